Context: an optimization exercise on an open-source flow, tuned for small area. The choices shown serve that exercise and are no tape-out recipe.
At most, simulation tests tie the RTL to the original design; equivalence was not proved.
Runs are listed by start time; runs that overlapped did not see each other's results, and the first one shown may already differ from the original design.
Not every run is shown, and edits may drop behaviour that the tests do not exercise.
Function not checked in runs 10, 12 and 13: the RTL went through the layout flow alone.

==> design/flow/design.v <==
module FFT32_pipeline (
		input clk,
		input i_rst,
		input signed [11-1:0] FFTInRe, 
		input signed [11-1:0] FFTInIm, 
		input in_valid,
		output signed [11-1:0] MDCOutUpRe, 
		output signed [11-1:0] MDCOutUpIm, 
		output signed [11-1:0] MDCOutDownRe, 
		output signed [11-1:0] MDCOutDownIm, 
		output MDC_out_valid,
		output signed [11-1:0] FFTOutRe, 
		output signed [11-1:0] FFTOutIm, 
		output FFT_out_valid
);
reg [4:0] cnt_r, cnt_w;
reg flag_start_cal_r;
reg flag_start_out_r;
reg signed [11-1:0] commutator_UO_re_pipe_r[0:3];
reg signed [11-1:0] commutator_UO_im_pipe_r[0:3];
reg signed [11-1:0] commutator_LO_re_pipe_r[0:3];
reg signed [11-1:0] commutator_LO_im_pipe_r[0:3];
reg signed [11-1:0] butterfly_UO_re_pipe_r[0:3];
reg signed [11-1:0] butterfly_UO_im_pipe_r[0:3];
reg signed [11-1:0] butterfly_LO_re_pipe_r[0:3];
reg signed [11-1:0] butterfly_LO_im_pipe_r[0:3];
reg signed [11-1:0] ROM_re_pipe_r[0:3];
reg signed [11-1:0] ROM_im_pipe_r[0:3];
reg [11-1:0] FFTInRe_FF_r;
reg [11-1:0] FFTInIm_FF_r;
reg in_valid_FF_r;
reg signed [11-1:0] MDCOutUpRe_FF_r; 
reg signed [11-1:0] MDCOutUpIm_FF_r; 
reg signed [11-1:0] MDCOutDownRe_FF_r; 
reg signed [11-1:0] MDCOutDownIm_FF_r; 
reg MDC_out_valid_FF_r;
reg signed [11-1:0] FFTOutRe_FF_r;
reg signed [11-1:0] FFTOutIm_FF_r;
reg FFT_out_valid_FF_r;
wire signed [11-1:0] w_delay_out_re_L_stage[1:4];
wire signed [11-1:0] w_delay_out_im_L_stage[1:4];
wire w_commutator_mode_stage[0:4];  
wire signed [11-1:0] w_commutator_UO_re_stage[0:4];
wire signed [11-1:0] w_commutator_UO_im_stage[0:4];
wire signed [11-1:0] w_commutator_LO_re_stage[0:4];
wire signed [11-1:0] w_commutator_LO_im_stage[0:4];
wire signed [11-1:0] w_delay_out_re_U_stage[0:4]; 
wire signed [11-1:0] w_delay_out_im_U_stage[0:4];
wire signed [11-1:0] w_butterfly_UO_re_stage[0:4];
wire signed [11-1:0] w_butterfly_UO_im_stage[0:4];
wire signed [11-1:0] w_butterfly_LO_re_stage[0:4];
wire signed [11-1:0] w_butterfly_LO_im_stage[0:4];
wire [3:0] w_addr_stage[0:4]; 
wire signed [11-1:0] w_ROM_out_re_stage[0:4];
wire signed [11-1:0] w_ROM_out_im_stage[0:4];
wire signed [11-1:0] w_twiddle_mul_result_re_stage[0:4];
wire signed [11-1:0] w_twiddle_mul_result_im_stage[0:4];
wire [11*2-1:0] w_MemOut;  
wire w_out_valid;
assign MDCOutUpRe = MDCOutUpRe_FF_r;
assign MDCOutUpIm = MDCOutUpIm_FF_r;
assign MDCOutDownRe = MDCOutDownRe_FF_r;  
assign MDCOutDownIm = MDCOutDownIm_FF_r;  
assign MDC_out_valid = MDC_out_valid_FF_r;
assign FFTOutRe = FFTOutRe_FF_r;
assign FFTOutIm = FFTOutIm_FF_r;
assign FFT_out_valid = FFT_out_valid_FF_r;
assign w_commutator_mode_stage[0] = (cnt_r <= 15)? 0: 1;  
assign w_addr_stage[0] = cnt_r[3:0] ;  
assign w_commutator_mode_stage[1] = (cnt_r >= 25 || cnt_r == 0)? 0: 1;  
assign w_addr_stage[1] = cnt_r[2:0] - 2;  
assign w_commutator_mode_stage[2] = (cnt_r == 31 || cnt_r <= 2 || (cnt_r >= 7 && cnt_r <= 10))? 0: 1;  
assign w_addr_stage[2] = cnt_r[1:0] ;  
assign w_commutator_mode_stage[3] = ((cnt_r >= 3 && cnt_r <= 4) || (cnt_r >= 7 && cnt_r <= 8) || (cnt_r >= 11 && cnt_r <= 12) || (cnt_r >= 15 && cnt_r <= 16))? 0: 1;  
assign w_addr_stage[3] = cnt_r[0];  
assign w_commutator_mode_stage[4] = (cnt_r == 16 || cnt_r == 18 || cnt_r == 20 || cnt_r == 6 || cnt_r == 8 || cnt_r == 10 || cnt_r == 12 || cnt_r == 14)? 0: 1;  
commutator commutator_stage1(
		.i_commutator_UI_re(0),
		.i_commutator_UI_im(0),
		.i_commutator_LI_re(FFTInRe_FF_r),
		.i_commutator_LI_im(FFTInIm_FF_r),
		.i_commutator_mode(w_commutator_mode_stage[0]), 
		.o_commutator_UO_re(w_commutator_UO_re_stage[0]),
		.o_commutator_UO_im(w_commutator_UO_im_stage[0]),
		.o_commutator_LO_re(w_commutator_LO_re_stage[0]),
		.o_commutator_LO_im(w_commutator_LO_im_stage[0])
);
delay_element #(16) delay_element_U_stage1(
		.clk(clk),
		.i_rst(i_rst),
		.i_delay_in_re(w_commutator_UO_re_stage[0]), 
		.i_delay_in_im(w_commutator_UO_im_stage[0]),
		.o_delay_out_re(w_delay_out_re_U_stage[0]), 
		.o_delay_out_im(w_delay_out_im_U_stage[0])
);
butterfly_unit butterfly_unit_stage1(
		.i_butterfly_UI_re(w_delay_out_re_U_stage[0]),
		.i_butterfly_UI_im(w_delay_out_im_U_stage[0]),
		.i_butterfly_LI_re(w_commutator_LO_re_stage[0]),
		.i_butterfly_LI_im(w_commutator_LO_im_stage[0]),
		.o_butterfly_UO_re(w_butterfly_UO_re_stage[0]),
		.o_butterfly_UO_im(w_butterfly_UO_im_stage[0]),
		.o_butterfly_LO_re(w_butterfly_LO_re_stage[0]),
		.o_butterfly_LO_im(w_butterfly_LO_im_stage[0])
);
always@(posedge clk or posedge i_rst)begin
	if(i_rst)begin
		butterfly_UO_re_pipe_r[0] <= 0;
		butterfly_UO_im_pipe_r[0] <= 0;
		butterfly_LO_re_pipe_r[0] <= 0;
		butterfly_LO_im_pipe_r[0] <= 0;
	end
	else begin
		butterfly_UO_re_pipe_r[0] <= w_butterfly_UO_re_stage[0];
		butterfly_UO_im_pipe_r[0] <= w_butterfly_UO_im_stage[0];
		butterfly_LO_re_pipe_r[0] <= w_butterfly_LO_re_stage[0];
		butterfly_LO_im_pipe_r[0] <= w_butterfly_LO_im_stage[0];
	end
end
ROM32 ROM32_stage1(
		.i_addr(w_addr_stage[0]),  
		.o_ROM_out_re(w_ROM_out_re_stage[0]),
		.o_ROM_out_im(w_ROM_out_im_stage[0])
);
always@(posedge clk or posedge i_rst)begin
	if(i_rst)begin
		ROM_re_pipe_r[0] <= 0;
		ROM_im_pipe_r[0] <= 0;
	end
	else begin
		ROM_re_pipe_r[0] <= w_ROM_out_re_stage[0];
		ROM_im_pipe_r[0] <= w_ROM_out_im_stage[0];
	end
end
twiddle_mul twiddle_mul_stage1(
		.i_twiddle_factor_re(ROM_re_pipe_r[0]),
		.i_twiddle_factor_im(ROM_im_pipe_r[0]),
		.i_butterfly_LO_re(butterfly_LO_re_pipe_r[0]),
		.i_butterfly_LO_im(butterfly_LO_im_pipe_r[0]),
		.o_twiddle_mul_result_re(w_twiddle_mul_result_re_stage[0]),
		.o_twiddle_mul_result_im(w_twiddle_mul_result_im_stage[0])
);
delay_element #(8) delay_element_L_stage2(
		.clk(clk),
		.i_rst(i_rst),
		.i_delay_in_re(w_twiddle_mul_result_re_stage[0]), 
		.i_delay_in_im(w_twiddle_mul_result_im_stage[0]),
		.o_delay_out_re(w_delay_out_re_L_stage[1]), 
		.o_delay_out_im(w_delay_out_im_L_stage[1])
);
commutator commutator_stage2(
		.i_commutator_UI_re(butterfly_UO_re_pipe_r[0]),
		.i_commutator_UI_im(butterfly_UO_im_pipe_r[0]),
		.i_commutator_LI_re(w_delay_out_re_L_stage[1]),
		.i_commutator_LI_im(w_delay_out_im_L_stage[1]),
		.i_commutator_mode(w_commutator_mode_stage[1]), 
		.o_commutator_UO_re(w_commutator_UO_re_stage[1]),
		.o_commutator_UO_im(w_commutator_UO_im_stage[1]),
		.o_commutator_LO_re(w_commutator_LO_re_stage[1]),
		.o_commutator_LO_im(w_commutator_LO_im_stage[1])
);
always@(posedge clk or posedge i_rst)begin
	if(i_rst)begin
		commutator_UO_re_pipe_r[0] <= 0;
		commutator_UO_im_pipe_r[0] <= 0;
		commutator_LO_re_pipe_r[0] <= 0;
		commutator_LO_im_pipe_r[0] <= 0;
	end
	else begin
		commutator_UO_re_pipe_r[0] <= w_commutator_UO_re_stage[1];
		commutator_UO_im_pipe_r[0] <= w_commutator_UO_im_stage[1];
		commutator_LO_re_pipe_r[0] <= w_commutator_LO_re_stage[1];
		commutator_LO_im_pipe_r[0] <= w_commutator_LO_im_stage[1];
	end
end
delay_element #(8) delay_element_U_stage2(
		.clk(clk),
		.i_rst(i_rst),
		.i_delay_in_re(commutator_UO_re_pipe_r[0]), 
		.i_delay_in_im(commutator_UO_im_pipe_r[0]),
		.o_delay_out_re(w_delay_out_re_U_stage[1]), 
		.o_delay_out_im(w_delay_out_im_U_stage[1])
);
butterfly_unit butterfly_unit_stage2(
		.i_butterfly_UI_re(w_delay_out_re_U_stage[1]),
		.i_butterfly_UI_im(w_delay_out_im_U_stage[1]),
		.i_butterfly_LI_re(commutator_LO_re_pipe_r[0]),
		.i_butterfly_LI_im(commutator_LO_im_pipe_r[0]),
		.o_butterfly_UO_re(w_butterfly_UO_re_stage[1]),
		.o_butterfly_UO_im(w_butterfly_UO_im_stage[1]),
		.o_butterfly_LO_re(w_butterfly_LO_re_stage[1]),
		.o_butterfly_LO_im(w_butterfly_LO_im_stage[1])
);
always@(posedge clk or posedge i_rst)begin
	if(i_rst)begin
		butterfly_UO_re_pipe_r[1] <= 0;
		butterfly_UO_im_pipe_r[1] <= 0;
		butterfly_LO_re_pipe_r[1] <= 0;
		butterfly_LO_im_pipe_r[1] <= 0;
	end
	else begin
		butterfly_UO_re_pipe_r[1] <= w_butterfly_UO_re_stage[1];
		butterfly_UO_im_pipe_r[1] <= w_butterfly_UO_im_stage[1];
		butterfly_LO_re_pipe_r[1] <= w_butterfly_LO_re_stage[1];
		butterfly_LO_im_pipe_r[1] <= w_butterfly_LO_im_stage[1];
	end
end
ROM16 ROM16_stage2(
		.i_addr(w_addr_stage[1]),  
		.o_ROM_out_re(w_ROM_out_re_stage[1]),
		.o_ROM_out_im(w_ROM_out_im_stage[1])
);
always@(posedge clk or posedge i_rst)begin
	if(i_rst)begin
		ROM_re_pipe_r[1] <= 0;
		ROM_im_pipe_r[1] <= 0;
	end
	else begin
		ROM_re_pipe_r[1] <= w_ROM_out_re_stage[1];
		ROM_im_pipe_r[1] <= w_ROM_out_im_stage[1];
	end
end
twiddle_mul twiddle_mul_stage2(
		.i_twiddle_factor_re(ROM_re_pipe_r[1]),
		.i_twiddle_factor_im(ROM_im_pipe_r[1]),
		.i_butterfly_LO_re(butterfly_LO_re_pipe_r[1]),
		.i_butterfly_LO_im(butterfly_LO_im_pipe_r[1]),
		.o_twiddle_mul_result_re(w_twiddle_mul_result_re_stage[1]),
		.o_twiddle_mul_result_im(w_twiddle_mul_result_im_stage[1])
);
delay_element #(4) delay_element_L_stage3(
		.clk(clk),
		.i_rst(i_rst),
		.i_delay_in_re(w_twiddle_mul_result_re_stage[1]), 
		.i_delay_in_im(w_twiddle_mul_result_im_stage[1]),
		.o_delay_out_re(w_delay_out_re_L_stage[2]), 
		.o_delay_out_im(w_delay_out_im_L_stage[2])
);
commutator commutator_stage3(
		.i_commutator_UI_re(butterfly_UO_re_pipe_r[1]),
		.i_commutator_UI_im(butterfly_UO_im_pipe_r[1]),
		.i_commutator_LI_re(w_delay_out_re_L_stage[2]),
		.i_commutator_LI_im(w_delay_out_im_L_stage[2]),
		.i_commutator_mode(w_commutator_mode_stage[2]), 
		.o_commutator_UO_re(w_commutator_UO_re_stage[2]),
		.o_commutator_UO_im(w_commutator_UO_im_stage[2]),
		.o_commutator_LO_re(w_commutator_LO_re_stage[2]),
		.o_commutator_LO_im(w_commutator_LO_im_stage[2])
);
always@(posedge clk or posedge i_rst)begin
	if(i_rst)begin
		commutator_UO_re_pipe_r[1] <= 0;
		commutator_UO_im_pipe_r[1] <= 0;
		commutator_LO_re_pipe_r[1] <= 0;
		commutator_LO_im_pipe_r[1] <= 0;
	end
	else begin
		commutator_UO_re_pipe_r[1] <= w_commutator_UO_re_stage[2];
		commutator_UO_im_pipe_r[1] <= w_commutator_UO_im_stage[2];
		commutator_LO_re_pipe_r[1] <= w_commutator_LO_re_stage[2];
		commutator_LO_im_pipe_r[1] <= w_commutator_LO_im_stage[2];
	end
end
delay_element #(4) delay_element_U_stage3(
		.clk(clk),
		.i_rst(i_rst),
		.i_delay_in_re(commutator_UO_re_pipe_r[1]), 
		.i_delay_in_im(commutator_UO_im_pipe_r[1]),
		.o_delay_out_re(w_delay_out_re_U_stage[2]), 
		.o_delay_out_im(w_delay_out_im_U_stage[2])
);
butterfly_unit butterfly_unit_stage3(
		.i_butterfly_UI_re(w_delay_out_re_U_stage[2]),
		.i_butterfly_UI_im(w_delay_out_im_U_stage[2]),
		.i_butterfly_LI_re(commutator_LO_re_pipe_r[1]),
		.i_butterfly_LI_im(commutator_LO_im_pipe_r[1]),
		.o_butterfly_UO_re(w_butterfly_UO_re_stage[2]),
		.o_butterfly_UO_im(w_butterfly_UO_im_stage[2]),
		.o_butterfly_LO_re(w_butterfly_LO_re_stage[2]),
		.o_butterfly_LO_im(w_butterfly_LO_im_stage[2])
);
always@(posedge clk or posedge i_rst)begin
	if(i_rst)begin
		butterfly_UO_re_pipe_r[2] <= 0;
		butterfly_UO_im_pipe_r[2] <= 0;
		butterfly_LO_re_pipe_r[2] <= 0;
		butterfly_LO_im_pipe_r[2] <= 0;
	end
	else begin
		butterfly_UO_re_pipe_r[2] <= w_butterfly_UO_re_stage[2];
		butterfly_UO_im_pipe_r[2] <= w_butterfly_UO_im_stage[2];
		butterfly_LO_re_pipe_r[2] <= w_butterfly_LO_re_stage[2];
		butterfly_LO_im_pipe_r[2] <= w_butterfly_LO_im_stage[2];
	end
end
ROM8 ROM8_stage3(
		.i_addr(w_addr_stage[2]),  
		.o_ROM_out_re(w_ROM_out_re_stage[2]),
		.o_ROM_out_im(w_ROM_out_im_stage[2])
);
always@(posedge clk or posedge i_rst)begin
	if(i_rst)begin
		ROM_re_pipe_r[2] <= 0;
		ROM_im_pipe_r[2] <= 0;
	end
	else begin
		ROM_re_pipe_r[2] <= w_ROM_out_re_stage[2];
		ROM_im_pipe_r[2] <= w_ROM_out_im_stage[2];
	end
end
twiddle_mul twiddle_mul_stage3(
		.i_twiddle_factor_re(ROM_re_pipe_r[2]),
		.i_twiddle_factor_im(ROM_im_pipe_r[2]),
		.i_butterfly_LO_re(butterfly_LO_re_pipe_r[2]),
		.i_butterfly_LO_im(butterfly_LO_im_pipe_r[2]),
		.o_twiddle_mul_result_re(w_twiddle_mul_result_re_stage[2]),
		.o_twiddle_mul_result_im(w_twiddle_mul_result_im_stage[2])
);
delay_element #(2) delay_element_L_stage4(
		.clk(clk),
		.i_rst(i_rst),
		.i_delay_in_re(w_twiddle_mul_result_re_stage[2]), 
		.i_delay_in_im(w_twiddle_mul_result_im_stage[2]),
		.o_delay_out_re(w_delay_out_re_L_stage[3]), 
		.o_delay_out_im(w_delay_out_im_L_stage[3])
);
commutator commutator_stage4(
		.i_commutator_UI_re(butterfly_UO_re_pipe_r[2]),
		.i_commutator_UI_im(butterfly_UO_im_pipe_r[2]),
		.i_commutator_LI_re(w_delay_out_re_L_stage[3]),
		.i_commutator_LI_im(w_delay_out_im_L_stage[3]),
		.i_commutator_mode(w_commutator_mode_stage[3]), 
		.o_commutator_UO_re(w_commutator_UO_re_stage[3]),
		.o_commutator_UO_im(w_commutator_UO_im_stage[3]),
		.o_commutator_LO_re(w_commutator_LO_re_stage[3]),
		.o_commutator_LO_im(w_commutator_LO_im_stage[3])
);
always@(posedge clk or posedge i_rst)begin
	if(i_rst)begin
		commutator_UO_re_pipe_r[2] <= 0;
		commutator_UO_im_pipe_r[2] <= 0;
		commutator_LO_re_pipe_r[2] <= 0;
		commutator_LO_im_pipe_r[2] <= 0;
	end
	else begin
		commutator_UO_re_pipe_r[2] <= w_commutator_UO_re_stage[3];
		commutator_UO_im_pipe_r[2] <= w_commutator_UO_im_stage[3];
		commutator_LO_re_pipe_r[2] <= w_commutator_LO_re_stage[3];
		commutator_LO_im_pipe_r[2] <= w_commutator_LO_im_stage[3];
	end
end
delay_element #(2) delay_element_U_stage4(
		.clk(clk),
		.i_rst(i_rst),
		.i_delay_in_re(commutator_UO_re_pipe_r[2]), 
		.i_delay_in_im(commutator_UO_im_pipe_r[2]),
		.o_delay_out_re(w_delay_out_re_U_stage[3]), 
		.o_delay_out_im(w_delay_out_im_U_stage[3])
);
butterfly_unit butterfly_unit_stage4(
		.i_butterfly_UI_re(w_delay_out_re_U_stage[3]),
		.i_butterfly_UI_im(w_delay_out_im_U_stage[3]),
		.i_butterfly_LI_re(commutator_LO_re_pipe_r[2]),
		.i_butterfly_LI_im(commutator_LO_im_pipe_r[2]),
		.o_butterfly_UO_re(w_butterfly_UO_re_stage[3]),
		.o_butterfly_UO_im(w_butterfly_UO_im_stage[3]),
		.o_butterfly_LO_re(w_butterfly_LO_re_stage[3]),
		.o_butterfly_LO_im(w_butterfly_LO_im_stage[3])
);
always@(posedge clk or posedge i_rst)begin
	if(i_rst)begin
		butterfly_UO_re_pipe_r[3] <= 0;
		butterfly_UO_im_pipe_r[3] <= 0;
		butterfly_LO_re_pipe_r[3] <= 0;
		butterfly_LO_im_pipe_r[3] <= 0;
	end
	else begin
		butterfly_UO_re_pipe_r[3] <= w_butterfly_UO_re_stage[3];
		butterfly_UO_im_pipe_r[3] <= w_butterfly_UO_im_stage[3];
		butterfly_LO_re_pipe_r[3] <= w_butterfly_LO_re_stage[3];
		butterfly_LO_im_pipe_r[3] <= w_butterfly_LO_im_stage[3];
	end
end
ROM4 ROM4_stage4(
		.i_addr(w_addr_stage[3]),  
		.o_ROM_out_re(w_ROM_out_re_stage[3]),
		.o_ROM_out_im(w_ROM_out_im_stage[3])
);
always@(posedge clk or posedge i_rst)begin
	if(i_rst)begin
		ROM_re_pipe_r[3] <= 0;
		ROM_im_pipe_r[3] <= 0;
	end
	else begin
		ROM_re_pipe_r[3] <= w_ROM_out_re_stage[3];
		ROM_im_pipe_r[3] <= w_ROM_out_im_stage[3];
	end
end
twiddle_mul twiddle_mul_stage4(
		.i_twiddle_factor_re(ROM_re_pipe_r[3]),
		.i_twiddle_factor_im(ROM_im_pipe_r[3]),
		.i_butterfly_LO_re(butterfly_LO_re_pipe_r[3]),
		.i_butterfly_LO_im(butterfly_LO_im_pipe_r[3]),
		.o_twiddle_mul_result_re(w_twiddle_mul_result_re_stage[3]),
		.o_twiddle_mul_result_im(w_twiddle_mul_result_im_stage[3])
);
delay_element #(1) delay_element_L_stage5(
		.clk(clk),
		.i_rst(i_rst),
		.i_delay_in_re(w_twiddle_mul_result_re_stage[3]), 
		.i_delay_in_im(w_twiddle_mul_result_im_stage[3]),
		.o_delay_out_re(w_delay_out_re_L_stage[4]), 
		.o_delay_out_im(w_delay_out_im_L_stage[4])
);
commutator commutator_stage5(
		.i_commutator_UI_re(butterfly_UO_re_pipe_r[3]),
		.i_commutator_UI_im(butterfly_UO_im_pipe_r[3]),
		.i_commutator_LI_re(w_delay_out_re_L_stage[4]),
		.i_commutator_LI_im(w_delay_out_im_L_stage[4]),
		.i_commutator_mode(w_commutator_mode_stage[4]), 
		.o_commutator_UO_re(w_commutator_UO_re_stage[4]),
		.o_commutator_UO_im(w_commutator_UO_im_stage[4]),
		.o_commutator_LO_re(w_commutator_LO_re_stage[4]),
		.o_commutator_LO_im(w_commutator_LO_im_stage[4])
);
always@(posedge clk or posedge i_rst)begin
	if(i_rst)begin
		commutator_UO_re_pipe_r[3] <= 0;
		commutator_UO_im_pipe_r[3] <= 0;
		commutator_LO_re_pipe_r[3] <= 0;
		commutator_LO_im_pipe_r[3] <= 0;
	end
	else begin
		commutator_UO_re_pipe_r[3] <= w_commutator_UO_re_stage[4];
		commutator_UO_im_pipe_r[3] <= w_commutator_UO_im_stage[4];
		commutator_LO_re_pipe_r[3] <= w_commutator_LO_re_stage[4];
		commutator_LO_im_pipe_r[3] <= w_commutator_LO_im_stage[4];
	end
end
delay_element #(1) delay_element_U_stage5(
		.clk(clk),
		.i_rst(i_rst),
		.i_delay_in_re(commutator_UO_re_pipe_r[3]), 
		.i_delay_in_im(commutator_UO_im_pipe_r[3]),
		.o_delay_out_re(w_delay_out_re_U_stage[4]), 
		.o_delay_out_im(w_delay_out_im_U_stage[4])
);
butterfly_unit butterfly_unit_stage5(
		.i_butterfly_UI_re(w_delay_out_re_U_stage[4]),
		.i_butterfly_UI_im(w_delay_out_im_U_stage[4]),
		.i_butterfly_LI_re(commutator_LO_re_pipe_r[3]),
		.i_butterfly_LI_im(commutator_LO_im_pipe_r[3]),
		.o_butterfly_UO_re(w_butterfly_UO_re_stage[4]),
		.o_butterfly_UO_im(w_butterfly_UO_im_stage[4]),
		.o_butterfly_LO_re(w_butterfly_LO_re_stage[4]),
		.o_butterfly_LO_im(w_butterfly_LO_im_stage[4])
);
pin_pon_buffer pin_pon_buffer_u0(
		.clk(clk),
		.i_rst(i_rst),
		.MemInUp({MDCOutUpRe_FF_r, MDCOutUpIm_FF_r}),  
		.MemInDown({MDCOutDownRe_FF_r, MDCOutDownIm_FF_r}),  
		.in_valid(MDC_out_valid_FF_r),
		.MemOut(w_MemOut),  
		.out_valid(w_out_valid)
);
always@(*)begin
	cnt_w = cnt_r;
	if(flag_start_cal_r) cnt_w = cnt_r + 1;
end
always@(posedge clk or posedge i_rst)begin
	if(i_rst)begin
		cnt_r <= 0;
	end
	else begin
		cnt_r <= cnt_w;
	end
end
always@(posedge clk or posedge i_rst)begin
	if(i_rst)begin
		flag_start_cal_r <= 0;
	end
	else if(in_valid)begin
		flag_start_cal_r <= 1;
	end
end
always@(posedge clk or posedge i_rst)begin
	if(i_rst)begin
		flag_start_out_r <= 0;
	end
	else if(cnt_r==31)begin
		flag_start_out_r <= in_valid_FF_r;
	end
end
always@(posedge clk or posedge i_rst)begin
	if(i_rst)begin
		FFTInRe_FF_r <= 0;
		FFTInIm_FF_r <= 0;
		in_valid_FF_r <= 0;
	end
	else begin
		FFTInRe_FF_r <= FFTInRe;
		FFTInIm_FF_r <= FFTInIm;
		in_valid_FF_r <= in_valid;
	end
end
always@(posedge clk or posedge i_rst)begin
	if(i_rst)begin
		MDCOutUpRe_FF_r <= 0;
		MDCOutUpIm_FF_r <= 0;
		MDCOutDownRe_FF_r <= 0;
		MDCOutDownIm_FF_r <= 0;
		MDC_out_valid_FF_r <= 0;
		FFTOutRe_FF_r <= 0;
		FFTOutIm_FF_r <= 0;
		FFT_out_valid_FF_r <= 0;
	end
	else begin
		MDCOutUpRe_FF_r <= w_butterfly_UO_re_stage[4];
		MDCOutUpIm_FF_r <= w_butterfly_UO_im_stage[4];
		MDCOutDownRe_FF_r <= w_butterfly_LO_re_stage[4];
		MDCOutDownIm_FF_r <= w_butterfly_LO_im_stage[4];
		MDC_out_valid_FF_r <= (flag_start_out_r && (cnt_r >= 7 && cnt_r <= 22));
		FFTOutRe_FF_r <= w_MemOut[11*2-1:11];
		FFTOutIm_FF_r <= w_MemOut[11-1:0];
		FFT_out_valid_FF_r <= w_out_valid;
	end
end
endmodule
module commutator (
		input signed [11-1:0] i_commutator_UI_re,
		input signed [11-1:0] i_commutator_UI_im,
		input signed [11-1:0] i_commutator_LI_re,
		input signed [11-1:0] i_commutator_LI_im,
		input i_commutator_mode,  
		output signed [11-1:0] o_commutator_UO_re,
		output signed [11-1:0] o_commutator_UO_im,
		output signed [11-1:0] o_commutator_LO_re,
		output signed [11-1:0] o_commutator_LO_im
);
assign {o_commutator_UO_re, o_commutator_UO_im}  = (i_commutator_mode==0)? {i_commutator_LI_re, i_commutator_LI_im}:{i_commutator_UI_re, i_commutator_UI_im};
assign {o_commutator_LO_re, o_commutator_LO_im}  = (i_commutator_mode==0)? {i_commutator_UI_re, i_commutator_UI_im}:{i_commutator_LI_re, i_commutator_LI_im};
endmodule
module delay_element #(
	parameter DELAY = 16
)(
		input clk,
		input i_rst,
		input signed [11-1:0] i_delay_in_re, 
		input signed [11-1:0] i_delay_in_im,
		output signed[11-1:0] o_delay_out_re, 
		output signed[11-1:0] o_delay_out_im
);
integer i;
reg signed [11-1:0] DFF_re_r [0:DELAY-1];
reg signed [11-1:0] DFF_im_r [0:DELAY-1];
assign o_delay_out_re = DFF_re_r[DELAY-1];
assign o_delay_out_im = DFF_im_r[DELAY-1];
always@(posedge clk or posedge i_rst)begin
	if(i_rst)begin
		for (i = 0; i < DELAY; i = i + 1)begin
			DFF_re_r[i] <= 0;
			DFF_im_r[i] <= 0;
		end
	end
	else begin
		DFF_re_r[0] <= i_delay_in_re;
		DFF_im_r[0] <= i_delay_in_im;
		for (i = 1; i < DELAY; i = i + 1)begin
			DFF_re_r[i] <= DFF_re_r[i - 1];
			DFF_im_r[i] <= DFF_im_r[i - 1];
		end
	end
end
endmodule
module butterfly_unit (
		input signed [11-1:0] i_butterfly_UI_re,
		input signed [11-1:0] i_butterfly_UI_im,
		input signed [11-1:0] i_butterfly_LI_re,
		input signed [11-1:0] i_butterfly_LI_im,
		output signed [11-1:0] o_butterfly_UO_re,
		output signed [11-1:0] o_butterfly_UO_im,
		output signed [11-1:0] o_butterfly_LO_re,
		output signed [11-1:0] o_butterfly_LO_im
);
wire signed[11:0] sum_re = i_butterfly_UI_re + i_butterfly_LI_re;  
wire signed[11:0] sum_im = i_butterfly_UI_im + i_butterfly_LI_im;  
wire signed[11:0] sub_re = i_butterfly_UI_re - i_butterfly_LI_re;  
wire signed[11:0] sub_im = i_butterfly_UI_im - i_butterfly_LI_im;  
assign o_butterfly_UO_re = (sum_re > 1023)? 1023: (sum_re < -1024)? -1024: sum_re[11-1:0];
assign o_butterfly_UO_im = (sum_im > 1023)? 1023: (sum_im < -1024)? -1024: sum_im[11-1:0];
assign o_butterfly_LO_re = (sub_re > 1023)? 1023: (sub_re < -1024)? -1024: sub_re[11-1:0];
assign o_butterfly_LO_im = (sub_im > 1023)? 1023: (sub_im < -1024)? -1024: sub_im[11-1:0];
endmodule
module twiddle_mul (
		input signed [11-1:0] i_twiddle_factor_re,
		input signed [11-1:0] i_twiddle_factor_im,
		input signed [11-1:0] i_butterfly_LO_re,
		input signed [11-1:0] i_butterfly_LO_im,
		output signed [11-1:0] o_twiddle_mul_result_re,
		output signed [11-1:0] o_twiddle_mul_result_im
);
wire signed[11*2 - 1:0] prod_arbr = i_twiddle_factor_re * i_butterfly_LO_re;   
wire signed[11*2 - 1:0] prod_aibi = i_twiddle_factor_im * i_butterfly_LO_im;   
wire signed[11*2 - 1:0] prod_arbi = i_twiddle_factor_re * i_butterfly_LO_im;   
wire signed[11*2 - 1:0] prod_aibr = i_twiddle_factor_im * i_butterfly_LO_re;   
wire signed[11*2:0] result_re = prod_arbr - prod_aibi;  
wire signed[11*2:0] result_im = prod_arbi + prod_aibr;  
wire signed[11*2 - 10:0] result_re_round = result_re[11*2:10] + result_re[9];  
wire signed[11*2 - 10:0] result_im_round = result_im[11*2:10] + result_im[9];  
assign o_twiddle_mul_result_re = (result_re_round > 1023)? 1023: (result_re_round < -1024)? -1024: result_re_round[11 - 1:0];  
assign o_twiddle_mul_result_im = (result_im_round > 1023)? 1023: (result_im_round < -1024)? -1024: result_im_round[11 - 1:0];  
endmodule
module ROM32 (
		input [3:0] i_addr,  
		output signed[11-1:0] o_ROM_out_re,
		output signed[11-1:0] o_ROM_out_im
);
wire signed [11-1:0] W_re [0:8];
wire signed [11-1:0] W_im [0:8];
assign W_re[0] = 'b01111111111;  assign W_im[0] = 'b00000000000;   
assign W_re[1] = 'b01111101100;  assign W_im[1] = 'b11100111000;   
assign W_re[2] = 'b01110110010;  assign W_im[2] = 'b11001111000;   
assign W_re[3] = 'b01101010011;  assign W_im[3] = 'b10111000111;   
assign W_re[4] = 'b01011010100;  assign W_im[4] = 'b10100101100;   
assign W_re[5] = 'b01000111001;  assign W_im[5] = 'b10010101101;   
assign W_re[6] = 'b00110001000;  assign W_im[6] = 'b10001001110;   
assign W_re[7] = 'b00011001000;  assign W_im[7] = 'b10000010100;   
assign W_re[8] = 'b00000000000;  assign W_im[8] = 'b10000000000;   
wire [3:0] mux_sel = (i_addr > 4'd8)? 16 - i_addr:i_addr;
wire signed [11-1:0] mux_out_re = W_re[mux_sel];
wire signed [11-1:0] mux_out_im = W_im[mux_sel];
assign o_ROM_out_re = (i_addr > 4'd8)? (~mux_out_re) + 1'b1:mux_out_re;
assign o_ROM_out_im = mux_out_im;
endmodule
module ROM16 (
		input [2:0] i_addr,  
		output signed[11-1:0] o_ROM_out_re,
		output signed[11-1:0] o_ROM_out_im
);
wire signed [11-1:0] W_re [0:4];
wire signed [11-1:0] W_im [0:4];
assign W_re[0] = 'b01111111111;  assign W_im[0] = 'b00000000000;   
assign W_re[1] = 'b01110110010;  assign W_im[1] = 'b11001111000;   
assign W_re[2] = 'b01011010100;  assign W_im[2] = 'b10100101100;   
assign W_re[3] = 'b00110001000;  assign W_im[3] = 'b10001001110;   
assign W_re[4] = 'b00000000000;  assign W_im[4] = 'b10000000000;   
wire [2:0] mux_sel = (i_addr > 4'd4)? 8 - i_addr:i_addr;
wire signed [11-1:0] mux_out_re = W_re[mux_sel];
wire signed [11-1:0] mux_out_im = W_im[mux_sel];
assign o_ROM_out_re = (i_addr > 4'd4)? (~mux_out_re) + 1'b1:mux_out_re;
assign o_ROM_out_im = mux_out_im;
endmodule
module ROM8 (
		input [1:0] i_addr,  
		output signed[11-1:0] o_ROM_out_re,
		output signed[11-1:0] o_ROM_out_im
);
wire signed [11-1:0] W_re [0:2];
wire signed [11-1:0] W_im [0:2];
assign W_re[0] = 'b01111111111;  assign W_im[0] = 'b00000000000;   
assign W_re[1] = 'b01011010100;  assign W_im[1] = 'b10100101100;   
assign W_re[2] = 'b00000000000;  assign W_im[2] = 'b10000000000;   
wire [1:0] mux_sel = (i_addr > 4'd2)? 4 - i_addr:i_addr;
wire signed [11-1:0] mux_out_re = W_re[mux_sel];
wire signed [11-1:0] mux_out_im = W_im[mux_sel];
assign o_ROM_out_re = (i_addr > 4'd2)? (~mux_out_re) + 1'b1:mux_out_re;
assign o_ROM_out_im = mux_out_im;
endmodule
module ROM4 (
		input  i_addr,  
		output signed[11-1:0] o_ROM_out_re,
		output signed[11-1:0] o_ROM_out_im
);
wire signed [11-1:0] W_re [0:1];
wire signed [11-1:0] W_im [0:1];
assign W_re[0] = 'b01111111111;  assign W_im[0] = 'b00000000000;   
assign W_re[1] = 'b00000000000;  assign W_im[1] = 'b10000000000;   
assign o_ROM_out_re = W_re[i_addr];
assign o_ROM_out_im = W_im[i_addr];
endmodule
module pin_pon_buffer (
		input clk,
		input i_rst,
		input [11*2-1:0] MemInUp,  
		input [11*2-1:0] MemInDown,  
		input in_valid,
		output [11*2-1:0] MemOut,  
		output out_valid
);
integer i;
localparam IDLE = 0, OUTPUT_STATE = 1;
reg st, nst;
reg [3:0] sub_cnt_r, sub_cnt_w;  
reg  in_bank_id_r, in_bank_id_w;  
reg  out_bank_id_r, out_bank_id_w;  
reg [4:0] main_cnt_r, main_cnt_w;  
reg [11*2-1:0] bank_A_regfile_r [0:31];
reg [11*2-1:0] bank_A_regfile_w [0:31];
reg [11*2-1:0] bank_B_regfile_r [0:31];
reg [11*2-1:0] bank_B_regfile_w [0:31];
assign out_valid = (st == OUTPUT_STATE);
assign MemOut = (out_bank_id_r==0)? bank_A_regfile_r[main_cnt_r]:bank_B_regfile_r[main_cnt_r];
always@(*)begin
	case(st)
		IDLE: nst = (sub_cnt_r==15)? OUTPUT_STATE:IDLE;
		OUTPUT_STATE: begin
			if(main_cnt_r==31 && sub_cnt_r!=15) nst = IDLE;
			else nst = OUTPUT_STATE;
		end
	endcase
end
always@(posedge clk or posedge i_rst)begin
	if(i_rst)begin
		st <= IDLE;
	end
	else begin
		st <= nst;
	end
end
always@(*)begin
	sub_cnt_w = sub_cnt_r;
	if(in_valid)begin
		sub_cnt_w = sub_cnt_r + 1;
	end
end
always@(posedge clk or posedge i_rst)begin
	if(i_rst)begin
		sub_cnt_r <= 0;
	end
	else begin
		sub_cnt_r <= sub_cnt_w;
	end
end
always@(*)begin
	main_cnt_w = main_cnt_r;
	if(st == IDLE)begin
		main_cnt_w = 0;
	end
	else if(st == OUTPUT_STATE)begin
		main_cnt_w = main_cnt_r + 1;
	end
end
always@(posedge clk or posedge i_rst)begin
	if(i_rst)begin
		main_cnt_r <= 0;
	end
	else begin
		main_cnt_r <= main_cnt_w;
	end
end
always@(*)begin
	in_bank_id_w = in_bank_id_r;
	out_bank_id_w = out_bank_id_r;
	if(sub_cnt_r == 15)begin  
		in_bank_id_w = ~in_bank_id_r;
	end
	if(main_cnt_r == 31)begin  
		out_bank_id_w = ~out_bank_id_r;
	end
end
always@(posedge clk or posedge i_rst)begin
	if(i_rst)begin
		in_bank_id_r <= 0;
		out_bank_id_r <= 0;
	end
	else begin
		in_bank_id_r <= in_bank_id_w;
		out_bank_id_r <= out_bank_id_w;
	end
end
wire [4:0]sub_cnt_x2 = {sub_cnt_r, 1'b0};
wire [4:0]sub_cnt_x2_plus1 = {sub_cnt_r, 1'b1};
wire [4:0]sub_cnt_x2_reverse = {sub_cnt_x2[0], sub_cnt_x2[1],sub_cnt_x2[2],sub_cnt_x2[3],sub_cnt_x2[4]};
wire [4:0]sub_cnt_x2_plus1_reverse = {sub_cnt_x2_plus1[0], sub_cnt_x2_plus1[1],sub_cnt_x2_plus1[2],sub_cnt_x2_plus1[3],sub_cnt_x2_plus1[4]};
always@(*)begin
	for (i = 0; i < 32; i = i + 1)begin
		bank_A_regfile_w[i] = bank_A_regfile_r[i];
		bank_B_regfile_w[i] = bank_B_regfile_r[i];
	end
	if(in_valid)begin
		if (in_bank_id_r==0)begin  
			bank_A_regfile_w[sub_cnt_x2_reverse] = MemInUp;
			bank_A_regfile_w[sub_cnt_x2_plus1_reverse] = MemInDown;
		end
		else begin  
			bank_B_regfile_w[sub_cnt_x2_reverse] = MemInUp;
			bank_B_regfile_w[sub_cnt_x2_plus1_reverse] = MemInDown;
		end	
	end
end
always@(posedge clk or posedge i_rst)begin
	if(i_rst)begin
		for (i = 0; i < 32; i = i + 1)begin
			bank_A_regfile_r[i] <= 0;
			bank_B_regfile_r[i] <= 0;
		end
	end
	else begin
		for (i = 0; i < 32; i = i + 1)begin
			bank_A_regfile_r[i] <= bank_A_regfile_w[i];
			bank_B_regfile_r[i] <= bank_B_regfile_w[i];
		end
	end
end
endmodule
==> design/flow/run.sh <==
#!/bin/bash
# synth_recipe.tcl (not shown) runs the flow's synth.tcl, then flattens the netlist and writes it again
# the make line also repeats each setting of config.mk as NAME=value (left out here)
make -C /OpenROAD-flow-scripts/flow DESIGN_CONFIG=/design/flow/config.mk WORK_HOME=/design/flow/orfs CLKGATE_MAP_FILE= SYNTH_SCRIPT=/design/flow/synth_recipe.tcl finish
==> design/flow/config.mk <==
export PLATFORM = sky130hd
export DESIGN_NAME = FFT32_pipeline
export DESIGN_NICKNAME = FFT32_pipeline
export VERILOG_FILES = /design/flow/design.v
export SDC_FILE = /design/flow/constraint.sdc
export NUM_CORES = 8
export LEC_CHECK = 0
export CAP_MARGIN = 20
export CORE_MARGIN = 2
export CORE_UTILIZATION = 40
export SLEW_MARGIN = 20
==> design/flow/constraint.sdc <==
create_clock -name core_clock -period 9.0 [get_ports {clk}]
set_input_delay 1.8000 -clock core_clock [delete_from_list [all_inputs] [get_ports {clk}]]
set_output_delay 1.8000 -clock core_clock [all_outputs]
set_load 0.01 [all_outputs]
==> impl_metrics.json, run 1 <==
{
  "status": "complete, no violations",
  "synth_edf_count": 0,
  "drt_wl_total_um": 462000,
  "rsz0062_at_grt": "no",
  "first_iter_violations": 8565,
  "final.min_clock_period_ns": 8.56,
  "syn-cell-area_sq_mm": 0.177,
  "ant_nets": 0,
  "cts_setup_buffers": 0,
  "layout_commonest_cell": "dfrtp_1",
  "dieArea_sq_mm": 0.448,
  "slowest_delay_ns": 0.94,
  "drc": 0,
  "cts_tree": "built",
  "final_layout_size_suffix_gt1_share_pct": 16.1,
  "track_usage_pct": 20.7,
  "rows": 244,
  "htree_levels": 5,
  "grt_pass1_vias": 117000,
  "grt_max_degree": 182,
  "numPortBuffers": 92,
  "syn_to_final_growth_pct": 10.9,
  "fin_skew_ns": 0.143,
  "critical_path_class": "flop to flop",
  "r2r_setup_slack_ns": 0.44,
  "setup_violations": 0,
  "r2r-end": "delay_element_L_stage4.DFF_re_r[0][0]",
  "grt_first_pass_wirelength_um": 717000,
  "whs_ns": 0.233,
  "critPathLaunch": "ROM_im_pipe_r[2][10]",
  "max_slew_margin_pct": 18.8,
  "cp-endpoint": "delay_element_L_stage4.DFF_re_r[0][0]",
  "max_freq_mhz": 117,
  "ys.flop_type": "dfrtp_1",
  "min_path_type": "flop to flop",
  "die_x_um": 670,
  "die_h_um": 670,
  "fin_util_pct": 44.5,
  "dr.pass1.iters": 8,
  "num_vias": 110000,
  "yosys-top-cells-area": "dfrtp_1, fa_1, mux2_2, ha_1, inv_1",
  "io_pins": 93,
  "final_cell_mix": "dfrtp_1, inv_1, fa_1, mux2_2, ha_1",
  "clockBufferDepth": 4,
  "cts_buffers": 316,
  "ys_ff_latch": 2928,
  "synthArstFlopShare_pct": 100,
  "cp-end-kind": "flop",
  "antenna_found_initial": 26,
  "yosys_warnings": 45,
  "grt_overflow": 0,
  "synth_largest_area_cell": "dfrtp_1",
  "crit_path_max_fanout": 22,
  "wl_per_cell_um": 21.9,
  "clock_sinks": 2928,
  "ys_seq_area_share_pct": 41.3,
  "crit_path_frequent_cell": "fa_1",
  "place.gp.congestion": 0.861,
  "tightest_slew_ns": 1.22,
  "setup.worst_path.start_class": "flop",
  "cts_root_buffer": "clkbuf_16",
  "start_util_pct": 40.1,
  "slew_viol_final": 0,
  "critPathSlowestCell": "fa_1",
  "clk_latency_ns": 0.99,
  "cap_violations": 0,
  "reg2regPathDepth": 25,
  "dpl.hpwl_um": 311000,
  "vias_per_cell": 5.23,
  "synth_cell_type_count": 97,
  "clkTransAtPathRegs_ns": 0.07,
  "fin_nets": 17600,
  "finalSetupTns_ns": 0,
  "synth_cells": 14900,
  "critPathArrivalTime_ns": 9.26,
  "core_area_sq_mm": 0.441,
  "syn-mean-instance-area_sq_um": 11.9,
  "fin_crit_sh_pct": 95.1,
  "r2r-start": "ROM_im_pipe_r[2][10]",
  "report.final.hold_viol_count": 0,
  "worstPathRequired_ns": 9.70,
  "netlist.area_leader.share_pct": 41.3
}
## routing by layer
layer	part of all wire (%)	routed length (um)	global-route usage, %
met1	42	194000	27.6
met2	49	224000	35.1
met3	5.8	26600	2.77
met4	3.7	17300	6.90
met5	0.0089	41	0
## through the flow
step / cells / instance area (sq um) / worst slack [ns]
2_1_floorplan: 14900 / 177000 / -33.54
3_3_place_gp: 20500 / 186000 / 0.602
3_5_place_dp: 20500 / 186000 / 0.509
4_1_cts: 21000 / 196000 / 0.441
5_1_grt: 21100 / 197000 / 0.00584
6_report: 21100 / 197000 / 0.442
## critical path, delay by kind of cell, from the launching register on
kind | cells | cell delay (ns)
flip-flops | 1 | 0.63
adder cells (fa/ha/maj) | 8 | 4.33
XOR/XNOR | 1 | 0.57
AO/OA/AOI/OAI | 8 | 1.69
AND/OR/NAND/NOR | 2 | 0.55
buffers and inverters | 5 | 0.34
multiplexers | 1 | 0.19
## cell usage after synthesis, types with 27 or more instances
library cell  instances
dfrtp_1            2928
inv_1              2443
fa_1               1668
mux2_2             1545
ha_1                982
nand2_1             770
clkbuf_1            639
and2_1              562
a21oi_1             383
o21ai_0             372
xnor2_1             356
nor2_1              285
a22oi_1             249
a221oi_1            171
xor2_1              115
nand4_1             109
nand3_1             106
nor2b_1              90
nor3_1               89
a222oi_1             87
a22o_1               86
a21o_1               80
mux2i_1              80
nand2b_1             70
o31ai_1              51
o21bai_1             44
o211ai_1             42
and3_1               38
a21boi_0             34
o21a_1               34
maj3_1               33
buf_1                32
a211oi_1             30
or3_1                27
## worst min path at each step
stage / startpoint / to / slack, ns / cells past startpoint
2_1_floorplan: delay_element_L_stage2.DFF_im_r[0][0] / delay_element_L_stage2.DFF_im_r[1][0] / 0.33 / 0
3_3_place_gp: delay_element_U_stage2.DFF_im_r[2][6] / delay_element_U_stage2.DFF_im_r[3][6] / 0.33 / 0
3_5_place_dp: delay_element_L_stage2.DFF_im_r[0][7] / delay_element_L_stage2.DFF_im_r[1][7] / 0.33 / 0
4_1_cts: delay_element_U_stage3.DFF_re_r[2][10] / delay_element_U_stage3.DFF_re_r[3][10] / 0.25 / 0
5_1_grt: delay_element_U_stage3.DFF_re_r[2][10] / delay_element_U_stage3.DFF_re_r[3][10] / 0.26 / 0
6_report: delay_element_U_stage3.DFF_re_r[2][10] / delay_element_U_stage3.DFF_re_r[3][10] / 0.23 / 0
## layout make-up
type / instances / area [sq um]
Fill cell: 40900 / 245000
Multi-Input combinational cell: 8866 / 92900
Sequential cell: 2928 / 73300
Inverter: 2446 / 9190
Clock buffer: 445 / 9160
Tap cell: 5904 / 7390
Timing Repair Buffer: 336 / 3000
Clock inverter: 124 / 1640
Antenna cell: 8 / 20.0
## registers in the layout, indices dropped and copies added, names as in the netlist, 88 cells and up
register,flops
delay_element_L_stage2.DFF_im_r,88
delay_element_L_stage2.DFF_re_r,88
delay_element_U_stage1.DFF_im_r,176
delay_element_U_stage1.DFF_re_r,176
delay_element_U_stage2.DFF_im_r,88
delay_element_U_stage2.DFF_re_r,88
pin_pon_buffer_u0.bank_A_regfile_r,704
pin_pon_buffer_u0.bank_B_regfile_r,704
## cell families after synthesis
| kind of cell | synth area share (%) |
|---|---|
| multiplexers | 10.3 |
| other | 0.00212 |
| XOR/XNOR | 2.33 |
| buffers and inverters | 6.62 |
| adder cells (fa/ha/maj) | 26.0 |
| flip-flops | 41.3 |
| AND/OR/NAND/NOR | 6.31 |
| AO/OA/AOI/OAI | 7.18 |
## repair_timing
item                                    CTS  global route
hold buffers                              0             0
endpoints found under the setup margin    0            26
resized for setup                         0             9
Power of run 1 is not shown: default switching activity piles up to over one toggle a cycle in this logic, so the estimate is an artifact.
==> run 2, diff against run 1 <==
==> design/flow/design.v (replaced) <==
module FFT32_pipeline (
    input clk,
    input i_rst,
    input signed [10:0] FFTInRe,
    input signed [10:0] FFTInIm,
    input in_valid,
    output signed [10:0] MDCOutUpRe,
    output signed [10:0] MDCOutUpIm,
    output signed [10:0] MDCOutDownRe,
    output signed [10:0] MDCOutDownIm,
    output MDC_out_valid,
    output signed [10:0] FFTOutRe,
    output signed [10:0] FFTOutIm,
    output FFT_out_valid
);
reg run;
reg [4:0] cnt;
reg vf1, vf2;    
always @(posedge clk or posedge i_rst) begin
    if (i_rst) begin
        run <= 1'b0; cnt <= 5'd0; vf1 <= 1'b0; vf2 <= 1'b0;
    end else begin
        if (in_valid) run <= 1'b1;
        if (run | in_valid) cnt <= cnt + 5'd1;
        if (cnt == 5'd31) begin vf1 <= in_valid; vf2 <= vf1; end
    end
end
wire [4:0] p1 = cnt;
wire [4:0] p2 = cnt - 5'd17;
wire [4:0] p3 = cnt - 5'd26;
wire [4:0] p4 = cnt - 5'd31;
wire [4:0] p5 = cnt - 5'd2;
wire [21:0] o1, o2, o3, o4, o5;
reg  [21:0] r1, r2, r3, r4;
wire [21:0] up5, dn5;
sdf_stage #(.S(16), .LOGS(4), .TSH(0)) st1 (.clk(clk), .pos(p1), .din({FFTInRe, FFTInIm}), .dout(o1), .bsum(), .bdiff());
always @(posedge clk) r1 <= o1;
sdf_stage #(.S(8), .LOGS(3), .TSH(1)) st2 (.clk(clk), .pos(p2), .din(r1), .dout(o2), .bsum(), .bdiff());
always @(posedge clk) r2 <= o2;
sdf_stage #(.S(4), .LOGS(2), .TSH(2)) st3 (.clk(clk), .pos(p3), .din(r2), .dout(o3), .bsum(), .bdiff());
always @(posedge clk) r3 <= o3;
sdf_stage #(.S(2), .LOGS(1), .TSH(3)) st4 (.clk(clk), .pos(p4), .din(r3), .dout(o4), .bsum(), .bdiff());
always @(posedge clk) r4 <= o4;
sdf_stage #(.S(1), .LOGS(0), .TSH(4)) st5 (.clk(clk), .pos(p5), .din(r4), .dout(o5), .bsum(up5), .bdiff(dn5));
assign {MDCOutUpRe, MDCOutUpIm} = up5;
assign {MDCOutDownRe, MDCOutDownIm} = dn5;
assign MDC_out_valid = cnt[0] & ((cnt == 5'd1) ? vf2 : vf1);
wire [21:0] br1, br2;
bitswap #(.L(6), .P(3), .Q(1)) bs1 (.clk(clk), .pos(cnt - 5'd3), .din(o5), .dout(br1));
bitswap #(.L(15), .P(4), .Q(0)) bs2 (.clk(clk), .pos(cnt - 5'd9), .din(br1), .dout(br2));
assign {FFTOutRe, FFTOutIm} = br2;
assign FFT_out_valid = (cnt >= 5'd24) ? vf1 : vf2;
endmodule
module sdf_stage #(parameter S = 16, parameter LOGS = 4, parameter TSH = 0) (
    input clk,
    input [4:0] pos,
    input [21:0] din,
    output [21:0] dout,
    output [21:0] bsum,
    output [21:0] bdiff
);
reg [21:0] D [0:S-1];
wire b = pos[LOGS];
wire [21:0] dl = D[S-1];
butterfly_unit bf (.u(dl), .l(din), .s(bsum), .d(bdiff));
assign dout = b ? bsum : dl;
always @(posedge clk) D[0] <= b ? bdiff : din;
generate if (S > 1) begin : g_rot
    wire [4:0] pp = pos - 5'd1;
    wire isdiff = pp[LOGS];
    wire [3:0] k = (pp[3:0] << TSH) & 4'hf;
    wire [21:0] rot;
    twiddle_mul tm (.k(k), .x(D[0]), .y(rot));
    always @(posedge clk) D[1] <= isdiff ? rot : D[0];
    genvar j;
    for (j = 2; j < S; j = j + 1) begin : g_d
        always @(posedge clk) D[j] <= D[j-1];
    end
end endgenerate
endmodule
module butterfly_unit (
    input [21:0] u,
    input [21:0] l,
    output [21:0] s,
    output [21:0] d
);
wire signed [10:0] ur = u[21:11], ui = u[10:0], lr = l[21:11], li = l[10:0];
wire signed [11:0] sr = ur + lr, si = ui + li, dr = ur - lr, di = ui - li;
function [10:0] sat12(input [11:0] v);
    sat12 = (v[11] != v[10]) ? {v[11], {10{~v[11]}}} : v[10:0];
endfunction
assign s = {sat12(sr), sat12(si)};
assign d = {sat12(dr), sat12(di)};
endmodule
module twiddle_mul (
    input [3:0] k,
    input [21:0] x,
    output [21:0] y
);
reg signed [10:0] wr, wi;
always @(*) case (k)
    4'd0: begin wr = 11'sd1023; wi = 11'sd0; end
    4'd1: begin wr = 11'sd1004; wi = -11'sd200; end
    4'd2: begin wr = 11'sd946; wi = -11'sd392; end
    4'd3: begin wr = 11'sd851; wi = -11'sd569; end
    4'd4: begin wr = 11'sd724; wi = -11'sd724; end
    4'd5: begin wr = 11'sd569; wi = -11'sd851; end
    4'd6: begin wr = 11'sd392; wi = -11'sd946; end
    4'd7: begin wr = 11'sd200; wi = -11'sd1004; end
    4'd8: begin wr = 11'sd0; wi = -11'sd1024; end
    4'd9: begin wr = -11'sd200; wi = -11'sd1004; end
    4'd10: begin wr = -11'sd392; wi = -11'sd946; end
    4'd11: begin wr = -11'sd569; wi = -11'sd851; end
    4'd12: begin wr = -11'sd724; wi = -11'sd724; end
    4'd13: begin wr = -11'sd851; wi = -11'sd569; end
    4'd14: begin wr = -11'sd946; wi = -11'sd392; end
    default: begin wr = -11'sd1004; wi = -11'sd200; end
endcase
wire signed [10:0] xr = x[21:11], xi = x[10:0];
wire signed [22:0] pre = wr * xr - wi * xi;
wire signed [22:0] pim = wr * xi + wi * xr;
wire signed [12:0] rr = pre[22:10] + pre[9];
wire signed [12:0] ri = pim[22:10] + pim[9];
assign y[21:11] = (rr > 13'sd1023) ? 11'sd1023 : (rr < -13'sd1024) ? -11'sd1024 : rr[10:0];
assign y[10:0]  = (ri > 13'sd1023) ? 11'sd1023 : (ri < -13'sd1024) ? -11'sd1024 : ri[10:0];
endmodule
module bitswap #(parameter L = 6, parameter P = 3, parameter Q = 1) (
    input clk,
    input [4:0] pos,
    input [21:0] din,
    output [21:0] dout
);
reg [21:0] D [0:L-1];
wire s = pos[P] & ~pos[Q];
assign dout = s ? din : D[L-1];
always @(posedge clk) D[0] <= s ? D[L-1] : din;
genvar j;
generate for (j = 1; j < L; j = j + 1) begin : g_d
    always @(posedge clk) D[j] <= D[j-1];
end endgenerate
endmodule
==> impl_metrics.json, run 2 <==
{
  "status": "complete, but fails checks",
  "checkFailReasons": "setup timing",
  "final.min_clock_period_ns": 9.07,
  "num_vias": 75200,
  "syn-mean-instance-area_sq_um": 9.77,
  "rsz0062_at_grt": "yes",
  "critPathLaunch": "cnt[1]",
  "clockBufferDepth": 3,
  "wl_per_cell_um": 18.7,
  "die_h_um": 520,
  "min_to": "bs2.D[12][1]",
  "layout_commonest_cell": "inv_1",
  "io_pins": 93,
  "top_register": "st1.D",
  "dr.pass1.iters": 8,
  "dieArea_sq_mm": 0.270,
  "syn-cell-area_sq_mm": 0.106,
  "rows": 189,
  "r2r-end": "st1.D[1][16]",
  "seq_area_sq_mm": 0.0249,
  "grt_pass1_vias": 80600,
  "max_slew_margin_pct": 20.9,
  "ys_ff_latch": 1240,
  "numPortBuffers": 92,
  "r2r_setup_slack_ns": -0.07,
  "reg2regPathDepth": 37,
  "hold_path_startpoint": "bs2.D[11][1]",
  "max_freq_mhz": 110,
  "grt_max_degree": 70,
  "critPathSlowestCell": "fa_1",
  "cts_root_buffer": "clkbuf_16",
  "ys.flop_type": "dfxtp_1",
  "cts_buffers": 121,
  "setup_slack_ns": -0.0675,
  "critical_path_class": "flop to flop",
  "ant_nets": 0,
  "yosys_warnings": 21,
  "r2r-start": "cnt[1]",
  "synth_edf_count": 0,
  "place.gp.congestion": 0.914,
  "synth_cell_type_count": 111,
  "synth_most_common_cell": "inv_1",
  "yosys-top-cells-area": "fa_1, dfxtp_1, ha_1, inv_1, nand2_1",
  "cts-hold-fix-buffers": 0,
  "netlist.area_leader.share_pct": 31.4,
  "final_layout_size_suffix_gt1_share_pct": 12.4,
  "syn_to_final_growth_pct": 16.3,
  "drt_wl_total_um": 286000,
  "antenna_found_initial": 9,
  "ys_seq_area_share_pct": 23.4,
  "grt_first_pass_wirelength_um": 457000,
  "clkTransAtPathRegs_ns": 0.06,
  "htree_levels": 3,
  "worstPathRequired_ns": 9.65,
  "min_path_cells": 0,
  "fin_util_pct": 46.7,
  "synth_cells": 10900,
  "tightest_slew_ns": 1.18,
  "multi_input_area_sq_mm": 0.0729,
  "crit_path_frequent_cell": "fa_1",
  "whs_ns": 0.235,
  "clk_latency_ns": 0.83,
  "crit_path_max_fanout": 12,
  "slowest_delay_ns": 0.54,
  "synth_common_cells": "inv_1, fa_1, dfxtp_1",
  "track_usage_pct": 21.5,
  "first_iter_violations": 4374,
  "largest_reg_flops": 352,
  "report.final.hold_viol_count": 0,
  "fin_nets": 14300,
  "reg_top3": "st1.D: 352 flops, bs2.D: 330 flops, st2.D: 176 flops",
  "cp-end-kind": "flop",
  "vias_per_cell": 4.93,
  "fin_skew_ns": 0.103,
  "slew_viol_final": 0,
  "fillers": 24900,
  "drc": 0,
  "critPathArrivalTime_ns": 9.72,
  "start_util_pct": 40.2,
  "clock_sinks": 1240,
  "grt_overflow": 0,
  "die_x_um": 520,
  "dpl.hpwl_um": 236000,
  "setup_violations": 18,
  "core_area_sq_mm": 0.265,
  "cap_violations": 0,
  "min_path_type": "flop to flop",
  "finalSetupTns_ns": -0.474,
  "setup.worst_path.start_class": "flop",
  "synth_largest_area_cell": "fa_1",
  "final_cell_mix": "inv_1, fa_1, dfxtp_1, ha_1, buf_4",
  "fin_crit_sh_pct": 101,
  "cts_tree": "built",
  "place_ws_ns": -0.836,
  "synthArstFlopShare_pct": 0.645
}
run 2: kinds of logic (layout without fill, tap and decap cells):
logic type      Yosys count  after routing  synth area share (%)
xor+xnor                408            408                  3.38
flops                  1240           1240                  23.4
fa+ha+maj              2678           2678                  43.2
other cells               2              9               0.00706
buf+inv                2724           3552                  9.63
compound gates         1460           1463                  9.05
simple gates           2316           2316                  10.7
mux                      60             60                 0.602
run 2: what timing repair did:
item | in CTS | in global routing
pin swaps | 69 | 52
resized for setup | 121 | 126
cloned | 6 | 2
setup buffers | 40 | 17
endpoints found under the setup margin | 58 | 85
run 2: how the worst max path moves through the flow:
stage                         to
detailed placement   st3.D[1][2]
finish              st1.D[1][16]
global route        st1.D[1][20]
floorplan            st2.D[1][0]
CTS                 st1.D[1][12]
global placement     st3.D[1][2]
run 2: area by class of cell:
| cell class | count | share of cell area (%) |
|---|---|---|
| Multi-Input combinational cell | 6928 | 59.0 |
| Sequential cell | 1240 | 20.1 |
| Inverter | 2368 | 7.20 |
| Timing Repair Buffer | 955 | 6.56 |
| Tap cell | 3533 | 3.57 |
| Clock buffer | 165 | 2.81 |
| Clock inverter | 64 | 0.779 |
| Antenna cell | 6 | 0.0121 |
run 2: routing by layer:
layer,GRT usage (%),wire [um]
met4,5.72,7830
met5,0,0
met1,29.5,129000
met2,36.1,137000
met3,2.20,12600
run 2: worst max-delay path: cells and delay by family (launching register included):
family	cells	cell delay, ns
simple gates	6	0.62
flops	1	0.37
compound gates	9	2.19
fa+ha+maj	9	3.96
buf+inv	13	1.75
run 2: through the flow:
| step | area [sq um] | std cells |
|---|---|---|
| finish | 124000 | 15300 |
| global route | 124000 | 15300 |
| CTS | 123000 | 15200 |
| detailed placement | 118000 | 15000 |
| global placement | 118000 | 15000 |
| floorplan | 107000 | 10900 |
Power of run 2 is left out for the same reason.
## Run 3: large edit since run 2, in outline
design/flow/design.v: 141 -> 1442 lines; modules unchanged: 1
  FFT32_pipeline: edited, 53 -> 76 lines
  sdf_stage1: new, 25 lines
  sdf_stage2: new, 21 lines
  sdf_stage3: new, 36 lines
  addsub12: new, 19 lines
  sdf_stage4: new, 18 lines
  sdf_stage5: new, 13 lines
  fa_cell: new, 4 lines
  ha_cell: new, 4 lines
  addsat11: new, 18 lines
  butterfly_unit: edited, 14 -> 11 lines
  twiddle_rot: new, 1007 lines, shown in part
  m724g: new, 141 lines
  triv_rot: new, 34 lines
  removed: sdf_stage, twiddle_mul
==> module FFT32_pipeline as of run 3 <==
module FFT32_pipeline (
    input clk,
    input i_rst,
    input signed [10:0] FFTInRe,
    input signed [10:0] FFTInIm,
    input in_valid,
    output signed [10:0] MDCOutUpRe,
    output signed [10:0] MDCOutUpIm,
    output signed [10:0] MDCOutDownRe,
    output signed [10:0] MDCOutDownIm,
    output MDC_out_valid,
    output signed [10:0] FFTOutRe,
    output signed [10:0] FFTOutIm,
    output FFT_out_valid
);
reg run;
reg [4:0] cnt;
reg vf1, vf2;    
always @(posedge clk or posedge i_rst) begin
    if (i_rst) begin
        run <= 1'b0; cnt <= 5'd0; vf1 <= 1'b0; vf2 <= 1'b0;
    end else begin
        if (in_valid) run <= 1'b1;
        if (run | in_valid) cnt <= cnt + 5'd1;
        if (cnt == 5'd31) begin vf1 <= in_valid; vf2 <= vf1; end
    end
end
wire [4:0] p2 = cnt - 5'd17;
wire [4:0] p3 = cnt - 5'd26;
wire [4:0] p4 = cnt - 5'd31;
wire [4:0] p5 = cnt - 5'd2;
wire w1a = (cnt >= 5'd18) & (cnt <= 5'd25);
wire w1b = (cnt >= 5'd2) & (cnt <= 5'd9);
wire [4:0] q1a = cnt - 5'd18;
wire [4:0] q1b = cnt + 5'd6;
wire [4:0] q2a = cnt - 5'd26;
wire [4:0] q2b = cnt - 5'd10;
wire [3:0] rk = w1a ? q1a[3:0] : w1b ? q1b[3:0] :
                (cnt[4:3] == 2'b01 || cnt == 5'd16 || cnt == 5'd17) ? {q2b[2:0], 1'b0} : {q2a[2:0], 1'b0};
reg we3, we11, we2;
always @(posedge clk) begin
    we3 <= w1a; we11 <= w1b; we2 <= ~(w1a | w1b);
end
wire [21:0] tap1, tap9, tap0, rot_in, rot_out;
assign rot_in = w1a ? tap1 : w1b ? tap9 : tap0;
twiddle_rot rot (.clk(clk), .k(rk), .x(rot_in), .y(rot_out));
wire [21:0] o1, o2, o3, o4, o5;
reg  [21:0] r1, r2, r3, r4;
wire [21:0] up5, dn5;
sdf_stage1 st1 (.clk(clk), .b(cnt[4]), .din({FFTInRe, FFTInIm}), .rot(rot_out),
                .we3(we3), .we11(we11), .tap1(tap1), .tap9(tap9), .dout(o1));
always @(posedge clk) r1 <= o1;
sdf_stage2 st2 (.clk(clk), .b(p2[3]), .din(r1), .rot(rot_out), .we2(we2),
                .tap0(tap0), .dout(o2));
always @(posedge clk) r2 <= o2;
wire [4:0] p3a = p3 - 5'd1;
wire [4:0] p3b = p3 - 5'd2;
wire [4:0] p3c = p3 - 5'd3;
sdf_stage3 st3 (.clk(clk), .b(p3[2]), .din(r2),
                .m0(p3a[2]), .n0(p3a[1:0]),
                .m1(p3b[2] & p3b[0]), .w4_1(~p3b[1]),
                .m2(p3c[2] & p3c[0]), .dout(o3));
always @(posedge clk) r3 <= o3;
wire [4:0] p4a = p4 - 5'd1;
sdf_stage4 st4 (.clk(clk), .b(p4[1]), .din(r3), .m0(p4a[1]), .w8(p4a[0]), .dout(o4));
always @(posedge clk) r4 <= o4;
sdf_stage5 st5 (.clk(clk), .b(p5[0]), .din(r4), .up(up5), .dn(dn5), .dout(o5));
assign {MDCOutUpRe, MDCOutUpIm} = up5;
assign {MDCOutDownRe, MDCOutDownIm} = dn5;
assign MDC_out_valid = cnt[0] & ((cnt == 5'd1) ? vf2 : vf1);
wire [21:0] br1, br2;
bitswap #(.L(6), .P(3), .Q(1)) bs1 (.clk(clk), .pos(cnt - 5'd3), .din(o5), .dout(br1));
bitswap #(.L(15), .P(4), .Q(0)) bs2 (.clk(clk), .pos(cnt - 5'd9), .din(br1), .dout(br2));
assign {FFTOutRe, FFTOutIm} = br2;
assign FFT_out_valid = (cnt >= 5'd24) ? vf1 : vf2;
endmodule
==> module sdf_stage1 as of run 3 <==
module sdf_stage1 (
    input clk,
    input b,
    input [21:0] din,
    input [21:0] rot,
    input we3,
    input we11,
    output [21:0] tap1,
    output [21:0] tap9,
    output [21:0] dout
);
reg [21:0] D [0:15];
wire [21:0] bs, bd;
butterfly_unit bf (.u(D[15]), .l(din), .s(bs), .d(bd));
assign dout = b ? bs : D[15];
assign tap1 = D[1];
assign tap9 = D[9];
integer j;
always @(posedge clk) begin
    D[0] <= b ? bd : din;
    for (j = 1; j < 16; j = j + 1) D[j] <= D[j-1];
    if (we3) D[3] <= rot;
    if (we11) D[11] <= rot;
end
endmodule
==> module sdf_stage2 as of run 3 <==
module sdf_stage2 (
    input clk,
    input b,
    input [21:0] din,
    input [21:0] rot,
    input we2,
    output [21:0] tap0,
    output [21:0] dout
);
reg [21:0] D [0:7];
wire [21:0] bs, bd;
butterfly_unit bf (.u(D[7]), .l(din), .s(bs), .d(bd));
assign dout = b ? bs : D[7];
assign tap0 = D[0];
integer j;
always @(posedge clk) begin
    D[0] <= b ? bd : din;
    for (j = 1; j < 8; j = j + 1) D[j] <= D[j-1];
    if (we2) D[2] <= rot;
end
endmodule
==> module sdf_stage3 as of run 3 <==
module sdf_stage3 (
    input clk,
    input b,
    input [21:0] din,
    input m0,       
    input [1:0] n0,  
    input m1,       
    input w4_1,     
    input m2,       
    output [21:0] dout
);
reg [21:0] D0, D3;
reg [23:0] D1;
reg [22:0] D2;
wire [21:0] bs, bd;
butterfly_unit bf (.u(D3), .l(din), .s(bs), .d(bd));
assign dout = b ? bs : D3;
wire [21:0] tv;
triv_rot tr (.x(D0), .w8(n0[1]), .y(tv));
wire w4_0 = ~n0[1];    
wire [11:0] f1, f2;
addsub12 p1 (.a(D0[21:11]), .b(D0[10:0]), .sub(~w4_0), .y(f1));
addsub12 p2 (.a(D0[21:11]), .b(D0[10:0]), .sub(w4_0), .y(f2));
wire [11:0] ma = m1 ? D1[23:12] : D2[11:0];
wire mng = m1 ? ~w4_1 : 1'b1;
wire [10:0] my;
m724g mul (.a(ma), .ng(mng), .y(my));
always @(posedge clk) begin
    D0 <= b ? bd : din;
    if (m0 & n0[0]) D1 <= {f1, f2};
    else if (m0) D1 <= {2'b00, tv};
    else D1 <= {2'b00, D0};
    D2 <= m1 ? {my, D1[11:0]} : {1'b0, D1[21:0]};
    D3 <= m2 ? {D2[22:12], my} : D2[21:0];
end
endmodule
==> module addsub12 as of run 3 <==
module addsub12 (
    input [10:0] a,
    input [10:0] b,
    input sub,
    output [11:0] y
);
wire [11:0] ae = {a[10], a};
wire [11:0] be = {b[10], b} ^ {12{sub}};
wire [12:0] c;
assign c[0] = sub;
genvar i;
generate for (i = 0; i < 12; i = i + 1) begin : g
    if (i < 11) begin : f
        fa_cell u (.a(ae[i]), .b(be[i]), .c(c[i]), .s(y[i]), .co(c[i+1]));
    end else begin : l
        assign y[i] = ae[i] ^ be[i] ^ c[i];
    end
end endgenerate
endmodule
==> module sdf_stage4 as of run 3 <==
module sdf_stage4 (
    input clk,
    input b,
    input [21:0] din,
    input m0,
    input w8,
    output [21:0] dout
);
reg [21:0] D0, D1;
wire [21:0] bs, bd, tv;
butterfly_unit bf (.u(D1), .l(din), .s(bs), .d(bd));
assign dout = b ? bs : D1;
triv_rot tr (.x(D0), .w8(w8), .y(tv));
always @(posedge clk) begin
    D0 <= b ? bd : din;
    D1 <= m0 ? tv : D0;
end
endmodule
==> module sdf_stage5 as of run 3 <==
module sdf_stage5 (
    input clk,
    input b,
    input [21:0] din,
    output [21:0] up,
    output [21:0] dn,
    output [21:0] dout
);
reg [21:0] D0;
butterfly_unit bf (.u(D0), .l(din), .s(up), .d(dn));
assign dout = b ? up : D0;
always @(posedge clk) D0 <= b ? dn : din;
endmodule
==> module fa_cell as of run 3 <==
module fa_cell (input a, input b, input c, output s, output co);
assign s = a ^ b ^ c;
assign co = (a & b) | (a & c) | (b & c);
endmodule
==> module ha_cell as of run 3 <==
module ha_cell (input a, input b, output s, output co);
assign s = a ^ b;
assign co = a & b;
endmodule
==> module addsat11 as of run 3 <==
module addsat11 #(parameter SUB = 0) (
    input [10:0] a,
    input [10:0] b,
    output [10:0] y
);
wire [10:0] bb = SUB ? ~b : b;
wire [11:0] c;
wire [10:0] s;
assign s[0] = SUB ? ~(a[0] ^ bb[0]) : (a[0] ^ bb[0]);
assign c[1] = SUB ? (a[0] | bb[0]) : (a[0] & bb[0]);
assign c[0] = 1'b0;
genvar i;
generate for (i = 1; i < 11; i = i + 1) begin : g
    fa_cell u (.a(a[i]), .b(bb[i]), .c(c[i]), .s(s[i]), .co(c[i+1]));
end endgenerate
wire ovf = c[11] ^ c[10];
assign y = ovf ? {a[10], {10{~a[10]}}} : s;
endmodule
==> module butterfly_unit as of run 3 <==
module butterfly_unit (
    input [21:0] u,
    input [21:0] l,
    output [21:0] s,
    output [21:0] d
);
addsat11 #(.SUB(0)) a0 (.a(u[21:11]), .b(l[21:11]), .y(s[21:11]));
addsat11 #(.SUB(0)) a1 (.a(u[10:0]),  .b(l[10:0]),  .y(s[10:0]));
addsat11 #(.SUB(1)) a2 (.a(u[21:11]), .b(l[21:11]), .y(d[21:11]));
addsat11 #(.SUB(1)) a3 (.a(u[10:0]),  .b(l[10:0]),  .y(d[10:0]));
endmodule
==> module twiddle_rot as of run 3, first 27 of 1007 lines <==
module twiddle_rot (input clk, input [3:0] k, input [21:0] x, output [21:0] y);
wire swi = ((k >= 4'd5) & (k <= 4'd7)) | (k >= 4'd13);
wire [10:0] u = swi ? x[10:0] : x[21:11];
wire [10:0] v = swi ? x[21:11] : x[10:0];
reg [12:0] t1_r0;
always @(*) case (k)
  4'd0: t1_r0 = {u[10],~u[10],~u[10],~u[9],~u[8],~u[7],~u[6],~u[5],~u[4],~u[3],~u[2],~u[1],~u[0]};
  4'd1: t1_r0 = {1'b1,1'b0,1'b0,1'b0,1'b0,1'b0,1'b0,1'b0,1'b0,1'b0,1'b0,1'b0,1'b0};
  4'd2: t1_r0 = {1'b1,1'b0,1'b0,1'b0,1'b0,1'b0,1'b0,1'b0,1'b0,1'b0,1'b0,1'b0,1'b0};
  4'd3: t1_r0 = {~v[10],v[10],v[10],v[9],v[8],v[7],v[6],v[5],v[4],v[3],v[2],v[1],v[0]};
  4'd4: t1_r0 = {~u[10],u[9],u[8],u[7],u[6],u[5],u[4],u[3],u[2],u[1],u[0],1'b0,1'b0};
  4'd5: t1_r0 = {~v[10],v[10],v[10],v[9],v[8],v[7],v[6],v[5],v[4],v[3],v[2],v[1],v[0]};
  4'd6: t1_r0 = {1'b1,1'b0,1'b0,1'b0,1'b0,1'b0,1'b0,1'b0,1'b0,1'b0,1'b0,1'b0,1'b0};
  4'd7: t1_r0 = {1'b1,1'b0,1'b0,1'b0,1'b0,1'b0,1'b0,1'b0,1'b0,1'b0,1'b0,1'b0,1'b0};
  4'd8: t1_r0 = {1'b1,1'b0,1'b0,1'b0,1'b0,1'b0,1'b0,1'b0,1'b0,1'b0,1'b0,1'b0,1'b0};
  4'd9: t1_r0 = {1'b1,1'b0,1'b0,1'b0,1'b0,1'b0,1'b0,1'b0,1'b0,1'b0,1'b0,1'b0,1'b0};
  4'd10: t1_r0 = {1'b1,1'b0,1'b0,1'b0,1'b0,1'b0,1'b0,1'b0,1'b0,1'b0,1'b0,1'b0,1'b0};
  4'd11: t1_r0 = {~v[10],v[10],v[10],v[9],v[8],v[7],v[6],v[5],v[4],v[3],v[2],v[1],v[0]};
  4'd12: t1_r0 = {~u[10],u[9],u[8],u[7],u[6],u[5],u[4],u[3],u[2],u[1],u[0],1'b0,1'b0};
  4'd13: t1_r0 = {~v[10],v[10],v[10],v[9],v[8],v[7],v[6],v[5],v[4],v[3],v[2],v[1],v[0]};
  4'd14: t1_r0 = {1'b1,1'b0,1'b0,1'b0,1'b0,1'b0,1'b0,1'b0,1'b0,1'b0,1'b0,1'b0,1'b0};
  4'd15: t1_r0 = {1'b1,1'b0,1'b0,1'b0,1'b0,1'b0,1'b0,1'b0,1'b0,1'b0,1'b0,1'b0,1'b0};
  default: t1_r0 = 13'bx;
endcase
reg [10:0] t1_r1;
always @(*) case (k)
  4'd0: t1_r1 = {1'b1,1'b0,1'b0,1'b0,1'b0,1'b0,1'b0,1'b0,1'b0,1'b0,1'b0};
==> module m724g as of run 3 <==
module m724g (input [11:0] a, input ng, output [10:0] y);
wire m724g_n1, m724g_n2;
fa_cell m724g_n1_fa (.a(a[0]), .b(a[2]), .c(ng), .s(m724g_n1), .co(m724g_n2));
wire m724g_n3, m724g_n4;
fa_cell m724g_n3_fa (.a(a[1]), .b(a[3]), .c(ng), .s(m724g_n3), .co(m724g_n4));
wire m724g_n5, m724g_n6;
fa_cell m724g_n5_fa (.a(a[0]), .b(a[2]), .c(a[4]), .s(m724g_n5), .co(m724g_n6));
wire m724g_n7, m724g_n8;
fa_cell m724g_n7_fa (.a(ng), .b(m724g_n4), .c(m724g_n5), .s(m724g_n7), .co(m724g_n8));
wire m724g_n9, m724g_n10;
fa_cell m724g_n9_fa (.a(a[0]), .b(a[1]), .c(a[3]), .s(m724g_n9), .co(m724g_n10));
wire m724g_n11, m724g_n12;
fa_cell m724g_n11_fa (.a(a[5]), .b(ng), .c(m724g_n6), .s(m724g_n11), .co(m724g_n12));
wire m724g_n13, m724g_n14;
fa_cell m724g_n13_fa (.a(m724g_n9), .b(m724g_n8), .c(m724g_n11), .s(m724g_n13), .co(m724g_n14));
wire m724g_n15, m724g_n16;
fa_cell m724g_n15_fa (.a(a[1]), .b(a[2]), .c(a[4]), .s(m724g_n15), .co(m724g_n16));
wire m724g_n17, m724g_n18;
fa_cell m724g_n17_fa (.a(a[6]), .b(ng), .c(m724g_n10), .s(m724g_n17), .co(m724g_n18));
wire m724g_n19, m724g_n20;
fa_cell m724g_n19_fa (.a(m724g_n15), .b(m724g_n12), .c(m724g_n17), .s(m724g_n19), .co(m724g_n20));
wire m724g_n21, m724g_n22;
fa_cell m724g_n21_fa (.a(a[0]), .b(a[2]), .c(a[3]), .s(m724g_n21), .co(m724g_n22));
wire m724g_n23, m724g_n24;
fa_cell m724g_n23_fa (.a(a[5]), .b(a[7]), .c(~ng), .s(m724g_n23), .co(m724g_n24));
wire m724g_n25, m724g_n26;
fa_cell m724g_n25_fa (.a(m724g_n16), .b(m724g_n21), .c(m724g_n23), .s(m724g_n25), .co(m724g_n26));
wire m724g_n27, m724g_n28;
fa_cell m724g_n27_fa (.a(m724g_n18), .b(m724g_n25), .c(m724g_n20), .s(m724g_n27), .co(m724g_n28));
wire m724g_n29, m724g_n30;
fa_cell m724g_n29_fa (.a(a[1]), .b(a[3]), .c(a[4]), .s(m724g_n29), .co(m724g_n30));
wire m724g_n31, m724g_n32;
fa_cell m724g_n31_fa (.a(a[6]), .b(a[8]), .c(ng), .s(m724g_n31), .co(m724g_n32));
wire m724g_n33, m724g_n34;
fa_cell m724g_n33_fa (.a(m724g_n22), .b(m724g_n24), .c(m724g_n29), .s(m724g_n33), .co(m724g_n34));
wire m724g_n35, m724g_n36;
fa_cell m724g_n35_fa (.a(m724g_n31), .b(m724g_n26), .c(m724g_n33), .s(m724g_n35), .co(m724g_n36));
wire m724g_n37, m724g_n38;
fa_cell m724g_n37_fa (.a(a[2]), .b(a[4]), .c(a[5]), .s(m724g_n37), .co(m724g_n38));
wire m724g_n39, m724g_n40;
fa_cell m724g_n39_fa (.a(a[7]), .b(a[9]), .c(ng), .s(m724g_n39), .co(m724g_n40));
wire m724g_n41, m724g_n42;
fa_cell m724g_n41_fa (.a(m724g_n30), .b(m724g_n32), .c(m724g_n37), .s(m724g_n41), .co(m724g_n42));
wire m724g_n43, m724g_n44;
fa_cell m724g_n43_fa (.a(m724g_n39), .b(m724g_n34), .c(m724g_n41), .s(m724g_n43), .co(m724g_n44));
wire m724g_n45, m724g_n46;
fa_cell m724g_n45_fa (.a(a[3]), .b(a[5]), .c(a[6]), .s(m724g_n45), .co(m724g_n46));
wire m724g_n47, m724g_n48;
fa_cell m724g_n47_fa (.a(a[8]), .b(a[10]), .c(ng), .s(m724g_n47), .co(m724g_n48));
wire m724g_n49, m724g_n50;
fa_cell m724g_n49_fa (.a(m724g_n38), .b(m724g_n40), .c(m724g_n45), .s(m724g_n49), .co(m724g_n50));
wire m724g_n51, m724g_n52;
fa_cell m724g_n51_fa (.a(m724g_n47), .b(m724g_n42), .c(m724g_n49), .s(m724g_n51), .co(m724g_n52));
wire m724g_n53, m724g_n54;
fa_cell m724g_n53_fa (.a(a[4]), .b(a[6]), .c(a[7]), .s(m724g_n53), .co(m724g_n54));
wire m724g_n55, m724g_n56;
fa_cell m724g_n55_fa (.a(a[9]), .b(~a[11]), .c(~ng), .s(m724g_n55), .co(m724g_n56));
wire m724g_n57, m724g_n58;
fa_cell m724g_n57_fa (.a(m724g_n46), .b(m724g_n48), .c(m724g_n53), .s(m724g_n57), .co(m724g_n58));
wire m724g_n59, m724g_n60;
fa_cell m724g_n59_fa (.a(m724g_n55), .b(m724g_n50), .c(m724g_n57), .s(m724g_n59), .co(m724g_n60));
wire m724g_n61 = ~(a[5] ^ a[7]);
wire m724g_n62 = a[5] | a[7];
wire m724g_n63, m724g_n64;
fa_cell m724g_n63_fa (.a(a[8]), .b(a[10]), .c(m724g_n54), .s(m724g_n63), .co(m724g_n64));
wire m724g_n65, m724g_n66;
fa_cell m724g_n65_fa (.a(m724g_n56), .b(m724g_n61), .c(m724g_n58), .s(m724g_n65), .co(m724g_n66));
wire m724g_n67, m724g_n68;
fa_cell m724g_n67_fa (.a(m724g_n63), .b(m724g_n60), .c(m724g_n65), .s(m724g_n67), .co(m724g_n68));
wire m724g_n69, m724g_n70;
fa_cell m724g_n69_fa (.a(a[6]), .b(a[8]), .c(a[9]), .s(m724g_n69), .co(m724g_n70));
wire m724g_n71, m724g_n72;
fa_cell m724g_n71_fa (.a(~a[11]), .b(m724g_n62), .c(m724g_n69), .s(m724g_n71), .co(m724g_n72));
wire m724g_n73, m724g_n74;
fa_cell m724g_n73_fa (.a(m724g_n64), .b(m724g_n71), .c(m724g_n66), .s(m724g_n73), .co(m724g_n74));
wire m724g_n75 = ~(a[7] ^ a[9]);
wire m724g_n76 = a[7] | a[9];
wire m724g_n77, m724g_n78;
fa_cell m724g_n77_fa (.a(a[10]), .b(m724g_n70), .c(m724g_n75), .s(m724g_n77), .co(m724g_n78));
wire m724g_n79, m724g_n80;
fa_cell m724g_n79_fa (.a(m724g_n72), .b(m724g_n77), .c(m724g_n74), .s(m724g_n79), .co(m724g_n80));
wire m724g_n81, m724g_n82;
fa_cell m724g_n81_fa (.a(a[8]), .b(a[10]), .c(~a[11]), .s(m724g_n81), .co(m724g_n82));
wire m724g_n83, m724g_n84;
fa_cell m724g_n83_fa (.a(m724g_n76), .b(m724g_n81), .c(m724g_n78), .s(m724g_n83), .co(m724g_n84));
wire m724g_n85, m724g_n86;
fa_cell m724g_n85_fa (.a(a[9]), .b(~a[11]), .c(m724g_n82), .s(m724g_n85), .co(m724g_n86));
wire m724g_n87 = ~(a[10] ^ m724g_n86);
wire m724g_n88 = a[10] | m724g_n86;
wire m724g_n89 = a[0] & ng;
wire m724g_n90 = (a[1] & ng) | (m724g_n89 & (a[1] | ng));
wire m724g_n91 = m724g_n1 & m724g_n90;
wire m724g_n92 = (m724g_n2 & m724g_n3) | (m724g_n91 & (m724g_n2 | m724g_n3));
wire m724g_n93 = m724g_n7 & m724g_n92;
wire m724g_n94 = m724g_n13 & m724g_n93;
wire m724g_n95 = (m724g_n14 & m724g_n19) | (m724g_n94 & (m724g_n14 | m724g_n19));
wire m724g_n96 = m724g_n27 & m724g_n95;
wire m724g_n97, m724g_n98;
fa_cell m724g_n97_fa (.a(m724g_n28), .b(m724g_n35), .c(m724g_n96), .s(m724g_n97), .co(m724g_n98));
wire m724g_n99, m724g_n100;
fa_cell m724g_n99_fa (.a(m724g_n36), .b(m724g_n43), .c(m724g_n98), .s(m724g_n99), .co(m724g_n100));
wire m724g_n101, m724g_n102;
fa_cell m724g_n101_fa (.a(m724g_n44), .b(m724g_n51), .c(m724g_n100), .s(m724g_n101), .co(m724g_n102));
wire m724g_n103, m724g_n104;
fa_cell m724g_n103_fa (.a(m724g_n52), .b(m724g_n59), .c(m724g_n102), .s(m724g_n103), .co(m724g_n104));
wire m724g_n105, m724g_n106;
ha_cell m724g_n105_ha (.a(m724g_n67), .b(m724g_n104), .s(m724g_n105), .co(m724g_n106));
wire m724g_n107, m724g_n108;
fa_cell m724g_n107_fa (.a(m724g_n68), .b(m724g_n73), .c(m724g_n106), .s(m724g_n107), .co(m724g_n108));
wire m724g_n109, m724g_n110;
ha_cell m724g_n109_ha (.a(m724g_n80), .b(m724g_n83), .s(m724g_n109), .co(m724g_n110));
wire m724g_n111, m724g_n112;
fa_cell m724g_n111_fa (.a(m724g_n84), .b(m724g_n85), .c(m724g_n110), .s(m724g_n111), .co(m724g_n112));
wire m724g_n113, m724g_n114;
ha_cell m724g_n113_ha (.a(m724g_n87), .b(m724g_n112), .s(m724g_n113), .co(m724g_n114));
wire m724g_n115, m724g_n116;
fa_cell m724g_n115_fa (.a(~a[11]), .b(m724g_n88), .c(m724g_n114), .s(m724g_n115), .co(m724g_n116));
wire m724g_n117 = ~m724g_n116;
wire m724g_n118 = 1'b1 ^ m724g_n116;
wire m724g_n119 = ~m724g_n79;
wire m724g_n120, m724g_n121;
fa_cell m724g_n120_fa (.a(m724g_n80), .b(m724g_n83), .c(m724g_n79), .s(m724g_n120), .co(m724g_n121));
wire m724g_n122, m724g_n123;
fa_cell m724g_n122_fa (.a(m724g_n84), .b(m724g_n85), .c(m724g_n121), .s(m724g_n122), .co(m724g_n123));
wire m724g_n124, m724g_n125;
ha_cell m724g_n124_ha (.a(m724g_n87), .b(m724g_n123), .s(m724g_n124), .co(m724g_n125));
wire m724g_n126, m724g_n127;
fa_cell m724g_n126_fa (.a(~a[11]), .b(m724g_n88), .c(m724g_n125), .s(m724g_n126), .co(m724g_n127));
wire m724g_n128 = ~m724g_n127;
wire m724g_n129 = 1'b1 ^ m724g_n127;
wire m724g_n130 = m724g_n108 ? m724g_n119 : m724g_n79;
wire m724g_n131 = m724g_n108 ? m724g_n120 : m724g_n109;
wire m724g_n132 = m724g_n108 ? m724g_n122 : m724g_n111;
wire m724g_n133 = m724g_n108 ? m724g_n124 : m724g_n113;
wire m724g_n134 = m724g_n108 ? m724g_n126 : m724g_n115;
wire m724g_n135 = m724g_n108 ? m724g_n128 : m724g_n117;
wire m724g_n136 = m724g_n108 ? m724g_n129 : m724g_n118;
wire [12:0] q = {m724g_n136,m724g_n135,m724g_n134,m724g_n133,m724g_n132,m724g_n131,m724g_n130,m724g_n107,m724g_n105,m724g_n103,m724g_n101,m724g_n99,m724g_n97};
wire [12:0] z = q ^ {13{ng}};
assign y = (z[12] != z[10] || z[11] != z[10]) ? {z[12], {10{~z[12]}}} : z[10:0];
endmodule
==> module triv_rot as of run 3 <==
module triv_rot (
    input [21:0] x,
    input w8,
    output [21:0] y
);
wire [10:0] xr = x[21:11], xi = x[10:0];
function [10:0] w0f(input [10:0] v);
    reg inc, dec, an, nr;
    integer i;
    begin
        inc = v[10] & (~v[9] | (v[8:0] == 9'd0));
        dec = ~v[10] & v[9] & (v[8:0] != 9'd0);
        an = 1'b1; nr = 1'b1;
        for (i = 0; i < 11; i = i + 1) begin
            w0f[i] = v[i] ^ ((inc & an) | (dec & nr));
            an = an & v[i];
            nr = nr & ~v[i];
        end
    end
endfunction
function [10:0] negsat(input [10:0] v);
    reg nr, lim;
    integer i;
    begin
        lim = v[10] & (v[9:0] == 10'd0);
        nr = 1'b1;
        for (i = 0; i < 11; i = i + 1) begin
            negsat[i] = ~v[i] ^ (nr & ~lim);
            nr = nr & ~v[i];
        end
    end
endfunction
assign y = w8 ? {xi, negsat(xr)} : {w0f(xr), w0f(xi)};
endmodule
--- a/design/flow/config.mk
+++ b/design/flow/config.mk
@@ -9,3 +9,4 @@
 export CORE_MARGIN = 2
 export CORE_UTILIZATION = 40
 export SLEW_MARGIN = 20
+export SYNTH_HIERARCHICAL = 1
==> impl_metrics.json, run 3 <==
{
  "status": "complete, no violations",
  "max_freq_mhz": 113,
  "r2r_setup_slack_ns": 0.33,
  "clkTransAtPathRegs_ns": 0.06,
  "top_register": "st1.D",
  "largest_reg_flops": 352,
  "htree_levels": 4,
  "cts_tree": "built",
  "worstPathRequired_ns": 7.20,
  "fin_crit_sh_pct": 98.0,
  "min_to": "st2.D[6][12]",
  "setup_violations": 0,
  "dieArea_sq_mm": 0.146,
  "core_area_sq_mm": 0.142,
  "reg_top3": "st1.D: 352 flops, bs2.D: 330 flops, st2.D: 176 flops",
  "dr.pass1.iters": 6,
  "track_usage_pct": 21.1,
  "hold_path_startpoint": "st2.D[5][12]",
  "die_x_um": 382,
  "cts_root_buffer": "clkbuf_16",
  "setup.worst_path.start_class": "flop",
  "rows": 138,
  "synth_cells": 4531,
  "drc": 0,
  "vias_per_cell": 5.09,
  "min_path_type": "flop to flop",
  "layout_commonest_cell": "dfxtp_1",
  "antenna_found_initial": 0,
  "yosys_warnings": 22,
  "final.min_clock_period_ns": 8.82,
  "fin_skew_ns": 0.0293,
  "min_path_cells": 0,
  "wl_per_cell_um": 22.8,
  "grt_pass1_vias": 35100,
  "first_iter_violations": 2554,
  "grt_overflow": 0,
  "cts-hold-fix-buffers": 0,
  "cp-end-kind": "output pin",
  "cap_violations": 0,
  "cts_buffers": 132,
  "report.final.hold_viol_count": 0,
  "clk_latency_ns": 0.76,
  "syn_to_final_growth_pct": 14.4,
  "tightest_slew_ns": 1.13,
  "critPathArrivalTime_ns": 7.02,
  "grt_first_pass_wirelength_um": 230000,
  "max_slew_margin_pct": 24.8,
  "clock_sinks": 1276,
  "fillers": 12800,
  "num_vias": 34300,
  "syn-cell-area_sq_mm": 0.0570,
  "clockBufferDepth": 3,
  "final_layout_size_suffix_gt1_share_pct": 22.2,
  "grt_max_degree": 69,
  "place.gp.congestion": 0.986,
  "start_util_pct": 40.3,
  "final_cell_mix": "dfxtp_1, fa_1, inv_1, mux2_4, mux2i_1",
  "die_h_um": 382,
  "r2r-end": "rot.t1_lo_q[5]",
  "crit_path_max_fanout": 4,
  "r2r-start": "cnt[0]",
  "reg2regPathDepth": 28,
  "postLayoutCellArea_sq_mm": 0.0652,
  "ant_nets": 0,
  "numPortBuffers": 92,
  "setup_slack_ns": 0.180,
  "syn-mean-instance-area_sq_um": 12.6,
  "slew_viol_final": 0,
  "placed_area_sq_mm": 0.0603,
  "fin_nets": 5334,
  "dpl.hpwl_um": 115000,
  "io_pins": 93,
  "critical_path_class": "flop to output pin",
  "drt_wl_total_um": 154000,
  "place_ws_ns": 0.169
}
run 3: repair_timing:
| action | 4_1_cts | 5_1_grt |
|---|---|---|
| pin swaps | 1 | 2 |
| setup buffers | 6 | 7 |
| cloned | 1 | 1 |
| gates resized for setup | 18 | 27 |
| hold endpoints to repair | 0 | 0 |
| endpoints found under the setup margin | 22 | 28 |
run 3: worst max-delay path by stage:
stage | from | endpoint
final | r4[0] | FFTOutIm[5]
after global routing | st5.D0[0] | FFTOutIm[5]
after CTS | st5.D0[11] | FFTOutRe[7]
after detailed placement | cnt[1] | rot.t2_lo_q[5]
after global placement | cnt[0] | rot.t1_lo_q[5]
after floorplan | cnt[1] | rot.t2_lo_q[5]
run 3: through the flow:
step	std cells	utilization [%]	TNS, ns	hold WS (ns)
6_report	6738	46.1	0	0.301
2_1_floorplan	4531	-	0	0.310
5_1_grt	6737	46.1	-0.0270	0.301
3_3_place_gp	6485	42.6	0	0.310
3_5_place_dp	6485	42.6	0	0.312
4_1_cts	6729	45.9	0	0.300
run 3: per-layer routing:
metal  vias to the layer above  global-route usage, %  wire length (um)
li1                      15700                      -                 -
met1                     17200                   28.3             67500
met2                      1104                   33.2             70000
met3                       306                   3.63              8240
met4                         0                   10.1              7930
met5                         -                      0                 0
run 3: critical path, stage by stage, from the launching register on:
cell	delay, ns
dfxtp_1	0.34
ha_1	0.20
fa_1	0.38
fa_1	0.39
fa_1	0.40
fa_2	0.36
fa_2	0.36
fa_2	0.35
fa_1	0.38
fa_1	0.40
fa_2	0.39
fa_2	0.38
xor2_2	0.24
buf_4	0.19
mux2i_1	0.13
mux2_4	0.36
mux2_4	0.26
mux2_4	0.26
clkdlybuf4s50_1	0.48
run 3: area by class of cell:
cell class / count / area (sq um) / share of cell area, %
antenna: 1 / 2.50 / 0.00384
clock buffer: 167 / 3620 / 5.56
clock inverter: 70 / 998 / 1.53
inverter: 385 / 1450 / 2.22
multi-input combinational: 2614 / 28200 / 43.3
sequential: 1276 / 25600 / 39.3
tap: 1890 / 2360 / 3.63
timing repair buffer: 335 / 2930 / 4.49
Power of run 3 is left out for the same reason.
==> run 4, diff against run 3 <==
==> design/flow/config.mk (replaced) <==
export PLATFORM = sky130hd
export DESIGN_NAME = FFT32_pipeline
export DESIGN_NICKNAME = FFT32_pipeline
export VERILOG_FILES = /design/flow/design.v
export SDC_FILE = /design/flow/constraint.sdc
export NUM_CORES = 8
export LEC_CHECK = 0
export CAP_MARGIN = 0
export CORE_MARGIN = 2
export CORE_UTILIZATION = 70
export CTS_BUF_LIST = sky130_fd_sc_hd__clkbuf_2 sky130_fd_sc_hd__clkbuf_4 sky130_fd_sc_hd__clkbuf_8
export SLEW_MARGIN = 0
export SYNTH_HIERARCHICAL = 1
==> impl_metrics.json, run 4 <==
{
  "max_freq_mhz": 113,
  "core_area_sq_mm": 0.0805,
  "final.min_clock_period_ns": 8.88,
  "grt_first_pass_wirelength_um": 242000,
  "numPortBuffers": 92,
  "final_cell_mix": "dfxtp_1, fa_1, inv_1, mux2_4, mux2i_1",
  "syn-mean-instance-area_sq_um": 12.6,
  "synth_cells": 4531,
  "whs_ns": 0.300,
  "max_slew_margin_pct": 7.04,
  "clockBufferDepth": 3,
  "top_register": "st1.D",
  "die_x_um": 289,
  "syn-cell-area_sq_mm": 0.0570,
  "cts_root_buffer": "clkbuf_8",
  "drt_wl_total_um": 164000,
  "dp_cells": 5598,
  "dpl.hpwl_um": 112000,
  "fin_nets": 5332,
  "htree_levels": 4,
  "clock_sinks": 1276,
  "status": "complete, no violations",
  "cts-hold-fix-buffers": 0,
  "postLayoutCellArea_sq_mm": 0.0634,
  "fin_skew_ns": 0.0497,
  "placed_area_sq_mm": 0.0587,
  "rows": 104,
  "crit_path_max_fanout": 23,
  "drc": 0,
  "critical_path_class": "flop to flop",
  "start_util_pct": 70.8,
  "vias_per_cell": 6.14,
  "syn_to_final_growth_pct": 11.2,
  "largest_reg_flops": 352,
  "ant_nets": 0,
  "clkTransAtPathRegs_ns": 0.07,
  "slew_viol_final": 0,
  "first_iter_violations": 4117,
  "cts_tree": "built",
  "die_h_um": 289,
  "final_layout_size_suffix_gt1_share_pct": 23.3,
  "cp-end-kind": "flop",
  "tightest_slew_ns": 1.39,
  "num_vias": 36600,
  "dr.pass1.iters": 6,
  "grt_overflow": 0,
  "final_cells": 5960,
  "layout_commonest_cell": "dfxtp_1",
  "min_path_type": "flop to flop",
  "clk_latency_ns": 0.90,
  "grt_pass1_vias": 38100,
  "track_usage_pct": 39.4,
  "report.final.hold_viol_count": 0,
  "grt_max_degree": 61,
  "dieArea_sq_mm": 0.0837,
  "wl_per_cell_um": 27.5,
  "place.gp.congestion": 1.07,
  "cap_violations": 0,
  "critPathArrivalTime_ns": 9.65,
  "setup_violations": 0,
  "reg_top3": "st1.D: 352 flops, bs2.D: 330 flops, st2.D: 176 flops",
  "antenna_found_initial": 14,
  "fin_crit_sh_pct": 98.7,
  "io_pins": 93,
  "setup.worst_path.start_class": "flop",
  "worstPathRequired_ns": 9.76,
  "yosys_warnings": 22,
  "cts_buffers": 182
}
## run 4: final cells by class
type,count,area [sq um]
fill,4463,17200
sequential,1276,25600
clock inverter,59,746
inverter,385,1450
timing repair buffer,281,2370
multi-input combinational,2616,28300
clock buffer,280,3600
tap,1060,1330
antenna,3,7.51
## run 4: path summary, 6_finish.rpt
check,start,to,slack [ns],depth (start not counted)
max,cnt[1],rot.t1_lo_q[5],0.12,26
min,bs2.D[3][17],bs2.D[4][17],0.30,0
max reg2reg,cnt[1],rot.t1_lo_q[5],0.12,26
min reg2reg,bs2.D[3][17],bs2.D[4][17],0.30,0
max in group asynchronous,i_rst,cnt[0],7.36,2
min in group asynchronous,i_rst,cnt[1],1.34,2
## run 4: stage by stage
stage | setup TNS (ns) | setup slack [ns] | utilization, %
6_report | 0 | 0.119 | 78.7
5_1_grt | -0.0337 | -0.0278 | 78.7
4_1_cts | 0 | 0.00610 | 78.4
3_5_place_dp | -0.0619 | -0.0567 | 72.9
3_3_place_gp | 0 | 0.0577 | 72.9
2_1_floorplan | 0 | 0.397 | -
## run 4: what timing repair did
action	CTS	global route
resized for setup	43	19
cloned	1	2
endpoints found under the setup margin	24	28
pin swaps	5	3
buffers inserted	9	8
## run 4: critical path, cell delays in order (launching register included)
cell       delay [ns]
dfrtp_1          0.38
inv_1            0.18
ha_1             0.31
nor2b_4          0.30
o31a_2           0.18
a2bb2oi_2        0.08
buf_4            0.17
a221o_2          0.53
buf_4            0.28
or3b_1           0.44
nand2_1          0.43
nor2_1           0.11
buf_4            0.23
a211oi_1         0.63
fa_1             0.57
fa_1             0.45
fa_1             0.43
and4_1           0.22
maj3_1           0.39
o2111ai_1        0.20
nand3_1          0.14
ha_1             0.22
fa_1             0.38
fa_1             0.43
fa_1             0.38
ha_1             0.20
fa_1             0.45
## run 4: per-layer routing
| layer | up-vias | GRT usage (%) | share of wire, % |
|---|---|---|---|
| li1 | 15800 | - | - |
| met1 | 18400 | 52.0 | 40 |
| met2 | 1930 | 59.7 | 45 |
| met3 | 465 | 9.98 | 9.2 |
| met4 | 6 | 22.2 | 5.6 |
| met5 | - | 0.284 | 0.027 |
Power of run 4 is left out for the same reason.
==> run 5, diff against run 4 <==
==> design/flow/config.mk (replaced) <==
export PLATFORM = sky130hd
export DESIGN_NAME = FFT32_pipeline
export DESIGN_NICKNAME = FFT32_pipeline
export VERILOG_FILES = /design/flow/design.v
export SDC_FILE = /design/flow/constraint.sdc
export NUM_CORES = 8
export LEC_CHECK = 0
export CAP_MARGIN = 20
export CORE_MARGIN = 2
export CORE_UTILIZATION = 60
export CTS_BUF_LIST = sky130_fd_sc_hd__clkbuf_4 sky130_fd_sc_hd__clkbuf_8
export SLEW_MARGIN = 20
export SYNTH_HIERARCHICAL = 1
==> impl_metrics.json, run 5 <==
{
  "io_pins": 93,
  "first_iter_violations": 3030,
  "worstPathRequired_ns": 7.20,
  "die_h_um": 312,
  "syn-cell-area_sq_mm": 0.0570,
  "r2r-end": "rot.t2_lo_q[5]",
  "synth_cells": 4531,
  "postLayoutCellArea_sq_mm": 0.0637,
  "r2r-start": "cnt[0]",
  "clockBufferDepth": 3,
  "grt_pass1_vias": 35800,
  "final_layout_size_suffix_gt1_share_pct": 23.9,
  "ant_nets": 0,
  "reg_top3": "st1.D: 352 flops, bs2.D: 330 flops, st2.D: 176 flops",
  "final_cells": 6202,
  "fin_crit_sh_pct": 97.6,
  "yosys_warnings": 22,
  "grt_first_pass_wirelength_um": 223000,
  "crit_chain": "ha_1 -> fa_2 -> fa_1 -> fa_2 -> fa_1 -> fa_2 -> fa_2 -> fa_2 -> fa_2 -> fa_2 -> fa_2 -> xor2_4 -> buf_6 -> buf_4 -> mux2i_1 -> mux2_4 -> mux2_4 -> mux2_4 -> dlygate4sd2_1",
  "fin_skew_ns": 0.0489,
  "numPortBuffers": 92,
  "top_register": "st1.D",
  "clk_latency_ns": 0.91,
  "track_usage_pct": 30.5,
  "clock_sinks": 1276,
  "antenna_found_initial": 6,
  "dieArea_sq_mm": 0.0975,
  "htree_levels": 4,
  "wl_met3_um": 9340,
  "min_path_type": "flop to flop",
  "largest_reg_flops": 352,
  "r2r_setup_slack_ns": 0.26,
  "fillers": 6966,
  "fin_nets": 5376,
  "cp-end-kind": "output pin",
  "reg2regPathDepth": 24,
  "rows": 113,
  "tightest_slew_ns": 1.06,
  "vias_per_cell": 5.60,
  "dpl.hpwl_um": 107000,
  "placed_area_sq_mm": 0.0593,
  "die_x_um": 312,
  "crit_path_max_fanout": 4,
  "slew_viol_final": 0,
  "drc": 0,
  "hold_path_startpoint": "st2.D[2][14]",
  "wl_per_cell_um": 23.6,
  "syn-mean-instance-area_sq_um": 12.6,
  "clkTransAtPathRegs_ns": 0.06,
  "min_to": "st2.D[3][14]",
  "grt_overflow": 0,
  "max_slew_margin_pct": 28.6,
  "slowest_delay_ns": 0.39,
  "grt_max_degree": 49,
  "setup_violations": 0,
  "cts_root_buffer": "clkbuf_8",
  "status": "complete, no violations",
  "setup.worst_path.start_class": "flop",
  "layout_commonest_cell": "dfxtp_1",
  "core_area_sq_mm": 0.0946,
  "drt_wl_total_um": 147000,
  "critPathArrivalTime_ns": 6.98,
  "wl_met1_um": 65000,
  "critical_path_class": "flop to output pin",
  "cap_violations": 0,
  "met2_length_um": 65100,
  "start_util_pct": 60.3,
  "cts_buffers": 189,
  "cts_tree": "built",
  "top_layer": "met5",
  "report.final.hold_viol_count": 0,
  "place.gp.congestion": 1.02,
  "final.min_clock_period_ns": 8.78,
  "min_path_cells": 0,
  "cts-hold-fix-buffers": 0,
  "final_cell_mix": "dfxtp_1, fa_1, inv_1, mux2_4, mux2i_1",
  "max_freq_mhz": 114,
  "crit_path_frequent_cell": "fa_2",
  "dp_cells": 5842,
  "syn_to_final_growth_pct": 11.8,
  "dr.pass1.iters": 6,
  "num_vias": 34800,
  "critPathSlowestCell": "fa_1",
  "fin_util_pct": 67.4
}
[run 5: worst max path at each step]
stage,startpoint,endpoint,slack (ns),cells past startpoint
after floorplan,cnt[1],rot.t2_lo_q[5],0.40,30
after global placement,cnt[0],rot.t2_h20_0,0.16,24
after detailed placement,cnt[0],rot.t2_h20_0,0.04,24
after CTS,st5.D0[0],FFTOutIm[6],0.0008,19
after global routing,cnt[0],rot.t2_lo_q[5],-0.003,29
final,st5.D0[0],FFTOutIm[6],0.22,19
[run 5: metrics by stage]
| stage | hold slack [ns] | setup TNS (ns) | setup WS (ns) |
|---|---|---|---|
| after global routing | 0.282 | -0.00255 | -0.00255 |
| after detailed placement | 0.312 | 0 | 0.0366 |
| after global placement | 0.310 | 0 | 0.157 |
| after floorplan | 0.310 | 0 | 0.397 |
| final | 0.297 | 0 | 0.217 |
| after CTS | 0.291 | 0 | 0.000771 |
[run 5: final cells by class]
class | count | area [sq um] | area share, %
sequential | 1276 | 25600 | 40.1
inverter | 385 | 1450 | 2.27
timing repair buffer | 320 | 2730 | 4.28
antenna | 3 | 7.51 | 0.0118
clock inverter | 51 | 532 | 0.834
clock buffer | 288 | 3610 | 5.66
tap | 1265 | 1580 | 2.48
multi-input combinational | 2614 | 28300 | 44.3
[run 5: routing by layer]
metal	up-vias	global-route usage (%)
li1	15800	-
met1	17300	42.4
met2	1240	46.0
met3	364	6.08
met4	6	14.6
met5	-	0
[run 5: what timing repair did]
action | CTS | global route
gates resized for setup | 47 | 17
setup endpoints to repair | 22 | 27
cloned | 2 | 0
pin swaps | 4 | 4
buffers inserted | 9 | 7
[run 5: critical path: cells and delay by family, from the launching register on]
family,cells,cell delay [ns]
buffers and inverters,3,0.58
DFF,1,0.33
muxes,4,1.11
xor gates and xnor gates,1,0.19
adders and majority gates,11,3.88
Power of run 5 is left out for the same reason.
==> run 6, diff against run 5 <==
--- a/design/flow/config.mk
+++ b/design/flow/config.mk
@@ -8,6 +8,8 @@
 export CAP_MARGIN = 20
 export CORE_MARGIN = 2
 export CORE_UTILIZATION = 60
-export CTS_BUF_LIST = sky130_fd_sc_hd__clkbuf_4 sky130_fd_sc_hd__clkbuf_8
+export CTS_BUF_LIST = sky130_fd_sc_hd__clkbuf_4 sky130_fd_sc_hd__clkbuf_8 sky130_fd_sc_hd__clkbuf_16
+export CTS_CLUSTER_DIAMETER = 60
+export CTS_CLUSTER_SIZE = 20
 export SLEW_MARGIN = 20
 export SYNTH_HIERARCHICAL = 1
==> impl_metrics.json, run 6 <==
{
  "die_x_um": 312,
  "postLayoutCellArea_sq_mm": 0.0626,
  "start_util_pct": 60.3,
  "cts_tree": "built",
  "top_register": "st1.D",
  "yosys_warnings": 22,
  "num_vias": 34100,
  "die_h_um": 312,
  "clkTransAtPathRegs_ns": 0.08,
  "drt_wl_total_um": 146000,
  "cts_root_buffer": "clkbuf_16",
  "fin_nets": 5275,
  "final.min_clock_period_ns": 8.83,
  "worstPathRequired_ns": 7.20,
  "final_cell_mix": "dfxtp_1, fa_1, inv_1, mux2_4, mux2i_1",
  "rows": 113,
  "cap_violations": 0,
  "reg_top3": "st1.D: 352 flops, bs2.D: 330 flops, st2.D: 176 flops",
  "status": "complete, no violations",
  "ant_nets": 0,
  "max_slew_margin_pct": 23.7,
  "setup_slack_ns": 0.173,
  "slew_viol_final": 0,
  "vias_per_cell": 5.69,
  "critPathSlowestCell": "clkdlybuf4s50_1",
  "critical_path_class": "flop to output pin",
  "setup.worst_path.start_class": "flop",
  "antenna_found_initial": 5,
  "setup_violations": 0,
  "drc": 0,
  "first_iter_violations": 2906,
  "dieArea_sq_mm": 0.0975,
  "cts_buffers": 91,
  "htree_levels": 3,
  "syn_to_final_growth_pct": 9.81,
  "min_path_type": "flop to flop",
  "cp-end-kind": "output pin",
  "finalSetupTns_ns": 0,
  "slowest_delay_ns": 0.47,
  "track_usage_pct": 30.0,
  "layout_commonest_cell": "dfxtp_1",
  "max_freq_mhz": 113,
  "cts-hold-fix-buffers": 0,
  "placed_area_sq_mm": 0.0593,
  "syn-mean-instance-area_sq_um": 12.6,
  "crit_path_frequent_cell": "fa_1",
  "dr.pass1.iters": 6,
  "io_pins": 93,
  "fin_crit_sh_pct": 98.1,
  "grt_first_pass_wirelength_um": 220000,
  "place_ws_ns": 0.0366,
  "wl_per_cell_um": 24.3,
  "tightest_slew_ns": 1.13,
  "largest_reg_flops": 352,
  "place.gp.congestion": 1.02,
  "grt_overflow": 0,
  "final_cells": 6000,
  "grt_pass1_vias": 34800,
  "clockBufferDepth": 3,
  "critPathArrivalTime_ns": 7.03,
  "dpl.hpwl_um": 107000,
  "critPathTopFamily": "adder cells",
  "clock_sinks": 1276,
  "crit_chain": "ha_1 -> fa_1 -> fa_1 -> fa_1 -> fa_1 -> fa_1 -> fa_2 -> fa_2 -> fa_1 -> fa_2 -> fa_2 -> xor2_2 -> buf_2 -> mux2i_1 -> mux2_4 -> mux2_4 -> mux2_4 -> clkdlybuf4s50_1",
  "cp.buffers_inverters": 2,
  "syn-cell-area_sq_mm": 0.0570,
  "final_layout_size_suffix_gt1_share_pct": 20.4,
  "numPortBuffers": 92,
  "clk_latency_ns": 0.69,
  "core_area_sq_mm": 0.0946,
  "report.final.hold_viol_count": 0,
  "dp_cells": 5842,
  "grt_max_degree": 49,
  "synth_cells": 4531,
  "crit_path_max_fanout": 5,
  "fin_skew_ns": 0.0296
}
[run 6: cell count changes in the layout (fill, tap and decap cells not counted), sizes merged, moves of 4 or more]
cell	change
buf	-4
clkdlybuf4s50	+4
dlymetal6s2s	+11
inv	+8
clkbuf	-189
dlygate4sd2	-13
clkinv	-13
[run 6: cell type report]
class / count / area, sq um
well taps: 1265 / 1580
inverters: 385 / 1450
fillers: 7040 / 32000
flip-flops and latches: 1276 / 25600
multi-input cells: 2614 / 28200
clock buffers: 98 / 2390
diodes: 1 / 2.50
repair buffers: 317 / 2730
clock inverters: 44 / 661
[run 6: repair_timing]
| item | CTS | global route |
|---|---|---|
| setup buffers | 2 | 12 |
| setup endpoints to repair | 19 | 28 |
| resized for setup | 7 | 27 |
| cloned | 0 | 1 |
[run 6: stage by stage]
step	util [%]	hold WS, ns
floorplan	-	0.310
finish	66.2	0.313
global route	66.2	0.319
CTS	66.0	0.319
detailed placement	62.7	0.312
global placement	62.7	0.310
[run 6: final timing paths]
check,from,end,cells past startpoint,slack (ns)
min,st2.D[5][20],st2.D[6][20],0,0.31
min reg2reg,st2.D[5][20],st2.D[6][20],0,0.31
min in group asynchronous,i_rst,vf1,2,1.52
max,st5.D0[11],FFTOutRe[3],18,0.17
max in group asynchronous,i_rst,cnt[0],2,7.22
max reg2reg,cnt[0],rot.t2_h20_0,23,0.25
[run 6: metal layers]
metal	wire length (um)	track usage, %	vias to the layer above
li1	-	-	15500
met1	64900	42.4	17100
met2	65000	46.0	1156
met5	36	0	-
met3	9070	4.90	331
met4	6550	12.5	6
Power of run 6 is left out for the same reason.
==> run 7, diff against run 6 <==
--- a/design/flow/design.v
+++ b/design/flow/design.v
@@ -86,9 +86,12 @@
     output [21:0] dout
 );
 reg [21:0] D [0:15];
-wire [21:0] bs, bd;
-butterfly_unit bf (.u(D[15]), .l(din), .s(bs), .d(bd));
-assign dout = b ? bs : D[15];
+wire [21:0] u = D[15];
+wire [21:0] sr, dr;
+wire [1:0] so, dov;
+bfly_raw bf (.u(u), .l(din), .g(b), .s(sr), .so(so), .d(dr), .dov(dov));
+assign dout = {so[1] ? {u[21], {10{~u[21]}}} : sr[21:11], so[0] ? {u[10], {10{~u[10]}}} : sr[10:0]};
+wire [21:0] bd = {dov[1] ? {u[21], {10{~u[21]}}} : dr[21:11], dov[0] ? {u[10], {10{~u[10]}}} : dr[10:0]};
 assign tap1 = D[1];
 assign tap9 = D[9];
 integer j;
@@ -109,9 +112,12 @@
     output [21:0] dout
 );
 reg [21:0] D [0:7];
-wire [21:0] bs, bd;
-butterfly_unit bf (.u(D[7]), .l(din), .s(bs), .d(bd));
-assign dout = b ? bs : D[7];
+wire [21:0] u = D[7];
+wire [21:0] sr, dr;
+wire [1:0] so, dov;
+bfly_raw bf (.u(u), .l(din), .g(b), .s(sr), .so(so), .d(dr), .dov(dov));
+assign dout = {so[1] ? {u[21], {10{~u[21]}}} : sr[21:11], so[0] ? {u[10], {10{~u[10]}}} : sr[10:0]};
+wire [21:0] bd = {dov[1] ? {u[21], {10{~u[21]}}} : dr[21:11], dov[0] ? {u[10], {10{~u[10]}}} : dr[10:0]};
 assign tap0 = D[0];
 integer j;
 always @(posedge clk) begin
@@ -134,9 +140,12 @@
 reg [21:0] D0, D3;
 reg [23:0] D1;
 reg [22:0] D2;
-wire [21:0] bs, bd;
-butterfly_unit bf (.u(D3), .l(din), .s(bs), .d(bd));
-assign dout = b ? bs : D3;
+wire [21:0] u = D3;
+wire [21:0] sr, dr;
+wire [1:0] so, dov;
+bfly_raw bf (.u(u), .l(din), .g(b), .s(sr), .so(so), .d(dr), .dov(dov));
+assign dout = {so[1] ? {u[21], {10{~u[21]}}} : sr[21:11], so[0] ? {u[10], {10{~u[10]}}} : sr[10:0]};
+wire [21:0] bd = {dov[1] ? {u[21], {10{~u[21]}}} : dr[21:11], dov[0] ? {u[10], {10{~u[10]}}} : dr[10:0]};
 wire [21:0] tv;
 triv_rot tr (.x(D0), .w8(n0[1]), .y(tv));
 wire w4_0 = ~n0[1];    
@@ -184,9 +193,12 @@
     output [21:0] dout
 );
 reg [21:0] D0, D1;
-wire [21:0] bs, bd, tv;
-butterfly_unit bf (.u(D1), .l(din), .s(bs), .d(bd));
-assign dout = b ? bs : D1;
+wire [21:0] u = D1;
+wire [21:0] sr, dr, tv;
+wire [1:0] so, dov;
+bfly_raw bf (.u(u), .l(din), .g(b), .s(sr), .so(so), .d(dr), .dov(dov));
+assign dout = {so[1] ? {u[21], {10{~u[21]}}} : sr[21:11], so[0] ? {u[10], {10{~u[10]}}} : sr[10:0]};
+wire [21:0] bd = {dov[1] ? {u[21], {10{~u[21]}}} : dr[21:11], dov[0] ? {u[10], {10{~u[10]}}} : dr[10:0]};
 triv_rot tr (.x(D0), .w8(w8), .y(tv));
 always @(posedge clk) begin
     D0 <= b ? bd : din;
@@ -202,8 +214,13 @@
     output [21:0] dout
 );
 reg [21:0] D0;
-butterfly_unit bf (.u(D0), .l(din), .s(up), .d(dn));
-assign dout = b ? up : D0;
+wire [21:0] u = D0;
+wire [21:0] sr, dr;
+wire [1:0] so, dov;
+bfly_raw bf (.u(u), .l(din), .g(b), .s(sr), .so(so), .d(dr), .dov(dov));
+assign up = {so[1] ? {u[21], {10{~u[21]}}} : sr[21:11], so[0] ? {u[10], {10{~u[10]}}} : sr[10:0]};
+assign dn = {dov[1] ? {u[21], {10{~u[21]}}} : dr[21:11], dov[0] ? {u[10], {10{~u[10]}}} : dr[10:0]};
+assign dout = up;
 always @(posedge clk) D0 <= b ? dn : din;
 endmodule
 module fa_cell (input a, input b, input c, output s, output co);
@@ -214,14 +231,14 @@
 assign s = a ^ b;
 assign co = a & b;
 endmodule
-module addsat11 #(parameter SUB = 0) (
+module rca11 #(parameter SUB = 0) (
     input [10:0] a,
     input [10:0] b,
-    output [10:0] y
+    output [10:0] s,
+    output ovf
 );
 wire [10:0] bb = SUB ? ~b : b;
 wire [11:0] c;
-wire [10:0] s;
 assign s[0] = SUB ? ~(a[0] ^ bb[0]) : (a[0] ^ bb[0]);
 assign c[1] = SUB ? (a[0] | bb[0]) : (a[0] & bb[0]);
 assign c[0] = 1'b0;
@@ -229,19 +246,22 @@
 generate for (i = 1; i < 11; i = i + 1) begin : g
     fa_cell u (.a(a[i]), .b(bb[i]), .c(c[i]), .s(s[i]), .co(c[i+1]));
 end endgenerate
-wire ovf = c[11] ^ c[10];
-assign y = ovf ? {a[10], {10{~a[10]}}} : s;
+assign ovf = c[11] ^ c[10];
 endmodule
-module butterfly_unit (
+module bfly_raw (
     input [21:0] u,
     input [21:0] l,
+    input g,
     output [21:0] s,
-    output [21:0] d
+    output [1:0] so,
+    output [21:0] d,
+    output [1:0] dov
 );
-addsat11 #(.SUB(0)) a0 (.a(u[21:11]), .b(l[21:11]), .y(s[21:11]));
-addsat11 #(.SUB(0)) a1 (.a(u[10:0]),  .b(l[10:0]),  .y(s[10:0]));
-addsat11 #(.SUB(1)) a2 (.a(u[21:11]), .b(l[21:11]), .y(d[21:11]));
-addsat11 #(.SUB(1)) a3 (.a(u[10:0]),  .b(l[10:0]),  .y(d[10:0]));
+wire [21:0] lg = l & {22{g}};
+rca11 #(.SUB(0)) a0 (.a(u[21:11]), .b(lg[21:11]), .s(s[21:11]), .ovf(so[1]));
+rca11 #(.SUB(0)) a1 (.a(u[10:0]),  .b(lg[10:0]),  .s(s[10:0]),  .ovf(so[0]));
+rca11 #(.SUB(1)) a2 (.a(u[21:11]), .b(l[21:11]),  .s(d[21:11]), .ovf(dov[1]));
+rca11 #(.SUB(1)) a3 (.a(u[10:0]),  .b(l[10:0]),   .s(d[10:0]),  .ovf(dov[0]));
 endmodule
 module twiddle_rot (input clk, input [3:0] k, input [21:0] x, output [21:0] y);
 wire swi = ((k >= 4'd5) & (k <= 4'd7)) | (k >= 4'd13);
@@ -1397,33 +1417,30 @@
     output [21:0] y
 );
 wire [10:0] xr = x[21:11], xi = x[10:0];
-function [10:0] w0f(input [10:0] v);
-    reg inc, dec, an, nr;
-    integer i;
-    begin
-        inc = v[10] & (~v[9] | (v[8:0] == 9'd0));
-        dec = ~v[10] & v[9] & (v[8:0] != 9'd0);
-        an = 1'b1; nr = 1'b1;
-        for (i = 0; i < 11; i = i + 1) begin
-            w0f[i] = v[i] ^ ((inc & an) | (dec & nr));
-            an = an & v[i];
-            nr = nr & ~v[i];
-        end
-    end
-endfunction
-function [10:0] negsat(input [10:0] v);
-    reg nr, lim;
-    integer i;
-    begin
-        lim = v[10] & (v[9:0] == 10'd0);
-        nr = 1'b1;
-        for (i = 0; i < 11; i = i + 1) begin
-            negsat[i] = ~v[i] ^ (nr & ~lim);
-            nr = nr & ~v[i];
-        end
-    end
-endfunction
-assign y = w8 ? {xi, negsat(xr)} : {w0f(xr), w0f(xi)};
+wire inc_r = xr[10] & (~xr[9] | (xr[8:0] == 9'd0));
+wire dec_r = ~xr[10] & xr[9] & (xr[8:0] != 9'd0);
+wire inc_i = xi[10] & (~xi[9] | (xi[8:0] == 9'd0));
+wire dec_i = ~xi[10] & xi[9] & (xi[8:0] != 9'd0);
+wire nz_r = ~(xr[10] & (xr[9:0] == 10'd0));
+wire [9:0] ar = w8 ? xi[9:0] : xr[9:0];
+wire br = dec_r & ~w8;
+wire cr = inc_r & ~w8;
+wire [9:0] ai = w8 ? ~xr[9:0] : xi[9:0];
+wire bi = dec_i & ~w8;
+wire ci = w8 ? nz_r : inc_i;
+wire [10:0] c1, c2;
+assign c1[0] = cr; assign c2[0] = ci;
+wire [9:0] sr, si;
+genvar i;
+generate for (i = 0; i < 10; i = i + 1) begin : g
+    fa_cell f1 (.a(ar[i]), .b(br), .c(c1[i]), .s(sr[i]), .co(c1[i+1]));
+    fa_cell f2 (.a(ai[i]), .b(bi), .c(c2[i]), .s(si[i]), .co(c2[i+1]));
+end endgenerate
+wire ti10 = ~xr[10] ^ (c2[10] & ~bi);
+assign y[21] = w8 ? xi[10] : xr[10];
+assign y[20:11] = sr;
+assign y[10] = w8 ? (~xr[10] ^ c2[10]) : xi[10];
+assign y[9:0] = si;
 endmodule
 module bitswap #(parameter L = 6, parameter P = 3, parameter Q = 1) (
     input clk,
==> design/flow/config.mk (replaced) <==
export PLATFORM = sky130hd
export DESIGN_NAME = FFT32_pipeline
export DESIGN_NICKNAME = FFT32_pipeline
export VERILOG_FILES = /design/flow/design.v
export SDC_FILE = /design/flow/constraint.sdc
export NUM_CORES = 8
export LEC_CHECK = 0
export CAP_MARGIN = 20
export CORE_MARGIN = 2
export CORE_UTILIZATION = 65
export CTS_BUF_LIST = sky130_fd_sc_hd__clkbuf_16
export CTS_CLUSTER_DIAMETER = 60
export CTS_CLUSTER_SIZE = 24
export SLEW_MARGIN = 20
export SYNTH_HIERARCHICAL = 1
==> impl_metrics.json, run 7 <==
{
  "layout_commonest_cell": "dfxtp_1",
  "syn_to_final_growth_pct": 8.82,
  "final.min_clock_period_ns": 8.84,
  "fin_nets": 5151,
  "grt_max_degree": 67,
  "r2r-end": "rot.t1_lo_q[5]",
  "fin_skew_ns": 0.0405,
  "finalSetupTns_ns": 0,
  "track_usage_pct": 32.9,
  "top_register": "st1.D",
  "largest_reg_flops": 352,
  "placed_area_sq_mm": 0.0560,
  "r2r_setup_slack_ns": 0.37,
  "cp-end-kind": "output pin",
  "drc": 0,
  "wl_per_cell_um": 24.7,
  "max_freq_mhz": 113,
  "syn-mean-instance-area_sq_um": 12.2,
  "dr.pass1.iters": 8,
  "cts-hold-fix-buffers": 0,
  "drt_wl_total_um": 139000,
  "cts_root_buffer": "clkbuf_16",
  "tightest_slew_ns": 1.03,
  "dieArea_sq_mm": 0.0855,
  "critPathArrivalTime_ns": 7.04,
  "min_path_type": "flop to flop",
  "cts_buffers": 74,
  "yosys_warnings": 19,
  "clockBufferDepth": 3,
  "fin_crit_sh_pct": 98.2,
  "start_util_pct": 65.8,
  "first_iter_violations": 2762,
  "io_pins": 93,
  "hold_path_startpoint": "st1.D[4][15]",
  "clkTransAtPathRegs_ns": 0.09,
  "cts_tree": "built",
  "worstPathRequired_ns": 7.20,
  "antennaDiodeCount": 0,
  "final_layout_size_suffix_gt1_share_pct": 17.4,
  "reg_top3": "st1.D: 352 flops, bs2.D: 330 flops, st2.D: 176 flops",
  "antenna_found_initial": 2,
  "min_to": "st1.D[5][15]",
  "cap_violations": 0,
  "setup.worst_path.start_class": "flop",
  "grt_pass1_vias": 33900,
  "ant_nets": 0,
  "min_path_cells": 0,
  "max_slew_margin_pct": 31.2,
  "dp_cells": 5492,
  "grt_overflow": 0,
  "grt_first_pass_wirelength_um": 210000,
  "numPortBuffers": 92,
  "rows": 105,
  "setup_violations": 0,
  "critical_path_class": "flop to output pin",
  "die_h_um": 292,
  "slew_viol_final": 0,
  "final_cell_mix": "dfxtp_1, fa_1, inv_1, o21ai_0, nor2_1",
  "clk_latency_ns": 0.67,
  "num_vias": 33100,
  "crit_path_max_fanout": 22,
  "core_area_sq_mm": 0.0822,
  "place.gp.congestion": 1.03,
  "report.final.hold_viol_count": 0,
  "vias_per_cell": 5.89,
  "final_cells": 5627,
  "dpl.hpwl_um": 102000,
  "postLayoutCellArea_sq_mm": 0.0588,
  "synth_cells": 4429,
  "r2r-start": "cnt[0]",
  "whs_ns": 0.301,
  "syn-cell-area_sq_mm": 0.0541,
  "die_x_um": 292,
  "clock_sinks": 1276,
  "status": "complete, no violations",
  "htree_levels": 3,
  "reg2regPathDepth": 27
}
==> run 7: area by class of cell <==
class	count	area, sq um
Tap cell	1070	1340
Timing Repair Buffer	280	2410
Fill cell	5704	23400
Clock inverter	36	566
Clock buffer	74	1850
Sequential cell	1276	25600
Multi-Input combinational cell	2592	26000
Inverter	299	1130
==> run 7: worst max-delay path: stages, from the launching register on <==
cell,delay (ns)
dfrtp_2,0.43
buf_12,0.16
and2_2,0.17
ha_1,0.18
fa_1,0.39
fa_2,0.36
fa_1,0.39
fa_1,0.40
fa_1,0.40
fa_2,0.37
fa_2,0.36
fa_2,0.36
fa_2,0.38
fa_2,0.42
xor2_4,0.29
buf_4,0.17
mux2_4,0.32
mux2_2,0.27
mux2_2,0.27
dlygate4sd2_1,0.29
==> run 7: timing repair <==
action                     4_1_cts  5_1_grt
buffers inserted                 3       19
gates cloned                     2        1
setup endpoints to repair       25       29
pin swaps                        1        4
resized for setup               48       27
==> run 7: per-stage QoR <==
step	util [%]	setup slack (ns)
after global routing	71.6	-0.0140
after CTS	71.2	0.0184
after global placement	68.1	0.328
after floorplan	-	0.361
after detailed placement	68.1	0.208
final	71.6	0.164
==> run 7: routing by layer <==
| metal | global-route usage (%) | part of all wire (%) | up-vias |
|---|---|---|---|
| li1 | - | - | 14900 |
| met3 | 5.67 | 7.0 | 320 |
| met2 | 52.4 | 46 | 1423 |
| met5 | 0 | 0.0058 | - |
| met1 | 44.5 | 42 | 16500 |
| met4 | 15.0 | 5.0 | 2 |
==> run 7: worst max-delay path by stage <==
stage,startpoint,end,depth (start not counted)
2_1_floorplan,cnt[0],rot.t2_lo_q[5],31
3_3_place_gp,cnt[0],rot.t1_lo_q[5],25
3_5_place_dp,cnt[0],FFTOutRe[4],19
4_1_cts,cnt[0],FFTOutRe[7],19
5_1_grt,cnt[0],FFTOutRe[10],19
6_report,cnt[0],FFTOutRe[10],19
Power of run 7 is left out for the same reason.
==> run 8, diff against run 7 <==
--- a/design/flow/config.mk
+++ b/design/flow/config.mk
@@ -8,8 +8,8 @@
 export CAP_MARGIN = 20
 export CORE_MARGIN = 2
 export CORE_UTILIZATION = 65
-export CTS_BUF_LIST = sky130_fd_sc_hd__clkbuf_16
-export CTS_CLUSTER_DIAMETER = 60
-export CTS_CLUSTER_SIZE = 24
+export CTS_BUF_LIST = sky130_fd_sc_hd__clkbuf_8
+export CTS_CLUSTER_DIAMETER = 50
+export CTS_CLUSTER_SIZE = 16
 export SLEW_MARGIN = 20
 export SYNTH_HIERARCHICAL = 1
==> impl_metrics.json, run 8 <==
{
  "status": "complete, no violations",
  "worstPathRequired_ns": 7.20,
  "io_pins": 93,
  "start_util_pct": 65.8,
  "cts_tree": "built",
  "dieArea_sq_mm": 0.0855,
  "vias_per_cell": 5.84,
  "min_path_type": "flop to flop",
  "fin_nets": 5180,
  "clockBufferDepth": 3,
  "syn_to_final_growth_pct": 7.91,
  "cts_root_buffer": "clkbuf_8",
  "clkTransAtPathRegs_ns": 0.09,
  "report.final.hold_viol_count": 0,
  "die_h_um": 292,
  "rsz0062_at_grt": "yes",
  "cts_buffers": 105,
  "die_x_um": 292,
  "syn-cell-area_sq_mm": 0.0541,
  "largest_reg_flops": 352,
  "max_freq_mhz": 113,
  "num_vias": 33100,
  "numPortBuffers": 92,
  "critPathLaunch": "cnt[0]",
  "crit_chain": "buf_12 -> and2_2 -> ha_1 -> fa_1 -> fa_2 -> fa_1 -> fa_2 -> fa_2 -> fa_2 -> fa_2 -> fa_2 -> fa_2 -> fa_2 -> xor2_4 -> buf_6 -> o21ai_2 -> mux2_4 -> mux2_4 -> clkdlybuf4s50_1",
  "reg_top3": "st1.D: 352 flops, bs2.D: 330 flops, st2.D: 176 flops",
  "first_iter_violations": 2840,
  "setup_slack_ns": 0.181,
  "fin_skew_ns": 0.0585,
  "final_cell_mix": "dfxtp_1, fa_1, inv_1, o21ai_0, nor2_1",
  "grt_first_pass_wirelength_um": 207000,
  "place.gp.congestion": 1.03,
  "max_slew_margin_pct": 27.9,
  "clock_sinks": 1276,
  "critPathSlowestCell": "clkdlybuf4s50_1",
  "antenna_found_initial": 4,
  "slowest_delay_ns": 0.49,
  "dpl.hpwl_um": 102000,
  "ant_nets": 0,
  "crit_path_frequent_cell": "fa_2",
  "cp.buffers_inverters": 3,
  "wl_per_cell_um": 24.0,
  "drc": 0,
  "rows": 105,
  "grt_overflow": 0,
  "critical_path_class": "flop to output pin",
  "yosys_warnings": 19,
  "grt_pass1_vias": 33700,
  "final_layout_size_suffix_gt1_share_pct": 18.2,
  "dr.pass1.iters": 6,
  "core_area_sq_mm": 0.0822,
  "r2r-start": "cnt[0]",
  "cap_violations": 0,
  "grt_max_degree": 67,
  "htree_levels": 3,
  "layout_commonest_cell": "dfxtp_1",
  "drt_wl_total_um": 136000,
  "synth_cells": 4429,
  "setup_violations": 0,
  "slew_viol_final": 0,
  "top_register": "st1.D",
  "place_ws_ns": 0.208,
  "final.min_clock_period_ns": 8.82,
  "hold_path_startpoint": "bs2.D[7][3]",
  "critPathArrivalTime_ns": 7.02,
  "setup.worst_path.start_class": "flop",
  "critPathTopFamily": "adder cells",
  "syn-mean-instance-area_sq_um": 12.2,
  "clk_latency_ns": 0.78,
  "fin_crit_sh_pct": 98.0,
  "crit_path_max_fanout": 22,
  "tightest_slew_ns": 1.08,
  "cp-end-kind": "output pin",
  "track_usage_pct": 32.4
}
==> run 8: per-layer routing <==
layer / GRT usage (%) / routed length [um] / up-vias
li1: - / - / 14900
met1: 44.1 / 57600 / 16500
met2: 50.6 / 61800 / 1320
met3: 5.53 / 9160 / 325
met4: 15.9 / 7230 / 2
met5: 0 / 13 / -
==> run 8: per-stage QoR <==
step	instances	TNS [ns]	hold slack, ns	util (%)	cell area, sq um
after floorplan	4429	0	0.310	-	54100
after global placement	5492	0	0.310	68.1	56000
after detailed placement	5492	0	0.312	68.1	56000
after CTS	5648	0	0.292	70.7	58100
after global routing	5665	-0.0713	0.306	71.0	58400
final	5666	0	0.296	71.0	58400
==> run 8: layout make-up <==
type	instances	area, sq um
multi-input combinational	2592	26000
sequential	1276	25600
inverter	299	1130
clock inverter	38	440
clock buffer	111	1530
fill	5849	23900
antenna	2	5.00
timing repair buffer	278	2370
tap	1070	1340
==> run 8: repair_timing <==
action	4_1_cts	5_1_grt
hold buffers	0	0
cloned	1	1
endpoints found under the setup margin	42	36
buffers inserted	6	15
pin swaps	5	3
resized for setup	60	28
==> run 8: path summary, 6_finish.rpt <==
kind                                       end  slack (ns)  cells past startpoint
min in group asynchronous               cnt[0]        1.43                      2
worst min-delay path               bs2.D[8][3]        0.30                      0
worst max register to register  rot.t1_lo_q[5]        0.32                     27
max in group asynchronous               cnt[4]        7.25                      2
worst min register to register     bs2.D[8][3]        0.30                      0
worst max-delay path               FFTOutRe[4]        0.18                     19
Power of run 8 is left out for the same reason.
==> run 9, diff against run 8 <==
--- a/design/flow/config.mk
+++ b/design/flow/config.mk
@@ -11,5 +11,6 @@
 export CTS_BUF_LIST = sky130_fd_sc_hd__clkbuf_8
 export CTS_CLUSTER_DIAMETER = 50
 export CTS_CLUSTER_SIZE = 16
+export GPL_TIMING_DRIVEN = 0
 export SLEW_MARGIN = 20
 export SYNTH_HIERARCHICAL = 1
==> impl_metrics.json, run 9 <==
{
  "clk_latency_ns": 0.80,
  "dr.pass1.iters": 7,
  "fillers": 5511,
  "status": "complete, no violations",
  "grt_max_degree": 18,
  "cap_violations": 0,
  "cp-endpoint": "rot.t2_lo_q[5]",
  "crit_path_frequent_cell": "fa_1",
  "cts_root_buffer": "clkbuf_8",
  "critical_path_class": "flop to flop",
  "syn-mean-instance-area_sq_um": 12.2,
  "htree_levels": 3,
  "syn-cell-area_sq_mm": 0.0541,
  "top_register": "st1.D",
  "place.gp.congestion": 1.08,
  "reg2regPathDepth": 29,
  "drt_wl_total_um": 146000,
  "rsz0062_at_grt": "yes",
  "drc": 0,
  "num_vias": 34400,
  "r2r-start": "cnt[0]",
  "final_layout_size_suffix_gt1_share_pct": 21.3,
  "vias_per_cell": 5.92,
  "cp.buffers_inverters": 4,
  "ant_nets": 0,
  "fin_nets": 5307,
  "grt_pass1_vias": 35400,
  "report.final.hold_viol_count": 0,
  "dpl.hpwl_um": 111000,
  "worstPathRequired_ns": 9.66,
  "critPathLaunch": "cnt[0]",
  "grt_overflow": 0,
  "die_h_um": 292,
  "die_x_um": 292,
  "cp-end-kind": "flop",
  "grt_first_pass_wirelength_um": 220000,
  "setup_slack_ns": 0.160,
  "reg_top3": "st1.D: 352 flops, bs2.D: 330 flops, st2.D: 176 flops",
  "cts-hold-fix-buffers": 0,
  "cts_tree": "built",
  "setup_violations": 0,
  "yosys_warnings": 19,
  "cp.depth": 29,
  "slowest_delay_ns": 0.52,
  "syn_to_final_growth_pct": 10.8,
  "wl_per_cell_um": 25.1,
  "critPathSlowestCell": "fa_1",
  "setup.worst_path.start_class": "flop",
  "r2r_setup_slack_ns": 0.16,
  "clockBufferDepth": 3,
  "crit_path_max_fanout": 10,
  "io_pins": 93,
  "max_freq_mhz": 113,
  "place_ws_ns": -1.97,
  "final.min_clock_period_ns": 8.84,
  "min_path_type": "flop to flop",
  "start_util_pct": 65.8,
  "fin_skew_ns": 0.0618,
  "rows": 105,
  "track_usage_pct": 34.7,
  "antenna_found_initial": 3,
  "clock_sinks": 1276,
  "max_slew_margin_pct": 26.6,
  "slew_viol_final": 0,
  "critPathArrivalTime_ns": 9.50,
  "multi_input_area_sq_mm": 0.0267,
  "numPortBuffers": 92,
  "fin_crit_sh_pct": 98.2,
  "cts_buffers": 108,
  "first_iter_violations": 3012,
  "core_area_sq_mm": 0.0822,
  "seq_area_sq_mm": 0.0256,
  "layout_commonest_cell": "dfxtp_1",
  "largest_reg_flops": 352,
  "critPathTopFamily": "adder cells",
  "r2r-end": "rot.t2_lo_q[5]",
  "synth_cells": 4429,
  "tightest_slew_ns": 1.10,
  "clkTransAtPathRegs_ns": 0.10,
  "final_cell_mix": "dfxtp_1, fa_1, inv_1, o21ai_0, mux2_2",
  "dieArea_sq_mm": 0.0855
}
-- run 9: cell count changes in the layout (fill, tap and decap cells not counted), sizes merged, moves of 2 or more --
cell,before,now
clkdlybuf4s15,0,4
clkinv,9,22
clkbuf,112,203
buf,186,219
bufinv,3,1
diode,2,7
dlymetal6s2s,3,0
-- run 9: stage by stage --
step | setup TNS (ns) | cell area [sq um] | cells | hold slack, ns | utilization (%)
final | 0 | 59900 | 5805 | 0.279 | 72.9
after global routing | -0.0456 | 59900 | 5803 | 0.289 | 72.9
after CTS | 0 | 59200 | 5779 | 0.278 | 72.0
after detailed placement | -29.57 | 56400 | 5595 | 0.312 | 68.6
after global placement | -29.51 | 56300 | 5591 | 0.310 | 68.5
after floorplan | 0 | 54100 | 4429 | 0.310 | -
-- run 9: layout make-up --
cell class	instances	area share (%)
diodes	7	0.0292
plain buffers	255	2.98
clock buffers	112	2.57
clock inverters	47	0.873
inverters	299	1.89
multi-input cells	2592	44.5
flip-flops and latches	1276	42.7
well taps	1070	2.23
repair buffers	147	2.20
-- run 9: worst min-delay path by stage --
stage,start,to,slack (ns),cells after the start
detailed placement,bs1.D[4][0],bs1.D[5][0],0.31,0
finish,st2.D[2][4],st2.D[3][4],0.28,0
global route,st2.D[2][4],st2.D[3][4],0.29,0
CTS,st2.D[2][4],st2.D[3][4],0.28,0
floorplan,bs1.D[0][0],bs1.D[1][0],0.31,0
global placement,st1.D[7][12],st1.D[8][12],0.31,0
-- run 9: routing by layer --
layer	GRT usage [%]	share of wire (%)
met1	46.0	40
met2	54.7	45
met3	6.68	7.9
met4	18.0	6.1
met5	0	0.082
-- run 9: repair_timing --
action	4_1_cts	5_1_grt
gates resized for setup	191	142
pin swaps	16	26
cloned	2	0
endpoints found under the setup margin	70	39
buffers inserted	29	19
Power of run 9 is left out for the same reason.
==> run 10: too many edits to list; what changed since run 9 <==
design/flow/design.v: 1459 -> 1722 lines; modules unchanged: 2
  FFT32_pipeline: edited, 76 -> 1714 lines, shown in part
  removed: sdf_stage1, sdf_stage2, sdf_stage3, addsub12, sdf_stage4, sdf_stage5, rca11, bfly_raw, twiddle_rot, m724g, triv_rot, bitswap
==> module FFT32_pipeline, changes in run 10, first 45 of 1713 lines <==
@@ -25,9 +25,15 @@
         if (cnt == 5'd31) begin vf1 <= in_valid; vf2 <= vf1; end
     end
 end
+wire [21:0] xin = {FFTInRe, FFTInIm};
+reg [21:0] r1, r2, r3, r4;
 wire [4:0] p2 = cnt - 5'd17;
 wire [4:0] p3 = cnt - 5'd26;
+wire [4:0] p3a = p3 - 5'd1;
+wire [4:0] p3b = p3 - 5'd2;
+wire [4:0] p3c = p3 - 5'd3;
 wire [4:0] p4 = cnt - 5'd31;
+wire [4:0] p4a = p4 - 5'd1;
 wire [4:0] p5 = cnt - 5'd2;
 wire w1a = (cnt >= 5'd18) & (cnt <= 5'd25);
 wire w1b = (cnt >= 5'd2) & (cnt <= 5'd9);
@@ -41,36 +47,1668 @@
 always @(posedge clk) begin
     we3 <= w1a; we11 <= w1b; we2 <= ~(w1a | w1b);
 end
-wire [21:0] tap1, tap9, tap0, rot_in, rot_out;
-assign rot_in = w1a ? tap1 : w1b ? tap9 : tap0;
-twiddle_rot rot (.clk(clk), .k(rk), .x(rot_in), .y(rot_out));
-wire [21:0] o1, o2, o3, o4, o5;
-reg  [21:0] r1, r2, r3, r4;
-wire [21:0] up5, dn5;
-sdf_stage1 st1 (.clk(clk), .b(cnt[4]), .din({FFTInRe, FFTInIm}), .rot(rot_out),
-                .we3(we3), .we11(we11), .tap1(tap1), .tap9(tap9), .dout(o1));
+wire [21:0] rot_in;
+wire [21:0] rot_out;
+wire [3:0] rot_k;
+assign rot_k = rk;
+wire [21:0] rot_x;
+assign rot_x = rot_in;
+wire [21:0] rot_y;
+assign rot_out = rot_y;
+wire rot_swi = ((rot_k >= 4'd5) & (rot_k <= 4'd7)) | (rot_k >= 4'd13);
+wire [10:0] rot_u = rot_swi ? rot_x[10:0] : rot_x[21:11];
+wire [10:0] rot_v = rot_swi ? rot_x[21:11] : rot_x[10:0];
+reg [10:0] rot_t1_r0;
+always @(*) case (rot_k)
+  4'd0: rot_t1_r0 = {1'b1,1'b0,1'b0,1'b0,1'b0,1'b0,1'b0,1'b0,1'b0,1'b0,1'b0};
+  4'd1: rot_t1_r0 = {1'b1,1'b0,1'b0,1'b0,1'b0,1'b0,1'b0,1'b0,1'b0,1'b0,1'b0};
+  4'd2: rot_t1_r0 = {1'b1,1'b0,1'b0,1'b0,1'b0,1'b0,1'b0,1'b0,1'b0,1'b0,1'b0};
+  4'd3: rot_t1_r0 = {rot_u[10],~rot_u[9],~rot_u[8],~rot_u[7],~rot_u[6],~rot_u[5],~rot_u[4],~rot_u[3],~rot_u[2],~rot_u[1],~rot_u[0]};
--- a/design/flow/config.mk
+++ b/design/flow/config.mk
@@ -11,6 +11,5 @@
 export CTS_BUF_LIST = sky130_fd_sc_hd__clkbuf_8
 export CTS_CLUSTER_DIAMETER = 50
 export CTS_CLUSTER_SIZE = 16
-export GPL_TIMING_DRIVEN = 0
 export SLEW_MARGIN = 20
 export SYNTH_HIERARCHICAL = 1
==> impl_metrics.json, run 10 <==
{
  "final_cell_mix": "dfxtp_1, fa_1, nor2_1, a21oi_1, nand2_1",
  "synthAdderAreaFrac_pct": 23.3,
  "syn_to_final_growth_pct": 10.9,
  "cts-hold-fix-buffers": 0,
  "crit_chain": "buf_4 -> and2_1 -> ha_1 -> fa_2 -> fa_2 -> fa_1 -> fa_2 -> fa_2 -> fa_1 -> fa_1 -> fa_2 -> fa_2 -> fa_2 -> xnor2_2 -> buf_6 -> buf_12 -> a21oi_4 -> o21ai_2 -> mux2_2 -> clkdlybuf4s50_1",
  "place.gp.congestion": 0.946,
  "dp_cells": 5113,
  "cp.buffers_inverters": 4,
  "fin_util_pct": 72.9,
  "grt_first_pass_wirelength_um": 188000,
  "dieArea_sq_mm": 0.0791,
  "fillers": 5074,
  "dpl.hpwl_um": 91100,
  "syn-mean-instance-area_sq_um": 12.4,
  "reg_top3": "D1: 352 flops, E15: 330 flops, D2: 176 flops",
  "fin_skew_ns": 0.0433,
  "placed_area_sq_mm": 0.0526,
  "min_path_type": "flop to flop",
  "rows": 101,
  "vias_per_cell": 5.67,
  "place_ws_ns": -0.0610,
  "track_usage_pct": 31.4,
  "setup_slack_ns": 0.206,
  "synthArstFlopShare_pct": 0.623,
  "top_register": "D1",
  "num_vias": 30100,
  "report.final.hold_viol_count": 0,
  "numPortBuffers": 92,
  "setup.worst_path.start_class": "flop",
  "dr.pass1.iters": 5,
  "status": "complete, no violations",
  "worstPathRequired_ns": 7.20,
  "cap_violations": 0,
  "final_layout_size_suffix_gt1_share_pct": 15.1,
  "max_slew_margin_pct": 24.8,
  "die_x_um": 281,
  "htree_levels": 3,
  "critPathTopFamily": "adder cells",
  "grt_max_degree": 89,
  "busiest_layer": "met2",
  "slew_viol_final": 0,
  "yosys_warnings": 11,
  "ant_nets": 0,
  "synth-compound-area-share_pct": 9.05,
  "ys_seq_area_share_pct": 51.5,
  "synthMuxAreaShare_pct": 6.20,
  "fin_nets": 4848,
  "yosys.area_share.xor_xnor_pct": 1.38,
  "tightest_slew_ns": 1.13,
  "syn-cell-area_sq_mm": 0.0500,
  "netlist.area_leader.share_pct": 51.1,
  "crit_path_max_fanout": 8,
  "multi_input_area_sq_mm": 0.0233,
  "grt_pass1_vias": 32000,
  "clkTransAtPathRegs_ns": 0.10,
  "crit_path_frequent_cell": "fa_2",
  "clockBufferDepth": 3,
  "fin_crit_sh_pct": 97.7,
  "ys.flop_type": "dfxtp_1",
  "critPathArrivalTime_ns": 6.99,
  "antenna_found_initial": 4,
  "use_met1_pct": 41.8,
  "critical_path_class": "flop to output pin",
  "synth_cell_type_count": 71,
  "yosys-top-cells-area": "dfxtp_1, fa_1, mux2_2, nor2_1, a21oi_1",
  "cp-end-kind": "output pin",
  "cts_buffers": 107,
  "drt_wl_total_um": 121000,
  "final.min_clock_period_ns": 8.79,
  "synth_cells": 4033,
  "rsz0062_at_grt": "yes",
  "drc": 0,
  "clk_latency_ns": 0.78,
  "grtUsageMet3_pct": 4.51,
  "use_met2_pct": 52.2,
  "io_pins": 93,
  "layout_commonest_cell": "dfxtp_1",
  "critPathSlowestCell": "dfrtp_4",
  "setup_violations": 0,
  "wl_per_cell_um": 22.9,
  "ys_ff_latch": 1284,
  "synth_largest_area_cell": "dfxtp_1",
  "die_h_um": 281,
  "start_util_pct": 65.7,
  "synth_edf_count": 0,
  "largest_reg_flops": 352,
  "final_cells": 5301,
  "postLayoutCellArea_sq_mm": 0.0554,
  "seq_area_sq_mm": 0.0258,
  "synth_common_cells": "dfxtp_1, fa_1, nor2_1",
  "synth_most_common_cell": "dfxtp_1",
  "synth_top_family_by_area": "adder cells",
  "core_area_sq_mm": 0.0761,
  "max_freq_mhz": 114,
  "cts_tree": "built",
  "clock_sinks": 1284,
  "synth-simple-area-share_pct": 5.49,
  "first_iter_violations": 2457,
  "slowest_delay_ns": 0.51,
  "cts_root_buffer": "clkbuf_8",
  "grt_overflow": 0
}
run 10: cell type report:
cell class	count	area share (%)
Tap cell	1030	2.32
Sequential cell	1284	46.5
Multi-Input combinational cell	2370	42.0
Clock inverter	50	1.05
Inverter	195	1.33
Timing Repair Buffer	264	4.19
Clock buffer	107	2.66
Antenna cell	1	0.00451
run 10: routing by layer:
layer / vias to the layer above / part of all wire (%)
li1: 13600 / -
met1: 15200 / 42
met2: 1029 / 49
met3: 277 / 5.2
met4: 2 / 4.2
met5: - / 0.0083
run 10: path summary, 6_finish.rpt:
kind                                from        endpoint  slack (ns)  cells after the start
worst min-delay path            D1[4][0]        D1[5][0]        0.31                      0
min in group asynchronous          i_rst             vf2        1.41                      2
worst min register to register  D1[4][0]        D1[5][0]        0.31                      0
max in group asynchronous          i_rst          cnt[0]        7.29                      2
worst max-delay path              cnt[0]     FFTOutIm[8]        0.21                     20
worst max register to register    cnt[1]  rot_t2_lo_q[5]        0.31                     33
run 10: kinds of logic (layout without fill, tap and decap cells):
logic type	after synthesis	count (layout)
simple gates	683	684
xor+xnor	79	79
other cells	0	1
flops	1284	1284
mux	276	276
compound gates	729	729
fa+ha+maj	602	602
buf+inv	380	616
run 10: worst register-to-register path: cells and delay by family (launching register included):
family / cells / cell delay [ns]
AOI/OAI and AO/OA: 6 / 1.20
adders and majority gates: 15 / 5.39
buffers and inverters: 4 / 0.50
DFF: 1 / 0.39
muxes: 1 / 0.36
and+or+nand+nor: 7 / 0.79
run 10: stage by stage:
stage	TNS (ns)	hold WS (ns)
final	0	0.313
after global routing	-0.0288	0.307
after CTS	-0.563	0.291
after detailed placement	-0.0615	0.312
after global placement	0	0.310
after floorplan	0	0.310
run 10: per-module statistics from Yosys (local to each module, per instance):
module          flip-flops and latches  cell area, sq um  cells inside  times used
fa_cell                              0              20.0             1         548
ha_cell                              0              12.5             1           8
FFT32_pipeline                    1284             38900          3477           1
run 10: timing repair:
action / 4_1_cts / 5_1_grt
gates cloned: 2 / 0
pin swaps: 7 / 9
setup buffers: 13 / 14
setup endpoints to repair: 45 / 39
gates resized for setup: 80 / 63
Power of run 10 is left out for the same reason.
==> run 11: too many edits to list; what changed since run 10 <==
design/flow/design.v: 1722 -> 1718 lines; modules unchanged: 2
  FFT32_pipeline: edited, 1714 -> 1710 lines, shown in part
==> module FFT32_pipeline as of run 11, first 58 of 1710 lines <==
module FFT32_pipeline (
    input clk,
    input i_rst,
    input signed [10:0] FFTInRe,
    input signed [10:0] FFTInIm,
    input in_valid,
    output signed [10:0] MDCOutUpRe,
    output signed [10:0] MDCOutUpIm,
    output signed [10:0] MDCOutDownRe,
    output signed [10:0] MDCOutDownIm,
    output MDC_out_valid,
    output signed [10:0] FFTOutRe,
    output signed [10:0] FFTOutIm,
    output FFT_out_valid
);
reg run;
reg [4:0] cnt;
reg vf1, vf2;    
always @(posedge clk or posedge i_rst) begin
    if (i_rst) begin
        run <= 1'b0; cnt <= 5'd0; vf1 <= 1'b0; vf2 <= 1'b0;
    end else begin
        if (in_valid) run <= 1'b1;
        if (run | in_valid) cnt <= cnt + 5'd1;
        if (cnt == 5'd31) begin vf1 <= in_valid; vf2 <= vf1; end
    end
end
wire [21:0] xin = {FFTInRe, FFTInIm};
reg [21:0] r1, r2, r3, r4;
wire [4:0] p2 = cnt - 5'd17;
wire [4:0] p3 = cnt - 5'd26;
wire [4:0] p3a = p3 - 5'd1;
wire [4:0] p3b = p3 - 5'd2;
wire [4:0] p3c = p3 - 5'd3;
wire [4:0] p4 = cnt - 5'd31;
wire [4:0] p4a = p4 - 5'd1;
wire [4:0] p5 = cnt - 5'd2;
wire w1a = (cnt >= 5'd18) & (cnt <= 5'd25);
wire w1b = (cnt >= 5'd2) & (cnt <= 5'd9);
wire [4:0] q1a = cnt - 5'd18;
wire [4:0] q1b = cnt + 5'd6;
wire [4:0] q2a = cnt - 5'd26;
wire [4:0] q2b = cnt - 5'd10;
wire [3:0] rk = w1a ? q1a[3:0] : w1b ? q1b[3:0] :
                (cnt[4:3] == 2'b01 || cnt == 5'd16 || cnt == 5'd17) ? {q2b[2:0], 1'b0} : {q2a[2:0], 1'b0};
reg we3, we11, we2;
always @(posedge clk) begin
    we3 <= w1a; we11 <= w1b; we2 <= ~(w1a | w1b);
end
wire [21:0] rot_in;
wire [21:0] rot_out;
wire [3:0] rot_k;
assign rot_k = rk;
wire [21:0] rot_x;
assign rot_x = rot_in;
wire [21:0] rot_y;
assign rot_out = rot_y;
wire rot_swi = ((rot_k >= 4'd5) & (rot_k <= 4'd7)) | (rot_k >= 4'd13);
==> impl_metrics.json, run 11 <==
{
  "cts_buffers": 106,
  "synth_most_common_cell": "dfxtp_1",
  "final_cell_mix": "dfxtp_1, fa_1, nor2_1, nand2_1, a21oi_1",
  "ys_seq_area_share_pct": 50.7,
  "numPortBuffers": 92,
  "die_x_um": 282,
  "critPathLaunch": "cnt[0]",
  "wl_per_cell_um": 21.6,
  "cap_violations": 0,
  "clkTransAtPathRegs_ns": 0.09,
  "netlist.area_leader.share_pct": 50.4,
  "crit_path_max_fanout": 16,
  "synth_cell_type_count": 73,
  "syn-cell-area_sq_mm": 0.0504,
  "clock_sinks": 1276,
  "worstPathRequired_ns": 7.20,
  "tightest_slew_ns": 1.05,
  "start_util_pct": 65.4,
  "synthArstFlopShare_pct": 0.627,
  "cts_tree": "built",
  "fillers": 5437,
  "dieArea_sq_mm": 0.0798,
  "setup_violations": 0,
  "yosys_warnings": 11,
  "postLayoutCellArea_sq_mm": 0.0555,
  "synth_edf_count": 0,
  "syn_to_final_growth_pct": 10.1,
  "grt_first_pass_wirelength_um": 179000,
  "fin_nets": 4888,
  "final.min_clock_period_ns": 8.87,
  "drt_wl_total_um": 116000,
  "critPathSlowestCell": "dfrtp_4",
  "status": "complete, no violations",
  "place.gp.congestion": 1.05,
  "clockBufferDepth": 3,
  "yosys-top-cells-area": "dfxtp_1, fa_1, mux2_2, a21oi_1, nor2_1",
  "crit_path_frequent_cell": "fa_1",
  "grt_max_degree": 66,
  "grt_overflow": 0,
  "first_iter_violations": 2091,
  "vias_per_cell": 5.63,
  "crit_chain": "inv_2 -> buf_8 -> nor2_1 -> fa_1 -> fa_1 -> fa_1 -> fa_1 -> fa_1 -> fa_1 -> fa_1 -> fa_1 -> fa_2 -> fa_2 -> xnor2_4 -> nor2_4 -> a21oi_2 -> o21ai_1 -> mux2_2 -> clkdlybuf4s50_1",
  "ys.flop_type": "dfxtp_1",
  "dr.pass1.iters": 9,
  "io_pins": 93,
  "rows": 102,
  "reg_top3": "D1: 352 flops, E15: 330 flops, D2: 176 flops",
  "dpl.hpwl_um": 87100,
  "die_h_um": 282,
  "cp-endpoint": "FFTOutIm[1]",
  "r2r_setup_slack_ns": 0.30,
  "grt_pass1_vias": 30700,
  "min_path_type": "flop to flop",
  "htree_levels": 3,
  "reg2regPathDepth": 32,
  "slowest_delay_ns": 0.53,
  "synth_common_cells": "dfxtp_1, fa_1, nor2_1",
  "setup.worst_path.start_class": "flop",
  "synth_largest_area_cell": "dfxtp_1",
  "core_area_sq_mm": 0.0771,
  "top_register": "D1",
  "setup_slack_ns": 0.125,
  "syn-mean-instance-area_sq_um": 12.3,
  "r2r-end": "rot_t1_lo_q[5]",
  "layout_commonest_cell": "dfxtp_1",
  "fin_skew_ns": 0.0399,
  "largest_reg_flops": 352,
  "ys_ff_latch": 1276,
  "cts-hold-fix-buffers": 0,
  "fin_crit_sh_pct": 98.6,
  "ant_nets": 0,
  "r2r-start": "cnt[1]",
  "whs_ns": 0.313,
  "max_slew_margin_pct": 29.3,
  "drc": 0,
  "clk_latency_ns": 0.76,
  "final_layout_size_suffix_gt1_share_pct": 14.0,
  "report.final.hold_viol_count": 0,
  "num_vias": 30100,
  "antenna_found_initial": 7,
  "track_usage_pct": 29.9,
  "max_freq_mhz": 113,
  "cp-end-kind": "output pin",
  "slew_viol_final": 0,
  "placed_area_sq_mm": 0.0530,
  "critical_path_class": "flop to output pin",
  "synth_cells": 4107,
  "rsz0062_at_grt": "yes",
  "cts_root_buffer": "clkbuf_8",
  "critPathArrivalTime_ns": 7.07,
  "place_ws_ns": 0.139
}
-- run 11: layout make-up --
| class | count | area (sq um) | share of cell area [%] |
|---|---|---|---|
| repair buffers | 238 | 2080 | 3.74 |
| clock inverters | 41 | 498 | 0.898 |
| diodes | 3 | 7.51 | 0.0135 |
| inverters | 215 | 817 | 1.47 |
| well taps | 1040 | 1300 | 2.35 |
| multi-input cells | 2419 | 23600 | 42.6 |
| clock buffers | 113 | 1560 | 2.80 |
| flip-flops and latches | 1276 | 25600 | 46.1 |
-- run 11: repair_timing --
action                     4_1_cts  5_1_grt
buffers inserted                 4        7
gates resized for setup         63       44
pin swaps                        5        7
setup endpoints to repair       43       25
cloned                           3        0
-- run 11: kinds of logic after synthesis --
kind of cell / share of synthesized area (%)
flops: 50.7
compound gates: 9.94
simple gates: 5.38
fa+ha+maj: 23.1
buf+inv: 3.19
mux: 6.28
xor+xnor: 1.36
-- run 11: metal layers --
layer / vias up / routed length, um / part of all wire (%) / track usage [%]
met4: 8 / 5960 / 5.2 / 13.5
li1: 13900 / - / - / -
met1: 14800 / 49400 / 43 / 40.4
met2: 1037 / 52900 / 46 / 47.2
met3: 348 / 7240 / 6.3 / 5.76
met5: - / 52 / 0.045 / 0
-- run 11: metrics by stage --
step                TNS (ns)  instances  utilization, %
finish                     0       5345            72.0
global placement           0       5173            68.8
global route          -0.652       5343            72.0
CTS                  -0.0184       5335            71.7
detailed placement         0       5174            68.8
floorplan                  0       4107               -
-- run 11: how the worst min path moves through the flow --
| stage | start | to | slack (ns) | cells past startpoint |
|---|---|---|---|---|
| finish | E15[7][9] | E15[8][9] | 0.31 | 0 |
| global route | E15[3][15] | E15[4][15] | 0.31 | 0 |
| CTS | D1[14][11] | D1[15][11] | 0.30 | 0 |
| detailed placement | D1[3][17] | D1[4][17] | 0.31 | 0 |
| global placement | D2[4][10] | D2[5][10] | 0.31 | 0 |
| floorplan | D1[11][0] | D1[12][0] | 0.31 | 0 |
-- run 11: Yosys stat by module (local to each module, per instance) --
module          flops+latches  cells inside  copies in the design
FFT32_pipeline           1276          3556                     1
fa_cell                     0             1                   533
ha_cell                     0             1                    18
-- run 11: critical path: cells and delay by family, from the launching register on --
kind,cells,cell delay (ns)
simple gates,2,0.20
compound gates,2,0.29
xor+xnor,1,0.30
mux,1,0.30
flops,1,0.53
buf+inv,3,0.74
fa+ha+maj,10,3.96
Power of run 11 is left out for the same reason.
==> run 12, diff against run 11 <==
--- a/design/flow/design.v
+++ b/design/flow/design.v
@@ -35,14 +35,20 @@
 wire [4:0] p4 = cnt - 5'd31;
 wire [4:0] p4a = p4 - 5'd1;
 wire [4:0] p5 = cnt - 5'd2;
-wire w1a = (cnt >= 5'd18) & (cnt <= 5'd25);
-wire w1b = (cnt >= 5'd2) & (cnt <= 5'd9);
-wire [4:0] q1a = cnt - 5'd18;
-wire [4:0] q1b = cnt + 5'd6;
-wire [4:0] q2a = cnt - 5'd26;
-wire [4:0] q2b = cnt - 5'd10;
-wire [3:0] rk = w1a ? q1a[3:0] : w1b ? q1b[3:0] :
-                (cnt[4:3] == 2'b01 || cnt == 5'd16 || cnt == 5'd17) ? {q2b[2:0], 1'b0} : {q2a[2:0], 1'b0};
+wire [4:0] cnt_n = (run | in_valid) ? cnt + 5'd1 : cnt;
+wire w1a_n = (cnt_n >= 5'd18) & (cnt_n <= 5'd25);
+wire w1b_n = (cnt_n >= 5'd2) & (cnt_n <= 5'd9);
+wire [4:0] q1a = cnt_n - 5'd18;
+wire [4:0] q1b = cnt_n + 5'd6;
+wire [4:0] q2a = cnt_n - 5'd26;
+wire [4:0] q2b = cnt_n - 5'd10;
+reg w1a, w1b;
+reg [3:0] rk;
+always @(posedge clk) begin
+    w1a <= w1a_n; w1b <= w1b_n;
+    rk <= w1a_n ? q1a[3:0] : w1b_n ? q1b[3:0] :
+          (cnt_n[4:3] == 2'b01 || cnt_n == 5'd16 || cnt_n == 5'd17) ? {q2b[2:0], 1'b0} : {q2a[2:0], 1'b0};
+end
 reg we3, we11, we2;
 always @(posedge clk) begin
     we3 <= w1a; we11 <= w1b; we2 <= ~(w1a | w1b);
==> impl_metrics.json, run 12 <==
{
  "status": "complete, no violations",
  "max_freq_mhz": 113,
  "numPortBuffers": 92,
  "fin_nets": 5159,
  "ys_ff_latch": 1302,
  "die_x_um": 287,
  "synth_largest_area_cell": "dfxtp_1",
  "use_met1_pct": 40.5,
  "grt_pass1_vias": 31500,
  "crit_path_max_fanout": 6,
  "cp-endpoint": "FFTOutRe[10]",
  "ant_nets": 0,
  "dieArea_sq_mm": 0.0821,
  "worstPathRequired_ns": 7.20,
  "synth_cell_type_count": 71,
  "synthArstFlopShare_pct": 0.614,
  "htree_levels": 3,
  "final.min_clock_period_ns": 8.84,
  "r2r_setup_slack_ns": 0.89,
  "rsz0062_at_grt": "yes",
  "setup_violations": 0,
  "clockBufferDepth": 3,
  "reg2regPathDepth": 22,
  "synth_cells": 4444,
  "syn-cell-area_sq_mm": 0.0519,
  "clk_latency_ns": 0.77,
  "fin_crit_sh_pct": 98.3,
  "dp_cells": 5464,
  "grt_overflow": 0,
  "busiest_layer": "met2",
  "wl_per_cell_um": 21.0,
  "cp-end-kind": "output pin",
  "critPathLaunch": "cnt[0]",
  "finalSetupTns_ns": 0,
  "syn_to_final_growth_pct": 8.62,
  "grt_first_pass_wirelength_um": 182000,
  "drt_wl_total_um": 118000,
  "final_layout_size_suffix_gt1_share_pct": 10.9,
  "netlist.area_leader.share_pct": 49.9,
  "cts_buffers": 103,
  "clkTransAtPathRegs_ns": 0.09,
  "core_area_sq_mm": 0.0790,
  "placed_area_sq_mm": 0.0540,
  "top_register": "D1",
  "synth_edf_count": 0,
  "cts-hold-fix-buffers": 0,
  "setup.worst_path.start_class": "flop",
  "first_iter_violations": 2486,
  "report.final.hold_viol_count": 0,
  "tightest_slew_ns": 1.09,
  "yosys-top-cells-area": "dfxtp_1, fa_1, mux2_2, nor2_1, a21oi_1",
  "final_cell_mix": "dfxtp_1, fa_1, nor2_1, nand2_1, a21oi_1",
  "ys_seq_area_share_pct": 50.3,
  "r2r-start": "rk[0]",
  "clock_sinks": 1302,
  "num_vias": 31600,
  "largest_reg_flops": 352,
  "syn-mean-instance-area_sq_um": 11.7,
  "cts_root_buffer": "clkbuf_8",
  "dpl.hpwl_um": 88100,
  "synth_common_cells": "dfxtp_1, fa_1, nor2_1",
  "drc": 0,
  "vias_per_cell": 5.61,
  "fin_skew_ns": 0.0395,
  "critical_path_class": "flop to output pin",
  "slew_viol_final": 0,
  "synth_most_common_cell": "dfxtp_1",
  "antenna_found_initial": 5,
  "critPathArrivalTime_ns": 7.04,
  "postLayoutCellArea_sq_mm": 0.0564,
  "layout_commonest_cell": "dfxtp_1",
  "reg_top3": "D1: 352 flops, E15: 330 flops, D2: 176 flops",
  "ys.flop_type": "dfxtp_1",
  "grtUsageMet3_pct": 4.62,
  "yosys_warnings": 11,
  "cts_tree": "built",
  "max_slew_margin_pct": 25.6,
  "use_met2_pct": 46.5,
  "min_path_type": "flop to flop",
  "io_pins": 93,
  "final_cells": 5621,
  "place.gp.congestion": 0.992,
  "dr.pass1.iters": 7,
  "start_util_pct": 65.7,
  "r2r-end": "rot_t1_lo_q[5]",
  "rows": 103,
  "die_h_um": 287,
  "grt_max_degree": 89,
  "track_usage_pct": 29.3,
  "fillers": 5793,
  "cap_violations": 0
}
-- run 12: changes by cell type in the layout (fill, tap and decap cells not counted), sizes merged, moves of 13 or more --
cell	before	now
a222oi	13	0
buf	146	104
dfxtp	1268	1294
o22a	25	0
o21ai	168	266
nor2	315	393
o21a	1	14
nand2	238	366
o221ai	33	13
mux2	193	172
clkdlybuf4s50	74	87
inv	234	249
a21oi	237	288
-- run 12: area by class of cell --
class                           count  area, sq um  area share (%)
Antenna cell                        3         7.51          0.0133
Clock buffer                      108         1490            2.64
Clock inverter                     38          483           0.857
Inverter                          227          852            1.51
Multi-Input combinational cell   2697        24300            43.2
Sequential cell                  1302        26100            46.4
Tap cell                         1050         1310            2.33
Timing Repair Buffer              196         1740            3.09
-- run 12: per-layer routing --
metal | wire length (um) | vias to the layer above
li1 | - | 14700
met1 | 50800 | 15400
met2 | 54600 | 1115
met3 | 7300 | 283
met4 | 5300 | 0
met5 | 0 | -
-- run 12: critical path, cell delays in order (launching register included) --
cell and delay, ns:
dfrtp_2 0.44, and2_1 0.15, ha_1 0.19, fa_1 0.39, fa_1 0.39, fa_1 0.39, fa_1 0.39, fa_1 0.38
fa_1 0.38, fa_1 0.38, fa_1 0.39, fa_2 0.39, fa_2 0.41, xnor2_4 0.25, buf_6 0.18, mux2i_4 0.26
o21ai_0 0.12, mux2_2 0.32, clkdlybuf4s50_1 0.48
-- run 12: cell families after synthesis --
| kind of cell | after synthesis | share of synthesized area [%] |
|---|---|---|
| xor+xnor | 78 | 1.35 |
| buf+inv | 446 | 3.38 |
| compound gates | 876 | 10.1 |
| flops | 1302 | 50.3 |
| mux | 275 | 5.75 |
| fa+ha+maj | 613 | 22.5 |
| simple gates | 854 | 6.67 |
-- run 12: worst min path at each step --
| stage | to | depth (start not counted) | startpoint | slack (ns) |
|---|---|---|---|---|
| after floorplan | D1[12][0] | 0 | D1[11][0] | 0.31 |
| after global placement | E15[6][5] | 0 | E15[5][5] | 0.31 |
| after detailed placement | D1[4][20] | 0 | D1[3][20] | 0.31 |
| after CTS | D2[5][14] | 0 | D2[4][14] | 0.29 |
| after global routing | E15[6][14] | 0 | E15[5][14] | 0.32 |
| final | D2[5][14] | 0 | D2[4][14] | 0.31 |
-- run 12: Yosys stat by module, one instance, submodules excluded --
module / copies in the design / flops+latches / cells / area [sq um]
ha_cell: 18 / 0 / 1 / 12.5
fa_cell: 533 / 0 / 1 / 20.0
FFT32_pipeline: 1 / 1302 / 3893 / 41000
-- run 12: repair_timing --
item / CTS / global route
setup buffers: 0 / 5
cloned: 1 / 2
endpoints found under the setup margin: 22 / 31
pin swaps: 1 / 3
gates resized for setup: 12 / 57
-- run 12: per-stage QoR --
stage | util (%) | setup slack (ns) | hold WS (ns)
final | 71.3 | 0.156 | 0.312
after global routing | 71.3 | -0.0233 | 0.316
after CTS | 70.9 | -0.0423 | 0.295
after detailed placement | 68.4 | 0.490 | 0.312
after global placement | 68.4 | 0.588 | 0.310
after floorplan | - | 0.856 | 0.310
Power of run 12 is left out for the same reason.
==> run 13, diff against run 12 <==
--- a/design/flow/design.v
+++ b/design/flow/design.v
@@ -35,20 +35,14 @@
 wire [4:0] p4 = cnt - 5'd31;
 wire [4:0] p4a = p4 - 5'd1;
 wire [4:0] p5 = cnt - 5'd2;
-wire [4:0] cnt_n = (run | in_valid) ? cnt + 5'd1 : cnt;
-wire w1a_n = (cnt_n >= 5'd18) & (cnt_n <= 5'd25);
-wire w1b_n = (cnt_n >= 5'd2) & (cnt_n <= 5'd9);
-wire [4:0] q1a = cnt_n - 5'd18;
-wire [4:0] q1b = cnt_n + 5'd6;
-wire [4:0] q2a = cnt_n - 5'd26;
-wire [4:0] q2b = cnt_n - 5'd10;
-reg w1a, w1b;
-reg [3:0] rk;
-always @(posedge clk) begin
-    w1a <= w1a_n; w1b <= w1b_n;
-    rk <= w1a_n ? q1a[3:0] : w1b_n ? q1b[3:0] :
-          (cnt_n[4:3] == 2'b01 || cnt_n == 5'd16 || cnt_n == 5'd17) ? {q2b[2:0], 1'b0} : {q2a[2:0], 1'b0};
-end
+wire w1a = (cnt >= 5'd18) & (cnt <= 5'd25);
+wire w1b = (cnt >= 5'd2) & (cnt <= 5'd9);
+wire [4:0] q1a = cnt - 5'd18;
+wire [4:0] q1b = cnt + 5'd6;
+wire [4:0] q2a = cnt - 5'd26;
+wire [4:0] q2b = cnt - 5'd10;
+wire [3:0] rk = w1a ? q1a[3:0] : w1b ? q1b[3:0] :
+                (cnt[4:3] == 2'b01 || cnt == 5'd16 || cnt == 5'd17) ? {q2b[2:0], 1'b0} : {q2a[2:0], 1'b0};
 reg we3, we11, we2;
 always @(posedge clk) begin
     we3 <= w1a; we11 <= w1b; we2 <= ~(w1a | w1b);
@@ -1145,9 +1139,9 @@
     if (we3) D1[3] <= rot_out;
     if (we11) D1[11] <= rot_out;
 end
-always @(posedge clk) r1 <= o1;
+always @(posedge clk) r1 <= ~o1;    
 reg [21:0] D2 [0:7];
-wire [21:0] b2_lg = r1 & {22{p2[3]}};
+wire [21:0] b2_lg = ~r1 & {22{p2[3]}};
 wire [10:0] b2_ur = D2[7][21:11], b2_ui = D2[7][10:0];
 wire [10:0] b2_lgr = b2_lg[21:11], b2_lgi = b2_lg[10:0];
 wire [10:0] b2_lr = r1[21:11], b2_li = r1[10:0];
@@ -1182,7 +1176,7 @@
 fa_cell b2_a1_f10 (.a(b2_ui[10]), .b(b2_a1_b[10]), .c(b2_a1_c[10]), .s(b2_a1_s[10]), .co(b2_a1_c[11]));
 assign b2_a1_o = b2_a1_c[11] ^ b2_a1_c[10];
 wire [10:0] b2_a2_s; wire [11:0] b2_a2_c; wire b2_a2_o;
-wire [10:0] b2_a2_b = ~b2_lr;
+wire [10:0] b2_a2_b = b2_lr;
 assign b2_a2_s[0] = ~(b2_ur[0] ^ b2_a2_b[0]); assign b2_a2_c[1] = b2_ur[0] | b2_a2_b[0];
 assign b2_a2_c[0] = 1'b0;
 fa_cell b2_a2_f1 (.a(b2_ur[1]), .b(b2_a2_b[1]), .c(b2_a2_c[1]), .s(b2_a2_s[1]), .co(b2_a2_c[2]));
@@ -1197,7 +1191,7 @@
 fa_cell b2_a2_f10 (.a(b2_ur[10]), .b(b2_a2_b[10]), .c(b2_a2_c[10]), .s(b2_a2_s[10]), .co(b2_a2_c[11]));
 assign b2_a2_o = b2_a2_c[11] ^ b2_a2_c[10];
 wire [10:0] b2_a3_s; wire [11:0] b2_a3_c; wire b2_a3_o;
-wire [10:0] b2_a3_b = ~b2_li;
+wire [10:0] b2_a3_b = b2_li;
 assign b2_a3_s[0] = ~(b2_ui[0] ^ b2_a3_b[0]); assign b2_a3_c[1] = b2_ui[0] | b2_a3_b[0];
 assign b2_a3_c[0] = 1'b0;
 fa_cell b2_a3_f1 (.a(b2_ui[1]), .b(b2_a3_b[1]), .c(b2_a3_c[1]), .s(b2_a3_s[1]), .co(b2_a3_c[2]));
@@ -1215,16 +1209,16 @@
 wire [21:0] b2_dif = {(b2_a2_o ? {D2[7][21], {10{~D2[7][21]}}} : b2_a2_s), (b2_a3_o ? {D2[7][10], {10{~D2[7][10]}}} : b2_a3_s)};
 integer j2;
 always @(posedge clk) begin
-    D2[0] <= p2[3] ? b2_dif : r1;
+    D2[0] <= p2[3] ? b2_dif : ~r1;
     for (j2 = 1; j2 < 8; j2 = j2 + 1) D2[j2] <= D2[j2-1];
     if (we2) D2[2] <= rot_out;
 end
-always @(posedge clk) r2 <= b2_sum;
+always @(posedge clk) r2 <= ~b2_sum;
 assign rot_in = w1a ? D1[1] : w1b ? D1[9] : D2[0];
 reg [21:0] D3_0, D3_3;
 reg [23:0] D3_1;
 reg [22:0] D3_2;
-wire [21:0] b3_lg = r2 & {22{p3[2]}};
+wire [21:0] b3_lg = ~r2 & {22{p3[2]}};
 wire [10:0] b3_ur = D3_3[21:11], b3_ui = D3_3[10:0];
 wire [10:0] b3_lgr = b3_lg[21:11], b3_lgi = b3_lg[10:0];
 wire [10:0] b3_lr = r2[21:11], b3_li = r2[10:0];
@@ -1259,7 +1253,7 @@
 fa_cell b3_a1_f10 (.a(b3_ui[10]), .b(b3_a1_b[10]), .c(b3_a1_c[10]), .s(b3_a1_s[10]), .co(b3_a1_c[11]));
 assign b3_a1_o = b3_a1_c[11] ^ b3_a1_c[10];
 wire [10:0] b3_a2_s; wire [11:0] b3_a2_c; wire b3_a2_o;
-wire [10:0] b3_a2_b = ~b3_lr;
+wire [10:0] b3_a2_b = b3_lr;
 assign b3_a2_s[0] = ~(b3_ur[0] ^ b3_a2_b[0]); assign b3_a2_c[1] = b3_ur[0] | b3_a2_b[0];
 assign b3_a2_c[0] = 1'b0;
 fa_cell b3_a2_f1 (.a(b3_ur[1]), .b(b3_a2_b[1]), .c(b3_a2_c[1]), .s(b3_a2_s[1]), .co(b3_a2_c[2]));
@@ -1274,7 +1268,7 @@
 fa_cell b3_a2_f10 (.a(b3_ur[10]), .b(b3_a2_b[10]), .c(b3_a2_c[10]), .s(b3_a2_s[10]), .co(b3_a2_c[11]));
 assign b3_a2_o = b3_a2_c[11] ^ b3_a2_c[10];
 wire [10:0] b3_a3_s; wire [11:0] b3_a3_c; wire b3_a3_o;
-wire [10:0] b3_a3_b = ~b3_li;
+wire [10:0] b3_a3_b = b3_li;
 assign b3_a3_s[0] = ~(b3_ui[0] ^ b3_a3_b[0]); assign b3_a3_c[1] = b3_ui[0] | b3_a3_b[0];
 assign b3_a3_c[0] = 1'b0;
 fa_cell b3_a3_f1 (.a(b3_ui[1]), .b(b3_a3_b[1]), .c(b3_a3_c[1]), .s(b3_a3_s[1]), .co(b3_a3_c[2]));
@@ -1509,16 +1503,16 @@
 wire [12:0] m7_z = m7_q ^ {13{m7_ng}};
 assign m7_y = (m7_z[12] != m7_z[10] || m7_z[11] != m7_z[10]) ? {m7_z[12], {10{~m7_z[12]}}} : m7_z[10:0];
 always @(posedge clk) begin
-    D3_0 <= p3[2] ? b3_dif : r2;
+    D3_0 <= p3[2] ? b3_dif : ~r2;
     if (p3a[2] & p3a[0]) D3_1 <= {f1_y, f2_y};
     else if (p3a[2]) D3_1 <= {2'b00, t3_y};
     else D3_1 <= {2'b00, D3_0};
     D3_2 <= m3_1 ? {my, D3_1[11:0]} : {1'b0, D3_1[21:0]};
     D3_3 <= m3_2 ? {D3_2[22:12], my} : D3_2[21:0];
 end
-always @(posedge clk) r3 <= b3_sum;
+always @(posedge clk) r3 <= ~b3_sum;
 reg [21:0] D4_0, D4_1;
-wire [21:0] b4_lg = r3 & {22{p4[1]}};
+wire [21:0] b4_lg = ~r3 & {22{p4[1]}};
 wire [10:0] b4_ur = D4_1[21:11], b4_ui = D4_1[10:0];
 wire [10:0] b4_lgr = b4_lg[21:11], b4_lgi = b4_lg[10:0];
 wire [10:0] b4_lr = r3[21:11], b4_li = r3[10:0];
@@ -1553,7 +1547,7 @@
 fa_cell b4_a1_f10 (.a(b4_ui[10]), .b(b4_a1_b[10]), .c(b4_a1_c[10]), .s(b4_a1_s[10]), .co(b4_a1_c[11]));
 assign b4_a1_o = b4_a1_c[11] ^ b4_a1_c[10];
 wire [10:0] b4_a2_s; wire [11:0] b4_a2_c; wire b4_a2_o;
-wire [10:0] b4_a2_b = ~b4_lr;
+wire [10:0] b4_a2_b = b4_lr;
 assign b4_a2_s[0] = ~(b4_ur[0] ^ b4_a2_b[0]); assign b4_a2_c[1] = b4_ur[0] | b4_a2_b[0];
 assign b4_a2_c[0] = 1'b0;
 fa_cell b4_a2_f1 (.a(b4_ur[1]), .b(b4_a2_b[1]), .c(b4_a2_c[1]), .s(b4_a2_s[1]), .co(b4_a2_c[2]));
@@ -1568,7 +1562,7 @@
 fa_cell b4_a2_f10 (.a(b4_ur[10]), .b(b4_a2_b[10]), .c(b4_a2_c[10]), .s(b4_a2_s[10]), .co(b4_a2_c[11]));
 assign b4_a2_o = b4_a2_c[11] ^ b4_a2_c[10];
 wire [10:0] b4_a3_s; wire [11:0] b4_a3_c; wire b4_a3_o;
-wire [10:0] b4_a3_b = ~b4_li;
+wire [10:0] b4_a3_b = b4_li;
 assign b4_a3_s[0] = ~(b4_ui[0] ^ b4_a3_b[0]); assign b4_a3_c[1] = b4_ui[0] | b4_a3_b[0];
 assign b4_a3_c[0] = 1'b0;
 fa_cell b4_a3_f1 (.a(b4_ui[1]), .b(b4_a3_b[1]), .c(b4_a3_c[1]), .s(b4_a3_s[1]), .co(b4_a3_c[2]));
@@ -1620,12 +1614,12 @@
 fa_cell t4_g9 (.a(t4_ai[9]), .b(t4_bi), .c(t4_c2[9]), .s(t4_si[9]), .co(t4_c2[10]));
 wire [21:0] t4_y = {p4a[0] ? t4_xi[10] : t4_xr[10], t4_sr, p4a[0] ? (~t4_xr[10] ^ t4_c2[10]) : t4_xi[10], t4_si};
 always @(posedge clk) begin
-    D4_0 <= p4[1] ? b4_dif : r3;
+    D4_0 <= p4[1] ? b4_dif : ~r3;
     D4_1 <= p4a[1] ? t4_y : D4_0;
 end
-always @(posedge clk) r4 <= b4_sum;
+always @(posedge clk) r4 <= ~b4_sum;
 reg [21:0] D5;
-wire [21:0] b5_lg = r4 & {22{p5[0]}};
+wire [21:0] b5_lg = ~r4 & {22{p5[0]}};
 wire [10:0] b5_ur = D5[21:11], b5_ui = D5[10:0];
 wire [10:0] b5_lgr = b5_lg[21:11], b5_lgi = b5_lg[10:0];
 wire [10:0] b5_lr = r4[21:11], b5_li = r4[10:0];
@@ -1660,7 +1654,7 @@
 fa_cell b5_a1_f10 (.a(b5_ui[10]), .b(b5_a1_b[10]), .c(b5_a1_c[10]), .s(b5_a1_s[10]), .co(b5_a1_c[11]));
 assign b5_a1_o = b5_a1_c[11] ^ b5_a1_c[10];
 wire [10:0] b5_a2_s; wire [11:0] b5_a2_c; wire b5_a2_o;
-wire [10:0] b5_a2_b = ~b5_lr;
+wire [10:0] b5_a2_b = b5_lr;
 assign b5_a2_s[0] = ~(b5_ur[0] ^ b5_a2_b[0]); assign b5_a2_c[1] = b5_ur[0] | b5_a2_b[0];
 assign b5_a2_c[0] = 1'b0;
 fa_cell b5_a2_f1 (.a(b5_ur[1]), .b(b5_a2_b[1]), .c(b5_a2_c[1]), .s(b5_a2_s[1]), .co(b5_a2_c[2]));
@@ -1675,7 +1669,7 @@
 fa_cell b5_a2_f10 (.a(b5_ur[10]), .b(b5_a2_b[10]), .c(b5_a2_c[10]), .s(b5_a2_s[10]), .co(b5_a2_c[11]));
 assign b5_a2_o = b5_a2_c[11] ^ b5_a2_c[10];
 wire [10:0] b5_a3_s; wire [11:0] b5_a3_c; wire b5_a3_o;
-wire [10:0] b5_a3_b = ~b5_li;
+wire [10:0] b5_a3_b = b5_li;
 assign b5_a3_s[0] = ~(b5_ui[0] ^ b5_a3_b[0]); assign b5_a3_c[1] = b5_ui[0] | b5_a3_b[0];
 assign b5_a3_c[0] = 1'b0;
 fa_cell b5_a3_f1 (.a(b5_ui[1]), .b(b5_a3_b[1]), .c(b5_a3_c[1]), .s(b5_a3_s[1]), .co(b5_a3_c[2]));
@@ -1691,7 +1685,7 @@
 assign b5_a3_o = b5_a3_c[11] ^ b5_a3_c[10];
 wire [21:0] b5_sum = {(b5_a0_o ? {D5[21], {10{~D5[21]}}} : b5_a0_s), (b5_a1_o ? {D5[10], {10{~D5[10]}}} : b5_a1_s)};
 wire [21:0] b5_dif = {(b5_a2_o ? {D5[21], {10{~D5[21]}}} : b5_a2_s), (b5_a3_o ? {D5[10], {10{~D5[10]}}} : b5_a3_s)};
-always @(posedge clk) D5 <= p5[0] ? b5_dif : r4;
+always @(posedge clk) D5 <= p5[0] ? b5_dif : ~r4;
 assign {MDCOutUpRe, MDCOutUpIm} = b5_sum;
 assign {MDCOutDownRe, MDCOutDownIm} = b5_dif;
 assign MDC_out_valid = cnt[0] & ((cnt == 5'd1) ? vf2 : vf1);
==> design/flow/flow/run.sh (new file) <==
#!/bin/bash
# Layout flow: the standard ORFS flow (standard.sh), with two changes:
#  - the port buffers are sky130_fd_sc_hd__buf_2 cells instead of the
#    delay-buffer cells buffer_ports picks by itself;
#  - clock tree synthesis inserts no dummy loads.
# Every tool's output goes to standard.log.
set -euo pipefail
export BUFFER_PORTS_ARGS="-buffer_cell sky130_fd_sc_hd__buf_2"
export CTS_ARGS="-sink_clustering_enable -repair_clock_nets -sink_clustering_size 16 -sink_clustering_max_diameter 50 -buf_list sky130_fd_sc_hd__clkbuf_8 -dont_use_dummy_load"
bash standard.sh > standard.log 2>&1
==> design/flow/standard.sh (new file) <==
#!/bin/bash
# synth_recipe.tcl (not shown) runs the flow's synth.tcl, then flattens the netlist and writes it again
# the make line also repeats each setting of config.mk as NAME=value (left out here)
make -C /OpenROAD-flow-scripts/flow DESIGN_CONFIG=/design/flow/config.mk WORK_HOME=/design/flow/orfs CLKGATE_MAP_FILE= SYNTH_SCRIPT=/design/flow/synth_recipe.tcl "${@:-finish}"
removed: design/flow/run.sh
==> impl_metrics.json, run 13 <==
{
  "synth_top_family_by_area": "adder cells",
  "setup_violations": 0,
  "synth_cells": 4022,
  "synth_common_cells": "dfxtp_1, fa_1, nor2_1",
  "largest_reg_flops": 352,
  "finalSetupTns_ns": 0,
  "num_vias": 30400,
  "place.gp.congestion": 1.02,
  "top_layer": "met4",
  "grt_max_degree": 89,
  "wl_met1_um": 51400,
  "layout_commonest_cell": "dfxtp_1",
  "ys.flop_type": "dfxtp_1",
  "ant_nets": 0,
  "fillers": 5185,
  "top_register": "D1",
  "cts_buffers": 101,
  "cp-end-kind": "output pin",
  "max_freq_mhz": 113,
  "vias_per_cell": 5.84,
  "numPortBuffers": 92,
  "reg2regPathDepth": 33,
  "wl_met3_um": 7780,
  "start_util_pct": 65.6,
  "critPathSlowestCell": "dfrtp_2",
  "slowest_delay_ns": 0.46,
  "io_pins": 93,
  "synth_edf_count": 0,
  "htree_levels": 3,
  "crit_path_frequent_cell": "fa_1",
  "dieArea_sq_mm": 0.0789,
  "r2r-end": "rot_t1_lo_q[5]",
  "rows": 101,
  "hold_path_startpoint": "D1[7][8]",
  "min_to": "D1[8][8]",
  "r2r-start": "cnt[1]",
  "grt_overflow": 0,
  "syn-mean-instance-area_sq_um": 12.4,
  "clk_latency_ns": 0.73,
  "clockBufferDepth": 3,
  "min_path_type": "flop to flop",
  "grt_first_pass_wirelength_um": 189000,
  "drc": 0,
  "synth_most_common_cell": "dfxtp_1",
  "report.final.hold_viol_count": 0,
  "slew_viol_final": 0,
  "setup.worst_path.start_class": "flop",
  "final_cell_mix": "dfxtp_1, fa_1, nor2_1, a21oi_1, nand2_1",
  "synth_cell_type_count": 69,
  "antenna_found_initial": 5,
  "multi_input_area_sq_mm": 0.0233,
  "grt_pass1_vias": 32000,
  "synthArstFlopShare_pct": 0.627,
  "crit_chain": "inv_6 -> buf_16 -> nor2_1 -> ha_1 -> fa_1 -> fa_1 -> fa_1 -> fa_1 -> fa_1 -> fa_1 -> fa_1 -> fa_1 -> fa_2 -> fa_2 -> xnor2_4 -> buf_6 -> mux2i_4 -> o21ai_1 -> mux2_2 -> buf_2",
  "tightest_slew_ns": 1.09,
  "reg_top3": "D1: 352 flops, E15: 330 flops, D2: 176 flops",
  "cts_tree": "built",
  "critical_path_class": "flop to output pin",
  "yosys-top-cells-area": "dfxtp_1, fa_1, mux2_2, a21oi_1, nor2_1",
  "fin_skew_ns": 0.117,
  "die_x_um": 281,
  "netlist.area_leader.share_pct": 50.9,
  "final.min_clock_period_ns": 8.82,
  "syn-cell-area_sq_mm": 0.0498,
  "min_path_cells": 0,
  "seq_area_sq_mm": 0.0256,
  "synth-simple-area-share_pct": 5.22,
  "met2_length_um": 58400,
  "ys_seq_area_share_pct": 51.3,
  "syn_to_final_growth_pct": 8.08,
  "cts_root_buffer": "clkbuf_8",
  "clkTransAtPathRegs_ns": 0.09,
  "yosys.area_share.xor_xnor_pct": 1.42,
  "synth_largest_area_cell": "dfxtp_1",
  "core_area_sq_mm": 0.0759,
  "synth-compound-area-share_pct": 9.71,
  "dr.pass1.iters": 8,
  "cap_violations": 0,
  "critPathLaunch": "cnt[0]",
  "crit_path_max_fanout": 11,
  "yosys_warnings": 11,
  "status": "complete, no violations",
  "drt_wl_total_um": 123000,
  "r2r_setup_slack_ns": 0.24,
  "wl_per_cell_um": 23.7,
  "dpl.hpwl_um": 91400,
  "fin_nets": 4797,
  "fin_crit_sh_pct": 98.0,
  "ys_ff_latch": 1276,
  "synthAdderAreaFrac_pct": 23.4,
  "final_layout_size_suffix_gt1_share_pct": 15.0,
  "clock_sinks": 1276,
  "synthMuxAreaShare_pct": 6.16,
  "max_slew_margin_pct": 27.0,
  "first_iter_violations": 2453,
  "die_h_um": 281,
  "worstPathRequired_ns": 7.20,
  "critPathArrivalTime_ns": 7.02,
  "track_usage_pct": 31.8
}
==> run 13: cell count changes after synthesis, moves of 13 or more <==
cell / delta
o22ai_1: +39
o211ai_1: +13
nand2_1: -117
a21o_1: -76
inv_1: -79
o21ai_1: -13
dfxtp_1: -26
o21ai_0: -107
a2bb2oi_1: +20
o221ai_1: +25
nor2_1: -83
clkbuf_1: -32
==> run 13: final cells by class <==
class,count,share of cell area [%]
inverters,148,1.06
flip-flops and latches,1276,47.5
clock buffers,101,2.58
well taps,1030,2.39
diodes,8,0.0372
repair buffers,238,3.13
multi-input cells,2400,43.3
==> run 13: modules after synthesis, one instance, submodules excluded <==
module          times used  cells  cell area [sq um]  flip-flops and latches
fa_cell                533      1               20.0                       0
FFT32_pipeline           1   3471              38900                    1276
ha_cell                 18      1               12.5                       0
==> run 13: cell families (layout without fill, tap and decap cells) <==
family          after synthesis  count (layout)
buf+inv                     346             487
compound gates              788             788
mux                         283             283
flops                      1276            1276
other cells                   0               8
simple gates                636             636
fa+ha+maj                   612             612
xor+xnor                     81              81
==> run 13: worst max path at each step <==
stage	end	slack, ns	depth (start not counted)
floorplan	rot_t1_lo_q[5]	-0.07	38
global placement	rot_t1_lo_q[5]	0.26	32
detailed placement	rot_t1_lo_q[5]	0.05	32
CTS	FFTOutRe[6]	-0.006	20
global route	FFTOutIm[10]	-0.05	20
finish	FFTOutIm[10]	0.18	20
==> run 13: routing by layer <==
| layer | GRT usage, % | vias up |
|---|---|---|
| li1 | - | 13600 |
| met1 | 42.9 | 15300 |
| met2 | 51.6 | 1177 |
| met3 | 4.95 | 309 |
| met4 | 13.3 | 0 |
| met5 | 0 | - |
==> run 13: repair_timing <==
| item | 4_1_cts | 5_1_grt |
|---|---|---|
| pin swaps | 1 | 6 |
| setup buffers | 2 | 12 |
| endpoints found under the setup margin | 25 | 37 |
| cloned | 3 | 2 |
| hold buffers | 0 | 0 |
| gates resized for setup | 22 | 42 |
==> run 13: critical path, delay by kind of cell, from the launching register on <==
family | cells | cell delay, ns
mux | 2 | 0.61
buf+inv | 4 | 0.60
fa+ha+maj | 11 | 4.17
flops | 1 | 0.46
xor+xnor | 1 | 0.26
compound gates | 1 | 0.12
simple gates | 1 | 0.06
==> run 13: metrics by stage <==
step | instance area, sq um | hold slack, ns | worst slack, ns | utilization [%] | cells
finish | 53900 | 0.248 | 0.178 | 70.9 | 5201
global route | 53900 | 0.239 | -0.0514 | 70.9 | 5197
CTS | 53500 | 0.242 | -0.00626 | 70.5 | 5177
floorplan | 50000 | 0.310 | -0.0664 | - | 4022
detailed placement | 51900 | 0.312 | 0.0521 | 68.4 | 5071
global placement | 51900 | 0.309 | 0.255 | 68.4 | 5071
Power of run 13 is left out for the same reason.
==> run 14: too many edits to list; what changed since run 13 <==
design/flow/design.v: 1718 -> 1761 lines; modules unchanged: 2
  FFT32_pipeline: edited, 1710 -> 1753 lines, shown in part
==> module FFT32_pipeline, changes in run 14, first 59 of 1246 lines <==
@@ -35,14 +35,47 @@
 wire [4:0] p4 = cnt - 5'd31;
 wire [4:0] p4a = p4 - 5'd1;
 wire [4:0] p5 = cnt - 5'd2;
-wire w1a = (cnt >= 5'd18) & (cnt <= 5'd25);
-wire w1b = (cnt >= 5'd2) & (cnt <= 5'd9);
-wire [4:0] q1a = cnt - 5'd18;
-wire [4:0] q1b = cnt + 5'd6;
-wire [4:0] q2a = cnt - 5'd26;
-wire [4:0] q2b = cnt - 5'd10;
-wire [3:0] rk = w1a ? q1a[3:0] : w1b ? q1b[3:0] :
-                (cnt[4:3] == 2'b01 || cnt == 5'd16 || cnt == 5'd17) ? {q2b[2:0], 1'b0} : {q2a[2:0], 1'b0};
+wire [4:0] cnt_n = (run | in_valid) ? cnt + 5'd1 : cnt;
+reg w1a, w1b;
+reg [3:0] rk;
+always @(posedge clk) begin
+    w1a <= (cnt_n >= 5'd18) & (cnt_n <= 5'd25);
+    w1b <= (cnt_n >= 5'd2) & (cnt_n <= 5'd9);
+    case (cnt_n)
+        5'd0: rk <= 4'd12;
+        5'd1: rk <= 4'd14;
+        5'd2: rk <= 4'd8;
+        5'd3: rk <= 4'd9;
+        5'd4: rk <= 4'd10;
+        5'd5: rk <= 4'd11;
+        5'd6: rk <= 4'd12;
+        5'd7: rk <= 4'd13;
+        5'd8: rk <= 4'd14;
+        5'd9: rk <= 4'd15;
+        5'd10: rk <= 4'd0;
+        5'd11: rk <= 4'd2;
+        5'd12: rk <= 4'd4;
+        5'd13: rk <= 4'd6;
+        5'd14: rk <= 4'd8;
+        5'd15: rk <= 4'd10;
+        5'd16: rk <= 4'd12;
+        5'd17: rk <= 4'd14;
+        5'd18: rk <= 4'd0;
+        5'd19: rk <= 4'd1;
+        5'd20: rk <= 4'd2;
+        5'd21: rk <= 4'd3;
+        5'd22: rk <= 4'd4;
+        5'd23: rk <= 4'd5;
+        5'd24: rk <= 4'd6;
+        5'd25: rk <= 4'd7;
+        5'd26: rk <= 4'd0;
+        5'd27: rk <= 4'd2;
+        5'd28: rk <= 4'd4;
+        5'd29: rk <= 4'd6;
+        5'd30: rk <= 4'd8;
+        5'd31: rk <= 4'd10;
+    endcase
+end
 reg we3, we11, we2;
 always @(posedge clk) begin
     we3 <= w1a; we11 <= w1b; we2 <= ~(w1a | w1b);
@@ -499,568 +532,604 @@
   default: rot_t2_kc = 23'bx;
 endcase
removed: design/flow/flow/run.sh
removed: design/flow/standard.sh
==> design/flow/run.sh (new file) <==
#!/bin/bash
# synth_recipe.tcl (not shown) runs the flow's synth.tcl, then flattens the netlist and writes it again
# the make line also repeats each setting of config.mk as NAME=value (left out here)
make -C /OpenROAD-flow-scripts/flow DESIGN_CONFIG=/design/flow/config.mk WORK_HOME=/design/flow/orfs CLKGATE_MAP_FILE= SYNTH_SCRIPT=/design/flow/synth_recipe.tcl finish
==> impl_metrics.json, run 14 <==
{
  "status": "complete, no violations",
  "reg_top3": "D1: 352 flops, E15: 330 flops, D2: 176 flops",
  "cts-hold-fix-buffers": 0,
  "antenna_found_initial": 4,
  "rows": 100,
  "crit_path_max_fanout": 6,
  "clk_latency_ns": 0.79,
  "grt_first_pass_wirelength_um": 176000,
  "synth_common_cells": "dfxtp_1, fa_1, nor2_1",
  "report.final.hold_viol_count": 0,
  "wl_per_cell_um": 22.2,
  "grt_pass1_vias": 30700,
  "clkTransAtPathRegs_ns": 0.09,
  "synth_cell_type_count": 76,
  "place.gp.congestion": 0.977,
  "final_layout_size_suffix_gt1_share_pct": 9.98,
  "setup_violations": 0,
  "dr.pass1.iters": 6,
  "slowest_delay_ns": 0.48,
  "vias_per_cell": 5.78,
  "critPathArrivalTime_ns": 7.09,
  "die_h_um": 279,
  "critical_path_class": "flop to output pin",
  "setup.worst_path.start_class": "flop",
  "ys.flop_type": "dfxtp_1",
  "cap_violations": 0,
  "syn-cell-area_sq_mm": 0.0491,
  "syn_to_final_growth_pct": 8.84,
  "synth_cells": 4012,
  "tightest_slew_ns": 1.16,
  "start_util_pct": 65.9,
  "fin_skew_ns": 0.0793,
  "grt_max_degree": 65,
  "r2r-start": "cnt[1]",
  "num_vias": 29600,
  "track_usage_pct": 29.6,
  "r2r-end": "D3_3[4]",
  "htree_levels": 3,
  "drt_wl_total_um": 114000,
  "grt_overflow": 0,
  "critPathLaunch": "cnt[0]",
  "first_iter_violations": 2487,
  "rsz0062_at_grt": "yes",
  "crit_chain": "inv_4 -> nor2_1 -> ha_1 -> fa_1 -> fa_1 -> fa_1 -> fa_1 -> fa_1 -> fa_1 -> fa_1 -> fa_1 -> fa_2 -> fa_2 -> xnor2_4 -> buf_4 -> buf_4 -> a21oi_2 -> o21ai_0 -> mux2_2 -> clkdlybuf4s50_1",
  "fin_crit_sh_pct": 98.7,
  "reg2regPathDepth": 19,
  "syn-mean-instance-area_sq_um": 12.2,
  "yosys-top-cells-area": "dfxtp_1, fa_1, a21oi_1, nor2_1, mux2_2",
  "clock_sinks": 1296,
  "drc": 0,
  "crit_path_frequent_cell": "fa_1",
  "dpl.hpwl_um": 83600,
  "cp-end-kind": "output pin",
  "ys_seq_area_share_pct": 52.9,
  "synth_edf_count": 0,
  "max_slew_margin_pct": 22.3,
  "cts_buffers": 104,
  "dieArea_sq_mm": 0.0778,
  "synth_largest_area_cell": "dfxtp_1",
  "r2r_setup_slack_ns": 1.02,
  "min_path_type": "flop to flop",
  "synth_most_common_cell": "dfxtp_1",
  "netlist.area_leader.share_pct": 52.5,
  "synthArstFlopShare_pct": 0.617,
  "slew_viol_final": 0,
  "critPathSlowestCell": "clkdlybuf4s50_1",
  "layout_commonest_cell": "dfxtp_1",
  "placed_area_sq_mm": 0.0510,
  "io_pins": 93,
  "core_area_sq_mm": 0.0746,
  "worstPathRequired_ns": 7.20,
  "ys_ff_latch": 1296,
  "numPortBuffers": 92,
  "final.min_clock_period_ns": 8.89,
  "die_x_um": 279,
  "yosys_warnings": 11,
  "top_register": "D1",
  "cts_tree": "built",
  "ant_nets": 0,
  "hold_path_startpoint": "E6[2][21]",
  "max_freq_mhz": 113,
  "fin_nets": 4717,
  "cts_root_buffer": "clkbuf_8",
  "final_cell_mix": "dfxtp_1, fa_1, nor2_1, a21oi_1, nand2_1",
  "clockBufferDepth": 3,
  "postLayoutCellArea_sq_mm": 0.0535,
  "largest_reg_flops": 352,
  "cp-endpoint": "FFTOutRe[4]"
}
[run 14: changes by cell type after synthesis, moves of 18 or more]
cell and delta:
nor2b_1 +24, nor2_1 +68, dfxtp_1 +20, a2bb2oi_1 -18, o21ai_0 -45, a21oi_1 +61
fa_1 -31, o22ai_1 -29, buf_2 +23, mux2_2 -78, clkbuf_1 -19
[run 14: layout make-up]
type | instances | area, sq um
fill | 5022 | 21100
inverter | 151 | 577
tap | 969 | 1210
antenna | 5 | 12.5
clock inverter | 40 | 517
sequential | 1296 | 26000
multi-input combinational | 2373 | 22000
clock buffer | 109 | 1500
timing repair buffer | 181 | 1650
[run 14: stage by stage]
| step | util (%) | TNS (ns) | hold WS, ns | setup slack (ns) | std cells |
|---|---|---|---|---|---|
| CTS | 71.3 | -0.0811 | 0.278 | -0.0506 | 5107 |
| finish | 71.7 | 0 | 0.280 | 0.113 | 5124 |
| detailed placement | 68.4 | 0 | 0.312 | 0.452 | 4958 |
| floorplan | - | 0 | 0.310 | 0.909 | 4012 |
| global route | 71.7 | -0.863 | 0.275 | -0.118 | 5121 |
| global placement | 68.4 | 0 | 0.310 | 0.529 | 4958 |
[run 14: Yosys stat by module, one instance, submodules excluded]
module	times used	cells inside	cell area (sq um)
FFT32_pipeline	1	3481	38700
fa_cell	502	1	20.0
ha_cell	29	1	12.5
[run 14: worst max-delay path: cells and delay by family, from the launching register on]
family | cells | cell delay, ns
xor+xnor | 1 | 0.19
compound gates | 2 | 0.32
flops | 1 | 0.42
buf+inv | 4 | 0.91
fa+ha+maj | 11 | 4.11
mux | 1 | 0.30
simple gates | 1 | 0.05
[run 14: repair_timing]
action / 4_1_cts / 5_1_grt
buffers inserted: 0 / 7
pin swaps: 1 / 7
endpoints found under the setup margin: 22 / 22
gates cloned: 0 / 5
gates resized for setup: 29 / 45
[run 14: worst min path at each step]
stage,slack [ns],endpoint,cells past startpoint
after floorplan,0.31,D1[12][0],0
after global placement,0.31,E15[10][16],0
after detailed placement,0.31,D2[7][1],0
after CTS,0.28,E6[3][21],0
after global routing,0.28,E6[3][21],0
final,0.28,E6[3][21],0
[run 14: kinds of logic after synthesis]
| kind of cell | after synthesis | share of synthesized area (%) |
|---|---|---|
| compound gates | 763 | 9.37 |
| xor+xnor | 58 | 1.03 |
| fa+ha+maj | 589 | 22.7 |
| buf+inv | 345 | 2.92 |
| flops | 1296 | 52.9 |
| mux | 220 | 4.83 |
| simple gates | 741 | 6.29 |
[run 14: metal layers]
layer | vias to the layer above | global-route usage (%) | share of wire, %
li1 | 13500 | - | -
met1 | 14600 | 40.4 | 42
met2 | 1223 | 47.7 | 47
met3 | 292 | 4.43 | 6.5
met4 | 2 | 12.4 | 4.5
met5 | - | 0 | 0.0088
Power of run 14 is left out for the same reason.
==> run 15, diff against run 14 <==
==> design/flow/flow/run.sh (new file) <==
#!/bin/bash
# Layout flow: the standard ORFS flow (standard.sh), with two changes:
#  - the port buffers are sky130_fd_sc_hd__buf_2 cells instead of the
#    delay-buffer cells buffer_ports picks by itself;
#  - clock tree synthesis inserts no dummy loads.
# Every tool's output goes to standard.log.
set -euo pipefail
export BUFFER_PORTS_ARGS="-buffer_cell sky130_fd_sc_hd__buf_2"
export CTS_ARGS="-sink_clustering_enable -repair_clock_nets -sink_clustering_size 16 -sink_clustering_max_diameter 50 -buf_list sky130_fd_sc_hd__clkbuf_8 -dont_use_dummy_load"
bash standard.sh > standard.log 2>&1
==> design/flow/standard.sh (new file) <==
#!/bin/bash
# synth_recipe.tcl (not shown) runs the flow's synth.tcl, then flattens the netlist and writes it again
# the make line also repeats each setting of config.mk as NAME=value (left out here)
make -C /OpenROAD-flow-scripts/flow DESIGN_CONFIG=/design/flow/config.mk WORK_HOME=/design/flow/orfs CLKGATE_MAP_FILE= SYNTH_SCRIPT=/design/flow/synth_recipe.tcl "${@:-finish}"
removed: design/flow/run.sh
==> impl_metrics.json, run 15 <==
{
  "status": "complete, no violations",
  "final_cell_mix": "dfxtp_1, fa_1, nor2_1, a21oi_1, nand2_1",
  "synth_most_common_cell": "dfxtp_1",
  "clockBufferDepth": 3,
  "ant_nets": 0,
  "reg2regPathDepth": 23,
  "ys_ff_latch": 1296,
  "min_path_cells": 0,
  "rsz0062_at_grt": "yes",
  "r2r_setup_slack_ns": 1.12,
  "cp-end-kind": "output pin",
  "drt_wl_total_um": 112000,
  "dr.pass1.iters": 6,
  "final_cells": 5065,
  "cts_root_buffer": "clkbuf_8",
  "cts_buffers": 106,
  "critical_path_class": "flop to output pin",
  "clkTransAtPathRegs_ns": 0.09,
  "numPortBuffers": 92,
  "fillers": 5229,
  "placed_area_sq_mm": 0.0506,
  "cts_setup_buffers": 0,
  "num_vias": 29300,
  "synth_cell_type_count": 76,
  "antenna_found_initial": 11,
  "crit_path_max_fanout": 30,
  "cts-hold-fix-buffers": 0,
  "critPathLaunch": "cnt[0]",
  "tightest_slew_ns": 1.23,
  "setup.worst_path.start_class": "flop",
  "critPathArrivalTime_ns": 6.89,
  "report.final.hold_viol_count": 0,
  "reg_top3": "D1: 352 flops, E15: 330 flops, D2: 176 flops",
  "place.gp.congestion": 1.02,
  "dpl.hpwl_um": 82600,
  "syn-cell-area_sq_mm": 0.0491,
  "netlist.area_leader.share_pct": 52.5,
  "first_iter_violations": 2355,
  "final_layout_size_suffix_gt1_share_pct": 10.7,
  "final.min_clock_period_ns": 8.69,
  "largest_reg_flops": 352,
  "fin_nets": 4706,
  "io_pins": 93,
  "die_x_um": 279,
  "multi_input_area_sq_mm": 0.0218,
  "ys_seq_area_share_pct": 52.9,
  "grt_max_degree": 67,
  "yosys-top-cells-area": "dfxtp_1, fa_1, a21oi_1, nor2_1, mux2_2",
  "dp_cells": 4957,
  "clock_sinks": 1296,
  "grt_overflow": 0,
  "setup_violations": 0,
  "syn_to_final_growth_pct": 6.13,
  "clk_latency_ns": 0.77,
  "r2r-end": "rot_t2_lo_q[3]",
  "synth_edf_count": 0,
  "vias_per_cell": 5.78,
  "cap_violations": 0,
  "cts_tree": "built",
  "hold_path_startpoint": "E6[0][18]",
  "max_freq_mhz": 115,
  "layout_commonest_cell": "dfxtp_1",
  "postLayoutCellArea_sq_mm": 0.0521,
  "fin_skew_ns": 0.135,
  "worstPathRequired_ns": 7.20,
  "drc": 0,
  "dieArea_sq_mm": 0.0778,
  "die_h_um": 279,
  "core_area_sq_mm": 0.0746,
  "wl_per_cell_um": 22.1,
  "synth_cells": 4012,
  "synth_common_cells": "dfxtp_1, fa_1, nor2_1",
  "yosys_warnings": 11,
  "fin_crit_sh_pct": 96.6,
  "htree_levels": 3,
  "r2r-start": "rk[1]",
  "track_usage_pct": 29.4,
  "grt_pass1_vias": 30900,
  "syn-mean-instance-area_sq_um": 12.2,
  "rows": 100,
  "start_util_pct": 65.9,
  "min_path_type": "flop to flop",
  "seq_area_sq_mm": 0.0260,
  "synth_largest_area_cell": "dfxtp_1",
  "slew_viol_final": 0,
  "synthArstFlopShare_pct": 0.617,
  "max_slew_margin_pct": 17.1,
  "min_to": "E6[1][18]",
  "finalSetupTns_ns": 0,
  "ys.flop_type": "dfxtp_1",
  "grt_first_pass_wirelength_um": 175000,
  "top_register": "D1"
}
[run 15: critical path: stages (launching register included)]
cell and delay, ns:
dfrtp_1 0.39, inv_2 0.12, buf_6 0.23, nor2_1 0.10, fa_1 0.42, fa_1 0.39
fa_1 0.39, fa_1 0.38, fa_1 0.38, fa_1 0.40, fa_1 0.40, fa_1 0.40
fa_1 0.44, fa_1 0.41, xnor2_1 0.21, buf_6 0.22, nor2_4 0.11, a21oi_1 0.25
o21ai_0 0.14, mux2_2 0.28, buf_2 0.14
[run 15: stage by stage]
step                      hold slack [ns]  setup WS, ns  utilization, %
after detailed placement            0.312         0.451            67.8
after floorplan                     0.310         0.909               -
final                               0.212         0.309            69.9
after global placement              0.309         0.647            67.8
after global routing                0.207       -0.0123            69.9
after CTS                           0.209        0.0474            69.8
[run 15: logic make-up after synthesis]
| kind of cell | Yosys count | synth area share (%) |
|---|---|---|
| DFF | 1296 | 52.9 |
| AOI/OAI and AO/OA | 763 | 9.37 |
| and+or+nand+nor | 741 | 6.29 |
| adders and majority gates | 589 | 22.7 |
| buffers and inverters | 345 | 2.92 |
| muxes | 220 | 4.83 |
| xor gates and xnor gates | 58 | 1.03 |
[run 15: cell type report]
| class | count | share of cell area, % |
|---|---|---|
| flip-flops and latches | 1296 | 49.9 |
| multi-input cells | 2371 | 41.9 |
| clock buffers | 106 | 2.80 |
| well taps | 969 | 2.33 |
| repair buffers | 170 | 2.03 |
| inverters | 151 | 1.10 |
| diodes | 2 | 0.00960 |
[run 15: what timing repair did]
item | 4_1_cts | 5_1_grt
resized for setup | 3 | 17
setup endpoints to repair | 12 | 20
gates cloned | 0 | 0
[run 15: worst max-delay path by stage]
stage | endpoint | slack (ns) | cells after the start
floorplan | FFTOutRe[9] | 0.91 | 20
global placement | FFTOutIm[0] | 0.65 | 20
detailed placement | FFTOutIm[0] | 0.45 | 20
CTS | FFTOutIm[0] | 0.05 | 20
global route | FFTOutIm[4] | -0.01 | 20
finish | FFTOutRe[0] | 0.31 | 20
[run 15: layer usage]
metal | track usage (%) | part of all wire, % | up-vias
li1 | - | - | 13400
met3 | 4.64 | 6.0 | 308
met5 | 0 | 0.012 | -
met4 | 12.4 | 4.7 | 2
met2 | 47.7 | 47 | 1086
met1 | 39.7 | 43 | 14500
[run 15: per-module statistics from Yosys, one instance, submodules excluded]
module | area [sq um] | cells | copies in the design
fa_cell | 20.0 | 1 | 502
ha_cell | 12.5 | 1 | 29
FFT32_pipeline | 38700 | 3481 | 1
Power of run 15 is left out for the same reason.
==> run 16, diff against run 15 <==
==> design/flow/flow/run.sh (replaced) <==
#!/bin/bash
# Layout flow: the standard ORFS flow (standard.sh), with two changes:
#  - the port buffers are sky130_fd_sc_hd__buf_2 cells instead of the
#    delay-buffer cells buffer_ports picks by itself;
#  - clock tree synthesis inserts no dummy loads.
# Every tool's output goes to standard.log.
set -euo pipefail
export BUFFER_PORTS_ARGS="-buffer_cell sky130_fd_sc_hd__buf_2"
export CTS_ARGS="-sink_clustering_enable -repair_clock_nets -sink_clustering_size 20 -sink_clustering_max_diameter 60 -buf_list sky130_fd_sc_hd__clkbuf_8 -dont_use_dummy_load"
bash standard.sh > standard.log 2>&1
==> design/flow/config.mk (replaced) <==
export PLATFORM = sky130hd
export DESIGN_NAME = FFT32_pipeline
export DESIGN_NICKNAME = FFT32_pipeline
export VERILOG_FILES = /design/flow/design.v
export SDC_FILE = /design/flow/constraint.sdc
export NUM_CORES = 8
export LEC_CHECK = 0
export CAP_MARGIN = 0
export CORE_MARGIN = 2
export CORE_UTILIZATION = 65
export SLEW_MARGIN = 0
export SYNTH_HIERARCHICAL = 1
==> impl_metrics.json, run 16 <==
{
  "status": "complete, no violations",
  "numPortBuffers": 92,
  "ant_nets": 0,
  "max_freq_mhz": 115,
  "cp.buffers_inverters": 4,
  "antenna_found_initial": 11,
  "ys_seq_area_share_pct": 52.9,
  "setup.worst_path.start_class": "flop",
  "reg_top3": "D1: 352 flops, E15: 330 flops, D2: 176 flops",
  "slowest_delay_ns": 0.44,
  "cts_tree": "built",
  "layout_commonest_cell": "dfxtp_1",
  "core_area_sq_mm": 0.0746,
  "grt_max_degree": 67,
  "place_ws_ns": 0.451,
  "grt_overflow": 0,
  "fin_nets": 4684,
  "critPathTopFamily": "adder cells",
  "drc": 0,
  "clk_latency_ns": 0.75,
  "synth_edf_count": 0,
  "synth_common_cells": "dfxtp_1, fa_1, nor2_1",
  "cts-hold-fix-buffers": 0,
  "clock_sinks": 1296,
  "io_pins": 93,
  "first_iter_violations": 2381,
  "ys_ff_latch": 1296,
  "tightest_slew_ns": 1.25,
  "vias_per_cell": 5.76,
  "final_layout_size_suffix_gt1_share_pct": 10.1,
  "fin_crit_sh_pct": 96.6,
  "cts_root_buffer": "clkbuf_8",
  "synthArstFlopShare_pct": 0.617,
  "syn_to_final_growth_pct": 5.45,
  "crit_chain": "inv_2 -> buf_6 -> nor2_1 -> fa_1 -> fa_1 -> fa_1 -> fa_1 -> fa_1 -> fa_1 -> fa_1 -> fa_1 -> fa_1 -> fa_1 -> xnor2_1 -> buf_6 -> nor2_4 -> a21oi_1 -> o21ai_0 -> mux2_2 -> buf_2",
  "syn-cell-area_sq_mm": 0.0491,
  "crit_path_max_fanout": 30,
  "ys.flop_type": "dfxtp_1",
  "dpl.hpwl_um": 82600,
  "drt_wl_total_um": 111000,
  "largest_reg_flops": 352,
  "track_usage_pct": 29.2,
  "fin_skew_ns": 0.0982,
  "rows": 100,
  "final.min_clock_period_ns": 8.69,
  "setup_violations": 0,
  "setup_slack_ns": 0.309,
  "slew_viol_final": 0,
  "synth_cells": 4012,
  "die_h_um": 279,
  "grt_pass1_vias": 30500,
  "critPathArrivalTime_ns": 6.89,
  "report.final.hold_viol_count": 0,
  "yosys_warnings": 11,
  "dieArea_sq_mm": 0.0778,
  "netlist.area_leader.share_pct": 52.5,
  "syn-mean-instance-area_sq_um": 12.2,
  "top_register": "D1",
  "die_x_um": 279,
  "synth_cell_type_count": 76,
  "grt_first_pass_wirelength_um": 174000,
  "clockBufferDepth": 3,
  "htree_levels": 3,
  "min_path_type": "flop to flop",
  "critical_path_class": "flop to output pin",
  "synth_most_common_cell": "dfxtp_1",
  "place.gp.congestion": 1.02,
  "cap_violations": 0,
  "dr.pass1.iters": 8,
  "cp-end-kind": "output pin",
  "worstPathRequired_ns": 7.20,
  "cts_buffers": 84,
  "wl_per_cell_um": 22.0,
  "synth_largest_area_cell": "dfxtp_1",
  "critPathSlowestCell": "fa_1",
  "max_slew_margin_pct": 16.3,
  "rsz0062_at_grt": "yes",
  "final_cell_mix": "dfxtp_1, fa_1, nor2_1, a21oi_1, nand2_1",
  "clkTransAtPathRegs_ns": 0.11,
  "yosys-top-cells-area": "dfxtp_1, fa_1, a21oi_1, nor2_1, mux2_2",
  "num_vias": 29000,
  "start_util_pct": 65.9,
  "crit_path_frequent_cell": "fa_1"
}
==> run 16: cell counts after synthesis <==
Identical to the previous run, type by type.
==> run 16: cells by family after synthesis <==
| family | synth area share (%) |
|---|---|
| DFF | 52.9 |
| muxes | 4.83 |
| adders and majority gates | 22.7 |
| and+or+nand+nor | 6.29 |
| xor gates and xnor gates | 1.03 |
| AOI/OAI and AO/OA | 9.37 |
| buffers and inverters | 2.92 |
==> run 16: worst paths after layout <==
| path | startpoint | endpoint | slack [ns] | cells after the start |
|---|---|---|---|---|
| setup / recovery | cnt[0] | FFTOutRe[8] | 0.31 | 20 |
| hold / removal | E6[2][10] | E6[3][10] | 0.23 | 0 |
| setup reg to reg | rk[1] | rot_t2_lo_q[3] | 1.11 | 23 |
| hold reg to reg | E6[2][10] | E6[3][10] | 0.23 | 0 |
| max in group asynchronous | i_rst | cnt[4] | 7.61 | 2 |
| min in group asynchronous | i_rst | cnt[1] | 1.09 | 2 |
==> run 16: cell type report <==
cell class,instances,area (sq um)
clock buffer,84,1160
inverter,151,574
antenna,2,5.00
tap,969,1210
multi-input combinational,2371,21800
fill,5307,22800
sequential,1296,26000
timing repair buffer,170,1060
==> run 16: stage by stage <==
| step | area, sq um | util, % | cells | hold WS [ns] | TNS (ns) |
|---|---|---|---|---|---|
| 3_3_place_gp | 50600 | 67.8 | 4957 | 0.309 | 0 |
| 3_5_place_dp | 50600 | 67.8 | 4957 | 0.312 | 0 |
| 4_1_cts | 51700 | 69.4 | 5041 | 0.231 | 0 |
| 5_1_grt | 51800 | 69.5 | 5042 | 0.228 | -0.103 |
| 2_1_floorplan | 49100 | - | 4012 | 0.310 | 0 |
| 6_report | 51800 | 69.5 | 5043 | 0.235 | 0 |
==> run 16: timing repair <==
action | in CTS | in global routing
pin swaps | 0 | 0
buffers inserted | 0 | 0
setup endpoints to repair | 9 | 20
resized for setup | 3 | 15
==> run 16: per-module statistics from Yosys (local to each module, per instance) <==
| module | times used | cell area (sq um) | cells | flops+latches |
|---|---|---|---|---|
| ha_cell | 29 | 12.5 | 1 | 0 |
| fa_cell | 502 | 20.0 | 1 | 0 |
| FFT32_pipeline | 1 | 38700 | 3481 | 1296 |
==> run 16: per-layer routing <==
layer,wire length [um],part of all wire [%],track usage (%),vias up
li1,-,-,-,13300
met3,6530,5.9,4.47,284
met4,5100,4.6,12.3,2
met1,47600,43,39.8,14400
met2,51500,47,47.0,1093
met5,14,0.013,0,-
Power of run 16 is left out for the same reason.
==> run 17, diff against run 16 <==
==> design/flow/flow/run.sh (replaced) <==
#!/bin/bash
# Layout flow: the standard ORFS flow (standard.sh), with two changes:
#  - the port buffers are sky130_fd_sc_hd__buf_2 cells instead of the
#    delay-buffer cells buffer_ports picks by itself;
#  - clock tree synthesis inserts no dummy loads.
# Every tool's output goes to standard.log.
set -euo pipefail
export BUFFER_PORTS_ARGS="-buffer_cell sky130_fd_sc_hd__buf_2"
export CTS_ARGS="-sink_clustering_enable -repair_clock_nets -sink_clustering_size 16 -sink_clustering_max_diameter 50 -buf_list sky130_fd_sc_hd__clkbuf_8 -dont_use_dummy_load"
bash standard.sh > standard.log 2>&1
==> impl_metrics.json, run 17 <==
{
  "status": "complete, no violations",
  "cp.buffers_inverters": 4,
  "cap_violations": 0,
  "yosys_warnings": 11,
  "critical_path_class": "flop to output pin",
  "start_util_pct": 65.9,
  "cts_buffers": 106,
  "synth_common_cells": "dfxtp_1, fa_1, nor2_1",
  "critPathTopFamily": "adder cells",
  "syn-cell-area_sq_mm": 0.0491,
  "rows": 100,
  "grt_overflow": 0,
  "seq_area_sq_mm": 0.0260,
  "layout_commonest_cell": "dfxtp_1",
  "tightest_slew_ns": 1.21,
  "dpl.hpwl_um": 82600,
  "synthArstFlopShare_pct": 0.617,
  "dieArea_sq_mm": 0.0778,
  "min_to": "E6[3][10]",
  "track_usage_pct": 29.4,
  "clk_latency_ns": 0.77,
  "largest_reg_flops": 352,
  "max_freq_mhz": 115,
  "fillers": 5236,
  "grt_first_pass_wirelength_um": 175000,
  "ant_nets": 0,
  "synth_edf_count": 0,
  "reg_top3": "D1: 352 flops, E15: 330 flops, D2: 176 flops",
  "yosys-top-cells-area": "dfxtp_1, fa_1, a21oi_1, nor2_1, mux2_2",
  "r2r-end": "rot_t2_lo_q[3]",
  "die_h_um": 279,
  "crit_path_max_fanout": 30,
  "first_iter_violations": 2298,
  "cp-end-kind": "output pin",
  "crit_chain": "inv_2 -> buf_6 -> nor2_1 -> fa_1 -> fa_1 -> fa_1 -> fa_1 -> fa_1 -> fa_1 -> fa_1 -> fa_1 -> fa_1 -> fa_1 -> xnor2_1 -> buf_6 -> nor2_4 -> a21oi_1 -> o21ai_0 -> mux2_2 -> buf_2",
  "final.min_clock_period_ns": 8.70,
  "hold_path_startpoint": "E6[2][10]",
  "drc": 0,
  "synth_largest_area_cell": "dfxtp_1",
  "syn_to_final_growth_pct": 6.08,
  "r2r_setup_slack_ns": 1.13,
  "fin_util_pct": 69.9,
  "max_slew_margin_pct": 18.4,
  "synth_cell_type_count": 76,
  "ys_ff_latch": 1296,
  "wl_per_cell_um": 22.1,
  "final_layout_size_suffix_gt1_share_pct": 10.6,
  "final_cell_mix": "dfxtp_1, fa_1, nor2_1, a21oi_1, nand2_1",
  "clockBufferDepth": 3,
  "synth_most_common_cell": "dfxtp_1",
  "min_path_cells": 0,
  "min_path_type": "flop to flop",
  "die_x_um": 279,
  "htree_levels": 3,
  "io_pins": 93,
  "syn-mean-instance-area_sq_um": 12.2,
  "place.gp.congestion": 1.02,
  "fin_nets": 4706,
  "critPathSlowestCell": "fa_1",
  "place_ws_ns": 0.451,
  "r2r-start": "rk[1]",
  "synth_cells": 4012,
  "setup.worst_path.start_class": "flop",
  "multi_input_area_sq_mm": 0.0218,
  "ys_seq_area_share_pct": 52.9,
  "cts_setup_buffers": 0,
  "numPortBuffers": 92,
  "critPathArrivalTime_ns": 6.90,
  "cts_tree": "built",
  "grt_pass1_vias": 30900,
  "dr.pass1.iters": 6,
  "setup_slack_ns": 0.304,
  "crit_path_frequent_cell": "fa_1",
  "setup_violations": 0,
  "clkTransAtPathRegs_ns": 0.09,
  "grt_max_degree": 67,
  "slew_viol_final": 0,
  "top_register": "D1",
  "rsz0062_at_grt": "yes",
  "vias_per_cell": 5.76,
  "fin_crit_sh_pct": 96.6,
  "clock_sinks": 1296,
  "core_area_sq_mm": 0.0746,
  "drt_wl_total_um": 112000,
  "netlist.area_leader.share_pct": 52.5,
  "worstPathRequired_ns": 7.20,
  "antenna_found_initial": 11,
  "reg2regPathDepth": 23,
  "slowest_delay_ns": 0.44,
  "cts_root_buffer": "clkbuf_8",
  "finalSetupTns_ns": 0,
  "fin_skew_ns": 0.133,
  "ys.flop_type": "dfxtp_1",
  "report.final.hold_viol_count": 0,
  "num_vias": 29200
}
run 17: changes by cell type in the layout (fill, tap and decap cells not counted), sizes merged:
cell / change
clkbuf: +22
diode: -1
run 17: logic make-up after synthesis:
kind of cell | after synthesis | synth area share, %
fa+ha+maj | 589 | 22.7
xor+xnor | 58 | 1.03
simple gates | 741 | 6.29
compound gates | 763 | 9.37
flops | 1296 | 52.9
mux | 220 | 4.83
buf+inv | 345 | 2.92
run 17: per-module statistics from Yosys, one instance, submodules excluded:
module	area, sq um	flops+latches	times used
FFT32_pipeline	38700	1296	1
fa_cell	20.0	0	502
ha_cell	12.5	0	29
run 17: worst max-delay path by stage:
stage	startpoint	slack [ns]	endpoint	cells past startpoint
after floorplan	cnt[0]	0.91	FFTOutRe[9]	20
after global placement	cnt[0]	0.65	FFTOutIm[0]	20
after detailed placement	cnt[0]	0.45	FFTOutIm[0]	20
after CTS	cnt[0]	0.05	FFTOutIm[0]	20
after global routing	cnt[0]	-0.01	FFTOutIm[4]	20
final	cnt[0]	0.30	FFTOutRe[0]	20
run 17: worst reg2reg max path, stage by stage (launching register included):
cell and delay, ns:
dfxtp_1 0.45, inv_1 0.13, ha_1 0.31, inv_1 0.11, a21o_1 0.73, inv_8 0.23, mux2i_1 0.23, buf_4 0.29
o22a_1 0.19, nand3_1 0.12, fa_1 0.52, fa_1 0.57, fa_1 0.45, fa_1 0.51, a31oi_1 0.18, nor2_1 0.07
maj3_1 0.36, a21oi_1 0.13, o2bb2ai_1 0.11, maj3_1 0.38, fa_1 0.43, fa_1 0.39, fa_1 0.39, fa_1 0.42
run 17: layout make-up:
type                    instances  share of cell area [%]
diodes                          1                 0.00480
clock buffers                 106                    2.80
inverters                     151                    1.10
multi-input cells            2371                    41.9
flip-flops and latches       1296                    49.9
well taps                     969                    2.33
repair buffers                170                    2.03
run 17: repair_timing:
item / 4_1_cts / 5_1_grt
hold endpoints to repair: 0 / 0
gates resized for setup: 3 / 17
hold buffers: 0 / 0
pin swaps: 0 / 0
setup endpoints to repair: 12 / 20
run 17: routing by layer:
layer  global-route usage (%)  wire length [um]  part of all wire, %  vias to the layer above
met1                     39.7             47600                   43                    14400
met5                        0                13                0.012                        -
met3                     4.64              6910                  6.2                      277
li1                         -                 -                    -                    13400
met2                     47.7             52300                   47                     1091
met4                     12.4              5040                  4.5                        2
run 17: metrics by stage:
step                      hold WS, ns  instances  instance area, sq um
after floorplan                 0.310       4012                 49100
after global placement          0.309       4957                 50600
after detailed placement        0.312       4957                 50600
after CTS                       0.209       5063                 52000
after global routing            0.207       5064                 52100
final                           0.215       5064                 52100
Power of run 17 is left out for the same reason.
==> run 18, diff against run 17 <==
==> design/flow/flow/run.sh (replaced) <==
#!/bin/bash
# Layout flow: the standard ORFS flow (standard.sh), with two changes:
#  - the port buffers are sky130_fd_sc_hd__buf_2 cells instead of the
#    delay-buffer cells buffer_ports picks by itself;
#  - clock tree synthesis inserts no dummy loads.
# Every tool's output goes to standard.log.
set -euo pipefail
export BUFFER_PORTS_ARGS="-buffer_cell sky130_fd_sc_hd__buf_2"
export CTS_ARGS="-sink_clustering_enable -repair_clock_nets -sink_clustering_size 18 -sink_clustering_max_diameter 50 -buf_list sky130_fd_sc_hd__clkbuf_8 -dont_use_dummy_load"
bash standard.sh > standard.log 2>&1
==> impl_metrics.json, run 18 <==
{
  "status": "complete, no violations",
  "synth_edf_count": 0,
  "clkTransAtPathRegs_ns": 0.10,
  "finalSetupTns_ns": 0,
  "synthAdderAreaFrac_pct": 22.7,
  "die_h_um": 279,
  "rows": 100,
  "fin_crit_sh_pct": 96.7,
  "place.gp.congestion": 1.02,
  "netlist.area_leader.share_pct": 52.5,
  "largest_reg_flops": 352,
  "dieArea_sq_mm": 0.0778,
  "cts_setup_buffers": 0,
  "grt_overflow": 0,
  "layout_commonest_cell": "dfxtp_1",
  "ys.flop_type": "dfxtp_1",
  "ant_nets": 0,
  "dpl.hpwl_um": 82600,
  "final.min_clock_period_ns": 8.70,
  "fillers": 5255,
  "cts_root_buffer": "clkbuf_8",
  "start_util_pct": 65.9,
  "synth_common_cells": "dfxtp_1, fa_1, nor2_1",
  "ys_ff_latch": 1296,
  "crit_chain": "inv_2 -> buf_6 -> nor2_1 -> fa_1 -> fa_1 -> fa_1 -> fa_1 -> fa_1 -> fa_1 -> fa_1 -> fa_1 -> fa_1 -> fa_1 -> xnor2_1 -> buf_4 -> nor2_4 -> a21oi_1 -> o21ai_0 -> mux2_2 -> buf_2",
  "synthMuxAreaShare_pct": 4.83,
  "fin_util_pct": 69.8,
  "grt_first_pass_wirelength_um": 174000,
  "syn-mean-instance-area_sq_um": 12.2,
  "worstPathRequired_ns": 7.20,
  "r2r_setup_slack_ns": 1.12,
  "htree_levels": 3,
  "reg_top3": "D1: 352 flops, E15: 330 flops, D2: 176 flops",
  "yosys-top-cells-area": "dfxtp_1, fa_1, a21oi_1, nor2_1, mux2_2",
  "track_usage_pct": 29.2,
  "num_vias": 29100,
  "report.final.hold_viol_count": 0,
  "core_area_sq_mm": 0.0746,
  "vias_per_cell": 5.76,
  "max_freq_mhz": 115,
  "slowest_delay_ns": 0.44,
  "numPortBuffers": 92,
  "final_cell_mix": "dfxtp_1, fa_1, nor2_1, a21oi_1, nand2_1",
  "clockBufferDepth": 3,
  "syn-cell-area_sq_mm": 0.0491,
  "dr.pass1.iters": 6,
  "crit_path_max_fanout": 30,
  "synth_cell_type_count": 76,
  "yosys.area_share.xor_xnor_pct": 1.03,
  "fin_skew_ns": 0.163,
  "clock_sinks": 1296,
  "top_register": "D1",
  "whs_ns": 0.249,
  "synth_cells": 4012,
  "first_iter_violations": 2298,
  "critPathArrivalTime_ns": 6.90,
  "grt_max_degree": 67,
  "seq_area_sq_mm": 0.0260,
  "synth-compound-area-share_pct": 9.37,
  "final_cells": 5060,
  "cap_violations": 0,
  "setup_violations": 0,
  "dp_cells": 4957,
  "synth-simple-area-share_pct": 6.29,
  "cts_tree": "built",
  "synthArstFlopShare_pct": 0.617,
  "fin_nets": 4702,
  "final_layout_size_suffix_gt1_share_pct": 10.3,
  "synth_most_common_cell": "dfxtp_1",
  "critical_path_class": "flop to output pin",
  "cts_buffers": 102,
  "drc": 0,
  "multi_input_area_sq_mm": 0.0218,
  "cts-hold-fix-buffers": 0,
  "synth_top_family_by_area": "adder cells",
  "cp-end-kind": "output pin",
  "io_pins": 93,
  "clk_latency_ns": 0.77,
  "wl_per_cell_um": 21.9,
  "yosys_warnings": 11,
  "max_slew_margin_pct": 18.0,
  "crit_path_frequent_cell": "fa_1",
  "antenna_found_initial": 10,
  "synth_largest_area_cell": "dfxtp_1",
  "setup.worst_path.start_class": "flop",
  "syn_to_final_growth_pct": 5.89,
  "slew_viol_final": 0,
  "grt_pass1_vias": 30900,
  "min_path_type": "flop to flop",
  "drt_wl_total_um": 111000,
  "critPathSlowestCell": "fa_1",
  "tightest_slew_ns": 1.22,
  "die_x_um": 279,
  "ys_seq_area_share_pct": 52.9
}
run 18: cell counts after synthesis:
Identical to the previous run, type by type.
run 18: routing by layer:
| layer | global-route usage (%) | vias up | routed length, um |
|---|---|---|---|
| li1 | - | 13300 | - |
| met4 | 12.1 | 2 | 5000 |
| met3 | 4.41 | 308 | 6730 |
| met1 | 39.8 | 14400 | 47600 |
| met2 | 47.3 | 1070 | 51600 |
| met5 | 0 | - | 13 |
run 18: final timing paths:
kind | from | end | depth (start not counted)
setup / recovery | cnt[0] | FFTOutRe[5] | 20
hold / removal | E15[8][10] | E15[9][10] | 0
setup reg to reg | rk[1] | rot_t2_lo_q[3] | 23
hold reg to reg | E15[8][10] | E15[9][10] | 0
max in group asynchronous | i_rst | cnt[4] | 2
min in group asynchronous | i_rst | cnt[1] | 2
run 18: what timing repair did:
| action | CTS | global route |
|---|---|---|
| setup endpoints to repair | 6 | 20 |
| resized for setup | 3 | 7 |
| pin swaps | 0 | 0 |
run 18: critical path: cells and delay by family (launching register included):
family,cells,cell delay [ns]
AO/OA/AOI/OAI,2,0.45
buffers and inverters,4,0.73
adder cells (fa/ha/maj),10,4.02
flip-flops,1,0.39
multiplexers,1,0.30
AND/OR/NAND/NOR,2,0.19
XOR/XNOR,1,0.18
run 18: cells by family (layout without fill, tap and decap cells):
kind of cell	after synthesis	count (layout)
simple gates	741	741
mux	220	220
flops	1296	1296
buf+inv	345	423
fa+ha+maj	589	589
other cells	0	1
xor+xnor	58	58
compound gates	763	763
run 18: final cells by class:
type | count | share of cell area, %
clock buffers | 102 | 2.70
inverters | 151 | 1.10
flip-flops and latches | 1296 | 50.0
multi-input cells | 2371 | 41.9
repair buffers | 170 | 2.03
diodes | 1 | 0.00481
well taps | 969 | 2.33
run 18: per-stage QoR:
stage          cell area (sq um)  setup slack (ns)
3_3_place_gp               50600             0.647
2_1_floorplan              49100             0.909
4_1_cts                    52000            0.0795
6_report                   52000             0.301
3_5_place_dp               50600             0.451
5_1_grt                    52000           -0.0155
run 18: Yosys stat by module, one instance, submodules excluded:
module | cells inside | cell area [sq um] | flip-flops and latches
ha_cell | 1 | 12.5 | 0
fa_cell | 1 | 20.0 | 0
FFT32_pipeline | 3481 | 38700 | 1296
Power of run 18 is left out for the same reason.
==> run 19, diff against run 18 <==
==> design/flow/flow/run.sh (replaced) <==
#!/bin/bash
# Layout flow: the standard ORFS flow (standard.sh), with two changes:
#  - the port buffers are sky130_fd_sc_hd__buf_2 cells instead of the
#    delay-buffer cells buffer_ports picks by itself;
#  - clock tree synthesis inserts no dummy loads.
# Every tool's output goes to standard.log.
set -euo pipefail
export BUFFER_PORTS_ARGS="-buffer_cell sky130_fd_sc_hd__buf_2"
export CTS_ARGS="-sink_clustering_enable -repair_clock_nets -sink_clustering_size 20 -sink_clustering_max_diameter 50 -buf_list sky130_fd_sc_hd__clkbuf_8 -dont_use_dummy_load"
bash standard.sh > standard.log 2>&1
--- a/design/flow/config.mk
+++ b/design/flow/config.mk
@@ -5,8 +5,8 @@
 export SDC_FILE = /design/flow/constraint.sdc
 export NUM_CORES = 8
 export LEC_CHECK = 0
-export CAP_MARGIN = 0
+export CAP_MARGIN = 20
 export CORE_MARGIN = 2
 export CORE_UTILIZATION = 65
-export SLEW_MARGIN = 0
+export SLEW_MARGIN = 20
 export SYNTH_HIERARCHICAL = 1
==> impl_metrics.json, run 19 <==
{
  "clock_sinks": 1296,
  "num_vias": 29100,
  "min_path_type": "flop to flop",
  "die_x_um": 279,
  "r2r-end": "rot_t2_lo_q[3]",
  "max_freq_mhz": 114,
  "slew_viol_final": 0,
  "cts_buffers": 97,
  "die_h_um": 279,
  "place_ws_ns": 0.451,
  "setup_violations": 0,
  "netlist.area_leader.share_pct": 52.5,
  "fillers": 5256,
  "clkTransAtPathRegs_ns": 0.11,
  "numPortBuffers": 92,
  "drc": 0,
  "ys_seq_area_share_pct": 52.9,
  "top_layer": "met5",
  "critical_path_class": "flop to output pin",
  "drt_wl_total_um": 111000,
  "fin_nets": 4697,
  "yosys-top-cells-area": "dfxtp_1, fa_1, a21oi_1, nor2_1, mux2_2",
  "seq_area_sq_mm": 0.0260,
  "yosys_warnings": 11,
  "reg_top3": "D1: 352 flops, E15: 330 flops, D2: 176 flops",
  "rsz0062_at_grt": "yes",
  "reg2regPathDepth": 23,
  "cp-end-kind": "output pin",
  "r2r-start": "rk[1]",
  "place.gp.congestion": 1.02,
  "fin_skew_ns": 0.116,
  "grt_max_degree": 67,
  "setup_slack_ns": 0.204,
  "final.min_clock_period_ns": 8.80,
  "synth_most_common_cell": "dfxtp_1",
  "wl_met3_um": 6600,
  "layout_commonest_cell": "dfxtp_1",
  "largest_reg_flops": 352,
  "cap_violations": 0,
  "final_layout_size_suffix_gt1_share_pct": 10.6,
  "dp_cells": 4957,
  "syn-mean-instance-area_sq_um": 12.2,
  "final_cells": 5057,
  "syn_to_final_growth_pct": 5.90,
  "ys.flop_type": "dfxtp_1",
  "top_register": "D1",
  "synth_cells": 4012,
  "setup.worst_path.start_class": "flop",
  "synthArstFlopShare_pct": 0.617,
  "grt_overflow": 0,
  "synth_cell_type_count": 76,
  "synth_edf_count": 0,
  "clockBufferDepth": 3,
  "critPathArrivalTime_ns": 7.00,
  "dpl.hpwl_um": 82600,
  "tightest_slew_ns": 1.25,
  "clk_latency_ns": 0.76,
  "wl_met1_um": 47800,
  "final_cell_mix": "dfxtp_1, fa_1, nor2_1, a21oi_1, nand2_1",
  "track_usage_pct": 29.3,
  "vias_per_cell": 5.75,
  "start_util_pct": 65.9,
  "first_iter_violations": 2301,
  "crit_path_max_fanout": 23,
  "met2_length_um": 51600,
  "grt_first_pass_wirelength_um": 174000,
  "r2r_setup_slack_ns": 1.11,
  "cts_tree": "built",
  "dieArea_sq_mm": 0.0778,
  "antenna_found_initial": 9,
  "max_slew_margin_pct": 15.8,
  "htree_levels": 3,
  "fin_crit_sh_pct": 97.7,
  "cts-hold-fix-buffers": 0,
  "finalSetupTns_ns": 0,
  "critPathLaunch": "cnt[0]",
  "dr.pass1.iters": 6,
  "rows": 100,
  "core_area_sq_mm": 0.0746,
  "synth_largest_area_cell": "dfxtp_1",
  "grt_pass1_vias": 30700,
  "ys_ff_latch": 1296,
  "report.final.hold_viol_count": 0,
  "worstPathRequired_ns": 7.20,
  "cts_setup_buffers": 0,
  "cp-endpoint": "FFTOutIm[0]",
  "ant_nets": 0,
  "multi_input_area_sq_mm": 0.0218,
  "status": "complete, no violations",
  "wl_per_cell_um": 22.0,
  "syn-cell-area_sq_mm": 0.0491,
  "synth_common_cells": "dfxtp_1, fa_1, nor2_1",
  "cts_root_buffer": "clkbuf_8",
  "io_pins": 93
}
-- run 19: cell counts after synthesis --
No cell type changed its count.
-- run 19: area by class of cell --
| type | count | area share [%] |
|---|---|---|
| multi-input combinational | 2371 | 42.0 |
| timing repair buffer | 170 | 2.03 |
| clock buffer | 97 | 2.57 |
| tap | 969 | 2.33 |
| antenna | 3 | 0.0144 |
| sequential | 1296 | 50.0 |
| inverter | 151 | 1.10 |
-- run 19: worst max-delay path: stages (launching register included) --
cell and delay, ns:
dfrtp_1 0.39, inv_2 0.12, buf_6 0.21, nor2_1 0.09
fa_1 0.42, fa_1 0.39, fa_1 0.38, fa_1 0.39
fa_1 0.39, fa_1 0.40, fa_1 0.40, fa_1 0.40
fa_1 0.43, fa_1 0.40, xnor2_1 0.13, buf_4 0.19
nor2_4 0.26, a21oi_2 0.10, o21ai_1 0.36, mux2_2 0.27
buf_2 0.14
-- run 19: kinds of logic after synthesis --
group,Yosys count,share of synthesized area (%)
DFF,1296,52.9
AOI/OAI and AO/OA,763,9.37
and+or+nand+nor,741,6.29
adders and majority gates,589,22.7
buffers and inverters,345,2.92
muxes,220,4.83
xor gates and xnor gates,58,1.03
-- run 19: modules after synthesis, one instance, submodules excluded --
module	flops+latches	area [sq um]	cells inside
fa_cell	0	20.0	1
ha_cell	0	12.5	1
FFT32_pipeline	1296	38700	3481
-- run 19: metrics by stage --
step	hold slack (ns)	area, sq um	utilization, %
floorplan	0.310	49100	-
global placement	0.309	50600	67.8
detailed placement	0.312	50600	67.8
CTS	0.234	51900	69.6
global route	0.238	52000	69.8
finish	0.234	52000	69.8
-- run 19: worst min path at each step --
stage | startpoint | end | slack [ns] | cells past startpoint
2_1_floorplan | D1[11][0] | D1[12][0] | 0.31 | 0
3_3_place_gp | E15[0][14] | E15[1][14] | 0.31 | 0
3_5_place_dp | D1[3][19] | D1[4][19] | 0.31 | 0
4_1_cts | E6[0][18] | E6[1][18] | 0.23 | 0
5_1_grt | E6[1][13] | E6[2][13] | 0.24 | 0
6_report | E6[0][18] | E6[1][18] | 0.23 | 0
-- run 19: metal layers --
| metal | track usage (%) | up-vias |
|---|---|---|
| met5 | 0 | - |
| met4 | 13.2 | 2 |
| met3 | 4.45 | 312 |
| met2 | 47.0 | 1073 |
| met1 | 39.7 | 14300 |
| li1 | - | 13300 |
-- run 19: repair_timing --
action / CTS / global route
setup endpoints to repair: 17 / 21
resized for setup: 3 / 20
pin swaps: 0 / 0
Power of run 19 is left out for the same reason.
==> run 20, diff against run 19 <==
==> design/flow/flow/run.sh (replaced) <==
#!/bin/bash
# Layout flow: the standard ORFS flow (standard.sh), with two changes:
#  - the port buffers are sky130_fd_sc_hd__buf_2 cells instead of the
#    delay-buffer cells buffer_ports picks by itself;
#  - clock tree synthesis inserts no dummy loads.
# Every tool's output goes to standard.log.
set -euo pipefail
export BUFFER_PORTS_ARGS="-buffer_cell sky130_fd_sc_hd__buf_2"
export CTS_ARGS="-sink_clustering_enable -repair_clock_nets -sink_clustering_size 18 -sink_clustering_max_diameter 60 -buf_list sky130_fd_sc_hd__clkbuf_8 -dont_use_dummy_load"
bash standard.sh > standard.log 2>&1
==> impl_metrics.json, run 20 <==
{
  "die_h_um": 279,
  "yosys-top-cells-area": "dfxtp_1, fa_1, a21oi_1, nor2_1, mux2_2",
  "cp-end-kind": "output pin",
  "reg2regPathDepth": 23,
  "first_iter_violations": 2291,
  "grt_first_pass_wirelength_um": 174000,
  "wl_per_cell_um": 22.0,
  "yosys_warnings": 11,
  "synth_most_common_cell": "dfxtp_1",
  "dpl.hpwl_um": 82600,
  "status": "complete, no violations",
  "critPathArrivalTime_ns": 6.91,
  "seq_area_sq_mm": 0.0260,
  "crit_path_max_fanout": 23,
  "layout_commonest_cell": "dfxtp_1",
  "fin_nets": 4690,
  "min_path_type": "flop to flop",
  "grt_overflow": 0,
  "top_layer": "met5",
  "critPathTopFamily": "adder cells",
  "grt_pass1_vias": 30600,
  "synthArstFlopShare_pct": 0.617,
  "drc": 0,
  "cts_buffers": 90,
  "slew_viol_final": 0,
  "placed_area_sq_mm": 0.0506,
  "critPathSlowestCell": "fa_1",
  "setup_violations": 0,
  "clkTransAtPathRegs_ns": 0.10,
  "die_x_um": 279,
  "setup_slack_ns": 0.290,
  "cts_root_buffer": "clkbuf_8",
  "num_vias": 29200,
  "ant_nets": 0,
  "htree_levels": 3,
  "fin_crit_sh_pct": 96.8,
  "fillers": 5271,
  "dieArea_sq_mm": 0.0778,
  "dp_cells": 4957,
  "start_util_pct": 65.9,
  "tightest_slew_ns": 1.24,
  "fin_skew_ns": 0.143,
  "clk_latency_ns": 0.75,
  "critical_path_class": "flop to output pin",
  "synth_common_cells": "dfxtp_1, fa_1, nor2_1",
  "synth_largest_area_cell": "dfxtp_1",
  "core_area_sq_mm": 0.0746,
  "crit_path_frequent_cell": "fa_1",
  "io_pins": 93,
  "dr.pass1.iters": 6,
  "worstPathRequired_ns": 7.20,
  "slowest_delay_ns": 0.43,
  "cap_violations": 0,
  "antenna_found_initial": 11,
  "cp.depth": 20,
  "rsz0062_at_grt": "yes",
  "clock_sinks": 1296,
  "ys_seq_area_share_pct": 52.9,
  "synth_cell_type_count": 76,
  "drt_wl_total_um": 111000,
  "numPortBuffers": 92,
  "syn-mean-instance-area_sq_um": 12.2,
  "wl_met1_um": 47400,
  "clockBufferDepth": 3,
  "synth_cells": 4012,
  "place_ws_ns": 0.451,
  "wl_met3_um": 6940,
  "max_freq_mhz": 115,
  "final.min_clock_period_ns": 8.71,
  "cp.buffers_inverters": 4,
  "syn_to_final_growth_pct": 5.61,
  "reg_top3": "D1: 352 flops, E15: 330 flops, D2: 176 flops",
  "min_path_cells": 0,
  "ys.flop_type": "dfxtp_1",
  "synth_edf_count": 0,
  "rows": 100,
  "max_slew_margin_pct": 16.4,
  "postLayoutCellArea_sq_mm": 0.0519,
  "grt_max_degree": 67,
  "largest_reg_flops": 352,
  "final_layout_size_suffix_gt1_share_pct": 10.2,
  "r2r-start": "rk[1]",
  "track_usage_pct": 29.2,
  "multi_input_area_sq_mm": 0.0218,
  "syn-cell-area_sq_mm": 0.0491,
  "netlist.area_leader.share_pct": 52.5,
  "final_cells": 5049,
  "ys_ff_latch": 1296,
  "setup.worst_path.start_class": "flop",
  "vias_per_cell": 5.78,
  "final_cell_mix": "dfxtp_1, fa_1, nor2_1, a21oi_1, nand2_1",
  "top_register": "D1",
  "cts_setup_buffers": 0,
  "critPathLaunch": "cnt[0]",
  "crit_chain": "inv_2 -> buf_4 -> nor2_1 -> fa_1 -> fa_1 -> fa_1 -> fa_1 -> fa_1 -> fa_1 -> fa_1 -> fa_1 -> fa_1 -> fa_1 -> xnor2_1 -> buf_4 -> nor2_4 -> a21oi_2 -> o21ai_1 -> mux2_2 -> buf_2",
  "met2_length_um": 51900,
  "place.gp.congestion": 1.02,
  "report.final.hold_viol_count": 0,
  "hold_path_startpoint": "E15[11][19]",
  "cts_tree": "built"
}
==> run 20: cell count changes in the layout (fill, tap and decap cells not counted), sizes merged <==
cell	delta
diode	-1
clkbuf	-7
==> run 20: worst register-to-register path, delay by kind of cell (launching register included) <==
family,cells,cell delay [ns]
adders and majority gates,11,4.73
AOI/OAI and AO/OA,5,1.36
buffers and inverters,4,0.77
DFF,1,0.46
muxes,1,0.22
and+or+nand+nor,2,0.19
==> run 20: layout make-up <==
cell class,count,share of cell area (%)
Tap cell,969,2.34
Timing Repair Buffer,170,2.02
Inverter,151,1.11
Multi-Input combinational cell,2371,42.0
Antenna cell,2,0.00965
Clock buffer,90,2.39
Sequential cell,1296,50.1
==> run 20: worst paths after layout <==
path / end / slack, ns
setup / recovery: FFTOutIm[0] / 0.29
hold / removal: E15[12][19] / 0.24
setup reg to reg: rot_t2_lo_q[3] / 1.12
hold reg to reg: E15[12][19] / 0.24
max in group asynchronous: cnt[4] / 7.55
min in group asynchronous: run / 1.09
==> run 20: routing by layer <==
metal | GRT usage (%) | vias to the layer above
met3 | 4.38 | 285
met1 | 39.8 | 14400
li1 | - | 13300
met2 | 47.2 | 1133
met5 | 0 | -
met4 | 12.1 | 2
==> run 20: per-stage QoR <==
stage	setup TNS [ns]	hold slack (ns)	util, %
2_1_floorplan	0	0.310	-
3_3_place_gp	0	0.309	67.8
3_5_place_dp	0	0.312	67.8
4_1_cts	0	0.242	69.5
5_1_grt	-0.196	0.254	69.6
6_report	0	0.242	69.6
==> run 20: logic make-up (layout without fill, tap and decap cells) <==
| group | count (synthesis) | after routing | share of synthesized area [%] |
|---|---|---|---|
| other cells | 0 | 2 | 0 |
| xor+xnor | 58 | 58 | 1.03 |
| flops | 1296 | 1296 | 52.9 |
| buf+inv | 345 | 411 | 2.92 |
| mux | 220 | 220 | 4.83 |
| compound gates | 763 | 763 | 9.37 |
| fa+ha+maj | 589 | 589 | 22.7 |
| simple gates | 741 | 741 | 6.29 |
==> run 20: timing repair <==
item,4_1_cts,5_1_grt
hold buffers,0,0
gates resized for setup,3,8
endpoints found under the setup margin,3,17
==> run 20: per-module statistics from Yosys (local to each module, per instance) <==
module	copies in the design	flip-flops and latches	cell area (sq um)	cells inside
ha_cell	29	0	12.5	1
fa_cell	502	0	20.0	1
FFT32_pipeline	1	1296	38700	3481
Power of run 20 is left out for the same reason.
==> run 21, diff against run 20 <==
==> design/flow/flow/run.sh (replaced) <==
#!/bin/bash
# Layout flow: the standard ORFS flow (standard.sh), with two changes:
#  - the port buffers are sky130_fd_sc_hd__buf_2 cells instead of the
#    delay-buffer cells buffer_ports picks by itself;
#  - clock tree synthesis inserts no dummy loads.
# Every tool's output goes to standard.log.
set -euo pipefail
export BUFFER_PORTS_ARGS="-buffer_cell sky130_fd_sc_hd__buf_2"
export CTS_ARGS="-sink_clustering_enable -repair_clock_nets -sink_clustering_size 16 -sink_clustering_max_diameter 50 -buf_list sky130_fd_sc_hd__clkbuf_8 -dont_use_dummy_load"
bash standard.sh > standard.log 2>&1
--- a/design/flow/config.mk
+++ b/design/flow/config.mk
@@ -5,6 +5,7 @@
 export SDC_FILE = /design/flow/constraint.sdc
 export NUM_CORES = 8
 export LEC_CHECK = 0
+export ABC_AREA = 1
 export CAP_MARGIN = 20
 export CORE_MARGIN = 2
 export CORE_UTILIZATION = 65
==> impl_metrics.json, run 21 <==
{
  "status": "complete, no violations",
  "worstPathRequired_ns": 7.20,
  "htree_levels": 3,
  "ant_nets": 0,
  "final_layout_size_suffix_gt1_share_pct": 7.85,
  "reg2regPathDepth": 27,
  "setup_violations": 0,
  "dr.pass1.iters": 8,
  "finalSetupTns_ns": 0,
  "dpl.hpwl_um": 78100,
  "cp-end-kind": "output pin",
  "report.final.hold_viol_count": 0,
  "fin_nets": 5083,
  "clk_latency_ns": 0.75,
  "syn-cell-area_sq_mm": 0.0487,
  "cts-hold-fix-buffers": 0,
  "netlist.area_leader.share_pct": 53.0,
  "slew_viol_final": 0,
  "setup.worst_path.start_class": "flop",
  "rsz0062_at_grt": "no",
  "synth-compound-area-share_pct": 9.53,
  "place.gp.congestion": 0.965,
  "synth_edf_count": 0,
  "fin_crit_sh_pct": 96.0,
  "top_register": "D1",
  "tightest_slew_ns": 0.953,
  "ys.flop_type": "dfxtp_1",
  "max_slew_margin_pct": 36.4,
  "yosys.area_share.xor_xnor_pct": 1.15,
  "syn-mean-instance-area_sq_um": 11.1,
  "cap_violations": 0,
  "min_path_cells": 0,
  "r2r-start": "cnt[1]",
  "grt_max_degree": 82,
  "synth_top_family_by_area": "adder cells",
  "critical_path_class": "flop to output pin",
  "grt_pass1_vias": 29700,
  "yosys-top-cells-area": "dfxtp_1, fa_1, nand2_1, o21ai_0, inv_1",
  "fin_skew_ns": 0.119,
  "synth_most_common_cell": "dfxtp_1",
  "clock_sinks": 1296,
  "start_util_pct": 65.5,
  "r2r_setup_slack_ns": 1.17,
  "synth_cell_type_count": 58,
  "rows": 100,
  "first_iter_violations": 2563,
  "min_to": "E6[3][21]",
  "ys_ff_latch": 1296,
  "core_area_sq_mm": 0.0743,
  "io_pins": 93,
  "final.min_clock_period_ns": 8.64,
  "num_vias": 29600,
  "min_path_type": "flop to flop",
  "yosys_warnings": 11,
  "antenna_found_initial": 4,
  "clkTransAtPathRegs_ns": 0.09,
  "synth_cells": 4390,
  "syn_to_final_growth_pct": 5.98,
  "track_usage_pct": 27.7,
  "numPortBuffers": 92,
  "grt_first_pass_wirelength_um": 165000,
  "largest_reg_flops": 352,
  "cts_buffers": 110,
  "die_x_um": 278,
  "whs_ns": 0.225,
  "synthMuxAreaShare_pct": 0.129,
  "wl_per_cell_um": 19.1,
  "clockBufferDepth": 3,
  "vias_per_cell": 5.43,
  "critPathArrivalTime_ns": 6.84,
  "drc": 0,
  "synth_largest_area_cell": "dfxtp_1",
  "r2r-end": "D3_2[16]",
  "synth_common_cells": "dfxtp_1, nand2_1, fa_1",
  "hold_path_startpoint": "E6[2][21]",
  "final_cell_mix": "dfxtp_1, nand2_1, fa_1, o21ai_0, inv_1",
  "reg_top3": "D1: 352 flops, E15: 330 flops, D2: 176 flops",
  "drt_wl_total_um": 104000,
  "dieArea_sq_mm": 0.0771,
  "cts_tree": "built",
  "cts_root_buffer": "clkbuf_8",
  "synth-simple-area-share_pct": 8.85,
  "max_freq_mhz": 116,
  "synthArstFlopShare_pct": 0.617,
  "layout_commonest_cell": "dfxtp_1",
  "grt_overflow": 0,
  "synthAdderAreaFrac_pct": 22.8,
  "crit_path_max_fanout": 12,
  "ys_seq_area_share_pct": 53.4,
  "die_h_um": 278
}
[run 21: cell families after synthesis]
| kind of cell | after synthesis |
|---|---|
| AOI/OAI and AO/OA | 832 |
| DFF | 1296 |
| and+or+nand+nor | 1092 |
| xor gates and xnor gates | 61 |
| buffers and inverters | 519 |
| adders and majority gates | 585 |
| muxes | 5 |
[run 21: timing repair]
action                                  CTS  global route
cloned                                    0             1
endpoints found under the setup margin    1             9
buffers inserted                          0             4
resized for setup                         1             1
[run 21: routing by layer]
metal,wire (um),GRT usage [%],share of wire (%),vias to the layer above
met5,0,0,0,-
met4,4490,11.2,4.3,0
met3,6210,4.40,6.0,267
met2,47200,43.4,45,1030
met1,46100,39.0,44,14200
li1,-,-,-,14100
[run 21: cell type report]
cell class / count / area [sq um]
diodes: 4 / 10.0
repair buffers: 151 / 903
repair inverters: 1 / 5.00
multi-input cells: 2575 / 20700
fillers: 5674 / 22700
flip-flops and latches: 1296 / 26000
clock buffers: 110 / 1510
inverters: 338 / 1270
well taps: 969 / 1210
[run 21: stage by stage]
stage	instances	worst slack (ns)	util [%]	area (sq um)
2_1_floorplan	4390	1.00	-	48700
3_3_place_gp	5325	0.787	67.3	50000
3_5_place_dp	5325	0.753	67.3	50000
4_1_cts	5435	0.117	69.3	51500
5_1_grt	5442	0.0250	69.4	51600
6_report	5444	0.361	69.4	51600
[run 21: how the worst max path moves through the flow]
stage	startpoint	to	slack [ns]	cells after the start
after floorplan	cnt[0]	FFTOutRe[0]	1.00	21
after global placement	cnt[0]	FFTOutIm[10]	0.79	22
after detailed placement	cnt[0]	FFTOutIm[10]	0.75	22
after CTS	cnt[0]	FFTOutIm[10]	0.12	22
after global routing	cnt[0]	FFTOutIm[10]	0.03	22
final	cnt[0]	FFTOutIm[0]	0.36	21
[run 21: modules after synthesis (local to each module, per instance)]
module | times used | cell area (sq um) | flops+latches
fa_cell | 502 | 20.0 | 0
ha_cell | 29 | 12.5 | 0
FFT32_pipeline | 1 | 38300 | 1296
[run 21: worst max-delay path, cell delays in order, from the launching register on]
cell,delay [ns]
dfrtp_2,0.45
clkinvlp_4,0.15
nor2_1,0.06
ha_1,0.19
fa_1,0.38
fa_1,0.40
fa_1,0.39
fa_1,0.39
fa_1,0.41
fa_1,0.40
fa_1,0.39
fa_1,0.39
fa_1,0.44
fa_1,0.40
xnor2_1,0.13
buf_4,0.17
nor2_1,0.12
inv_2,0.10
nand2_1,0.17
o21ai_0,0.12
o21ai_0,0.30
buf_2,0.21
Power of run 21 is left out for the same reason.
==> run 22, diff against run 21 <==
==> design/flow/flow/run.sh (replaced) <==
#!/bin/bash
# Layout flow: the standard ORFS flow (standard.sh), with two changes:
#  - the port buffers are sky130_fd_sc_hd__buf_2 cells instead of the
#    delay-buffer cells buffer_ports picks by itself;
#  - clock tree synthesis inserts no dummy loads.
# Every tool's output goes to standard.log.
set -euo pipefail
export BUFFER_PORTS_ARGS="-buffer_cell sky130_fd_sc_hd__buf_2"
export CTS_ARGS="-sink_clustering_enable -repair_clock_nets -sink_clustering_size 18 -sink_clustering_max_diameter 60 -buf_list sky130_fd_sc_hd__clkbuf_8 -dont_use_dummy_load"
bash standard.sh > standard.log 2>&1
==> impl_metrics.json, run 22 <==
{
  "core_area_sq_mm": 0.0743,
  "grt_overflow": 0,
  "top_register": "D1",
  "min_path_cells": 0,
  "synth_cell_type_count": 58,
  "clkTransAtPathRegs_ns": 0.11,
  "slew_viol_final": 0,
  "syn_to_final_growth_pct": 5.36,
  "hold_path_startpoint": "D1[4][16]",
  "layout_commonest_cell": "dfxtp_1",
  "finalSetupTns_ns": 0,
  "ys.flop_type": "dfxtp_1",
  "numPortBuffers": 92,
  "synthMuxAreaShare_pct": 0.129,
  "critPathArrivalTime_ns": 6.82,
  "reg2regPathDepth": 26,
  "crit_path_frequent_cell": "fa_1",
  "cp.buffers_inverters": 4,
  "synth_top_family_by_area": "adder cells",
  "fin_crit_sh_pct": 95.7,
  "wl_per_cell_um": 19.1,
  "report.final.hold_viol_count": 0,
  "clockBufferDepth": 3,
  "clock_sinks": 1296,
  "cts_root_buffer": "clkbuf_8",
  "synth_largest_area_cell": "dfxtp_1",
  "synth_cells": 4390,
  "clk_latency_ns": 0.74,
  "netlist.area_leader.share_pct": 53.0,
  "start_util_pct": 65.5,
  "reg_top3": "D1: 352 flops, E15: 330 flops, D2: 176 flops",
  "yosys-top-cells-area": "dfxtp_1, fa_1, nand2_1, o21ai_0, inv_1",
  "die_x_um": 278,
  "grt_first_pass_wirelength_um": 164000,
  "num_vias": 29500,
  "cap_violations": 0,
  "max_slew_margin_pct": 36.3,
  "synthAdderAreaFrac_pct": 22.8,
  "min_path_type": "flop to flop",
  "tightest_slew_ns": 0.956,
  "crit_path_max_fanout": 12,
  "io_pins": 93,
  "critPathTopFamily": "adder cells",
  "dr.pass1.iters": 6,
  "rsz0062_at_grt": "no",
  "drc": 0,
  "die_h_um": 278,
  "yosys.area_share.xor_xnor_pct": 1.15,
  "dieArea_sq_mm": 0.0771,
  "r2r_setup_slack_ns": 1.16,
  "dpl.hpwl_um": 78100,
  "place.gp.congestion": 0.965,
  "yosys_warnings": 11,
  "status": "complete, no violations",
  "ant_nets": 0,
  "cp.depth": 21,
  "rows": 100,
  "vias_per_cell": 5.43,
  "drt_wl_total_um": 104000,
  "synth_common_cells": "dfxtp_1, nand2_1, fa_1",
  "synth-compound-area-share_pct": 9.53,
  "synth-simple-area-share_pct": 8.85,
  "final_layout_size_suffix_gt1_share_pct": 7.39,
  "first_iter_violations": 2583,
  "r2r-end": "D3_2[16]",
  "critPathSlowestCell": "dfrtp_2",
  "syn-cell-area_sq_mm": 0.0487,
  "fin_skew_ns": 0.115,
  "largest_reg_flops": 352,
  "cp-end-kind": "output pin",
  "synthArstFlopShare_pct": 0.617,
  "worstPathRequired_ns": 7.20,
  "critical_path_class": "flop to output pin",
  "grt_pass1_vias": 29400,
  "cts_tree": "built",
  "ys_seq_area_share_pct": 53.4,
  "synth_most_common_cell": "dfxtp_1",
  "final.min_clock_period_ns": 8.62,
  "synth_edf_count": 0,
  "grt_max_degree": 82,
  "setup.worst_path.start_class": "flop",
  "slowest_delay_ns": 0.47,
  "syn-mean-instance-area_sq_um": 11.1,
  "setup_violations": 0,
  "min_to": "D1[5][16]",
  "track_usage_pct": 27.6,
  "antenna_found_initial": 3,
  "max_freq_mhz": 116,
  "r2r-start": "cnt[1]",
  "fin_nets": 5061,
  "final_cell_mix": "dfxtp_1, nand2_1, fa_1, o21ai_0, inv_1",
  "htree_levels": 3,
  "cts_buffers": 88,
  "crit_chain": "clkinvlp_4 -> nor2_1 -> ha_1 -> fa_1 -> fa_1 -> fa_1 -> fa_1 -> fa_1 -> fa_1 -> fa_1 -> fa_1 -> fa_1 -> fa_1 -> xnor2_1 -> buf_4 -> nor2_1 -> inv_2 -> nand2_1 -> o21ai_0 -> o21ai_0 -> buf_2",
  "ys_ff_latch": 1296
}
run 22: cell counts after synthesis:
Identical to the previous run, type by type.
run 22: stage by stage:
stage / setup slack, ns / hold slack (ns) / cell area (sq um) / instances / utilization [%]
CTS: 0.108 / 0.228 / 51200 / 5413 / 68.9
floorplan: 1.00 / 0.310 / 48700 / 4390 / -
finish: 0.385 / 0.233 / 51300 / 5423 / 69.0
detailed placement: 0.753 / 0.312 / 50000 / 5325 / 67.3
global placement: 0.787 / 0.310 / 50000 / 5325 / 67.3
global route: 0.00548 / 0.228 / 51300 / 5420 / 69.0
run 22: worst max path at each step:
stage	start	end	slack [ns]
5_1_grt	cnt[0]	FFTOutIm[10]	0.005
3_5_place_dp	cnt[0]	FFTOutIm[10]	0.75
6_report	cnt[0]	FFTOutIm[0]	0.38
3_3_place_gp	cnt[0]	FFTOutIm[10]	0.79
4_1_cts	cnt[0]	FFTOutIm[10]	0.11
2_1_floorplan	cnt[0]	FFTOutRe[0]	1.00
run 22: modules after synthesis, one instance, submodules excluded:
module	cells inside	flops+latches	area, sq um
FFT32_pipeline	3859	1296	38300
fa_cell	1	0	20.0
ha_cell	1	0	12.5
run 22: logic make-up (layout without fill, tap and decap cells):
logic type,count (synthesis),count (layout)
other,0,5
AO/OA/AOI/OAI,832,832
adder cells (fa/ha/maj),585,585
XOR/XNOR,61,61
multiplexers,5,5
flip-flops,1296,1296
buffers and inverters,519,578
AND/OR/NAND/NOR,1092,1092
run 22: per-layer routing:
layer  track usage [%]  vias up  routed length [um]
met5                 0        -                   0
met4              10.9        0                4370
met3              3.94      251                6220
met2              43.3     1028               47000
met1              39.3    14200               46100
li1                  -    14000                   -
run 22: cell type report:
cell class                      instances  area, sq um
Fill cell                            5696        23000
Sequential cell                      1296        26000
Timing Repair inverter                  1         5.00
Multi-Input combinational cell       2575        20700
Antenna cell                            5         12.5
Timing Repair Buffer                  151          903
Clock buffer                           88         1210
Inverter                              338         1270
Tap cell                              969         1210
run 22: what timing repair did:
item                                    in CTS  in global routing
hold buffers                                 0                  0
gates resized for setup                      1                  1
gates cloned                                 0                  1
endpoints found under the setup margin       1                 11
hold endpoints to repair                     0                  0
setup buffers                                0                  4
Power of run 22 is left out for the same reason.
==> run 23, diff against run 22 <==
==> design/flow/flow/run.sh (replaced) <==
#!/bin/bash
# Layout flow: the standard ORFS flow (standard.sh), with two changes:
#  - the port buffers are sky130_fd_sc_hd__buf_1 cells instead of the
#    delay-buffer cells buffer_ports picks by itself;
#  - clock tree synthesis inserts no dummy loads.
# Every tool's output goes to standard.log.
set -euo pipefail
export BUFFER_PORTS_ARGS="-buffer_cell sky130_fd_sc_hd__buf_1"
export CTS_ARGS="-sink_clustering_enable -repair_clock_nets -sink_clustering_size 30 -sink_clustering_max_diameter 80 -buf_list sky130_fd_sc_hd__clkbuf_16 -dont_use_dummy_load"
bash standard.sh > standard.log 2>&1
==> impl_metrics.json, run 23 <==
{
  "status": "complete, no violations",
  "ys.flop_type": "dfxtp_1",
  "track_usage_pct": 27.8,
  "clockBufferDepth": 3,
  "synth_cell_type_count": 58,
  "tightest_slew_ns": 0.996,
  "reg_top3": "D1: 352 flops, E15: 330 flops, D2: 176 flops",
  "num_vias": 29400,
  "finalSetupTns_ns": 0,
  "first_iter_violations": 2698,
  "top_register": "D1",
  "final_cell_mix": "dfxtp_1, nand2_1, fa_1, o21ai_0, inv_1",
  "die_h_um": 278,
  "clkTransAtPathRegs_ns": 0.10,
  "fin_nets": 5027,
  "layout_commonest_cell": "dfxtp_1",
  "htree_levels": 2,
  "wl_met3_um": 6500,
  "synthArstFlopShare_pct": 0.617,
  "cts_root_buffer": "clkbuf_16",
  "top_layer": "met5",
  "netlist.area_leader.share_pct": 53.0,
  "wl_met1_um": 45800,
  "grt_overflow": 0,
  "dpl.hpwl_um": 79000,
  "ys_seq_area_share_pct": 53.4,
  "max_freq_mhz": 116,
  "crit_path_max_fanout": 12,
  "worstPathRequired_ns": 7.20,
  "synth_common_cells": "dfxtp_1, nand2_1, fa_1",
  "fin_crit_sh_pct": 95.5,
  "io_pins": 93,
  "multi_input_area_sq_mm": 0.0207,
  "numPortBuffers": 92,
  "min_path_type": "flop to flop",
  "setup.worst_path.start_class": "flop",
  "grt_first_pass_wirelength_um": 166000,
  "met2_length_um": 48100,
  "max_slew_margin_pct": 33.6,
  "yosys-top-cells-area": "dfxtp_1, fa_1, nand2_1, o21ai_0, inv_1",
  "setup_violations": 0,
  "critPathTopFamily": "adder cells",
  "wl_per_cell_um": 19.4,
  "ys_ff_latch": 1296,
  "rsz0062_at_grt": "no",
  "dr.pass1.iters": 6,
  "synth_cells": 4390,
  "clk_latency_ns": 0.65,
  "ant_nets": 0,
  "critical_path_class": "flop to output pin",
  "drc": 0,
  "syn-mean-instance-area_sq_um": 11.1,
  "antenna_found_initial": 3,
  "clock_sinks": 1296,
  "synth_edf_count": 0,
  "synth_largest_area_cell": "dfxtp_1",
  "crit_chain": "clkinvlp_4 -> nor2_1 -> ha_1 -> fa_1 -> fa_1 -> fa_1 -> fa_1 -> fa_1 -> fa_1 -> fa_1 -> fa_1 -> fa_1 -> fa_1 -> xnor2_1 -> buf_4 -> nor2_1 -> inv_2 -> nand2_1 -> o21ai_1 -> o21ai_0 -> buf_1",
  "slowest_delay_ns": 0.44,
  "critPathArrivalTime_ns": 6.80,
  "largest_reg_flops": 352,
  "cap_violations": 0,
  "rows": 100,
  "synth_most_common_cell": "dfxtp_1",
  "cts_buffers": 53,
  "core_area_sq_mm": 0.0743,
  "grt_max_degree": 82,
  "place.gp.congestion": 0.966,
  "syn-cell-area_sq_mm": 0.0487,
  "vias_per_cell": 5.46,
  "critPathSlowestCell": "fa_1",
  "dieArea_sq_mm": 0.0771,
  "die_x_um": 278,
  "syn_to_final_growth_pct": 5.40,
  "final.min_clock_period_ns": 8.60,
  "fillers": 5652,
  "fin_skew_ns": 0.0964,
  "yosys_warnings": 11,
  "report.final.hold_viol_count": 0,
  "slew_viol_final": 0,
  "cts_tree": "built",
  "start_util_pct": 65.5,
  "seq_area_sq_mm": 0.0260,
  "crit_path_frequent_cell": "fa_1",
  "drt_wl_total_um": 105000,
  "cp.buffers_inverters": 4,
  "final_layout_size_suffix_gt1_share_pct": 4.62,
  "cp-end-kind": "output pin",
  "grt_pass1_vias": 29200
}
run 23: cell types whose count changed in the layout (fill, tap and decap cells not counted), moves of 2 or more:
cell	change
buf_1	+92
buf_2	-92
buf_4	+2
clkbuf_16	+53
clkbuf_8	-88
run 23: logic make-up after synthesis:
family | after synthesis | share of synthesized area, %
compound gates | 832 | 9.53
fa+ha+maj | 585 | 22.8
simple gates | 1092 | 8.85
xor+xnor | 61 | 1.15
flops | 1296 | 53.4
buf+inv | 519 | 4.18
mux | 5 | 0.129
run 23: final timing paths:
| path | startpoint | endpoint | slack [ns] | cells after the start |
|---|---|---|---|---|
| max | cnt[0] | FFTOutIm[0] | 0.40 | 21 |
| min | E15[6][3] | E15[7][3] | 0.28 | 0 |
| max reg2reg | cnt[1] | D3_2[16] | 1.09 | 27 |
| min reg2reg | E15[6][3] | E15[7][3] | 0.28 | 0 |
| max in group asynchronous | i_rst | cnt[0] | 7.60 | 2 |
| min in group asynchronous | i_rst | cnt[3] | 1.09 | 2 |
run 23: through the flow:
step	utilization, %	cell area (sq um)	hold slack (ns)	setup slack [ns]	cells
finish	69.0	51300	0.279	0.403	5390
global route	69.0	51300	0.273	0.0158	5384
CTS	68.9	51200	0.273	0.0955	5378
detailed placement	67.1	49900	0.312	0.627	5325
global placement	67.1	49900	0.309	0.760	5325
floorplan	-	48700	0.310	1.00	4390
run 23: modules after synthesis (local to each module, per instance):
module | flops+latches | area [sq um] | cells
fa_cell | 0 | 20.0 | 1
ha_cell | 0 | 12.5 | 1
FFT32_pipeline | 1296 | 38300 | 3859
run 23: repair_timing:
item                                    CTS  global route
endpoints found under the setup margin    2            17
hold buffers                              0             0
buffers inserted                          0             6
gates resized for setup                   1             4
run 23: cell type report:
cell class	instances	area share (%)
Antenna cell	6	0.0293
Inverter	338	2.48
Sequential cell	1296	50.7
Tap cell	969	2.36
Timing Repair Buffer	153	1.57
Multi-Input combinational cell	2575	40.3
Clock buffer	53	2.59
run 23: routing by layer:
metal,vias up,GRT usage (%)
met5,-,0
met4,2,9.59
met3,281,4.01
met2,997,44.4
met1,14200,39.3
li1,14000,-
Power of run 23 is left out for the same reason.
==> run 24, diff against run 23 <==
==> design/flow/flow/run.sh (replaced) <==
#!/bin/bash
# Layout flow: the standard ORFS flow (standard.sh), with two changes:
#  - the port buffers are sky130_fd_sc_hd__buf_1 cells instead of the
#    delay-buffer cells buffer_ports picks by itself;
#  - clock tree synthesis inserts no dummy loads.
# Every tool's output goes to standard.log.
set -euo pipefail
export BUFFER_PORTS_ARGS="-buffer_cell sky130_fd_sc_hd__buf_1"
export CTS_ARGS="-sink_clustering_enable -repair_clock_nets -sink_clustering_size 18 -sink_clustering_max_diameter 60 -buf_list sky130_fd_sc_hd__clkbuf_8 -dont_use_dummy_load"
bash standard.sh > standard.log 2>&1
--- a/design/flow/config.mk
+++ b/design/flow/config.mk
@@ -8,6 +8,6 @@
 export ABC_AREA = 1
 export CAP_MARGIN = 20
 export CORE_MARGIN = 2
-export CORE_UTILIZATION = 65
+export CORE_UTILIZATION = 70
 export SLEW_MARGIN = 20
 export SYNTH_HIERARCHICAL = 1
==> impl_metrics.json, run 24 <==
{
  "status": "complete, no violations",
  "fin_util_pct": 74.4,
  "grt_overflow": 0,
  "critPathArrivalTime_ns": 6.83,
  "critPathTopFamily": "adder cells",
  "place.gp.congestion": 0.980,
  "numPortBuffers": 92,
  "io_pins": 93,
  "cp-end-kind": "output pin",
  "rsz0062_at_grt": "no",
  "netlist.area_leader.share_pct": 53.0,
  "place_ws_ns": 0.521,
  "worstPathRequired_ns": 7.20,
  "rows": 96,
  "dr.pass1.iters": 6,
  "cts_buffers": 87,
  "syn-mean-instance-area_sq_um": 11.1,
  "critPathSlowestCell": "dfrtp_2",
  "num_vias": 30000,
  "yosys_warnings": 11,
  "ys.flop_type": "dfxtp_1",
  "fin_nets": 5059,
  "grt_pass1_vias": 29900,
  "cap_violations": 0,
  "fin_skew_ns": 0.0944,
  "setup_slack_ns": 0.366,
  "syn-cell-area_sq_mm": 0.0487,
  "cts_tree": "built",
  "dp_cells": 5285,
  "cts_root_buffer": "clkbuf_8",
  "max_slew_margin_pct": 36.0,
  "clockBufferDepth": 3,
  "grt_max_degree": 82,
  "largest_reg_flops": 352,
  "synth_cells": 4390,
  "top_register": "D1",
  "synth_most_common_cell": "dfxtp_1",
  "ys_seq_area_share_pct": 53.4,
  "ant_nets": 0,
  "fin_crit_sh_pct": 95.9,
  "yosys-top-cells-area": "dfxtp_1, fa_1, nand2_1, o21ai_0, inv_1",
  "slew_viol_final": 0,
  "clk_latency_ns": 0.73,
  "vias_per_cell": 5.58,
  "htree_levels": 3,
  "cts-hold-fix-buffers": 0,
  "start_util_pct": 70.8,
  "crit_path_frequent_cell": "fa_1",
  "synth_largest_area_cell": "dfxtp_1",
  "antenna_found_initial": 3,
  "clock_sinks": 1296,
  "setup.worst_path.start_class": "flop",
  "crit_chain": "clkinvlp_4 -> buf_4 -> nor2_1 -> fa_1 -> fa_1 -> fa_1 -> fa_1 -> fa_1 -> fa_1 -> fa_1 -> fa_1 -> fa_1 -> fa_1 -> xnor2_1 -> buf_4 -> nor2_1 -> inv_2 -> nand2_1 -> o21ai_0 -> o21ai_0 -> buf_1",
  "dieArea_sq_mm": 0.0717,
  "final.min_clock_period_ns": 8.63,
  "critical_path_class": "flop to output pin",
  "synth_common_cells": "dfxtp_1, nand2_1, fa_1",
  "final_layout_size_suffix_gt1_share_pct": 5.31,
  "finalSetupTns_ns": 0,
  "die_x_um": 268,
  "final_cell_mix": "dfxtp_1, nand2_1, fa_1, o21ai_0, inv_1",
  "synth_cell_type_count": 58,
  "clkTransAtPathRegs_ns": 0.10,
  "track_usage_pct": 30.2,
  "dpl.hpwl_um": 78700,
  "core_area_sq_mm": 0.0687,
  "layout_commonest_cell": "dfxtp_1",
  "setup_violations": 0,
  "cp.buffers_inverters": 5,
  "grt_first_pass_wirelength_um": 165000,
  "drc": 0,
  "drt_wl_total_um": 105000,
  "wl_per_cell_um": 19.5,
  "synth_edf_count": 0,
  "ys_ff_latch": 1296,
  "syn_to_final_growth_pct": 5.04,
  "die_h_um": 268,
  "report.final.hold_viol_count": 0,
  "min_path_type": "flop to flop",
  "max_freq_mhz": 116,
  "first_iter_violations": 2863,
  "crit_path_max_fanout": 12,
  "reg_top3": "D1: 352 flops, E15: 330 flops, D2: 176 flops",
  "slowest_delay_ns": 0.44,
  "synthArstFlopShare_pct": 0.617,
  "tightest_slew_ns": 0.953,
  "final_cells": 5383
}
run 24: kinds of logic (layout without fill, tap and decap cells):
logic type	after synthesis	in the layout	synth area share, %
XOR/XNOR	61	61	1.15
other	0	5	0
AO/OA/AOI/OAI	832	832	9.53
flip-flops	1296	1296	53.4
AND/OR/NAND/NOR	1092	1092	8.85
adder cells (fa/ha/maj)	585	585	22.8
multiplexers	5	5	0.129
buffers and inverters	519	576	4.18
run 24: layout make-up:
class	count	area [sq um]
Tap cell	931	1160
Fill cell	4786	17600
Clock buffer	87	1200
Sequential cell	1296	26000
Inverter	338	1270
Timing Repair Buffer	151	813
Antenna cell	5	12.5
Multi-Input combinational cell	2575	20700
run 24: worst paths after layout:
| path | cells after the start | slack, ns | from | end |
|---|---|---|---|---|
| min in group asynchronous | 2 | 1.03 | i_rst | cnt[3] |
| hold / removal | 0 | 0.28 | E6[3][14] | E6[4][14] |
| hold reg to reg | 0 | 0.28 | E6[3][14] | E6[4][14] |
| setup reg to reg | 27 | 1.01 | cnt[1] | D3_2[19] |
| max in group asynchronous | 2 | 7.71 | i_rst | vf1 |
| setup / recovery | 21 | 0.37 | cnt[0] | FFTOutIm[6] |
run 24: worst register-to-register path, delay by kind of cell (launching register included):
kind / cells / cell delay (ns)
and+or+nand+nor: 7 / 1.22
buffers and inverters: 4 / 0.86
DFF: 1 / 0.53
xor gates and xnor gates: 1 / 0.17
adders and majority gates: 10 / 4.38
AOI/OAI and AO/OA: 5 / 0.75
run 24: metrics by stage:
stage,hold WS [ns],cell area (sq um)
floorplan,0.310,48700
global placement,0.309,49800
detailed placement,0.312,49800
CTS,0.265,51000
global route,0.279,51100
finish,0.276,51100
run 24: modules after synthesis (local to each module, per instance):
module / copies in the design / cells / cell area (sq um)
FFT32_pipeline: 1 / 3859 / 38300
ha_cell: 29 / 1 / 12.5
fa_cell: 502 / 1 / 20.0
run 24: metal layers:
layer | wire, um | GRT usage, % | vias up
met1 | 45100 | 42.2 | 14600
met3 | 6760 | 4.62 | 269
met4 | 4510 | 11.9 | 0
met2 | 48400 | 47.8 | 1148
li1 | - | - | 14000
met5 | 0 | 0 | -
run 24: repair_timing:
action	CTS	global route
buffers inserted	0	6
setup endpoints to repair	9	18
gates resized for setup	3	3
Power of run 24 is left out for the same reason.
==> run 25, diff against run 24 <==
--- a/design/flow/config.mk
+++ b/design/flow/config.mk
@@ -8,6 +8,6 @@
 export ABC_AREA = 1
 export CAP_MARGIN = 20
 export CORE_MARGIN = 2
-export CORE_UTILIZATION = 70
+export CORE_UTILIZATION = 65
 export SLEW_MARGIN = 20
 export SYNTH_HIERARCHICAL = 1
==> impl_metrics.json, run 25 <==
{
  "status": "complete, no violations",
  "wl_per_cell_um": 19.3,
  "crit_chain": "clkinvlp_4 -> nor2_1 -> ha_1 -> fa_1 -> fa_1 -> fa_1 -> fa_1 -> fa_1 -> fa_1 -> fa_1 -> fa_1 -> fa_1 -> fa_1 -> xnor2_1 -> buf_4 -> nor2_1 -> inv_2 -> nand2_1 -> o21ai_1 -> o21ai_0 -> buf_1",
  "ys_ff_latch": 1296,
  "syn_to_final_growth_pct": 5.09,
  "htree_levels": 3,
  "grt_max_degree": 82,
  "cts-hold-fix-buffers": 0,
  "rows": 100,
  "synth_common_cells": "dfxtp_1, nand2_1, fa_1",
  "cp-end-kind": "output pin",
  "final_cell_mix": "dfxtp_1, nand2_1, fa_1, o21ai_0, inv_1",
  "synthMuxAreaShare_pct": 0.129,
  "critical_path_class": "flop to output pin",
  "top_register": "D1",
  "r2r-start": "cnt[1]",
  "slowest_delay_ns": 0.44,
  "max_freq_mhz": 115,
  "syn-mean-instance-area_sq_um": 11.1,
  "yosys-top-cells-area": "dfxtp_1, fa_1, nand2_1, o21ai_0, inv_1",
  "synth_most_common_cell": "dfxtp_1",
  "synth_top_family_by_area": "adder cells",
  "yosys.area_share.xor_xnor_pct": 1.15,
  "synth_edf_count": 0,
  "min_path_type": "flop to flop",
  "grt_overflow": 0,
  "yosys_warnings": 11,
  "setup_violations": 0,
  "crit_path_max_fanout": 12,
  "synth_largest_area_cell": "dfxtp_1",
  "drt_wl_total_um": 105000,
  "max_slew_margin_pct": 33.8,
  "place.gp.congestion": 0.966,
  "clockBufferDepth": 3,
  "crit_path_frequent_cell": "fa_1",
  "fin_crit_sh_pct": 96.2,
  "synth-simple-area-share_pct": 8.85,
  "critPathSlowestCell": "dfrtp_2",
  "r2r_setup_slack_ns": 1.19,
  "die_x_um": 278,
  "critPathArrivalTime_ns": 6.86,
  "num_vias": 29400,
  "min_path_cells": 0,
  "clkTransAtPathRegs_ns": 0.10,
  "synth_cell_type_count": 58,
  "min_to": "E6[3][12]",
  "layout_commonest_cell": "dfxtp_1",
  "cts_buffers": 86,
  "cap_violations": 0,
  "final_layout_size_suffix_gt1_share_pct": 5.31,
  "cts_tree": "built",
  "reg2regPathDepth": 27,
  "postLayoutCellArea_sq_mm": 0.0511,
  "core_area_sq_mm": 0.0743,
  "dpl.hpwl_um": 79000,
  "cts_root_buffer": "clkbuf_8",
  "ant_nets": 0,
  "cp.buffers_inverters": 4,
  "vias_per_cell": 5.42,
  "synth-compound-area-share_pct": 9.53,
  "ys_seq_area_share_pct": 53.4,
  "track_usage_pct": 27.9,
  "ys.flop_type": "dfxtp_1",
  "r2r-end": "D3_2[16]",
  "finalSetupTns_ns": 0,
  "place_ws_ns": 0.627,
  "grt_pass1_vias": 29300,
  "fin_skew_ns": 0.0843,
  "final.min_clock_period_ns": 8.66,
  "synthArstFlopShare_pct": 0.617,
  "antenna_found_initial": 2,
  "netlist.area_leader.share_pct": 53.0,
  "rsz0062_at_grt": "no",
  "report.final.hold_viol_count": 0,
  "die_h_um": 278,
  "tightest_slew_ns": 0.993,
  "fin_nets": 5059,
  "setup.worst_path.start_class": "flop",
  "reg_top3": "D1: 352 flops, E15: 330 flops, D2: 176 flops",
  "fillers": 5684,
  "largest_reg_flops": 352,
  "io_pins": 93,
  "placed_area_sq_mm": 0.0499,
  "synthAdderAreaFrac_pct": 22.8,
  "first_iter_violations": 2655,
  "grt_first_pass_wirelength_um": 165000,
  "dieArea_sq_mm": 0.0771,
  "dr.pass1.iters": 6,
  "synth_cells": 4390,
  "worstPathRequired_ns": 7.20,
  "setup_slack_ns": 0.339,
  "syn-cell-area_sq_mm": 0.0487,
  "clock_sinks": 1296,
  "slew_viol_final": 0,
  "critPathTopFamily": "adder cells",
  "drc": 0,
  "numPortBuffers": 92,
  "start_util_pct": 65.5,
  "hold_path_startpoint": "E6[2][12]",
  "clk_latency_ns": 0.72
}
## run 25: cell counts after synthesis
Identical to the previous run, type by type.
## run 25: worst max path at each step
stage | start | end | slack, ns | depth (start not counted)
final | cnt[0] | FFTOutIm[0] | 0.34 | 21
after global routing | cnt[0] | FFTOutIm[0] | 0.02 | 21
after CTS | cnt[0] | FFTOutIm[0] | 0.03 | 21
after detailed placement | cnt[0] | FFTOutIm[0] | 0.63 | 21
after global placement | cnt[0] | FFTOutIm[0] | 0.76 | 21
after floorplan | cnt[0] | FFTOutRe[0] | 1.00 | 21
## run 25: modules after synthesis (local to each module, per instance)
| module | times used | cell area (sq um) | flip-flops and latches |
|---|---|---|---|
| fa_cell | 502 | 20.0 | 0 |
| ha_cell | 29 | 12.5 | 0 |
| FFT32_pipeline | 1 | 38300 | 1296 |
## run 25: cell families after synthesis
kind of cell | Yosys count
AO/OA/AOI/OAI | 832
adder cells (fa/ha/maj) | 585
buffers and inverters | 519
flip-flops | 1296
multiplexers | 5
AND/OR/NAND/NOR | 1092
XOR/XNOR | 61
## run 25: layout make-up
cell class | instances | area [sq um] | share of cell area, %
diodes | 6 | 15.0 | 0.0294
multi-input cells | 2575 | 20700 | 40.4
flip-flops and latches | 1296 | 26000 | 50.8
well taps | 969 | 1210 | 2.37
repair buffers | 152 | 796 | 1.56
inverters | 338 | 1270 | 2.49
clock buffers | 86 | 1180 | 2.31
## run 25: metal layers
layer  track usage (%)  wire length (um)  part of all wire [%]  up-vias
met3              4.31              6200                   5.9      254
met1              39.4             46100                    44    14100
met4              10.8              4340                   4.2        0
met5                 0                 0                     0        -
met2              43.9             47800                    46     1000
li1                  -                 -                     -    14000
## run 25: repair_timing
action | 4_1_cts | 5_1_grt
resized for setup | 1 | 6
setup buffers | 0 | 5
setup endpoints to repair | 4 | 21
## run 25: stage by stage
| stage | instances | util [%] | hold WS (ns) |
|---|---|---|---|
| global placement | 5325 | 67.1 | 0.309 |
| CTS | 5411 | 68.7 | 0.263 |
| finish | 5422 | 68.8 | 0.280 |
| floorplan | 4390 | - | 0.310 |
| detailed placement | 5325 | 67.1 | 0.312 |
| global route | 5417 | 68.8 | 0.285 |
Power of run 25 is left out for the same reason.
==> run 26, diff against run 25 <==
==> design/flow/flow/run.sh (replaced) <==
#!/bin/bash
# Layout flow: the standard ORFS flow (standard.sh) with these changes:
#  - synthesis maps the logic with an area-only ABC script (the registers,
#    the synthesis passes and the flattening are those of the standard flow);
#  - the port buffers are sky130_fd_sc_hd__buf_1 cells instead of the
#    delay-buffer cells buffer_ports picks by itself;
#  - clock tree synthesis inserts no dummy loads.
# Every tool's output goes to standard.log (and ORFS's own logs under orfs/).
set -euo pipefail
rm -rf scripts_area
cp -r "$FLOW_HOME/scripts" scripts_area
printf 'strash\ndch\nmap -a\n' > scripts_area/abc_area.script
export SCRIPTS_DIR="$PWD/scripts_area"
export BUFFER_PORTS_ARGS="-buffer_cell sky130_fd_sc_hd__buf_1"
export CTS_ARGS="-sink_clustering_enable -repair_clock_nets -sink_clustering_size 18 -sink_clustering_max_diameter 60 -buf_list sky130_fd_sc_hd__clkbuf_8 -dont_use_dummy_load"
bash standard.sh > standard.log 2>&1
==> impl_metrics.json, run 26 <==
{
  "cp.buffers_inverters": 5,
  "synth_common_cells": "dfxtp_1, nand2_1, fa_1",
  "clockBufferDepth": 3,
  "synthAdderAreaFrac_pct": 23.4,
  "critPathArrivalTime_ns": 6.91,
  "max_freq_mhz": 115,
  "antenna_found_initial": 3,
  "syn_to_final_growth_pct": 7.39,
  "cts_buffers": 89,
  "worstPathRequired_ns": 7.20,
  "status": "complete, no violations",
  "cap_violations": 0,
  "dpl.hpwl_um": 81800,
  "setup.worst_path.start_class": "flop",
  "ant_nets": 0,
  "fillers": 5328,
  "multi_input_area_sq_mm": 0.0204,
  "grt_first_pass_wirelength_um": 169000,
  "yosys-top-cells-area": "dfxtp_1, fa_1, nand2_1, o21ai_0, nor2_1",
  "ys_seq_area_share_pct": 54.9,
  "rows": 98,
  "die_x_um": 274,
  "synth-simple-area-share_pct": 7.67,
  "dr.pass1.iters": 7,
  "io_pins": 93,
  "final.min_clock_period_ns": 8.71,
  "ys.flop_type": "dfxtp_1",
  "grt_overflow": 0,
  "max_slew_margin_pct": 17.4,
  "tightest_slew_ns": 1.23,
  "drc": 0,
  "min_path_type": "flop to flop",
  "critPathTopFamily": "adder cells",
  "reg2regPathDepth": 26,
  "track_usage_pct": 29.7,
  "wl_per_cell_um": 20.5,
  "htree_levels": 3,
  "cts_root_buffer": "clkbuf_8",
  "layout_commonest_cell": "dfxtp_1",
  "synth_top_family_by_area": "adder cells",
  "whs_ns": 0.231,
  "crit_path_frequent_cell": "fa_1",
  "start_util_pct": 65.9,
  "setup_violations": 0,
  "synthMuxAreaShare_pct": 0.172,
  "seq_area_sq_mm": 0.0260,
  "top_register": "D1",
  "drt_wl_total_um": 108000,
  "cp.depth": 21,
  "fin_nets": 4923,
  "r2r-start": "cnt[2]",
  "syn-mean-instance-area_sq_um": 11.7,
  "synth_cell_type_count": 37,
  "critPathSlowestCell": "dfrtp_2",
  "crit_path_max_fanout": 13,
  "numPortBuffers": 92,
  "r2r-end": "D3_1[11]",
  "final_layout_size_suffix_gt1_share_pct": 4.71,
  "critPathLaunch": "cnt[0]",
  "synth_most_common_cell": "dfxtp_1",
  "vias_per_cell": 5.62,
  "fin_skew_ns": 0.178,
  "largest_reg_flops": 352,
  "cts_tree": "built",
  "final_cell_mix": "dfxtp_1, nand2_1, fa_1, o21ai_0, nor2_1",
  "crit_chain": "inv_6 -> buf_4 -> nor2_1 -> fa_1 -> fa_1 -> fa_1 -> fa_1 -> fa_1 -> fa_1 -> fa_1 -> fa_1 -> fa_1 -> fa_1 -> xnor2_2 -> buf_4 -> clkinv_1 -> o21ai_4 -> nand2_1 -> o21ai_0 -> o21ai_0 -> buf_1",
  "first_iter_violations": 2614,
  "clkTransAtPathRegs_ns": 0.12,
  "core_area_sq_mm": 0.0719,
  "dieArea_sq_mm": 0.0750,
  "place.gp.congestion": 0.998,
  "netlist.area_leader.share_pct": 54.4,
  "yosys.area_share.xor_xnor_pct": 0.962,
  "die_h_um": 274,
  "syn-cell-area_sq_mm": 0.0474,
  "reg_top3": "D1: 352 flops, E15: 330 flops, D2: 176 flops",
  "r2r_setup_slack_ns": 0.66,
  "clk_latency_ns": 0.77,
  "grt_max_degree": 89,
  "slew_viol_final": 0,
  "rsz0062_at_grt": "yes",
  "synth_cells": 4056,
  "hold_path_startpoint": "D1[11][20]",
  "synth_largest_area_cell": "dfxtp_1",
  "slowest_delay_ns": 0.45,
  "num_vias": 29600,
  "min_path_cells": 0,
  "synth-compound-area-share_pct": 10.5,
  "yosys_warnings": 11,
  "fin_crit_sh_pct": 96.8,
  "synth_edf_count": 0,
  "synthArstFlopShare_pct": 0.617,
  "grt_pass1_vias": 30000,
  "finalSetupTns_ns": 0,
  "critical_path_class": "flop to output pin",
  "clock_sinks": 1296,
  "cp-end-kind": "output pin",
  "ys_ff_latch": 1296,
  "min_to": "D1[12][20]",
  "report.final.hold_viol_count": 0
}
## run 26: modules after synthesis (local to each module, per instance)
module	cells inside	cell area, sq um	copies in the design
fa_cell	1	20.0	502
FFT32_pipeline	3525	37000	1
ha_cell	1	12.5	29
## run 26: worst max path at each step
stage | end | slack (ns)
after detailed placement | FFTOutIm[10] | 0.66
after global placement | FFTOutIm[10] | 0.81
after floorplan | FFTOutRe[10] | 0.11
final | FFTOutIm[10] | 0.29
after global routing | FFTOutIm[10] | -0.09
after CTS | FFTOutIm[10] | 0.04
## run 26: final cells by class
type | count | share of cell area (%)
diodes | 3 | 0.0148
clock buffers | 89 | 2.41
inverters | 302 | 2.24
multi-input cells | 2454 | 40.1
flip-flops and latches | 1296 | 51.1
well taps | 950 | 2.34
repair buffers | 170 | 1.84
## run 26: logic make-up (layout without fill, tap and decap cells)
logic type                 count (synthesis)  count (layout)
DFF                                     1296            1296
and+or+nand+nor                          951             951
AOI/OAI and AO/OA                        857             857
adders and majority gates                586             586
buffers and inverters                    306             561
xor gates and xnor gates                  52              52
muxes                                      8               8
other                                      0               3
## run 26: layer usage
| metal | vias to the layer above | part of all wire (%) | global-route usage [%] |
|---|---|---|---|
| li1 | 13800 | - | - |
| met1 | 14500 | 42 | 40.0 |
| met2 | 1093 | 47 | 48.1 |
| met3 | 269 | 6.6 | 5.19 |
| met4 | 2 | 4.5 | 12.2 |
| met5 | - | 0.019 | 0 |
## run 26: repair_timing
item	CTS	global route
endpoints found under the setup margin	11	29
cloned	0	0
resized for setup	4	24
pin swaps	1	1
hold buffers	0	0
setup buffers	1	0
## run 26: through the flow
stage,util [%],std cells,area (sq um),setup slack (ns)
after floorplan,-,4056,47400,0.110
after detailed placement,68.9,5171,49500,0.656
after CTS,70.7,5261,50800,0.0366
after global routing,70.8,5262,50900,-0.0941
after global placement,68.9,5171,49500,0.813
final,70.8,5264,50900,0.292
Power of run 26 is left out for the same reason.
==> run 27, diff against run 26 <==
--- a/design/flow/flow/run.sh
+++ b/design/flow/flow/run.sh
@@ -9,7 +9,7 @@
 set -euo pipefail
 rm -rf scripts_area
 cp -r "$FLOW_HOME/scripts" scripts_area
-printf 'strash\ndch\nmap -a\n' > scripts_area/abc_area.script
+printf 'strash\ndch\nmap -a\ntopo\nstime -c\nbuffer -c\nupsize -c\ndnsize -c\n' > scripts_area/abc_area.script
 export SCRIPTS_DIR="$PWD/scripts_area"
 export BUFFER_PORTS_ARGS="-buffer_cell sky130_fd_sc_hd__buf_1"
 export CTS_ARGS="-sink_clustering_enable -repair_clock_nets -sink_clustering_size 18 -sink_clustering_max_diameter 60 -buf_list sky130_fd_sc_hd__clkbuf_8 -dont_use_dummy_load"
==> impl_metrics.json, run 27 <==
{
  "status": "complete, no violations",
  "dieArea_sq_mm": 0.0765,
  "netlist.area_leader.share_pct": 53.4,
  "final_cell_mix": "dfxtp_1, nand2_1, fa_1, o21ai_0, nor2_1",
  "final_layout_size_suffix_gt1_share_pct": 5.40,
  "crit_path_max_fanout": 12,
  "vias_per_cell": 5.54,
  "yosys-top-cells-area": "dfxtp_1, fa_1, nand2_1, o21ai_0, nor2_1",
  "cts-hold-fix-buffers": 0,
  "ys.flop_type": "dfxtp_1",
  "track_usage_pct": 28.1,
  "grt_max_degree": 89,
  "fillers": 5508,
  "clockBufferDepth": 3,
  "grtUsageMet3_pct": 4.89,
  "critPathTopFamily": "adder cells",
  "fin_skew_ns": 0.0924,
  "rows": 99,
  "report.final.hold_viol_count": 0,
  "critical_path_class": "flop to output pin",
  "setup.worst_path.start_class": "flop",
  "grt_first_pass_wirelength_um": 166000,
  "yosys_warnings": 11,
  "grt_overflow": 0,
  "dr.pass1.iters": 5,
  "cp-end-kind": "output pin",
  "numPortBuffers": 92,
  "first_iter_violations": 2807,
  "synth_most_common_cell": "dfxtp_1",
  "critPathLaunch": "cnt[0]",
  "r2r_setup_slack_ns": 1.05,
  "place_ws_ns": 0.466,
  "syn_to_final_growth_pct": 5.34,
  "die_x_um": 277,
  "dp_cells": 5165,
  "setup_slack_ns": 0.370,
  "largest_reg_flops": 352,
  "cts_buffers": 91,
  "critPathArrivalTime_ns": 6.83,
  "core_area_sq_mm": 0.0732,
  "fin_crit_sh_pct": 95.9,
  "worstPathRequired_ns": 7.20,
  "grt_pass1_vias": 29200,
  "use_met1_pct": 39.6,
  "clk_latency_ns": 0.72,
  "drt_wl_total_um": 105000,
  "io_pins": 93,
  "critPathSlowestCell": "dfrtp_1",
  "synthArstFlopShare_pct": 0.617,
  "place.gp.congestion": 0.988,
  "synth_largest_area_cell": "dfxtp_1",
  "start_util_pct": 65.9,
  "cp.buffers_inverters": 4,
  "slowest_delay_ns": 0.42,
  "final_cells": 5262,
  "max_slew_margin_pct": 35.7,
  "setup_violations": 0,
  "cts_root_buffer": "clkbuf_8",
  "final.min_clock_period_ns": 8.63,
  "syn-cell-area_sq_mm": 0.0483,
  "min_path_type": "flop to flop",
  "top_register": "D1",
  "tightest_slew_ns": 0.956,
  "fin_nets": 4912,
  "cap_violations": 0,
  "ys_ff_latch": 1296,
  "busiest_layer": "met2",
  "crit_chain": "clkinvlp_4 -> nor2_1 -> ha_1 -> fa_1 -> fa_1 -> fa_1 -> fa_1 -> fa_1 -> fa_1 -> fa_1 -> fa_1 -> fa_1 -> fa_1 -> xnor2_1 -> buf_4 -> nor2_4 -> inv_1 -> o21ai_0 -> nand2_1 -> o21ai_0 -> o21ai_0 -> buf_1",
  "synth_edf_count": 0,
  "ant_nets": 0,
  "max_freq_mhz": 116,
  "clock_sinks": 1296,
  "whs_ns": 0.277,
  "seq_area_sq_mm": 0.0260,
  "drc": 0,
  "antenna_found_initial": 5,
  "synth_cells": 4245,
  "hold_path_startpoint": "D1[5][16]",
  "synth_cell_type_count": 53,
  "syn-mean-instance-area_sq_um": 11.4,
  "dpl.hpwl_um": 79200,
  "cts_tree": "built",
  "clkTransAtPathRegs_ns": 0.10,
  "multi_input_area_sq_mm": 0.0204,
  "ys_seq_area_share_pct": 53.8,
  "slew_viol_final": 0,
  "num_vias": 29100,
  "crit_path_frequent_cell": "fa_1",
  "use_met2_pct": 43.9,
  "layout_commonest_cell": "dfxtp_1",
  "reg_top3": "D1: 352 flops, E15: 330 flops, D2: 176 flops",
  "synth_common_cells": "dfxtp_1, nand2_1, fa_1",
  "r2r-start": "cnt[1]",
  "die_h_um": 277,
  "wl_per_cell_um": 19.9,
  "htree_levels": 3
}
run 27: cell count changes after synthesis, moves of 19 or more:
cell      delta
inv_1      +264
clkinv_1   -295
inv_2       +31
buf_2       +35
o21ai_1     +19
o21ai_0     -19
clkbuf_1   +145
run 27: area by class of cell:
type / instances / area share (%)
clock buffer: 91 / 2.46
tap: 959 / 2.36
antenna: 3 / 0.0148
multi-input combinational: 2454 / 40.2
sequential: 1296 / 51.1
timing repair buffer: 157 / 1.64
inverter: 302 / 2.24
run 27: Yosys stat by module (local to each module, per instance):
| module | cell area, sq um | flops+latches | copies in the design |
|---|---|---|---|
| ha_cell | 12.5 | 0 | 29 |
| FFT32_pipeline | 37900 | 1296 | 1 |
| fa_cell | 20.0 | 0 | 502 |
run 27: repair_timing:
action | CTS | global route
setup buffers | 0 | 3
pin swaps | 0 | 1
setup endpoints to repair | 22 | 22
gates resized for setup | 4 | 4
cloned | 0 | 0
run 27: per-stage QoR:
step / util (%) / TNS (ns) / cell area [sq um]
final: 69.5 / 0 / 50900
after global routing: 69.5 / -0.00121 / 50900
after CTS: 69.4 / 0 / 50800
after detailed placement: 67.7 / 0 / 49600
after global placement: 67.7 / 0 / 49600
after floorplan: - / 0 / 48300
run 27: cell families (layout without fill, tap and decap cells):
family / count (synthesis) / in the layout / share of synthesized area (%)
adders and majority gates: 586 / 586 / 23.0
AOI/OAI and AO/OA: 857 / 857 / 10.4
buffers and inverters: 495 / 550 / 3.99
muxes: 8 / 8 / 0.168
DFF: 1296 / 1296 / 53.8
and+or+nand+nor: 951 / 951 / 7.65
xor gates and xnor gates: 52 / 52 / 1.01
other: 0 / 3 / 0
run 27: path summary, 6_finish.rpt:
kind	to	depth (start not counted)
worst min-delay path	D1[6][16]	0
min in group asynchronous	cnt[0]	2
worst max register to register	D3_3[7]	26
max in group asynchronous	cnt[4]	2
worst max-delay path	FFTOutIm[10]	22
worst min register to register	D1[6][16]	0
run 27: layer usage:
layer / part of all wire, % / vias up
met5: 0.020 / -
met4: 4.5 / 4
met3: 6.4 / 273
met2: 45 / 1025
met1: 44 / 14100
li1: - / 13700
Power of run 27 is left out for the same reason.
==> run 28, diff against run 27 <==
--- a/design/flow/flow/run.sh
+++ b/design/flow/flow/run.sh
@@ -9,7 +9,7 @@
 set -euo pipefail
 rm -rf scripts_area
 cp -r "$FLOW_HOME/scripts" scripts_area
-printf 'strash\ndch\nmap -a\ntopo\nstime -c\nbuffer -c\nupsize -c\ndnsize -c\n' > scripts_area/abc_area.script
+printf 'strash\n&get -n\n&st\n&dch\n&nf -a\n&put\n' > scripts_area/abc_area.script
 export SCRIPTS_DIR="$PWD/scripts_area"
 export BUFFER_PORTS_ARGS="-buffer_cell sky130_fd_sc_hd__buf_1"
 export CTS_ARGS="-sink_clustering_enable -repair_clock_nets -sink_clustering_size 18 -sink_clustering_max_diameter 60 -buf_list sky130_fd_sc_hd__clkbuf_8 -dont_use_dummy_load"
==> impl_metrics.json, run 28 <==
{
  "status": "complete, no violations",
  "top_register": "D1",
  "worstPathRequired_ns": 7.20,
  "r2r_setup_slack_ns": 0.52,
  "netlist.area_leader.share_pct": 54.2,
  "critPathArrivalTime_ns": 6.92,
  "seq_area_sq_mm": 0.0260,
  "syn_to_final_growth_pct": 7.60,
  "fin_skew_ns": 0.0832,
  "clk_latency_ns": 0.74,
  "finalSetupTns_ns": 0,
  "ys_ff_latch": 1296,
  "clock_sinks": 1296,
  "reg2regPathDepth": 23,
  "grt_first_pass_wirelength_um": 175000,
  "tightest_slew_ns": 1.25,
  "synth_edf_count": 0,
  "cts_tree": "built",
  "synth_common_cells": "dfxtp_1, fa_1, nand2_1",
  "synthArstFlopShare_pct": 0.617,
  "start_util_pct": 65.4,
  "drt_wl_total_um": 112000,
  "max_freq_mhz": 115,
  "cts-hold-fix-buffers": 0,
  "r2r-start": "cnt[1]",
  "synth_cells": 3840,
  "grt_overflow": 0,
  "min_path_type": "flop to flop",
  "syn-cell-area_sq_mm": 0.0475,
  "die_x_um": 274,
  "cts_root_buffer": "clkbuf_8",
  "dpl.hpwl_um": 85600,
  "grt_pass1_vias": 30300,
  "fin_nets": 4723,
  "cp-end-kind": "output pin",
  "crit_path_max_fanout": 13,
  "largest_reg_flops": 352,
  "cts_buffers": 89,
  "rsz0062_at_grt": "yes",
  "synth_cell_type_count": 49,
  "final_cell_mix": "dfxtp_1, fa_1, nand2_1, nor2_1, o21ai_0",
  "first_iter_violations": 2308,
  "rows": 99,
  "die_h_um": 274,
  "ys_seq_area_share_pct": 54.7,
  "clkTransAtPathRegs_ns": 0.10,
  "r2r-end": "D3_2[19]",
  "dieArea_sq_mm": 0.0753,
  "max_slew_margin_pct": 14.1,
  "place.gp.congestion": 1.06,
  "cap_violations": 0,
  "dr.pass1.iters": 6,
  "core_area_sq_mm": 0.0727,
  "critical_path_class": "flop to output pin",
  "synth_most_common_cell": "dfxtp_1",
  "reg_top3": "D1: 352 flops, E15: 330 flops, D2: 176 flops",
  "cp-endpoint": "FFTOutRe[8]",
  "clockBufferDepth": 3,
  "vias_per_cell": 5.75,
  "num_vias": 29100,
  "htree_levels": 3,
  "setup_violations": 0,
  "drc": 0,
  "setup.worst_path.start_class": "flop",
  "ant_nets": 0,
  "synth_largest_area_cell": "dfxtp_1",
  "syn-mean-instance-area_sq_um": 12.4,
  "final.min_clock_period_ns": 8.72,
  "final_layout_size_suffix_gt1_share_pct": 5.11,
  "track_usage_pct": 30.8,
  "yosys-top-cells-area": "dfxtp_1, fa_1, o21ai_0, nand2_1, a21oi_1",
  "fillers": 5126,
  "wl_per_cell_um": 22.2,
  "io_pins": 93,
  "multi_input_area_sq_mm": 0.0211,
  "antenna_found_initial": 7,
  "report.final.hold_viol_count": 0,
  "critPathLaunch": "cnt[0]",
  "numPortBuffers": 92,
  "ys.flop_type": "dfxtp_1",
  "slew_viol_final": 0,
  "layout_commonest_cell": "dfxtp_1",
  "fin_crit_sh_pct": 96.9,
  "yosys_warnings": 11,
  "grt_max_degree": 89
}
run 28: worst min path at each step:
stage | startpoint | to | slack (ns) | depth (start not counted)
2_1_floorplan | D1[11][0] | D1[12][0] | 0.31 | 0
6_report | D3_1[4] | D3_2[4] | 0.28 | 0
3_3_place_gp | E15[3][9] | E15[4][9] | 0.31 | 0
4_1_cts | D1[4][12] | D1[5][12] | 0.28 | 0
3_5_place_dp | D1[12][4] | D1[13][4] | 0.31 | 0
5_1_grt | D1[4][12] | D1[5][12] | 0.28 | 0
run 28: cell families after synthesis:
| kind of cell | count (synthesis) | share of synthesized area [%] |
|---|---|---|
| adders and majority gates | 587 | 23.4 |
| AOI/OAI and AO/OA | 861 | 10.7 |
| DFF | 1296 | 54.7 |
| buffers and inverters | 150 | 1.18 |
| muxes | 88 | 1.91 |
| and+or+nand+nor | 787 | 6.87 |
| xor gates and xnor gates | 71 | 1.31 |
run 28: Yosys stat by module (local to each module, per instance):
module	copies in the design	cell area (sq um)	flops+latches
ha_cell	29	12.5	0
fa_cell	502	20.0	0
FFT32_pipeline	1	37100	1296
run 28: final cells by class:
type | instances | area share [%]
Sequential cell | 1296 | 50.8
Multi-Input combinational cell | 2396 | 41.3
Clock buffer | 89 | 2.39
Tap cell | 959 | 2.35
Timing Repair Buffer | 180 | 2.01
Inverter | 150 | 1.10
Antenna cell | 1 | 0.00489
run 28: per-layer routing:
layer  vias to the layer above  global-route usage [%]  share of wire (%)
li1                      13400                       -                  -
met1                     14500                    39.4                 40
met2                       999                    50.0                 47
met3                       282                    4.67                5.4
met4                         0                    18.0                6.8
met5                         -                       0                  0
run 28: worst max-delay path, cell delays in order (launching register included):
cell and delay, ns:
dfrtp_2 0.41, clkinv_1 0.16, buf_4 0.20, nor2_1 0.08, fa_1 0.42, fa_1 0.40, fa_1 0.39, fa_1 0.42
fa_1 0.39, fa_1 0.40, fa_1 0.39, fa_1 0.40, fa_1 0.44, fa_1 0.41, xnor2_1 0.14, buf_4 0.26
nor2_4 0.12, a21oi_1 0.30, nand2_1 0.10, o21ai_0 0.13, a21oi_1 0.10, buf_1 0.17
run 28: metrics by stage:
stage	utilization, %	hold WS, ns	setup WS, ns	area (sq um)	instances
after global routing	70.3	0.281	-0.0537	51100	5071
after global placement	68.5	0.309	0.648	49800	4977
final	70.3	0.277	0.277	51100	5071
after CTS	70.2	0.278	0.122	51000	5066
after floorplan	-	0.310	0.195	47500	3840
after detailed placement	68.5	0.312	0.447	49800	4977
run 28: timing repair:
| action | in CTS | in global routing |
|---|---|---|
| endpoints found under the setup margin | 22 | 29 |
| buffers inserted | 0 | 2 |
| gates resized for setup | 4 | 16 |
| gates cloned | 0 | 2 |
| pin swaps | 0 | 3 |
| endpoints found under the hold margin | 0 | 0 |
Power of run 28 is left out for the same reason.

-- afterwards: timing with drivers on the ports --
Ports are ideal in the flow. The routed layouts listed here were re-timed in OpenROAD.
Step 1 sets driving cells, clkbuf_16 on the clock port and buf_2 on the other inputs (assumed; they add their load-dependent delay and slew).
Step 2 times the ports against the registers' clock, not the clock port: input delays grow and output delays shrink by t, the midpoint of the rising clock arrivals with the driver on.
a / b / c = no drivers / after step 1 / after step 2; a / b = the first two.
| run | shift t [ns] | setup WS [ns] | slew at the worst register clock pin (ns) |
|---|---|---|---|
| run 1 | 1.023 | 0.442 / 0.442 / 0.442 | 0.07 / 0.07 |
| run 2 | 0.874 | -0.068 / -0.068 / -0.068 | 0.10 / 0.10 |
| run 3 | 0.821 | 0.180 / 0.106 / 0.329 | 0.07 / 0.07 |
| run 4 | 0.944 | 0.119 / 0.071 / 0.119 | 0.08 / 0.08 |
| run 5 | 0.952 | 0.217 / 0.147 / 0.265 | 0.08 / 0.08 |
| run 6 | 0.750 | 0.173 / 0.101 / 0.249 | 0.08 / 0.08 |
| run 7 | 0.712 | 0.164 / 0.097 / 0.368 | 0.10 / 0.10 |
| run 8 | 0.819 | 0.181 / 0.113 / 0.317 | 0.10 / 0.10 |
| run 9 | 0.853 | 0.160 / 0.110 / 0.160 | 0.10 / 0.10 |
| run 10 | 0.821 | 0.206 / 0.143 / 0.307 | 0.11 / 0.11 |
| run 11 | 0.801 | 0.125 / 0.059 / 0.299 | 0.10 / 0.10 |
| run 12 | 0.816 | 0.156 / 0.085 / 0.892 | 0.10 / 0.10 |
| run 13 | 0.750 | 0.178 / 0.110 / 0.245 | 0.10 / 0.10 |
| run 14 | 0.820 | 0.113 / 0.046 / 0.866 | 0.10 / 0.10 |
| run 15 | 0.775 | 0.309 / 0.246 / 1.021 | 0.10 / 0.10 |
| run 16 | 0.756 | 0.309 / 0.247 / 1.003 | 0.12 / 0.12 |
| run 17 | 0.772 | 0.304 / 0.241 / 1.013 | 0.10 / 0.10 |
| run 18 | 0.730 | 0.301 / 0.240 / 0.969 | 0.11 / 0.11 |
| run 19 | 0.763 | 0.204 / 0.142 / 0.906 | 0.11 / 0.11 |
| run 20 | 0.723 | 0.290 / 0.229 / 0.952 | 0.11 / 0.11 |
| run 21 | 0.769 | 0.361 / 0.301 / 1.071 | 0.10 / 0.10 |
| run 22 | 0.745 | 0.385 / 0.323 / 1.068 | 0.11 / 0.11 |
| run 23 | 0.669 | 0.403 / 0.338 / 1.007 | 0.11 / 0.11 |
| run 24 | 0.740 | 0.366 / 0.307 / 1.007 | 0.11 / 0.11 |
| run 25 | 0.744 | 0.339 / 0.277 / 1.022 | 0.11 / 0.11 |
| run 26 | 0.746 | 0.292 / 0.231 / 0.661 | 0.12 / 0.12 |
| run 27 | 0.735 | 0.370 / 0.309 / 1.043 | 0.11 / 0.11 |
| run 28 | 0.761 | 0.277 / 0.204 / 0.523 | 0.11 / 0.11 |
